Background: an optimization exercise with open tools, aiming at a short achievable clock period. Do not read the settings as production practice. RTL that was checked went through simulation tests only; none was proved equivalent to the original. Order is by start time. A run may have started before the one above it ended, and the first run may already hold edits. Not every run is shown, and edits may drop behaviour that the tests do not exercise. Only the layout flow was run in runs 1 to 7, 11, 13 to 16 and 19 to 24; the RTL was not checked for function there. The clock cells of runs 10 to 35 come from the design's own scripts or RTL, not from TritonCTS. No driver is modelled on the clock port, so clock power and skew are understated where the tree is cut down; a real chip needs a root buffer or a tree. Power is estimated from default activity; no workload was simulated.

$ cat flow/config.mk
export PLATFORM = sky130hd
export DESIGN_NAME = fft_4
export DESIGN_NICKNAME = fft_4
export VERILOG_FILES = /design/flow/design.v
export SDC_FILE = /design/flow/constraint.sdc
export NUM_CORES = 4
export LEC_CHECK = 0
export CAP_MARGIN = 20
export CORE_MARGIN = 2
export CORE_UTILIZATION = 40
export SLEW_MARGIN = 20
$ cat flow/constraint.sdc
create_clock -name core_clock -period 3.5 [get_ports {clk}]
set_input_delay 0.7000 -clock core_clock [delete_from_list [all_inputs] [get_ports {clk}]]
set_output_delay 0.7000 -clock core_clock [all_outputs]
set_load 0.01 [all_outputs]
$ cat flow/design.v
`timescale 1ns / 1ps
module fft_4(
        input               clk,
        input               rst_n,
        input wire signed [ 15:0]                   x0_real, 
        input wire signed [ 15:0]                   x0_imag,
        input wire signed [ 15:0]                   x1_real,
        input wire signed [ 15:0]                   x1_imag,
        input wire signed [ 15:0]                   x2_real,
        input wire signed [ 15:0]                   x2_imag,
        input wire signed [ 15:0]                   x3_real,
        input wire signed [ 15:0]                   x3_imag,
        output reg signed [ 15:0]                   X0_real,
        output reg signed [ 15:0]                   X0_imag,
        output reg signed [ 15:0]                   X1_real,
        output reg signed [ 15:0]                   X1_imag,            
        output reg signed [ 15:0]                   X2_real,
        output reg signed [ 15:0]                   X2_imag,
        output reg signed [ 15:0]                   X3_real,
        output reg signed [ 15:0]                   X3_imag
    );
parameter W4_0_real = 16'h7FFF; 
parameter W4_0_imag = 16'h0000;
parameter W4_1_real = 16'h0000;
parameter W4_1_imag = 16'h8000; 
parameter W4_2_real = 16'h8000; 
parameter W4_2_imag = 16'h0000; 
parameter W4_3_real = 16'h0000;   
parameter W4_3_imag = 16'h7FFF; 
        reg signed [ 15:0]              s0_real;
        reg signed [ 15:0]              s0_imag;
        reg signed [ 15:0]              s1_real;
        reg signed [ 15:0]              s1_imag;
        reg signed [ 15:0]              s2_real;
        reg signed [ 15:0]              s2_imag;
        reg signed [ 15:0]              s3_real;
        reg signed [ 15:0]              s3_imag;
        reg signed [ 15:0]              r0_real;
        reg signed [ 15:0]              r0_imag;
        reg signed [ 15:0]              r1_real;
        reg signed [ 15:0]              r1_imag;
        reg signed [ 15:0]              r2_real;
        reg signed [ 15:0]              r2_imag;
        reg signed [ 15:0]              r3_real;
        reg signed [ 15:0]              r3_imag;       
always @(posedge clk or negedge rst_n) begin
    if(!rst_n)begin
        s0_real     <=      'h0;
        s0_imag     <=      'h0;      
        s1_real     <=      'h0;
        s1_imag     <=      'h0;
        s2_real     <=      'h0;
        s2_imag     <=      'h0;
        s3_real     <=      'h0;
        s3_imag     <=      'h0;
    end
    else begin
        s0_real     <=      x0_real + x1_real;
        s0_imag     <=      x0_imag + x1_imag;
        s1_real     <=      x0_real - x1_real;
        s1_imag     <=      x0_imag - x1_imag;  
        s2_real     <=      x2_real + x3_real;
        s2_imag     <=      x2_imag + x3_imag;
        s3_real     <=      x2_real - x3_real;
        s3_imag     <=      x2_imag - x3_imag;
    end
end
always@(posedge clk or negedge rst_n)begin
    if (!rst_n)begin
        r0_real     <=      'h0;      
        r0_imag     <=      'h0;
        r1_real     <=      'h0;
        r1_imag     <=      'h0;
        r2_real     <=      'h0;
        r2_imag     <=      'h0;
        r3_real     <=      'h0;
        r3_imag     <=      'h0;
    end
    else begin
        r0_real     <=      s0_real + s2_real;
        r0_imag     <=      s0_imag + s2_imag;
        r2_real     <=      s0_real - s2_real;
        r2_imag     <=      s0_imag - s2_imag;
        r1_real     <=      s1_real + s3_imag;
        r1_imag     <=      s1_imag - s3_real;
        r3_real     <=      s1_real - s3_imag;
        r3_imag     <=      s1_imag + s3_real;
    end
end
always@(posedge clk or negedge rst_n)begin
    if (!rst_n)begin
        X0_real    <=       'b0;    
        X0_imag    <=       'b0; 
        X1_real    <=       'b0; 
        X1_imag    <=       'b0; 
        X2_real    <=       'b0; 
        X2_imag    <=       'b0; 
        X3_real    <=       'b0; 
        X3_imag    <=       'b0;
    end
    else begin
        X0_real    <=       r0_real;
        X0_imag    <=       r0_imag;
        X1_real    <=       r1_real;
        X1_imag    <=       r1_imag;
        X2_real    <=       r2_real;
        X2_imag    <=       r2_imag;
        X3_real    <=       r3_real;
        X3_imag    <=       r3_imag;
        end
end
endmodule
$ cat flow/run.sh
#!/bin/bash
# synth_recipe.tcl (not shown) runs the flow's synth.tcl, then flattens the netlist and writes it again
# the make line also repeats each setting of config.mk as NAME=value (left out here)
make -C /OpenROAD-flow-scripts/flow DESIGN_CONFIG=/design/flow/config.mk WORK_HOME=/design/flow/orfs CLKGATE_MAP_FILE= SYNTH_SCRIPT=/design/flow/synth_recipe.tcl finish
==> flow_metrics.tcl, run 1 <==
set metrics [dict create \
    grt_pass1_wl_mm 83.8 \
    endpoint_kind "register" \
    fin_nets 2714 \
    cellPowerDensity_mw_per_mm2 740 \
    dr_wl_met3_mm 2.25 \
    top_layer "met5" \
    die_w_um 233 \
    vias 15300 \
    num_io_pins 258 \
    synth_ff_type "dfrtp_1" \
    final_util_pct 49.9 \
    status "complete, no violations" \
    worstPathRequired_ps 3920 \
    htreeDepth 2 \
    start_kind "input pin" \
    synth_edf_count 0 \
    synthArstFlopShare_pct 100 \
    dp_hpwl_mm 41.7 \
    hold_class "in2async" \
    fin_cells 3042 \
    drc 0 \
    min_period_over_period_pct 82.6 \
    slew_headroom_pct 49.0 \
    pre_cts_ws_ps 88.1 \
    cts_resized 0 \
    grt_max_degree 96 \
    via_per_inst 5.04 \
    rr_endpoint "r3_real[14]" \
    worstSetupEndpoint "s0_real[15]" \
    final_area_sq_mm 0.0257 \
    grt_pass1_vias 15700 \
    ant_nets 0 \
    yosysWarningCount 1 \
    regToRegSetupSlack_ps 690 \
    setup_tns_ps 0 \
    synth_seq_cells 372 \
    clockRootBuffer "clkbuf_16" \
    first_pass_iters 5 \
    r2r_cells 10 \
    rsz0062_at_grt "no" \
    worst_pin_slew_ps 756 \
    max_freq_mhz 346 \
    layout_common_cells "372 x dfrtp_1, 256 x clkdlybuf4s50_1, 240 x ha_1, 220 x inv_1, 191 x a21oi_1" \
    clkLatencyLatePin_ps 560 \
    wl_met2_mm 24.9 \
    worstPathMaxFanout 4 \
    cts_sinks 372 \
    core_sq_mm 0.0516 \
    drv_slew 0 \
    startpoint "x1_real[1]" \
    place.gp.congestion 0.922 \
    die_area_sq_mm 0.0544 \
    timing.final.hold_violations 0 \
    finalSetupViolations 0 \
    yosysTopAreaCell "dfrtp_1" \
    place_area_sq_mm 0.0243 \
    placementRows 83 \
    drt_wl_total_mm 53.1 \
    worstPathArrival_ps 3310 \
    clk_pin_slew_worst_paths_ps 60 \
    portBuffers 257 \
    dp_cells 2964 \
    clock-skew-final_ps 7.55 \
    wl_met1_mm 24.2 \
    irDropWorstVdd_uv 383 \
    syn-instance-count 2093 \
    drive_gt1_share_pct 4.49 \
    syn2layout_area_growth_pct 22.6 \
    start_util_pct 40.7 \
    critical_path_class "in2reg" \
    post-cts-setup-buffers 0 \
    cts-buffers-inserted 42 \
    timing.rr.start "s0_real[0]" \
    cts_hold_buf 0 \
    syn_area_per_cell_sq_um 10.0 \
    wire_per_inst_um 17.5 \
    period_needed_ps 2890 \
    layout_setup_ws_ps 609 \
    antenna_found_initial 6 \
    syn_area_sq_mm 0.0210 \
    drv_cap 0 \
    grt_usage_pct 19.7 \
    synth_area_leaders "dfrtp_1 44%, ha_1 14%, xnor2_1 6.8%" \
    final_common_cell "dfrtp_1" \
    p_leak_nw 11.7 \
    clk_path_buf_depth 3 \
    gr-total-overflow 0 \
    ys_seq_area_share_pct 44.3 \
    cts_tree "yes" \
    die_y_um 233 \
    yosys.area.top_type_share_pct 44.3 \
    drt-initial-drc-count 898 \
    yosysUniqueCellTypes 80 \
]
-- Yosys cell counts, types with 31 or more instances --
cell        n
dfrtp_1   372
ha_1      240
inv_1     220
a21oi_1   191
nor2_1    180
xnor2_1   162
clkbuf_1   67
o21ai_0    58
nand2_1    57
nand2b_1   49
xor2_1     46
o21ai_1    44
nor3_1     33
nor2b_1    31
-- through the flow --
| stage | power [mW] | hold slack (ps) |
|---|---|---|
| floorplan | 11.3 | 331 |
| global placement | 14.5 | 333 |
| detailed placement | 14.5 | 335 |
| CTS | 19.3 | 198 |
| global route | 20.4 | 208 |
| finish | 19.1 | 152 |
-- worst min-delay path by stage --
stage | startpoint | endpoint | slack (ps) | cells past startpoint
finish | rst_n | X2_real[13] | 150 | 1
global route | rst_n | X2_real[9] | 210 | 1
CTS | rst_n | X2_real[6] | 200 | 1
detailed placement | r0_imag[10] | X0_imag[10] | 330 | 0
global placement | r3_real[9] | X3_real[9] | 330 | 0
floorplan | r0_imag[10] | X0_imag[10] | 330 | 0
-- area by class of cell --
type,instances,area [sq um]
fill,4793,25900
clock buffer,60,1230
multi-input combinational,1411,10500
inverter,230,863
sequential,372,9310
clock inverter,15,244
timing repair buffer,271,2730
antenna,3,7.51
tap,680,851
-- cells by family after synthesis --
kind of cell / share of synthesized area [%]
muxes: 0.101
and+or+nand+nor: 10.3
adders and majority gates: 15.8
DFF: 44.3
AOI/OAI and AO/OA: 15.2
xor gates and xnor gates: 8.67
buffers and inverters: 5.65
-- power breakdown --
part / total, mW / internal (mW) / switching (mW) / leakage (nW)
registers: 6.76 / 6.06 / 0.700 / 4.33
clock network: 4.62 / 2.90 / 1.72 / 0.713
logic: 7.68 / 3.62 / 4.06 / 6.65
total: 19.1 / 12.6 / 6.48 / 11.7
-- per-layer routing --
layer,up-vias,global-route usage [%]
met3,100,3.03
met4,4,7.52
li1,7474,-
met1,7424,26.2
met5,-,0
met2,333,32.4
-- critical path: stages --
cell and delay (ps):
clkdlybuf4s50_1 600, inv_1 70, ha_1 290, nor2b_1 160
o21ai_1 80, o211a_1 160, a211o_1 330, o41ai_1 550
o21ai_1 210, xnor2_1 160
==> inputs of run 2 (changes only) <==
==> flow/design.v (replaced) <==
module fft_4(
        input               clk,
        input               rst_n,
        input wire signed [15:0]  x0_real,
        input wire signed [15:0]  x0_imag,
        input wire signed [15:0]  x1_real,
        input wire signed [15:0]  x1_imag,
        input wire signed [15:0]  x2_real,
        input wire signed [15:0]  x2_imag,
        input wire signed [15:0]  x3_real,
        input wire signed [15:0]  x3_imag,
        output reg signed [15:0]  X0_real,
        output reg signed [15:0]  X0_imag,
        output reg signed [15:0]  X1_real,
        output reg signed [15:0]  X1_imag,
        output reg signed [15:0]  X2_real,
        output reg signed [15:0]  X2_imag,
        output reg signed [15:0]  X3_real,
        output reg signed [15:0]  X3_imag
    );
reg [15:0] a0_real, a0_imag, a1_real, a1_imag;
reg [15:0] a2_real, a2_imag, a3_real, a3_imag;
reg [15:0] s0_real, s0_imag, s1_real, s1_imag;
reg [15:0] s2_real, s2_imag, s3_real, s3_imag;
always @(posedge clk or negedge rst_n) begin
    if (!rst_n) begin
        a0_real <= 16'h0; a0_imag <= 16'h0;
        a1_real <= 16'h0; a1_imag <= 16'h0;
        a2_real <= 16'h0; a2_imag <= 16'h0;
        a3_real <= 16'h0; a3_imag <= 16'h0;
    end else begin
        a0_real <= x0_real; a0_imag <= x0_imag;
        a1_real <= x1_real; a1_imag <= x1_imag;
        a2_real <= x2_real; a2_imag <= x2_imag;
        a3_real <= x3_real; a3_imag <= x3_imag;
    end
end
always @(posedge clk or negedge rst_n) begin
    if (!rst_n) begin
        s0_real <= 16'h0; s0_imag <= 16'h0;
        s1_real <= 16'h0; s1_imag <= 16'h0;
        s2_real <= 16'h0; s2_imag <= 16'h0;
        s3_real <= 16'h0; s3_imag <= 16'h0;
    end else begin
        s0_real <= a0_real + a1_real;
        s0_imag <= a0_imag + a1_imag;
        s1_real <= a0_real - a1_real;
        s1_imag <= a0_imag - a1_imag;
        s2_real <= a2_real + a3_real;
        s2_imag <= a2_imag + a3_imag;
        s3_real <= a2_real - a3_real;
        s3_imag <= a2_imag - a3_imag;
    end
end
always @(posedge clk or negedge rst_n) begin
    if (!rst_n) begin
        X0_real <= 16'h0; X0_imag <= 16'h0;
        X1_real <= 16'h0; X1_imag <= 16'h0;
        X2_real <= 16'h0; X2_imag <= 16'h0;
        X3_real <= 16'h0; X3_imag <= 16'h0;
    end else begin
        X0_real <= s0_real + s2_real;
        X0_imag <= s0_imag + s2_imag;
        X2_real <= s0_real - s2_real;
        X2_imag <= s0_imag - s2_imag;
        X1_real <= s1_real + s3_imag;
        X1_imag <= s1_imag - s3_real;
        X3_real <= s1_real - s3_imag;
        X3_imag <= s1_imag + s3_real;
    end
end
endmodule
==> flow_metrics.tcl, run 2 <==
set metrics [dict create \
    syn_area_sq_mm 0.0212 \
    worst_pin_slew_ps 626 \
    synth_ff_type "dfrtp_1" \
    grt_usage_pct 19.8 \
    ys_seq_area_share_pct 44.4 \
    clock-skew-final_ps 12.8 \
    power_frac_clock_pct 26.1 \
    period_needed_ps 2840 \
    gr-total-overflow 0 \
    irDropWorstVdd_uv 497 \
    synth_edf_count 0 \
    drive_gt1_share_pct 4.89 \
    share_comb_of_total_power_pct 41.1 \
    hold_class "in2async" \
    synthArstFlopShare_pct 100 \
    yosys-top-cells-count "376 x dfrtp_1, 240 x ha_1, 222 x inv_1" \
    num_io_pins 258 \
    fin_nets 2706 \
    yosys.area.top_type_share_pct 44.4 \
    endpoint_kind "register" \
    vias 15400 \
    p_sw_share_pct 35.1 \
    cts_tree "yes" \
    clk_path_buf_depth 3 \
    core_sq_mm 0.0524 \
    power_switching_mw 6.54 \
    die_area_sq_mm 0.0548 \
    cellPowerDensity_mw_per_mm2 718 \
    worstPathRequired_ps 3980 \
    timing.rr.start "s3_imag[0]" \
    clk_pin_slew_worst_paths_ps 60 \
    p_seq_share_pct 32.8 \
    post-cts-setup-buffers 0 \
    syn2layout_area_growth_pct 22.4 \
    grt_pass1_vias 15600 \
    start_util_pct 40.4 \
    first_pass_iters 7 \
    yosysTopAreaCell "dfrtp_1" \
    syn-instance-count 2093 \
    max_freq_mhz 352 \
    final_util_pct 49.4 \
    htreeDepth 2 \
    drc 0 \
    syn_area_per_cell_sq_um 10.1 \
    timing.final.hold_violations 0 \
    critical_path_class "reg2reg" \
    finalSetupViolations 0 \
    slew_headroom_pct 58.3 \
    rsz0062_at_grt "no" \
    r2r_cells 9 \
    start_kind "register" \
    place.gp.congestion 0.886 \
    cts-buffers-inserted 43 \
    ant_nets 0 \
    synth_most_common_cell "dfrtp_1" \
    synth_area_leaders "dfrtp_1 44%, ha_1 14%, xnor2_1 6.9%" \
    antenna_found_initial 3 \
    yosysWarningCount 1 \
    worstPathArrival_ps 3330 \
    wire_per_inst_um 17.6 \
    drv_cap 0 \
    drv_slew 0 \
    worstPathMaxFanout 4 \
    yosysUniqueCellTypes 75 \
    cts_resized 0 \
    grt_max_degree 74 \
    drt_wl_total_mm 53.6 \
    p_leak_nw 11.7 \
    layout_common_cells "376 x dfrtp_1, 256 x clkdlybuf4s50_1, 240 x ha_1, 222 x inv_1" \
    cts_hold_buf 0 \
    rr_endpoint "X0_imag[14]" \
    clkLatencyLatePin_ps 570 \
    cts_sinks 376 \
    min_period_over_period_pct 81.2 \
    setup_tns_ps 0 \
    fin_cells 3043 \
    status "complete, no violations" \
    grt_pass1_wl_mm 84.2 \
    internal_power_mw 12.1 \
    dp_cells 2963 \
    die_y_um 234 \
    synth_seq_cells 376 \
    regToRegSetupSlack_ps 660 \
    via_per_inst 5.07 \
    final_common_cell "dfrtp_1" \
    die_w_um 234 \
    dp_hpwl_mm 41.5 \
    portBuffers 257 \
    placementRows 84 \
    drt-initial-drc-count 866 \
    clockRootBuffer "clkbuf_16" \
]
## run 2: worst max path at each step
stage	startpoint	end	slack (ps)	cells past startpoint
after global routing	s3_imag[0]	X0_imag[14]	550	9
after global placement	s3_imag[0]	X0_imag[14]	740	9
after floorplan	s3_imag[0]	X0_imag[14]	960	9
final	s3_imag[0]	X0_imag[14]	660	9
after detailed placement	s3_imag[0]	X0_imag[14]	660	9
after CTS	s3_imag[0]	X0_imag[14]	640	9
## run 2: final cells by class
type | count | area, sq um
multi-input cells | 1395 | 10500
repair buffers | 263 | 2670
flip-flops and latches | 376 | 9410
fillers | 4755 | 26500
clock buffers | 60 | 1300
diodes | 2 | 5.00
well taps | 688 | 861
clock inverters | 18 | 250
inverters | 241 | 905
## run 2: critical path, cell delays in order, from the launching register on
cell,delay (ps)
dfrtp_1,420
ha_1,240
fa_1,420
nor2b_2,180
o21ai_1,150
or4b_4,520
a311oi_4,390
o21ai_1,120
a21oi_1,190
xnor2_1,140
## run 2: cells by family (layout without fill, tap and decap cells)
logic type / after synthesis / count (layout) / synth area share, %
xor+xnor: 203 / 203 / 8.40
buf+inv: 322 / 582 / 5.97
mux: 3 / 3 / 0.142
compound gates: 498 / 498 / 15.4
other cells: 0 / 2 / 0
fa+ha+maj: 256 / 256 / 15.7
flops: 376 / 376 / 44.4
simple gates: 435 / 435 / 9.94
## run 2: metal layers
layer	up-vias	track usage [%]	routed length (um)
met3	86	2.85	2260
li1	7516	-	-
met4	0	6.76	1490
met1	7488	27.4	25000
met2	333	31.8	24800
met5	-	0	0
## run 2: power by group through the flow
stage | clock, mW | combinational (mW) | sequential, mW
2_1_floorplan | 0 | 4.37 | 6.32
3_3_place_gp | 0 | 7.62 | 6.21
3_5_place_dp | 0 | 7.65 | 6.20
4_1_cts | 5.01 | 7.72 | 6.14
5_1_grt | 5.19 | 8.45 | 6.22
6_report | 4.85 | 7.64 | 6.11
## run 2: stage by stage
step	setup slack [ps]	hold WS, ps	area [sq um]	power, mW
floorplan	960	404	21200	10.7
global placement	736	523	24300	13.8
detailed placement	662	533	24300	13.8
CTS	643	106	25900	18.9
global route	545	114	25900	19.9
finish	656	80.4	25900	18.6
==> inputs of run 3 (changes only) <==
--- a/flow/config.mk
+++ b/flow/config.mk
@@ -6,6 +6,8 @@
 export NUM_CORES = 4
 export LEC_CHECK = 0
+export ABC_CLOCK_PERIOD_IN_PS = 1200
 export CAP_MARGIN = 20
 export CORE_MARGIN = 2
 export CORE_UTILIZATION = 40
+export SETUP_SLACK_MARGIN = 2.2
 export SLEW_MARGIN = 20
==> flow_metrics.tcl, run 3 <==
set metrics [dict create \
    power_frac_clock_pct 22.1 \
    die_y_um 234 \
    p_leak_nw 13.6 \
    power_switching_mw 7.54 \
    grt_pass1_vias 16400 \
    ys_seq_area_share_pct 44.4 \
    clockRootBuffer "clkbuf_16" \
    yosysWarningCount 1 \
    start_kind "register" \
    period_needed_ps 2480 \
    fillers 4324 \
    regToRegSetupSlack_ps 1020 \
    rr_endpoint "X0_imag[12]" \
    start_util_pct 40.4 \
    p_seq_share_pct 30.2 \
    grt_max_degree 92 \
    cts_tree "yes" \
    cts_sinks 376 \
    r2r_cells 9 \
    dp_hpwl_mm 42.2 \
    synth_most_common_cell "dfrtp_1" \
    yosys.area.top_type_share_pct 44.4 \
    status "complete, no violations" \
    die_area_sq_mm 0.0548 \
    dp_cells 2967 \
    drv_cap 0 \
    hold_class "in2async" \
    yosysUniqueCellTypes 75 \
    syn_area_per_cell_sq_um 10.1 \
    worstPathArrival_ps 2970 \
    synth_edf_count 0 \
    num_io_pins 258 \
    p_sw_share_pct 37.0 \
    drv_slew 0 \
    fin_cells 3261 \
    finalSetupViolations 0 \
    first_pass_iters 5 \
    synth_seq_cells 376 \
    via_per_inst 5.09 \
    place.gp.congestion 0.848 \
    final_util_pct 58.5 \
    clk_pin_slew_worst_paths_ps 60 \
    clkLatencyLatePin_ps 570 \
    drt_wl_total_mm 60.0 \
    setup_tns_ps 0 \
    timing.rr.start "s3_imag[0]" \
    clock-skew-final_ps 15.4 \
    drt-initial-drc-count 778 \
    synth_area_leaders "dfrtp_1 44%, ha_1 14%, xnor2_1 6.9%" \
    die_w_um 234 \
    irDropWorstVdd_uv 493 \
    final_common_cell "dfrtp_1" \
    cts-buffers-inserted 43 \
    grt_pass1_wl_mm 90.3 \
    syn2layout_area_growth_pct 44.9 \
    placementRows 84 \
    wire_per_inst_um 18.4 \
    slew_headroom_pct 49.7 \
    drive_gt1_share_pct 37.4 \
    cpMaxStageDelayCell "or4b_4" \
    antenna_found_initial 3 \
    portBuffers 257 \
    min_period_over_period_pct 71.0 \
    internal_power_mw 12.8 \
    rsz0062_at_grt "yes" \
    cp_slowest_stage_delay_ps 510 \
    grt_usage_pct 21.2 \
    synthArstFlopShare_pct 100 \
    layout_common_cells "357 x dfrtp_1, 186 x inv_1, 151 x ha_1, 144 x nor2_1, 133 x buf_4" \
    worst_pin_slew_ps 755 \
    yosys-top-cells-count "376 x dfrtp_1, 240 x ha_1, 222 x inv_1" \
    syn-instance-count 2093 \
    syn_area_sq_mm 0.0212 \
    gr-total-overflow 0 \
    share_comb_of_total_power_pct 47.7 \
    ant_nets 0 \
    timing.final.hold_violations 0 \
    max_freq_mhz 402 \
    core_sq_mm 0.0524 \
    cellPowerDensity_mw_per_mm2 664 \
    path_cells "ha_2, fa_2, nor2b_4, o21ai_2, or4b_4, a311oi_4, o21bai_1, a21oi_1, xnor2_1" \
    worstPathMaxFanout 3 \
    vias 16600 \
    endpoint_kind "register" \
    critical_path_class "reg2reg" \
    multiInputGateArea_sq_mm 0.0139 \
    synth_ff_type "dfrtp_1" \
    drc 0 \
    clk_path_buf_depth 3 \
    seq_area_sq_mm 0.00943 \
    htreeDepth 2 \
    worstPathRequired_ps 3980 \
    fin_nets 2924 \
    cts_hold_buf 0 \
    yosysTopAreaCell "dfrtp_1" \
]
[run 3: cell counts after synthesis]
Identical to the previous run, type by type.
[run 3: how the worst max path moves through the flow]
stage / startpoint / end / slack, ps
2_1_floorplan: s3_imag[0] / X0_imag[12] / 1170
3_3_place_gp: s3_imag[0] / X0_imag[14] / 980
3_5_place_dp: s3_imag[0] / X0_imag[12] / 960
4_1_cts: s1_imag[0] / X0_imag[12] / 1030
5_1_grt: s1_imag[0] / X0_imag[12] / 890
6_report: s3_imag[0] / X0_imag[12] / 1020
[run 3: final cells by class]
type / count / area share, %
Multi-Input combinational cell: 1395 / 45.3
Sequential cell: 376 / 30.8
Timing Repair Buffer: 481 / 13.5
Clock buffer: 58 / 4.03
Inverter: 241 / 3.01
Tap cell: 688 / 2.81
Clock inverter: 21 / 0.600
Antenna cell: 1 / 0.00816
[run 3: kinds of logic (layout without fill, tap and decap cells)]
group	Yosys count	in the layout	share of synthesized area, %
DFF	376	376	44.4
other	0	1	0
AOI/OAI and AO/OA	498	498	15.4
buffers and inverters	322	801	5.97
adders and majority gates	256	256	15.7
xor gates and xnor gates	203	203	8.40
and+or+nand+nor	435	435	9.94
muxes	3	3	0.142
[run 3: power groups by stage]
stage               Sequential, mW  Clock (mW)  Combinational, mW
floorplan                     6.32           0               4.88
global placement              6.16           0               8.00
detailed placement            6.18           0               7.99
CTS                           6.14        4.62               8.79
global route                  6.24        4.82               10.5
finish                        6.14        4.51               9.70
[run 3: worst max-delay path: cells and delay by family (launching register included)]
kind	cells	cell delay, ps
AOI/OAI and AO/OA	4	660
xor gates and xnor gates	1	130
adders and majority gates	2	540
DFF	1	410
and+or+nand+nor	2	650
[run 3: metal layers]
metal	global-route usage, %	up-vias	share of wire [%]	wire, um
li1	-	7942	-	-
met1	28.5	8199	44	26500
met2	35.4	347	49	29400
met3	2.95	104	3.9	2350
met4	7.10	0	3.0	1830
met5	0	-	0	0
[run 3: per-stage QoR]
| step | area [sq um] | hold WS (ps) | setup WS [ps] | total power, mW |
|---|---|---|---|---|
| 3_3_place_gp | 25100 | 537 | 975 | 14.2 |
| 3_5_place_dp | 25100 | 539 | 958 | 14.2 |
| 6_report | 30700 | 168 | 1020 | 20.3 |
| 2_1_floorplan | 22200 | 404 | 1170 | 11.2 |
| 5_1_grt | 30700 | 206 | 894 | 21.6 |
| 4_1_cts | 28900 | 166 | 1030 | 19.5 |
[run 3: timing repair]
| action | CTS | global route |
|---|---|---|
| pin swaps | 203 | 187 |
| resized for setup | 903 | 240 |
| buffers inserted | 144 | 70 |
| setup endpoints to repair | 351 | 362 |
==> inputs of run 4 (changes only) <==
--- a/flow/design.v
+++ b/flow/design.v
@@ -19,4 +19,24 @@
         output reg signed [15:0]  X3_imag
     );
+function [15:0] add16;
+    input [15:0] a;
+    input [15:0] b;
+    input        cin;
+    reg   [15:0] g, p, gg, pp;
+    integer i, d;
+    begin
+        g = a & b;
+        p = a ^ b;
+        gg = g;
+        pp = p;
+        gg[0] = g[0] | (p[0] & cin);
+        for (d = 1; d < 16; d = d * 2)
+            for (i = 15; i >= d; i = i - 1) begin
+                gg[i] = gg[i] | (pp[i] & gg[i-d]);
+                pp[i] = pp[i] & pp[i-d];
+            end
+        add16 = p ^ {gg[14:0], cin};
+    end
+endfunction
 reg [15:0] a0_real, a0_imag, a1_real, a1_imag;
 reg [15:0] a2_real, a2_imag, a3_real, a3_imag;
@@ -43,12 +63,12 @@
         s3_real <= 16'h0; s3_imag <= 16'h0;
     end else begin
-        s0_real <= a0_real + a1_real;
-        s0_imag <= a0_imag + a1_imag;
-        s1_real <= a0_real - a1_real;
-        s1_imag <= a0_imag - a1_imag;
-        s2_real <= a2_real + a3_real;
-        s2_imag <= a2_imag + a3_imag;
-        s3_real <= a2_real - a3_real;
-        s3_imag <= a2_imag - a3_imag;
+        s0_real <= add16(a0_real, a1_real, 1'b0);
+        s0_imag <= add16(a0_imag, a1_imag, 1'b0);
+        s1_real <= add16(a0_real, ~a1_real, 1'b1);
+        s1_imag <= add16(a0_imag, ~a1_imag, 1'b1);
+        s2_real <= add16(a2_real, a3_real, 1'b0);
+        s2_imag <= add16(a2_imag, a3_imag, 1'b0);
+        s3_real <= add16(a2_real, ~a3_real, 1'b1);
+        s3_imag <= add16(a2_imag, ~a3_imag, 1'b1);
     end
 end
@@ -60,12 +80,12 @@
         X3_real <= 16'h0; X3_imag <= 16'h0;
     end else begin
-        X0_real <= s0_real + s2_real;
-        X0_imag <= s0_imag + s2_imag;
-        X2_real <= s0_real - s2_real;
-        X2_imag <= s0_imag - s2_imag;
-        X1_real <= s1_real + s3_imag;
-        X1_imag <= s1_imag - s3_real;
-        X3_real <= s1_real - s3_imag;
-        X3_imag <= s1_imag + s3_real;
+        X0_real <= add16(s0_real, s2_real, 1'b0);
+        X0_imag <= add16(s0_imag, s2_imag, 1'b0);
+        X2_real <= add16(s0_real, ~s2_real, 1'b1);
+        X2_imag <= add16(s0_imag, ~s2_imag, 1'b1);
+        X1_real <= add16(s1_real, s3_imag, 1'b0);
+        X1_imag <= add16(s1_imag, ~s3_real, 1'b1);
+        X3_real <= add16(s1_real, ~s3_imag, 1'b1);
+        X3_imag <= add16(s1_imag, s3_real, 1'b0);
     end
 end
==> flow_metrics.tcl, run 4 <==
set metrics [dict create \
    status "complete, no violations" \
    synth_area_leaders "dfrtp_1 45%, ha_1 14%, xnor2_1 6.5%" \
    layout_common_cells "351 x dfrtp_1, 179 x inv_1, 157 x buf_6, 156 x buf_4, 148 x ha_1" \
    die_y_um 232 \
    regToRegSetupSlack_ps 1070 \
    worstPathRequired_ps 4000 \
    core_sq_mm 0.0513 \
    synthAdderAreaFrac_pct 16.0 \
    cellPowerDensity_mw_per_mm2 670 \
    portBuffers 257 \
    drv_slew 0 \
    timing.final.hold_violations 0 \
    htreeDepth 2 \
    timing.rr.start "a2_imag[0]" \
    p_sw_share_pct 35.9 \
    final_util_pct 61.0 \
    gr-total-overflow 0 \
    rr_endpoint "s2_imag[14]" \
    syn_area_per_cell_sq_um 10.4 \
    fin_cells 3236 \
    p_leak_nw 13.9 \
    cts-buffers-inserted 44 \
    yosys-top-cells-count "376 x dfrtp_1, 240 x ha_1, 232 x inv_1" \
    drive_gt1_share_pct 42.7 \
    drc 0 \
    clockRootBuffer "clkbuf_16" \
    synth_top_family_by_area "adder cells" \
    synthArstFlopShare_pct 100 \
    cts_sinks 376 \
    endpoint_kind "register" \
    dp_cells 2872 \
    yosysWarningCount 1 \
    yosys.area.top_type_share_pct 45.4 \
    clkLatencyLatePin_ps 570 \
    ys_seq_area_share_pct 45.4 \
    clk_path_buf_depth 3 \
    slew_headroom_pct 55.3 \
    period_needed_ps 2430 \
    fin_nets 2908 \
    cts_tree "yes" \
    worst_pin_slew_ps 663 \
    synth_ff_type "dfrtp_1" \
    finalSetupViolations 0 \
    place.gp.congestion 0.842 \
    final_area_sq_mm 0.0313 \
    syn2layout_area_growth_pct 50.9 \
    wire_per_inst_um 18.1 \
    grt_usage_pct 21.0 \
    share_comb_of_total_power_pct 47.8 \
    cts_hold_buf 0 \
    synthXorXnorAreaFrac_pct 8.70 \
    via_per_inst 4.95 \
    first_pass_iters 5 \
    yosysTopAreaCell "dfrtp_1" \
    drt_wl_total_mm 58.6 \
    clock-skew-final_ps 14.2 \
    worstPathArrival_ps 2930 \
    p_seq_share_pct 29.5 \
    max_freq_mhz 412 \
    synth_seq_cells 376 \
    die_area_sq_mm 0.0537 \
    syn-instance-count 1995 \
    hold_class "in2async" \
    seq_area_sq_mm 0.00944 \
    die_w_um 232 \
    syn_area_sq_mm 0.0207 \
    grt_pass1_wl_mm 88.2 \
    grt_pass1_vias 16500 \
    internal_power_mw 13.4 \
    min_period_over_period_pct 69.4 \
    drt-initial-drc-count 718 \
    r2r_cells 9 \
    critical_path_class "reg2reg" \
    clk_pin_slew_worst_paths_ps 60 \
    irDropWorstVdd_uv 480 \
    dp_hpwl_mm 39.4 \
    yosysUniqueCellTypes 78 \
    antenna_found_initial 1 \
    antennaDiodeCount 0 \
    placementRows 83 \
    synthMuxAreaShare_pct 0 \
    drv_cap 0 \
    grt_max_degree 89 \
    power_switching_mw 7.53 \
    start_kind "register" \
    fillers 4081 \
    worstPathMaxFanout 3 \
    place_area_sq_mm 0.0247 \
    num_io_pins 258 \
    synthSimpleGateAreaFrac_pct 9.66 \
    start_util_pct 40.4 \
    synth_compound_area_share_pct 14.5 \
    final_common_cell "dfrtp_1" \
    vias 16000 \
    power_frac_clock_pct 22.7 \
    multiInputGateArea_sq_mm 0.0137 \
    rsz0062_at_grt "yes" \
    ant_nets 0 \
    setup_tns_ps 0 \
    synth_most_common_cell "dfrtp_1" \
    synth_edf_count 0 \
]
## run 4: logic make-up (layout without fill, tap and decap cells)
kind of cell / count (synthesis) / count (layout)
flops: 376 / 376
compound gates: 454 / 454
xor+xnor: 206 / 206
simple gates: 400 / 400
buf+inv: 303 / 864
fa+ha+maj: 256 / 256
## run 4: per-stage QoR
stage	hold slack [ps]	setup WS (ps)	power, mW
after detailed placement	551	965	13.8
after global routing	148	986	22.1
final	117	1070	21.0
after floorplan	404	1180	10.9
after CTS	103	1090	19.7
after global placement	548	1010	13.8
## run 4: per-layer routing
layer / vias up / routed length [um] / GRT usage [%]
met5: - / 0 / 0
met4: 0 / 1430 / 5.75
met3: 88 / 2450 / 3.19
met2: 352 / 29800 / 36.8
met1: 7837 / 24900 / 26.8
li1: 7732 / - / -
## run 4: final cells by class
type	count	share of cell area, %
multi-input cells	1316	43.9
flip-flops and latches	376	30.2
inverters	235	2.86
well taps	680	2.72
clock buffers	63	4.33
repair buffers	549	15.4
clock inverters	17	0.568
## run 4: timing repair
action	CTS	global route
setup endpoints to repair	351	361
hold endpoints to repair	0	0
setup buffers	187	97
pin swaps	257	217
resized for setup	944	310
## run 4: power groups by stage
stage	combinational (mW)	sequential, mW	clock, mW
finish	10.0	6.18	4.75
global route	10.8	6.29	5.07
CTS	8.64	6.16	4.90
detailed placement	7.60	6.19	0
global placement	7.59	6.21	0
floorplan	4.53	6.33	0
## run 4: critical path: stages (launching register included)
cell and delay, ps:
dfrtp_1 390, ha_2 210, fa_2 390, a21oi_4 160, o21ai_2 90, a21oi_4 180
o22ai_2 120, o41a_1 350, or4_1 410, nand3_1 90
## run 4: worst max-delay path by stage
| stage | from | end | slack (ps) | cells past startpoint |
|---|---|---|---|---|
| 3_3_place_gp | s1_imag[0] | X2_imag[14] | 1010 | 11 |
| 3_5_place_dp | s1_imag[0] | X2_imag[14] | 960 | 11 |
| 5_1_grt | a2_imag[0] | s2_imag[14] | 990 | 9 |
| 4_1_cts | s3_real[0] | X3_imag[10] | 1090 | 10 |
| 6_report | a2_imag[0] | s2_imag[14] | 1070 | 9 |
| 2_1_floorplan | a2_imag[0] | s2_imag[14] | 1180 | 9 |
==> inputs of run 5 (changes only) <==
--- a/flow/config.mk
+++ b/flow/config.mk
@@ -6,5 +6,4 @@
 export NUM_CORES = 4
 export LEC_CHECK = 0
-export ABC_CLOCK_PERIOD_IN_PS = 1200
 export CAP_MARGIN = 20
 export CORE_MARGIN = 2
==> flow_metrics.tcl, run 5 <==
set metrics [dict create \
    cts_hold_buf 0 \
    synth_most_common_cell "dfrtp_1" \
    syn2layout_area_growth_pct 50.9 \
    synth_edf_count 0 \
    yosys.area.top_type_share_pct 45.4 \
    status "complete, no violations" \
    slew_headroom_pct 55.3 \
    ant_nets 0 \
    min_period_over_period_pct 69.4 \
    endpoint_kind "register" \
    drive_gt1_share_pct 42.7 \
    grt_pass1_vias 16500 \
    yosysTopAreaCell "dfrtp_1" \
    syn-instance-count 1995 \
    antennaDiodeCount 0 \
    fin_cells 3236 \
    clkLatencyLatePin_ps 570 \
    cts-buffers-inserted 44 \
    start_util_pct 40.4 \
    drt_wl_total_mm 58.6 \
    worstPathRequired_ps 4000 \
    clk_path_buf_depth 3 \
    dp_hpwl_mm 39.4 \
    yosysWarningCount 1 \
    path_cells "ha_2, fa_2, a21oi_4, o21ai_2, a21oi_4, o22ai_2, o41a_1, or4_1, nand3_1" \
    seq_area_sq_mm 0.00944 \
    clock-skew-final_ps 14.2 \
    period_needed_ps 2430 \
    fin_nets 2908 \
    grt_max_degree 89 \
    die_area_sq_mm 0.0537 \
    finalPower_mw 21.0 \
    holdWs_ps 117 \
    worstPathMaxFanout 3 \
    multiInputGateArea_sq_mm 0.0137 \
    worst_pin_slew_ps 663 \
    core_sq_mm 0.0513 \
    crit_top_cell "a21oi_4" \
    yosys-top-cells-count "376 x dfrtp_1, 240 x ha_1, 232 x inv_1" \
    fillers 4081 \
    final_common_cell "dfrtp_1" \
    first_pass_iters 5 \
    worstPathArrival_ps 2930 \
    cellPowerDensity_mw_per_mm2 670 \
    regToRegSetupSlack_ps 1070 \
    clk_pin_slew_worst_paths_ps 60 \
    ys_seq_area_share_pct 45.4 \
    dp_cells 2872 \
    critical_path_class "reg2reg" \
    die_y_um 232 \
    drv_cap 0 \
    hold_class "in2async" \
    htreeDepth 2 \
    die_w_um 232 \
    finalSetupViolations 0 \
    timing.final.hold_violations 0 \
    gr-total-overflow 0 \
    vias 16000 \
    drt-initial-drc-count 718 \
    cts_tree "yes" \
    num_io_pins 258 \
    irDropWorstVdd_uv 480 \
    synth_area_leaders "dfrtp_1 45%, ha_1 14%, xnor2_1 6.5%" \
    place.gp.congestion 0.842 \
    rsz0062_at_grt "yes" \
    cpMaxStageDelayCell "or4_1" \
    cp_slowest_stage_delay_ps 410 \
    layout_common_cells "351 x dfrtp_1, 179 x inv_1, 157 x buf_6, 156 x buf_4, 148 x ha_1" \
    synth_ff_type "dfrtp_1" \
    drv_slew 0 \
    drc 0 \
    grt_pass1_wl_mm 88.2 \
    synthArstFlopShare_pct 100 \
    rr_endpoint "s2_imag[14]" \
    syn_area_per_cell_sq_um 10.4 \
    p_leak_nw 13.9 \
    antenna_found_initial 1 \
    synth_seq_cells 376 \
    wire_per_inst_um 18.1 \
    max_freq_mhz 412 \
    cts_sinks 376 \
    grt_usage_pct 21.0 \
    start_kind "register" \
    timing.rr.start "a2_imag[0]" \
    clockRootBuffer "clkbuf_16" \
    portBuffers 257 \
    via_per_inst 4.95 \
    placementRows 83 \
    syn_area_sq_mm 0.0207 \
    setup_tns_ps 0 \
    r2r_cells 9 \
    yosysUniqueCellTypes 78 \
]
[run 5: cell counts after synthesis]
Identical to the previous run, type by type.
[run 5: cell families after synthesis]
family / count (synthesis) / synth area share (%)
compound gates: 454 / 14.5
simple gates: 400 / 9.66
flops: 376 / 45.4
buf+inv: 303 / 5.78
fa+ha+maj: 256 / 16.0
xor+xnor: 206 / 8.70
[run 5: power breakdown]
part | internal [mW] | switching [mW] | leakage (nW) | total (mW)
clock network | 2.90 | 1.85 | 0.754 | 4.75
logic | 5.04 | 4.99 | 8.84 | 10.0
registers | 5.49 | 0.694 | 4.35 | 6.18
[run 5: stage by stage]
step / setup WS [ps] / util [%] / cell area (sq um)
6_report: 1070 / 61.0 / 31300
5_1_grt: 986 / 61.0 / 31300
4_1_cts: 1090 / 56.5 / 29000
3_5_place_dp: 965 / 48.1 / 24700
3_3_place_gp: 1010 / 48.1 / 24700
2_1_floorplan: 1180 / - / 21600
[run 5: metal layers]
layer  vias up  global-route usage, %  share of wire [%]
met2       352                   36.8                 51
li1       7732                      -                  -
met5         -                      0                  0
met3        88                   3.19                4.2
met1      7837                   26.8                 42
met4         0                   5.75                2.4
[run 5: area by class of cell]
class	instances	area share (%)
well taps	680	2.72
inverters	235	2.86
clock inverters	17	0.568
repair buffers	549	15.4
flip-flops and latches	376	30.2
multi-input cells	1316	43.9
clock buffers	63	4.33
[run 5: repair_timing]
| item | CTS | global route |
|---|---|---|
| setup endpoints to repair | 351 | 361 |
| pin swaps | 257 | 217 |
| endpoints found under the hold margin | 0 | 0 |
| gates resized for setup | 944 | 310 |
| buffers inserted | 187 | 97 |
[run 5: worst max-delay path: cells and delay by family (launching register included)]
| family | cells | cell delay, ps |
|---|---|---|
| compound gates | 5 | 900 |
| fa+ha+maj | 2 | 600 |
| simple gates | 2 | 500 |
| flops | 1 | 390 |
[run 5: how the worst max path moves through the flow]
stage / start / endpoint / slack [ps]
floorplan: a2_imag[0] / s2_imag[14] / 1180
global placement: s1_imag[0] / X2_imag[14] / 1010
detailed placement: s1_imag[0] / X2_imag[14] / 960
CTS: s3_real[0] / X3_imag[10] / 1090
global route: a2_imag[0] / s2_imag[14] / 990
finish: a2_imag[0] / s2_imag[14] / 1070
==> run 6: too many edits to list; what changed since run 5 <==
flow/design.v: 92 -> 2361 lines; modules unchanged: 0
  fft_4: edited, 92 -> 2314 lines, shown in part
  f4c_g0_sub: new, 3 lines
  f4c_g_0001: new, 3 lines
  f4c_g_0011: new, 3 lines
  f4c_g_1100: new, 3 lines
  f4c_g_1110: new, 3 lines
  f4c_p_001: new, 3 lines
  f4c_p_110: new, 3 lines
  f4c_pg_add: new, 4 lines
  f4c_pg_sub: new, 4 lines
  f4c_s_0: new, 3 lines
  f4c_s_1: new, 3 lines
  f4c_s_buf: new, 3 lines
  f4c_s_inv: new, 3 lines
  f4c_x_add: new, 3 lines
  f4c_x_sub: new, 3 lines
==> module fft_4, changes in run 6, first 37 of 2352 lines <==
@@ -19,73 +19,2295 @@
         output reg signed [15:0]  X3_imag
     );
-function [15:0] add16;
-    input [15:0] a;
-    input [15:0] b;
-    input        cin;
-    reg   [15:0] g, p, gg, pp;
-    integer i, d;
-    begin
-        g = a & b;
-        p = a ^ b;
-        gg = g;
-        pp = p;
-        gg[0] = g[0] | (p[0] & cin);
-        for (d = 1; d < 16; d = d * 2)
-            for (i = 15; i >= d; i = i - 1) begin
-                gg[i] = gg[i] | (pp[i] & gg[i-d]);
-                pp[i] = pp[i] & pp[i-d];
-            end
-        add16 = p ^ {gg[14:0], cin};
-    end
-endfunction
-reg [15:0] a0_real, a0_imag, a1_real, a1_imag;
-reg [15:0] a2_real, a2_imag, a3_real, a3_imag;
-reg [15:0] s0_real, s0_imag, s1_real, s1_imag;
-reg [15:0] s2_real, s2_imag, s3_real, s3_imag;
+reg [15:0] a0_real, a0_imag, a1_real, a1_imag, a2_real, a2_imag, a3_real, a3_imag;
+reg [15:0] s0_real, s0_imag, s1_real, s1_imag, s2_real, s2_imag, s3_real, s3_imag;
+wire [15:0] s0_real_d, s0_imag_d, s1_real_d, s1_imag_d, s2_real_d, s2_imag_d, s3_real_d, s3_imag_d, X0_real_d, X0_imag_d, X2_real_d, X2_imag_d, X1_real_d, X1_imag_d, X3_real_d, X3_imag_d;
+wire n1, n3, n4, n6, n8, n9, n11, n13, n14, n16, n18, n19, n21, n23, n24, n26;
+wire n28, n29, n31, n33, n34, n36, n38, n39, n41, n43, n44, n46, n48, n49, n51, n53;
+wire n54, n56, n58, n59, n61, n63, n64, n66, n68, n69, n71, n73, n74, n76, n78, n79;
+wire n81, n83, n85, n87, n89, n91, n93, n95, n97, n99, n101, n103, n105, n107, n109, n111;
+wire n113, n115, n117, n119, n121, n123, n125, n127, n129, n131, n133, n135, n137, n139, n141, n143;
+wire n145, n147, n149, n151, n153, n155, n157, n159, n161, n163, n165, n167, n169, n171, n173, n175;
+wire n177, n179, n181, n183, n185, n187, n189, n191, n193, n195, n197, n199, n201, n203, n205, n207;
==> module f4c_g0_sub as of run 6 <==
module f4c_g0_sub(input a, input b, output gn);
    assign gn = ~(a | ~b);
endmodule
==> module f4c_g_0001 as of run 6 <==
module f4c_g_0001(input gh, input ph, input gl, output g);
    assign g = ((~gh) | ((~ph) & (~gl)));
endmodule
==> module f4c_g_0011 as of run 6 <==
module f4c_g_0011(input gh, input ph, input gl, output g);
    assign g = ((~gh) | ((~ph) & (gl)));
endmodule
==> module f4c_g_1100 as of run 6 <==
module f4c_g_1100(input gh, input ph, input gl, output g);
    assign g = ~((gh) | ((ph) & (~gl)));
endmodule
==> module f4c_g_1110 as of run 6 <==
module f4c_g_1110(input gh, input ph, input gl, output g);
    assign g = ~((gh) | ((ph) & (gl)));
endmodule
==> module f4c_p_001 as of run 6 <==
module f4c_p_001(input ph, input pl, output p);
    assign p = ((~ph) & (~pl));
endmodule
==> module f4c_p_110 as of run 6 <==
module f4c_p_110(input ph, input pl, output p);
    assign p = ~((ph) & (pl));
endmodule
==> module f4c_pg_add as of run 6 <==
module f4c_pg_add(input a, input b, output gn, output pn);
    assign gn = ~(a & b);
    assign pn = ~(a | b);
endmodule
==> module f4c_pg_sub as of run 6 <==
module f4c_pg_sub(input a, input b, output gn, output pn);
    assign gn = ~(a & ~b);
    assign pn = ~(a | ~b);
endmodule
==> module f4c_s_0 as of run 6 <==
module f4c_s_0(input x, input c, output s);
    assign s = x ^ ~c;
endmodule
==> module f4c_s_1 as of run 6 <==
module f4c_s_1(input x, input c, output s);
    assign s = x ^ c;
endmodule
==> module f4c_s_buf as of run 6 <==
module f4c_s_buf(input x, output s);
    assign s = x;
endmodule
==> module f4c_s_inv as of run 6 <==
module f4c_s_inv(input x, output s);
    assign s = ~x;
endmodule
==> module f4c_x_add as of run 6 <==
module f4c_x_add(input a, input b, output x);
    assign x = a ^ b;
endmodule
==> module f4c_x_sub as of run 6 <==
module f4c_x_sub(input a, input b, output x);
    assign x = a ^ ~b;
endmodule
--- a/flow/config.mk
+++ b/flow/config.mk
@@ -9,4 +9,4 @@
 export CORE_MARGIN = 2
 export CORE_UTILIZATION = 40
-export SETUP_SLACK_MARGIN = 2.2
 export SLEW_MARGIN = 20
+export SYNTH_HIERARCHICAL = 1
==> flow_metrics.tcl, run 6 <==
set metrics [dict create \
    finalSetupViolations 0 \
    drc 0 \
    wire_per_inst_um 18.2 \
    setup_tns_ps 0 \
    num_io_pins 258 \
    fillers 5590 \
    ant_nets 0 \
    clockRootBuffer "clkbuf_16" \
    cts_sinks 384 \
    period_needed_ps 2390 \
    drive_gt1_share_pct 18.2 \
    dp_hpwl_mm 55.3 \
    antennaDiodeCount 0 \
    critical_path_buf_inv_count 1 \
    worstPathMaxFanout 1 \
    grt_pass1_vias 18800 \
    syn-instance-count 2656 \
    cpMaxStageDelayCell "clkdlybuf4s50_1" \
    drv_cap 0 \
    cellPowerDensity_mw_per_mm2 711 \
    slew_headroom_pct 55.8 \
    clock-skew-final_ps 18.8 \
    yosysWarningCount 7 \
    syn2layout_area_growth_pct 21.7 \
    critical_path_class "reg2out" \
    cp_slowest_stage_delay_ps 620 \
    die_area_sq_mm 0.0613 \
    fin_nets 3091 \
    cts_hold_buf 0 \
    path_cells "clkdlybuf4s50_1" \
    gr-total-overflow 0 \
    start_util_pct 40.4 \
    worstPathArrival_ps 1690 \
    layout_common_cells "432 x nor2_1, 384 x dfrtp_1, 384 x o21ai_1, 320 x a21oi_2, 296 x nand2_1" \
    drv_slew 0 \
    first_pass_iters 5 \
    max_freq_mhz 419 \
    grt_pass1_wl_mm 105 \
    post-cts-setup-buffers 0 \
    endpoint_kind "output pin" \
    worst_pin_slew_ps 658 \
    grt_usage_pct 22.2 \
    grt_max_degree 79 \
    clkLatencyLatePin_ps 570 \
    final_area_sq_mm 0.0289 \
    timing.rr.start "s1_real[0]" \
    final_common_cell "nor2_1" \
    rr_endpoint "X1_real[14]" \
    regToRegSetupSlack_ps 1200 \
    worstPathRequired_ps 2800 \
    rsz0062_at_grt "no" \
    htreeDepth 2 \
    die_w_um 248 \
    cts_tree "yes" \
    min_period_over_period_pct 68.2 \
    syn_area_sq_mm 0.0237 \
    via_per_inst 5.08 \
    r2r_cells 6 \
    cts_resized 0 \
    irDropWorstVdd_uv 449 \
    holdWs_ps 121 \
    antenna_found_initial 6 \
    timing.final.hold_violations 0 \
    finalPower_mw 20.5 \
    syn_area_per_cell_sq_um 8.94 \
    core_sq_mm 0.0588 \
    clk_pin_slew_worst_paths_ps 60 \
    cts-buffers-inserted 44 \
    start_kind "register" \
    portBuffers 257 \
    hold_class "in2async" \
    final_util_pct 49.1 \
    vias 19100 \
    drt_wl_total_mm 68.6 \
    place.gp.congestion 0.905 \
    drt-initial-drc-count 882 \
    die_y_um 248 \
    status "complete, no violations" \
    p_leak_nw 11.5 \
    placementRows 89 \
    clk_path_buf_depth 3 \
    place_area_sq_mm 0.0274 \
    crit_family "buffers and inverters" \
]
==> run 6: cell types whose count changed in the layout (fill, tap and decap cells not counted), sizes merged, moves of 149 or more <==
cell and change:
a21oi +149, buf -410, ha -240, nand2 +251, nor2 +290, o21ai +330
xor2 +155
==> run 6: worst max path at each step <==
stage,cells past startpoint,end,slack (ps),from
after floorplan,6,X0_imag[14],2060,s0_imag[0]
after global placement,6,X1_real[14],1260,s1_real[0]
after detailed placement,6,X1_real[14],1220,s1_real[0]
after CTS,1,X3_real[15],1050,X3_real[15]
after global routing,1,X3_real[15],1040,X3_real[15]
final,1,X3_real[15],1110,X3_real[15]
==> run 6: metal layers <==
| layer | global-route usage (%) | vias up | wire length [um] | part of all wire [%] |
|---|---|---|---|---|
| met4 | 5.57 | 0 | 1470 | 2.1 |
| met5 | 0 | - | 0 | 0 |
| li1 | - | 9411 | - | - |
| met2 | 35.9 | 492 | 31200 | 45 |
| met1 | 31.2 | 9130 | 32300 | 47 |
| met3 | 3.31 | 97 | 3600 | 5.3 |
==> run 6: metrics by stage <==
stage | cells | worst slack (ps)
finish | 3768 | 1110
global route | 3768 | 1040
CTS | 3768 | 1050
detailed placement | 3688 | 1220
global placement | 3688 | 1260
floorplan | 2656 | 2060
==> run 6: layout make-up <==
cell class	instances	area, sq um	share of cell area [%]
multi-input cells	2176	13700	47.6
flip-flops and latches	384	9610	33.3
repair buffers	267	2720	9.40
clock buffers	55	1230	4.27
well taps	773	967	3.35
inverters	88	330	1.14
clock inverters	25	289	1.00
==> run 6: power by group <==
group / internal, mW / total [mW] / switching [mW] / leakage (nW)
clock: 2.89 / 4.80 / 1.92 / 0.741
combinational: 4.07 / 8.97 / 4.90 / 6.26
sequential: 5.61 / 6.76 / 1.15 / 4.47
total: 12.6 / 20.5 / 7.97 / 11.5
==> inputs of run 7 (changes only) <==
--- a/flow/config.mk
+++ b/flow/config.mk
@@ -9,4 +9,5 @@
 export CORE_MARGIN = 2
 export CORE_UTILIZATION = 40
+export SETUP_SLACK_MARGIN = 2.0
 export SLEW_MARGIN = 20
 export SYNTH_HIERARCHICAL = 1
==> flow_metrics.tcl, run 7 <==
set metrics [dict create \
    status "complete, no violations" \
    cts-buffers-inserted 44 \
    finalSetupViolations 0 \
    yosysWarningCount 7 \
    clockRootBuffer "clkbuf_16" \
    num_io_pins 258 \
    portBuffers 257 \
    final_util_pct 58.4 \
    crit_family "flip-flops" \
    core_sq_mm 0.0588 \
    critical_path_buf_inv_count 1 \
    layout_common_cells "275 x a21oi_2, 268 x xnor2_1, 253 x nand2_1, 217 x buf_4, 216 x dfrtp_2" \
    vias 20600 \
    period_needed_ps 1910 \
    min_period_over_period_pct 54.5 \
    endpoint_kind "output pin" \
    drv_slew 0 \
    drv_cap 0 \
    grt_usage_pct 23.2 \
    cts_tree "yes" \
    die_y_um 248 \
    rsz0062_at_grt "yes" \
    worstPathArrival_ps 1210 \
    max_freq_mhz 525 \
    worst_pin_slew_ps 645 \
    critical_path_class "reg2out" \
    p_leak_nw 13.7 \
    slew_headroom_pct 56.7 \
    fin_cells 4002 \
    drt_wl_total_mm 77.0 \
    cp_slowest_stage_delay_ps 480 \
    syn_area_per_cell_sq_um 8.94 \
    wire_per_inst_um 19.2 \
    cpMaxStageDelayCell "dfrtp_2" \
    die_area_sq_mm 0.0613 \
    die_w_um 248 \
    setup_tns_ps 0 \
    syn_area_sq_mm 0.0237 \
    syn-instance-count 2656 \
    dp_hpwl_mm 55.3 \
    clkLatencyLatePin_ps 570 \
    via_per_inst 5.15 \
    drc 0 \
    grt_pass1_wl_mm 110 \
    fin_nets 3323 \
    syn2layout_area_growth_pct 44.7 \
    cts_hold_buf 0 \
    worstPathRequired_ps 2800 \
    first_pass_iters 5 \
    clk_path_buf_depth 3 \
    gr-total-overflow 0 \
    irDropWorstVdd_uv 444 \
    timing.final.hold_violations 0 \
    antenna_found_initial 6 \
    start_util_pct 40.4 \
    grt_pass1_vias 19800 \
    clk_pin_slew_worst_paths_ps 60 \
    grt_max_degree 79 \
    place.gp.congestion 0.905 \
    path_cells "buf_6" \
    drt-initial-drc-count 1089 \
    clock-skew-final_ps 16.2 \
    cts_sinks 384 \
    cellPowerDensity_mw_per_mm2 654 \
    ant_nets 0 \
    finalPower_mw 22.5 \
    drive_gt1_share_pct 52.3 \
    hold_class "in2async" \
    worstPathMaxFanout 1 \
    htreeDepth 2 \
    dp_cells 3688 \
    placementRows 89 \
    start_kind "register" \
    final_common_cell "a21oi_2" \
]
[run 7: through the flow]
step	setup slack, ps	instance area (sq um)	hold WS [ps]
after floorplan	2060	23700	404
after global placement	1260	27400	524
after detailed placement	1220	27400	523
after CTS	1560	30500	116
after global routing	1560	34300	146
final	1590	34300	116
[run 7: routing by layer]
metal  global-route usage, %  up-vias  part of all wire, %
li1                        -     9840                    -
met1                    32.0    10100                   45
met2                    37.9      541                   48
met3                    3.19      151                  4.7
met4                    6.62        0                  2.9
met5                       0        -                    0
[run 7: final timing paths]
path / start / cells after the start / slack, ps / end
max reg2reg: s3_imag[3] / 6 / 1850 / X1_real[14]
max in group asynchronous: rst_n / 2 / 2470 / s3_real[11]
max: X1_real[15] / 1 / 1590 / X1_real[15]
min in group core_clock: a1_real[0] / 1 / 530 / s0_real[0]
min reg2reg: a1_real[0] / 1 / 530 / s0_real[0]
min: rst_n / 1 / 120 / X2_imag[12]
[run 7: what timing repair did]
item | 4_1_cts | 5_1_grt
resized for setup | 1039 | 635
pin swaps | 74 | 231
setup buffers | 78 | 154
endpoints found under the hold margin | 0 | 0
endpoints found under the setup margin | 312 | 298
gates cloned | 0 | 0
[run 7: final cells by class]
type | count | area [sq um]
Fill cell | 5010 | 24500
Multi-Input combinational cell | 2176 | 17500
Sequential cell | 384 | 9880
Timing Repair Buffer | 499 | 4130
Clock buffer | 55 | 1230
Tap cell | 773 | 967
Inverter | 88 | 333
Clock inverter | 25 | 289
Antenna cell | 2 | 5.00
[run 7: report_power, final]
group	leakage, nW	switching [mW]	internal [mW]
clock	0.741	1.94	2.89
sequential	4.26	1.34	5.68
combinational	8.68	5.88	4.75
total	13.7	9.15	13.3
## Run 8: large edit since run 7, in outline
flow/design.v: 2361 -> 2426 lines; modules unchanged: 13
  fft_4: edited, 2314 -> 2382 lines, shown in part
  f4c_inv: new, 3 lines
  removed: f4c_g_0011, f4c_g_1100
==> module fft_4, changes in run 8, first 18 of 4358 lines <==
@@ -30,127 +30,131 @@
 wire n177, n179, n181, n183, n185, n187, n189, n191, n193, n195, n197, n199, n201, n203, n205, n207;
 wire n209, n211, n213, n215, n217, n219, n221, n223, n225, n227, n229, n231, n233, n235, n237, n239;
-wire n241, n243, n245, n263, n265, n266, n268, n270, n271, n273, n275, n276, n278, n280, n281, n283;
-wire n285, n286, n288, n290, n291, n293, n295, n296, n298, n300, n301, n303, n305, n306, n308, n310;
-wire n311, n313, n315, n316, n318, n320, n321, n323, n325, n326, n328, n330, n331, n333, n335, n336;
-wire n338, n340, n341, n343, n345, n347, n349, n351, n353, n355, n357, n359, n361, n363, n365, n367;
+wire n241, n243, n245, n247, n249, n251, n253, n271, n273, n274, n276, n278, n279, n281, n283, n284;
+wire n286, n288, n289, n291, n293, n294, n296, n298, n299, n301, n303, n304, n306, n308, n309, n311;
+wire n313, n314, n316, n318, n319, n321, n323, n324, n326, n328, n329, n331, n333, n334, n336, n338;
+wire n339, n341, n343, n344, n346, n348, n349, n351, n353, n355, n357, n359, n361, n363, n365, n367;
 wire n369, n371, n373, n375, n377, n379, n381, n383, n385, n387, n389, n391, n393, n395, n397, n399;
 wire n401, n403, n405, n407, n409, n411, n413, n415, n417, n419, n421, n423, n425, n427, n429, n431;
 wire n433, n435, n437, n439, n441, n443, n445, n447, n449, n451, n453, n455, n457, n459, n461, n463;
 wire n465, n467, n469, n471, n473, n475, n477, n479, n481, n483, n485, n487, n489, n491, n493, n495;
-wire n497, n499, n501, n503, n505, n507, n525, n527, n529, n531, n532, n534, n536, n537, n539, n541;
-wire n542, n544, n546, n547, n549, n551, n552, n554, n556, n557, n559, n561, n562, n564, n566, n567;
-wire n569, n571, n572, n574, n576, n577, n579, n581, n582, n584, n586, n587, n589, n591, n592, n594;
==> module f4c_inv as of run 8 <==
module f4c_inv(input a, output y);
    assign y = ~a;
endmodule
--- a/flow/config.mk
+++ b/flow/config.mk
@@ -9,4 +9,7 @@
 export CORE_MARGIN = 2
 export CORE_UTILIZATION = 40
+export CTS_CLUSTER_DIAMETER = 100
+export CTS_CLUSTER_SIZE = 30
+export GPL_TIMING_DRIVEN = 1
 export SETUP_SLACK_MARGIN = 2.0
 export SLEW_MARGIN = 20
==> flow_metrics.tcl, run 8 <==
set metrics [dict create \
    cellPowerDensity_mw_per_mm2 605 \
    htreeDepth 1 \
    grt_max_degree 81 \
    max_freq_mhz 524 \
    syn2layout_area_growth_pct 45.4 \
    p_leak_nw 13.6 \
    timing.final.hold_violations 0 \
    syn-instance-count 2640 \
    start_util_pct 40.2 \
    placementRows 89 \
    cts_hold_buf 0 \
    portBuffers 257 \
    die_w_um 247 \
    critical_path_buf_inv_count 1 \
    syn_area_per_cell_sq_um 8.94 \
    rsz0062_at_grt "yes" \
    clockRootBuffer "clkbuf_16" \
    core_sq_mm 0.0587 \
    crit_family "flip-flops" \
    critical_path_class "reg2out" \
    clk_pin_slew_worst_paths_ps 100 \
    dp_hpwl_mm 54.0 \
    cpMaxStageDelayCell "dfrtp_2" \
    clk_path_buf_depth 3 \
    drt_wl_total_mm 74.8 \
    grt_pass1_wl_mm 108 \
    grt_usage_pct 22.7 \
    via_per_inst 5.08 \
    finalSetupViolations 0 \
    startpoint "X0_imag[15]" \
    cts-buffers-inserted 21 \
    drive_gt1_share_pct 54.5 \
    cp_slowest_stage_delay_ps 490 \
    endpoint_kind "output pin" \
    die_area_sq_mm 0.0610 \
    die_y_um 247 \
    fin_cells 4004 \
    timing.rr.start "a2_imag[2]" \
    grt_pass1_vias 19700 \
    num_io_pins 258 \
    min_period_over_period_pct 54.6 \
    wire_per_inst_um 18.7 \
    worstPathRequired_ps 2800 \
    drv_cap 0 \
    clkLatencyLatePin_ps 590 \
    final_common_cell "buf_4" \
    status "complete, no violations" \
    drt-initial-drc-count 828 \
    vias 20300 \
    syn_area_sq_mm 0.0236 \
    worst_pin_slew_ps 692 \
    path_cells "buf_6" \
    place.gp.congestion 0.932 \
    cts_sinks 384 \
    fin_nets 3347 \
    period_needed_ps 1910 \
    start_kind "register" \
    worstPathMaxFanout 1 \
    slew_headroom_pct 53.6 \
    drv_slew 0 \
    yosysWarningCount 7 \
    layout_common_cells "270 x buf_4, 269 x a21oi_2, 262 x xnor2_1, 240 x nand2_1, 220 x dfrtp_2" \
    setup_tns_ps 0 \
    first_pass_iters 8 \
    irDropWorstVdd_uv 482 \
    ant_nets 0 \
    hold_class "in2async" \
    gr-total-overflow 0 \
    cts_tree "yes" \
    worstPathArrival_ps 1210 \
    dp_cells 3670 \
    clock-skew-final_ps 20.8 \
    antenna_found_initial 3 \
    drc 0 \
]
## run 8: cell count changes in the layout (fill, tap and decap cells not counted), sizes merged
cell | before | now
buf | 371 | 434
clkbuf | 55 | 23
inv | 91 | 80
clkinv | 12 | 4
bufinv | 5 | 0
clkinvlp | 5 | 1
diode | 2 | 1
## run 8: cell type report
type	instances	area, sq um
Timing Repair Buffer	562	4650
Antenna cell	1	2.50
Fill cell	4907	24300
Tap cell	773	967
Clock buffer	23	543
Sequential cell	384	9880
Clock inverter	13	190
Multi-Input combinational cell	2176	17800
Inverter	72	270
## run 8: repair_timing
action,CTS,global route
endpoints found under the setup margin,304,292
gates resized for setup,1060,713
pin swaps,83,269
setup buffers,110,187
## run 8: power breakdown
part / internal, mW / switching (mW)
logic: 4.92 / 5.96
clock network: 1.24 / 1.71
registers: 5.67 / 1.28
total: 11.8 / 8.95
## run 8: final timing paths
path,to,cells past startpoint,slack (ps)
worst min-delay path,X0_real[12],1,100
worst max-delay path,X0_imag[15],1,1590
worst min register to register,X2_real[0],2,550
worst max register to register,s3_imag[15],6,1840
max in group asynchronous,s0_imag[5],2,2480
min in group core_clock,a3_imag[8],1,530
## run 8: layer usage
layer	up-vias	track usage [%]	part of all wire, %
met1	9952	30.7	44
met4	0	6.47	3.1
met2	412	38.8	50
met5	-	0	0
met3	121	1.91	3.4
li1	9853	-	-
## run 8: stage by stage
step | instance area, sq um | hold slack (ps) | setup WS, ps | utilization (%) | power, mW
floorplan | 23600 | 404 | 2030 | - | 12.2
global placement | 27200 | 519 | 1600 | 46.4 | 15.7
detailed placement | 27200 | 527 | 1620 | 46.4 | 15.7
CTS | 29900 | 95.8 | 1560 | 50.9 | 19.0
global route | 34300 | 126 | 1560 | 58.5 | 22.1
finish | 34300 | 105 | 1590 | 58.5 | 20.8
==> inputs of run 9 (changes only) <==
--- a/flow/config.mk
+++ b/flow/config.mk
@@ -8,8 +8,7 @@
 export CAP_MARGIN = 20
 export CORE_MARGIN = 2
-export CORE_UTILIZATION = 40
-export CTS_CLUSTER_DIAMETER = 100
-export CTS_CLUSTER_SIZE = 30
+export CORE_UTILIZATION = 70
 export GPL_TIMING_DRIVEN = 1
+export PLACE_DENSITY = 0.8
 export SETUP_SLACK_MARGIN = 2.0
 export SLEW_MARGIN = 20
==> flow_metrics.tcl, run 9 <==
set metrics [dict create \
    status "did not finish" \
    haltStage "global routing" \
    error "[ERROR DPL-0038] Utilization greater than 100%, impossible to legalize" \
    postGrtWorstEndpoint "X1_imag[11]" \
    syn_area_sq_mm 0.0236 \
    cts_hold_buf 0 \
    start_util_pct 70.8 \
    dp_hpwl_mm 51.9 \
    cts_sinks 384 \
    syn-instance-count 2640 \
    place.gp.congestion 1.02 \
    grt_max_degree 92 \
    num_io_pins 258 \
    worstEpCategory "output port" \
    clk_path_buf_depth 3 \
    die_w_um 188 \
    cts-buffers-inserted 41 \
    portBuffers 257 \
    clockRootBuffer "clkbuf_16" \
    syn_area_per_cell_sq_um 8.94 \
    yosysWarningCount 7 \
    pre_cts_ws_ps 1510 \
    die_y_um 188 \
    placementRows 67 \
    htreeDepth 2 \
]
[run 9: worst max path at each step]
stage / from / end / slack (ps) / cells after the start
2_1_floorplan: s0_imag[0] / X0_imag[14] / 2030 / 6
3_3_place_gp: a0_real[0] / s0_real[14] / 1570 / 6
3_5_place_dp: a0_real[0] / s0_real[14] / 1510 / 6
4_1_cts: X3_real[5] / X3_real[5] / 1610 / 1
[run 9: power by group through the flow]
stage	Sequential, mW	Clock (mW)	Combinational (mW)
after detailed placement	6.87	0	8.78
after global placement	6.81	0	8.55
after floorplan	6.84	0	5.39
after CTS	6.94	4.60	9.52
[run 9: timing repair]
item / 4_1_cts
endpoints found under the setup margin: 310
pin swaps: 101
buffers inserted: 81
resized for setup: 1147
cloned: 0
[run 9: stage by stage]
stage	total power, mW	std cells	instance area (sq um)
after detailed placement	15.7	3346	26800
after CTS	21.1	3499	30300
after global placement	15.4	3346	26800
after floorplan	12.2	2640	23600
==> inputs of run 10 (changes only) <==
==> flow/flow/run.sh (new file) <==
#!/bin/bash
# Own layout flow: the standard flow, except that output flip-flops are
# placed next to their output buffers and the clock tree is a hand-built
# two-level tree (flow/clock_tree.tcl) instead of TritonCTS's.
set -euo pipefail
here=$PWD
export MY_CLK_LEAVES=${MY_CLK_LEAVES:-16}
export MY_CLK_TOP=${MY_CLK_TOP:-4}
bash standard.sh synth > log_synth.txt 2>&1
bash standard.sh PRE_DETAIL_PLACE_TCL=$here/flow/pre_dp.tcl place > log_place.txt 2>&1
# a copy of the ORFS scripts whose cts.tcl builds our own tree
rm -rf myscripts; cp -r $FLOW_HOME/scripts myscripts
sed -i "s#log_cmd clock_tree_synthesis {\*}\$cts_args#source $here/flow/clock_tree.tcl#" myscripts/cts.tcl
grep -q "flow/clock_tree.tcl" myscripts/cts.tcl
sed -n 's/^make -C \(.*\) "\${@:-finish}"$/\1/p' standard.sh > make_args.txt
eval "make -C $(cat make_args.txt) SCRIPTS_DIR=$here/myscripts do-4_1_cts do-4_cts" > log_cts.txt 2>&1
bash standard.sh > log_finish.txt 2>&1
==> flow/flow/clock_tree.tcl (new file) <==
# Two-level clock tree in place of clock_tree_synthesis. The clock port
# drives NTOP clkbuf_16s, each of which drives its share of K leaf
# clkbuf_16s; each leaf drives a cluster of flip-flops. Clusters are made by
# k-means with equal cluster sizes, so every flip-flop sees the same tree.
set K $::env(MY_CLK_LEAVES)
set NTOP $::env(MY_CLK_TOP)
set block [ord::get_db_block]
set db [ord::get_db]
set master [$db findMaster sky130_fd_sc_hd__clkbuf_16]
set clk_net [[$block findBTerm clk] getNet]

# balanced k-means: returns {assign cxs cys}
proc bal_kmeans {xs ys K} {
  set n [llength $xs]
  set cap [expr {($n + $K - 1) / $K}]
  set order [lsort -real -indices $xs]
  set cxs {}; set cys {}
  # initial centres: a grid over the bounding box
  set xmin [::tcl::mathfunc::min {*}$xs]; set xmax [::tcl::mathfunc::max {*}$xs]
  set ymin [::tcl::mathfunc::min {*}$ys]; set ymax [::tcl::mathfunc::max {*}$ys]
  set gx [expr {int(ceil(sqrt($K)))}]
  set gy [expr {int(ceil(double($K) / $gx))}]
  for {set k 0} {$k < $K} {incr k} {
    set ix [expr {$k % $gx}]; set iy [expr {$k / $gx}]
    lappend cxs [expr {$xmin + ($ix + 0.5) * ($xmax - $xmin) / $gx}]
    lappend cys [expr {$ymin + ($iy + 0.5) * ($ymax - $ymin) / $gy}]
  }
  set assign [lrepeat $n 0]
  for {set iter 0} {$iter < 30} {incr iter} {
    # order points by how much they lose if not given their nearest centre
    set keyed {}
    for {set i 0} {$i < $n} {incr i} {
      set x [lindex $xs $i]; set y [lindex $ys $i]
      set ds {}
      for {set k 0} {$k < $K} {incr k} {
        lappend ds [expr {abs($x - [lindex $cxs $k]) + abs($y - [lindex $cys $k])}]
      }
      set s [lsort -real $ds]
      lappend keyed [list $i [expr {[lindex $s end] - [lindex $s 0]}] $ds]
    }
    set used [lrepeat $K 0]
    foreach e [lsort -real -decreasing -index 1 $keyed] {
      lassign $e i regret ds
      set best -1; set bd 1e30
      for {set k 0} {$k < $K} {incr k} {
        if {[lindex $used $k] >= $cap} { continue }
        if {[lindex $ds $k] < $bd} { set bd [lindex $ds $k]; set best $k }
      }
      lset assign $i $best
      lset used $best [expr {[lindex $used $best] + 1}]
    }
    set sx [lrepeat $K 0.0]; set sy [lrepeat $K 0.0]; set sc [lrepeat $K 0]
    for {set i 0} {$i < $n} {incr i} {
      set k [lindex $assign $i]
      lset sx $k [expr {[lindex $sx $k] + [lindex $xs $i]}]
      lset sy $k [expr {[lindex $sy $k] + [lindex $ys $i]}]
      lset sc $k [expr {[lindex $sc $k] + 1}]
    }
    for {set k 0} {$k < $K} {incr k} {
      if {[lindex $sc $k] > 0} {
        lset cxs $k [expr {[lindex $sx $k] / [lindex $sc $k]}]
        lset cys $k [expr {[lindex $sy $k] / [lindex $sc $k]}]
      }
    }
  }
  puts "clock_tree: cluster sizes $sc"
  return [list $assign $cxs $cys]
}

proc add_buf {name x y in_net out_name} {
  global block master
  set b [odb::dbInst_create $block $master $name]
  $b setLocation [expr {int($x)}] [expr {int($y)}]
  $b setPlacementStatus PLACED
  set net [odb::dbNet_create $block $out_name]
  $net setSigType CLOCK
  foreach it [$b getITerms] {
    set mt [$it getMTerm]
    if {[$mt getName] eq "A"} { $it connect $in_net }
    if {[$mt getName] eq "X"} { $it connect $net }
  }
  return $net
}

set sinks {}
foreach it [$clk_net getITerms] { lappend sinks $it }
set n [llength $sinks]
set xs {}; set ys {}
foreach it $sinks {
  set bb [[$it getInst] getBBox]
  lappend xs [expr {([$bb xMin] + [$bb xMax]) / 2.0}]
  lappend ys [expr {([$bb yMin] + [$bb yMax]) / 2.0}]
}
lassign [bal_kmeans $xs $ys $K] assign cxs cys
lassign [bal_kmeans $cxs $cys $NTOP] tassign tcxs tcys

foreach it $sinks { $it disconnect }
set top_nets {}
for {set t 0} {$t < $NTOP} {incr t} {
  lappend top_nets [add_buf clktop_$t [lindex $tcxs $t] [lindex $tcys $t] $clk_net clknet_top_$t]
}
set leaf_nets {}
for {set k 0} {$k < $K} {incr k} {
  lappend leaf_nets [add_buf clkleaf_$k [lindex $cxs $k] [lindex $cys $k] \
    [lindex $top_nets [lindex $tassign $k]] clknet_leaf_$k]
}
for {set i 0} {$i < $n} {incr i} {
  [lindex $sinks $i] connect [lindex $leaf_nets [lindex $assign $i]]
}
$clk_net setSigType CLOCK
set_propagated_clock [all_clocks]
==> flow/flow/pre_dp.tcl (new file) <==
# Before detailed placement: put each output port's flip-flop right next to
# the port's output buffer, so the flop's Q drives a short wire.
set block [ord::get_db_block]
set moved 0
foreach bterm [$block getBTerms] {
  if { [$bterm getIoType] ne "OUTPUT" } { continue }
  set net [$bterm getNet]
  if { $net eq "NULL" } { continue }
  set buf ""
  foreach it [$net getITerms] {
    if { [$it isOutputSignal] } { set buf [$it getInst] }
  }
  if { $buf eq "" } { continue }
  set ff ""
  foreach it [$buf getITerms] {
    if { [$it isInputSignal] } {
      set n2 [$it getNet]
      foreach it2 [$n2 getITerms] {
        if { [$it2 isOutputSignal] } { set ff [$it2 getInst] }
      }
    }
  }
  if { $ff eq "" } { continue }
  if { ![string match "*DFF*" [[$ff getMaster] getName]] && ![string match "*df*" [[$ff getMaster] getName]] } { continue }
  set bb [$buf getBBox]
  set bx [expr {([$bb xMin] + [$bb xMax]) / 2}]
  set by [expr {([$bb yMin] + [$bb yMax]) / 2}]
  # step from the buffer toward the core centre
  set core [$block getCoreArea]
  set cx [expr {([$core xMin] + [$core xMax]) / 2}]
  set cy [expr {([$core yMin] + [$core yMax]) / 2}]
  set dx [expr {$cx - $bx}]
  set dy [expr {$cy - $by}]
  set d [expr {sqrt($dx*$dx + $dy*$dy)}]
  if { $d < 1 } { set d 1 }
  set step 6000
  set nx [expr {int($bx + $dx / $d * $step)}]
  set ny [expr {int($by + $dy / $d * $step)}]
  $ff setLocation $nx $ny
  incr moved
}
puts "pre_dp: moved $moved output flops next to their buffers"
==> flow/standard.sh (new file) <==
#!/bin/bash
# synth_recipe.tcl (not shown) runs the flow's synth.tcl, then flattens the netlist and writes it again
# the make line also repeats each setting of config.mk as NAME=value (left out here)
make -C /OpenROAD-flow-scripts/flow DESIGN_CONFIG=/design/flow/config.mk WORK_HOME=/design/flow/orfs CLKGATE_MAP_FILE= SYNTH_SCRIPT=/design/flow/synth_recipe.tcl "${@:-finish}"
--- a/flow/config.mk
+++ b/flow/config.mk
@@ -8,7 +8,5 @@
 export CAP_MARGIN = 20
 export CORE_MARGIN = 2
-export CORE_UTILIZATION = 70
-export GPL_TIMING_DRIVEN = 1
-export PLACE_DENSITY = 0.8
+export CORE_UTILIZATION = 40
 export SETUP_SLACK_MARGIN = 2.0
 export SLEW_MARGIN = 20
removed: flow/run.sh
==> flow_metrics.tcl, run 10 <==
set metrics [dict create \
    endpoint_kind "register" \
    path_cells "nand2b_4, o21ai_4, a21oi_4, o21ai_4, a21oi_4, xnor2_4" \
    clkLatencyLatePin_ps 360 \
    clk_pin_slew_worst_paths_ps 100 \
    die_y_um 247 \
    layout_common_cells "286 x buf_4, 264 x a21oi_2, 260 x xnor2_1, 239 x nand2_1, 218 x dfrtp_2" \
    holdWs_ps 350 \
    dp_hpwl_mm 54.5 \
    vias 20300 \
    die_area_sq_mm 0.0610 \
    worstPathMaxFanout 5 \
    yosysWarningCount 7 \
    core_sq_mm 0.0587 \
    clock-skew-final_ps 35.3 \
    cp_slowest_stage_delay_ps 470 \
    timing.final.hold_violations 0 \
    final_common_cell "buf_4" \
    grt_pass1_vias 19900 \
    r2r_cells 6 \
    grt_max_degree 81 \
    first_pass_iters 6 \
    portBuffers 257 \
    rsz0062_at_grt "yes" \
    drv_cap 0 \
    num_io_pins 258 \
    die_w_um 247 \
    drive_gt1_share_pct 54.5 \
    finalSetupViolations 0 \
    via_per_inst 5.09 \
    drv_slew 0 \
    regToRegSetupSlack_ps 1830 \
    wire_per_inst_um 19.0 \
    place.gp.congestion 0.932 \
    fillers 4937 \
    critical_path_class "reg2reg" \
    start_util_pct 40.2 \
    grt_pass1_wl_mm 110 \
    max_freq_mhz 599 \
    setup_tns_ps 0 \
    syn-instance-count 2640 \
    ant_nets 0 \
    drt-initial-drc-count 837 \
    cts_hold_buf 0 \
    gr-total-overflow 0 \
    worst_pin_slew_ps 673 \
    seq_area_sq_mm 0.00988 \
    drt_wl_total_mm 76.0 \
    crit_family "compound AO/OA/AOI/OAI gates" \
    placementRows 89 \
    multiInputGateArea_sq_mm 0.0178 \
    min_period_over_period_pct 47.7 \
    drc 0 \
    grt_usage_pct 22.9 \
    cpMaxStageDelayCell "dfrtp_2" \
    syn_area_sq_mm 0.0236 \
    antenna_found_initial 6 \
    rr_endpoint "X2_imag[15]" \
    worstPathRequired_ps 3720 \
    hold_class "in2async" \
    cellPowerDensity_mw_per_mm2 605 \
    timing.rr.start "s2_imag[1]" \
    start_kind "register" \
    period_needed_ps 1670 \
    worstPathArrival_ps 1890 \
    critical_path_buf_inv_count 0 \
    status "complete, no violations" \
    syn2layout_area_growth_pct 44.4 \
    syn_area_per_cell_sq_um 8.94 \
    irDropWorstVdd_uv 507 \
    slew_headroom_pct 54.8 \
    p_leak_nw 13.5 \
    fin_nets 3353 \
]
## run 10: layout make-up
| type | count | share of cell area, % |
|---|---|---|
| diodes | 1 | 0.00734 |
| multi-input cells | 2176 | 52.3 |
| flip-flops and latches | 384 | 29.0 |
| inverters | 72 | 0.800 |
| well taps | 773 | 2.84 |
| repair buffers | 569 | 13.6 |
| plain buffers | 20 | 1.47 |
## run 10: worst max-delay path by stage
stage	from	end	cells after the start	slack, ps
finish	s2_imag[1]	X2_imag[15]	6	1830
floorplan	s0_imag[0]	X0_imag[14]	6	2030
global route	s2_imag[6]	X2_imag[15]	6	1810
detailed placement	s2_imag[3]	X2_imag[15]	6	1420
CTS	s0_imag[4]	X2_imag[14]	6	1840
global placement	a2_imag[0]	s2_imag[6]	5	1600
## run 10: stage by stage
stage / utilization (%) / setup slack [ps] / total power [mW] / instances / area [sq um]
6_report: 58.1 / 1830 / 20.6 / 3995 / 34100
5_1_grt: 58.1 / 1810 / 21.9 / 3994 / 34100
3_3_place_gp: 46.4 / 1600 / 15.7 / 3670 / 27200
3_5_place_dp: 46.4 / 1420 / 15.8 / 3670 / 27200
2_1_floorplan: - / 2030 / 12.2 / 2640 / 23600
4_1_cts: 50.9 / 1840 / 18.9 / 3823 / 29900
## run 10: where the power goes
| part | internal, mW | leakage (nW) | total, mW | switching [mW] |
|---|---|---|---|---|
| registers | 5.67 | 4.26 | 6.89 | 1.23 |
| clock network | 1.04 | 0.246 | 2.40 | 1.36 |
| logic | 5.08 | 9.02 | 11.4 | 6.27 |
| total | 11.8 | 13.5 | 20.6 | 8.86 |
## run 10: per-layer routing
metal	wire length [um]	vias to the layer above	global-route usage [%]
met5	27	-	0
met4	2260	4	5.69
met3	2480	118	1.93
met2	38300	411	39.7
met1	32900	9944	30.8
li1	-	9847	-
## run 10: repair_timing
item / in CTS / in global routing
hold endpoints to repair: 0 / 0
endpoints found under the setup margin: 311 / 299
gates resized for setup: 1093 / 673
buffers inserted: 133 / 171
pin swaps: 95 / 281
--- run 11: outline of the changes from run 10 ---
flow/design.v: 2426 -> 2377 lines; modules unchanged: 7
  fft_4: edited, 2382 -> 2320 lines, shown in part
  f4c_and_01: new, 3 lines
  f4c_and_10: new, 3 lines
  f4c_and_11: new, 3 lines
  f4c_maj_011: new, 3 lines
  f4c_maj_101: new, 3 lines
  f4c_maj_110: new, 3 lines
  f4c_maj_111: new, 3 lines
  f4c_or_00: new, 3 lines
  f4c_or_01: new, 3 lines
  f4c_or_10: new, 3 lines
  f4c_or_11: new, 3 lines
  f4c_xor: new, 3 lines
  removed: f4c_g0_sub, f4c_pg_add, f4c_pg_sub, f4c_s_buf, f4c_s_inv, f4c_x_add, f4c_x_sub
==> module fft_4 as of run 11, first 61 of 2320 lines <==
module fft_4(
        input               clk,
        input               rst_n,
        input wire signed [15:0]  x0_real,
        input wire signed [15:0]  x0_imag,
        input wire signed [15:0]  x1_real,
        input wire signed [15:0]  x1_imag,
        input wire signed [15:0]  x2_real,
        input wire signed [15:0]  x2_imag,
        input wire signed [15:0]  x3_real,
        input wire signed [15:0]  x3_imag,
        output reg signed [15:0]  X0_real,
        output reg signed [15:0]  X0_imag,
        output reg signed [15:0]  X1_real,
        output reg signed [15:0]  X1_imag,
        output reg signed [15:0]  X2_real,
        output reg signed [15:0]  X2_imag,
        output reg signed [15:0]  X3_real,
        output reg signed [15:0]  X3_imag
    );
reg [15:0] a0_real, a0_imag, a1_real, a1_imag, a2_real, a2_imag, a3_real, a3_imag;
reg [15:0] X0_real_x;
wire [15:0] X0_real_x_d;
reg [14:0] X0_real_g;
wire [14:0] X0_real_g_d;
reg [14:0] X0_real_p;
wire [14:0] X0_real_p_d;
reg [15:0] X0_imag_x;
wire [15:0] X0_imag_x_d;
reg [14:0] X0_imag_g;
wire [14:0] X0_imag_g_d;
reg [14:0] X0_imag_p;
wire [14:0] X0_imag_p_d;
reg [15:0] X2_real_x;
wire [15:0] X2_real_x_d;
reg [14:0] X2_real_g;
wire [14:0] X2_real_g_d;
reg [14:0] X2_real_p;
wire [14:0] X2_real_p_d;
reg [15:0] X2_imag_x;
wire [15:0] X2_imag_x_d;
reg [14:0] X2_imag_g;
wire [14:0] X2_imag_g_d;
reg [14:0] X2_imag_p;
wire [14:0] X2_imag_p_d;
reg [15:0] X1_real_x;
wire [15:0] X1_real_x_d;
reg [14:0] X1_real_g;
wire [14:0] X1_real_g_d;
reg [14:0] X1_real_p;
wire [14:0] X1_real_p_d;
reg [15:0] X1_imag_x;
wire [15:0] X1_imag_x_d;
reg [14:0] X1_imag_g;
wire [14:0] X1_imag_g_d;
reg [14:0] X1_imag_p;
wire [14:0] X1_imag_p_d;
reg [15:0] X3_real_x;
wire [15:0] X3_real_x_d;
reg [14:0] X3_real_g;
wire [14:0] X3_real_g_d;
==> module f4c_and_01 as of run 11 <==
module f4c_and_01(input a, input b, output y);
    assign y = ~a & b;
endmodule
==> module f4c_and_10 as of run 11 <==
module f4c_and_10(input a, input b, output y);
    assign y = a & ~b;
endmodule
==> module f4c_and_11 as of run 11 <==
module f4c_and_11(input a, input b, output y);
    assign y = a & b;
endmodule
==> module f4c_maj_011 as of run 11 <==
module f4c_maj_011(input a, input b, input c, output y);
    assign y = (~a & b) | (c & (~a | b));
endmodule
==> module f4c_maj_101 as of run 11 <==
module f4c_maj_101(input a, input b, input c, output y);
    assign y = (a & ~b) | (c & (a | ~b));
endmodule
==> module f4c_maj_110 as of run 11 <==
module f4c_maj_110(input a, input b, input c, output y);
    assign y = (a & b) | (~c & (a | b));
endmodule
==> module f4c_maj_111 as of run 11 <==
module f4c_maj_111(input a, input b, input c, output y);
    assign y = (a & b) | (c & (a | b));
endmodule
==> module f4c_or_00 as of run 11 <==
module f4c_or_00(input a, input b, output y);
    assign y = ~a | ~b;
endmodule
==> module f4c_or_01 as of run 11 <==
module f4c_or_01(input a, input b, output y);
    assign y = ~a | b;
endmodule
==> module f4c_or_10 as of run 11 <==
module f4c_or_10(input a, input b, output y);
    assign y = a | ~b;
endmodule
==> module f4c_or_11 as of run 11 <==
module f4c_or_11(input a, input b, output y);
    assign y = a | b;
endmodule
==> module f4c_xor as of run 11 <==
module f4c_xor(input a, input b, output y);
    assign y = a ^ b;
endmodule
--- a/flow/flow/run.sh
+++ b/flow/flow/run.sh
@@ -2,9 +2,11 @@
 # Own layout flow: the standard flow, except that output flip-flops are
 # placed next to their output buffers and the clock tree is a hand-built
-# two-level tree (flow/clock_tree.tcl) instead of TritonCTS's.
+# two-level inverter tree (flow/clock_tree.tcl) instead of TritonCTS's.
 set -euo pipefail
 here=$PWD
 export MY_CLK_LEAVES=${MY_CLK_LEAVES:-16}
 export MY_CLK_TOP=${MY_CLK_TOP:-4}
+export MY_CLK_TOP_CELL=${MY_CLK_TOP_CELL:-sky130_fd_sc_hd__clkinv_16}
+export MY_CLK_LEAF_CELL=${MY_CLK_LEAF_CELL:-sky130_fd_sc_hd__clkinv_16}
 bash standard.sh synth > log_synth.txt 2>&1
 bash standard.sh PRE_DETAIL_PLACE_TCL=$here/flow/pre_dp.tcl place > log_place.txt 2>&1
--- a/flow/flow/clock_tree.tcl
+++ b/flow/flow/clock_tree.tcl
@@ -1,5 +1,6 @@
 # Two-level clock tree in place of clock_tree_synthesis. The clock port
-# drives NTOP clkbuf_16s, each of which drives its share of K leaf
-# clkbuf_16s; each leaf drives a cluster of flip-flops. Clusters are made by
+# drives NTOP top cells, each of which drives its share of K leaf cells;
+# each leaf drives a cluster of flip-flops. With inverters at both levels
+# the flip-flops see the clock in its own polarity. Clusters are made by
 # k-means with equal cluster sizes, so every flip-flop sees the same tree.
 set K $::env(MY_CLK_LEAVES)
@@ -7,5 +8,6 @@
 set block [ord::get_db_block]
 set db [ord::get_db]
-set master [$db findMaster sky130_fd_sc_hd__clkbuf_16]
+set top_master [$db findMaster $::env(MY_CLK_TOP_CELL)]
+set leaf_master [$db findMaster $::env(MY_CLK_LEAF_CELL)]
 set clk_net [[$block findBTerm clk] getNet]
 
@@ -68,6 +70,6 @@
 }
 
-proc add_buf {name x y in_net out_name} {
-  global block master
+proc add_buf {master name x y in_net out_name} {
+  global block
   set b [odb::dbInst_create $block $master $name]
   $b setLocation [expr {int($x)}] [expr {int($y)}]
@@ -78,5 +80,5 @@
     set mt [$it getMTerm]
     if {[$mt getName] eq "A"} { $it connect $in_net }
-    if {[$mt getName] eq "X"} { $it connect $net }
+    if {[$mt getName] eq "X" || [$mt getName] eq "Y"} { $it connect $net }
   }
   return $net
@@ -98,9 +100,9 @@
 set top_nets {}
 for {set t 0} {$t < $NTOP} {incr t} {
-  lappend top_nets [add_buf clktop_$t [lindex $tcxs $t] [lindex $tcys $t] $clk_net clknet_top_$t]
+  lappend top_nets [add_buf $top_master clktop_$t [lindex $tcxs $t] [lindex $tcys $t] $clk_net clknet_top_$t]
 }
 set leaf_nets {}
 for {set k 0} {$k < $K} {incr k} {
-  lappend leaf_nets [add_buf clkleaf_$k [lindex $cxs $k] [lindex $cys $k] \
+  lappend leaf_nets [add_buf $leaf_master clkleaf_$k [lindex $cxs $k] [lindex $cys $k] \
     [lindex $top_nets [lindex $tassign $k]] clknet_leaf_$k]
 }
==> flow_metrics.tcl, run 11 <==
set metrics [dict create \
    drive_gt1_share_pct 52.0 \
    placementRows 99 \
    final_util_pct 58.2 \
    worstPathRequired_ps 3640 \
    drc 0 \
    drv_cap 0 \
    die_y_um 277 \
    syn2layout_area_growth_pct 43.6 \
    syn_area_per_cell_sq_um 11.6 \
    finalPower_mw 26.1 \
    syn_area_sq_mm 0.0297 \
    multiInputGateArea_sq_mm 0.0187 \
    dp_hpwl_mm 70.9 \
    grt_max_degree 85 \
    holdPathStages 0 \
    place.gp.congestion 0.938 \
    hp-start "X3_imag_x[0]" \
    synthArstFlopShare_pct 100 \
    die_area_sq_mm 0.0765 \
    power_switching_mw 11.0 \
    vias 19600 \
    die_w_um 277 \
    max_freq_mhz 538 \
    setup_tns_ps 0 \
    final_area_sq_mm 0.0427 \
    synth_edf_count 0 \
    portBuffers 257 \
    ant_nets 0 \
    first_pass_iters 5 \
    drt-initial-drc-count 851 \
    grt_usage_pct 23.6 \
    internal_power_mw 15.0 \
    finalSetupViolations 0 \
    start_util_pct 40.6 \
    drv_slew 0 \
    fin_cells 4144 \
    num_io_pins 258 \
    p_sw_share_pct 42.3 \
    worst_pin_slew_ps 754 \
    irDropWorstVdd_uv 360 \
    start_kind "register" \
    synth_area_leaders "dfrtp_1 52%, xor2_1 16%, maj3_2 8.8%" \
    layout_setup_ws_ps 1640 \
    share_comb_of_total_power_pct 47.6 \
    min_period_over_period_pct 53.1 \
    seq_area_sq_mm 0.0155 \
    drt_wl_total_mm 92.2 \
    final_common_cell "dfrtp_1" \
    layout_common_cells "490 x dfrtp_1, 273 x inv_1, 235 x xor2_1, 231 x maj3_2, 171 x buf_6" \
    antennaDiodeCount 0 \
    startpoint "a0_imag[2]" \
    ys_seq_area_share_pct 51.7 \
    clk_pin_slew_worst_paths_ps 100 \
    worstPathMaxFanout 4 \
    syn-instance-count 2569 \
    p_seq_share_pct 41.0 \
    status "complete, no violations" \
    yosys.area.top_type_share_pct 51.7 \
    cellPowerDensity_mw_per_mm2 610 \
    pre_cts_ws_ps 1420 \
    power_frac_clock_pct 11.4 \
    slew_headroom_pct 49.7 \
    timing.final.hold_violations 0 \
    timing.rr.start "a0_imag[2]" \
    critical_path_class "reg2reg" \
    synth_most_common_cell "dfrtp_1" \
    core_sq_mm 0.0733 \
    yosysTopAreaCell "dfrtp_1" \
    wire_per_inst_um 22.3 \
    synth_ff_type "dfrtp_1" \
    synth_seq_cells 614 \
    fillers 5929 \
    gr-total-overflow 0 \
    via_per_inst 4.73 \
    worstPathArrival_ps 1990 \
    yosysUniqueCellTypes 14 \
    yosysWarningCount 23 \
    hold_class "reg2reg" \
    antenna_found_initial 0 \
    grt_pass1_vias 21200 \
    cts_hold_buf 0 \
    grt_pass1_wl_mm 135 \
    period_needed_ps 1860 \
    yosys-top-cells-count "614 x dfrtp_1, 544 x xor2_1, 298 x inv_1" \
    endpoint_kind "register" \
    fin_nets 3317 \
    clock-skew-final_ps 17.0 \
    clkLatencyLatePin_ps 240 \
    holdWs_ps 356 \
    dp_cells 3811 \
    rsz0062_at_grt "yes" \
    p_leak_nw 18.3 \
    place_area_sq_mm 0.0347 \
    r2r_cells 7 \
]
run 11: per-layer routing:
metal | share of wire [%] | track usage, % | vias up
li1 | - | - | 9075
met4 | 2.7 | 4.82 | 0
met5 | 0 | 0 | -
met2 | 53 | 43.4 | 271
met1 | 43 | 31.0 | 10100
met3 | 1.9 | 1.25 | 102
run 11: logic make-up (layout without fill, tap and decap cells):
logic type | after synthesis | after routing | synth area share (%)
flip-flops | 614 | 614 | 51.7
XOR/XNOR | 584 | 584 | 17.2
AND/OR/NAND/NOR | 480 | 480 | 10.0
AO/OA/AOI/OAI | 360 | 360 | 8.58
buffers and inverters | 298 | 907 | 3.76
adder cells (fa/ha/maj) | 232 | 232 | 8.78
other | 1 | 8 | 0.0126
run 11: Yosys stat by module, one instance, submodules excluded, a selection:
module | times used | cells inside
f4c_or_10 | 52 | 1
f4c_and_01 | 28 | 1
f4c_or_11 | 34 | 1
f4c_s_0 | 40 | 1
f4c_p_001 | 88 | 1
f4c_and_11 | 34 | 1
f4c_g_1110 | 200 | 1
fft_4 | 1 | 615
f4c_inv | 124 | 1
f4c_and_10 | 52 | 1
f4c_p_110 | 160 | 1
f4c_g_0001 | 160 | 1
f4c_xor | 464 | 1
f4c_maj_111 | 58 | 1
f4c_or_00 | 4 | 1
run 11: final timing paths:
path | to | slack (ps)
max | X1_imag_x[3] | 1640
min | X3_imag[0] | 360
max reg2reg | X1_imag_x[3] | 1640
min reg2reg | X3_imag[0] | 360
max in group asynchronous | a1_real[8] | 2190
min in group asynchronous | X0_imag[1] | 420
run 11: worst max-delay path: stages (launching register included):
cell     delay (ps)
dfrtp_2         480
xor2_4          210
buf_12          140
xor2_4          180
buf_12          150
maj3_2          340
xor2_1          180
inv_1            60
run 11: power groups by stage:
stage | combinational, mW | clock, mW | sequential [mW]
3_3_place_gp | 9.88 | 0 | 10.7
5_1_grt | 13.2 | 3.37 | 10.9
6_report | 12.4 | 2.98 | 10.7
4_1_cts | 11.2 | 3.08 | 10.6
2_1_floorplan | 5.39 | 0 | 10.6
3_5_place_dp | 9.98 | 0 | 10.7
run 11: area by class of cell:
cell class / count / area share [%]
well taps: 959 / 2.81
flip-flops and latches: 614 / 36.3
multi-input cells: 1664 / 43.8
repair buffers: 589 / 13.0
inverters: 318 / 4.03
run 11: repair_timing:
action,CTS,global route
hold endpoints to repair,0,0
setup endpoints to repair,585,432
pin swaps,333,290
setup buffers,212,101
gates resized for setup,1074,346
==> inputs of run 12 (changes only) <==
==> flow/design.v: back to that of run 8 <==
==> flow_metrics.tcl, run 12 <==
set metrics [dict create \
    clock-skew-final_ps 23.6 \
    hold_class "in2async" \
    syn_area_sq_mm 0.0236 \
    placementRows 89 \
    vias 20300 \
    irDropWorstVdd_uv 425 \
    dp_cells 3670 \
    endpoint_kind "register" \
    yosysWarningCount 7 \
    drv_cap 0 \
    cp_slowest_stage_delay_ps 450 \
    setup_tns_ps 0 \
    finalSetupViolations 0 \
    syn2layout_area_growth_pct 42.9 \
    grt_use_met1_pct 30.6 \
    grt_use_met3_pct 1.93 \
    num_io_pins 258 \
    die_area_sq_mm 0.0610 \
    share_comb_of_total_power_pct 54.6 \
    path_cells "nor2b_4, o21ai_4, a21oi_4, o21ai_2, a21oi_2, xnor2_2" \
    start_kind "register" \
    cpMaxStageDelayCell "dfrtp_2" \
    met2_usage_pct 38.8 \
    clk_pin_slew_worst_paths_ps 70 \
    status "complete, no violations" \
    syn-instance-count 2640 \
    ant_nets 0 \
    worstPathMaxFanout 5 \
    syn_area_per_cell_sq_um 8.94 \
    antenna_found_initial 7 \
    slew_headroom_pct 53.0 \
    grt_max_degree 81 \
    first_pass_iters 5 \
    grt_pass1_vias 19700 \
    internal_power_mw 10.9 \
    drt_wl_total_mm 75.0 \
    final_common_cell "a21oi_2" \
    core_sq_mm 0.0587 \
    worstPathRequired_ps 3570 \
    busiest_layer "met2" \
    grt_pass1_wl_mm 108 \
    p_seq_share_pct 34.2 \
    grt_usage_pct 22.6 \
    r2r_cells 6 \
    drv_slew 0 \
    worstPathArrival_ps 1760 \
    antennaDiodeCount 0 \
    timing.rr.start "s2_imag[2]" \
    cts_hold_buf 0 \
    die_w_um 247 \
    regToRegSetupSlack_ps 1810 \
    max_freq_mhz 593 \
    worst_pin_slew_ps 700 \
    via_per_inst 5.12 \
    fin_cells 3961 \
    power_switching_mw 9.20 \
    drive_gt1_share_pct 54.1 \
    drc 0 \
    p_leak_nw 13.3 \
    cellPowerDensity_mw_per_mm2 595 \
    layout_common_cells "269 x a21oi_2, 261 x xnor2_1, 258 x buf_4, 234 x nand2_1, 210 x dfrtp_2" \
    timing.final.hold_violations 0 \
    drt-initial-drc-count 844 \
    finalPower_mw 20.1 \
    rr_endpoint "X2_imag[15]" \
    fin_nets 3320 \
    rsz0062_at_grt "yes" \
    die_y_um 247 \
    period_needed_ps 1690 \
    clkLatencyLatePin_ps 230 \
    wire_per_inst_um 18.9 \
    dp_hpwl_mm 54.5 \
    portBuffers 257 \
    critical_path_class "reg2reg" \
    min_period_over_period_pct 48.1 \
    place.gp.congestion 0.932 \
    power_frac_clock_pct 11.2 \
    start_util_pct 40.2 \
    startpoint "s2_imag[2]" \
    gr-total-overflow 0 \
    p_sw_share_pct 45.8 \
]
==> run 12: power by group through the flow <==
| stage | registers (mW) | clock network (mW) | logic [mW] |
|---|---|---|---|
| 2_1_floorplan | 6.84 | 0 | 5.39 |
| 3_3_place_gp | 6.77 | 0 | 8.94 |
| 3_5_place_dp | 6.75 | 0 | 9.07 |
| 4_1_cts | 6.74 | 2.36 | 9.55 |
| 5_1_grt | 7.01 | 2.56 | 11.8 |
| 6_report | 6.86 | 2.24 | 11.0 |
==> run 12: stage by stage <==
step                      worst slack (ps)  instance area, sq um  utilization (%)  hold slack [ps]
final                                 1810                 33700             57.5              404
after detailed placement              1420                 27200             46.4              533
after floorplan                       2030                 23600                -              404
after global placement                1600                 27200             46.4              519
after CTS                             1860                 29700             50.7              497
after global routing                  1770                 33700             57.5              430
==> run 12: cell type report <==
type / instances / area [sq um]
timing repair buffer: 536 / 4180
multi-input combinational: 2176 / 17900
fill: 4961 / 24900
tap: 773 / 967
sequential: 384 / 9870
inverter: 92 / 871
==> run 12: routing by layer <==
layer	share of wire [%]	routed length, um	vias to the layer above
met3	3.7	2740	109
met2	51	37900	434
li1	-	-	9769
met1	43	32200	9950
met5	0	0	-
met4	2.7	2040	0
==> run 12: what timing repair did <==
action / 4_1_cts / 5_1_grt
setup buffers: 106 / 165
cloned: 0 / 0
pin swaps: 81 / 256
endpoints found under the setup margin: 308 / 280
gates resized for setup: 1013 / 700
==> run 12: how the worst max path moves through the flow <==
stage	end	slack (ps)	cells after the start
after floorplan	X0_imag[14]	2030	6
after global placement	s2_imag[6]	1600	5
after detailed placement	X2_imag[15]	1420	6
after CTS	X2_imag[15]	1860	6
after global routing	s0_imag[13]	1770	6
final	X2_imag[15]	1810	6
==> run 12: critical path: cells and delay by family (launching register included) <==
| family | cells | cell delay (ps) |
|---|---|---|
| compound gates | 4 | 580 |
| xor+xnor | 1 | 330 |
| simple gates | 1 | 170 |
| flops | 1 | 450 |
==> run 13: too many edits to list; what changed since run 12 <==
flow/design.v: 2426 -> 2044 lines; modules unchanged: 5
  fft_4: edited, 2382 -> 1990 lines, shown in part
  f4c_maj_011: new, 3 lines
  f4c_maj_101: new, 3 lines
  f4c_maj_110: new, 3 lines
  f4c_maj_111: new, 3 lines
  f4c_nand_00: new, 3 lines
  f4c_nand_01: new, 3 lines
  f4c_nand_10: new, 3 lines
  f4c_nand_11: new, 3 lines
  f4c_nor_00: new, 3 lines
  f4c_nor_01: new, 3 lines
  f4c_nor_10: new, 3 lines
  f4c_nor_11: new, 3 lines
  f4c_xor: new, 3 lines
  removed: f4c_g0_sub, f4c_pg_add, f4c_pg_sub, f4c_s_0, f4c_s_1, f4c_s_buf, f4c_s_inv, f4c_x_add, f4c_x_sub
==> module fft_4 as of run 13, first 56 of 1990 lines <==
module fft_4(
        input               clk,
        input               rst_n,
        input wire signed [15:0]  x0_real,
        input wire signed [15:0]  x0_imag,
        input wire signed [15:0]  x1_real,
        input wire signed [15:0]  x1_imag,
        input wire signed [15:0]  x2_real,
        input wire signed [15:0]  x2_imag,
        input wire signed [15:0]  x3_real,
        input wire signed [15:0]  x3_imag,
        output reg signed [15:0]  X0_real,
        output reg signed [15:0]  X0_imag,
        output reg signed [15:0]  X1_real,
        output reg signed [15:0]  X1_imag,
        output reg signed [15:0]  X2_real,
        output reg signed [15:0]  X2_imag,
        output reg signed [15:0]  X3_real,
        output reg signed [15:0]  X3_imag
    );
reg [15:0] s1_x0_real_x1_real_x2_real;    
reg [15:0] s1_x0_imag_x1_imag_x2_imag;    
reg [15:0] s1_x0_real_x1_real_x2_imag;    
reg [15:0] s1_x0_imag_x1_imag_x2_real;    
reg [14:0] c1_X0_real;    
reg [14:0] c1_X0_imag;    
reg [14:0] c1_X2_real;    
reg [14:0] c1_X2_imag;    
reg [14:0] c1_X1_real;    
reg [14:0] c1_X1_imag;    
reg [14:0] c1_X3_real;    
reg [14:0] c1_X3_imag;    
reg [15:0] d_x3_real;    
reg [15:0] d_x3_imag;    
reg [15:0] X0_real_x;    
reg [14:0] X0_real_g;    
reg [12:0] X0_real_p;    
reg [15:0] X0_imag_x;    
reg [14:0] X0_imag_g;    
reg [12:0] X0_imag_p;    
reg [15:0] X2_real_x;    
reg [14:0] X2_real_g;    
reg [12:0] X2_real_p;    
reg [15:0] X2_imag_x;    
reg [14:0] X2_imag_g;    
reg [12:0] X2_imag_p;    
reg [15:0] X1_real_x;    
reg [14:0] X1_real_g;    
reg [12:0] X1_real_p;    
reg [15:0] X1_imag_x;    
reg [14:0] X1_imag_g;    
reg [12:0] X1_imag_p;    
reg [15:0] X3_real_x;    
reg [14:0] X3_real_g;    
reg [12:0] X3_real_p;    
reg [15:0] X3_imag_x;    
==> module f4c_maj_011 as of run 13 <==
module f4c_maj_011(input a, input b, input c, output y);
    assign y = (~a & b) | (c & (~a | b));
endmodule
==> module f4c_maj_101 as of run 13 <==
module f4c_maj_101(input a, input b, input c, output y);
    assign y = (a & ~b) | (c & (a | ~b));
endmodule
==> module f4c_maj_110 as of run 13 <==
module f4c_maj_110(input a, input b, input c, output y);
    assign y = (a & b) | (~c & (a | b));
endmodule
==> module f4c_maj_111 as of run 13 <==
module f4c_maj_111(input a, input b, input c, output y);
    assign y = (a & b) | (c & (a | b));
endmodule
==> module f4c_nand_00 as of run 13 <==
module f4c_nand_00(input a, input b, output y);
    assign y = ~(~a & ~b);
endmodule
==> module f4c_nand_01 as of run 13 <==
module f4c_nand_01(input a, input b, output y);
    assign y = ~(~a & b);
endmodule
==> module f4c_nand_10 as of run 13 <==
module f4c_nand_10(input a, input b, output y);
    assign y = ~(a & ~b);
endmodule
==> module f4c_nand_11 as of run 13 <==
module f4c_nand_11(input a, input b, output y);
    assign y = ~(a & b);
endmodule
==> module f4c_nor_00 as of run 13 <==
module f4c_nor_00(input a, input b, output y);
    assign y = ~(~a | ~b);
endmodule
==> module f4c_nor_01 as of run 13 <==
module f4c_nor_01(input a, input b, output y);
    assign y = ~(~a | b);
endmodule
==> module f4c_nor_10 as of run 13 <==
module f4c_nor_10(input a, input b, output y);
    assign y = ~(a | ~b);
endmodule
==> module f4c_nor_11 as of run 13 <==
module f4c_nor_11(input a, input b, output y);
    assign y = ~(a | b);
endmodule
==> module f4c_xor as of run 13 <==
module f4c_xor(input a, input b, output y);
    assign y = a ^ b;
endmodule
==> flow_metrics.tcl, run 13 <==
set metrics [dict create \
    ys_seq_area_share_pct 55.0 \
    synth_top_family_by_area "XOR/XNOR gates" \
    dp_cells 3939 \
    ant_nets 0 \
    min_period_over_period_pct 44.0 \
    synth_seq_cells 686 \
    max_freq_mhz 649 \
    die_w_um 284 \
    die_area_sq_mm 0.0809 \
    drv_slew 0 \
    synth_most_common_cell "xor2_1" \
    clkLatencyLatePin_ps 260 \
    worstPathRequired_ps 3640 \
    drt_wl_total_mm 84.2 \
    cellPowerDensity_mw_per_mm2 657 \
    r2r_cells 4 \
    place_area_sq_mm 0.0356 \
    synthXorXnorAreaFrac_pct 17.1 \
    yosysWarningCount 7 \
    drt-initial-drc-count 984 \
    worst_pin_slew_ps 557 \
    synth_edf_count 0 \
    worstPathArrival_ps 1680 \
    timing.rr.start "X1_imag_p[2]" \
    synth_ff_type "dfrtp_1" \
    yosys.area.top_type_share_pct 47.4 \
    syn_area_sq_mm 0.0314 \
    via_per_inst 4.75 \
    holdWs_ps 329 \
    setup_tns_ps 0 \
    syn2layout_area_growth_pct 18.6 \
    antenna_found_initial 17 \
    timing.final.hold_violations 0 \
    final_util_pct 48.1 \
    final_area_sq_mm 0.0373 \
    synthArstFlopShare_pct 100 \
    rr_endpoint "X1_imag[13]" \
    grt_pass1_wl_mm 125 \
    worstSetupEndpoint "X1_imag[13]" \
    synthSimpleGateAreaFrac_pct 8.98 \
    start_util_pct 40.5 \
    fin_cells 4053 \
    portBuffers 257 \
    rsz0062_at_grt "yes" \
    slew_headroom_pct 62.9 \
    synthAdderAreaFrac_pct 8.31 \
    wire_per_inst_um 20.8 \
    dp_hpwl_mm 67.5 \
    synth_area_leaders "dfrtp_1 47%, xor2_1 17%, maj3_2 8.3%" \
    grt_max_degree 95 \
    synth_compound_area_share_pct 7.47 \
    drv_cap 0 \
    drive_gt1_share_pct 33.4 \
    critical_path_class "reg2reg" \
    die_y_um 284 \
    worstPathMaxFanout 3 \
    grt_pass1_vias 20400 \
    first_pass_iters 5 \
    p_leak_nw 16.8 \
    synthMuxAreaShare_pct 0 \
    num_io_pins 258 \
    gr-total-overflow 0 \
    yosysTopAreaCell "dfrtp_1" \
    status "complete, no violations" \
    layout_common_cells "561 x dfrtp_1, 501 x xor2_1, 266 x inv_1, 232 x maj3_2, 180 x o21ai_1" \
    syn_area_per_cell_sq_um 12.0 \
    placementRows 102 \
    startpoint "X1_imag_p[2]" \
    endpoint_kind "register" \
    period_needed_ps 1540 \
    drc 0 \
    final_common_cell "dfrtp_1" \
    yosysUniqueCellTypes 13 \
    clk_pin_slew_worst_paths_ps 110 \
    fillers 7127 \
    vias 19300 \
    syn-instance-count 2622 \
    core_sq_mm 0.0776 \
    irDropWorstVdd_uv 394 \
    grt_usage_pct 20.5 \
    yosys-top-cells-count "614 x xor2_1, 596 x dfrtp_1, 266 x inv_1" \
    fin_nets 3138 \
    hold_class "in2async" \
    place.gp.congestion 0.960 \
    regToRegSetupSlack_ps 1960 \
    start_kind "register" \
    clock-skew-final_ps 29.1 \
    finalSetupViolations 0 \
]
## run 13: cell families after synthesis
logic type	Yosys count
AO/OA/AOI/OAI	352
XOR/XNOR	614
adder cells (fa/ha/maj)	232
buffers and inverters	266
flip-flops	686
AND/OR/NAND/NOR	472
## run 13: timing repair
item	in CTS	in global routing
setup endpoints to repair	540	397
hold buffers	0	0
pin swaps	20	56
setup buffers	33	54
resized for setup	694	133
## run 13: per-module statistics from Yosys, one instance, submodules excluded, a selection
module,cells,flops+latches,area (sq um),copies in the design
f4c_nor_10,1,0,13.8,56
f4c_maj_101,2,0,15.0,114
f4c_xor,1,0,8.76,614
f4c_nand_11,1,0,3.75,28
f4c_nand_01,1,0,6.26,26
fft_4,738,686,17500,1
f4c_g_0001,1,0,5.00,196
f4c_nor_00,1,0,6.26,6
f4c_maj_111,1,0,11.3,58
f4c_nand_00,1,0,6.26,2
f4c_nor_01,1,0,13.8,26
f4c_nand_10,1,0,6.26,58
f4c_g_1110,1,0,8.76,156
f4c_maj_110,2,0,15.0,30
f4c_nor_11,1,0,3.75,28
## run 13: where the power goes
part           leakage [nW]  switching (mW)  internal (mW)  total, mW
logic                  8.68            5.18           3.69       8.87
registers              7.91            1.87           10.6       12.4
clock network         0.228            2.74          0.459       3.19
## run 13: metrics by stage
stage	setup WS, ps	total power, mW
6_report	1960	24.5
5_1_grt	1930	26.0
4_1_cts	1850	24.4
3_5_place_dp	1430	21.6
3_3_place_gp	1450	21.5
2_1_floorplan	2170	17.2
## run 13: layout make-up
class	instances	area [sq um]	share of cell area (%)
repair buffers	364	2840	7.62
well taps	1040	1300	3.49
diodes	7	17.5	0.0470
multi-input cells	1670	14200	38.1
flip-flops and latches	686	17300	46.5
inverters	286	1600	4.29
## run 13: routing by layer
| layer | wire length [um] | share of wire [%] | vias up | track usage, % |
|---|---|---|---|---|
| met2 | 42900 | 51 | 308 | 37.2 |
| li1 | - | - | 8988 | - |
| met1 | 36700 | 44 | 9870 | 27.2 |
| met3 | 2670 | 3.2 | 86 | 1.60 |
| met4 | 1830 | 2.2 | 8 | 3.11 |
| met5 | 50 | 0.059 | - | 0 |
## run 13: worst min path at each step
stage	endpoint	cells past startpoint
global placement	X0_real[0]	0
finish	X1_imag[0]	1
floorplan	X0_imag[0]	0
global route	X1_imag[1]	1
CTS	X0_real[0]	0
detailed placement	X0_real[0]	0
## run 13: critical path, stage by stage (launching register included)
cell     delay (ps)
dfstp_2         570
nand2_1          80
o21ai_1         430
a21oi_2         140
xor2_1          200
## Run 14: large edit since run 13, in outline
flow/design.v: 2044 -> 2168 lines; modules unchanged: 18
  fft_4: edited, 1990 -> 2096 lines, shown in part
  f4c_g_0001_c: new, 3 lines
  f4c_g_0101: new, 3 lines
  f4c_g_1010: new, 3 lines
  f4c_nand_10_c: new, 3 lines
  f4c_p_001_c: new, 3 lines
  f4c_xor_c: new, 3 lines
==> module fft_4, changes in run 14, first 23 of 3046 lines <==
@@ -31,6 +31,8 @@
 reg [14:0] c1_X3_real;    
 reg [14:0] c1_X3_imag;    
-reg [15:0] d_x3_real;    
-reg [15:0] d_x3_imag;    
+reg [15:0] da_x3_real;    
+reg [15:0] da_x3_imag;    
+reg [15:0] db_x3_real;    
+reg [15:0] db_x3_imag;    
 reg [15:0] X0_real_x;    
 reg [14:0] X0_real_g;    
@@ -57,12 +59,12 @@
 reg [14:0] X3_imag_g;    
 reg [12:0] X3_imag_p;    
-wire [15:0] X0_real_d = {~n2477, ~n2475, ~n2473, ~n2471, ~n2469, ~n2467, n2465, n2463, n2461, n2459, ~n2457, ~n2455, n2453, ~n2451, ~X0_real_x[1], X0_real_x[0]};
-wire [15:0] X0_imag_d = {~n2607, ~n2605, ~n2603, ~n2601, ~n2599, ~n2597, n2595, n2593, n2591, n2589, ~n2587, ~n2585, n2583, ~n2581, ~X0_imag_x[1], X0_imag_x[0]};
-wire [15:0] X2_real_d = {n2745, n2743, n2741, n2739, n2737, n2735, n2733, ~n2731, ~n2729, ~n2727, ~n2725, n2723, n2721, ~n2719, n2717, X2_real_x[0]};
-wire [15:0] X2_imag_d = {n2883, n2881, n2879, n2877, n2875, n2873, n2871, ~n2869, ~n2867, ~n2865, ~n2863, n2861, n2859, ~n2857, n2855, X2_imag_x[0]};
-wire [15:0] X1_real_d = {n3021, n3019, n3017, n3015, n3013, n3011, n3009, ~n3007, ~n3005, ~n3003, ~n3001, n2999, n2997, ~n2995, n2993, X1_real_x[0]};
-wire [15:0] X1_imag_d = {n3159, n3157, n3155, n3153, n3151, n3149, n3147, ~n3145, ~n3143, ~n3141, ~n3139, n3137, n3135, ~n3133, ~n3131, X1_imag_x[0]};
-wire [15:0] X3_real_d = {n3297, n3295, n3293, n3291, n3289, n3287, n3285, ~n3283, ~n3281, ~n3279, ~n3277, n3275, n3273, ~n3271, ~n3269, X3_real_x[0]};
-wire [15:0] X3_imag_d = {n3435, n3433, n3431, n3429, n3427, n3425, n3423, ~n3421, ~n3419, ~n3417, ~n3415, n3413, n3411, ~n3409, n3407, X3_imag_x[0]};
+wire [15:0] X0_real_d = {~n2655, ~n2653, ~n2651, ~n2649, ~n2647, ~n2645, n2643, n2641, n2639, n2637, ~n2635, ~n2633, n2631, n2629, X0_real_x[1], X0_real_x[0]};
==> module f4c_g_0001_c as of run 14 <==
module f4c_g_0001_c(input gh, input ph, input gl, output g);
    assign g = ~(((~gh) | ((~ph) & (~gl))));
endmodule
==> module f4c_g_0101 as of run 14 <==
module f4c_g_0101(input gh, input ph, input gl, output g);
    assign g = ((~gh) | ((ph) & (~gl)));
endmodule
==> module f4c_g_1010 as of run 14 <==
module f4c_g_1010(input gh, input ph, input gl, output g);
    assign g = ~((gh) | ((~ph) & (gl)));
endmodule
==> module f4c_nand_10_c as of run 14 <==
module f4c_nand_10_c(input a, input b, output y);
    assign y = ~(~(a & ~b));
endmodule
==> module f4c_p_001_c as of run 14 <==
module f4c_p_001_c(input ph, input pl, output p);
    assign p = ~(((~ph) & (~pl)));
endmodule
==> module f4c_xor_c as of run 14 <==
module f4c_xor_c(input a, input b, output y);
    assign y = ~(a ^ b);
endmodule
--- a/flow/flow/run.sh
+++ b/flow/flow/run.sh
@@ -3,12 +3,15 @@
 # placed next to their output buffers and the clock tree is a hand-built
 # two-level inverter tree (flow/clock_tree.tcl) instead of TritonCTS's.
+# Ports are buffered with buf_4 (which timing repair may resize) rather
+# than the delay cell buffer_ports picks by default.
 set -euo pipefail
 here=$PWD
-export MY_CLK_LEAVES=${MY_CLK_LEAVES:-16}
+export MY_CLK_LEAVES=${MY_CLK_LEAVES:-0}
+export MY_CLK_PER_LEAF=${MY_CLK_PER_LEAF:-24}
 export MY_CLK_TOP=${MY_CLK_TOP:-4}
 export MY_CLK_TOP_CELL=${MY_CLK_TOP_CELL:-sky130_fd_sc_hd__clkinv_16}
 export MY_CLK_LEAF_CELL=${MY_CLK_LEAF_CELL:-sky130_fd_sc_hd__clkinv_16}
 bash standard.sh synth > log_synth.txt 2>&1
-bash standard.sh PRE_DETAIL_PLACE_TCL=$here/flow/pre_dp.tcl place > log_place.txt 2>&1
+bash standard.sh PRE_DETAIL_PLACE_TCL=$here/flow/pre_dp.tcl "BUFFER_PORTS_ARGS=-buffer_cell sky130_fd_sc_hd__buf_4" place > log_place.txt 2>&1
 # a copy of the ORFS scripts whose cts.tcl builds our own tree
 rm -rf myscripts; cp -r $FLOW_HOME/scripts myscripts
--- a/flow/flow/clock_tree.tcl
+++ b/flow/flow/clock_tree.tcl
@@ -88,4 +88,6 @@
 foreach it [$clk_net getITerms] { lappend sinks $it }
 set n [llength $sinks]
+if {$K <= 0} { set K [expr {($n + $::env(MY_CLK_PER_LEAF) - 1) / $::env(MY_CLK_PER_LEAF)}] }
+puts "clock_tree: $n sinks, $K leaves, $NTOP top cells"
 set xs {}; set ys {}
 foreach it $sinks {
==> flow_metrics.tcl, run 14 <==
set metrics [dict create \
    status "complete, no violations" \
    p_leak_nw 18.6 \
    startpoint "X0_real[3]" \
    final_common_cell "dfrtp_1" \
    synth_area_leaders "dfrtp_1 53%, xor2_1 16%, maj3_2 8.0%" \
    grt_pass1_wl_mm 132 \
    syn-instance-count 2802 \
    die_y_um 289 \
    rr_endpoint "X2_real_p[7]" \
    finalPower_mw 26.8 \
    synth_ff_type "dfrtp_1" \
    start_kind "register" \
    layout_common_cells "648 x dfrtp_1, 451 x xor2_1, 444 x inv_1, 237 x buf_4, 232 x maj3_2" \
    gr-total-overflow 0 \
    grt_use_met1_pct 29.8 \
    met2_usage_pct 34.9 \
    worstPathRequired_ps 2800 \
    endpoint_kind "output pin" \
    cp_slowest_stage_delay_ps 390 \
    fillers 7137 \
    num_io_pins 258 \
    max_freq_mhz 648 \
    via_per_inst 4.61 \
    drt-initial-drc-count 1019 \
    drc 0 \
    slew_headroom_pct 40.8 \
    regToRegSetupSlack_ps 1970 \
    busiest_layer "met2" \
    worstPathMaxFanout 1 \
    die_area_sq_mm 0.0835 \
    cts_hold_buf 0 \
    cpMaxStageDelayCell "dfrtp_1" \
    clock-skew-final_ps 37.6 \
    grt_max_degree 80 \
    ant_nets 0 \
    drv_cap 0 \
    fin_nets 3361 \
    period_needed_ps 1540 \
    die_w_um 289 \
    place.gp.congestion 0.877 \
    drive_gt1_share_pct 36.4 \
    holdPathStages 0 \
    worst_pin_slew_ps 888 \
    cp.depth 1 \
    wire_per_inst_um 20.6 \
    rsz0062_at_grt "yes" \
    worstPathArrival_ps 840 \
    synth_edf_count 0 \
    clkLatencyLatePin_ps 330 \
    syn2layout_area_growth_pct 22.5 \
    portBuffers 257 \
    syn_area_per_cell_sq_um 11.6 \
    grt_usage_pct 21.1 \
    yosysWarningCount 7 \
    path_cells "buf_6" \
    grt_pass1_vias 21000 \
    first_pass_iters 5 \
    setup_tns_ps 0 \
    finalSetupViolations 0 \
    vias 19800 \
    critical_path_buf_inv_count 1 \
    timing.final.hold_violations 0 \
    r2r_cells 4 \
    dp_hpwl_mm 70.2 \
    yosys-top-cells-count "686 x dfrtp_1, 610 x xor2_1, 444 x inv_1" \
    final_area_sq_mm 0.0398 \
    hold_class "reg2reg" \
    drt_wl_total_mm 88.6 \
    yosysUniqueCellTypes 15 \
    irDropWorstVdd_uv 580 \
    antenna_found_initial 20 \
    synthArstFlopShare_pct 100 \
    syn_area_sq_mm 0.0325 \
    clk_pin_slew_worst_paths_ps 80 \
    place_area_sq_mm 0.0360 \
    synth_most_common_cell "dfrtp_1" \
    crit_family "flip-flops" \
    yosys.area.top_type_share_pct 52.9 \
    timing.rr.start "db_x3_real[8]" \
    holdWs_ps 354 \
    critical_path_class "reg2out" \
    placementRows 104 \
    cellPowerDensity_mw_per_mm2 673 \
    start_util_pct 40.4 \
    min_period_over_period_pct 44.1 \
    hp-start "X0_imag_x[0]" \
    core_sq_mm 0.0804 \
    ys_seq_area_share_pct 52.9 \
    hold_path_end "X0_imag[0]" \
    drv_slew 0 \
    grt_use_met3_pct 3.65 \
    yosysTopAreaCell "dfrtp_1" \
    synth_seq_cells 686 \
]
[run 14: worst register-to-register path, cell delays in order (launching register included)]
cell and delay, ps:
dfrtp_2 530, buf_6 170, maj3_2 320, nor2b_4 140
or2_1 240
[run 14: how the worst max path moves through the flow]
stage | slack, ps | end
finish | 1960 | X0_real[3]
global route | 1910 | X3_real_g[5]
CTS | 1940 | X3_imag[14]
detailed placement | 1630 | X1_real_p[0]
global placement | 1680 | X1_real_g[1]
floorplan | 2070 | X1_real_p[10]
[run 14: routing by layer]
metal / part of all wire (%) / up-vias
met1: 45 / 10000
li1: - / 9351
met4: 1.8 / 26
met5: 0.19 / -
met2: 48 / 312
met3: 4.8 / 90
[run 14: modules after synthesis, one instance, submodules excluded, a selection]
module / cell area (sq um) / copies in the design / flops+latches
f4c_maj_011: 15.0 / 30 / 0
f4c_maj_110: 15.0 / 30 / 0
f4c_nor_10: 13.8 / 56 / 0
f4c_g_1010: 12.5 / 120 / 0
f4c_g_0101: 12.5 / 66 / 0
f4c_maj_111: 11.3 / 58 / 0
f4c_xor: 8.76 / 610 / 0
f4c_g_0001_c: 7.51 / 6 / 0
f4c_nand_10: 6.26 / 58 / 0
f4c_g_0001: 5.00 / 124 / 0
[run 14: repair_timing]
action | CTS | global route
endpoints found under the setup margin | 389 | 307
pin swaps | 28 | 118
resized for setup | 242 | 123
setup buffers | 40 | 74
cloned | 0 | 0
[run 14: area by class of cell]
class	instances	area, sq um	share of cell area (%)
Timing Repair Buffer	394	3640	9.14
Inverter	477	2660	6.68
Tap cell	1060	1330	3.33
Antenna cell	4	10.0	0.0252
Multi-Input combinational cell	1672	14900	37.6
Sequential cell	686	17200	43.3
[run 14: cells by family after synthesis]
kind of cell    synth area share (%)
flops                           52.9
xor+xnor                        16.6
simple gates                    9.38
buf+inv                         5.13
compound gates                  8.04
fa+ha+maj                       8.04
[run 14: metrics by stage]
step | instances | util (%) | setup WS, ps
2_1_floorplan | 2802 | - | 2070
3_3_place_gp | 4142 | 44.8 | 1680
3_5_place_dp | 4142 | 44.8 | 1630
4_1_cts | 4215 | 47.8 | 1940
5_1_grt | 4291 | 49.5 | 1910
6_report | 4293 | 49.5 | 1960
[run 14: where the power goes]
| part | internal, mW | switching (mW) |
|---|---|---|
| registers | 10.3 | 2.08 |
| clock network | 0.673 | 3.25 |
| logic | 4.82 | 5.62 |
==> inputs of run 15 (changes only) <==
--- a/flow/design.v
+++ b/flow/design.v
@@ -33,6 +33,6 @@
 reg [15:0] da_x3_real;    
 reg [15:0] da_x3_imag;    
-reg [15:0] db_x3_real;    
 reg [15:0] db_x3_imag;    
+reg [15:0] db_x3_real;    
 reg [15:0] X0_real_x;    
 reg [14:0] X0_real_g;    
@@ -663,49 +663,49 @@
     f4c_xor_c u962(.a(n737), .b(n733), .y(n961));
     f4c_nand_10_c u964(.a(n737), .b(n733), .y(n963));
-    f4c_xor u966(.a(s1_x0_real_x1_real_x2_real[0]), .b(db_x3_real[0]), .y(n965));
-    f4c_nor_00 u968(.a(s1_x0_real_x1_real_x2_real[0]), .b(db_x3_real[0]), .y(n967));
-    f4c_xor u970(.a(c1_X2_real[0]), .b(db_x3_real[1]), .y(n969));
+    f4c_xor u966(.a(s1_x0_real_x1_real_x2_real[0]), .b(da_x3_real[0]), .y(n965));
+    f4c_nor_00 u968(.a(s1_x0_real_x1_real_x2_real[0]), .b(da_x3_real[0]), .y(n967));
+    f4c_xor u970(.a(c1_X2_real[0]), .b(da_x3_real[1]), .y(n969));
     f4c_xor u972(.a(s1_x0_real_x1_real_x2_real[1]), .b(n969), .y(n971));
-    f4c_maj_101 u974(.a(s1_x0_real_x1_real_x2_real[1]), .b(c1_X2_real[0]), .c(db_x3_real[1]), .y(n973));
-    f4c_xor u976(.a(c1_X2_real[1]), .b(db_x3_real[2]), .y(n975));
+    f4c_maj_101 u974(.a(s1_x0_real_x1_real_x2_real[1]), .b(c1_X2_real[0]), .c(da_x3_real[1]), .y(n973));
+    f4c_xor u976(.a(c1_X2_real[1]), .b(da_x3_real[2]), .y(n975));
     f4c_xor u978(.a(s1_x0_real_x1_real_x2_real[2]), .b(n975), .y(n977));
-    f4c_maj_101 u980(.a(s1_x0_real_x1_real_x2_real[2]), .b(c1_X2_real[1]), .c(db_x3_real[2]), .y(n979));
-    f4c_xor u982(.a(c1_X2_real[2]), .b(db_x3_real[3]), .y(n981));
+    f4c_maj_101 u980(.a(s1_x0_real_x1_real_x2_real[2]), .b(c1_X2_real[1]), .c(da_x3_real[2]), .y(n979));
+    f4c_xor u982(.a(c1_X2_real[2]), .b(da_x3_real[3]), .y(n981));
     f4c_xor u984(.a(s1_x0_real_x1_real_x2_real[3]), .b(n981), .y(n983));
-    f4c_maj_101 u986(.a(s1_x0_real_x1_real_x2_real[3]), .b(c1_X2_real[2]), .c(db_x3_real[3]), .y(n985));
-    f4c_xor u988(.a(c1_X2_real[3]), .b(db_x3_real[4]), .y(n987));
+    f4c_maj_101 u986(.a(s1_x0_real_x1_real_x2_real[3]), .b(c1_X2_real[2]), .c(da_x3_real[3]), .y(n985));
+    f4c_xor u988(.a(c1_X2_real[3]), .b(da_x3_real[4]), .y(n987));
     f4c_xor u990(.a(s1_x0_real_x1_real_x2_real[4]), .b(n987), .y(n989));
-    f4c_maj_101 u992(.a(s1_x0_real_x1_real_x2_real[4]), .b(c1_X2_real[3]), .c(db_x3_real[4]), .y(n991));
-    f4c_xor u994(.a(c1_X2_real[4]), .b(db_x3_real[5]), .y(n993));
+    f4c_maj_101 u992(.a(s1_x0_real_x1_real_x2_real[4]), .b(c1_X2_real[3]), .c(da_x3_real[4]), .y(n991));
+    f4c_xor u994(.a(c1_X2_real[4]), .b(da_x3_real[5]), .y(n993));
     f4c_xor u996(.a(s1_x0_real_x1_real_x2_real[5]), .b(n993), .y(n995));
-    f4c_maj_101 u998(.a(s1_x0_real_x1_real_x2_real[5]), .b(c1_X2_real[4]), .c(db_x3_real[5]), .y(n997));
-    f4c_xor u1000(.a(c1_X2_real[5]), .b(db_x3_real[6]), .y(n999));
+    f4c_maj_101 u998(.a(s1_x0_real_x1_real_x2_real[5]), .b(c1_X2_real[4]), .c(da_x3_real[5]), .y(n997));
+    f4c_xor u1000(.a(c1_X2_real[5]), .b(da_x3_real[6]), .y(n999));
     f4c_xor u1002(.a(s1_x0_real_x1_real_x2_real[6]), .b(n999), .y(n1001));
-    f4c_maj_101 u1004(.a(s1_x0_real_x1_real_x2_real[6]), .b(c1_X2_real[5]), .c(db_x3_real[6]), .y(n1003));
-    f4c_xor u1006(.a(c1_X2_real[6]), .b(db_x3_real[7]), .y(n1005));
+    f4c_maj_101 u1004(.a(s1_x0_real_x1_real_x2_real[6]), .b(c1_X2_real[5]), .c(da_x3_real[6]), .y(n1003));
+    f4c_xor u1006(.a(c1_X2_real[6]), .b(da_x3_real[7]), .y(n1005));
     f4c_xor u1008(.a(s1_x0_real_x1_real_x2_real[7]), .b(n1005), .y(n1007));
-    f4c_maj_101 u1010(.a(s1_x0_real_x1_real_x2_real[7]), .b(c1_X2_real[6]), .c(db_x3_real[7]), .y(n1009));
-    f4c_xor u1012(.a(c1_X2_real[7]), .b(db_x3_real[8]), .y(n1011));
+    f4c_maj_101 u1010(.a(s1_x0_real_x1_real_x2_real[7]), .b(c1_X2_real[6]), .c(da_x3_real[7]), .y(n1009));
+    f4c_xor u1012(.a(c1_X2_real[7]), .b(da_x3_real[8]), .y(n1011));
     f4c_xor u1014(.a(s1_x0_real_x1_real_x2_real[8]), .b(n1011), .y(n1013));
-    f4c_maj_101 u1016(.a(s1_x0_real_x1_real_x2_real[8]), .b(c1_X2_real[7]), .c(db_x3_real[8]), .y(n1015));
-    f4c_xor u1018(.a(c1_X2_real[8]), .b(db_x3_real[9]), .y(n1017));
+    f4c_maj_101 u1016(.a(s1_x0_real_x1_real_x2_real[8]), .b(c1_X2_real[7]), .c(da_x3_real[8]), .y(n1015));
+    f4c_xor u1018(.a(c1_X2_real[8]), .b(da_x3_real[9]), .y(n1017));
     f4c_xor u1020(.a(s1_x0_real_x1_real_x2_real[9]), .b(n1017), .y(n1019));
-    f4c_maj_101 u1022(.a(s1_x0_real_x1_real_x2_real[9]), .b(c1_X2_real[8]), .c(db_x3_real[9]), .y(n1021));
-    f4c_xor u1024(.a(c1_X2_real[9]), .b(db_x3_real[10]), .y(n1023));
+    f4c_maj_101 u1022(.a(s1_x0_real_x1_real_x2_real[9]), .b(c1_X2_real[8]), .c(da_x3_real[9]), .y(n1021));
+    f4c_xor u1024(.a(c1_X2_real[9]), .b(da_x3_real[10]), .y(n1023));
     f4c_xor u1026(.a(s1_x0_real_x1_real_x2_real[10]), .b(n1023), .y(n1025));
-    f4c_maj_101 u1028(.a(s1_x0_real_x1_real_x2_real[10]), .b(c1_X2_real[9]), .c(db_x3_real[10]), .y(n1027));
-    f4c_xor u1030(.a(c1_X2_real[10]), .b(db_x3_real[11]), .y(n1029));
+    f4c_maj_101 u1028(.a(s1_x0_real_x1_real_x2_real[10]), .b(c1_X2_real[9]), .c(da_x3_real[10]), .y(n1027));
+    f4c_xor u1030(.a(c1_X2_real[10]), .b(da_x3_real[11]), .y(n1029));
     f4c_xor u1032(.a(s1_x0_real_x1_real_x2_real[11]), .b(n1029), .y(n1031));
-    f4c_maj_101 u1034(.a(s1_x0_real_x1_real_x2_real[11]), .b(c1_X2_real[10]), .c(db_x3_real[11]), .y(n1033));
-    f4c_xor u1036(.a(c1_X2_real[11]), .b(db_x3_real[12]), .y(n1035));
+    f4c_maj_101 u1034(.a(s1_x0_real_x1_real_x2_real[11]), .b(c1_X2_real[10]), .c(da_x3_real[11]), .y(n1033));
+    f4c_xor u1036(.a(c1_X2_real[11]), .b(da_x3_real[12]), .y(n1035));
     f4c_xor u1038(.a(s1_x0_real_x1_real_x2_real[12]), .b(n1035), .y(n1037));
-    f4c_maj_101 u1040(.a(s1_x0_real_x1_real_x2_real[12]), .b(c1_X2_real[11]), .c(db_x3_real[12]), .y(n1039));
-    f4c_xor u1042(.a(c1_X2_real[12]), .b(db_x3_real[13]), .y(n1041));
+    f4c_maj_101 u1040(.a(s1_x0_real_x1_real_x2_real[12]), .b(c1_X2_real[11]), .c(da_x3_real[12]), .y(n1039));
+    f4c_xor u1042(.a(c1_X2_real[12]), .b(da_x3_real[13]), .y(n1041));
     f4c_xor u1044(.a(s1_x0_real_x1_real_x2_real[13]), .b(n1041), .y(n1043));
-    f4c_maj_101 u1046(.a(s1_x0_real_x1_real_x2_real[13]), .b(c1_X2_real[12]), .c(db_x3_real[13]), .y(n1045));
-    f4c_xor u1048(.a(c1_X2_real[13]), .b(db_x3_real[14]), .y(n1047));
+    f4c_maj_101 u1046(.a(s1_x0_real_x1_real_x2_real[13]), .b(c1_X2_real[12]), .c(da_x3_real[13]), .y(n1045));
+    f4c_xor u1048(.a(c1_X2_real[13]), .b(da_x3_real[14]), .y(n1047));
     f4c_xor u1050(.a(s1_x0_real_x1_real_x2_real[14]), .b(n1047), .y(n1049));
-    f4c_maj_101 u1052(.a(s1_x0_real_x1_real_x2_real[14]), .b(c1_X2_real[13]), .c(db_x3_real[14]), .y(n1051));
-    f4c_xor u1054(.a(c1_X2_real[14]), .b(db_x3_real[15]), .y(n1053));
+    f4c_maj_101 u1052(.a(s1_x0_real_x1_real_x2_real[14]), .b(c1_X2_real[13]), .c(da_x3_real[14]), .y(n1051));
+    f4c_xor u1054(.a(c1_X2_real[14]), .b(da_x3_real[15]), .y(n1053));
     f4c_xor u1056(.a(s1_x0_real_x1_real_x2_real[15]), .b(n1053), .y(n1055));
     f4c_xor u1058(.a(n971), .b(n967), .y(n1057));
@@ -793,49 +793,49 @@
     f4c_p_001_c u1222(.ph(n1139), .pl(n1137), .p(n1221));
     f4c_p_001_c u1224(.ph(n1141), .pl(n1139), .p(n1223));
-    f4c_xor u1226(.a(s1_x0_imag_x1_imag_x2_imag[0]), .b(db_x3_imag[0]), .y(n1225));
-    f4c_nor_00 u1228(.a(s1_x0_imag_x1_imag_x2_imag[0]), .b(db_x3_imag[0]), .y(n1227));
-    f4c_xor u1230(.a(c1_X2_imag[0]), .b(db_x3_imag[1]), .y(n1229));
+    f4c_xor u1226(.a(s1_x0_imag_x1_imag_x2_imag[0]), .b(da_x3_imag[0]), .y(n1225));
+    f4c_nor_00 u1228(.a(s1_x0_imag_x1_imag_x2_imag[0]), .b(da_x3_imag[0]), .y(n1227));
+    f4c_xor u1230(.a(c1_X2_imag[0]), .b(da_x3_imag[1]), .y(n1229));
     f4c_xor u1232(.a(s1_x0_imag_x1_imag_x2_imag[1]), .b(n1229), .y(n1231));
-    f4c_maj_101 u1234(.a(s1_x0_imag_x1_imag_x2_imag[1]), .b(c1_X2_imag[0]), .c(db_x3_imag[1]), .y(n1233));
-    f4c_xor u1236(.a(c1_X2_imag[1]), .b(db_x3_imag[2]), .y(n1235));
+    f4c_maj_101 u1234(.a(s1_x0_imag_x1_imag_x2_imag[1]), .b(c1_X2_imag[0]), .c(da_x3_imag[1]), .y(n1233));
+    f4c_xor u1236(.a(c1_X2_imag[1]), .b(da_x3_imag[2]), .y(n1235));
     f4c_xor u1238(.a(s1_x0_imag_x1_imag_x2_imag[2]), .b(n1235), .y(n1237));
-    f4c_maj_101 u1240(.a(s1_x0_imag_x1_imag_x2_imag[2]), .b(c1_X2_imag[1]), .c(db_x3_imag[2]), .y(n1239));
-    f4c_xor u1242(.a(c1_X2_imag[2]), .b(db_x3_imag[3]), .y(n1241));
+    f4c_maj_101 u1240(.a(s1_x0_imag_x1_imag_x2_imag[2]), .b(c1_X2_imag[1]), .c(da_x3_imag[2]), .y(n1239));
+    f4c_xor u1242(.a(c1_X2_imag[2]), .b(da_x3_imag[3]), .y(n1241));
     f4c_xor u1244(.a(s1_x0_imag_x1_imag_x2_imag[3]), .b(n1241), .y(n1243));
-    f4c_maj_101 u1246(.a(s1_x0_imag_x1_imag_x2_imag[3]), .b(c1_X2_imag[2]), .c(db_x3_imag[3]), .y(n1245));
-    f4c_xor u1248(.a(c1_X2_imag[3]), .b(db_x3_imag[4]), .y(n1247));
+    f4c_maj_101 u1246(.a(s1_x0_imag_x1_imag_x2_imag[3]), .b(c1_X2_imag[2]), .c(da_x3_imag[3]), .y(n1245));
+    f4c_xor u1248(.a(c1_X2_imag[3]), .b(da_x3_imag[4]), .y(n1247));
     f4c_xor u1250(.a(s1_x0_imag_x1_imag_x2_imag[4]), .b(n1247), .y(n1249));
-    f4c_maj_101 u1252(.a(s1_x0_imag_x1_imag_x2_imag[4]), .b(c1_X2_imag[3]), .c(db_x3_imag[4]), .y(n1251));
-    f4c_xor u1254(.a(c1_X2_imag[4]), .b(db_x3_imag[5]), .y(n1253));
+    f4c_maj_101 u1252(.a(s1_x0_imag_x1_imag_x2_imag[4]), .b(c1_X2_imag[3]), .c(da_x3_imag[4]), .y(n1251));
+    f4c_xor u1254(.a(c1_X2_imag[4]), .b(da_x3_imag[5]), .y(n1253));
     f4c_xor u1256(.a(s1_x0_imag_x1_imag_x2_imag[5]), .b(n1253), .y(n1255));
-    f4c_maj_101 u1258(.a(s1_x0_imag_x1_imag_x2_imag[5]), .b(c1_X2_imag[4]), .c(db_x3_imag[5]), .y(n1257));
-    f4c_xor u1260(.a(c1_X2_imag[5]), .b(db_x3_imag[6]), .y(n1259));
+    f4c_maj_101 u1258(.a(s1_x0_imag_x1_imag_x2_imag[5]), .b(c1_X2_imag[4]), .c(da_x3_imag[5]), .y(n1257));
+    f4c_xor u1260(.a(c1_X2_imag[5]), .b(da_x3_imag[6]), .y(n1259));
     f4c_xor u1262(.a(s1_x0_imag_x1_imag_x2_imag[6]), .b(n1259), .y(n1261));
-    f4c_maj_101 u1264(.a(s1_x0_imag_x1_imag_x2_imag[6]), .b(c1_X2_imag[5]), .c(db_x3_imag[6]), .y(n1263));
-    f4c_xor u1266(.a(c1_X2_imag[6]), .b(db_x3_imag[7]), .y(n1265));
+    f4c_maj_101 u1264(.a(s1_x0_imag_x1_imag_x2_imag[6]), .b(c1_X2_imag[5]), .c(da_x3_imag[6]), .y(n1263));
+    f4c_xor u1266(.a(c1_X2_imag[6]), .b(da_x3_imag[7]), .y(n1265));
     f4c_xor u1268(.a(s1_x0_imag_x1_imag_x2_imag[7]), .b(n1265), .y(n1267));
-    f4c_maj_101 u1270(.a(s1_x0_imag_x1_imag_x2_imag[7]), .b(c1_X2_imag[6]), .c(db_x3_imag[7]), .y(n1269));
-    f4c_xor u1272(.a(c1_X2_imag[7]), .b(db_x3_imag[8]), .y(n1271));
+    f4c_maj_101 u1270(.a(s1_x0_imag_x1_imag_x2_imag[7]), .b(c1_X2_imag[6]), .c(da_x3_imag[7]), .y(n1269));
+    f4c_xor u1272(.a(c1_X2_imag[7]), .b(da_x3_imag[8]), .y(n1271));
     f4c_xor u1274(.a(s1_x0_imag_x1_imag_x2_imag[8]), .b(n1271), .y(n1273));
-    f4c_maj_101 u1276(.a(s1_x0_imag_x1_imag_x2_imag[8]), .b(c1_X2_imag[7]), .c(db_x3_imag[8]), .y(n1275));
-    f4c_xor u1278(.a(c1_X2_imag[8]), .b(db_x3_imag[9]), .y(n1277));
+    f4c_maj_101 u1276(.a(s1_x0_imag_x1_imag_x2_imag[8]), .b(c1_X2_imag[7]), .c(da_x3_imag[8]), .y(n1275));
+    f4c_xor u1278(.a(c1_X2_imag[8]), .b(da_x3_imag[9]), .y(n1277));
     f4c_xor u1280(.a(s1_x0_imag_x1_imag_x2_imag[9]), .b(n1277), .y(n1279));
-    f4c_maj_101 u1282(.a(s1_x0_imag_x1_imag_x2_imag[9]), .b(c1_X2_imag[8]), .c(db_x3_imag[9]), .y(n1281));
-    f4c_xor u1284(.a(c1_X2_imag[9]), .b(db_x3_imag[10]), .y(n1283));
+    f4c_maj_101 u1282(.a(s1_x0_imag_x1_imag_x2_imag[9]), .b(c1_X2_imag[8]), .c(da_x3_imag[9]), .y(n1281));
+    f4c_xor u1284(.a(c1_X2_imag[9]), .b(da_x3_imag[10]), .y(n1283));
     f4c_xor u1286(.a(s1_x0_imag_x1_imag_x2_imag[10]), .b(n1283), .y(n1285));
-    f4c_maj_101 u1288(.a(s1_x0_imag_x1_imag_x2_imag[10]), .b(c1_X2_imag[9]), .c(db_x3_imag[10]), .y(n1287));
-    f4c_xor u1290(.a(c1_X2_imag[10]), .b(db_x3_imag[11]), .y(n1289));
+    f4c_maj_101 u1288(.a(s1_x0_imag_x1_imag_x2_imag[10]), .b(c1_X2_imag[9]), .c(da_x3_imag[10]), .y(n1287));
+    f4c_xor u1290(.a(c1_X2_imag[10]), .b(da_x3_imag[11]), .y(n1289));
     f4c_xor u1292(.a(s1_x0_imag_x1_imag_x2_imag[11]), .b(n1289), .y(n1291));
-    f4c_maj_101 u1294(.a(s1_x0_imag_x1_imag_x2_imag[11]), .b(c1_X2_imag[10]), .c(db_x3_imag[11]), .y(n1293));
-    f4c_xor u1296(.a(c1_X2_imag[11]), .b(db_x3_imag[12]), .y(n1295));
+    f4c_maj_101 u1294(.a(s1_x0_imag_x1_imag_x2_imag[11]), .b(c1_X2_imag[10]), .c(da_x3_imag[11]), .y(n1293));
+    f4c_xor u1296(.a(c1_X2_imag[11]), .b(da_x3_imag[12]), .y(n1295));
     f4c_xor u1298(.a(s1_x0_imag_x1_imag_x2_imag[12]), .b(n1295), .y(n1297));
-    f4c_maj_101 u1300(.a(s1_x0_imag_x1_imag_x2_imag[12]), .b(c1_X2_imag[11]), .c(db_x3_imag[12]), .y(n1299));
-    f4c_xor u1302(.a(c1_X2_imag[12]), .b(db_x3_imag[13]), .y(n1301));
+    f4c_maj_101 u1300(.a(s1_x0_imag_x1_imag_x2_imag[12]), .b(c1_X2_imag[11]), .c(da_x3_imag[12]), .y(n1299));
+    f4c_xor u1302(.a(c1_X2_imag[12]), .b(da_x3_imag[13]), .y(n1301));
     f4c_xor u1304(.a(s1_x0_imag_x1_imag_x2_imag[13]), .b(n1301), .y(n1303));
-    f4c_maj_101 u1306(.a(s1_x0_imag_x1_imag_x2_imag[13]), .b(c1_X2_imag[12]), .c(db_x3_imag[13]), .y(n1305));
-    f4c_xor u1308(.a(c1_X2_imag[13]), .b(db_x3_imag[14]), .y(n1307));
+    f4c_maj_101 u1306(.a(s1_x0_imag_x1_imag_x2_imag[13]), .b(c1_X2_imag[12]), .c(da_x3_imag[13]), .y(n1305));
+    f4c_xor u1308(.a(c1_X2_imag[13]), .b(da_x3_imag[14]), .y(n1307));
     f4c_xor u1310(.a(s1_x0_imag_x1_imag_x2_imag[14]), .b(n1307), .y(n1309));
-    f4c_maj_101 u1312(.a(s1_x0_imag_x1_imag_x2_imag[14]), .b(c1_X2_imag[13]), .c(db_x3_imag[14]), .y(n1311));
-    f4c_xor u1314(.a(c1_X2_imag[14]), .b(db_x3_imag[15]), .y(n1313));
+    f4c_maj_101 u1312(.a(s1_x0_imag_x1_imag_x2_imag[14]), .b(c1_X2_imag[13]), .c(da_x3_imag[14]), .y(n1311));
+    f4c_xor u1314(.a(c1_X2_imag[14]), .b(da_x3_imag[15]), .y(n1313));
     f4c_xor u1316(.a(s1_x0_imag_x1_imag_x2_imag[15]), .b(n1313), .y(n1315));
     f4c_xor u1318(.a(n1231), .b(n1227), .y(n1317));
@@ -923,49 +923,49 @@
     f4c_p_001_c u1482(.ph(n1399), .pl(n1397), .p(n1481));
     f4c_p_001_c u1484(.ph(n1401), .pl(n1399), .p(n1483));
-    f4c_xor u1486(.a(s1_x0_real_x1_real_x2_imag[0]), .b(da_x3_imag[0]), .y(n1485));
-    f4c_nor_00 u1488(.a(s1_x0_real_x1_real_x2_imag[0]), .b(da_x3_imag[0]), .y(n1487));
-    f4c_xor u1490(.a(c1_X1_real[0]), .b(da_x3_imag[1]), .y(n1489));
+    f4c_xor u1486(.a(s1_x0_real_x1_real_x2_imag[0]), .b(db_x3_imag[0]), .y(n1485));
+    f4c_nor_00 u1488(.a(s1_x0_real_x1_real_x2_imag[0]), .b(db_x3_imag[0]), .y(n1487));
+    f4c_xor u1490(.a(c1_X1_real[0]), .b(db_x3_imag[1]), .y(n1489));
     f4c_xor u1492(.a(s1_x0_real_x1_real_x2_imag[1]), .b(n1489), .y(n1491));
-    f4c_maj_101 u1494(.a(s1_x0_real_x1_real_x2_imag[1]), .b(c1_X1_real[0]), .c(da_x3_imag[1]), .y(n1493));
-    f4c_xor u1496(.a(c1_X1_real[1]), .b(da_x3_imag[2]), .y(n1495));
+    f4c_maj_101 u1494(.a(s1_x0_real_x1_real_x2_imag[1]), .b(c1_X1_real[0]), .c(db_x3_imag[1]), .y(n1493));
+    f4c_xor u1496(.a(c1_X1_real[1]), .b(db_x3_imag[2]), .y(n1495));
     f4c_xor u1498(.a(s1_x0_real_x1_real_x2_imag[2]), .b(n1495), .y(n1497));
-    f4c_maj_101 u1500(.a(s1_x0_real_x1_real_x2_imag[2]), .b(c1_X1_real[1]), .c(da_x3_imag[2]), .y(n1499));
-    f4c_xor u1502(.a(c1_X1_real[2]), .b(da_x3_imag[3]), .y(n1501));
+    f4c_maj_101 u1500(.a(s1_x0_real_x1_real_x2_imag[2]), .b(c1_X1_real[1]), .c(db_x3_imag[2]), .y(n1499));
+    f4c_xor u1502(.a(c1_X1_real[2]), .b(db_x3_imag[3]), .y(n1501));
     f4c_xor u1504(.a(s1_x0_real_x1_real_x2_imag[3]), .b(n1501), .y(n1503));
-    f4c_maj_101 u1506(.a(s1_x0_real_x1_real_x2_imag[3]), .b(c1_X1_real[2]), .c(da_x3_imag[3]), .y(n1505));
-    f4c_xor u1508(.a(c1_X1_real[3]), .b(da_x3_imag[4]), .y(n1507));
+    f4c_maj_101 u1506(.a(s1_x0_real_x1_real_x2_imag[3]), .b(c1_X1_real[2]), .c(db_x3_imag[3]), .y(n1505));
+    f4c_xor u1508(.a(c1_X1_real[3]), .b(db_x3_imag[4]), .y(n1507));
     f4c_xor u1510(.a(s1_x0_real_x1_real_x2_imag[4]), .b(n1507), .y(n1509));
-    f4c_maj_101 u1512(.a(s1_x0_real_x1_real_x2_imag[4]), .b(c1_X1_real[3]), .c(da_x3_imag[4]), .y(n1511));
-    f4c_xor u1514(.a(c1_X1_real[4]), .b(da_x3_imag[5]), .y(n1513));
+    f4c_maj_101 u1512(.a(s1_x0_real_x1_real_x2_imag[4]), .b(c1_X1_real[3]), .c(db_x3_imag[4]), .y(n1511));
+    f4c_xor u1514(.a(c1_X1_real[4]), .b(db_x3_imag[5]), .y(n1513));
     f4c_xor u1516(.a(s1_x0_real_x1_real_x2_imag[5]), .b(n1513), .y(n1515));
-    f4c_maj_101 u1518(.a(s1_x0_real_x1_real_x2_imag[5]), .b(c1_X1_real[4]), .c(da_x3_imag[5]), .y(n1517));
-    f4c_xor u1520(.a(c1_X1_real[5]), .b(da_x3_imag[6]), .y(n1519));
+    f4c_maj_101 u1518(.a(s1_x0_real_x1_real_x2_imag[5]), .b(c1_X1_real[4]), .c(db_x3_imag[5]), .y(n1517));
+    f4c_xor u1520(.a(c1_X1_real[5]), .b(db_x3_imag[6]), .y(n1519));
     f4c_xor u1522(.a(s1_x0_real_x1_real_x2_imag[6]), .b(n1519), .y(n1521));
-    f4c_maj_101 u1524(.a(s1_x0_real_x1_real_x2_imag[6]), .b(c1_X1_real[5]), .c(da_x3_imag[6]), .y(n1523));
-    f4c_xor u1526(.a(c1_X1_real[6]), .b(da_x3_imag[7]), .y(n1525));
+    f4c_maj_101 u1524(.a(s1_x0_real_x1_real_x2_imag[6]), .b(c1_X1_real[5]), .c(db_x3_imag[6]), .y(n1523));
+    f4c_xor u1526(.a(c1_X1_real[6]), .b(db_x3_imag[7]), .y(n1525));
     f4c_xor u1528(.a(s1_x0_real_x1_real_x2_imag[7]), .b(n1525), .y(n1527));
-    f4c_maj_101 u1530(.a(s1_x0_real_x1_real_x2_imag[7]), .b(c1_X1_real[6]), .c(da_x3_imag[7]), .y(n1529));
-    f4c_xor u1532(.a(c1_X1_real[7]), .b(da_x3_imag[8]), .y(n1531));
+    f4c_maj_101 u1530(.a(s1_x0_real_x1_real_x2_imag[7]), .b(c1_X1_real[6]), .c(db_x3_imag[7]), .y(n1529));
+    f4c_xor u1532(.a(c1_X1_real[7]), .b(db_x3_imag[8]), .y(n1531));
     f4c_xor u1534(.a(s1_x0_real_x1_real_x2_imag[8]), .b(n1531), .y(n1533));
-    f4c_maj_101 u1536(.a(s1_x0_real_x1_real_x2_imag[8]), .b(c1_X1_real[7]), .c(da_x3_imag[8]), .y(n1535));
-    f4c_xor u1538(.a(c1_X1_real[8]), .b(da_x3_imag[9]), .y(n1537));
+    f4c_maj_101 u1536(.a(s1_x0_real_x1_real_x2_imag[8]), .b(c1_X1_real[7]), .c(db_x3_imag[8]), .y(n1535));
+    f4c_xor u1538(.a(c1_X1_real[8]), .b(db_x3_imag[9]), .y(n1537));
     f4c_xor u1540(.a(s1_x0_real_x1_real_x2_imag[9]), .b(n1537), .y(n1539));
-    f4c_maj_101 u1542(.a(s1_x0_real_x1_real_x2_imag[9]), .b(c1_X1_real[8]), .c(da_x3_imag[9]), .y(n1541));
-    f4c_xor u1544(.a(c1_X1_real[9]), .b(da_x3_imag[10]), .y(n1543));
+    f4c_maj_101 u1542(.a(s1_x0_real_x1_real_x2_imag[9]), .b(c1_X1_real[8]), .c(db_x3_imag[9]), .y(n1541));
+    f4c_xor u1544(.a(c1_X1_real[9]), .b(db_x3_imag[10]), .y(n1543));
     f4c_xor u1546(.a(s1_x0_real_x1_real_x2_imag[10]), .b(n1543), .y(n1545));
-    f4c_maj_101 u1548(.a(s1_x0_real_x1_real_x2_imag[10]), .b(c1_X1_real[9]), .c(da_x3_imag[10]), .y(n1547));
-    f4c_xor u1550(.a(c1_X1_real[10]), .b(da_x3_imag[11]), .y(n1549));
+    f4c_maj_101 u1548(.a(s1_x0_real_x1_real_x2_imag[10]), .b(c1_X1_real[9]), .c(db_x3_imag[10]), .y(n1547));
+    f4c_xor u1550(.a(c1_X1_real[10]), .b(db_x3_imag[11]), .y(n1549));
     f4c_xor u1552(.a(s1_x0_real_x1_real_x2_imag[11]), .b(n1549), .y(n1551));
-    f4c_maj_101 u1554(.a(s1_x0_real_x1_real_x2_imag[11]), .b(c1_X1_real[10]), .c(da_x3_imag[11]), .y(n1553));
-    f4c_xor u1556(.a(c1_X1_real[11]), .b(da_x3_imag[12]), .y(n1555));
+    f4c_maj_101 u1554(.a(s1_x0_real_x1_real_x2_imag[11]), .b(c1_X1_real[10]), .c(db_x3_imag[11]), .y(n1553));
+    f4c_xor u1556(.a(c1_X1_real[11]), .b(db_x3_imag[12]), .y(n1555));
     f4c_xor u1558(.a(s1_x0_real_x1_real_x2_imag[12]), .b(n1555), .y(n1557));
-    f4c_maj_101 u1560(.a(s1_x0_real_x1_real_x2_imag[12]), .b(c1_X1_real[11]), .c(da_x3_imag[12]), .y(n1559));
-    f4c_xor u1562(.a(c1_X1_real[12]), .b(da_x3_imag[13]), .y(n1561));
+    f4c_maj_101 u1560(.a(s1_x0_real_x1_real_x2_imag[12]), .b(c1_X1_real[11]), .c(db_x3_imag[12]), .y(n1559));
+    f4c_xor u1562(.a(c1_X1_real[12]), .b(db_x3_imag[13]), .y(n1561));
     f4c_xor u1564(.a(s1_x0_real_x1_real_x2_imag[13]), .b(n1561), .y(n1563));
-    f4c_maj_101 u1566(.a(s1_x0_real_x1_real_x2_imag[13]), .b(c1_X1_real[12]), .c(da_x3_imag[13]), .y(n1565));
-    f4c_xor u1568(.a(c1_X1_real[13]), .b(da_x3_imag[14]), .y(n1567));
+    f4c_maj_101 u1566(.a(s1_x0_real_x1_real_x2_imag[13]), .b(c1_X1_real[12]), .c(db_x3_imag[13]), .y(n1565));
+    f4c_xor u1568(.a(c1_X1_real[13]), .b(db_x3_imag[14]), .y(n1567));
     f4c_xor u1570(.a(s1_x0_real_x1_real_x2_imag[14]), .b(n1567), .y(n1569));
-    f4c_maj_101 u1572(.a(s1_x0_real_x1_real_x2_imag[14]), .b(c1_X1_real[13]), .c(da_x3_imag[14]), .y(n1571));
-    f4c_xor u1574(.a(c1_X1_real[14]), .b(da_x3_imag[15]), .y(n1573));
+    f4c_maj_101 u1572(.a(s1_x0_real_x1_real_x2_imag[14]), .b(c1_X1_real[13]), .c(db_x3_imag[14]), .y(n1571));
+    f4c_xor u1574(.a(c1_X1_real[14]), .b(db_x3_imag[15]), .y(n1573));
     f4c_xor u1576(.a(s1_x0_real_x1_real_x2_imag[15]), .b(n1573), .y(n1575));
     f4c_xor u1578(.a(n1491), .b(n1487), .y(n1577));
@@ -1184,49 +1184,49 @@
     f4c_p_001_c u2004(.ph(n1919), .pl(n1917), .p(n2003));
     f4c_p_001_c u2006(.ph(n1921), .pl(n1919), .p(n2005));
-    f4c_xor u2008(.a(s1_x0_real_x1_real_x2_imag[0]), .b(da_x3_imag[0]), .y(n2007));
-    f4c_nor_11 u2010(.a(s1_x0_real_x1_real_x2_imag[0]), .b(da_x3_imag[0]), .y(n2009));
-    f4c_xor u2012(.a(c1_X3_real[0]), .b(da_x3_imag[1]), .y(n2011));
+    f4c_xor u2008(.a(s1_x0_real_x1_real_x2_imag[0]), .b(db_x3_imag[0]), .y(n2007));
+    f4c_nor_11 u2010(.a(s1_x0_real_x1_real_x2_imag[0]), .b(db_x3_imag[0]), .y(n2009));
+    f4c_xor u2012(.a(c1_X3_real[0]), .b(db_x3_imag[1]), .y(n2011));
     f4c_xor u2014(.a(s1_x0_real_x1_real_x2_imag[1]), .b(n2011), .y(n2013));
-    f4c_maj_101 u2016(.a(s1_x0_real_x1_real_x2_imag[1]), .b(c1_X3_real[0]), .c(da_x3_imag[1]), .y(n2015));
-    f4c_xor u2018(.a(c1_X3_real[1]), .b(da_x3_imag[2]), .y(n2017));
+    f4c_maj_101 u2016(.a(s1_x0_real_x1_real_x2_imag[1]), .b(c1_X3_real[0]), .c(db_x3_imag[1]), .y(n2015));
+    f4c_xor u2018(.a(c1_X3_real[1]), .b(db_x3_imag[2]), .y(n2017));
     f4c_xor u2020(.a(s1_x0_real_x1_real_x2_imag[2]), .b(n2017), .y(n2019));
-    f4c_maj_101 u2022(.a(s1_x0_real_x1_real_x2_imag[2]), .b(c1_X3_real[1]), .c(da_x3_imag[2]), .y(n2021));
-    f4c_xor u2024(.a(c1_X3_real[2]), .b(da_x3_imag[3]), .y(n2023));
+    f4c_maj_101 u2022(.a(s1_x0_real_x1_real_x2_imag[2]), .b(c1_X3_real[1]), .c(db_x3_imag[2]), .y(n2021));
+    f4c_xor u2024(.a(c1_X3_real[2]), .b(db_x3_imag[3]), .y(n2023));
     f4c_xor u2026(.a(s1_x0_real_x1_real_x2_imag[3]), .b(n2023), .y(n2025));
-    f4c_maj_101 u2028(.a(s1_x0_real_x1_real_x2_imag[3]), .b(c1_X3_real[2]), .c(da_x3_imag[3]), .y(n2027));
-    f4c_xor u2030(.a(c1_X3_real[3]), .b(da_x3_imag[4]), .y(n2029));
+    f4c_maj_101 u2028(.a(s1_x0_real_x1_real_x2_imag[3]), .b(c1_X3_real[2]), .c(db_x3_imag[3]), .y(n2027));
+    f4c_xor u2030(.a(c1_X3_real[3]), .b(db_x3_imag[4]), .y(n2029));
     f4c_xor u2032(.a(s1_x0_real_x1_real_x2_imag[4]), .b(n2029), .y(n2031));
-    f4c_maj_101 u2034(.a(s1_x0_real_x1_real_x2_imag[4]), .b(c1_X3_real[3]), .c(da_x3_imag[4]), .y(n2033));
-    f4c_xor u2036(.a(c1_X3_real[4]), .b(da_x3_imag[5]), .y(n2035));
+    f4c_maj_101 u2034(.a(s1_x0_real_x1_real_x2_imag[4]), .b(c1_X3_real[3]), .c(db_x3_imag[4]), .y(n2033));
+    f4c_xor u2036(.a(c1_X3_real[4]), .b(db_x3_imag[5]), .y(n2035));
     f4c_xor u2038(.a(s1_x0_real_x1_real_x2_imag[5]), .b(n2035), .y(n2037));
-    f4c_maj_101 u2040(.a(s1_x0_real_x1_real_x2_imag[5]), .b(c1_X3_real[4]), .c(da_x3_imag[5]), .y(n2039));
-    f4c_xor u2042(.a(c1_X3_real[5]), .b(da_x3_imag[6]), .y(n2041));
+    f4c_maj_101 u2040(.a(s1_x0_real_x1_real_x2_imag[5]), .b(c1_X3_real[4]), .c(db_x3_imag[5]), .y(n2039));
+    f4c_xor u2042(.a(c1_X3_real[5]), .b(db_x3_imag[6]), .y(n2041));
     f4c_xor u2044(.a(s1_x0_real_x1_real_x2_imag[6]), .b(n2041), .y(n2043));
-    f4c_maj_101 u2046(.a(s1_x0_real_x1_real_x2_imag[6]), .b(c1_X3_real[5]), .c(da_x3_imag[6]), .y(n2045));
-    f4c_xor u2048(.a(c1_X3_real[6]), .b(da_x3_imag[7]), .y(n2047));
+    f4c_maj_101 u2046(.a(s1_x0_real_x1_real_x2_imag[6]), .b(c1_X3_real[5]), .c(db_x3_imag[6]), .y(n2045));
+    f4c_xor u2048(.a(c1_X3_real[6]), .b(db_x3_imag[7]), .y(n2047));
     f4c_xor u2050(.a(s1_x0_real_x1_real_x2_imag[7]), .b(n2047), .y(n2049));
-    f4c_maj_101 u2052(.a(s1_x0_real_x1_real_x2_imag[7]), .b(c1_X3_real[6]), .c(da_x3_imag[7]), .y(n2051));
-    f4c_xor u2054(.a(c1_X3_real[7]), .b(da_x3_imag[8]), .y(n2053));
+    f4c_maj_101 u2052(.a(s1_x0_real_x1_real_x2_imag[7]), .b(c1_X3_real[6]), .c(db_x3_imag[7]), .y(n2051));
+    f4c_xor u2054(.a(c1_X3_real[7]), .b(db_x3_imag[8]), .y(n2053));
     f4c_xor u2056(.a(s1_x0_real_x1_real_x2_imag[8]), .b(n2053), .y(n2055));
-    f4c_maj_101 u2058(.a(s1_x0_real_x1_real_x2_imag[8]), .b(c1_X3_real[7]), .c(da_x3_imag[8]), .y(n2057));
-    f4c_xor u2060(.a(c1_X3_real[8]), .b(da_x3_imag[9]), .y(n2059));
+    f4c_maj_101 u2058(.a(s1_x0_real_x1_real_x2_imag[8]), .b(c1_X3_real[7]), .c(db_x3_imag[8]), .y(n2057));
+    f4c_xor u2060(.a(c1_X3_real[8]), .b(db_x3_imag[9]), .y(n2059));
     f4c_xor u2062(.a(s1_x0_real_x1_real_x2_imag[9]), .b(n2059), .y(n2061));
-    f4c_maj_101 u2064(.a(s1_x0_real_x1_real_x2_imag[9]), .b(c1_X3_real[8]), .c(da_x3_imag[9]), .y(n2063));
-    f4c_xor u2066(.a(c1_X3_real[9]), .b(da_x3_imag[10]), .y(n2065));
+    f4c_maj_101 u2064(.a(s1_x0_real_x1_real_x2_imag[9]), .b(c1_X3_real[8]), .c(db_x3_imag[9]), .y(n2063));
+    f4c_xor u2066(.a(c1_X3_real[9]), .b(db_x3_imag[10]), .y(n2065));
     f4c_xor u2068(.a(s1_x0_real_x1_real_x2_imag[10]), .b(n2065), .y(n2067));
-    f4c_maj_101 u2070(.a(s1_x0_real_x1_real_x2_imag[10]), .b(c1_X3_real[9]), .c(da_x3_imag[10]), .y(n2069));
-    f4c_xor u2072(.a(c1_X3_real[10]), .b(da_x3_imag[11]), .y(n2071));
+    f4c_maj_101 u2070(.a(s1_x0_real_x1_real_x2_imag[10]), .b(c1_X3_real[9]), .c(db_x3_imag[10]), .y(n2069));
+    f4c_xor u2072(.a(c1_X3_real[10]), .b(db_x3_imag[11]), .y(n2071));
     f4c_xor u2074(.a(s1_x0_real_x1_real_x2_imag[11]), .b(n2071), .y(n2073));
-    f4c_maj_101 u2076(.a(s1_x0_real_x1_real_x2_imag[11]), .b(c1_X3_real[10]), .c(da_x3_imag[11]), .y(n2075));
-    f4c_xor u2078(.a(c1_X3_real[11]), .b(da_x3_imag[12]), .y(n2077));
+    f4c_maj_101 u2076(.a(s1_x0_real_x1_real_x2_imag[11]), .b(c1_X3_real[10]), .c(db_x3_imag[11]), .y(n2075));
+    f4c_xor u2078(.a(c1_X3_real[11]), .b(db_x3_imag[12]), .y(n2077));
     f4c_xor u2080(.a(s1_x0_real_x1_real_x2_imag[12]), .b(n2077), .y(n2079));
-    f4c_maj_101 u2082(.a(s1_x0_real_x1_real_x2_imag[12]), .b(c1_X3_real[11]), .c(da_x3_imag[12]), .y(n2081));
-    f4c_xor u2084(.a(c1_X3_real[12]), .b(da_x3_imag[13]), .y(n2083));
+    f4c_maj_101 u2082(.a(s1_x0_real_x1_real_x2_imag[12]), .b(c1_X3_real[11]), .c(db_x3_imag[12]), .y(n2081));
+    f4c_xor u2084(.a(c1_X3_real[12]), .b(db_x3_imag[13]), .y(n2083));
     f4c_xor u2086(.a(s1_x0_real_x1_real_x2_imag[13]), .b(n2083), .y(n2085));
-    f4c_maj_101 u2088(.a(s1_x0_real_x1_real_x2_imag[13]), .b(c1_X3_real[12]), .c(da_x3_imag[13]), .y(n2087));
-    f4c_xor u2090(.a(c1_X3_real[13]), .b(da_x3_imag[14]), .y(n2089));
+    f4c_maj_101 u2088(.a(s1_x0_real_x1_real_x2_imag[13]), .b(c1_X3_real[12]), .c(db_x3_imag[13]), .y(n2087));
+    f4c_xor u2090(.a(c1_X3_real[13]), .b(db_x3_imag[14]), .y(n2089));
     f4c_xor u2092(.a(s1_x0_real_x1_real_x2_imag[14]), .b(n2089), .y(n2091));
-    f4c_maj_101 u2094(.a(s1_x0_real_x1_real_x2_imag[14]), .b(c1_X3_real[13]), .c(da_x3_imag[14]), .y(n2093));
-    f4c_xor u2096(.a(c1_X3_real[14]), .b(da_x3_imag[15]), .y(n2095));
+    f4c_maj_101 u2094(.a(s1_x0_real_x1_real_x2_imag[14]), .b(c1_X3_real[13]), .c(db_x3_imag[14]), .y(n2093));
+    f4c_xor u2096(.a(c1_X3_real[14]), .b(db_x3_imag[15]), .y(n2095));
     f4c_xor u2098(.a(s1_x0_real_x1_real_x2_imag[15]), .b(n2095), .y(n2097));
     f4c_xor u2100(.a(n2013), .b(n2009), .y(n2099));
@@ -2009,6 +2009,6 @@
         da_x3_real <= 16'b0000000000000000;
         da_x3_imag <= 16'b0000000000000000;
-        db_x3_real <= 16'b0000000000000000;
         db_x3_imag <= 16'b0000000000000000;
+        db_x3_real <= 16'b0000000000000000;
         X0_real_x <= 16'b0000000000000000;
         X0_real_g <= 15'b000000000000000;
@@ -2058,6 +2058,6 @@
         da_x3_real <= {x3_real[15], x3_real[14], x3_real[13], x3_real[12], x3_real[11], x3_real[10], x3_real[9], x3_real[8], x3_real[7], x3_real[6], x3_real[5], x3_real[4], x3_real[3], x3_real[2], x3_real[1], x3_real[0]};
         da_x3_imag <= {x3_imag[15], x3_imag[14], x3_imag[13], x3_imag[12], x3_imag[11], x3_imag[10], x3_imag[9], x3_imag[8], x3_imag[7], x3_imag[6], x3_imag[5], x3_imag[4], x3_imag[3], x3_imag[2], x3_imag[1], x3_imag[0]};
-        db_x3_real <= {x3_real[15], x3_real[14], x3_real[13], x3_real[12], x3_real[11], x3_real[10], x3_real[9], x3_real[8], x3_real[7], x3_real[6], x3_real[5], x3_real[4], x3_real[3], x3_real[2], x3_real[1], x3_real[0]};
         db_x3_imag <= {x3_imag[15], x3_imag[14], x3_imag[13], x3_imag[12], x3_imag[11], x3_imag[10], x3_imag[9], x3_imag[8], x3_imag[7], x3_imag[6], x3_imag[5], x3_imag[4], x3_imag[3], x3_imag[2], x3_imag[1], x3_imag[0]};
+        db_x3_real <= {x3_real[15], x3_real[14], x3_real[13], x3_real[12], x3_real[11], x3_real[10], x3_real[9], x3_real[8], x3_real[7], x3_real[6], x3_real[5], x3_real[4], x3_real[3], x3_real[2], x3_real[1], x3_real[0]};
         X0_real_x <= {n617, n615, n613, n611, n609, n607, n605, n603, n601, n599, n597, n595, n593, n591, n727, n497};
         X0_real_g <= {n723, n719, n715, n711, n707, n703, n699, n695, n691, n687, n683, n679, n675, n729, 1'b0};
--- a/flow/flow/run.sh
+++ b/flow/flow/run.sh
@@ -8,8 +8,8 @@
 here=$PWD
 export MY_CLK_LEAVES=${MY_CLK_LEAVES:-0}
-export MY_CLK_PER_LEAF=${MY_CLK_PER_LEAF:-24}
+export MY_CLK_PER_LEAF=${MY_CLK_PER_LEAF:-18}
 export MY_CLK_TOP=${MY_CLK_TOP:-4}
 export MY_CLK_TOP_CELL=${MY_CLK_TOP_CELL:-sky130_fd_sc_hd__clkinv_16}
-export MY_CLK_LEAF_CELL=${MY_CLK_LEAF_CELL:-sky130_fd_sc_hd__clkinv_16}
+export MY_CLK_LEAF_CELL=${MY_CLK_LEAF_CELL:-sky130_fd_sc_hd__clkinv_8}
 bash standard.sh synth > log_synth.txt 2>&1
 bash standard.sh PRE_DETAIL_PLACE_TCL=$here/flow/pre_dp.tcl "BUFFER_PORTS_ARGS=-buffer_cell sky130_fd_sc_hd__buf_4" place > log_place.txt 2>&1
==> flow_metrics.tcl, run 15 <==
set metrics [dict create \
    synth_seq_cells 686 \
    clkLatencyLatePin_ps 290 \
    grt_pass1_vias 21100 \
    cellPowerDensity_mw_per_mm2 669 \
    core_sq_mm 0.0804 \
    holdWs_ps 351 \
    yosys-top-cells-count "686 x dfrtp_1, 610 x xor2_1, 444 x inv_1" \
    syn-instance-count 2802 \
    min_period_over_period_pct 43.8 \
    vias 19900 \
    grt_pass1_wl_mm 133 \
    cts_hold_buf 0 \
    finalSetupViolations 0 \
    period_needed_ps 1530 \
    yosysUniqueCellTypes 15 \
    pre_cts_ws_ps 1630 \
    placementRows 104 \
    syn_area_per_cell_sq_um 11.6 \
    antenna_found_initial 23 \
    cpMaxStageDelayCell "dfrtp_2" \
    critical_path_class "reg2reg" \
    fin_cells 4307 \
    ys_seq_area_share_pct 52.9 \
    drt-initial-drc-count 1093 \
    layout_setup_ws_ps 1970 \
    synth_ff_type "dfrtp_1" \
    rsz0062_at_grt "yes" \
    final_util_pct 49.0 \
    yosysTopAreaCell "dfrtp_1" \
    slew_headroom_pct 41.6 \
    setup_tns_ps 0 \
    num_io_pins 258 \
    drive_gt1_share_pct 36.3 \
    dp_hpwl_mm 70.2 \
    place.gp.congestion 0.877 \
    via_per_inst 4.62 \
    finalPower_mw 26.3 \
    drv_cap 0 \
    gr-total-overflow 0 \
    synth_area_leaders "dfrtp_1 53%, xor2_1 16%, maj3_2 8.0%" \
    worstPathRequired_ps 3660 \
    synthArstFlopShare_pct 100 \
    drv_slew 0 \
    die_y_um 289 \
    dp_cells 4142 \
    yosys.area.top_type_share_pct 52.9 \
    clock-skew-final_ps 32.5 \
    start_util_pct 40.4 \
    portBuffers 257 \
    path_cells "buf_4, maj3_2, nor2b_4, or2_1" \
    endpoint_kind "register" \
    worstPathArrival_ps 1690 \
    drc 0 \
    die_area_sq_mm 0.0835 \
    p_leak_nw 18.5 \
    final_common_cell "dfrtp_1" \
    clk_pin_slew_worst_paths_ps 90 \
    irDropWorstVdd_uv 459 \
    die_w_um 289 \
    worst_pin_slew_ps 876 \
    syn_area_sq_mm 0.0325 \
    worstPathMaxFanout 8 \
    max_freq_mhz 652 \
    grt_max_degree 80 \
    hold_class "reg2reg" \
    synth_most_common_cell "dfrtp_1" \
    grt_usage_pct 21.3 \
    synth_edf_count 0 \
    syn2layout_area_growth_pct 21.3 \
    fin_nets 3374 \
    drt_wl_total_mm 89.3 \
    first_pass_iters 5 \
    place_area_sq_mm 0.0360 \
    timing.final.hold_violations 0 \
    status "complete, no violations" \
    yosysWarningCount 7 \
    final_area_sq_mm 0.0394 \
    wire_per_inst_um 20.7 \
    cp_slowest_stage_delay_ps 520 \
    ant_nets 0 \
    layout_common_cells "648 x dfrtp_1, 462 x xor2_1, 444 x inv_1, 266 x buf_4, 232 x maj3_2" \
    start_kind "register" \
]
[run 15: cell type report]
| cell class | count | area (sq um) |
|---|---|---|
| multi-input cells | 1672 | 14900 |
| well taps | 1060 | 1330 |
| flip-flops and latches | 686 | 17200 |
| fillers | 7172 | 41000 |
| repair buffers | 397 | 3550 |
| inverters | 487 | 2420 |
| diodes | 5 | 12.5 |
[run 15: logic make-up after synthesis]
| logic type | synth area share (%) |
|---|---|
| adders and majority gates | 8.04 |
| and+or+nand+nor | 9.38 |
| DFF | 52.9 |
| AOI/OAI and AO/OA | 8.04 |
| xor gates and xnor gates | 16.6 |
| buffers and inverters | 5.13 |
[run 15: modules after synthesis (local to each module, per instance), excerpt]
module         cells inside  times used  flops+latches
f4c_inv                   1          44              0
f4c_nor_11                1          28              0
f4c_p_001_c               1          78              0
f4c_g_0101                2          66              0
f4c_nor_01                1          26              0
f4c_nand_11               1          28              0
f4c_nand_10_c             1           2              0
f4c_xor                   1         610              0
f4c_g_0001                1         124              0
[run 15: timing repair]
action / 4_1_cts / 5_1_grt
setup buffers: 41 / 76
pin swaps: 28 / 94
resized for setup: 177 / 150
setup endpoints to repair: 322 / 305
hold endpoints to repair: 0 / 0
[run 15: path summary, 6_finish.rpt]
path                          startpoint  cells past startpoint  slack, ps      endpoint
max reg2reg                da_x3_real[4]                      4       1970  X2_real_p[4]
min reg2reg                 X0_imag_x[0]                      0        350    X0_imag[0]
min in group asynchronous          rst_n                      1        460    X1_imag[4]
max in group asynchronous          rst_n                      2       2110   X2_imag[11]
max                        da_x3_real[4]                      4       1970  X2_real_p[4]
min                         X0_imag_x[0]                      0        350    X0_imag[0]
[run 15: power by group]
| part | leakage [nW] | switching, mW | internal [mW] |
|---|---|---|---|
| combinational | 10.1 | 5.60 | 4.75 |
| clock | 0.314 | 3.06 | 0.524 |
| sequential | 8.04 | 2.06 | 10.3 |
[run 15: layer usage]
metal,track usage [%],share of wire (%),vias to the layer above
met3,3.64,5.0,115
met2,34.7,47,355
met5,0,0.20,-
li1,-,-,9413
met4,4.36,2.4,28
met1,29.9,45,9997
[run 15: critical path: cells and delay by family (launching register included)]
kind,cells,cell delay (ps)
DFF,1,520
and+or+nand+nor,2,390
adders and majority gates,1,330
buffers and inverters,1,170
==> inputs of run 16 (changes only) <==
--- a/flow/flow/run.sh
+++ b/flow/flow/run.sh
@@ -8,5 +8,5 @@
 here=$PWD
 export MY_CLK_LEAVES=${MY_CLK_LEAVES:-0}
-export MY_CLK_PER_LEAF=${MY_CLK_PER_LEAF:-18}
+export MY_CLK_PER_LEAF=${MY_CLK_PER_LEAF:-24}
 export MY_CLK_TOP=${MY_CLK_TOP:-4}
 export MY_CLK_TOP_CELL=${MY_CLK_TOP_CELL:-sky130_fd_sc_hd__clkinv_16}
==> flow_metrics.tcl, run 16 <==
set metrics [dict create \
    yosysUniqueCellTypes 15 \
    regToRegSetupSlack_ps 1980 \
    synthAdderAreaFrac_pct 8.04 \
    worstSetupEndpoint "X1_imag_p[0]" \
    r2r_cells 4 \
    max_freq_mhz 659 \
    syn-instance-count 2802 \
    timing.final.hold_violations 0 \
    share_comb_of_total_power_pct 39.6 \
    power_frac_clock_pct 12.4 \
    hp-start "X0_imag_x[0]" \
    p_sw_share_pct 40.3 \
    p_seq_share_pct 48.0 \
    synth_most_common_cell "dfrtp_1" \
    met2_usage_pct 34.6 \
    drt_wl_total_mm 88.5 \
    crit_top_cell "xor2_1" \
    holdWs_ps 355 \
    core_sq_mm 0.0804 \
    final_area_sq_mm 0.0390 \
    layout_common_cells "648 x dfrtp_1, 462 x xor2_1, 444 x inv_1, 312 x buf_4, 232 x maj3_2" \
    clock-skew-final_ps 27.1 \
    drive_gt1_share_pct 36.1 \
    internal_power_mw 15.3 \
    yosysTopAreaCell "dfrtp_1" \
    dp_hpwl_mm 70.2 \
    fin_nets 3360 \
    worst_pin_slew_ps 887 \
    status "complete, no violations" \
    wire_per_inst_um 20.6 \
    yosysWarningCount 7 \
    irDropWorstVdd_uv 415 \
    yosys-top-cells-count "686 x dfrtp_1, 610 x xor2_1, 444 x inv_1" \
    cellPowerDensity_mw_per_mm2 658 \
    setup_tns_ps 0 \
    grt_usage_pct 21.0 \
    synth_ff_type "dfrtp_1" \
    worstPathArrival_ps 1650 \
    final_util_pct 48.5 \
    synth_seq_cells 686 \
    p_leak_nw 18.3 \
    die_w_um 289 \
    synthMuxAreaShare_pct 0 \
    portBuffers 257 \
    start_util_pct 40.4 \
    crit_family "flip-flops" \
    start_kind "register" \
    hold_class "reg2reg" \
    place_area_sq_mm 0.0360 \
    grt_use_met3_pct 3.41 \
    die_y_um 289 \
    ant_nets 0 \
    drt-initial-drc-count 1041 \
    gr-total-overflow 0 \
    synth_edf_count 0 \
    num_io_pins 258 \
    dp_cells 4142 \
    place.gp.congestion 0.877 \
    cp.depth 4 \
    period_needed_ps 1520 \
    first_pass_iters 5 \
    via_per_inst 4.65 \
    syn_area_per_cell_sq_um 11.6 \
    synthSimpleGateAreaFrac_pct 9.38 \
    worstPathRequired_ps 3630 \
    antenna_found_initial 19 \
    grt_pass1_wl_mm 132 \
    startpoint "da_x3_real[1]" \
    syn2layout_area_growth_pct 20.1 \
    clkLatencyLatePin_ps 260 \
    grt_pass1_vias 20900 \
    fin_cells 4292 \
    synthXorXnorAreaFrac_pct 16.6 \
    ys_seq_area_share_pct 52.9 \
    grt_max_degree 80 \
    vias 19900 \
    drv_slew 0 \
    synth_top_family_by_area "XOR/XNOR gates" \
    worstPathMaxFanout 8 \
    cp_slowest_stage_delay_ps 540 \
    placementRows 104 \
    final_common_cell "dfrtp_1" \
    critical_path_buf_inv_count 0 \
    drc 0 \
    clk_pin_slew_worst_paths_ps 100 \
    cpMaxStageDelayCell "dfrtp_2" \
    die_area_sq_mm 0.0835 \
    busiest_layer "met2" \
    timing.rr.start "da_x3_real[1]" \
    syn_area_sq_mm 0.0325 \
    power_switching_mw 10.4 \
    synth_area_leaders "dfrtp_1 53%, xor2_1 16%, maj3_2 8.0%" \
    grt_use_met1_pct 29.8 \
    rr_endpoint "X1_imag_p[0]" \
    min_period_over_period_pct 43.3 \
    drv_cap 0 \
    critical_path_class "reg2reg" \
    synth_compound_area_share_pct 8.04 \
    synthArstFlopShare_pct 100 \
    rsz0062_at_grt "yes" \
    yosys.area.top_type_share_pct 52.9 \
    path_cells "xor2_1, xor2_1, and2_1, or2_1" \
    finalSetupViolations 0 \
    endpoint_kind "register" \
    slew_headroom_pct 40.9 \
]
-- run 16: cell count changes in the layout (fill, tap and decap cells not counted), sizes merged --
cell	previous run	this run
clkinv	43	33
diode	5	4
buf	397	393
-- run 16: cell type report --
cell class	instances	area [sq um]
well taps	1060	1330
diodes	4	10.0
inverters	477	2260
repair buffers	393	3340
flip-flops and latches	686	17200
fillers	7245	41400
multi-input cells	1672	14900
-- run 16: metal layers --
layer	share of wire, %	wire (um)	vias to the layer above
met5	0.18	163	-
met4	1.9	1710	26
met3	4.7	4170	96
met2	47	42000	346
met1	46	40400	10100
li1	-	-	9396
-- run 16: worst min-delay path by stage --
stage          slack, ps  depth (start not counted)    endpoint
6_report             350                          0  X0_imag[0]
5_1_grt              370                          0  X0_imag[0]
4_1_cts              350                          0  X0_imag[0]
3_5_place_dp         330                          0  X0_imag[0]
3_3_place_gp         330                          0  X0_imag[0]
2_1_floorplan        330                          0  X0_imag[0]
-- run 16: kinds of logic after synthesis --
logic type	after synthesis
AO/OA/AOI/OAI	352
XOR/XNOR	614
adder cells (fa/ha/maj)	232
buffers and inverters	444
flip-flops	686
AND/OR/NAND/NOR	474
-- run 16: per-stage QoR --
step	total power [mW]	worst slack [ps]
floorplan	17.5	2070
detailed placement	21.7	1630
finish	25.7	1980
CTS	25.3	2000
global route	27.3	1910
global placement	21.6	1680
-- run 16: power by group through the flow --
stage | sequential (mW) | combinational (mW) | clock, mW
2_1_floorplan | 12.1 | 5.40 | 0
6_report | 12.3 | 10.2 | 3.19
5_1_grt | 12.6 | 11.1 | 3.61
3_5_place_dp | 12.3 | 9.37 | 0
4_1_cts | 12.2 | 9.78 | 3.32
3_3_place_gp | 12.3 | 9.22 | 0
-- run 16: Yosys stat by module (local to each module, per instance), a selection --
module        times used  area [sq um]  cells inside
f4c_maj_101          114          15.0             2
f4c_nor_11            28          3.75             1
f4c_g_0101            66          12.5             2
f4c_p_001            102          3.75             1
f4c_nor_10            56          13.8             1
f4c_nand_11           28          3.75             1
f4c_nor_00             6          6.26             1
f4c_g_0001_c           6          7.51             1
f4c_nand_01           26          6.26             1
-- run 16: worst register-to-register path: stages (launching register included) --
cell and delay, ps:
dfrtp_2 540, xor2_1 220, xor2_1 200, and2_1 200, or2_1 240
-- run 16: what timing repair did --
item,in CTS,in global routing
gates resized for setup,118,163
pin swaps,23,102
setup buffers,42,71
endpoints found under the setup margin,267,243
hold buffers,0,0
gates cloned,0,0
## Run 17: large edit since run 16, in outline
flow/design.v: 2168 -> 2097 lines; modules unchanged: 23
  fft_4: edited, 2096 -> 2013 lines, shown in part
  f4c_pp_01001: new, 3 lines
  f4c_pp_01011: new, 3 lines
  f4c_pp_10101: new, 3 lines
  f4c_pp_11100: new, 3 lines
  f4c_pp_11110: new, 3 lines
  removed: f4c_p_001_c
==> module fft_4, changes in run 17, first 14 of 2513 lines <==
@@ -59,12 +59,12 @@
 reg [14:0] X3_imag_g;    
 reg [12:0] X3_imag_p;    
-wire [15:0] X0_real_d = {~n2655, ~n2653, ~n2651, ~n2649, ~n2647, ~n2645, n2643, n2641, n2639, n2637, ~n2635, ~n2633, n2631, n2629, X0_real_x[1], X0_real_x[0]};
-wire [15:0] X0_imag_d = {~n2783, ~n2781, ~n2779, ~n2777, ~n2775, ~n2773, n2771, n2769, n2767, n2765, ~n2763, ~n2761, n2759, n2757, X0_imag_x[1], X0_imag_x[0]};
-wire [15:0] X2_real_d = {n2923, n2921, n2919, n2917, n2915, n2913, n2911, ~n2909, ~n2907, ~n2905, ~n2903, n2901, n2899, n2897, n2895, X2_real_x[0]};
-wire [15:0] X2_imag_d = {n3063, n3061, n3059, n3057, n3055, n3053, n3051, ~n3049, ~n3047, ~n3045, ~n3043, n3041, n3039, n3037, n3035, X2_imag_x[0]};
-wire [15:0] X1_real_d = {n3203, n3201, n3199, n3197, n3195, n3193, n3191, ~n3189, ~n3187, ~n3185, ~n3183, n3181, n3179, n3177, n3175, X1_real_x[0]};
-wire [15:0] X1_imag_d = {n3343, n3341, n3339, n3337, n3335, n3333, n3331, ~n3329, ~n3327, ~n3325, ~n3323, n3321, n3319, n3317, n3315, X1_imag_x[0]};
-wire [15:0] X3_real_d = {n3483, n3481, n3479, n3477, n3475, n3473, n3471, ~n3469, ~n3467, ~n3465, ~n3463, n3461, n3459, n3457, n3455, X3_real_x[0]};
-wire [15:0] X3_imag_d = {n3623, n3621, n3619, n3617, n3615, n3613, n3611, ~n3609, ~n3607, ~n3605, ~n3603, n3601, n3599, n3597, n3595, X3_imag_x[0]};
+wire [15:0] X0_real_d = {~n2499, ~n2497, ~n2495, ~n2493, ~n2491, ~n2489, n2487, n2485, n2483, n2481, ~n2479, ~n2477, n2475, n2473, X0_real_x[1], X0_real_x[0]};
+wire [15:0] X0_imag_d = {~n2627, ~n2625, ~n2623, ~n2621, ~n2619, ~n2617, n2615, n2613, n2611, n2609, ~n2607, ~n2605, n2603, n2601, X0_imag_x[1], X0_imag_x[0]};
+wire [15:0] X2_real_d = {n2767, n2765, n2763, n2761, n2759, n2757, n2755, ~n2753, ~n2751, ~n2749, ~n2747, n2745, n2743, n2741, n2739, X2_real_x[0]};
==> module f4c_pp_01001 as of run 17 <==
module f4c_pp_01001(input a, input b, input c, input d, output y);
    assign y = ~((~a | b) & (~c | ~d));
endmodule
==> module f4c_pp_01011 as of run 17 <==
module f4c_pp_01011(input a, input b, input c, input d, output y);
    assign y = ~((~a | b) & (~c | d));
endmodule
==> module f4c_pp_10101 as of run 17 <==
module f4c_pp_10101(input a, input b, input c, input d, output y);
    assign y = ~((a | ~b) & (c | ~d));
endmodule
==> module f4c_pp_11100 as of run 17 <==
module f4c_pp_11100(input a, input b, input c, input d, output y);
    assign y = ((a | b) & (c | ~d));
endmodule
==> module f4c_pp_11110 as of run 17 <==
module f4c_pp_11110(input a, input b, input c, input d, output y);
    assign y = ((a | b) & (c | d));
endmodule
--- a/flow/config.mk
+++ b/flow/config.mk
@@ -9,5 +9,5 @@
 export CORE_MARGIN = 2
 export CORE_UTILIZATION = 40
-export SETUP_SLACK_MARGIN = 2.0
+export SETUP_SLACK_MARGIN = 2.4
 export SLEW_MARGIN = 20
 export SYNTH_HIERARCHICAL = 1
==> flow_metrics.tcl, run 17 <==
set metrics [dict create \
    timing.final.hold_violations 0 \
    yosys-top-cells-count "686 x dfrtp_1, 610 x xor2_1, 598 x inv_1" \
    max_freq_mhz 643 \
    synth_ff_type "dfrtp_1" \
    first_pass_iters 5 \
    ys_seq_area_share_pct 51.0 \
    regToRegSetupSlack_ps 1940 \
    syn-instance-count 2958 \
    synth_most_common_cell "dfrtp_1" \
    yosysUniqueCellTypes 17 \
    drt-initial-drc-count 1165 \
    synth_edf_count 0 \
    cts_hold_buf 0 \
    timing.rr.start "da_x3_imag[12]" \
    status "complete, no violations" \
    grt_pass1_wl_mm 139 \
    vias 21600 \
    layout_common_cells "614 x dfrtp_1, 409 x inv_1, 313 x xor2_1, 278 x buf_4, 265 x buf_6" \
    clk_pin_slew_worst_paths_ps 110 \
    worstPathRequired_ps 3670 \
    yosysTopAreaCell "dfrtp_1" \
    antenna_found_initial 20 \
    worstPathMaxFanout 8 \
    rsz0062_at_grt "yes" \
    synth_area_leaders "dfrtp_1 51%, xor2_1 16%, maj3_2 7.8%" \
    p_leak_nw 21.6 \
    slew_headroom_pct 64.9 \
    layout_setup_ws_ps 1940 \
    worst_pin_slew_ps 526 \
    drv_cap 0 \
    place_area_sq_mm 0.0386 \
    finalPower_mw 30.0 \
    syn_area_sq_mm 0.0337 \
    yosysWarningCount 7 \
    yosys.area.top_type_share_pct 51.0 \
    ant_nets 0 \
    endpoint_kind "register" \
    irDropWorstVdd_uv 446 \
    finalSetupViolations 0 \
    drc 0 \
    worstPathArrival_ps 1730 \
    core_sq_mm 0.0836 \
    critical_path_class "reg2reg" \
    synthArstFlopShare_pct 100 \
    placementRows 106 \
    start_util_pct 40.3 \
    drt_wl_total_mm 94.9 \
    die_area_sq_mm 0.0865 \
    num_io_pins 258 \
    place.gp.congestion 0.852 \
    fillers 6677 \
    grt_usage_pct 21.5 \
    synth_seq_cells 686 \
    drv_slew 0 \
    drive_gt1_share_pct 55.6 \
    setup_tns_ps 0 \
    fin_nets 3723 \
    gr-total-overflow 0 \
    period_needed_ps 1560 \
    final_common_cell "dfrtp_1" \
    clkLatencyLatePin_ps 280 \
    pre_cts_ws_ps 1700 \
    hold_class "in2async" \
    final_area_sq_mm 0.0481 \
    via_per_inst 4.63 \
    wire_per_inst_um 20.3 \
    syn_area_per_cell_sq_um 11.4 \
    grt_max_degree 71 \
    startpoint "da_x3_imag[12]" \
    clock-skew-final_ps 53.3 \
    portBuffers 257 \
    dp_hpwl_mm 68.5 \
    min_period_over_period_pct 44.5 \
    grt_pass1_vias 22500 \
    die_y_um 294 \
    cellPowerDensity_mw_per_mm2 623 \
    syn2layout_area_growth_pct 43.0 \
    start_kind "register" \
    die_w_um 294 \
]
==> run 17: changes by cell type in the layout (fill, tap and decap cells not counted), sizes merged <==
cell    change
buf       +203
inv       +154
or2        -78
o22ai      +76
nor2       -24
o22a       +24
bufbuf      +4
diode       +3
nand2       +2
o21ai       +2
==> run 17: what timing repair did <==
| item | 4_1_cts | 5_1_grt |
|---|---|---|
| setup endpoints to repair | 1172 | 569 |
| cloned | 5 | 0 |
| buffers inserted | 233 | 83 |
| pin swaps | 361 | 276 |
| resized for setup | 715 | 372 |
==> run 17: final cells by class <==
| cell class | count | area (sq um) | share of cell area (%) |
|---|---|---|---|
| inverter | 631 | 3360 | 6.99 |
| timing repair buffer | 600 | 6290 | 13.1 |
| multi-input combinational | 1674 | 19800 | 41.2 |
| antenna | 7 | 17.5 | 0.0364 |
| sequential | 686 | 17300 | 35.9 |
| tap | 1080 | 1350 | 2.81 |
==> run 17: layer usage <==
| metal | vias to the layer above | wire (um) | share of wire (%) | global-route usage, % |
|---|---|---|---|---|
| met3 | 119 | 5300 | 5.6 | 4.28 |
| met2 | 376 | 46000 | 48 | 35.7 |
| met1 | 10900 | 41200 | 43 | 29.6 |
| met5 | - | 162 | 0.17 | 0 |
| li1 | 10200 | - | - | - |
| met4 | 26 | 2240 | 2.4 | 3.47 |
==> run 17: cells by family after synthesis <==
| logic type | share of synthesized area, % |
|---|---|
| fa+ha+maj | 7.76 |
| flops | 51.0 |
| buf+inv | 6.67 |
| simple gates | 7.35 |
| compound gates | 11.3 |
| xor+xnor | 16.0 |
==> run 17: worst max-delay path, stage by stage (launching register included) <==
cell     delay, ps
dfrtp_2        590
buf_12         160
xor2_4         190
xor2_4         180
buf_12         150
xor2_2         160
==> run 17: power by group <==
group          internal, mW  total (mW)  switching (mW)  leakage [nW]
Combinational          7.11        14.0            6.91          13.4
Sequential             10.4        12.7            2.38          8.00
Clock                 0.431        3.26            2.83         0.246
==> run 17: per-module statistics from Yosys, one instance, submodules excluded, a selection <==
module / copies in the design / cell area (sq um) / cells inside / flip-flops and latches
f4c_maj_110: 30 / 15.0 / 2 / 0
f4c_g_1110: 36 / 8.76 / 1 / 0
f4c_nand_11: 28 / 3.75 / 1 / 0
f4c_inv: 44 / 3.75 / 1 / 0
f4c_maj_101: 114 / 15.0 / 2 / 0
f4c_nor_11: 28 / 3.75 / 1 / 0
f4c_g_0001_c: 6 / 7.51 / 1 / 0
==> run 17: final timing paths <==
check | endpoint | cells after the start
min in group core_clock | X0_real[1] | 0
max | X2_imag_x[12] | 5
min | da_x3_imag[10] | 1
max reg2reg | X2_imag_x[12] | 5
max in group asynchronous | c1_X3_real[0] | 3
min reg2reg | X0_real[1] | 0
==> run 17: stage by stage <==
step | hold slack [ps] | std cells | utilization, %
detailed placement | 342 | 4317 | 46.2
floorplan | 331 | 2958 | -
CTS | 307 | 4588 | 54.4
finish | 317 | 4678 | 57.6
global route | 301 | 4672 | 57.6
global placement | 334 | 4317 | 46.2
==> inputs of run 18 (changes only) <==
--- a/flow/config.mk
+++ b/flow/config.mk
@@ -9,5 +9,5 @@
 export CORE_MARGIN = 2
 export CORE_UTILIZATION = 40
-export SETUP_SLACK_MARGIN = 2.4
+export SETUP_SLACK_MARGIN = 2.0
 export SLEW_MARGIN = 20
 export SYNTH_HIERARCHICAL = 1
==> flow_metrics.tcl, run 18 <==
set metrics [dict create \
    synth_area_leaders "dfrtp_1 51%, xor2_1 16%, maj3_2 7.8%" \
    setup_tns_ps 0 \
    final_area_sq_mm 0.0407 \
    timing.rr.start "da_x3_real[10]" \
    synth_most_common_cell "dfrtp_1" \
    yosys.area.top_type_share_pct 51.0 \
    yosysWarningCount 7 \
    drt_wl_total_mm 88.5 \
    layout_setup_ws_ps 2000 \
    synthArstFlopShare_pct 100 \
    dp_cells 4310 \
    finalPower_mw 26.7 \
    num_io_pins 258 \
    die_y_um 294 \
    irDropWorstVdd_uv 417 \
    critical_path_class "reg2out" \
    start_kind "register" \
    hp-start "X0_imag_x[1]" \
    drc 0 \
    rsz0062_at_grt "yes" \
    dp_hpwl_mm 69.6 \
    syn-instance-count 2958 \
    worstPathArrival_ps 800 \
    hold_class "reg2reg" \
    placementRows 106 \
    min_period_over_period_pct 42.8 \
    clock-skew-final_ps 55.3 \
    syn_area_sq_mm 0.0337 \
    cp_slowest_stage_delay_ps 410 \
    holdPathStages 0 \
    yosys-top-cells-count "686 x dfrtp_1, 610 x xor2_1, 598 x inv_1" \
    yosysUniqueCellTypes 17 \
    antenna_found_initial 19 \
    vias 20600 \
    fin_cells 4505 \
    drive_gt1_share_pct 37.5 \
    start_util_pct 40.3 \
    period_needed_ps 1500 \
    regToRegSetupSlack_ps 2010 \
    startpoint "X0_real[14]" \
    worst_pin_slew_ps 534 \
    critical_path_buf_inv_count 1 \
    layout_common_cells "649 x dfrtp_1, 598 x inv_1, 447 x xor2_1, 343 x buf_4, 231 x maj3_2" \
    path_cells "buf_6" \
    pre_cts_ws_ps 1610 \
    grt_pass1_vias 20700 \
    grt_pass1_wl_mm 130 \
    clk_pin_slew_worst_paths_ps 90 \
    portBuffers 257 \
    syn_area_per_cell_sq_um 11.4 \
    synth_edf_count 0 \
    core_sq_mm 0.0836 \
    slew_headroom_pct 64.3 \
    p_leak_nw 19.4 \
    place_area_sq_mm 0.0372 \
    rr_endpoint "X2_real_g[10]" \
    crit_family "flip-flops" \
    via_per_inst 4.57 \
    holdWs_ps 354 \
    grt_max_degree 100 \
    max_freq_mhz 668 \
    gr-total-overflow 0 \
    clkLatencyLatePin_ps 280 \
    finalSetupViolations 0 \
    grt_use_met3_pct 2.79 \
    ys_seq_area_share_pct 51.0 \
    final_util_pct 48.7 \
    synth_ff_type "dfrtp_1" \
    endpoint_kind "output pin" \
    die_area_sq_mm 0.0865 \
    drv_cap 0 \
    worstPathMaxFanout 1 \
    first_pass_iters 4 \
    place.gp.congestion 0.866 \
    die_w_um 294 \
    cpMaxStageDelayCell "dfrtp_1" \
    r2r_cells 5 \
    status "complete, no violations" \
    ant_nets 0 \
    hold_path_end "X0_imag[1]" \
    synth_seq_cells 686 \
    yosysTopAreaCell "dfrtp_1" \
    final_common_cell "dfrtp_1" \
    grt_use_met1_pct 28.5 \
    met2_usage_pct 33.0 \
    drv_slew 0 \
    drt-initial-drc-count 1035 \
    worstPathRequired_ps 2800 \
    syn2layout_area_growth_pct 20.9 \
    cellPowerDensity_mw_per_mm2 657 \
    fin_nets 3552 \
    grt_usage_pct 20.1 \
    busiest_layer "met2" \
    timing.final.hold_violations 0 \
    wire_per_inst_um 19.6 \
]
==> run 18: Yosys stat by module (local to each module, per instance), excerpt <==
module        cell area, sq um  copies in the design
f4c_maj_101               15.0                   114
f4c_p_110                 3.75                    62
f4c_g_1110                8.76                    36
f4c_g_0001_c              7.51                     6
f4c_pp_10101              20.0                    52
f4c_maj_011               15.0                    30
f4c_g_0101                12.5                    66
==> run 18: worst max-delay path by stage <==
stage                         end  slack, ps  cells past startpoint
finish                X0_real[14]       2000                      1
global route        X3_imag_x[12]       1910                      4
detailed placement  X1_real_x[14]       1610                      3
floorplan           X1_real_g[10]       2020                      4
global placement    X1_real_g[14]       1610                      4
CTS                   X0_real[14]       1970                      1
==> run 18: kinds of logic (layout without fill, tap and decap cells) <==
| group | count (synthesis) | in the layout | synth area share (%) |
|---|---|---|---|
| buffers and inverters | 598 | 1060 | 6.67 |
| xor gates and xnor gates | 614 | 614 | 16.0 |
| DFF | 686 | 686 | 51.0 |
| and+or+nand+nor | 374 | 374 | 7.35 |
| other | 0 | 5 | 0 |
| AOI/OAI and AO/OA | 454 | 454 | 11.3 |
| adders and majority gates | 232 | 232 | 7.76 |
==> run 18: final cells by class <==
cell class	count	area, sq um
Antenna cell	5	12.5
Fill cell	7567	42900
Inverter	631	2840
Multi-Input combinational cell	1674	15600
Sequential cell	686	17200
Tap cell	1080	1350
Timing Repair Buffer	429	3680
==> run 18: timing repair <==
item / 4_1_cts / 5_1_grt
gates resized for setup: 175 / 120
cloned: 0 / 1
setup endpoints to repair: 341 / 351
pin swaps: 54 / 59
buffers inserted: 67 / 89
hold buffers: 0 / 0
==> run 18: per-layer routing <==
layer  routed length (um)  part of all wire [%]  vias to the layer above
met5                  109                  0.12                        -
met4                 2210                   2.5                       20
met3                 3640                   4.1                      101
met2                42400                    48                      293
met1                40200                    45                    10200
li1                     -                     -                     9952
==> run 18: where the power goes <==
group	leakage [nW]	internal, mW	total (mW)	switching [mW]
sequential	8.04	10.3	12.3	1.96
combinational	11.2	5.11	11.2	6.10
clock	0.246	0.431	3.23	2.79
--- run 19: outline of the changes from run 18 ---
flow/design.v: 2097 -> 2291 lines; modules unchanged: 28
  fft_4: edited, 2013 -> 2207 lines, shown in part
==> module fft_4, changes in run 19, first 25 of 3182 lines <==
@@ -35,4 +35,12 @@
 reg [15:0] db_x3_imag;    
 reg [15:0] db_x3_real;    
+reg [15:0] u_X0_real;    
+reg [15:0] u_X0_imag;    
+reg [15:0] u_X2_real;    
+reg [15:0] u_X2_imag;    
+reg [15:0] u_X1_real;    
+reg [15:0] u_X1_imag;    
+reg [15:0] u_X3_real;    
+reg [15:0] u_X3_imag;    
 reg [15:0] X0_real_x;    
 reg [14:0] X0_real_g;    
@@ -59,12 +67,12 @@
 reg [14:0] X3_imag_g;    
 reg [12:0] X3_imag_p;    
-wire [15:0] X0_real_d = {~n2499, ~n2497, ~n2495, ~n2493, ~n2491, ~n2489, n2487, n2485, n2483, n2481, ~n2479, ~n2477, n2475, n2473, X0_real_x[1], X0_real_x[0]};
-wire [15:0] X0_imag_d = {~n2627, ~n2625, ~n2623, ~n2621, ~n2619, ~n2617, n2615, n2613, n2611, n2609, ~n2607, ~n2605, n2603, n2601, X0_imag_x[1], X0_imag_x[0]};
-wire [15:0] X2_real_d = {n2767, n2765, n2763, n2761, n2759, n2757, n2755, ~n2753, ~n2751, ~n2749, ~n2747, n2745, n2743, n2741, n2739, X2_real_x[0]};
-wire [15:0] X2_imag_d = {n2907, n2905, n2903, n2901, n2899, n2897, n2895, ~n2893, ~n2891, ~n2889, ~n2887, n2885, n2883, n2881, n2879, X2_imag_x[0]};
-wire [15:0] X1_real_d = {n3047, n3045, n3043, n3041, n3039, n3037, n3035, ~n3033, ~n3031, ~n3029, ~n3027, n3025, n3023, n3021, n3019, X1_real_x[0]};
-wire [15:0] X1_imag_d = {n3187, n3185, n3183, n3181, n3179, n3177, n3175, ~n3173, ~n3171, ~n3169, ~n3167, n3165, n3163, n3161, n3159, X1_imag_x[0]};
-wire [15:0] X3_real_d = {n3327, n3325, n3323, n3321, n3319, n3317, n3315, ~n3313, ~n3311, ~n3309, ~n3307, n3305, n3303, n3301, n3299, X3_real_x[0]};
-wire [15:0] X3_imag_d = {n3467, n3465, n3463, n3461, n3459, n3457, n3455, ~n3453, ~n3451, ~n3449, ~n3447, n3445, n3443, n3441, n3439, X3_imag_x[0]};
+wire [15:0] X0_real_d = {n2755, n2751, n2747, n2743, n2739, n2735, n2731, n2729, n2727, n2725, n2723, n2719, n2715, n2713, X0_real_x[1], X0_real_x[0]};
==> flow_metrics.tcl, run 19 <==
set metrics [dict create \
    synth_area_leaders "dfrtp_1 53%, xor2_1 13%, maj3_2 10%" \
    ys_seq_area_share_pct 52.6 \
    final_util_pct 46.3 \
    rr_endpoint "X1_imag[15]" \
    drt-initial-drc-count 1042 \
    cellPowerDensity_mw_per_mm2 653 \
    critical_path_buf_inv_count 1 \
    synth_compound_area_share_pct 10.0 \
    crit_family "flip-flops" \
    drc 0 \
    drv_cap 0 \
    clkLatencyLatePin_ps 310 \
    vias 21900 \
    status "complete, no violations" \
    gr-total-overflow 0 \
    die_area_sq_mm 0.0971 \
    yosys-top-cells-count "796 x dfrtp_1, 642 x inv_1, 570 x xor2_1" \
    slew_headroom_pct 44.0 \
    grt_usage_pct 18.9 \
    syn_area_sq_mm 0.0378 \
    synth_edf_count 0 \
    start_util_pct 40.4 \
    antenna_found_initial 6 \
    timing.rr.start "X1_imag_g[0]" \
    critical_path_class "reg2out" \
    synthAdderAreaFrac_pct 10.2 \
    grt_pass1_vias 22400 \
    layout_common_cells "785 x dfrtp_1, 642 x inv_1, 512 x xor2_1, 344 x maj3_2, 150 x buf_4" \
    portBuffers 257 \
    clock-skew-final_ps 62.7 \
    fin_cells 4803 \
    min_period_over_period_pct 44.2 \
    hold_path_end "X0_imag[0]" \
    wire_per_inst_um 19.2 \
    setup_tns_ps 0 \
    die_w_um 312 \
    cp_slowest_stage_delay_ps 400 \
    r2r_cells 5 \
    finalSetupViolations 0 \
    yosysUniqueCellTypes 17 \
    drive_gt1_share_pct 31.6 \
    timing.final.hold_violations 0 \
    synthArstFlopShare_pct 100 \
    fillers 8672 \
    irDropWorstVdd_uv 453 \
    synth_most_common_cell "dfrtp_1" \
    yosysTopAreaCell "dfrtp_1" \
    max_freq_mhz 647 \
    regToRegSetupSlack_ps 2010 \
    endpoint_kind "output pin" \
    synthXorXnorAreaFrac_pct 14.2 \
    holdPathStages 0 \
    ant_nets 0 \
    hold_class "reg2reg" \
    grt_pass1_wl_mm 139 \
    start_kind "register" \
    yosysWarningCount 7 \
    via_per_inst 4.56 \
    num_io_pins 258 \
    cts_hold_buf 0 \
    syn2layout_area_growth_pct 14.6 \
    hp-start "X0_imag_x[0]" \
    die_y_um 312 \
    place.gp.congestion 0.881 \
    p_leak_nw 20.5 \
    rsz0062_at_grt "yes" \
    worstPathArrival_ps 850 \
    syn_area_per_cell_sq_um 11.7 \
    drv_slew 0 \
    place_area_sq_mm 0.0416 \
    dp_hpwl_mm 73.5 \
    period_needed_ps 1550 \
    syn-instance-count 3224 \
    core_sq_mm 0.0936 \
    synth_ff_type "dfrtp_1" \
    synth_seq_cells 796 \
    synthSimpleGateAreaFrac_pct 6.54 \
    holdWs_ps 357 \
    synth_top_family_by_area "XOR/XNOR gates" \
    path_cells "buf_6" \
    grt_max_degree 80 \
    placementRows 112 \
    worst_pin_slew_ps 838 \
    synthMuxAreaShare_pct 0 \
    cpMaxStageDelayCell "dfrtp_1" \
    worstPathRequired_ps 2800 \
    yosys.area.top_type_share_pct 52.6 \
    drt_wl_total_mm 92.2 \
    worstPathMaxFanout 1 \
    first_pass_iters 5 \
    dp_cells 4750 \
    final_common_cell "dfrtp_1" \
    clk_pin_slew_worst_paths_ps 100 \
    final_area_sq_mm 0.0434 \
    fin_nets 3675 \
]
run 19: cell types whose count changed in the layout (fill, tap and decap cells not counted), moves of 3 or more:
cell      previous run  this run
inv_1              598       642
xor2_1             447       512
xnor2_1              4        42
maj3_2             231       344
a21oi_4             11        14
dfrtp_1            649       785
a21oi_2            145       142
clkinv_8            29        34
nand2b_4             3         0
xor2_2             162        57
buf_4              343       150
nand2b_1            81        84
dfrtp_2             37        11
buf_6               73       121
run 19: cell families (layout without fill, tap and decap cells):
kind of cell	after synthesis	after routing
flops	796	796
buf+inv	642	961
xor+xnor	614	614
compound gates	454	454
simple gates	374	374
fa+ha+maj	344	344
other cells	0	6
run 19: per-stage QoR:
| step | worst slack, ps | power, mW |
|---|---|---|
| 3_3_place_gp | 1800 | 23.9 |
| 3_5_place_dp | 1780 | 24.1 |
| 2_1_floorplan | 2220 | 19.5 |
| 6_report | 1950 | 28.3 |
| 5_1_grt | 1910 | 30.1 |
| 4_1_cts | 1900 | 28.6 |
run 19: where the power goes:
part | internal, mW | total, mW | switching [mW]
registers | 11.8 | 13.6 | 1.88
logic | 4.81 | 10.9 | 6.14
clock network | 0.476 | 3.73 | 3.25
run 19: area by class of cell:
cell class,instances,area (sq um),share of cell area [%]
Antenna cell,6,15.0,0.0346
Inverter,680,3080,7.11
Multi-Input combinational cell,1786,16100,37.1
Sequential cell,796,19900,46.0
Tap cell,1254,1570,3.62
Timing Repair Buffer,281,2680,6.19
run 19: how the worst max path moves through the flow:
stage / from / cells after the start / slack [ps] / to
final: X2_imag[15] / 1 / 1950 / X2_imag[15]
after floorplan: x2_imag[9] / 3 / 2220 / u_X2_imag[10]
after CTS: X1_imag_g[0] / 5 / 1900 / X1_imag[15]
after detailed placement: X2_imag_g[0] / 5 / 1780 / X2_imag[15]
after global routing: X1_imag_g[0] / 5 / 1910 / X1_imag[15]
after global placement: rst_n / 2 / 1800 / X1_imag[15]
run 19: per-module statistics from Yosys (local to each module, per instance), a selection:
module | flip-flops and latches | cells | area, sq um | copies in the design
f4c_nand_01 | 0 | 1 | 6.26 | 26
f4c_xor | 0 | 1 | 8.76 | 570
f4c_g_0001_c | 0 | 1 | 7.51 | 6
f4c_nand_10_c | 0 | 1 | 13.8 | 2
f4c_nor_01 | 0 | 1 | 13.8 | 26
f4c_inv | 0 | 1 | 3.75 | 44
f4c_nand_11 | 0 | 1 | 3.75 | 28
f4c_pp_11110 | 0 | 1 | 8.76 | 24
f4c_maj_110 | 0 | 2 | 15.0 | 58
f4c_nand_10 | 0 | 1 | 6.26 | 58
run 19: routing by layer:
metal	part of all wire (%)	track usage (%)	wire, um	vias to the layer above
li1	-	-	-	10700
met1	43	24.4	39800	10900
met2	52	34.6	47900	258
met3	2.7	1.66	2520	93
met4	2.1	3.45	1950	4
met5	0.017	0	16	-
run 19: timing repair:
action | in CTS | in global routing
buffers inserted | 1 | 8
endpoints found under the setup margin | 150 | 178
gates resized for setup | 154 | 54
pin swaps | 4 | 6
==> inputs of run 20 (changes only) <==
--- a/flow/config.mk
+++ b/flow/config.mk
@@ -8,5 +8,6 @@
 export CAP_MARGIN = 20
 export CORE_MARGIN = 2
-export CORE_UTILIZATION = 40
+export CORE_UTILIZATION = 55
+export PLACE_DENSITY = 0.65
 export SETUP_SLACK_MARGIN = 2.0
 export SLEW_MARGIN = 20
==> flow_metrics.tcl, run 20 <==
set metrics [dict create \
    clkLatencyLatePin_ps 280 \
    period_needed_ps 1520 \
    setup_tns_ps 0 \
    path_cells "xor2_1, nand2_1, o21ai_1" \
    slew_headroom_pct 48.1 \
    busiest_layer "met2" \
    clock-skew-final_ps 37.2 \
    yosys-top-cells-count "796 x dfrtp_1, 642 x inv_1, 570 x xor2_1" \
    synthXorXnorAreaFrac_pct 14.2 \
    grt_pass1_wl_mm 136 \
    portBuffers 257 \
    dp_hpwl_mm 71.5 \
    final_area_sq_mm 0.0427 \
    yosys.area.top_type_share_pct 52.6 \
    cp_slowest_stage_delay_ps 640 \
    share_comb_of_total_power_pct 38.2 \
    hold_class "in2async" \
    p_seq_share_pct 48.9 \
    yosysWarningCount 7 \
    critical_path_class "reg2reg" \
    finalPower_mw 27.9 \
    gr-total-overflow 0 \
    synthArstFlopShare_pct 100 \
    place.gp.congestion 0.918 \
    rsz0062_at_grt "yes" \
    clk_pin_slew_worst_paths_ps 100 \
    place_area_sq_mm 0.0411 \
    final_common_cell "dfrtp_1" \
    antenna_found_initial 2 \
    timing.final.hold_violations 0 \
    syn_area_per_cell_sq_um 11.7 \
    drt-initial-drc-count 1184 \
    via_per_inst 5.03 \
    synth_edf_count 0 \
    synth_area_leaders "dfrtp_1 53%, xor2_1 13%, maj3_2 10%" \
    syn-instance-count 3224 \
    num_io_pins 258 \
    p_sw_share_pct 39.3 \
    final_util_pct 62.5 \
    worstPathMaxFanout 5 \
    drv_cap 0 \
    syn_area_sq_mm 0.0378 \
    synth_most_common_cell "dfrtp_1" \
    start_kind "register" \
    start_util_pct 55.4 \
    grt_use_met1_pct 32.4 \
    synthMuxAreaShare_pct 0 \
    cellPowerDensity_mw_per_mm2 653 \
    status "complete, no violations" \
    cpMaxStageDelayCell "xor2_1" \
    synth_top_family_by_area "XOR/XNOR gates" \
    wire_per_inst_um 20.2 \
    ys_seq_area_share_pct 52.6 \
    min_period_over_period_pct 43.5 \
    worstPathRequired_ps 3700 \
    drc 0 \
    die_area_sq_mm 0.0709 \
    die_y_um 266 \
    layout_common_cells "787 x dfrtp_1, 642 x inv_1, 524 x xor2_1, 344 x maj3_2, 164 x buf_4" \
    grt_use_met3_pct 2.01 \
    ant_nets 0 \
    drive_gt1_share_pct 31.2 \
    finalSetupViolations 0 \
    power_frac_clock_pct 12.8 \
    drt_wl_total_mm 89.3 \
    internal_power_mw 16.9 \
    core_sq_mm 0.0683 \
    yosysTopAreaCell "dfrtp_1" \
    yosysUniqueCellTypes 17 \
    synthAdderAreaFrac_pct 10.2 \
    irDropWorstVdd_uv 465 \
    power_switching_mw 11.0 \
    synth_ff_type "dfrtp_1" \
    synth_seq_cells 796 \
    grt_pass1_vias 23300 \
    drv_slew 0 \
    fin_nets 3674 \
    synth_compound_area_share_pct 10.0 \
    vias 22300 \
    syn2layout_area_growth_pct 12.8 \
    die_w_um 266 \
    worstPathArrival_ps 1720 \
    worst_pin_slew_ps 776 \
    endpoint_kind "register" \
    grt_usage_pct 25.3 \
    first_pass_iters 4 \
    placementRows 96 \
    grt_max_degree 150 \
    met2_usage_pct 45.6 \
    synthSimpleGateAreaFrac_pct 6.54 \
    p_leak_nw 20.4 \
    max_freq_mhz 657 \
]
[run 20: cell type report]
| class | count | area, sq um |
|---|---|---|
| Sequential cell | 796 | 19900 |
| Inverter | 680 | 3080 |
| Timing Repair Buffer | 280 | 2650 |
| Tap cell | 882 | 1100 |
| Multi-Input combinational cell | 1786 | 15900 |
| Antenna cell | 1 | 2.50 |
| Fill cell | 5538 | 25600 |
[run 20: what timing repair did]
item                                    4_1_cts  5_1_grt
cloned                                        0        1
pin swaps                                     0        2
endpoints found under the hold margin         0        0
hold buffers                                  0        0
gates resized for setup                      79       97
buffers inserted                              0        4
endpoints found under the setup margin      266      368
[run 20: final timing paths]
kind / from / end / slack, ps / cells after the start
worst max-delay path: s1_x0_imag_x1_imag_x2_imag[4] / X0_imag_g[5] / 1980 / 3
worst min-delay path: rst_n / c1_X3_imag[0] / 330 / 1
worst max register to register: s1_x0_imag_x1_imag_x2_imag[4] / X0_imag_g[5] / 1980 / 3
worst min register to register: X0_real_x[1] / X0_real[1] / 360 / 0
max in group asynchronous: rst_n / X0_imag_p[10] / 2130 / 3
min in group core_clock: X0_real_x[1] / X0_real[1] / 360 / 0
[run 20: per-module statistics from Yosys, one instance, submodules excluded, excerpt]
module / cells inside / flip-flops and latches
f4c_g_0001_c: 1 / 0
f4c_g_0101: 2 / 0
f4c_maj_111: 1 / 0
f4c_nand_00: 1 / 0
f4c_nand_11: 1 / 0
f4c_xor: 1 / 0
f4c_nor_01: 1 / 0
f4c_pp_10101: 3 / 0
f4c_xor_c: 1 / 0
f4c_maj_110: 2 / 0
f4c_nor_10: 1 / 0
f4c_pp_01001: 3 / 0
f4c_maj_101: 2 / 0
f4c_nand_10_c: 1 / 0
f4c_maj_011: 2 / 0
f4c_p_110: 1 / 0
[run 20: logic make-up (layout without fill, tap and decap cells)]
family          count (synthesis)  after routing
compound gates                454            454
xor+xnor                      614            614
fa+ha+maj                     344            344
buf+inv                       642            960
flops                         796            796
other cells                     0              1
simple gates                  374            374
[run 20: power groups by stage]
| stage | sequential (mW) | clock, mW | combinational, mW |
|---|---|---|---|
| 2_1_floorplan | 13.5 | 0 | 6.02 |
| 3_5_place_dp | 13.7 | 0 | 10.3 |
| 4_1_cts | 13.6 | 3.76 | 10.6 |
| 3_3_place_gp | 13.7 | 0 | 9.96 |
| 5_1_grt | 13.9 | 4.08 | 11.5 |
| 6_report | 13.6 | 3.58 | 10.7 |
[run 20: through the flow]
stage          instances  hold slack [ps]  setup slack [ps]
2_1_floorplan       3224              331              2220
3_3_place_gp        4381              336              1680
3_5_place_dp        4381              344              1670
4_1_cts             4419              357              1940
5_1_grt             4424              320              1940
6_report            4425              329              1980
[run 20: worst max-delay path, delay by kind of cell, from the launching register on]
kind / cells / cell delay, ps
AO/OA/AOI/OAI: 1 / 180
XOR/XNOR: 1 / 640
flip-flops: 1 / 460
AND/OR/NAND/NOR: 1 / 190
[run 20: metal layers]
layer	vias up	wire (um)
li1	10600	-
met1	11200	37200
met2	304	46100
met3	141	2280
met4	4	3690
met5	-	30
==> inputs of run 21 (changes only) <==
--- a/flow/config.mk
+++ b/flow/config.mk
@@ -8,6 +8,6 @@
 export CAP_MARGIN = 20
 export CORE_MARGIN = 2
-export CORE_UTILIZATION = 55
-export PLACE_DENSITY = 0.65
+export CORE_UTILIZATION = 65
+export PLACE_DENSITY = 0.75
 export SETUP_SLACK_MARGIN = 2.0
 export SLEW_MARGIN = 20
==> flow_metrics.tcl, run 21 <==
set metrics [dict create \
    p_seq_share_pct 49.0 \
    yosysTopAreaCell "dfrtp_1" \
    yosysUniqueCellTypes 17 \
    cpMaxStageDelayCell "dfrtp_1" \
    drc 0 \
    start_util_pct 65.7 \
    clkLatencyLatePin_ps 280 \
    internal_power_mw 16.9 \
    die_y_um 245 \
    via_per_inst 5.26 \
    finalSetupViolations 0 \
    drt-initial-drc-count 1259 \
    layout_common_cells "786 x dfrtp_1, 642 x inv_1, 524 x xor2_1, 344 x maj3_2, 176 x buf_4" \
    max_freq_mhz 657 \
    timing.final.hold_violations 0 \
    yosys.area.top_type_share_pct 52.6 \
    syn-instance-count 3224 \
    irDropWorstVdd_uv 481 \
    r2r_cells 3 \
    drv_slew 0 \
    syn_area_sq_mm 0.0378 \
    antennaDiodeCount 0 \
    synth_seq_cells 796 \
    drv_cap 0 \
    min_period_over_period_pct 43.5 \
    yosys-top-cells-count "796 x dfrtp_1, 642 x inv_1, 570 x xor2_1" \
    fin_cells 4308 \
    critical_path_buf_inv_count 1 \
    worstPathMaxFanout 1 \
    clk_pin_slew_worst_paths_ps 100 \
    vias 22600 \
    syn2layout_area_growth_pct 12.5 \
    place.gp.congestion 0.866 \
    p_leak_nw 20.4 \
    met2_usage_pct 54.9 \
    synth_ff_type "dfrtp_1" \
    die_area_sq_mm 0.0602 \
    status "complete, no violations" \
    fin_nets 3675 \
    power_frac_clock_pct 12.7 \
    hold_class "in2async" \
    ys_seq_area_share_pct 52.6 \
    grt_pass1_wl_mm 134 \
    fillers 3868 \
    grt_max_degree 84 \
    placementRows 88 \
    drive_gt1_share_pct 31.2 \
    worstPathArrival_ps 820 \
    synth_most_common_cell "dfrtp_1" \
    rsz0062_at_grt "yes" \
    endpoint_kind "output pin" \
    share_comb_of_total_power_pct 38.3 \
    ant_nets 0 \
    synth_area_leaders "dfrtp_1 53%, xor2_1 13%, maj3_2 10%" \
    dp_cells 4267 \
    worstPathRequired_ps 2800 \
    layout_setup_ws_ps 1980 \
    crit_family "flip-flops" \
    final_util_pct 73.9 \
    first_pass_iters 6 \
    slew_headroom_pct 41.5 \
    synthArstFlopShare_pct 100 \
    antenna_found_initial 1 \
    pre_cts_ws_ps 1540 \
    num_io_pins 258 \
    busiest_layer "met2" \
    wire_per_inst_um 20.3 \
    rr_endpoint "X0_imag_g[4]" \
    drt_wl_total_mm 87.6 \
    clock-skew-final_ps 36.4 \
    path_cells "buf_6" \
    cp_slowest_stage_delay_ps 420 \
    dp_hpwl_mm 69.7 \
    syn_area_per_cell_sq_um 11.7 \
    final_common_cell "dfrtp_1" \
    grt_use_met3_pct 2.13 \
    regToRegSetupSlack_ps 1990 \
    gr-total-overflow 0 \
    grt_usage_pct 29.4 \
    worst_pin_slew_ps 874 \
    critical_path_class "reg2out" \
    grt_use_met1_pct 36.7 \
    power_switching_mw 11.0 \
    cts_hold_buf 0 \
    timing.rr.start "s1_x0_imag_x1_imag_x2_imag[4]" \
    die_w_um 245 \
    grt_pass1_vias 23800 \
    synth_edf_count 0 \
    core_sq_mm 0.0576 \
    yosysWarningCount 7 \
    period_needed_ps 1520 \
    portBuffers 257 \
    finalPower_mw 27.9 \
    p_sw_share_pct 39.4 \
    setup_tns_ps 0 \
    cellPowerDensity_mw_per_mm2 655 \
    start_kind "register" \
]
-- run 21: power by group through the flow --
stage	Clock, mW	Combinational, mW	Sequential, mW
after floorplan	0	6.02	13.5
after global placement	0	9.84	13.7
after detailed placement	0	10.2	13.7
after CTS	3.65	10.5	13.6
after global routing	3.98	11.5	13.9
final	3.54	10.7	13.7
-- run 21: through the flow --
| step | area, sq um | hold WS (ps) |
|---|---|---|
| 2_1_floorplan | 37800 | 331 |
| 3_3_place_gp | 41000 | 336 |
| 3_5_place_dp | 41000 | 341 |
| 4_1_cts | 42100 | 362 |
| 5_1_grt | 42600 | 354 |
| 6_report | 42600 | 328 |
-- run 21: layout make-up --
| cell class | instances | area (sq um) | area share [%] |
|---|---|---|---|
| inverters | 680 | 3080 | 7.24 |
| multi-input cells | 1786 | 16000 | 37.6 |
| flip-flops and latches | 796 | 19900 | 46.8 |
| well taps | 765 | 957 | 2.25 |
| repair buffers | 281 | 2600 | 6.11 |
-- run 21: logic make-up (layout without fill, tap and decap cells) --
logic type / Yosys count / count (layout) / share of synthesized area, %
buffers and inverters: 642 / 961 / 6.37
flip-flops: 796 / 796 / 52.6
adder cells (fa/ha/maj): 344 / 344 / 10.2
XOR/XNOR: 614 / 614 / 14.2
AND/OR/NAND/NOR: 374 / 374 / 6.54
AO/OA/AOI/OAI: 454 / 454 / 10.0
-- run 21: what timing repair did --
action                                  CTS  global route
pin swaps                                 6             1
endpoints found under the setup margin   77           261
resized for setup                        75            93
cloned                                    0             0
setup buffers                             1             2
-- run 21: layer usage --
metal / vias up / share of wire [%]
met2: 397 / 53
met1: 11500 / 40
met3: 144 / 3.1
met4: 0 / 3.6
li1: 10600 / -
met5: - / 0
-- run 21: worst max path at each step --
stage	startpoint	to	slack (ps)	depth (start not counted)
2_1_floorplan	x2_imag[9]	u_X2_imag[10]	2220	3
3_3_place_gp	s1_x0_imag_x1_imag_x2_imag[3]	X0_imag_g[4]	1610	3
3_5_place_dp	s1_x0_imag_x1_imag_x2_imag[3]	X0_imag_g[4]	1540	3
4_1_cts	s1_x0_imag_x1_imag_x2_imag[3]	X0_imag_g[4]	1940	3
5_1_grt	X2_imag[2]	X2_imag[2]	1950	1
6_report	X2_imag[2]	X2_imag[2]	1980	1
-- run 21: modules after synthesis, one instance, submodules excluded, a selection --
module        flip-flops and latches  cells inside  cell area, sq um
f4c_pp_01011                       0             3              20.0
f4c_pp_01001                       0             3              16.3
f4c_nor_10                         0             1              13.8
f4c_nor_01                         0             1              13.8
f4c_g_1010                         0             2              12.5
f4c_nand_10                        0             1              6.26
f4c_g_0001                         0             1              5.00
f4c_nand_11                        0             1              3.75
f4c_inv                            0             1              3.75
==> inputs of run 22 (changes only) <==
--- a/flow/config.mk
+++ b/flow/config.mk
@@ -8,7 +8,6 @@
 export CAP_MARGIN = 20
 export CORE_MARGIN = 2
-export CORE_UTILIZATION = 65
-export PLACE_DENSITY = 0.75
-export SETUP_SLACK_MARGIN = 2.0
+export CORE_UTILIZATION = 40
+export SETUP_SLACK_MARGIN = 2.5
 export SLEW_MARGIN = 20
 export SYNTH_HIERARCHICAL = 1
==> flow_metrics.tcl, run 22 <==
set metrics [dict create \
    antenna_found_initial 5 \
    wire_per_inst_um 21.1 \
    vias 25000 \
    syn2layout_area_growth_pct 53.9 \
    ys_seq_area_share_pct 52.6 \
    die_area_sq_mm 0.0971 \
    p_leak_nw 26.0 \
    rsz0062_at_grt "yes" \
    critical_path_buf_inv_count 1 \
    yosysWarningCount 7 \
    place.gp.congestion 0.859 \
    clkLatencyLatePin_ps 300 \
    synthArstFlopShare_pct 100 \
    irDropWorstVdd_uv 419 \
    drive_gt1_share_pct 63.5 \
    drv_slew 0 \
    yosys-top-cells-count "796 x dfrtp_1, 642 x inv_1, 570 x xor2_1" \
    final_common_cell "dfrtp_1" \
    final_area_sq_mm 0.0582 \
    min_period_over_period_pct 44.0 \
    via_per_inst 4.65 \
    syn_area_sq_mm 0.0378 \
    synth_seq_cells 796 \
    yosysTopAreaCell "dfrtp_1" \
    start_util_pct 40.4 \
    portBuffers 257 \
    final_util_pct 62.2 \
    syn-instance-count 3224 \
    synth_area_leaders "dfrtp_1 53%, xor2_1 13%, maj3_2 10%" \
    grt_usage_pct 22.7 \
    worst_pin_slew_ps 484 \
    endpoint_kind "output pin" \
    status "complete, no violations" \
    dp_hpwl_mm 75.3 \
    core_sq_mm 0.0936 \
    die_w_um 312 \
    path_cells "buf_6" \
    synth_edf_count 0 \
    critical_path_class "reg2out" \
    crit_family "flip-flops" \
    gr-total-overflow 0 \
    slew_headroom_pct 67.7 \
    grt_pass1_vias 26200 \
    cpMaxStageDelayCell "dfrtp_1" \
    cts_hold_buf 0 \
    drt-initial-drc-count 1088 \
    timing.final.hold_violations 0 \
    max_freq_mhz 649 \
    clock-skew-final_ps 41.6 \
    cp_slowest_stage_delay_ps 410 \
    finalSetupViolations 0 \
    grt_pass1_wl_mm 166 \
    synth_ff_type "dfrtp_1" \
    drt_wl_total_mm 114 \
    start_kind "register" \
    first_pass_iters 4 \
    cellPowerDensity_mw_per_mm2 600 \
    fin_nets 4255 \
    setup_tns_ps 0 \
    die_y_um 312 \
    grt_max_degree 85 \
    num_io_pins 258 \
    period_needed_ps 1540 \
    clk_pin_slew_worst_paths_ps 120 \
    ant_nets 0 \
    synth_most_common_cell "dfrtp_1" \
    yosys.area.top_type_share_pct 52.6 \
    worstPathArrival_ps 840 \
    place_area_sq_mm 0.0436 \
    worstPathRequired_ps 2800 \
    placementRows 112 \
    drv_cap 0 \
    yosysUniqueCellTypes 17 \
    hold_class "in2async" \
    layout_common_cells "662 x dfrtp_1, 395 x buf_6, 329 x xor2_1, 313 x maj3_2, 302 x inv_1" \
    worstPathMaxFanout 1 \
    drc 0 \
    syn_area_per_cell_sq_um 11.7 \
]
run 22: changes by cell type in the layout (fill, tap and decap cells not counted), sizes merged:
cell | before | now
inv | 642 | 641
clkbuf | 0 | 6
clkinv | 38 | 39
buf | 281 | 850
bufbuf | 0 | 5
diode | 0 | 2
run 22: final timing paths:
check,startpoint,to,slack (ps),cells past startpoint
max,X1_real[12],X1_real[12],1960,1
min,rst_n,X0_imag_x[0],310,1
max reg2reg,X2_real_p[2],X2_real[13],2040,5
min reg2reg,X0_imag_x[1],X0_imag[1],340,0
max in group asynchronous,rst_n,u_X1_real[13],2480,3
min in group core_clock,X0_imag_x[1],X0_imag[1],340,0
run 22: area by class of cell:
cell class,count,area [sq um]
diodes,2,5.00
fillers,6973,35400
inverters,680,3650
multi-input cells,1786,21000
flip-flops and latches,796,20100
well taps,1254,1570
repair buffers,861,11900
run 22: timing repair:
item	in CTS	in global routing
endpoints found under the setup margin	1541	1031
resized for setup	1210	511
pin swaps	623	502
cloned	51	6
hold endpoints to repair	0	0
buffers inserted	409	115
run 22: cells by family after synthesis:
| family | share of synthesized area (%) |
|---|---|
| flip-flops | 52.6 |
| AND/OR/NAND/NOR | 6.54 |
| adder cells (fa/ha/maj) | 10.2 |
| buffers and inverters | 6.37 |
| AO/OA/AOI/OAI | 10.0 |
| XOR/XNOR | 14.2 |
run 22: metrics by stage:
step	cells	setup WS, ps	hold slack [ps]	total power [mW]
floorplan	3224	2240	331	20.2
global placement	4758	1720	336	24.7
detailed placement	4758	1720	347	24.9
CTS	5256	1940	264	33.1
global route	5377	1930	281	36.7
finish	5379	1960	309	34.9
run 22: power by group:
group          internal (mW)  total (mW)  switching (mW)
clock                  0.483        3.79            3.31
sequential              11.8        14.2            2.42
combinational           8.74        16.9            8.13
total                   21.0        34.9            13.9
run 22: per-module statistics from Yosys, one instance, submodules excluded, a selection:
| module | area, sq um | flops+latches | copies in the design |
|---|---|---|---|
| f4c_nand_01 | 6.26 | 0 | 26 |
| f4c_nand_10_c | 13.8 | 0 | 2 |
| f4c_p_001 | 3.75 | 0 | 78 |
| f4c_nor_01 | 13.8 | 0 | 26 |
| f4c_maj_111 | 11.3 | 0 | 86 |
| f4c_g_0001_c | 7.51 | 0 | 6 |
| f4c_maj_101 | 15.0 | 0 | 142 |
| f4c_g_0101 | 12.5 | 0 | 66 |
| f4c_nand_10 | 6.26 | 0 | 58 |
run 22: per-layer routing:
| layer | vias up | routed length [um] | share of wire [%] | global-route usage [%] |
|---|---|---|---|---|
| li1 | 11700 | - | - | - |
| met4 | 6 | 3130 | 2.7 | 4.36 |
| met2 | 369 | 57500 | 51 | 39.7 |
| met3 | 108 | 3800 | 3.3 | 1.86 |
| met1 | 12800 | 49300 | 43 | 31.2 |
| met5 | - | 35 | 0.031 | 0 |
==> inputs of run 23 (changes only) <==
--- a/flow/config.mk
+++ b/flow/config.mk
@@ -9,5 +9,5 @@
 export CORE_MARGIN = 2
 export CORE_UTILIZATION = 40
-export SETUP_SLACK_MARGIN = 2.5
+export SETUP_SLACK_MARGIN = 2.2
 export SLEW_MARGIN = 20
 export SYNTH_HIERARCHICAL = 1
==> flow_metrics.tcl, run 23 <==
set metrics [dict create \
    synth_compound_area_share_pct 10.0 \
    setup_tns_ps 0 \
    hold_class "in2async" \
    cts_hold_buf 0 \
    min_period_over_period_pct 43.4 \
    fin_nets 3767 \
    die_w_um 312 \
    vias 22300 \
    syn2layout_area_growth_pct 22.1 \
    synth_seq_cells 796 \
    yosys.area.top_type_share_pct 52.6 \
    synthAdderAreaFrac_pct 10.2 \
    p_leak_nw 21.3 \
    yosysUniqueCellTypes 17 \
    drv_cap 0 \
    worstPathMaxFanout 1 \
    yosysTopAreaCell "dfrtp_1" \
    yosys-top-cells-count "796 x dfrtp_1, 642 x inv_1, 570 x xor2_1" \
    startpoint "X2_imag[15]" \
    timing.rr.start "X1_real_g[4]" \
    dp_cells 4750 \
    drv_slew 0 \
    die_area_sq_mm 0.0971 \
    layout_common_cells "693 x dfrtp_1, 599 x inv_1, 442 x xor2_1, 344 x maj3_2, 212 x buf_4" \
    grt_max_degree 80 \
    status "complete, no violations" \
    fin_cells 4895 \
    drc 0 \
    ant_nets 0 \
    period_needed_ps 1520 \
    finalPower_mw 30.3 \
    core_sq_mm 0.0936 \
    finalSetupViolations 0 \
    drive_gt1_share_pct 41.2 \
    cp_slowest_stage_delay_ps 410 \
    max_freq_mhz 658 \
    drt-initial-drc-count 1018 \
    num_io_pins 258 \
    crit_family "flip-flops" \
    first_pass_iters 5 \
    synthMuxAreaShare_pct 0 \
    die_y_um 312 \
    pre_cts_ws_ps 1780 \
    synth_edf_count 0 \
    ys_seq_area_share_pct 52.6 \
    gr-total-overflow 0 \
    synthArstFlopShare_pct 100 \
    synth_most_common_cell "dfrtp_1" \
    start_util_pct 40.4 \
    slew_headroom_pct 64.2 \
    rsz0062_at_grt "yes" \
    worstPathRequired_ps 2800 \
    path_cells "buf_6" \
    worstPathArrival_ps 820 \
    synth_area_leaders "dfrtp_1 53%, xor2_1 13%, maj3_2 10%" \
    drt_wl_total_mm 94.1 \
    worst_pin_slew_ps 537 \
    synthXorXnorAreaFrac_pct 14.2 \
    yosysWarningCount 7 \
    via_per_inst 4.55 \
    portBuffers 257 \
    antenna_found_initial 7 \
    critical_path_class "reg2out" \
    endpoint_kind "output pin" \
    synth_ff_type "dfrtp_1" \
    clk_pin_slew_worst_paths_ps 110 \
    final_common_cell "dfrtp_1" \
    syn_area_per_cell_sq_um 11.7 \
    dp_hpwl_mm 73.5 \
    critical_path_buf_inv_count 1 \
    grt_pass1_wl_mm 141 \
    synth_top_family_by_area "XOR/XNOR gates" \
    syn-instance-count 3224 \
    layout_setup_ws_ps 1980 \
    clock-skew-final_ps 74.3 \
    grt_pass1_vias 23000 \
    syn_area_sq_mm 0.0378 \
    synthSimpleGateAreaFrac_pct 6.54 \
    timing.final.hold_violations 0 \
    place.gp.congestion 0.881 \
    start_kind "register" \
    final_util_pct 49.3 \
    cellPowerDensity_mw_per_mm2 656 \
    clkLatencyLatePin_ps 290 \
    grt_usage_pct 19.2 \
    irDropWorstVdd_uv 453 \
    placementRows 112 \
    cpMaxStageDelayCell "dfrtp_1" \
    wire_per_inst_um 19.2 \
]
==> run 23: cell counts after synthesis <==
Identical to the previous run, type by type.
==> run 23: repair_timing <==
action,4_1_cts,5_1_grt
pin swaps,90,129
gates resized for setup,383,242
setup endpoints to repair,528,290
buffers inserted,55,46
==> run 23: Yosys stat by module (local to each module, per instance), excerpt <==
| module | area, sq um | copies in the design |
|---|---|---|
| f4c_maj_101 | 15.0 | 142 |
| f4c_nor_00 | 6.26 | 6 |
| f4c_g_0001 | 5.00 | 124 |
| f4c_g_0101 | 12.5 | 66 |
| f4c_g_1010 | 12.5 | 120 |
| f4c_maj_111 | 11.3 | 86 |
| f4c_nor_10 | 13.8 | 56 |
| f4c_pp_01011 | 20.0 | 24 |
| f4c_pp_01001 | 16.3 | 2 |
==> run 23: path summary, 6_finish.rpt <==
path	depth (start not counted)	endpoint	slack, ps
setup / recovery	1	X2_imag[15]	1980
hold / removal	1	X3_imag_p[3]	340
setup reg to reg	4	X1_real[15]	2110
hold reg to reg	0	X0_imag[0]	360
max in group asynchronous	2	s1_x0_imag_x1_imag_x2_imag[11]	2330
min in group core_clock	0	X0_imag[0]	360
==> run 23: area by class of cell <==
class	instances	area, sq um
flip-flops and latches	796	20000
multi-input cells	1786	17900
fillers	8418	47400
well taps	1254	1570
inverters	680	3090
diodes	6	15.0
repair buffers	373	3550
==> run 23: power by group <==
part	internal [mW]	switching, mW	total, mW
Combinational	5.88	6.73	12.6
Sequential	11.8	2.15	13.9
Clock	0.482	3.25	3.74
Total	18.2	12.1	30.3
==> run 23: routing by layer <==
| layer | GRT usage, % | wire length (um) | up-vias |
|---|---|---|---|
| met4 | 4.33 | 2570 | 6 |
| met1 | 24.7 | 39900 | 11100 |
| met2 | 35.0 | 49000 | 271 |
| li1 | - | - | 10800 |
| met3 | 1.59 | 2540 | 113 |
| met5 | 0 | 29 | - |
==> run 23: cells by family (layout without fill, tap and decap cells) <==
| kind of cell | Yosys count | count (layout) |
|---|---|---|
| simple gates | 374 | 374 |
| xor+xnor | 614 | 614 |
| flops | 796 | 796 |
| fa+ha+maj | 344 | 344 |
| compound gates | 454 | 454 |
| other cells | 0 | 6 |
| buf+inv | 642 | 1053 |
==> run 23: per-stage QoR <==
stage / area [sq um] / hold WS (ps)
2_1_floorplan: 37800 / 331
3_3_place_gp: 41600 / 337
3_5_place_dp: 41600 / 335
4_1_cts: 44600 / 347
5_1_grt: 46200 / 347
6_report: 46200 / 342
==> inputs of run 24 (changes only) <==
--- a/flow/flow/run.sh
+++ b/flow/flow/run.sh
@@ -12,4 +12,5 @@
 export MY_CLK_TOP_CELL=${MY_CLK_TOP_CELL:-sky130_fd_sc_hd__clkinv_16}
 export MY_CLK_LEAF_CELL=${MY_CLK_LEAF_CELL:-sky130_fd_sc_hd__clkinv_8}
+export MY_CLK_LEAF_UP=${MY_CLK_LEAF_UP-sky130_fd_sc_hd__clkinv_16}
 bash standard.sh synth > log_synth.txt 2>&1
 bash standard.sh PRE_DETAIL_PLACE_TCL=$here/flow/pre_dp.tcl "BUFFER_PORTS_ARGS=-buffer_cell sky130_fd_sc_hd__buf_4" place > log_place.txt 2>&1
--- a/flow/flow/clock_tree.tcl
+++ b/flow/flow/clock_tree.tcl
@@ -114,2 +114,43 @@
 $clk_net setSigType CLOCK
 set_propagated_clock [all_clocks]
+
+# Size the leaves: the latest leaves get the stronger cell as long as the
+# latest clock arrival at any flip-flop keeps dropping.
+if {$::env(MY_CLK_LEAF_UP) ne ""} {
+  source $::env(PLATFORM_DIR)/setRC.tcl
+  set up_master [$db findMaster $::env(MY_CLK_LEAF_UP)]
+  proc leaf_arrivals {K} {
+    set res {}
+    for {set k 0} {$k < $K} {incr k} {
+      lappend res [get_property [get_pins clkleaf_$k/Y] arrival_max_rise]
+    }
+    return $res
+  }
+  estimate_parasitics -placement
+  set arr [leaf_arrivals $K]
+  set best [::tcl::mathfunc::max {*}$arr]
+  puts "clock_tree: leaf arrivals [format %.3f [::tcl::mathfunc::min {*}$arr]] .. [format %.3f $best]"
+  for {set iter 0} {$iter < 12} {incr iter} {
+    set order [lsort -real -decreasing -indices $arr]
+    set swapped {}
+    foreach k [lrange $order 0 1] {
+      set inst [$block findInst clkleaf_$k]
+      if {[[$inst getMaster] getName] ne [$up_master getName]} {
+        $inst swapMaster $up_master
+        lappend swapped $k
+      }
+    }
+    if {$swapped eq ""} { break }
+    estimate_parasitics -placement
+    set arr [leaf_arrivals $K]
+    set worst [::tcl::mathfunc::max {*}$arr]
+    puts "clock_tree: upsized leaves $swapped, latest arrival [format %.3f $worst]"
+    if {$worst >= $best - 0.001} {
+      foreach k $swapped { [$block findInst clkleaf_$k] swapMaster $leaf_master }
+      estimate_parasitics -placement
+      set arr [leaf_arrivals $K]
+      break
+    }
+    set best $worst
+  }
+}
==> flow_metrics.tcl, run 24 <==
set metrics [dict create \
    status "complete, no violations" \
    p_leak_nw 21.3 \
    r2r_cells 4 \
    die_w_um 312 \
    dp_hpwl_mm 73.5 \
    internal_power_mw 18.2 \
    regToRegSetupSlack_ps 2110 \
    p_seq_share_pct 46.0 \
    cpMaxStageDelayCell "dfrtp_1" \
    power_switching_mw 12.1 \
    die_area_sq_mm 0.0971 \
    final_common_cell "dfrtp_1" \
    slew_headroom_pct 64.2 \
    endpoint_kind "output pin" \
    antenna_found_initial 7 \
    period_needed_ps 1520 \
    max_freq_mhz 658 \
    dp_cells 4750 \
    cts_hold_buf 0 \
    drv_slew 0 \
    die_y_um 312 \
    cellPowerDensity_mw_per_mm2 656 \
    startpoint "X2_imag[15]" \
    yosys.area.top_type_share_pct 52.6 \
    drive_gt1_share_pct 41.2 \
    yosys-top-cells-count "796 x dfrtp_1, 642 x inv_1, 570 x xor2_1" \
    core_sq_mm 0.0936 \
    yosysUniqueCellTypes 17 \
    timing.final.hold_violations 0 \
    ys_seq_area_share_pct 52.6 \
    synthArstFlopShare_pct 100 \
    syn_area_per_cell_sq_um 11.7 \
    setup_tns_ps 0 \
    worstPathArrival_ps 820 \
    finalSetupViolations 0 \
    ant_nets 0 \
    critical_path_class "reg2out" \
    yosysWarningCount 7 \
    worst_pin_slew_ps 537 \
    first_pass_iters 5 \
    share_comb_of_total_power_pct 41.6 \
    path_cells "buf_6" \
    vias 22300 \
    clk_pin_slew_worst_paths_ps 110 \
    syn-instance-count 3224 \
    grt_usage_pct 19.2 \
    grt_max_degree 80 \
    power_frac_clock_pct 12.3 \
    timing.rr.start "X1_real_g[4]" \
    cp_slowest_stage_delay_ps 410 \
    crit_family "flip-flops" \
    irDropWorstVdd_uv 453 \
    worstPathMaxFanout 1 \
    num_io_pins 258 \
    cp.depth 1 \
    placementRows 112 \
    drt_wl_total_mm 94.1 \
    portBuffers 257 \
    synth_edf_count 0 \
    layout_common_cells "693 x dfrtp_1, 599 x inv_1, 442 x xor2_1, 344 x maj3_2, 212 x buf_4" \
    clkLatencyLatePin_ps 290 \
    hold_class "in2async" \
    gr-total-overflow 0 \
    synth_most_common_cell "dfrtp_1" \
    syn2layout_area_growth_pct 22.1 \
    grt_pass1_wl_mm 141 \
    fin_cells 4895 \
    drv_cap 0 \
    worstSetupEndpoint "X2_imag[15]" \
    yosysTopAreaCell "dfrtp_1" \
    min_period_over_period_pct 43.4 \
    rr_endpoint "X1_real[15]" \
    place.gp.congestion 0.881 \
    synth_area_leaders "dfrtp_1 53%, xor2_1 13%, maj3_2 10%" \
    start_util_pct 40.4 \
    worstPathRequired_ps 2800 \
    p_sw_share_pct 40.0 \
    rsz0062_at_grt "yes" \
    clock-skew-final_ps 74.3 \
    drc 0 \
    via_per_inst 4.55 \
    synth_seq_cells 796 \
    syn_area_sq_mm 0.0378 \
    fin_nets 3767 \
    critical_path_buf_inv_count 1 \
    synth_ff_type "dfrtp_1" \
    start_kind "register" \
    grt_pass1_vias 23000 \
    drt-initial-drc-count 1018 \
    wire_per_inst_um 19.2 \
]
==> run 24: cell counts in the layout (fill, tap and decap cells not counted) <==
No cell type changed its count.
==> run 24: cell type report <==
cell class / count / area, sq um
Antenna cell: 6 / 15.0
Fill cell: 8418 / 47400
Inverter: 680 / 3090
Multi-Input combinational cell: 1786 / 17900
Sequential cell: 796 / 20000
Tap cell: 1254 / 1570
Timing Repair Buffer: 373 / 3550
==> run 24: cell families after synthesis <==
family                   synth area share [%]
flip-flops                               52.6
adder cells (fa/ha/maj)                  10.2
AO/OA/AOI/OAI                            10.0
XOR/XNOR                                 14.2
AND/OR/NAND/NOR                          6.54
buffers and inverters                    6.37
==> run 24: power groups by stage <==
stage / sequential, mW / clock, mW / combinational, mW
2_1_floorplan: 13.5 / 0 / 6.02
3_3_place_gp: 13.8 / 0 / 10.1
3_5_place_dp: 13.7 / 0 / 10.4
4_1_cts: 13.8 / 3.94 / 12.0
5_1_grt: 14.2 / 4.28 / 13.6
6_report: 13.9 / 3.74 / 12.6
==> run 24: how the worst min path moves through the flow <==
stage / startpoint / to / slack [ps]
finish: rst_n / X3_imag_p[3] / 340
global route: rst_n / X3_imag_p[3] / 350
CTS: rst_n / c1_X2_real[6] / 350
detailed placement: X0_imag_x[0] / X0_imag[0] / 330
global placement: X0_imag_x[1] / X0_imag[1] / 340
floorplan: X0_imag_x[0] / X0_imag[0] / 330
==> run 24: per-layer routing <==
| metal | global-route usage [%] | routed length, um | vias to the layer above |
|---|---|---|---|
| met2 | 35.0 | 49000 | 271 |
| met3 | 1.59 | 2540 | 113 |
| met5 | 0 | 29 | - |
| met4 | 4.33 | 2570 | 6 |
| met1 | 24.7 | 39900 | 11100 |
| li1 | - | - | 10800 |
==> run 24: timing repair <==
item,4_1_cts,5_1_grt
resized for setup,383,242
endpoints found under the setup margin,528,290
buffers inserted,55,46
pin swaps,90,129
==> run 24: per-stage QoR <==
stage | instance area (sq um) | hold WS [ps] | setup WS, ps | power [mW] | util (%)
6_report | 46200 | 342 | 1980 | 30.3 | 49.3
3_5_place_dp | 41600 | 335 | 1780 | 24.1 | 44.4
3_3_place_gp | 41600 | 337 | 1800 | 23.9 | 44.4
5_1_grt | 46200 | 347 | 1940 | 32.1 | 49.3
4_1_cts | 44600 | 347 | 1960 | 29.8 | 47.7
2_1_floorplan | 37800 | 331 | 2220 | 19.5 | -
==> run 24: modules after synthesis (local to each module, per instance), a selection <==
module	copies in the design	area, sq um	flip-flops and latches
f4c_g_1110	36	8.76	0
f4c_inv	44	3.75	0
f4c_pp_11110	24	8.76	0
f4c_nor_10	56	13.8	0
f4c_nand_01	26	6.26	0
f4c_g_1010	120	12.5	0
f4c_nand_00	2	6.26	0
==> run 25: too many edits to list; what changed since run 24 <==
flow/design.v: 2291 -> 2211 lines; modules unchanged: 27
  fft_4: edited, 2207 -> 2115 lines, shown in part
  f4c_c2_000: new, 3 lines
  f4c_c2_101: new, 3 lines
  f4c_c2_111: new, 3 lines
  f4c_pp_11101: new, 3 lines
  f4c_pp_11111: new, 3 lines
  removed: f4c_pp_10101
==> module fft_4 as of run 25, first 56 of 2115 lines <==
module fft_4(
        input               clk,
        input               rst_n,
        input wire signed [15:0]  x0_real,
        input wire signed [15:0]  x0_imag,
        input wire signed [15:0]  x1_real,
        input wire signed [15:0]  x1_imag,
        input wire signed [15:0]  x2_real,
        input wire signed [15:0]  x2_imag,
        input wire signed [15:0]  x3_real,
        input wire signed [15:0]  x3_imag,
        output reg signed [15:0]  X0_real,
        output reg signed [15:0]  X0_imag,
        output reg signed [15:0]  X1_real,
        output reg signed [15:0]  X1_imag,
        output reg signed [15:0]  X2_real,
        output reg signed [15:0]  X2_imag,
        output reg signed [15:0]  X3_real,
        output reg signed [15:0]  X3_imag
    );
reg [15:0] s1_x0_real_x1_real_x2_real;    
reg [15:0] s1_x0_imag_x1_imag_x2_imag;    
reg [15:0] s1_x0_real_x1_real_x2_imag;    
reg [15:0] s1_x0_imag_x1_imag_x2_real;    
reg [15:0] da_x3_real;    
reg [15:0] da_x3_imag;    
reg [15:0] db_x3_imag;    
reg [15:0] db_x3_real;    
reg [15:0] u_X0_real;    
reg [15:0] u_X0_imag;    
reg [15:0] u_X2_real;    
reg [15:0] u_X2_imag;    
reg [15:0] u_X1_real;    
reg [15:0] u_X1_imag;    
reg [15:0] u_X3_real;    
reg [15:0] u_X3_imag;    
reg [15:0] X0_real_x;    
reg [14:0] X0_real_g;    
reg [12:0] X0_real_p;    
reg [15:0] X0_imag_x;    
reg [14:0] X0_imag_g;    
reg [12:0] X0_imag_p;    
reg [15:0] X2_real_x;    
reg [14:0] X2_real_g;    
reg [12:0] X2_real_p;    
reg [15:0] X2_imag_x;    
reg [14:0] X2_imag_g;    
reg [12:0] X2_imag_p;    
reg [15:0] X1_real_x;    
reg [14:0] X1_real_g;    
reg [12:0] X1_real_p;    
reg [15:0] X1_imag_x;    
reg [14:0] X1_imag_g;    
reg [12:0] X1_imag_p;    
reg [15:0] X3_real_x;    
reg [14:0] X3_real_g;    
==> module f4c_c2_000 as of run 25 <==
module f4c_c2_000(input s, input u, input d, output y);
    assign y = ~d ? (~s | ~(~u)) : (~s & ~u);
endmodule
==> module f4c_c2_101 as of run 25 <==
module f4c_c2_101(input s, input u, input d, output y);
    assign y = d ? (s | ~(~u)) : (s & ~u);
endmodule
==> module f4c_c2_111 as of run 25 <==
module f4c_c2_111(input s, input u, input d, output y);
    assign y = d ? (s | ~(u)) : (s & u);
endmodule
==> module f4c_pp_11101 as of run 25 <==
module f4c_pp_11101(input a, input b, input c, input d, output y);
    assign y = ~((a | b) & (c | ~d));
endmodule
==> module f4c_pp_11111 as of run 25 <==
module f4c_pp_11111(input a, input b, input c, input d, output y);
    assign y = ~((a | b) & (c | d));
endmodule
==> flow_metrics.tcl, run 25 <==
set metrics [dict create \
    clk_pin_slew_worst_paths_ps 110 \
    layout_common_cells "634 x dfrtp_1, 399 x xor2_1, 369 x inv_1, 163 x buf_4, 149 x nor2_1" \
    wire_per_inst_um 20.9 \
    grt_pass1_vias 20500 \
    first_pass_iters 5 \
    status "complete, no violations" \
    yosysTopAreaCell "dfrtp_1" \
    clkLatencyLatePin_ps 280 \
    max_freq_mhz 660 \
    pre_cts_ws_ps 1650 \
    hold_class "in2async" \
    synth_ff_type "dfrtp_1" \
    busiest_layer "met2" \
    timing.final.hold_violations 0 \
    start_kind "register" \
    drv_cap 0 \
    worstPathArrival_ps 820 \
    cpMaxStageDelayCell "dfrtp_1" \
    slew_headroom_pct 68.8 \
    dp_hpwl_mm 68.1 \
    grt_max_degree 82 \
    gr-total-overflow 0 \
    drt-initial-drc-count 1257 \
    final_common_cell "dfrtp_1" \
    synth_area_leaders "dfrtp_1 54%, xor2_1 14%, inv_1 4.4%" \
    syn_area_per_cell_sq_um 11.7 \
    critical_path_class "reg2out" \
    worstPathRequired_ps 2800 \
    synth_seq_cells 684 \
    die_w_um 287 \
    core_sq_mm 0.0790 \
    worst_pin_slew_ps 464 \
    finalSetupViolations 0 \
    critical_path_buf_inv_count 1 \
    setup_tns_ps 0 \
    yosysWarningCount 7 \
    synth_edf_count 0 \
    syn2layout_area_growth_pct 21.4 \
    cellPowerDensity_mw_per_mm2 697 \
    grt_use_met1_pct 28.0 \
    cts_hold_buf 0 \
    path_cells "buf_6" \
    period_needed_ps 1520 \
    placementRows 103 \
    layout_setup_ws_ps 1980 \
    antenna_found_initial 25 \
    yosys-top-cells-count "684 x dfrtp_1, 514 x xor2_1, 374 x inv_1" \
    grt_use_met3_pct 4.42 \
    drive_gt1_share_pct 33.9 \
    syn-instance-count 2732 \
    met2_usage_pct 34.3 \
    portBuffers 257 \
    ant_nets 0 \
    worstPathMaxFanout 1 \
    crit_family "flip-flops" \
    vias 19700 \
    die_y_um 287 \
    synthArstFlopShare_pct 100 \
    synth_most_common_cell "dfrtp_1" \
    yosys.area.top_type_share_pct 53.6 \
    endpoint_kind "output pin" \
    grt_usage_pct 20.7 \
    start_util_pct 40.5 \
    drt_wl_total_mm 86.2 \
    min_period_over_period_pct 43.3 \
    via_per_inst 4.77 \
    place.gp.congestion 0.909 \
    clock-skew-final_ps 37.7 \
    fin_nets 3203 \
    drc 0 \
    startpoint "X1_real[13]" \
    yosysUniqueCellTypes 20 \
    timing.rr.start "X3_imag_g[2]" \
    irDropWorstVdd_uv 409 \
    syn_area_sq_mm 0.0320 \
    cp_slowest_stage_delay_ps 410 \
    num_io_pins 258 \
    rsz0062_at_grt "yes" \
    p_leak_nw 17.5 \
    grt_pass1_wl_mm 127 \
    die_area_sq_mm 0.0822 \
    ys_seq_area_share_pct 53.6 \
    drv_slew 0 \
]
run 25: worst paths after layout:
| path | to | cells past startpoint | slack (ps) |
|---|---|---|---|
| max in group asynchronous | X2_imag_g[4] | 2 | 2460 |
| worst max-delay path | X1_real[13] | 1 | 1980 |
| worst min-delay path | u_X3_imag[12] | 1 | 310 |
| worst max register to register | X3_imag[15] | 4 | 2110 |
| min in group core_clock | X0_real[0] | 0 | 350 |
| worst min register to register | X0_real[0] | 0 | 350 |
run 25: kinds of logic after synthesis:
kind of cell	count (synthesis)	share of synthesized area [%]
AO/OA/AOI/OAI	454	10.9
XOR/XNOR	614	16.8
adder cells (fa/ha/maj)	120	4.23
buffers and inverters	374	4.39
flip-flops	684	53.6
multiplexers	112	4.38
AND/OR/NAND/NOR	374	5.71
run 25: modules after synthesis, one instance, submodules excluded, a selection:
| module | cells | flops+latches | area (sq um) | times used |
|---|---|---|---|---|
| f4c_maj_011 | 2 | 0 | 15.0 | 30 |
| f4c_g_1110 | 1 | 0 | 8.76 | 36 |
| f4c_c2_000 | 1 | 0 | 10.0 | 56 |
| f4c_pp_11110 | 1 | 0 | 8.76 | 24 |
| f4c_nand_10_c | 1 | 0 | 13.8 | 2 |
| f4c_g_0001_c | 1 | 0 | 7.51 | 6 |
run 25: where the power goes:
group	switching (mW)	total [mW]	internal, mW
clock network	2.78	3.21	0.430
registers	2.22	12.7	10.5
logic	5.98	11.1	5.16
total	11.0	27.0	16.1
run 25: final cells by class:
cell class                 instances  area [sq um]
timing repair buffer             306          2980
sequential                       684         17200
multi-input combinational       1674         15300
inverter                         407          2000
antenna                            5          12.5
tap                             1050          1310
fill                            6959         40200
run 25: per-stage QoR:
stage | utilization [%] | power (mW) | cells | area, sq um | hold slack [ps]
CTS | 47.6 | 26.8 | 4103 | 37600 | 357
global route | 49.1 | 28.7 | 4123 | 38800 | 303
finish | 49.1 | 27.0 | 4126 | 38800 | 314
detailed placement | 44.9 | 22.4 | 4055 | 35500 | 336
floorplan | - | 18.1 | 2732 | 32000 | 331
global placement | 44.9 | 22.2 | 4055 | 35500 | 334
run 25: per-layer routing:
metal | vias to the layer above | part of all wire [%]
li1 | 9313 | -
met1 | 9846 | 43
met2 | 371 | 48
met3 | 125 | 6.5
met4 | 36 | 2.6
met5 | - | 0.27
run 25: repair_timing:
item,4_1_cts,5_1_grt
pin swaps,20,50
resized for setup,278,181
setup buffers,15,16
endpoints found under the setup margin,761,466
gates cloned,0,2
==> inputs of run 26 (changes only) <==
--- a/flow/flow/run.sh
+++ b/flow/flow/run.sh
@@ -8,8 +8,8 @@
 here=$PWD
 export MY_CLK_LEAVES=${MY_CLK_LEAVES:-0}
-export MY_CLK_PER_LEAF=${MY_CLK_PER_LEAF:-24}
+export MY_CLK_PER_LEAF=${MY_CLK_PER_LEAF:-30}
 export MY_CLK_TOP=${MY_CLK_TOP:-4}
 export MY_CLK_TOP_CELL=${MY_CLK_TOP_CELL:-sky130_fd_sc_hd__clkinv_16}
-export MY_CLK_LEAF_CELL=${MY_CLK_LEAF_CELL:-sky130_fd_sc_hd__clkinv_8}
+export MY_CLK_LEAF_CELL=${MY_CLK_LEAF_CELL:-sky130_fd_sc_hd__clkinv_16}
 export MY_CLK_LEAF_UP=${MY_CLK_LEAF_UP-sky130_fd_sc_hd__clkinv_16}
 bash standard.sh synth > log_synth.txt 2>&1
==> flow_metrics.tcl, run 26 <==
set metrics [dict create \
    dr_wl_met3_mm 5.12 \
    drv_slew 0 \
    synth_seq_cells 684 \
    clk_pin_slew_worst_paths_ps 80 \
    place.gp.congestion 0.909 \
    ant_nets 0 \
    yosysUniqueCellTypes 20 \
    core_sq_mm 0.0790 \
    cp_slowest_stage_delay_ps 400 \
    endpoint_kind "output pin" \
    grt_pass1_vias 20500 \
    wl_met2_mm 41.2 \
    top_layer "met5" \
    wl_met1_mm 37.2 \
    fillers 6961 \
    drt-initial-drc-count 1024 \
    drt_wl_total_mm 85.9 \
    grt_pass1_wl_mm 127 \
    syn2layout_area_growth_pct 21.9 \
    die_area_sq_mm 0.0822 \
    cellPowerDensity_mw_per_mm2 705 \
    syn_area_sq_mm 0.0320 \
    timing.rr.start "X3_imag_g[8]" \
    final_util_pct 49.3 \
    slew_headroom_pct 58.0 \
    layout_common_cells "633 x dfrtp_1, 404 x xor2_1, 367 x inv_1, 171 x buf_4, 145 x nor2_1" \
    start_kind "register" \
    critical_path_buf_inv_count 1 \
    die_y_um 287 \
    dp_hpwl_mm 68.1 \
    finalSetupViolations 0 \
    clock-skew-final_ps 43.0 \
    status "complete, no violations" \
    path_cells "buf_6" \
    clkLatencyLatePin_ps 290 \
    start_util_pct 40.5 \
    multiInputGateArea_sq_mm 0.0152 \
    drc 0 \
    final_common_cell "dfrtp_1" \
    portBuffers 257 \
    seq_area_sq_mm 0.0172 \
    vias 19700 \
    wire_per_inst_um 20.8 \
    finalPower_mw 27.5 \
    fin_nets 3205 \
    synth_area_leaders "dfrtp_1 54%, xor2_1 14%, inv_1 4.4%" \
    fin_cells 4128 \
    synth_most_common_cell "dfrtp_1" \
    num_io_pins 258 \
    setup_tns_ps 0 \
    yosys-top-cells-count "684 x dfrtp_1, 514 x xor2_1, 374 x inv_1" \
    r2r_cells 4 \
    rr_endpoint "X3_imag[15]" \
    gr-total-overflow 0 \
    critical_path_class "reg2out" \
    p_leak_nw 17.6 \
    drive_gt1_share_pct 33.8 \
    yosysTopAreaCell "dfrtp_1" \
    hp-start "X0_real_x[0]" \
    irDropWorstVdd_uv 493 \
    grt_max_degree 82 \
    hold_path_end "X0_real[0]" \
    yosysWarningCount 7 \
    cpMaxStageDelayCell "dfrtp_1" \
    regToRegSetupSlack_ps 2080 \
    antenna_found_initial 25 \
    worstPathRequired_ps 2800 \
    worstPathArrival_ps 810 \
    synth_edf_count 0 \
    synth_ff_type "dfrtp_1" \
    rsz0062_at_grt "yes" \
    dp_cells 4055 \
    syn_area_per_cell_sq_um 11.7 \
    max_freq_mhz 661 \
    first_pass_iters 7 \
    worstPathMaxFanout 1 \
    syn-instance-count 2732 \
    holdPathStages 0 \
    worst_pin_slew_ps 630 \
    crit_family "flip-flops" \
    ys_seq_area_share_pct 53.6 \
    grt_usage_pct 20.7 \
    hold_class "reg2reg" \
    placementRows 103 \
    die_w_um 287 \
    via_per_inst 4.77 \
    period_needed_ps 1510 \
    synthArstFlopShare_pct 100 \
    timing.final.hold_violations 0 \
    yosys.area.top_type_share_pct 53.6 \
    min_period_over_period_pct 43.2 \
    drv_cap 0 \
]
==> run 26: kinds of logic after synthesis <==
group                    count (synthesis)  synth area share, %
multiplexers                           112                 4.38
flip-flops                             684                 53.6
XOR/XNOR                               614                 16.8
AO/OA/AOI/OAI                          454                 10.9
adder cells (fa/ha/maj)                120                 4.23
AND/OR/NAND/NOR                        374                 5.71
buffers and inverters                  374                 4.39
==> run 26: per-module statistics from Yosys (local to each module, per instance), excerpt <==
module        times used  cells  area (sq um)
f4c_c2_000            56      1          10.0
f4c_c2_111            28      1          15.0
f4c_g_0001           124      1          5.00
f4c_g_0001_c           6      1          7.51
f4c_inv               44      1          3.75
f4c_maj_101           30      2          15.0
f4c_nand_10            6      1          6.26
f4c_nand_11           80      1          3.75
f4c_nor_01            26      1          13.8
f4c_nor_10             4      1          13.8
f4c_nor_11            80      1          3.75
f4c_pp_01011          24      3          20.0
f4c_pp_11110          24      1          8.76
f4c_pp_11111          48      1          6.26
f4c_xor              514      1          8.76
f4c_xor_c            100      1          8.76
==> run 26: worst max path at each step <==
| stage | from | to | cells after the start |
|---|---|---|---|
| 2_1_floorplan | x2_imag[9] | u_X2_imag[10] | 3 |
| 3_3_place_gp | rst_n | X2_imag[14] | 2 |
| 3_5_place_dp | X3_imag_g[0] | X3_imag[15] | 5 |
| 4_1_cts | X0_imag[2] | X0_imag[2] | 1 |
| 5_1_grt | X0_real[3] | X0_real[3] | 1 |
| 6_report | X0_imag[2] | X0_imag[2] | 1 |
==> run 26: layer usage <==
| layer | up-vias | global-route usage (%) |
|---|---|---|
| li1 | 9290 | - |
| met1 | 9855 | 27.9 |
| met2 | 370 | 34.4 |
| met3 | 117 | 4.45 |
| met4 | 38 | 4.14 |
| met5 | - | 0 |
==> run 26: power by group <==
part	switching (mW)	internal, mW	total (mW)
sequential	2.21	10.5	12.7
clock	3.00	0.572	3.57
combinational	6.00	5.20	11.2
total	11.2	16.3	27.5
==> run 26: cell type report <==
cell class | count | area share, %
Antenna cell | 5 | 0.0321
Tap cell | 1050 | 3.37
Sequential cell | 684 | 44.1
Timing Repair Buffer | 314 | 7.77
Multi-Input combinational cell | 1674 | 39.1
Inverter | 401 | 5.68
==> run 26: timing repair <==
item	4_1_cts	5_1_grt
resized for setup	275	176
setup endpoints to repair	716	385
gates cloned	0	1
pin swaps	42	47
setup buffers	22	18
hold buffers	0	0
==> run 26: stage by stage <==
step / cell area, sq um / setup WS (ps) / hold WS [ps]
2_1_floorplan: 32000 / 2220 / 331
3_3_place_gp: 35500 / 1760 / 334
3_5_place_dp: 35500 / 1650 / 336
4_1_cts: 37800 / 1970 / 356
5_1_grt: 39000 / 1940 / 365
6_report: 39000 / 1990 / 353
==> inputs of run 27 (changes only) <==
--- a/flow/flow/run.sh
+++ b/flow/flow/run.sh
@@ -8,5 +8,5 @@
 here=$PWD
 export MY_CLK_LEAVES=${MY_CLK_LEAVES:-0}
-export MY_CLK_PER_LEAF=${MY_CLK_PER_LEAF:-30}
+export MY_CLK_PER_LEAF=${MY_CLK_PER_LEAF:-36}
 export MY_CLK_TOP=${MY_CLK_TOP:-4}
 export MY_CLK_TOP_CELL=${MY_CLK_TOP_CELL:-sky130_fd_sc_hd__clkinv_16}
==> flow_metrics.tcl, run 27 <==
set metrics [dict create \
    timing.final.hold_violations 0 \
    critical_path_class "reg2out" \
    grt_use_met1_pct 27.8 \
    wire_per_inst_um 20.7 \
    worstPathRequired_ps 2800 \
    clk_pin_slew_worst_paths_ps 90 \
    drive_gt1_share_pct 33.2 \
    die_w_um 287 \
    worstPathArrival_ps 800 \
    period_needed_ps 1500 \
    synthArstFlopShare_pct 100 \
    max_freq_mhz 666 \
    core_sq_mm 0.0790 \
    antenna_found_initial 23 \
    drt_wl_total_mm 85.4 \
    portBuffers 257 \
    synth_seq_cells 684 \
    final_common_cell "dfrtp_1" \
    fin_nets 3194 \
    ant_nets 0 \
    die_area_sq_mm 0.0822 \
    pre_cts_ws_ps 1650 \
    cp_slowest_stage_delay_ps 400 \
    placementRows 103 \
    dp_hpwl_mm 68.1 \
    irDropWorstVdd_uv 427 \
    layout_setup_ws_ps 2000 \
    cts_hold_buf 0 \
    endpoint_kind "output pin" \
    place.gp.congestion 0.909 \
    grt_pass1_wl_mm 127 \
    gr-total-overflow 0 \
    synth_edf_count 0 \
    grt_max_degree 82 \
    worstPathMaxFanout 1 \
    synth_most_common_cell "dfrtp_1" \
    start_util_pct 40.5 \
    holdWs_ps 314 \
    rsz0062_at_grt "yes" \
    first_pass_iters 6 \
    critical_path_buf_inv_count 1 \
    vias 19600 \
    num_io_pins 258 \
    yosys.area.top_type_share_pct 53.6 \
    synth_ff_type "dfrtp_1" \
    syn2layout_area_growth_pct 21.3 \
    min_period_over_period_pct 42.9 \
    syn-instance-count 2732 \
    syn_area_per_cell_sq_um 11.7 \
    syn_area_sq_mm 0.0320 \
    hold_class "in2async" \
    regToRegSetupSlack_ps 2110 \
    grt_usage_pct 20.6 \
    finalSetupViolations 0 \
    crit_family "flip-flops" \
    finalPower_mw 27.1 \
    path_cells "buf_6" \
    drc 0 \
    layout_common_cells "641 x dfrtp_1, 404 x xor2_1, 370 x inv_1, 166 x buf_4, 148 x nor2_1" \
    drv_slew 0 \
    drv_cap 0 \
    setup_tns_ps 0 \
    met2_usage_pct 34.4 \
    yosysUniqueCellTypes 20 \
    yosys-top-cells-count "684 x dfrtp_1, 514 x xor2_1, 374 x inv_1" \
    cpMaxStageDelayCell "dfrtp_1" \
    ys_seq_area_share_pct 53.6 \
    drt-initial-drc-count 1060 \
    busiest_layer "met2" \
    grt_use_met3_pct 4.15 \
    p_leak_nw 17.5 \
    slew_headroom_pct 56.6 \
    grt_pass1_vias 20400 \
    via_per_inst 4.76 \
    die_y_um 287 \
    clkLatencyLatePin_ps 270 \
    clock-skew-final_ps 47.5 \
    yosysTopAreaCell "dfrtp_1" \
    status "complete, no violations" \
    yosysWarningCount 7 \
    start_kind "register" \
    synth_area_leaders "dfrtp_1 54%, xor2_1 14%, inv_1 4.4%" \
    worst_pin_slew_ps 650 \
    cellPowerDensity_mw_per_mm2 700 \
]
run 27: worst reg2reg max path, delay by kind of cell (launching register included):
| kind | cells | cell delay, ps |
|---|---|---|
| xor+xnor | 1 | 280 |
| flops | 1 | 440 |
| compound gates | 3 | 570 |
run 27: modules after synthesis, one instance, submodules excluded, excerpt:
| module | cells inside | flops+latches |
|---|---|---|
| f4c_c2_111 | 1 | 0 |
| f4c_pp_11110 | 1 | 0 |
| f4c_xor | 1 | 0 |
| f4c_nand_01 | 1 | 0 |
| f4c_pp_01011 | 3 | 0 |
| f4c_g_1110 | 1 | 0 |
| f4c_nor_00 | 1 | 0 |
| f4c_g_0001 | 1 | 0 |
| f4c_p_110 | 1 | 0 |
| f4c_g_1010 | 2 | 0 |
| fft_4 | 684 | 684 |
| f4c_nor_11 | 1 | 0 |
| f4c_nor_10 | 1 | 0 |
| f4c_p_001 | 1 | 0 |
| f4c_pp_11101 | 2 | 0 |
| f4c_nand_00 | 1 | 0 |
run 27: worst paths after layout:
kind                       cells past startpoint                       endpoint         start
setup / recovery                               1                    X1_real[13]   X1_real[13]
min in group core_clock                        0                     X0_real[0]  X0_real_x[0]
hold reg to reg                                0                     X0_real[0]  X0_real_x[0]
setup reg to reg                               4                    X3_imag[15]  X3_imag_g[8]
hold / removal                                 1                   u_X3_imag[8]         rst_n
max in group asynchronous                      2  s1_x0_imag_x1_imag_x2_imag[3]         rst_n
run 27: logic make-up (layout without fill, tap and decap cells):
group                    after synthesis  count (layout)  share of synthesized area, %
buffers and inverters                374             704                          4.39
AO/OA/AOI/OAI                        454             454                          10.9
XOR/XNOR                             614             614                          16.8
flip-flops                           684             684                          53.6
other                                  0               6                             0
adder cells (fa/ha/maj)              120             120                          4.23
AND/OR/NAND/NOR                      374             374                          5.71
multiplexers                         112             112                          4.38
run 27: final cells by class:
class / count / area [sq um]
fill: 6974 / 40200
multi-input combinational: 1674 / 15200
tap: 1050 / 1310
antenna: 6 / 15.0
inverter: 397 / 2090
timing repair buffer: 307 / 2950
sequential: 684 / 17200
run 27: power by group:
| group | switching [mW] | total [mW] | internal [mW] |
|---|---|---|---|
| registers | 2.21 | 12.7 | 10.5 |
| clock network | 2.84 | 3.35 | 0.506 |
| logic | 5.96 | 11.1 | 5.16 |
run 27: per-stage QoR:
step | cells | area, sq um | util [%]
finish | 4118 | 38800 | 49.1
global route | 4114 | 38800 | 49.1
floorplan | 2732 | 32000 | -
CTS | 4094 | 37500 | 47.5
detailed placement | 4055 | 35500 | 44.9
global placement | 4055 | 35500 | 44.9
run 27: what timing repair did:
action | CTS | global route
buffers inserted | 16 | 18
resized for setup | 254 | 183
setup endpoints to repair | 709 | 336
pin swaps | 20 | 44
run 27: metal layers:
layer  up-vias  part of all wire [%]  wire, um
li1       9288                     -         -
met1      9778                    43     36700
met2       372                    48     41200
met3       116                   6.1      5200
met4        34                   2.5      2120
met5         -                  0.25       214
==> inputs of run 28 (changes only) <==
--- a/flow/flow/run.sh
+++ b/flow/flow/run.sh
@@ -8,5 +8,5 @@
 here=$PWD
 export MY_CLK_LEAVES=${MY_CLK_LEAVES:-0}
-export MY_CLK_PER_LEAF=${MY_CLK_PER_LEAF:-36}
+export MY_CLK_PER_LEAF=${MY_CLK_PER_LEAF:-44}
 export MY_CLK_TOP=${MY_CLK_TOP:-4}
 export MY_CLK_TOP_CELL=${MY_CLK_TOP_CELL:-sky130_fd_sc_hd__clkinv_16}
==> flow_metrics.tcl, run 28 <==
set metrics [dict create \
    status "complete, no violations" \
    worstPathMaxFanout 1 \
    num_io_pins 258 \
    period_needed_ps 1490 \
    grt_use_met3_pct 4.04 \
    first_pass_iters 7 \
    start_util_pct 40.5 \
    cpMaxStageDelayCell "dfrtp_1" \
    final_area_sq_mm 0.0389 \
    multiInputGateArea_sq_mm 0.0153 \
    drc 0 \
    finalSetupViolations 0 \
    yosysTopAreaCell "dfrtp_1" \
    layout_common_cells "627 x dfrtp_1, 398 x xor2_1, 368 x inv_1, 166 x buf_4, 146 x nor2_1" \
    yosys.area.top_type_share_pct 53.6 \
    min_period_over_period_pct 42.5 \
    timing.final.hold_violations 0 \
    worstPathRequired_ps 2800 \
    synth_most_common_cell "dfrtp_1" \
    slew_headroom_pct 66.7 \
    drt-initial-drc-count 1070 \
    fin_cells 4116 \
    cp_slowest_stage_delay_ps 400 \
    synthArstFlopShare_pct 100 \
    grt_pass1_vias 20400 \
    yosysWarningCount 7 \
    yosys-top-cells-count "684 x dfrtp_1, 514 x xor2_1, 374 x inv_1" \
    ant_nets 0 \
    grt_max_degree 82 \
    syn_area_sq_mm 0.0320 \
    clkLatencyLatePin_ps 260 \
    share_comb_of_total_power_pct 41.3 \
    pre_cts_ws_ps 1650 \
    place.gp.congestion 0.909 \
    drt_wl_total_mm 85.8 \
    portBuffers 257 \
    core_sq_mm 0.0790 \
    syn_area_per_cell_sq_um 11.7 \
    via_per_inst 4.75 \
    syn-instance-count 2732 \
    hold_class "in2async" \
    synth_edf_count 0 \
    grt_use_met1_pct 27.7 \
    fin_nets 3192 \
    placementRows 103 \
    busiest_layer "met2" \
    antenna_found_initial 24 \
    cellPowerDensity_mw_per_mm2 696 \
    clock-skew-final_ps 21.3 \
    vias 19600 \
    crit_family "flip-flops" \
    irDropWorstVdd_uv 351 \
    start_kind "register" \
    grt_usage_pct 20.5 \
    power_frac_clock_pct 11.7 \
    critical_path_class "reg2out" \
    dp_hpwl_mm 68.1 \
    gr-total-overflow 0 \
    seq_area_sq_mm 0.0172 \
    syn2layout_area_growth_pct 21.6 \
    drive_gt1_share_pct 33.9 \
    worst_pin_slew_ps 489 \
    clk_pin_slew_worst_paths_ps 100 \
    synth_area_leaders "dfrtp_1 54%, xor2_1 14%, inv_1 4.4%" \
    internal_power_mw 16.1 \
    met2_usage_pct 34.1 \
    grt_pass1_wl_mm 126 \
    die_y_um 287 \
    worstPathArrival_ps 790 \
    wire_per_inst_um 20.8 \
    place_area_sq_mm 0.0355 \
    fillers 6978 \
    setup_tns_ps 0 \
    critical_path_buf_inv_count 1 \
    power_switching_mw 10.9 \
    endpoint_kind "output pin" \
    ys_seq_area_share_pct 53.6 \
    p_seq_share_pct 47.0 \
    path_cells "buf_6" \
    rsz0062_at_grt "yes" \
    final_common_cell "dfrtp_1" \
    p_sw_share_pct 40.4 \
    drv_slew 0 \
    p_leak_nw 17.5 \
    dp_cells 4055 \
    die_area_sq_mm 0.0822 \
    synth_seq_cells 684 \
    yosysUniqueCellTypes 20 \
    layout_setup_ws_ps 2010 \
    synth_ff_type "dfrtp_1" \
    die_w_um 287 \
    max_freq_mhz 672 \
    drv_cap 0 \
]
-- run 28: changes by cell type in the layout (fill, tap and decap cells not counted), moves of 4 or more --
cell	delta
xor2_1	-6
dfrtp_1	-14
xor2_2	+6
a21oi_4	+4
dfrtp_2	+14
a21oi_2	-4
-- run 28: final timing paths --
kind	from	endpoint	slack [ps]	depth (start not counted)
min in group core_clock	X0_real_x[0]	X0_real[0]	360	0
max in group asynchronous	rst_n	s1_x0_imag_x1_imag_x2_imag[7]	2450	2
worst max-delay path	X1_real[13]	X1_real[13]	2010	1
worst max register to register	X3_imag_g[8]	X3_imag[15]	2110	4
worst min-delay path	rst_n	u_X0_real[12]	330	1
worst min register to register	X0_real_x[0]	X0_real[0]	360	0
-- run 28: final cells by class --
type | instances | area share, %
Sequential cell | 684 | 44.2
Multi-Input combinational cell | 1674 | 39.5
Timing Repair Buffer | 308 | 7.72
Inverter | 394 | 5.16
Tap cell | 1050 | 3.38
Antenna cell | 6 | 0.0386
-- run 28: through the flow --
stage | power, mW | utilization [%] | hold WS [ps]
after floorplan | 18.1 | - | 331
final | 27.0 | 49.2 | 329
after global routing | 28.7 | 49.2 | 323
after detailed placement | 22.4 | 44.9 | 336
after CTS | 26.7 | 47.5 | 358
after global placement | 22.2 | 44.9 | 334
-- run 28: power groups by stage --
stage / registers (mW) / clock network [mW] / logic [mW]
after floorplan: 12.3 / 0 / 5.82
after global placement: 12.4 / 0 / 9.72
after detailed placement: 12.4 / 0 / 9.96
after CTS: 12.5 / 3.29 / 10.9
after global routing: 13.0 / 3.56 / 12.1
final: 12.7 / 3.15 / 11.2
-- run 28: what timing repair did --
item	4_1_cts	5_1_grt
setup buffers	15	18
pin swaps	22	40
setup endpoints to repair	786	358
resized for setup	266	201
hold buffers	0	0
gates cloned	0	2
-- run 28: routing by layer --
layer	part of all wire, %	up-vias
met5	0.27	-
met1	44	9798
met2	48	344
li1	-	9263
met3	5.7	115
met4	2.6	34
-- run 28: cell families (layout without fill, tap and decap cells) --
kind of cell / Yosys count / count (layout) / share of synthesized area (%)
flops: 684 / 684 / 53.6
xor+xnor: 614 / 614 / 16.8
compound gates: 454 / 454 / 10.9
simple gates: 374 / 374 / 5.71
buf+inv: 374 / 702 / 4.39
fa+ha+maj: 120 / 120 / 4.23
mux: 112 / 112 / 4.38
other cells: 0 / 6 / 0
-- run 28: per-module statistics from Yosys, one instance, submodules excluded, a selection --
module,area [sq um],cells inside,copies in the design,flops+latches
f4c_c2_101,15.0,1,28,0
f4c_c2_111,15.0,1,28,0
f4c_g_0001,5.00,1,124,0
f4c_g_0101,12.5,2,66,0
f4c_maj_011,15.0,2,30,0
f4c_maj_101,15.0,2,30,0
f4c_nand_10,6.26,1,6,0
f4c_nand_11,3.75,1,80,0
f4c_nor_01,13.8,1,26,0
f4c_nor_10,13.8,1,4,0
f4c_nor_11,3.75,1,80,0
f4c_p_110,3.75,1,62,0
f4c_pp_11110,8.76,1,24,0
f4c_xor_c,8.76,1,100,0
fft_4,17100,684,1,684
==> inputs of run 29 (changes only) <==
--- a/flow/flow/run.sh
+++ b/flow/flow/run.sh
@@ -8,5 +8,5 @@
 here=$PWD
 export MY_CLK_LEAVES=${MY_CLK_LEAVES:-0}
-export MY_CLK_PER_LEAF=${MY_CLK_PER_LEAF:-44}
+export MY_CLK_PER_LEAF=${MY_CLK_PER_LEAF:-52}
 export MY_CLK_TOP=${MY_CLK_TOP:-4}
 export MY_CLK_TOP_CELL=${MY_CLK_TOP_CELL:-sky130_fd_sc_hd__clkinv_16}
==> flow_metrics.tcl, run 29 <==
set metrics [dict create \
    worstPathRequired_ps 2800 \
    wire_per_inst_um 20.9 \
    synth_seq_cells 684 \
    irDropWorstVdd_uv 374 \
    ant_nets 0 \
    status "complete, no violations" \
    syn_area_per_cell_sq_um 11.7 \
    antenna_found_initial 22 \
    clk_pin_slew_worst_paths_ps 110 \
    syn2layout_area_growth_pct 21.4 \
    finalPower_mw 27.0 \
    die_w_um 287 \
    finalSetupViolations 0 \
    placementRows 103 \
    yosys.area.top_type_share_pct 53.6 \
    layout_common_cells "637 x dfrtp_1, 399 x xor2_1, 366 x inv_1, 168 x buf_4, 145 x nor2_1" \
    ys_seq_area_share_pct 53.6 \
    worstPathMaxFanout 1 \
    worstPathArrival_ps 790 \
    path_cells "buf_6" \
    syn-instance-count 2732 \
    synth_top_family_by_area "XOR/XNOR gates" \
    synth_compound_area_share_pct 10.9 \
    drc 0 \
    worst_pin_slew_ps 487 \
    core_sq_mm 0.0790 \
    dp_hpwl_mm 68.1 \
    drt-initial-drc-count 1161 \
    portBuffers 257 \
    synth_edf_count 0 \
    synthXorXnorAreaFrac_pct 16.8 \
    first_pass_iters 6 \
    yosysTopAreaCell "dfrtp_1" \
    yosysUniqueCellTypes 20 \
    vias 19600 \
    synthArstFlopShare_pct 100 \
    final_common_cell "dfrtp_1" \
    fillers 6985 \
    clock-skew-final_ps 42.0 \
    synthMuxAreaShare_pct 4.38 \
    cpMaxStageDelayCell "dfrtp_1" \
    min_period_over_period_pct 42.6 \
    via_per_inst 4.76 \
    grt_usage_pct 20.6 \
    clkLatencyLatePin_ps 270 \
    cp_slowest_stage_delay_ps 400 \
    drt_wl_total_mm 86.2 \
    synth_ff_type "dfrtp_1" \
    cellPowerDensity_mw_per_mm2 697 \
    setup_tns_ps 0 \
    timing.final.hold_violations 0 \
    num_io_pins 258 \
    dp_cells 4055 \
    synth_area_leaders "dfrtp_1 54%, xor2_1 14%, inv_1 4.4%" \
    start_kind "register" \
    critical_path_class "reg2out" \
    start_util_pct 40.5 \
    slew_headroom_pct 66.9 \
    drive_gt1_share_pct 33.7 \
    hold_class "in2async" \
    endpoint_kind "output pin" \
    regToRegSetupSlack_ps 2060 \
    grt_pass1_vias 20500 \
    fin_cells 4116 \
    final_util_pct 49.1 \
    drv_slew 0 \
    die_y_um 287 \
    synthAdderAreaFrac_pct 4.23 \
    fin_nets 3194 \
    synth_most_common_cell "dfrtp_1" \
    die_area_sq_mm 0.0822 \
    critical_path_buf_inv_count 1 \
    period_needed_ps 1490 \
    holdWs_ps 315 \
    yosysWarningCount 7 \
    crit_family "flip-flops" \
    drv_cap 0 \
    syn_area_sq_mm 0.0320 \
    max_freq_mhz 670 \
    grt_max_degree 82 \
    cts_hold_buf 0 \
    grt_pass1_wl_mm 127 \
    p_leak_nw 17.5 \
    yosys-top-cells-count "684 x dfrtp_1, 514 x xor2_1, 374 x inv_1" \
    rsz0062_at_grt "yes" \
    place.gp.congestion 0.909 \
    synthSimpleGateAreaFrac_pct 5.71 \
    gr-total-overflow 0 \
]
==> run 29: cell types whose count changed in the layout (fill, tap and decap cells not counted), moves of 3 or more <==
cell | previous run | this run
dfrtp_1 | 627 | 637
dfrtp_2 | 56 | 46
a21oi_2 | 126 | 123
a21oi_4 | 30 | 33
mux2i_1 | 7 | 10
xor2_4 | 24 | 21
==> run 29: kinds of logic (layout without fill, tap and decap cells) <==
group,Yosys count,in the layout
buf+inv,374,704
xor+xnor,614,614
compound gates,454,454
mux,112,112
simple gates,374,374
other cells,0,4
fa+ha+maj,120,120
flops,684,684
==> run 29: through the flow <==
stage          setup WS [ps]  area [sq um]
3_5_place_dp            1650         35500
2_1_floorplan           2220         32000
4_1_cts                 1980         37600
6_report                2010         38800
5_1_grt                 1970         38800
3_3_place_gp            1760         35500
==> run 29: worst paths after layout <==
kind                               from                            end  depth (start not counted)
setup / recovery             X1_real[2]                     X1_real[2]                          1
hold / removal                    rst_n                  X2_real_g[10]                          1
setup reg to reg           X3_imag_g[8]                    X3_imag[15]                          4
hold reg to reg            X0_real_x[0]                     X0_real[0]                          0
max in group asynchronous         rst_n  s1_x0_imag_x1_imag_x2_imag[7]                          2
min in group core_clock    X0_real_x[0]                     X0_real[0]                          0
==> run 29: power breakdown <==
part           switching, mW  internal [mW]  total (mW)  leakage [nW]
sequential              2.23           10.5        12.7          8.01
clock                   2.65          0.423        3.07         0.205
combinational           6.03           5.24        11.3          9.28
==> run 29: final cells by class <==
| class | count | area [sq um] | share of cell area (%) |
|---|---|---|---|
| diodes | 4 | 10.0 | 0.0258 |
| flip-flops and latches | 684 | 17200 | 44.3 |
| multi-input cells | 1674 | 15300 | 39.5 |
| well taps | 1050 | 1310 | 3.39 |
| repair buffers | 312 | 3040 | 7.83 |
| inverters | 392 | 1940 | 5.01 |
==> run 29: routing by layer <==
layer / vias up / part of all wire (%) / track usage, %
met1: 9857 / 43 / 27.9
met3: 102 / 6.1 / 4.06
li1: 9264 / - / -
met5: - / 0.25 / 0
met2: 354 / 48 / 34.7
met4: 34 / 2.3 / 3.44
==> run 29: timing repair <==
action / in CTS / in global routing
cloned: 0 / 2
setup endpoints to repair: 772 / 349
setup buffers: 22 / 15
pin swaps: 38 / 48
resized for setup: 277 / 185
==> run 29: per-module statistics from Yosys, one instance, submodules excluded, excerpt <==
module | cells inside | flip-flops and latches | cell area [sq um] | copies in the design
f4c_g_0001_c | 1 | 0 | 7.51 | 6
f4c_g_1110 | 1 | 0 | 8.76 | 36
f4c_pp_11101 | 2 | 0 | 16.3 | 4
f4c_pp_01001 | 3 | 0 | 16.3 | 2
f4c_p_110 | 1 | 0 | 3.75 | 62
f4c_nor_11 | 1 | 0 | 3.75 | 80
f4c_nand_11 | 1 | 0 | 3.75 | 80
f4c_c2_000 | 1 | 0 | 10.0 | 56
f4c_xor | 1 | 0 | 8.76 | 514
f4c_maj_101 | 2 | 0 | 15.0 | 30
f4c_pp_01011 | 3 | 0 | 20.0 | 24
f4c_g_0001 | 1 | 0 | 5.00 | 124
f4c_c2_111 | 1 | 0 | 15.0 | 28
==> inputs of run 30 (changes only) <==
--- a/flow/flow/run.sh
+++ b/flow/flow/run.sh
@@ -8,5 +8,5 @@
 here=$PWD
 export MY_CLK_LEAVES=${MY_CLK_LEAVES:-0}
-export MY_CLK_PER_LEAF=${MY_CLK_PER_LEAF:-52}
+export MY_CLK_PER_LEAF=${MY_CLK_PER_LEAF:-44}
 export MY_CLK_TOP=${MY_CLK_TOP:-4}
 export MY_CLK_TOP_CELL=${MY_CLK_TOP_CELL:-sky130_fd_sc_hd__clkinv_16}
--- a/flow/config.mk
+++ b/flow/config.mk
@@ -9,4 +9,5 @@
 export CORE_MARGIN = 2
 export CORE_UTILIZATION = 40
+export GPL_TIMING_DRIVEN = 1
 export SETUP_SLACK_MARGIN = 2.2
 export SLEW_MARGIN = 20
==> flow_metrics.tcl, run 30 <==
set metrics [dict create \
    grt_pass1_wl_mm 126 \
    drv_cap 0 \
    drt_wl_total_mm 85.8 \
    regToRegSetupSlack_ps 2110 \
    syn_area_per_cell_sq_um 11.7 \
    final_util_pct 49.2 \
    synth_most_common_cell "dfrtp_1" \
    yosysUniqueCellTypes 20 \
    antenna_found_initial 24 \
    syn-instance-count 2732 \
    dp_cells 4055 \
    cpMaxStageDelayCell "dfrtp_1" \
    seq_area_sq_mm 0.0172 \
    syn_area_sq_mm 0.0320 \
    r2r_cells 4 \
    place.gp.congestion 0.909 \
    clk_pin_slew_worst_paths_ps 100 \
    first_pass_iters 7 \
    syn2layout_area_growth_pct 21.6 \
    period_needed_ps 1490 \
    vias 19600 \
    max_freq_mhz 672 \
    grt_pass1_vias 20400 \
    slew_headroom_pct 66.7 \
    p_leak_nw 17.5 \
    die_y_um 287 \
    rsz0062_at_grt "yes" \
    clkLatencyLatePin_ps 260 \
    portBuffers 257 \
    rr_endpoint "X3_imag[15]" \
    yosys-top-cells-count "684 x dfrtp_1, 514 x xor2_1, 374 x inv_1" \
    placementRows 103 \
    synth_ff_type "dfrtp_1" \
    hold_class "in2async" \
    num_io_pins 258 \
    die_w_um 287 \
    worstPathRequired_ps 2800 \
    clock-skew-final_ps 21.3 \
    synth_seq_cells 684 \
    status "complete, no violations" \
    grt_max_degree 82 \
    drv_slew 0 \
    critical_path_buf_inv_count 1 \
    fin_cells 4116 \
    worst_pin_slew_ps 489 \
    yosysWarningCount 7 \
    worstPathArrival_ps 790 \
    synthArstFlopShare_pct 100 \
    start_util_pct 40.5 \
    multiInputGateArea_sq_mm 0.0153 \
    dp_hpwl_mm 68.1 \
    yosysTopAreaCell "dfrtp_1" \
    yosys.area.top_type_share_pct 53.6 \
    drc 0 \
    layout_common_cells "627 x dfrtp_1, 398 x xor2_1, 368 x inv_1, 166 x buf_4, 146 x nor2_1" \
    synth_edf_count 0 \
    worstPathMaxFanout 1 \
    gr-total-overflow 0 \
    final_common_cell "dfrtp_1" \
    drive_gt1_share_pct 33.9 \
    irDropWorstVdd_uv 351 \
    path_cells "buf_6" \
    cts_hold_buf 0 \
    ys_seq_area_share_pct 53.6 \
    holdWs_ps 329 \
    timing.rr.start "X3_imag_g[8]" \
    cp_slowest_stage_delay_ps 400 \
    crit_family "flip-flops" \
    fillers 6978 \
    drt-initial-drc-count 1070 \
    setup_tns_ps 0 \
    ant_nets 0 \
    timing.final.hold_violations 0 \
    finalSetupViolations 0 \
    cellPowerDensity_mw_per_mm2 696 \
    min_period_over_period_pct 42.5 \
    fin_nets 3192 \
    cp.depth 1 \
    die_area_sq_mm 0.0822 \
    grt_usage_pct 20.5 \
    core_sq_mm 0.0790 \
    via_per_inst 4.75 \
    start_kind "register" \
    synth_area_leaders "dfrtp_1 54%, xor2_1 14%, inv_1 4.4%" \
    critical_path_class "reg2out" \
    endpoint_kind "output pin" \
    wire_per_inst_um 20.8 \
]
## run 30: final cells by class
class / instances / share of cell area [%]
diodes: 6 / 0.0386
inverters: 394 / 5.16
well taps: 1050 / 3.38
repair buffers: 308 / 7.72
multi-input cells: 1674 / 39.5
flip-flops and latches: 684 / 44.2
## run 30: routing by layer
| layer | routed length, um | part of all wire [%] | GRT usage (%) |
|---|---|---|---|
| met1 | 37400 | 44 | 27.7 |
| met2 | 41000 | 48 | 34.1 |
| met3 | 4860 | 5.7 | 4.04 |
| met4 | 2260 | 2.6 | 4.42 |
| met5 | 228 | 0.27 | 0 |
## run 30: worst register-to-register path, stage by stage, from the launching register on
cell,delay [ps]
dfrtp_1,440
a21oi_2,260
o21ai_2,100
a21oi_2,200
xor2_2,280
## run 30: worst max path at each step
stage,endpoint,from,slack (ps)
final,X1_real[13],X1_real[13],2010
after global routing,X0_real[3],X0_real[3],1980
after CTS,X1_real[13],X1_real[13],2000
after detailed placement,X3_imag[15],X3_imag_g[0],1650
after global placement,X2_imag[14],rst_n,1760
after floorplan,u_X2_imag[10],x2_imag[9],2220
## run 30: per-module statistics from Yosys (local to each module, per instance), a selection
module	flip-flops and latches	cells inside	area, sq um
f4c_pp_01011	0	3	20.0
f4c_pp_11101	0	2	16.3
f4c_maj_011	0	2	15.0
f4c_nor_01	0	1	13.8
f4c_g_1010	0	2	12.5
f4c_maj_111	0	1	11.3
f4c_c2_000	0	1	10.0
f4c_xor	0	1	8.76
f4c_nand_10	0	1	6.26
f4c_nand_11	0	1	3.75
f4c_p_110	0	1	3.75
## run 30: logic make-up (layout without fill, tap and decap cells)
| logic type | count (synthesis) | count (layout) | synth area share, % |
|---|---|---|---|
| and+or+nand+nor | 374 | 374 | 5.71 |
| AOI/OAI and AO/OA | 454 | 454 | 10.9 |
| buffers and inverters | 374 | 702 | 4.39 |
| xor gates and xnor gates | 614 | 614 | 16.8 |
| other | 0 | 6 | 0 |
| muxes | 112 | 112 | 4.38 |
| DFF | 684 | 684 | 53.6 |
| adders and majority gates | 120 | 120 | 4.23 |
## run 30: through the flow
| step | area [sq um] | worst slack, ps | power [mW] |
|---|---|---|---|
| final | 38900 | 2010 | 27.0 |
| after floorplan | 32000 | 2220 | 18.1 |
| after global routing | 38800 | 1980 | 28.7 |
| after global placement | 35500 | 1760 | 22.2 |
| after CTS | 37500 | 2000 | 26.7 |
| after detailed placement | 35500 | 1650 | 22.4 |
## run 30: timing repair
item / in CTS / in global routing
cloned: 0 / 2
setup buffers: 15 / 18
resized for setup: 266 / 201
pin swaps: 22 / 40
endpoints found under the setup margin: 786 / 358
## run 30: report_power, final
group / internal [mW] / switching (mW)
clock: 0.457 / 2.70
sequential: 10.5 / 2.23
combinational: 5.18 / 5.99
==> inputs of run 31 (changes only) <==
--- a/flow/flow/pre_dp.tcl
+++ b/flow/flow/pre_dp.tcl
@@ -23,9 +23,13 @@
   if { $ff eq "" } { continue }
   if { ![string match "*DFF*" [[$ff getMaster] getName]] && ![string match "*df*" [[$ff getMaster] getName]] } { continue }
-  set bb [$buf getBBox]
-  set bx [expr {([$bb xMin] + [$bb xMax]) / 2}]
-  set by [expr {([$bb yMin] + [$bb yMax]) / 2}]
-  # step from the buffer toward the core centre
+  # the buffer goes right inside the core edge next to its pin
   set core [$block getCoreArea]
+  set pb [$bterm getBBox]
+  set px [expr {([$pb xMin] + [$pb xMax]) / 2}]
+  set py [expr {([$pb yMin] + [$pb yMax]) / 2}]
+  set bx [expr {max([$core xMin] + 1000, min([$core xMax] - 3000, $px))}]
+  set by [expr {max([$core yMin] + 1000, min([$core yMax] - 3000, $py))}]
+  $buf setLocation $bx $by
+  # the flip-flop just inside the buffer
   set cx [expr {([$core xMin] + [$core xMax]) / 2}]
   set cy [expr {([$core yMin] + [$core yMax]) / 2}]
@@ -34,5 +38,5 @@
   set d [expr {sqrt($dx*$dx + $dy*$dy)}]
   if { $d < 1 } { set d 1 }
-  set step 6000
+  set step 5000
   set nx [expr {int($bx + $dx / $d * $step)}]
   set ny [expr {int($by + $dy / $d * $step)}]
--- a/flow/config.mk
+++ b/flow/config.mk
@@ -9,5 +9,4 @@
 export CORE_MARGIN = 2
 export CORE_UTILIZATION = 40
-export GPL_TIMING_DRIVEN = 1
 export SETUP_SLACK_MARGIN = 2.2
 export SLEW_MARGIN = 20
==> flow_metrics.tcl, run 31 <==
set metrics [dict create \
    clkLatencyLatePin_ps 250 \
    portBuffers 257 \
    first_pass_iters 5 \
    die_w_um 287 \
    die_y_um 287 \
    cpMaxStageDelayCell "dfrtp_1" \
    status "complete, no violations" \
    num_io_pins 258 \
    finalSetupViolations 0 \
    ant_nets 0 \
    synth_area_leaders "dfrtp_1 54%, xor2_1 14%, inv_1 4.4%" \
    yosys-top-cells-count "684 x dfrtp_1, 514 x xor2_1, 374 x inv_1" \
    drv_slew 0 \
    synth_most_common_cell "dfrtp_1" \
    synthMuxAreaShare_pct 4.38 \
    wire_per_inst_um 20.6 \
    share_comb_of_total_power_pct 41.7 \
    power_switching_mw 10.9 \
    critical_path_class "reg2out" \
    via_per_inst 4.76 \
    p_seq_share_pct 46.8 \
    synth_edf_count 0 \
    cellPowerDensity_mw_per_mm2 696 \
    p_leak_nw 17.5 \
    fin_cells 4118 \
    syn_area_per_cell_sq_um 11.7 \
    period_needed_ps 1490 \
    grt_pass1_wl_mm 125 \
    drv_cap 0 \
    ys_seq_area_share_pct 53.6 \
    layout_common_cells "631 x dfrtp_1, 396 x xor2_1, 366 x inv_1, 166 x buf_4, 147 x nor2_1" \
    pre_cts_ws_ps 1680 \
    die_area_sq_mm 0.0822 \
    endpoint_kind "output pin" \
    grt_usage_pct 20.5 \
    irDropWorstVdd_uv 379 \
    yosys.area.top_type_share_pct 53.6 \
    worstPathRequired_ps 2800 \
    cp.depth 1 \
    syn_area_sq_mm 0.0320 \
    place.gp.congestion 0.909 \
    p_sw_share_pct 40.4 \
    grt_pass1_vias 20000 \
    grt_max_degree 82 \
    worstPathMaxFanout 1 \
    yosysTopAreaCell "dfrtp_1" \
    synthXorXnorAreaFrac_pct 16.8 \
    fin_nets 3195 \
    hold_class "in2async" \
    dp_hpwl_mm 67.8 \
    synth_seq_cells 684 \
    syn-instance-count 2732 \
    rr_endpoint "X2_real[15]" \
    cts_hold_buf 0 \
    final_util_pct 49.3 \
    yosysUniqueCellTypes 20 \
    drt_wl_total_mm 84.6 \
    critical_path_buf_inv_count 1 \
    synth_compound_area_share_pct 10.9 \
    drt-initial-drc-count 1211 \
    path_cells "buf_6" \
    clk_pin_slew_worst_paths_ps 100 \
    max_freq_mhz 672 \
    cp_slowest_stage_delay_ps 410 \
    yosysWarningCount 7 \
    rsz0062_at_grt "yes" \
    r2r_cells 5 \
    worst_pin_slew_ps 660 \
    startpoint "X1_real[13]" \
    timing.rr.start "X2_real_p[4]" \
    start_util_pct 40.5 \
    antenna_found_initial 21 \
    setup_tns_ps 0 \
    drive_gt1_share_pct 34.1 \
    synthArstFlopShare_pct 100 \
    dp_cells 4055 \
    regToRegSetupSlack_ps 2100 \
    power_frac_clock_pct 11.6 \
    min_period_over_period_pct 42.5 \
    synthSimpleGateAreaFrac_pct 5.71 \
    synth_ff_type "dfrtp_1" \
    gr-total-overflow 0 \
    timing.final.hold_violations 0 \
    final_common_cell "dfrtp_1" \
    vias 19600 \
    layout_setup_ws_ps 2010 \
    worstPathArrival_ps 790 \
    slew_headroom_pct 56.0 \
    placementRows 103 \
    synthAdderAreaFrac_pct 4.23 \
    internal_power_mw 16.2 \
    syn2layout_area_growth_pct 21.9 \
    crit_family "flip-flops" \
    holdWs_ps 326 \
    clock-skew-final_ps 22.0 \
    synth_top_family_by_area "XOR/XNOR gates" \
    core_sq_mm 0.0790 \
    start_kind "register" \
    drc 0 \
]
-- run 31: cell counts after synthesis --
No cell type changed its count.
-- run 31: Yosys stat by module, one instance, submodules excluded, excerpt --
module	copies in the design	cell area, sq um	cells inside
f4c_c2_101	28	15.0	1
f4c_xor_c	100	8.76	1
fft_4	1	17100	684
f4c_g_0001_c	6	7.51	1
f4c_maj_101	30	15.0	2
f4c_nand_11	80	3.75	1
f4c_pp_11101	4	16.3	2
f4c_g_1010	120	12.5	2
f4c_pp_11111	48	6.26	1
f4c_nand_10	6	6.26	1
f4c_maj_111	30	11.3	1
f4c_nand_01	26	6.26	1
-- run 31: worst max-delay path by stage --
stage,slack (ps),to
finish,2010,X1_real[13]
global route,1970,X1_real[13]
CTS,2000,X1_real[13]
detailed placement,1680,X3_imag[15]
global placement,1760,X2_imag[14]
floorplan,2220,u_X2_imag[10]
-- run 31: cell families (layout without fill, tap and decap cells) --
logic type / Yosys count / count (layout)
and+or+nand+nor: 374 / 374
muxes: 112 / 112
adders and majority gates: 120 / 120
AOI/OAI and AO/OA: 454 / 454
xor gates and xnor gates: 614 / 614
other: 0 / 5
DFF: 684 / 684
buffers and inverters: 374 / 705
-- run 31: layout make-up --
cell class,instances,area [sq um]
Antenna cell,5,12.5
Fill cell,6893,40000
Inverter,394,2000
Multi-Input combinational cell,1674,15400
Sequential cell,684,17200
Tap cell,1050,1310
Timing Repair Buffer,311,3020
-- run 31: metal layers --
metal	global-route usage, %	vias up	share of wire [%]
li1	-	9268	-
met1	27.9	9799	43
met2	34.3	373	48
met3	4.25	108	6.1
met4	3.22	34	2.4
met5	0	-	0.26
-- run 31: metrics by stage --
step	power [mW]	area, sq um
after CTS	26.8	37600
after global routing	28.8	38900
after detailed placement	22.4	35500
final	27.1	39000
after floorplan	18.1	32000
after global placement	22.2	35500
-- run 31: timing repair --
action                     in CTS  in global routing
resized for setup             271                209
setup endpoints to repair     745                392
buffers inserted               20                 18
cloned                          0                  0
pin swaps                      37                 52
-- run 31: worst register-to-register path, cell delays in order, from the launching register on --
cell	delay, ps
dfrtp_1	420
inv_2	60
a21oi_4	180
o21ai_4	100
a21oi_4	320
xor2_2	230
-- run 31: power by group through the flow --
stage | Sequential (mW) | Combinational, mW | Clock, mW
finish | 12.7 | 11.3 | 3.14
global route | 13.0 | 12.2 | 3.58
CTS | 12.5 | 11.0 | 3.28
detailed placement | 12.4 | 9.96 | 0
global placement | 12.4 | 9.72 | 0
floorplan | 12.3 | 5.82 | 0
==> inputs of run 32 (changes only) <==
--- a/flow/config.mk
+++ b/flow/config.mk
@@ -8,5 +8,6 @@
 export CAP_MARGIN = 20
 export CORE_MARGIN = 2
-export CORE_UTILIZATION = 40
+export CORE_UTILIZATION = 55
+export PLACE_DENSITY = 0.65
 export SETUP_SLACK_MARGIN = 2.2
 export SLEW_MARGIN = 20
==> flow_metrics.tcl, run 32 <==
set metrics [dict create \
    via_per_inst 5.11 \
    drt_wl_total_mm 79.2 \
    p_leak_nw 17.4 \
    hold_class "in2async" \
    yosysWarningCount 7 \
    path_cells "buf_6" \
    drc 0 \
    place.gp.congestion 0.906 \
    die_area_sq_mm 0.0601 \
    die_w_um 245 \
    clock-skew-final_ps 19.5 \
    first_pass_iters 5 \
    endpoint_kind "output pin" \
    power_frac_clock_pct 11.6 \
    power_switching_mw 10.5 \
    yosys.area.top_type_share_pct 53.6 \
    worstPathArrival_ps 780 \
    wire_per_inst_um 20.7 \
    ys_seq_area_share_pct 53.6 \
    synthArstFlopShare_pct 100 \
    cp_slowest_stage_delay_ps 410 \
    grt_pass1_vias 20100 \
    rsz0062_at_grt "yes" \
    fillers 4351 \
    die_y_um 245 \
    cpMaxStageDelayCell "dfrtp_1" \
    dp_hpwl_mm 64.0 \
    multiInputGateArea_sq_mm 0.0151 \
    synth_seq_cells 684 \
    crit_family "flip-flops" \
    placementRows 88 \
    cellPowerDensity_mw_per_mm2 693 \
    grt_pass1_wl_mm 120 \
    period_needed_ps 1480 \
    layout_common_cells "643 x dfrtp_1, 409 x xor2_1, 366 x inv_1, 165 x buf_4, 149 x nor2_1" \
    drt-initial-drc-count 933 \
    synth_ff_type "dfrtp_1" \
    num_io_pins 258 \
    grt_usage_pct 26.6 \
    min_period_over_period_pct 42.3 \
    drv_slew 0 \
    synth_edf_count 0 \
    syn2layout_area_growth_pct 19.3 \
    critical_path_class "reg2out" \
    clk_pin_slew_worst_paths_ps 90 \
    start_util_pct 55.5 \
    setup_tns_ps 0 \
    worst_pin_slew_ps 530 \
    yosysUniqueCellTypes 20 \
    final_area_sq_mm 0.0381 \
    synth_area_leaders "dfrtp_1 54%, xor2_1 14%, inv_1 4.4%" \
    timing.final.hold_violations 0 \
    synth_most_common_cell "dfrtp_1" \
    critical_path_buf_inv_count 1 \
    worstPathMaxFanout 1 \
    share_comb_of_total_power_pct 40.5 \
    holdWs_ps 330 \
    grt_max_degree 81 \
    place_area_sq_mm 0.0351 \
    clkLatencyLatePin_ps 250 \
    p_seq_share_pct 47.9 \
    internal_power_mw 15.9 \
    seq_area_sq_mm 0.0172 \
    core_sq_mm 0.0576 \
    gr-total-overflow 0 \
    p_sw_share_pct 39.7 \
    slew_headroom_pct 64.7 \
    cts_hold_buf 0 \
    max_freq_mhz 675 \
    ant_nets 0 \
    yosysTopAreaCell "dfrtp_1" \
    vias 19500 \
    antenna_found_initial 8 \
    syn_area_per_cell_sq_um 11.7 \
    syn_area_sq_mm 0.0320 \
    yosys-top-cells-count "684 x dfrtp_1, 514 x xor2_1, 374 x inv_1" \
    status "complete, no violations" \
    worstPathRequired_ps 2800 \
    start_kind "register" \
    portBuffers 257 \
    regToRegSetupSlack_ps 2180 \
    finalSetupViolations 0 \
    irDropWorstVdd_uv 567 \
    syn-instance-count 2732 \
    final_common_cell "dfrtp_1" \
    drive_gt1_share_pct 32.8 \
    drv_cap 0 \
    fin_nets 3189 \
]
run 32: worst reg2reg max path, delay by kind of cell, from the launching register on:
| kind | cells | cell delay (ps) |
|---|---|---|
| flops | 1 | 390 |
| buf+inv | 1 | 80 |
| compound gates | 3 | 480 |
| xor+xnor | 1 | 250 |
run 32: path summary, 6_finish.rpt:
path | from | endpoint | cells past startpoint
max | X1_real[13] | X1_real[13] | 1
min | rst_n | X3_real[1] | 1
max reg2reg | X3_real_g[0] | X3_real[15] | 5
min reg2reg | X0_real_x[1] | X0_real[1] | 0
max in group asynchronous | rst_n | s1_x0_imag_x1_imag_x2_real[11] | 3
min in group core_clock | X0_real_x[1] | X0_real[1] | 0
run 32: power by group through the flow:
stage	Sequential, mW	Clock (mW)	Combinational, mW
after global placement	12.4	0	9.53
after floorplan	12.3	0	5.82
after detailed placement	12.4	0	9.68
after CTS	12.5	3.17	10.4
after global routing	13.0	3.50	11.6
final	12.7	3.06	10.7
run 32: stage by stage:
| stage | power, mW | cells | util, % | setup slack [ps] |
|---|---|---|---|---|
| floorplan | 18.1 | 2732 | - | 2220 |
| global route | 28.1 | 3823 | 66.2 | 1990 |
| CTS | 26.1 | 3802 | 64.1 | 2010 |
| finish | 26.5 | 3823 | 66.2 | 2020 |
| detailed placement | 22.1 | 3774 | 61.0 | 1740 |
| global placement | 21.9 | 3774 | 61.0 | 1770 |
run 32: Yosys stat by module (local to each module, per instance), a selection:
module | cells | flops+latches
f4c_nand_10 | 1 | 0
f4c_c2_101 | 1 | 0
f4c_nor_10 | 1 | 0
f4c_nand_11 | 1 | 0
f4c_nand_10_c | 1 | 0
f4c_g_1010 | 2 | 0
f4c_pp_01001 | 3 | 0
run 32: timing repair:
action	CTS	global route
pin swaps	5	35
cloned	0	1
buffers inserted	8	19
gates resized for setup	234	182
setup endpoints to repair	406	354
run 32: final cells by class:
class | count | area share (%)
sequential | 684 | 45.0
inverter | 394 | 5.25
tap | 765 | 2.51
timing repair buffer | 305 | 7.73
multi-input combinational | 1674 | 39.5
antenna | 1 | 0.00656
run 32: metal layers:
metal	part of all wire [%]	vias to the layer above	GRT usage, %
li1	-	9256	-
met1	46	9904	38.3
met2	49	288	45.2
met3	3.5	67	2.69
met4	1.5	12	3.37
met5	0.11	-	0
run 32: logic make-up (layout without fill, tap and decap cells):
kind of cell    after synthesis  in the layout  synth area share (%)
xor+xnor                    614            614                  16.8
compound gates              454            454                  10.9
simple gates                374            374                  5.71
flops                       684            684                  53.6
fa+ha+maj                   120            120                  4.23
other cells                   0              1                     0
buf+inv                     374            699                  4.39
mux                         112            112                  4.38
==> inputs of run 33 (changes only) <==
==> flow/flow/pre_dp.tcl (replaced) <==
# Before detailed placement: put each output port's buffer at the core edge
# next to its pin and the port's flip-flop right beside it, so the flop's Q
# drives a short wire.
set block [ord::get_db_block]
set moved 0
foreach bterm [$block getBTerms] {
  if { [$bterm getIoType] ne "OUTPUT" } { continue }
  set net [$bterm getNet]
  if { $net eq "NULL" } { continue }
  set buf ""
  foreach it [$net getITerms] {
    if { [$it isOutputSignal] } { set buf [$it getInst] }
  }
  if { $buf eq "" } { continue }
  set ff ""
  foreach it [$buf getITerms] {
    if { [$it isInputSignal] } {
      set n2 [$it getNet]
      foreach it2 [$n2 getITerms] {
        if { [$it2 isOutputSignal] } { set ff [$it2 getInst] }
      }
    }
  }
  if { $ff eq "" } { continue }
  if { ![string match "*DFF*" [[$ff getMaster] getName]] && ![string match "*df*" [[$ff getMaster] getName]] } { continue }
  # the buffer goes at the core edge next to its pin, and the flip-flop
  # right inward of the buffer, so Q drives almost no wire
  set core [$block getCoreArea]
  set pb [$bterm getBBox]
  set px [expr {([$pb xMin] + [$pb xMax]) / 2}]
  set py [expr {([$pb yMin] + [$pb yMax]) / 2}]
  set fw [[$ff getMaster] getWidth]
  set bw [[$buf getMaster] getWidth]
  set rh [[$buf getMaster] getHeight]
  set dl [expr {abs($px - [$core xMin])}]
  set dr [expr {abs($px - [$core xMax])}]
  set db [expr {abs($py - [$core yMin])}]
  set dt [expr {abs($py - [$core yMax])}]
  set m [::tcl::mathfunc::min $dl $dr $db $dt]
  set cx [expr {max([$core xMin], min([$core xMax] - $fw, $px - $fw / 2))}]
  set cy [expr {max([$core yMin], min([$core yMax] - $rh, $py - $rh / 2))}]
  if {$m == $db} {
    $buf setLocation $cx [$core yMin]
    $ff setLocation $cx [expr {[$core yMin] + $rh}]
  } elseif {$m == $dt} {
    $buf setLocation $cx [expr {[$core yMax] - $rh}]
    $ff setLocation $cx [expr {[$core yMax] - 2 * $rh}]
  } elseif {$m == $dl} {
    $buf setLocation [$core xMin] $cy
    $ff setLocation [expr {[$core xMin] + $bw}] $cy
  } else {
    $buf setLocation [expr {[$core xMax] - $bw}] $cy
    $ff setLocation [expr {[$core xMax] - $bw - $fw}] $cy
  }
  incr moved
}
puts "pre_dp: moved $moved output flops next to their buffers"
==> flow_metrics.tcl, run 33 <==
set metrics [dict create \
    grt_usage_pct 26.8 \
    final_area_sq_mm 0.0382 \
    startpoint "X1_real[0]" \
    critical_path_class "reg2out" \
    worstPathMaxFanout 1 \
    synth_area_leaders "dfrtp_1 54%, xor2_1 14%, inv_1 4.4%" \
    syn_area_per_cell_sq_um 11.7 \
    timing.rr.start "s1_x0_imag_x1_imag_x2_real[14]" \
    status "complete, no violations" \
    gr-total-overflow 0 \
    slew_headroom_pct 62.8 \
    synth_compound_area_share_pct 10.9 \
    num_io_pins 258 \
    yosysWarningCount 7 \
    worstSetupEndpoint "X1_real[0]" \
    regToRegSetupSlack_ps 2180 \
    worstPathRequired_ps 2800 \
    rr_endpoint "X3_imag_p[12]" \
    power_frac_clock_pct 11.5 \
    first_pass_iters 4 \
    core_sq_mm 0.0576 \
    grt_pass1_wl_mm 121 \
    placementRows 88 \
    final_common_cell "dfrtp_1" \
    antenna_found_initial 9 \
    synth_top_family_by_area "XOR/XNOR gates" \
    synth_ff_type "dfrtp_1" \
    setup_tns_ps 0 \
    grt_max_degree 81 \
    power_switching_mw 10.6 \
    wire_per_inst_um 20.9 \
    endpoint_kind "output pin" \
    hold_class "in2async" \
    drive_gt1_share_pct 33.2 \
    grt_use_met1_pct 38.6 \
    synthMuxAreaShare_pct 4.38 \
    grt_pass1_vias 20100 \
    cts_hold_buf 0 \
    final_util_pct 66.3 \
    syn2layout_area_growth_pct 19.5 \
    finalSetupViolations 0 \
    r2r_cells 2 \
    syn_area_sq_mm 0.0320 \
    yosysTopAreaCell "dfrtp_1" \
    synthXorXnorAreaFrac_pct 16.8 \
    grt_use_met3_pct 2.49 \
    yosys.area.top_type_share_pct 53.6 \
    drc 0 \
    timing.final.hold_violations 0 \
    finalPower_mw 26.5 \
    period_needed_ps 1490 \
    clock-skew-final_ps 20.7 \
    rsz0062_at_grt "yes" \
    max_freq_mhz 673 \
    irDropWorstVdd_uv 469 \
    min_period_over_period_pct 42.5 \
    cellPowerDensity_mw_per_mm2 695 \
    place_area_sq_mm 0.0351 \
    p_leak_nw 17.4 \
    p_sw_share_pct 39.8 \
    die_w_um 245 \
    syn-instance-count 2732 \
    p_seq_share_pct 47.8 \
    cpMaxStageDelayCell "dfrtp_1" \
    clkLatencyLatePin_ps 250 \
    crit_family "flip-flops" \
    die_y_um 245 \
    die_area_sq_mm 0.0601 \
    synth_seq_cells 684 \
    synthAdderAreaFrac_pct 4.23 \
    drt-initial-drc-count 1014 \
    vias 19600 \
    place.gp.congestion 0.906 \
    drv_cap 0 \
    ys_seq_area_share_pct 53.6 \
    internal_power_mw 16.0 \
    yosys-top-cells-count "684 x dfrtp_1, 514 x xor2_1, 374 x inv_1" \
    met2_usage_pct 45.6 \
    yosysUniqueCellTypes 20 \
    share_comb_of_total_power_pct 40.6 \
    synthSimpleGateAreaFrac_pct 5.71 \
    layout_common_cells "635 x dfrtp_1, 407 x xor2_1, 369 x inv_1, 166 x buf_4, 145 x nor2_1" \
    dp_hpwl_mm 63.6 \
    busiest_layer "met2" \
    start_kind "register" \
    critical_path_buf_inv_count 1 \
    portBuffers 257 \
    start_util_pct 55.5 \
    clk_pin_slew_worst_paths_ps 100 \
    path_cells "buf_6" \
    cp_slowest_stage_delay_ps 410 \
    drt_wl_total_mm 79.8 \
    worst_pin_slew_ps 557 \
    fin_nets 3191 \
    worstPathArrival_ps 790 \
    via_per_inst 5.11 \
    synth_edf_count 0 \
    drv_slew 0 \
    cp.depth 1 \
    synthArstFlopShare_pct 100 \
    synth_most_common_cell "dfrtp_1" \
    ant_nets 0 \
]
[run 33: cell counts after synthesis]
No cell type changed its count.
[run 33: power groups by stage]
stage	Combinational [mW]	Sequential, mW	Clock, mW
6_report	10.8	12.7	3.06
5_1_grt	11.7	13.0	3.49
4_1_cts	10.4	12.5	3.17
3_5_place_dp	9.69	12.4	0
3_3_place_gp	9.53	12.4	0
2_1_floorplan	5.82	12.3	0
[run 33: Yosys stat by module (local to each module, per instance), excerpt]
module	area, sq um	cells inside
f4c_pp_11111	6.26	1
f4c_inv	3.75	1
f4c_pp_11110	8.76	1
f4c_xor	8.76	1
f4c_nor_01	13.8	1
f4c_xor_c	8.76	1
f4c_c2_101	15.0	1
f4c_maj_011	15.0	2
f4c_nand_10_c	13.8	1
f4c_nor_10	13.8	1
f4c_maj_110	15.0	2
f4c_g_1010	12.5	2
[run 33: final cells by class]
class / count / area (sq um)
fillers: 4342 / 19400
flip-flops and latches: 684 / 17200
multi-input cells: 1674 / 15100
repair buffers: 307 / 2970
inverters: 394 / 2000
well taps: 765 / 957
diodes: 1 / 2.50
[run 33: worst min-delay path by stage]
stage | to | from
global route | X3_real[2] | rst_n
detailed placement | X0_imag[0] | X0_imag_x[0]
global placement | X0_imag[1] | X0_imag_x[1]
finish | X3_real[0] | rst_n
CTS | X0_imag[0] | X0_imag_x[0]
floorplan | X0_imag[0] | X0_imag_x[0]
[run 33: repair_timing]
item,4_1_cts,5_1_grt
endpoints found under the setup margin,407,383
resized for setup,231,197
pin swaps,14,30
gates cloned,0,1
buffers inserted,10,19
[run 33: per-layer routing]
metal / part of all wire (%) / up-vias
met1: 45 / 9892
met3: 3.5 / 73
met4: 1.4 / 16
met2: 49 / 311
met5: 0.13 / -
li1: - / 9272
[run 33: cells by family after synthesis]
family	after synthesis
muxes	112
DFF	684
and+or+nand+nor	374
AOI/OAI and AO/OA	454
buffers and inverters	374
xor gates and xnor gates	614
adders and majority gates	120
[run 33: per-stage QoR]
step	hold WS, ps	std cells	worst slack, ps
after floorplan	331	2732	2220
after global placement	337	3774	1770
after detailed placement	339	3774	1730
after CTS	361	3804	2020
after global routing	330	3825	1990
final	319	3825	2010
==> inputs of run 34 (changes only) <==
==> flow/flow/pre_dp.tcl (replaced) <==
# Before detailed placement: put each output port's flip-flop next to its
# pin and the port's output buffer right beside it, so the flop's Q drives a
# short wire.
set block [ord::get_db_block]
set moved 0
foreach bterm [$block getBTerms] {
  if { [$bterm getIoType] ne "OUTPUT" } { continue }
  set net [$bterm getNet]
  if { $net eq "NULL" } { continue }
  set buf ""
  foreach it [$net getITerms] {
    if { [$it isOutputSignal] } { set buf [$it getInst] }
  }
  if { $buf eq "" } { continue }
  set ff ""
  foreach it [$buf getITerms] {
    if { [$it isInputSignal] } {
      set n2 [$it getNet]
      foreach it2 [$n2 getITerms] {
        if { [$it2 isOutputSignal] } { set ff [$it2 getInst] }
      }
    }
  }
  if { $ff eq "" } { continue }
  if { ![string match "*DFF*" [[$ff getMaster] getName]] && ![string match "*df*" [[$ff getMaster] getName]] } { continue }
  # the flip-flop goes right inside the core edge next to its pin, and
  # the buffer right beside the flip-flop, so Q drives almost no wire
  set core [$block getCoreArea]
  set pb [$bterm getBBox]
  set px [expr {([$pb xMin] + [$pb xMax]) / 2}]
  set py [expr {([$pb yMin] + [$pb yMax]) / 2}]
  set fw [[$ff getMaster] getWidth]
  set bw [[$buf getMaster] getWidth]
  set fx [expr {max([$core xMin] + 2000, min([$core xMax] - $fw - $bw - 2000, $px - $fw / 2))}]
  set fy [expr {max([$core yMin] + 2000, min([$core yMax] - 5000, $py))}]
  $ff setLocation $fx $fy
  $buf setLocation [expr {$fx + $fw}] $fy
  incr moved
}
puts "pre_dp: moved $moved output flops next to their buffers"
==> flow_metrics.tcl, run 34 <==
set metrics [dict create \
    timing.final.hold_violations 0 \
    status "complete, no violations" \
    grt_pass1_vias 20000 \
    synth_area_leaders "dfrtp_1 54%, xor2_1 14%, inv_1 4.4%" \
    dp_hpwl_mm 64.0 \
    die_w_um 245 \
    antenna_found_initial 7 \
    drt-initial-drc-count 1024 \
    slew_headroom_pct 64.5 \
    gr-total-overflow 0 \
    num_io_pins 258 \
    path_cells "buf_6" \
    min_period_over_period_pct 42.2 \
    setup_tns_ps 0 \
    core_sq_mm 0.0576 \
    start_util_pct 55.5 \
    hold_class "reg2reg" \
    die_area_sq_mm 0.0601 \
    syn_area_sq_mm 0.0320 \
    final_common_cell "dfrtp_1" \
    fin_nets 3193 \
    die_y_um 245 \
    worstPathMaxFanout 1 \
    max_freq_mhz 677 \
    drc 0 \
    p_leak_nw 17.4 \
    layout_setup_ws_ps 2020 \
    clk_pin_slew_worst_paths_ps 100 \
    irDropWorstVdd_uv 537 \
    first_pass_iters 5 \
    synth_edf_count 0 \
    grt_usage_pct 26.5 \
    cpMaxStageDelayCell "dfrtp_1" \
    cts_hold_buf 0 \
    cp_slowest_stage_delay_ps 410 \
    yosys-top-cells-count "684 x dfrtp_1, 514 x xor2_1, 374 x inv_1" \
    syn2layout_area_growth_pct 19.3 \
    clock-skew-final_ps 22.8 \
    internal_power_mw 16.0 \
    power_frac_clock_pct 11.6 \
    start_kind "register" \
    p_seq_share_pct 47.7 \
    portBuffers 257 \
    placementRows 88 \
    met2_usage_pct 44.9 \
    via_per_inst 5.12 \
    endpoint_kind "output pin" \
    synth_seq_cells 684 \
    period_needed_ps 1480 \
    busiest_layer "met2" \
    ys_seq_area_share_pct 53.6 \
    drt_wl_total_mm 79.3 \
    yosys.area.top_type_share_pct 53.6 \
    crit_family "flip-flops" \
    synthArstFlopShare_pct 100 \
    yosysUniqueCellTypes 20 \
    grt_use_met3_pct 2.27 \
    drv_slew 0 \
    vias 19600 \
    yosysTopAreaCell "dfrtp_1" \
    grt_use_met1_pct 38.4 \
    finalSetupViolations 0 \
    power_switching_mw 10.5 \
    syn-instance-count 2732 \
    worstPathRequired_ps 2800 \
    critical_path_class "reg2out" \
    yosysWarningCount 7 \
    synth_ff_type "dfrtp_1" \
    drv_cap 0 \
    critical_path_buf_inv_count 1 \
    drive_gt1_share_pct 32.9 \
    syn_area_per_cell_sq_um 11.7 \
    cellPowerDensity_mw_per_mm2 695 \
    share_comb_of_total_power_pct 40.7 \
    finalPower_mw 26.5 \
    clkLatencyLatePin_ps 250 \
    wire_per_inst_um 20.7 \
    worstPathArrival_ps 780 \
    place.gp.congestion 0.906 \
    p_sw_share_pct 39.8 \
    rsz0062_at_grt "yes" \
    ant_nets 0 \
    layout_common_cells "640 x dfrtp_1, 410 x xor2_1, 370 x inv_1, 169 x buf_4, 148 x nor2_1" \
    grt_max_degree 81 \
    grt_pass1_wl_mm 120 \
    synth_most_common_cell "dfrtp_1" \
    pre_cts_ws_ps 1740 \
    worst_pin_slew_ps 532 \
]
## run 34: cell counts after synthesis
No cell type changed its count.
## run 34: worst paths after layout
path	from	to	slack [ps]	cells after the start
worst max-delay path	X1_real[13]	X1_real[13]	2020	1
worst min-delay path	X0_imag_x[0]	X0_imag[0]	350	0
worst max register to register	X1_imag_p[6]	X1_imag[13]	2170	5
worst min register to register	X0_imag_x[0]	X0_imag[0]	350	0
max in group asynchronous	rst_n	s1_x0_imag_x1_imag_x2_real[13]	2280	3
min in group asynchronous	rst_n	X3_real[2]	370	1
## run 34: routing by layer
layer,wire [um],vias up
met1,36200,9874
met2,38700,340
li1,-,9288
met4,1320,10
met5,69,-
met3,3000,73
## run 34: area by class of cell
| class | instances | area [sq um] |
|---|---|---|
| well taps | 765 | 957 |
| inverters | 394 | 2000 |
| repair buffers | 309 | 2980 |
| multi-input cells | 1674 | 15000 |
| flip-flops and latches | 684 | 17200 |
| diodes | 2 | 5.00 |
| fillers | 4309 | 19400 |
## run 34: cell families after synthesis
group	synth area share, %
mux	4.38
simple gates	5.71
compound gates	10.9
xor+xnor	16.8
flops	53.6
buf+inv	4.39
fa+ha+maj	4.23
## run 34: timing repair
action / 4_1_cts / 5_1_grt
resized for setup: 238 / 174
endpoints found under the setup margin: 414 / 380
pin swaps: 16 / 38
buffers inserted: 11 / 20
gates cloned: 0 / 1
## run 34: worst reg2reg max path: stages, from the launching register on
cell,delay [ps]
dfrtp_1,430
nor2_1,320
nand2_1,90
inv_1,80
a21oi_2,70
xor2_1,240
## run 34: Yosys stat by module, one instance, submodules excluded, a selection
module | flip-flops and latches | cell area (sq um) | copies in the design | cells
f4c_g_1010 | 0 | 12.5 | 120 | 2
fft_4 | 684 | 17100 | 1 | 684
f4c_nand_11 | 0 | 3.75 | 80 | 1
f4c_g_0001_c | 0 | 7.51 | 6 | 1
f4c_g_0001 | 0 | 5.00 | 124 | 1
f4c_p_001 | 0 | 3.75 | 78 | 1
f4c_nor_10 | 0 | 13.8 | 4 | 1
f4c_nor_11 | 0 | 3.75 | 80 | 1
f4c_pp_01001 | 0 | 16.3 | 2 | 3
f4c_nand_10_c | 0 | 13.8 | 2 | 1
f4c_maj_111 | 0 | 11.3 | 30 | 1
f4c_nor_01 | 0 | 13.8 | 26 | 1
f4c_c2_101 | 0 | 15.0 | 28 | 1
f4c_nand_01 | 0 | 6.26 | 26 | 1
f4c_pp_11111 | 0 | 6.26 | 48 | 1
f4c_xor_c | 0 | 8.76 | 100 | 1
## run 34: stage by stage
| step | instances | util, % | hold WS, ps | cell area [sq um] |
|---|---|---|---|---|
| 2_1_floorplan | 2732 | - | 331 | 32000 |
| 3_3_place_gp | 3774 | 61.0 | 337 | 35100 |
| 3_5_place_dp | 3774 | 61.0 | 337 | 35100 |
| 4_1_cts | 3805 | 64.1 | 348 | 36900 |
| 5_1_grt | 3828 | 66.2 | 356 | 38100 |
| 6_report | 3828 | 66.2 | 345 | 38100 |
## run 34: power groups by stage
stage	Clock [mW]	Combinational, mW	Sequential [mW]
final	3.08	10.8	12.6
after global routing	3.49	11.7	12.9
after CTS	3.19	10.5	12.5
after detailed placement	0	9.73	12.4
after global placement	0	9.53	12.4
after floorplan	0	5.82	12.3
==> inputs of run 35 (changes only) <==
--- a/flow/flow/clock_tree.tcl
+++ b/flow/flow/clock_tree.tcl
@@ -155,2 +155,29 @@
   }
 }
+
+# Each output buffer right beside its flip-flop's Q pin (the flip-flops stay
+# where placement put them); the detailed placement that follows legalizes.
+foreach bterm [$block getBTerms] {
+  if { [$bterm getIoType] ne "OUTPUT" } { continue }
+  set net [$bterm getNet]
+  set buf ""
+  foreach it [$net getITerms] { if { [$it isOutputSignal] } { set buf [$it getInst] } }
+  if { $buf eq "" } { continue }
+  set q ""
+  foreach it [$buf getITerms] {
+    if { [$it isInputSignal] } {
+      foreach it2 [[$it getNet] getITerms] { if { [$it2 isOutputSignal] } { set q $it2 } }
+    }
+  }
+  if { $q eq "" } { continue }
+  set ff [$q getInst]
+  set fb [$ff getBBox]
+  set qb [$q getBBox]
+  set bw [[$buf getMaster] getWidth]
+  if { [$qb xMin] + [$qb xMax] > [$fb xMin] + [$fb xMax] } {
+    $buf setLocation [$fb xMax] [$fb yMin]
+  } else {
+    $buf setLocation [expr {[$fb xMin] - $bw}] [$fb yMin]
+  }
+  $buf setOrient [$ff getOrient]
+}
==> flow_metrics.tcl, run 35 <==
set metrics [dict create \
    holdWs_ps 346 \
    clkLatencyLatePin_ps 250 \
    core_sq_mm 0.0576 \
    holdPathStages 0 \
    critical_path_buf_inv_count 1 \
    num_io_pins 258 \
    synth_most_common_cell "dfrtp_1" \
    wl_met1_mm 36.4 \
    yosys-top-cells-count "684 x dfrtp_1, 514 x xor2_1, 374 x inv_1" \
    ant_nets 0 \
    drv_slew 0 \
    multiInputGateArea_sq_mm 0.0150 \
    synth_seq_cells 684 \
    cp_slowest_stage_delay_ps 400 \
    rsz0062_at_grt "yes" \
    die_area_sq_mm 0.0601 \
    grt_pass1_vias 20000 \
    slew_headroom_pct 64.2 \
    timing.final.hold_violations 0 \
    synthXorXnorAreaFrac_pct 16.8 \
    gr-total-overflow 0 \
    p_leak_nw 17.4 \
    drc 0 \
    cpMaxStageDelayCell "dfrtp_1" \
    synthSimpleGateAreaFrac_pct 5.71 \
    critical_path_class "reg2out" \
    drive_gt1_share_pct 32.9 \
    hold_class "reg2reg" \
    cellPowerDensity_mw_per_mm2 696 \
    first_pass_iters 5 \
    worstPathArrival_ps 770 \
    synthAdderAreaFrac_pct 4.23 \
    min_period_over_period_pct 42.1 \
    clock-skew-final_ps 24.5 \
    grt_max_degree 81 \
    wire_per_inst_um 20.8 \
    dp_hpwl_mm 64.0 \
    endpoint_kind "output pin" \
    placementRows 88 \
    portBuffers 257 \
    worst_pin_slew_ps 536 \
    synth_ff_type "dfrtp_1" \
    syn2layout_area_growth_pct 19.3 \
    crit_family "flip-flops" \
    antenna_found_initial 7 \
    seq_area_sq_mm 0.0172 \
    top_layer "met5" \
    grt_pass1_wl_mm 120 \
    irDropWorstVdd_uv 582 \
    die_w_um 245 \
    yosysWarningCount 7 \
    place.gp.congestion 0.906 \
    yosys.area.top_type_share_pct 53.6 \
    die_y_um 245 \
    drt_wl_total_mm 79.6 \
    synthArstFlopShare_pct 100 \
    synth_top_family_by_area "XOR/XNOR gates" \
    fin_nets 3191 \
    period_needed_ps 1470 \
    place_area_sq_mm 0.0351 \
    syn-instance-count 2732 \
    layout_common_cells "638 x dfrtp_1, 410 x xor2_1, 371 x inv_1, 167 x buf_4, 148 x nor2_1" \
    yosysUniqueCellTypes 20 \
    grt_usage_pct 26.6 \
    vias 19500 \
    start_kind "register" \
    start_util_pct 55.5 \
    synthMuxAreaShare_pct 4.38 \
    setup_tns_ps 0 \
    wl_met2_mm 38.9 \
    via_per_inst 5.10 \
    clk_pin_slew_worst_paths_ps 100 \
    syn_area_sq_mm 0.0320 \
    max_freq_mhz 679 \
    fillers 4319 \
    finalSetupViolations 0 \
    dr_wl_met3_mm 2.94 \
    syn_area_per_cell_sq_um 11.7 \
    final_common_cell "dfrtp_1" \
    synth_compound_area_share_pct 10.9 \
    path_cells "buf_6" \
    final_area_sq_mm 0.0381 \
    yosysTopAreaCell "dfrtp_1" \
    synth_edf_count 0 \
    r2r_cells 5 \
    drv_cap 0 \
    status "complete, no violations" \
    worstPathMaxFanout 1 \
    drt-initial-drc-count 1024 \
    cp.depth 1 \
    worstPathRequired_ps 2800 \
    ys_seq_area_share_pct 53.6 \
    synth_area_leaders "dfrtp_1 54%, xor2_1 14%, inv_1 4.4%" \
]
run 35: cell counts after synthesis:
Identical to the previous run, type by type.
run 35: logic make-up (layout without fill, tap and decap cells):
logic type | Yosys count | count (layout)
mux | 112 | 112
buf+inv | 374 | 701
other cells | 0 | 2
xor+xnor | 614 | 614
flops | 684 | 684
simple gates | 374 | 374
fa+ha+maj | 120 | 120
compound gates | 454 | 454
run 35: layout make-up:
class / count / area share [%]
flip-flops and latches: 684 / 45.1
diodes: 2 / 0.0131
inverters: 394 / 5.26
well taps: 765 / 2.51
multi-input cells: 1674 / 39.4
repair buffers: 307 / 7.77
run 35: final timing paths:
kind | from | to | slack [ps]
setup / recovery | X0_imag[9] | X0_imag[9] | 2030
hold / removal | X0_imag_x[0] | X0_imag[0] | 350
setup reg to reg | X1_imag_p[6] | X1_imag[13] | 2180
hold reg to reg | X0_imag_x[0] | X0_imag[0] | 350
max in group asynchronous | rst_n | u_X1_imag[13] | 2260
min in group asynchronous | rst_n | X3_real[2] | 360
run 35: per-module statistics from Yosys (local to each module, per instance), a selection:
module / flops+latches / copies in the design / cells
f4c_g_0101: 0 / 66 / 2
f4c_maj_101: 0 / 30 / 2
f4c_pp_11111: 0 / 48 / 1
f4c_p_001: 0 / 78 / 1
f4c_nor_10: 0 / 4 / 1
f4c_inv: 0 / 44 / 1
f4c_g_1010: 0 / 120 / 2
f4c_maj_111: 0 / 30 / 1
f4c_nand_11: 0 / 80 / 1
f4c_pp_01011: 0 / 24 / 3
run 35: layer usage:
metal,global-route usage (%),up-vias
met2,45.2,328
met5,0,-
met3,2.69,76
met4,3.69,10
li1,-,9273
met1,38.2,9841
run 35: per-stage QoR:
step	cells	util, %	power (mW)	worst slack [ps]
final	3826	66.2	26.5	2030
after global routing	3826	66.2	28.1	1990
after CTS	3805	64.1	26.2	2030
after detailed placement	3774	61.0	22.1	1740
after global placement	3774	61.0	21.9	1770
after floorplan	2732	-	18.1	2220
run 35: power breakdown:
part           switching (mW)  internal, mW  total [mW]
clock                    2.61         0.459        3.07
combinational            5.79          5.04        10.8
sequential               2.16          10.5        12.6
total                    10.6          16.0        26.5
run 35: repair_timing:
item / CTS / global route
hold buffers: 0 / 0
setup buffers: 11 / 18
endpoints found under the setup margin: 416 / 379
pin swaps: 16 / 35
gates cloned: 0 / 1
gates resized for setup: 237 / 175

## re-timing with driven ports
In the flow no input, the clock included, has a driving cell. The finished layouts below were timed again as built, in two steps.
Step 1: set_driving_cell puts a clkbuf_16 on clk and a buf_2 on each other input, an assumption about the parent block.
Step 2 times the ports against the registers' clock, not the clock port: input delays grow and output delays shrink by t, the midpoint of the rising clock arrivals with the driver on.
a / b / c = ideal / step 1 / step 2; a / b = the first two.
| run | shift t [ns] | setup slack, ns | worst setup path at the end | clock arrival spread, ns |
|---|---|---|---|---|
| run 1 | 0.607 | 0.609 / 0.636 / 0.029 | input to register | 0.009 / 0.009 |
| run 2 | 0.618 | 0.656 / 0.656 / 0.656 | register to register | 0.014 / 0.014 |
| run 3 | 0.621 | 1.015 / 1.015 / 1.015 | register to register | 0.016 / 0.016 |
| run 4 | 0.623 | 1.070 / 1.070 / 1.070 | register to register | 0.017 / 0.017 |
| run 5 | 0.623 | 1.070 / 1.070 / 1.070 | register to register | 0.017 / 0.017 |
| run 6 | 0.616 | 1.113 / 1.055 / 1.204 | register to register | 0.025 / 0.024 |
| run 7 | 0.622 | 1.594 / 1.533 / 1.850 | input, reset recovery | 0.022 / 0.022 |
| run 8 | 0.635 | 1.590 / 1.531 / 1.837 | register to register | 0.022 / 0.022 |
| run 10 | 0.476 | 1.831 / 1.779 / 1.828 | input, reset recovery | 0.036 / 0.036 |
| run 11 | 0.514 | 1.642 / 1.641 / 1.641 | register to register | 0.025 / 0.025 |
| run 12 | 0.474 | 1.815 / 1.794 / 1.815 | register to register | 0.025 / 0.025 |
| run 13 | 0.506 | 1.960 / 1.757 / 1.680 | input to register | 0.032 / 0.032 |
| run 14 | 0.577 | 1.958 / 1.690 / 1.779 | input, reset recovery | 0.039 / 0.039 |
| run 15 | 0.543 | 1.967 / 1.703 / 1.785 | input, reset recovery | 0.043 / 0.045 |
| run 16 | 0.514 | 1.984 / 1.747 / 1.799 | input, reset recovery | 0.031 / 0.033 |
| run 17 | 0.522 | 1.944 / 1.722 / 1.943 | register to register | 0.056 / 0.055 |
| run 18 | 0.516 | 2.003 / 1.734 / 1.913 | input, reset recovery | 0.057 / 0.056 |
| run 19 | 0.522 | 1.954 / 1.712 / 1.897 | input to register | 0.073 / 0.077 |
| run 20 | 0.530 | 1.979 / 1.711 / 1.803 | input, reset recovery | 0.040 / 0.041 |
| run 21 | 0.520 | 1.977 / 1.714 / 1.878 | input to register | 0.038 / 0.038 |
| run 22 | 0.554 | 1.960 / 1.678 / 1.848 | input to register | 0.053 / 0.055 |
| run 23 | 0.516 | 1.979 / 1.712 / 1.905 | input to register | 0.077 / 0.080 |
| run 24 | 0.516 | 1.979 / 1.712 / 1.905 | input to register | 0.077 / 0.080 |
| run 25 | 0.516 | 1.984 / 1.720 / 1.910 | input to register | 0.044 / 0.045 |
| run 26 | 0.535 | 1.986 / 1.722 / 1.895 | input to register | 0.048 / 0.048 |
| run 27 | 0.524 | 1.999 / 1.724 / 1.912 | input to register | 0.055 / 0.055 |
| run 28 | 0.512 | 2.012 / 1.746 / 1.898 | input to register | 0.024 / 0.024 |
| run 29 | 0.506 | 2.008 / 1.746 / 1.914 | input to register | 0.049 / 0.046 |
| run 30 | 0.512 | 2.012 / 1.746 / 1.898 | input to register | 0.024 / 0.024 |
| run 31 | 0.510 | 2.012 / 1.743 / 1.910 | input to register | 0.024 / 0.024 |
| run 32 | 0.495 | 2.018 / 1.757 / 1.866 | input to register | 0.023 / 0.024 |
| run 33 | 0.495 | 2.014 / 1.753 / 1.879 | input to register | 0.023 / 0.023 |
| run 34 | 0.492 | 2.023 / 1.765 / 1.897 | input to register | 0.027 / 0.027 |
| run 35 | 0.492 | 2.027 / 1.767 / 1.880 | input to register | 0.029 / 0.029 |
After both steps setup and hold are still met in every run listed. The setup slack of run 1, which loses most, moves by +0.027 ns with the drivers and by -0.580 ns with both steps. Setup slack includes reset recovery checks.
